This design comes from an exercise in tuning for small area and a short achievable clock period on the open sky130 flow, not from production work.
At most, simulation tests tie the RTL to the original design; equivalence was not proved.
The runs stand in the order in which they began. Some may have run side by side, so a run need not build on the results above it, and the first need not be the original design.
Some runs may be left out. An edit can pass the tests and still lose a function that they never use.
Only the layout flow was run in runs 2 to 8, 10 to 15, 23 to 25, 31, 32 and 38; the RTL was not checked for function there.
Power figures rest on the tool's default switching activity, not on a simulated workload.

[flow/config.mk]
export PLATFORM = sky130hd
export DESIGN_NAME = fir_retimed
export DESIGN_NICKNAME = fir_retimed
export VERILOG_FILES = /design/flow/design.v
export SDC_FILE = /design/flow/constraint.sdc
export NUM_CORES = 4
export LEC_CHECK = 0
export CAP_MARGIN = 20
export CORE_MARGIN = 2
export CORE_UTILIZATION = 40
export SLEW_MARGIN = 20
[flow/design.v]
module fir_retimed #(
    parameter N_TAPS = 4, 
    parameter DATA_WIDTH = 18,
    parameter COEFF_WIDTH = 18
) (
    input clk,
    input reset_n,
    input ena,
    input signed [DATA_WIDTH-1:0] data_in,
    output signed [(DATA_WIDTH + COEFF_WIDTH + 2)-1:0] data_out  
);
    localparam OUTPUT_WIDTH = DATA_WIDTH + COEFF_WIDTH + 2;  
    localparam PRODUCT_WIDTH = DATA_WIDTH + COEFF_WIDTH;
    localparam INTERMEDIATE_SUM_WIDTH = OUTPUT_WIDTH; 
    localparam signed [COEFF_WIDTH-1:0] b0 = 18'd10;
    localparam signed [COEFF_WIDTH-1:0] b1 = 18'd20;
    localparam signed [COEFF_WIDTH-1:0] b2 = 18'd30;
    localparam signed [COEFF_WIDTH-1:0] b3 = 18'd40;
    reg signed [DATA_WIDTH-1:0] delay_line_s1 [0:3]; 
    wire signed [PRODUCT_WIDTH-1:0] product_s1_comb [0:3]; 
    reg signed [PRODUCT_WIDTH-1:0] product_reg_s2 [0:3];
    wire signed [INTERMEDIATE_SUM_WIDTH-1:0] sum1_s2_comb;
    wire signed [INTERMEDIATE_SUM_WIDTH-1:0] sum2_s2_comb;
    reg signed [INTERMEDIATE_SUM_WIDTH-1:0] sum1_reg_s3;
    reg signed [INTERMEDIATE_SUM_WIDTH-1:0] sum2_reg_s3;
    wire signed [OUTPUT_WIDTH-1:0] final_sum_s3_comb;
    reg signed [OUTPUT_WIDTH-1:0] data_out_reg_s4;
    assign data_out = data_out_reg_s4; 
    always @(posedge clk or negedge reset_n) begin
        if (!reset_n) begin
            delay_line_s1[0] <= {DATA_WIDTH{1'b0}};
            delay_line_s1[1] <= {DATA_WIDTH{1'b0}};
            delay_line_s1[2] <= {DATA_WIDTH{1'b0}};
            delay_line_s1[3] <= {DATA_WIDTH{1'b0}};
        end else if (ena) begin
            delay_line_s1[0] <= data_in;
            delay_line_s1[1] <= delay_line_s1[0];
            delay_line_s1[2] <= delay_line_s1[1];
            delay_line_s1[3] <= delay_line_s1[2];
        end
    end
    assign product_s1_comb[0] = delay_line_s1[0] * b0;
    assign product_s1_comb[1] = delay_line_s1[1] * b1;
    assign product_s1_comb[2] = delay_line_s1[2] * b2;
    assign product_s1_comb[3] = delay_line_s1[3] * b3;
    always @(posedge clk or negedge reset_n) begin
        if (!reset_n) begin
            product_reg_s2[0] <= {PRODUCT_WIDTH{1'b0}};
            product_reg_s2[1] <= {PRODUCT_WIDTH{1'b0}};
            product_reg_s2[2] <= {PRODUCT_WIDTH{1'b0}};
            product_reg_s2[3] <= {PRODUCT_WIDTH{1'b0}};
        end else if (ena) begin
            product_reg_s2[0] <= product_s1_comb[0];
            product_reg_s2[1] <= product_s1_comb[1];
            product_reg_s2[2] <= product_s1_comb[2];
            product_reg_s2[3] <= product_s1_comb[3];
        end
    end
    assign sum1_s2_comb = product_reg_s2[0] + product_reg_s2[1];
    assign sum2_s2_comb = product_reg_s2[2] + product_reg_s2[3];
    always @(posedge clk or negedge reset_n) begin
        if (!reset_n) begin
            sum1_reg_s3 <= {INTERMEDIATE_SUM_WIDTH{1'b0}};
            sum2_reg_s3 <= {INTERMEDIATE_SUM_WIDTH{1'b0}};
        end else if (ena) begin
            sum1_reg_s3 <= sum1_s2_comb;
            sum2_reg_s3 <= sum2_s2_comb;
        end
    end
    assign final_sum_s3_comb = sum1_reg_s3 + sum2_reg_s3;
    always @(posedge clk or negedge reset_n) begin
        if (!reset_n) begin
            data_out_reg_s4 <= {OUTPUT_WIDTH{1'b0}};
        end else if (ena) begin
            data_out_reg_s4 <= final_sum_s3_comb;
        end
    end
endmodule 
[flow/run.sh]
#!/bin/bash
# synth_recipe.tcl (not shown) runs the flow's synth.tcl, then flattens the netlist and writes it again
# the make line also repeats each setting of config.mk as NAME=value (left out here)
make -C /OpenROAD-flow-scripts/flow DESIGN_CONFIG=/design/flow/config.mk WORK_HOME=/design/flow/orfs CLKGATE_MAP_FILE= SYNTH_SCRIPT=/design/flow/synth_recipe.tcl finish
[flow/constraint.sdc]
create_clock -name core_clock -period 4.5 [get_ports {clk}]
set_input_delay 0.9000 -clock core_clock [delete_from_list [all_inputs] [get_ports {clk}]]
set_output_delay 0.9000 -clock core_clock [all_outputs]
set_load 0.01 [all_outputs]
==> flow_metrics.env, run 1 <==
export IMPL_synth_seq_area_share=0.360
export IMPL_post_detailed_routing_wire_length_mm=39.2
export IMPL_cts_reportedPaths_clkPinSlew_ns=0.06
export IMPL_rr_startpoint="delay_line_s1[2][3]$_DFFE_PN0P_"
export IMPL_status="timing/DRC/antenna clean"
export IMPL_gr_total_overflow=0
export IMPL_buffer_cell_driving_the_clock_tree_root="sky130_fd_sc_hd__clkbuf_16"
export IMPL_cts_tree="built"
export IMPL_synth_distinct_cells=67
export IMPL_route_detailed_vias_per_inst=5.28
export IMPL_ys_warn_count=3
export IMPL_synth_cell_area_sq_um=18300
export IMPL_nets_finish=2109
export IMPL_cts_setup_buffers=0
export IMPL_cpMaxStageDelayCell="sky130_fd_sc_hd__fa_1"
export IMPL_critical_path_max_stage_delay_ns=0.50
export IMPL_routabilityCongestion=0.848
export IMPL_hold_buffers=0
export IMPL_clk_latency_ns=0.54
export IMPL_hp_class="primary input to async pin"
export IMPL_routed_wire_length_per_instance_um=15.9
export IMPL_floorplan_die_area_sq_um=47500
export IMPL_dp_hpwl_mm=29.3
export IMPL_io_pin_count=59
export IMPL_slew_viol_final=0
export IMPL_ctsResizeCount=0
export IMPL_synth_edf_count=0
export IMPL_timing_worst_setup_path_type="flip-flop to flip-flop"
export IMPL_grt_first_pass_wirelength_mm=66.2
export IMPL_required_ns=4.92
export IMPL_setup_viol=0
export IMPL_postSynth_asyncResetShare=1.00
export IMPL_grt_setup_unrepaired="false"
export IMPL_critPathCaptureType="flip-flop"
export IMPL_tritoncts_num_buffers=34
export IMPL_timing_critical_path_cells="ha_1 > fa_1 > inv_1 > fa_1 > inv_1 > ha_1 > a21o_1 > nor3_2 > a211oi_1 > a2111oi_1 > buf_4 > a21oi_2 > o41ai_2 > o21a_2 > xnor2_1 > mux2_4"
export IMPL_synthDominantAreaCellType="sky130_fd_sc_hd__dfrtp_1"
export IMPL_port_buffers=57
export IMPL_tightest_slew_ns=0.921
export IMPL_crit_arrival_ns=4.60
export IMPL_synthesized_flop_and_latch_total=263
export IMPL_post_route_cells_drive_above_1_share=0.142
export IMPL_cts_path_max_buffers=3
export IMPL_cp_start_kind="flip-flop"
export IMPL_period_minus_slack_ns=4.18
export IMPL_die_width_um=218
export IMPL_worst_clock_skew_ns=0.0161
export IMPL_synth_top_cells_by_area="sky130_fd_sc_hd__dfrtp_1 (36%), sky130_fd_sc_hd__ha_1 (15%), sky130_fd_sc_hd__mux2_2 (11%)"
export IMPL_max_freq_ghz=0.239
export IMPL_grt_antenna_before_repair=0
export IMPL_grt_max_degree=125
export IMPL_most_repeated_cell_in_the_gate_level_netlist_after_synthesis="sky130_fd_sc_hd__dfrtp_1"
export IMPL_synth_top_area_frac=0.360
export IMPL_hold_violations=0
export IMPL_mappedNetlistNets=2059
export IMPL_clock_sinks=263
export IMPL_max_slew_margin_rel=0.386
export IMPL_worst_path_dominant_cell_family="adder cells"
export IMPL_synth_top_cells_by_count="sky130_fd_sc_hd__dfrtp_1 (263), sky130_fd_sc_hd__ha_1 (220), sky130_fd_sc_hd__mux2_2 (174), sky130_fd_sc_hd__a21oi_1 (129), sky130_fd_sc_hd__inv_1 (113)"
export IMPL_die_y_um=218
export IMPL_firstDrtPassIters=5
export IMPL_drc=0
export IMPL_dr_first_iter_drc_count=688
export IMPL_synth_avg_cell_area_sq_um=10.3
export IMPL_ant_nets=0
export IMPL_grt_usage=0.171
export IMPL_synth_main_ff_cell="sky130_fd_sc_hd__dfrtp_1"
export IMPL_cts_htree_levels=2
export IMPL_antennaDiodeCount=0
export IMPL_period_share=0.929
export IMPL_via_count_of_the_first_global_routing_pass=13200
export IMPL_max_cap_viol_count=0
export IMPL_vias=13000
export IMPL_path_buf_inv=3
export IMPL_synthesis_instances=1783
export IMPL_floorplan_core_area_sq_um=45300
export IMPL_path_max_fanout=6
export IMPL_initial_utilization=0.404
export IMPL_synthToLayoutAreaGrowth_pct=13.2
export IMPL_num_rows=78
export IMPL_finalSetupTns_ns=0
export IMPL_timing_critical_path_from="delay_line_s1[2][3]$_DFFE_PN0P_"
-- layout make-up --
| class | count | area [sq um] |
|---|---|---|
| fill | 4302 | 24600 |
| multi-input combinational | 1354 | 11100 |
| inverter | 113 | 424 |
| clock inverter | 10 | 143 |
| sequential | 263 | 6580 |
| tap | 600 | 751 |
| timing repair buffer | 67 | 693 |
| clock buffer | 50 | 1020 |
-- final timing paths --
kind | slack (ns) | cells after the start | to
hold reg to reg | 0.48 | 1 | sum2_reg_s3[27]$_DFFE_PN0P_
hold / removal | 0.32 | 1 | delay_line_s1[0][7]$_DFFE_PN0P_
setup reg to reg | 0.32 | 16 | product_reg_s2[2][21]$_DFFE_PN0P_
min in group core_clock | 0.48 | 1 | sum2_reg_s3[27]$_DFFE_PN0P_
max in group asynchronous | 3.13 | 2 | sum2_reg_s3[27]$_DFFE_PN0P_
setup / recovery | 0.32 | 16 | product_reg_s2[2][21]$_DFFE_PN0P_
-- placed cells by master (no fill, tap or decap), types with 27 or more instances in the layout --
cell type	n
sky130_fd_sc_hd__a21o_1	59
sky130_fd_sc_hd__a21oi_1	128
sky130_fd_sc_hd__clkbuf_16	37
sky130_fd_sc_hd__clkdlybuf4s50_1	55
sky130_fd_sc_hd__dfrtp_1	263
sky130_fd_sc_hd__fa_1	35
sky130_fd_sc_hd__ha_1	220
sky130_fd_sc_hd__inv_1	112
sky130_fd_sc_hd__mux2_2	174
sky130_fd_sc_hd__nand2_1	99
sky130_fd_sc_hd__nand3_1	27
sky130_fd_sc_hd__nor2_1	101
sky130_fd_sc_hd__o21a_1	33
sky130_fd_sc_hd__o21ai_0	100
sky130_fd_sc_hd__xnor2_1	97
sky130_fd_sc_hd__xor2_1	36
-- per-layer routing --
metal	global-route usage	wire, um	up-vias	share of wire
met3	0.0226	1260	64	0.032
met2	0.272	17400	193	0.44
met4	0.0549	939	0	0.024
li1	-	-	6493	-
met5	0	0	-	0
met1	0.240	19600	6233	0.50
-- cells by family after synthesis --
logic type,count (synthesis),share of synthesized area
fa+ha+maj,255,0.189
simple gates,341,0.0876
xor+xnor,133,0.0637
compound gates,446,0.156
buf+inv,166,0.0343
other cells,1,0.000205
flops,263,0.360
mux,178,0.110
-- sequential cells by signal (all words and copies together) (netlist names) --
register	count
data_out_reg_s4	37
sum1_reg_s3	35
delay_line_s1	72
sum2_reg_s3	35
product_reg_s2	84
-- metrics by stage --
stage | utilization | cell area [sq um] | std cells | hold WS [ns] | setup WS [ns]
after detailed placement | 0.431 | 19500 | 2397 | 0.473 | 0.282
after floorplan | - | 18300 | 1783 | 0.449 | 0.571
after global placement | 0.431 | 19500 | 2397 | 0.465 | 0.311
after CTS | 0.457 | 20700 | 2457 | 0.328 | 0.264
final | 0.457 | 20700 | 2457 | 0.321 | 0.320
after global routing | 0.457 | 20700 | 2457 | 0.354 | 0.0142
-- worst register-to-register path, stage by stage (launching register included) --
cell	delay [ns]
sky130_fd_sc_hd__dfrtp_1	0.46
sky130_fd_sc_hd__ha_1	0.34
sky130_fd_sc_hd__fa_1	0.50
sky130_fd_sc_hd__inv_1	0.05
sky130_fd_sc_hd__fa_1	0.49
sky130_fd_sc_hd__inv_1	0.04
sky130_fd_sc_hd__ha_1	0.30
sky130_fd_sc_hd__a21o_1	0.22
sky130_fd_sc_hd__nor3_2	0.14
sky130_fd_sc_hd__a211oi_1	0.10
sky130_fd_sc_hd__a2111oi_1	0.35
sky130_fd_sc_hd__buf_4	0.19
sky130_fd_sc_hd__a21oi_2	0.06
sky130_fd_sc_hd__o41ai_2	0.29
sky130_fd_sc_hd__o21a_2	0.23
sky130_fd_sc_hd__xnor2_1	0.06
sky130_fd_sc_hd__mux2_4	0.25
Power of run 1 is not shown: the default activity estimate is doubtful for this run.
==> run 2: changes to the inputs <==
==> flow/design.v (replaced) <==
module fir_retimed #(
    parameter N_TAPS = 4,
    parameter DATA_WIDTH = 18,
    parameter COEFF_WIDTH = 18
) (
    input clk,
    input reset_n,
    input ena,
    input signed [DATA_WIDTH-1:0] data_in,
    output signed [(DATA_WIDTH + COEFF_WIDTH + 2)-1:0] data_out
);
    reg signed [17:0] x0, x1, x2, x3, x4, x5;
    reg signed [23:0] z;
    wire signed [23:0] a = x2;
    wire signed [23:0] b = x3;
    wire signed [23:0] c = x4;
    wire signed [23:0] d = x5;
    wire signed [23:0] z_next = (a <<< 2) + a + (b <<< 3) + (b <<< 1)
                              + (c <<< 4) - c + (d <<< 4) + (d <<< 2);
    always @(posedge clk or negedge reset_n) begin
        if (!reset_n) begin
            x0 <= 18'd0;
            x1 <= 18'd0;
            x2 <= 18'd0;
            x3 <= 18'd0;
            x4 <= 18'd0;
            x5 <= 18'd0;
            z  <= 24'd0;
        end else if (ena) begin
            x0 <= data_in;
            x1 <= x0;
            x2 <= x1;
            x3 <= x2;
            x4 <= x3;
            x5 <= x4;
            z  <= z_next;
        end
    end
    assign data_out = {{13{z[23]}}, z, 1'b0};
endmodule
==> flow_metrics.env, run 2 <==
export IMPL_layout_cells_most_common_list="sky130_fd_sc_hd__inv_1 (132), sky130_fd_sc_hd__dfrtp_1 (130), sky130_fd_sc_hd__fa_1 (108)"
export IMPL_synthDominantAreaCellType="sky130_fd_sc_hd__dfrtp_1"
export IMPL_cp_start_kind="flip-flop"
export IMPL_synth_seq_area_share=0.379
export IMPL_mappedNetlistNets=912
export IMPL_drc=0
export IMPL_cell_count_final_fillers_out=1098
export IMPL_route_detailed_vias_per_inst=4.85
export IMPL_status="timing/DRC/antenna clean"
export IMPL_num_rows=54
export IMPL_timing_worst_setup_path_type="flip-flop to flip-flop"
export IMPL_crit_arrival_ns=4.67
export IMPL_tightest_slew_ns=0.721
export IMPL_globalRouteMet2Util=0.285
export IMPL_globalRoute_busiestLayer="met2"
export IMPL_clock_sinks=132
export IMPL_die_y_um=152
export IMPL_port_buffers=57
export IMPL_cts_htree_levels=4
export IMPL_worst_clock_skew_ns=0.00743
export IMPL_synth_edf_count=0
export IMPL_initial_utilization=0.404
export IMPL_flip_flop_count_of_the_largest_register_all_copies_and_words_added=24
export IMPL_grt_use_met3=0.0353
export IMPL_io_pin_count=59
export IMPL_buffer_cell_driving_the_clock_tree_root="sky130_fd_sc_hd__clkbuf_16"
export IMPL_hold_ws_ns=0.420
export IMPL_tritoncts_num_buffers=17
export IMPL_grt_max_degree=69
export IMPL_placed_cells_incl_taps=1064
export IMPL_critPathCaptureType="flip-flop"
export IMPL_routabilityCongestion=0.793
export IMPL_postSynth_asyncResetShare=1.00
export IMPL_cpMaxStageDelayCell="sky130_fd_sc_hd__fa_1"
export IMPL_nets_finish=966
export IMPL_layout_cells_most_common="sky130_fd_sc_hd__inv_1"
export IMPL_ant_nets=0
export IMPL_period_minus_slack_ns=4.36
export IMPL_max_slew_margin_rel=0.519
export IMPL_die_width_um=152
export IMPL_clk_latency_ns=0.42
export IMPL_slew_viol_final=0
export IMPL_max_cap_viol_count=0
export IMPL_cts_path_max_buffers=2
export IMPL_synth_top_cells_by_area="sky130_fd_sc_hd__dfrtp_1 (38%), sky130_fd_sc_hd__fa_1 (25%), sky130_fd_sc_hd__mux2_2 (10%)"
export IMPL_post_detailed_routing_wire_length_mm=16.6
export IMPL_required_ns=4.81
export IMPL_via_count_of_the_first_global_routing_pass=5770
export IMPL_period_share=0.969
export IMPL_grt_antenna_before_repair=0
export IMPL_grt_first_pass_wirelength_mm=28.1
export IMPL_dp_hpwl_mm=12.5
export IMPL_vias=5322
export IMPL_critical_path_max_stage_delay_ns=0.55
export IMPL_timing_critical_path_cells="inv_2 > fa_1 > inv_1 > fa_1 > fa_1 > inv_1 > fa_1 > inv_1 > ha_4 > o21ai_2 > o21a_1 > or2_4 > o2111ai_1 > xor2_1 > mux2_2"
export IMPL_synthesis_instances=751
export IMPL_synth_top_cells_by_count="sky130_fd_sc_hd__inv_1 (138), sky130_fd_sc_hd__dfrtp_1 (132), sky130_fd_sc_hd__fa_1 (109), sky130_fd_sc_hd__mux2_2 (79), sky130_fd_sc_hd__nand2_1 (63)"
export IMPL_synthToLayoutAreaGrowth_pct=18.4
export IMPL_synthesized_flop_and_latch_total=132
export IMPL_hp_class="primary input to async pin"
export IMPL_path_max_fanout=3
export IMPL_cts_reportedPaths_clkPinSlew_ns=0.06
export IMPL_floorplan_core_area_sq_um=21600
export IMPL_synth_top_area_frac=0.379
export IMPL_floorplan_die_area_sq_um=23000
export IMPL_layout_core_utilization=0.478
export IMPL_synth_main_ff_cell="sky130_fd_sc_hd__dfrtp_1"
export IMPL_met1_usage=0.192
export IMPL_synth_distinct_cells=46
export IMPL_cts_tree="built"
export IMPL_firstDrtPassIters=6
export IMPL_hold_violations=0
export IMPL_synth_avg_cell_area_sq_um=11.6
export IMPL_post_route_cells_drive_above_1_share=0.198
export IMPL_grt_usage=0.160
export IMPL_synth_cell_area_sq_um=8720
export IMPL_gr_total_overflow=0
export IMPL_dr_first_iter_drc_count=207
export IMPL_most_repeated_cell_in_the_gate_level_netlist_after_synthesis="sky130_fd_sc_hd__inv_1"
export IMPL_antennaDiodeCount=0
export IMPL_ys_warn_count=1
export IMPL_registers_top_by_ff_count="z"
export IMPL_max_freq_ghz=0.229
export IMPL_library_cell_appearing_most_often_on_the_critical_path="sky130_fd_sc_hd__fa_1"
export IMPL_setup_viol=0
export IMPL_routed_wire_length_per_instance_um=15.1
-- run 2: changes by cell type in the layout (fill, tap and decap cells not counted), moves of 31 or more --
cell / change
sky130_fd_sc_hd__ha_1: -194
sky130_fd_sc_hd__dfrtp_1: -133
sky130_fd_sc_hd__a21oi_1: -113
sky130_fd_sc_hd__mux2_2: -95
sky130_fd_sc_hd__nor2_1: -92
sky130_fd_sc_hd__xnor2_1: -86
sky130_fd_sc_hd__fa_1: +73
sky130_fd_sc_hd__a21o_1: -53
sky130_fd_sc_hd__o21ai_0: -47
sky130_fd_sc_hd__nand2_1: -36
sky130_fd_sc_hd__xor2_1: -32
sky130_fd_sc_hd__o21a_1: -31
-- run 2: area by class of cell --
| type | instances | area, sq um |
|---|---|---|
| fill | 1982 | 11300 |
| multi-input combinational | 442 | 4850 |
| sequential | 132 | 3310 |
| timing repair buffer | 74 | 701 |
| inverter | 138 | 518 |
| clock buffer | 18 | 429 |
| tap | 280 | 350 |
| clock inverter | 14 | 174 |
-- run 2: what timing repair did --
| action | CTS | global route |
|---|---|---|
| pin swaps | 0 | 8 |
| gates resized for setup | 2 | 31 |
| endpoints found under the setup margin | 1 | 12 |
| buffers inserted | 0 | 2 |
| hold buffers | 0 | 0 |
| cloned | 0 | 0 |
-- run 2: per-stage QoR --
step | worst slack (ns) | cell area (sq um) | setup TNS (ns)
after floorplan | 0.273 | 8720 | 0
after global placement | 0.0690 | 9560 | 0
after detailed placement | 0.0128 | 9560 | 0
after CTS | 0.0391 | 10200 | 0
after global routing | -0.0141 | 10300 | -0.0228
final | 0.141 | 10300 | 0
-- run 2: worst paths after layout --
check,slack [ns],endpoint,cells past startpoint,startpoint
setup / recovery,0.14,z[17]$_DFFE_PN0P_,15,x3[3]$_DFFE_PN0P_
hold / removal,0.42,x1[5]$_DFFE_PN0P_,1,reset_n
setup reg to reg,0.14,z[17]$_DFFE_PN0P_,15,x3[3]$_DFFE_PN0P_
hold reg to reg,0.48,x4[5]$_DFFE_PN0P_,2,x3[5]$_DFFE_PN0P_
max in group asynchronous,3.12,z[14]$_DFFE_PN0P_,2,reset_n
min in group core_clock,0.48,x4[5]$_DFFE_PN0P_,2,x3[5]$_DFFE_PN0P_
-- run 2: critical path, delay by kind of cell, from the launching register on --
| kind | cells | cell delay, ns |
|---|---|---|
| AND/OR/NAND/NOR | 1 | 0.29 |
| multiplexers | 1 | 0.27 |
| flip-flops | 1 | 0.35 |
| XOR/XNOR | 1 | 0.13 |
| adder cells (fa/ha/maj) | 5 | 2.42 |
| AO/OA/AOI/OAI | 3 | 0.53 |
| buffers and inverters | 4 | 0.26 |
-- run 2: logic make-up after synthesis --
logic type,count (synthesis),share of synthesized area
AO/OA/AOI/OAI,107,0.0751
XOR/XNOR,15,0.0151
adder cells (fa/ha/maj),140,0.295
buffers and inverters,177,0.0826
flip-flops,132,0.379
multiplexers,81,0.104
other,1,0.000430
AND/OR/NAND/NOR,98,0.0492
-- run 2: layer usage --
| layer | routed length (um) | vias to the layer above |
|---|---|---|
| met2 | 8870 | 56 |
| met3 | 364 | 17 |
| li1 | - | 2492 |
| met4 | 205 | 0 |
| met1 | 7120 | 2757 |
| met5 | 0 | - |
Power of run 2 is not shown: default switching activity piles up to over one toggle a cycle in this logic, so the estimate is an artifact.
==> run 3: changes to the inputs <==
==> flow/design.v (replaced) <==
module fir_retimed #(
    parameter N_TAPS = 4,
    parameter DATA_WIDTH = 18,
    parameter COEFF_WIDTH = 18
) (
    input clk,
    input reset_n,
    input ena,
    input signed [DATA_WIDTH-1:0] data_in,
    output signed [(DATA_WIDTH + COEFF_WIDTH + 2)-1:0] data_out
);
    reg signed [17:0] x0, x1, x2, x3;
    reg signed [23:0] q;
    reg signed [23:0] p;
    reg signed [23:0] z;
    wire signed [23:0] b = x2;
    wire signed [23:0] d = x3;
    wire signed [23:0] q_next = (b <<< 4) - b + (d <<< 4) + (d <<< 2);
    wire signed [23:0] p_next = q + (b <<< 3) + (b <<< 1);
    wire signed [23:0] z_next = p + (b <<< 2) + b;
    always @(posedge clk or negedge reset_n) begin
        if (!reset_n) begin
            x0 <= 18'd0;
            x1 <= 18'd0;
            x2 <= 18'd0;
            x3 <= 18'd0;
            q  <= 24'd0;
            p  <= 24'd0;
            z  <= 24'd0;
        end else if (ena) begin
            x0 <= data_in;
            x1 <= x0;
            x2 <= x1;
            x3 <= x2;
            q  <= q_next;
            p  <= p_next;
            z  <= z_next;
        end
    end
    assign data_out = {{13{z[23]}}, z, 1'b0};
endmodule
--- a/flow/config.mk
+++ b/flow/config.mk
@@ -6,6 +6,8 @@
 export NUM_CORES = 4
 export LEC_CHECK = 0
+export ABC_CLOCK_PERIOD_IN_PS = 2000
 export CAP_MARGIN = 20
 export CORE_MARGIN = 2
 export CORE_UTILIZATION = 40
+export SETUP_SLACK_MARGIN = 2.5
 export SLEW_MARGIN = 20
==> flow_metrics.env, run 3 <==
export IMPL_cts_tree="built"
export IMPL_ys_warn_count=1
export IMPL_postSynth_asyncResetShare=1.00
export IMPL_layout_cells_most_common_list="sky130_fd_sc_hd__dfrtp_1 (124), sky130_fd_sc_hd__inv_1 (96), sky130_fd_sc_hd__buf_4 (77)"
export IMPL_grt_usage=0.175
export IMPL_finalSetupTns_ns=0
export IMPL_via_count_of_the_first_global_routing_pass=7665
export IMPL_tightest_slew_ns=0.855
export IMPL_ant_nets=0
export IMPL_crit_arrival_ns=3.62
export IMPL_layout_top_registers="p (24), q (24), z (24)"
export IMPL_synthToLayoutAreaGrowth_pct=32.9
export IMPL_hold_buffers=0
export IMPL_synthesis_instances=1000
export IMPL_layout_core_utilization=0.542
export IMPL_port_buffers=57
export IMPL_hp_class="flip-flop to flip-flop"
export IMPL_clk_latency_ns=0.42
export IMPL_antennaDiodeCount=0
export IMPL_tritoncts_num_buffers=17
export IMPL_buffer_cell_driving_the_clock_tree_root="sky130_fd_sc_hd__clkbuf_16"
export IMPL_cp_start_kind="flip-flop"
export IMPL_post_detailed_routing_wire_length_mm=23.1
export IMPL_period_minus_slack_ns=3.32
export IMPL_layout_cells_most_common="sky130_fd_sc_hd__dfrtp_1"
export IMPL_firstDrtPassIters=5
export IMPL_critPathCaptureType="flip-flop"
export IMPL_mappedNetlistNets=1166
export IMPL_r2r_setup_slack_ns=1.18
export IMPL_vias=7569
export IMPL_nets_finish=1304
export IMPL_post_route_cells_drive_above_1_share=0.372
export IMPL_num_rows=58
export IMPL_synth_distinct_cells=68
export IMPL_timing_critical_path_cells="inv_2 > fa_1 > inv_2 > fa_1 > inv_2 > ha_4 > a21oi_4 > buf_6 > o22ai_4 > o2111ai_4 > o211ai_1 > buf_4 > xor2_1 > mux2_4"
export IMPL_cts_reportedPaths_clkPinSlew_ns=0.06
export IMPL_routed_wire_length_per_instance_um=15.6
export IMPL_setup_viol=0
export IMPL_io_pin_count=59
export IMPL_die_y_um=164
export IMPL_grt_max_degree=135
export IMPL_max_freq_ghz=0.301
export IMPL_synthesized_flop_and_latch_total=143
export IMPL_floorplan_die_area_sq_um=27000
export IMPL_grt_first_pass_wirelength_mm=37.7
export IMPL_grt_antenna_before_repair=0
export IMPL_grt_setup_unrepaired="true"
export IMPL_route_detailed_vias_per_inst=5.11
export IMPL_synth_main_ff_cell="sky130_fd_sc_hd__dfrtp_1"
export IMPL_slew_viol_final=0
export IMPL_clock_sinks=143
export IMPL_initial_utilization=0.408
export IMPL_max_slew_margin_rel=0.430
export IMPL_drc=0
export IMPL_synth_cell_area_sq_um=10300
export IMPL_max_cap_viol_count=0
export IMPL_critical_path_max_stage_delay_ns=0.55
export IMPL_gr_total_overflow=0
export IMPL_synth_top_area_frac=0.348
export IMPL_floorplan_core_area_sq_um=25300
export IMPL_hold_violations=0
export IMPL_synth_top_cells_by_count="sky130_fd_sc_hd__dfrtp_1 (143), sky130_fd_sc_hd__inv_1 (116), sky130_fd_sc_hd__mux2_2 (83), sky130_fd_sc_hd__ha_1 (75), sky130_fd_sc_hd__nand2_1 (74)"
export IMPL_path_max_fanout=4
export IMPL_die_width_um=164
export IMPL_synthDominantAreaCellType="sky130_fd_sc_hd__dfrtp_1"
export IMPL_required_ns=4.80
export IMPL_period_share=0.738
export IMPL_worst_clock_skew_ns=0.00984
export IMPL_library_cell_appearing_most_often_on_the_critical_path="sky130_fd_sc_hd__inv_2"
export IMPL_synth_top_cells_by_area="sky130_fd_sc_hd__dfrtp_1 (35%), sky130_fd_sc_hd__fa_1 (14%), sky130_fd_sc_hd__ha_1 (9.1%)"
export IMPL_dr_first_iter_drc_count=342
export IMPL_routabilityCongestion=0.822
export IMPL_dp_hpwl_mm=14.8
export IMPL_synth_avg_cell_area_sq_um=10.3
export IMPL_most_repeated_cell_in_the_gate_level_netlist_after_synthesis="sky130_fd_sc_hd__dfrtp_1"
export IMPL_timing_worst_setup_path_type="flip-flop to flip-flop"
export IMPL_cpMaxStageDelayCell="sky130_fd_sc_hd__fa_1"
export IMPL_synth_seq_area_share=0.348
export IMPL_cts_path_max_buffers=2
export IMPL_status="timing/DRC/antenna clean"
export IMPL_cts_htree_levels=4
export IMPL_synth_edf_count=0
export IMPL_hold_ws_ns=0.479
==> run 3: cell count changes after synthesis, sizes merged, moves of 7 or more <==
cell    before  now
a21oi       16   67
ha          31   75
fa         109   70
nor2        10   38
xnor2       11   35
inv        138  116
a21o         7   23
nand3        3   16
dfrtp      132  143
nand2       63   74
o21ai       57   68
xor2         4   12
clkbuf      19   26
==> run 3: path summary, 6_finish.rpt <==
path                                    from                 to  depth (start not counted)
max                        x2[6]$_DFFE_PN0P_  q[20]$_DFFE_PN0P_                         14
min                        x1[1]$_DFFE_PN0P_  x2[1]$_DFFE_PN0P_                          2
max reg2reg                x2[6]$_DFFE_PN0P_  q[20]$_DFFE_PN0P_                         14
min reg2reg                x1[1]$_DFFE_PN0P_  x2[1]$_DFFE_PN0P_                          2
max in group asynchronous            reset_n  z[18]$_DFFE_PN0P_                          2
min in group asynchronous            reset_n  x0[3]$_DFFE_PN0P_                          1
==> run 3: timing repair <==
action | 4_1_cts | 5_1_grt
buffers inserted | 77 | 30
setup endpoints to repair | 96 | 109
gates resized for setup | 182 | 79
pin swaps | 87 | 51
cloned | 0 | 1
==> run 3: worst max-delay path, delay by kind of cell, from the launching register on <==
family,cells,cell delay (ns)
compound gates,4,0.76
xor+xnor,1,0.06
fa+ha+maj,3,1.35
buf+inv,5,0.41
flops,1,0.37
mux,1,0.25
==> run 3: layout make-up <==
type / count / area, sq um
Clock inverter: 10 / 88.8
Timing Repair Buffer: 169 / 1620
Tap cell: 330 / 413
Sequential cell: 143 / 3600
Multi-Input combinational cell: 691 / 7050
Fill cell: 2185 / 11600
Clock buffer: 22 / 464
Inverter: 116 / 439
==> run 3: stage by stage <==
stage | setup WS (ns) | cell area [sq um] | std cells
2_1_floorplan | 1.21 | 10900 | 1000
3_3_place_gp | 0.942 | 11600 | 1341
3_5_place_dp | 0.903 | 11600 | 1341
4_1_cts | 1.16 | 13100 | 1450
5_1_grt | 1.05 | 13700 | 1481
6_report | 1.18 | 13700 | 1481
==> run 3: cell families after synthesis <==
group | Yosys count | synth area share
mux | 84 | 0.0918
compound gates | 238 | 0.148
xor+xnor | 47 | 0.0400
fa+ha+maj | 145 | 0.227
flops | 143 | 0.348
simple gates | 176 | 0.0791
buf+inv | 166 | 0.0660
other cells | 1 | 0.000364
==> run 3: per-layer routing <==
layer	track usage	part of all wire	up-vias
li1	-	-	3717
met5	0	0	-
met2	0.288	0.47	101
met3	0.0221	0.020	22
met1	0.241	0.49	3729
met4	0.0557	0.017	0
Power of run 3 is not shown: the default activity estimate is doubtful for this run.
==> run 4: changes to the inputs <==
--- a/flow/config.mk
+++ b/flow/config.mk
@@ -6,8 +6,6 @@
 export NUM_CORES = 4
 export LEC_CHECK = 0
-export ABC_CLOCK_PERIOD_IN_PS = 2000
 export CAP_MARGIN = 20
 export CORE_MARGIN = 2
 export CORE_UTILIZATION = 40
-export SETUP_SLACK_MARGIN = 2.5
 export SLEW_MARGIN = 20
==> flow_metrics.env, run 4 <==
export IMPL_required_ns=4.80
export IMPL_path_max_fanout=7
export IMPL_critPathCaptureType="flip-flop"
export IMPL_floorplan_core_area_sq_um=25300
export IMPL_hold_buffers=0
export IMPL_ant_nets=0
export IMPL_grt_max_degree=81
export IMPL_layout_top_registers="p (24), q (24), z (24)"
export IMPL_hp_class="flip-flop to flip-flop"
export IMPL_synth_main_ff_cell="sky130_fd_sc_hd__dfrtp_1"
export IMPL_floorplan_die_area_sq_um=27000
export IMPL_worst_clock_skew_ns=0.0130
export IMPL_cts_path_max_buffers=2
export IMPL_cell_count_final_fillers_out=1375
export IMPL_grt_antenna_before_repair=0
export IMPL_setup_viol=0
export IMPL_finish_instance_area_sq_um=11700
export IMPL_drc=0
export IMPL_finalWorstSetupSlack_ns=0.626
export IMPL_status="timing/DRC/antenna clean"
export IMPL_port_buffers=57
export IMPL_via_count_of_the_first_global_routing_pass=6996
export IMPL_sequential_cell_area_sq_um=3580
export IMPL_gr_total_overflow=0
export IMPL_r2r_setup_slack_ns=0.63
export IMPL_layout_cells_most_common_list="sky130_fd_sc_hd__dfrtp_1 (143), sky130_fd_sc_hd__inv_1 (116), sky130_fd_sc_hd__mux2_2 (83)"
export IMPL_vias=7054
export IMPL_slew_viol_final=0
export IMPL_synthDominantAreaCellType="sky130_fd_sc_hd__dfrtp_1"
export IMPL_synth_top_cells_by_area="sky130_fd_sc_hd__dfrtp_1 (35%), sky130_fd_sc_hd__fa_1 (14%), sky130_fd_sc_hd__ha_1 (9.1%)"
export IMPL_grt_usage=0.162
export IMPL_most_repeated_cell_in_the_gate_level_netlist_after_synthesis="sky130_fd_sc_hd__dfrtp_1"
export IMPL_io_pin_count=59
export IMPL_nets_finish=1198
export IMPL_synth_edf_count=0
export IMPL_clk_latency_ns=0.42
export IMPL_die_y_um=164
export IMPL_synthesis_instances=1000
export IMPL_cell_area_after_placement_sq_um=11100
export IMPL_clock_sinks=143
export IMPL_synth_seq_area_share=0.348
export IMPL_buffer_cell_driving_the_clock_tree_root="sky130_fd_sc_hd__clkbuf_16"
export IMPL_synth_distinct_cells=68
export IMPL_ff2ff_path_depth=13
export IMPL_synthesized_flop_and_latch_total=143
export IMPL_ys_warn_count=1
export IMPL_grt_setup_unrepaired="false"
export IMPL_period_minus_slack_ns=3.87
export IMPL_tritoncts_num_buffers=17
export IMPL_cts_reportedPaths_clkPinSlew_ns=0.07
export IMPL_post_route_cells_drive_above_1_share=0.131
export IMPL_max_freq_ghz=0.258
export IMPL_timing_worst_setup_path_type="flip-flop to flip-flop"
export IMPL_max_cap_viol_count=0
export IMPL_die_width_um=164
export IMPL_dr_first_iter_drc_count=330
export IMPL_initial_utilization=0.408
export IMPL_placed_cells_incl_taps=1343
export IMPL_max_slew_margin_rel=0.446
export IMPL_cp_start_kind="flip-flop"
export IMPL_area_of_combinational_cells_with_multiple_inputs_sq_um=6040
export IMPL_synth_top_cells_by_count="sky130_fd_sc_hd__dfrtp_1 (143), sky130_fd_sc_hd__inv_1 (116), sky130_fd_sc_hd__mux2_2 (83), sky130_fd_sc_hd__ha_1 (75), sky130_fd_sc_hd__nand2_1 (74)"
export IMPL_postSynth_asyncResetShare=1.00
export IMPL_route_detailed_vias_per_inst=5.13
export IMPL_cts_tree="built"
export IMPL_grt_first_pass_wirelength_mm=34.9
export IMPL_post_detailed_routing_wire_length_mm=20.4
export IMPL_finalSetupTns_ns=0
export IMPL_ctsResizeCount=0
export IMPL_synth_top_area_frac=0.348
export IMPL_cts_setup_buffers=0
export IMPL_crit_arrival_ns=4.18
export IMPL_tightest_slew_ns=0.832
export IMPL_mappedNetlistNets=1166
export IMPL_period_share=0.861
export IMPL_routabilityCongestion=0.875
export IMPL_synth_cell_area_sq_um=10300
export IMPL_synthToLayoutAreaGrowth_pct=13.9
export IMPL_filler_cell_count=2399
export IMPL_min_path_cells=2
export IMPL_routed_wire_length_per_instance_um=14.8
export IMPL_firstDrtPassIters=4
export IMPL_num_rows=58
export IMPL_layout_cells_most_common="sky130_fd_sc_hd__dfrtp_1"
export IMPL_cts_htree_levels=4
export IMPL_hold_violations=0
export IMPL_pre_cts_slack_ns=0.588
export IMPL_dp_hpwl_mm=14.9
export IMPL_antennaDiodeCount=0
export IMPL_synth_avg_cell_area_sq_um=10.3
[run 4: layout make-up]
| class | count | area share |
|---|---|---|
| multi-input combinational | 691 | 0.515 |
| sequential | 143 | 0.305 |
| timing repair buffer | 63 | 0.0538 |
| clock buffer | 19 | 0.0386 |
| inverter | 116 | 0.0371 |
| tap | 330 | 0.0352 |
| clock inverter | 13 | 0.0149 |
[run 4: kinds of logic (layout without fill, tap and decap cells)]
group | after synthesis | count (layout) | synth area share
other | 1 | 1 | 0.000364
adders and majority gates | 145 | 145 | 0.227
AOI/OAI and AO/OA | 238 | 238 | 0.148
DFF | 143 | 143 | 0.348
muxes | 84 | 84 | 0.0918
and+or+nand+nor | 176 | 176 | 0.0791
buffers and inverters | 166 | 211 | 0.0660
xor gates and xnor gates | 47 | 47 | 0.0400
[run 4: final timing paths]
path | start | end
worst min register to register | x1[12]$_DFFE_PN0P_ | x2[12]$_DFFE_PN0P_
min in group asynchronous | reset_n | x0[2]$_DFFE_PN0P_
worst max register to register | x2[6]$_DFFE_PN0P_ | q[21]$_DFFE_PN0P_
max in group asynchronous | reset_n | p[14]$_DFFE_PN0P_
worst min-delay path | x1[12]$_DFFE_PN0P_ | x2[12]$_DFFE_PN0P_
worst max-delay path | x2[6]$_DFFE_PN0P_ | q[21]$_DFFE_PN0P_
[run 4: critical path, cell delays in order, from the launching register on]
cell and delay [ns]:
sky130_fd_sc_hd__dfrtp_1 0.64, sky130_fd_sc_hd__inv_1 0.15, sky130_fd_sc_hd__fa_1 0.52, sky130_fd_sc_hd__inv_1 0.05, sky130_fd_sc_hd__fa_1 0.49, sky130_fd_sc_hd__inv_1 0.04
sky130_fd_sc_hd__ha_1 0.35, sky130_fd_sc_hd__a21oi_2 0.20, sky130_fd_sc_hd__o21ai_2 0.10, sky130_fd_sc_hd__a41o_1 0.29, sky130_fd_sc_hd__a21o_1 0.21, sky130_fd_sc_hd__a41oi_2 0.24
sky130_fd_sc_hd__mux2i_1 0.10, sky130_fd_sc_hd__a2111o_1 0.37
[run 4: through the flow]
stage / hold WS, ns / utilization
2_1_floorplan: 0.449 / -
3_3_place_gp: 0.465 / 0.439
3_5_place_dp: 0.470 / 0.439
4_1_cts: 0.486 / 0.464
5_1_grt: 0.504 / 0.464
6_report: 0.480 / 0.464
[run 4: routing by layer]
metal,vias to the layer above,wire (um),GRT usage
met1,3415,10600,0.240
met5,-,0,0
met3,17,662,0.0251
met4,0,212,0.0403
met2,115,8920,0.248
li1,3507,-,-
Power of run 4 is not shown: the default activity estimate is doubtful for this run.
==> run 5: changes to the inputs <==
==> flow/design.v (replaced) <==
module fir_retimed #(
    parameter N_TAPS = 4,
    parameter DATA_WIDTH = 18,
    parameter COEFF_WIDTH = 18
) (
    input clk,
    input reset_n,
    input ena,
    input signed [DATA_WIDTH-1:0] data_in,
    output signed [(DATA_WIDTH + COEFF_WIDTH + 2)-1:0] data_out
);
    reg signed [17:0] x0, x1, x2;
    reg signed [19:0] t;
    reg signed [20:0] s2;
    reg signed [21:0] s1;
    reg signed [21:0] s;
    reg signed [23:0] z;
    wire signed [19:0] t_next  = {{2{x0[17]}}, x0} + {x0[17], x0, 1'b0};
    wire signed [20:0] s2_next = {t[19], t} + {{1{x2[17]}}, x2, 2'b00};
    wire signed [21:0] s1_next = {s2[20], s2} + {{3{x1[17]}}, x1, 1'b0};
    wire signed [21:0] s_next  = s1 + {{4{x1[17]}}, x1};
    wire signed [23:0] z_next  = {{2{s[21]}}, s} + {s, 2'b00};
    always @(posedge clk or negedge reset_n) begin
        if (!reset_n) begin
            x0 <= 18'd0;
            x1 <= 18'd0;
            x2 <= 18'd0;
            t  <= 20'd0;
            s2 <= 21'd0;
            s1 <= 22'd0;
            s  <= 22'd0;
            z  <= 24'd0;
        end else if (ena) begin
            x0 <= data_in;
            x1 <= x0;
            x2 <= x1;
            t  <= t_next;
            s2 <= s2_next;
            s1 <= s1_next;
            s  <= s_next;
            z  <= z_next;
        end
    end
    assign data_out = {{13{z[23]}}, z, 1'b0};
endmodule
==> flow_metrics.env, run 5 <==
export IMPL_max_cap_viol_count=0
export IMPL_filler_cell_count=2584
export IMPL_synthesized_flop_and_latch_total=160
export IMPL_hold_ws_ns=0.480
export IMPL_hold_buffers=0
export IMPL_timing_worst_setup_path_type="flip-flop to flip-flop"
export IMPL_cts_htree_levels=4
export IMPL_clk_latency_ns=0.43
export IMPL_most_repeated_cell_in_the_gate_level_netlist_after_synthesis="sky130_fd_sc_hd__dfrtp_1"
export IMPL_tritoncts_num_buffers=17
export IMPL_vdd_ir_drop_worst_mv=0.283
export IMPL_cts_reportedPaths_clkPinSlew_ns=0.08
export IMPL_buffer_cell_driving_the_clock_tree_root="sky130_fd_sc_hd__clkbuf_16"
export IMPL_ff2ff_path_depth=9
export IMPL_p_seq_frac=0.259
export IMPL_synth_avg_cell_area_sq_um=9.90
export IMPL_synthDominantAreaCellType="sky130_fd_sc_hd__dfrtp_1"
export IMPL_worst_hold_path_endpoint="z[15]$_DFFE_PN0P_"
export IMPL_synth_cell_area_sq_um=10900
export IMPL_hold_violations=0
export IMPL_routed_wire_length_per_instance_um=15.6
export IMPL_period_minus_slack_ns=2.85
export IMPL_cts_setup_buffers=0
export IMPL_synth_distinct_cells=83
export IMPL_synth_main_ff_cell="sky130_fd_sc_hd__dfrtp_1"
export IMPL_power_total_mw=9.19
export IMPL_synth_seq_area_share=0.367
export IMPL_synth_edf_count=0
export IMPL_nets_finish=1256
export IMPL_p_comb_frac=0.579
export IMPL_floorplan_die_area_sq_um=28600
export IMPL_die_y_um=169
export IMPL_cts_path_max_buffers=2
export IMPL_flip_flop_count_of_the_largest_register_all_copies_and_words_added=24
export IMPL_critical_path_max_stage_delay_ns=0.71
export IMPL_power_density_nw_per_um2=747
export IMPL_rr_startpoint="x2[0]$_DFFE_PN0P_"
export IMPL_grt_usage=0.167
export IMPL_status="timing/DRC/antenna clean"
export IMPL_antennaDiodeCount=0
export IMPL_path_max_fanout=3
export IMPL_placed_cells_incl_taps=1455
export IMPL_synthToLayoutAreaGrowth_pct=12.7
export IMPL_drc=0
export IMPL_gr_total_overflow=0
export IMPL_clock_sinks=160
export IMPL_r2r_setup_slack_ns=1.65
export IMPL_hp_class="flip-flop to flip-flop"
export IMPL_grt_first_pass_wirelength_mm=39.4
export IMPL_synth_top_area_frac=0.367
export IMPL_timing_critical_path_cells="ha_1 > inv_1 > fa_1 > nor2b_1 > o31a_1 > o21ai_0 > a2111oi_0 > mux2i_1 > o311ai_0"
export IMPL_worstHoldStart="z[15]$_DFFE_PN0P_"
export IMPL_grt_setup_unrepaired="false"
export IMPL_crit_arrival_ns=3.13
export IMPL_layout_cells_most_common_list="sky130_fd_sc_hd__dfrtp_1 (160), sky130_fd_sc_hd__mux2_2 (97), sky130_fd_sc_hd__ha_1 (97)"
export IMPL_period_share=0.633
export IMPL_io_pin_count=59
export IMPL_cell_count_final_fillers_out=1487
export IMPL_static_leakage_power_nw=5.25
export IMPL_cp_start_kind="flip-flop"
export IMPL_layout_cells_most_common="sky130_fd_sc_hd__dfrtp_1"
export IMPL_min_path_cells=2
export IMPL_registers_top_by_ff_count="z"
export IMPL_critPathCaptureType="flip-flop"
export IMPL_max_freq_ghz=0.351
export IMPL_critical_path_reg2reg_endpoint="s2[16]$_DFFE_PN0P_"
export IMPL_ctsResizeCount=0
export IMPL_ant_nets=0
export IMPL_mappedNetlistNets=1226
export IMPL_ys_warn_count=1
export IMPL_slew_viol_final=0
export IMPL_initial_utilization=0.406
export IMPL_post_detailed_routing_wire_length_mm=23.1
export IMPL_tightest_slew_ns=0.985
export IMPL_max_slew_margin_rel=0.344
export IMPL_dr_first_iter_drc_count=452
export IMPL_grt_antenna_before_repair=0
export IMPL_route_detailed_vias_per_inst=5.54
export IMPL_layout_core_utilization=0.458
export IMPL_synth_top_cells_by_area="sky130_fd_sc_hd__dfrtp_1 (37%), sky130_fd_sc_hd__ha_1 (11%), sky130_fd_sc_hd__mux2_2 (10%)"
export IMPL_floorplan_core_area_sq_um=26900
export IMPL_via_count_of_the_first_global_routing_pass=8184
export IMPL_cts_tree="built"
export IMPL_cpMaxStageDelayCell="sky130_fd_sc_hd__a2111oi_0"
export IMPL_num_rows=60
export IMPL_clock_group_share_of_total_power=0.162
export IMPL_grt_max_degree=103
export IMPL_sw_frac_of_total=0.419
export IMPL_power_net_switching_mw=3.85
export IMPL_synth_top_cells_by_count="sky130_fd_sc_hd__dfrtp_1 (160), sky130_fd_sc_hd__ha_1 (97), sky130_fd_sc_hd__mux2_2 (97), sky130_fd_sc_hd__nand2_1 (76), sky130_fd_sc_hd__nor2_1 (73)"
export IMPL_layout_top_registers="z (24), s1 (22), s (22)"
export IMPL_setup_viol=0
export IMPL_synthesis_instances=1103
export IMPL_post_route_cells_drive_above_1_share=0.140
export IMPL_die_width_um=169
export IMPL_worst_clock_skew_ns=0.0153
export IMPL_vias=8239
export IMPL_port_buffers=57
export IMPL_finalSetupTns_ns=0
export IMPL_dp_hpwl_mm=16.5
export IMPL_postSynth_asyncResetShare=1.00
export IMPL_routabilityCongestion=0.864
export IMPL_cell_internal_pwr_mw=5.34
export IMPL_firstDrtPassIters=5
export IMPL_required_ns=4.78
-- run 5: changes by cell type after synthesis, moves of 14 or more --
cell                       delta
sky130_fd_sc_hd__nor2_1      +35
sky130_fd_sc_hd__inv_1       -83
sky130_fd_sc_hd__nor3_1      +15
sky130_fd_sc_hd__a211oi_1    +21
sky130_fd_sc_hd__fa_1        -65
sky130_fd_sc_hd__dfrtp_1     +17
sky130_fd_sc_hd__ha_1        +22
sky130_fd_sc_hd__o21a_1      +15
sky130_fd_sc_hd__mux2_2      +14
-- run 5: per-layer routing --
layer  routed length [um]  GRT usage
met3                  658     0.0247
met1                11300      0.225
met4                  289     0.0476
met2                10900      0.280
met5                    0          0
-- run 5: final cells by class --
type	instances	area [sq um]	share of cell area
Multi-Input combinational cell	859	6540	0.531
Tap cell	341	427	0.0347
Inverter	34	128	0.0104
Clock inverter	14	166	0.0135
Timing Repair Buffer	61	616	0.0500
Sequential cell	160	4000	0.325
Clock buffer	18	429	0.0349
-- run 5: worst max-delay path, delay by kind of cell (launching register included) --
family | cells | cell delay, ns
adder cells (fa/ha/maj) | 2 | 0.61
multiplexers | 1 | 0.24
AO/OA/AOI/OAI | 4 | 1.21
buffers and inverters | 1 | 0.06
flip-flops | 1 | 0.38
AND/OR/NAND/NOR | 1 | 0.19
-- run 5: cell families after synthesis --
logic type | synth area share
xor gates and xnor gates | 0.0393
muxes | 0.108
and+or+nand+nor | 0.126
buffers and inverters | 0.0346
adders and majority gates | 0.120
AOI/OAI and AO/OA | 0.205
DFF | 0.367
other | 0.000343
-- run 5: worst max-delay path by stage --
| stage | startpoint | endpoint | slack [ns] |
|---|---|---|---|
| after detailed placement | ena | s1[14]$_DFFE_PN0P_ | 1.51 |
| after CTS | t[0]$_DFFE_PN0P_ | s1[17]$_DFFE_PN0P_ | 1.66 |
| after floorplan | t[0]$_DFFE_PN0P_ | s1[17]$_DFFE_PN0P_ | 2.07 |
| final | x2[0]$_DFFE_PN0P_ | s2[16]$_DFFE_PN0P_ | 1.65 |
| after global routing | t[0]$_DFFE_PN0P_ | s1[17]$_DFFE_PN0P_ | 1.48 |
| after global placement | ena | s2[16]$_DFFE_PN0P_ | 1.54 |
-- run 5: metrics by stage --
step                      area [sq um]  setup slack, ns
after floorplan                  10900             2.07
after global placement           11700             1.54
after detailed placement         11700             1.51
after CTS                        12300             1.66
after global routing             12300             1.48
final                            12300             1.65
-- run 5: power groups by stage --
stage	Clock, mW	Sequential, mW	Combinational (mW)
2_1_floorplan	0	2.34	4.14
3_3_place_gp	0	2.40	5.19
3_5_place_dp	0	2.42	5.28
4_1_cts	1.54	2.39	5.31
5_1_grt	1.60	2.47	5.97
6_report	1.49	2.38	5.32
==> run 6: changes to the inputs <==
--- a/flow/config.mk
+++ b/flow/config.mk
@@ -6,6 +6,8 @@
 export NUM_CORES = 4
 export LEC_CHECK = 0
+export ABC_CLOCK_PERIOD_IN_PS = 1500
 export CAP_MARGIN = 20
 export CORE_MARGIN = 2
 export CORE_UTILIZATION = 40
+export SETUP_SLACK_MARGIN = 2.5
 export SLEW_MARGIN = 20
==> flow_metrics.env, run 6 <==
export IMPL_io_pin_count=59
export IMPL_worst_path_dominant_cell_family="compound AO/OA/AOI/OAI gates"
export IMPL_grt_first_pass_wirelength_mm=42.9
export IMPL_synth_top_cells_by_count="sky130_fd_sc_hd__dfrtp_1 (160), sky130_fd_sc_hd__ha_1 (97), sky130_fd_sc_hd__mux2_2 (97), sky130_fd_sc_hd__nand2_1 (76), sky130_fd_sc_hd__nor2_1 (73)"
export IMPL_port_buffers=57
export IMPL_rr_startpoint="t[0]$_DFFE_PN0P_"
export IMPL_nets_finish=1381
export IMPL_grt_usage=0.182
export IMPL_area_of_combinational_cells_with_multiple_inputs_sq_um=7950
export IMPL_clock_sinks=160
export IMPL_routabilityCongestion=0.834
export IMPL_most_repeated_cell_in_the_gate_level_netlist_after_synthesis="sky130_fd_sc_hd__dfrtp_1"
export IMPL_synth_top_area_frac=0.367
export IMPL_postSynth_asyncResetShare=1.00
export IMPL_r2r_setup_slack_ns=2.10
export IMPL_path_buf_inv=0
export IMPL_drc=0
export IMPL_worst_clock_skew_ns=0.0150
export IMPL_die_width_um=169
export IMPL_route_detailed_vias_per_inst=5.61
export IMPL_hp_class="flip-flop to flip-flop"
export IMPL_placed_cells_incl_taps=1457
export IMPL_grt_antenna_before_repair=0
export IMPL_synth_main_ff_cell="sky130_fd_sc_hd__dfrtp_1"
export IMPL_max_slew_margin_rel=0.383
export IMPL_cell_count_final_fillers_out=1612
export IMPL_synth_top_cells_by_area="sky130_fd_sc_hd__dfrtp_1 (37%), sky130_fd_sc_hd__ha_1 (11%), sky130_fd_sc_hd__mux2_2 (10%)"
export IMPL_max_cap_viol_count=0
export IMPL_tightest_slew_ns=0.925
export IMPL_main_combinational_cell_family_by_area_after_synthesis="compound AO/OA/AOI/OAI gates"
export IMPL_ff2ff_path_depth=8
export IMPL_dp_hpwl_mm=16.5
export IMPL_antennaDiodeCount=0
export IMPL_synth_edf_count=0
export IMPL_cp_start_kind="flip-flop"
export IMPL_layout_core_utilization=0.554
export IMPL_floorplan_die_area_sq_um=28600
export IMPL_synthesis_instances=1103
export IMPL_vias=9040
export IMPL_grt_setup_unrepaired="true"
export IMPL_grt_max_degree=101
export IMPL_post_detailed_routing_wire_length_mm=26.8
export IMPL_synth_avg_cell_area_sq_um=9.90
export IMPL_gr_total_overflow=0
export IMPL_synth_cell_area_sq_um=10900
export IMPL_dr_first_iter_drc_count=481
export IMPL_synthSimpleGateAreaFrac=0.126
export IMPL_status="timing/DRC/antenna clean"
export IMPL_critical_path_max_stage_delay_ns=0.45
export IMPL_critPathCaptureType="flip-flop"
export IMPL_required_ns=4.80
export IMPL_post_synthesis_compound_gate_area_fraction=0.205
export IMPL_floorplan_core_area_sq_um=26900
export IMPL_synth_xor_area_frac=0.0393
export IMPL_synth_seq_area_share=0.367
export IMPL_period_share=0.534
export IMPL_setup_viol=0
export IMPL_cpMaxStageDelayCell="sky130_fd_sc_hd__dfrtp_2"
export IMPL_buffer_cell_driving_the_clock_tree_root="sky130_fd_sc_hd__clkbuf_16"
export IMPL_mappedNetlistNets=1226
export IMPL_critical_path_depth=8
export IMPL_endpoint="s1[17]$_DFFE_PN0P_"
export IMPL_critical_path_reg2reg_endpoint="s1[17]$_DFFE_PN0P_"
export IMPL_flip_flop_count_of_the_largest_register_all_copies_and_words_added=24
export IMPL_sequential_cell_area_sq_um=4040
export IMPL_initial_utilization=0.406
export IMPL_period_minus_slack_ns=2.40
export IMPL_routed_wire_length_per_instance_um=16.6
export IMPL_firstDrtPassIters=5
export IMPL_synth_distinct_cells=83
export IMPL_layout_cells_most_common="sky130_fd_sc_hd__dfrtp_1"
export IMPL_die_y_um=169
export IMPL_cts_tree="built"
export IMPL_hold_buffers=0
export IMPL_max_freq_ghz=0.416
export IMPL_filler_cell_count=2280
export IMPL_ant_nets=0
export IMPL_crit_arrival_ns=2.71
export IMPL_tritoncts_num_buffers=17
export IMPL_via_count_of_the_first_global_routing_pass=8959
export IMPL_hold_violations=0
export IMPL_timing_worst_setup_path_type="flip-flop to flip-flop"
export IMPL_clk_latency_ns=0.43
export IMPL_synthToLayoutAreaGrowth_pct=36.3
export IMPL_finalSetupTns_ns=0
export IMPL_num_rows=60
export IMPL_post_synth_fa_ha_maj_area_fraction=0.120
export IMPL_synthDominantAreaCellType="sky130_fd_sc_hd__dfrtp_1"
export IMPL_path_max_fanout=3
export IMPL_cts_htree_levels=4
export IMPL_ys_warn_count=1
export IMPL_timing_critical_path_from="t[0]$_DFFE_PN0P_"
export IMPL_slew_viol_final=0
export IMPL_layout_cells_most_common_list="sky130_fd_sc_hd__dfrtp_1 (135), sky130_fd_sc_hd__buf_4 (92), sky130_fd_sc_hd__mux2_2 (89)"
export IMPL_cts_reportedPaths_clkPinSlew_ns=0.07
export IMPL_synthesized_flop_and_latch_total=160
export IMPL_registers_top_by_ff_count="z"
export IMPL_post_route_cells_drive_above_1_share=0.391
export IMPL_cts_path_max_buffers=2
export IMPL_synth_area_mux_share=0.108
export IMPL_layout_top_registers="z (24), s1 (22), s (22)"
export IMPL_timing_critical_path_cells="ha_4 > fa_2 > a211oi_4 > o211ai_2 > a32oi_2 > o21a_2 > nor4b_1 > or3_1"
==> run 6: cell counts after synthesis <==
Identical to the previous run, type by type.
==> run 6: worst min-delay path by stage <==
stage / cells past startpoint / end / slack (ns) / startpoint
finish: 2 / z[15]$_DFFE_PN0P_ / 0.48 / z[15]$_DFFE_PN0P_
global placement: 1 / s1[4]$_DFFE_PN0P_ / 0.47 / s1[4]$_DFFE_PN0P_
detailed placement: 2 / z[16]$_DFFE_PN0P_ / 0.47 / z[16]$_DFFE_PN0P_
global route: 2 / z[15]$_DFFE_PN0P_ / 0.51 / z[15]$_DFFE_PN0P_
floorplan: 2 / s2[3]$_DFFE_PN0P_ / 0.46 / s2[3]$_DFFE_PN0P_
CTS: 2 / z[15]$_DFFE_PN0P_ / 0.48 / z[15]$_DFFE_PN0P_
==> run 6: routing by layer <==
layer	GRT usage	vias to the layer above	wire [um]
met5	0	-	0
met1	0.234	4427	12700
met2	0.319	162	13200
met4	0.0569	0	364
li1	-	4420	-
met3	0.0252	31	563
==> run 6: cell families after synthesis <==
kind of cell / after synthesis
AOI/OAI and AO/OA: 323
and+or+nand+nor: 279
DFF: 160
muxes: 105
adders and majority gates: 102
buffers and inverters: 84
xor gates and xnor gates: 49
other: 1
==> run 6: tightest hold or removal path, stage by stage, from the launching register on <==
cell                      delay (ns)
sky130_fd_sc_hd__dfrtp_1        0.34
sky130_fd_sc_hd__nand2_1        0.05
sky130_fd_sc_hd__o31ai_1        0.05
==> run 6: timing repair <==
action                                  in CTS  in global routing
endpoints found under the hold margin        0                  0
gates resized for setup                    306                118
setup buffers                               90                 33
endpoints found under the setup margin     172                152
pin swaps                                   98                 89
==> run 6: final cells by class <==
| cell class | instances | share of cell area |
|---|---|---|
| multi-input combinational | 859 | 0.534 |
| timing repair buffer | 186 | 0.117 |
| clock buffer | 18 | 0.0295 |
| inverter | 34 | 0.00875 |
| clock inverter | 14 | 0.0103 |
| tap | 341 | 0.0287 |
| sequential | 160 | 0.271 |
==> run 6: metrics by stage <==
step                      area, sq um  hold WS [ns]  worst slack [ns]
after floorplan                 11100         0.457              2.21
after global placement          11900         0.472              1.54
after detailed placement        11900         0.473              1.48
after CTS                       14100         0.485              2.14
after global routing            14900         0.506              2.05
final                           14900         0.485              2.10
Power of run 6 is not shown: the default activity estimate is doubtful for this run.
==> run 7: changes to the inputs <==
--- a/flow/design.v
+++ b/flow/design.v
@@ -10,12 +10,12 @@
     output signed [(DATA_WIDTH + COEFF_WIDTH + 2)-1:0] data_out
 );
-    reg signed [17:0] x0, x1, x2;
-    reg signed [19:0] t;
+    reg signed [17:0] x0, x1;
+    reg signed [18:0] u;
     reg signed [20:0] s2;
     reg signed [21:0] s1;
     reg signed [21:0] s;
     reg signed [23:0] z;
-    wire signed [19:0] t_next  = {{2{x0[17]}}, x0} + {x0[17], x0, 1'b0};
-    wire signed [20:0] s2_next = {t[19], t} + {{1{x2[17]}}, x2, 2'b00};
+    wire signed [18:0] u_next  = {x0[17], x0} + {x1[17], x1};
+    wire signed [20:0] s2_next = {u, 2'b00} - {{3{x1[17]}}, x1};
     wire signed [21:0] s1_next = {s2[20], s2} + {{3{x1[17]}}, x1, 1'b0};
     wire signed [21:0] s_next  = s1 + {{4{x1[17]}}, x1};
@@ -25,6 +25,5 @@
             x0 <= 18'd0;
             x1 <= 18'd0;
-            x2 <= 18'd0;
-            t  <= 20'd0;
+            u  <= 19'd0;
             s2 <= 21'd0;
             s1 <= 22'd0;
@@ -34,6 +33,5 @@
             x0 <= data_in;
             x1 <= x0;
-            x2 <= x1;
-            t  <= t_next;
+            u  <= u_next;
             s2 <= s2_next;
             s1 <= s1_next;
--- a/flow/config.mk
+++ b/flow/config.mk
@@ -6,8 +6,7 @@
 export NUM_CORES = 4
 export LEC_CHECK = 0
-export ABC_CLOCK_PERIOD_IN_PS = 1500
 export CAP_MARGIN = 20
 export CORE_MARGIN = 2
 export CORE_UTILIZATION = 40
-export SETUP_SLACK_MARGIN = 2.5
+export SETUP_SLACK_MARGIN = 1.8
 export SLEW_MARGIN = 20
==> flow_metrics.env, run 7 <==
export IMPL_cts_htree_levels=4
export IMPL_post_route_cells_drive_above_1_share=0.150
export IMPL_timing_critical_path_cells="ha_1 > o21ai_0 > a211oi_1 > nand3_1 > a21boi_1 > a221oi_1 > xnor2_1 > mux2_2"
export IMPL_dr_first_iter_drc_count=378
export IMPL_synth_distinct_cells=77
export IMPL_power_density_nw_per_um2=737
export IMPL_layout_top_registers="z (24), s1 (22), s (22)"
export IMPL_pre_cts_slack_ns=1.70
export IMPL_critPathCaptureType="flip-flop"
export IMPL_synth_seq_area_share=0.348
export IMPL_floorplan_die_area_sq_um=27200
export IMPL_synthToLayoutAreaGrowth_pct=15.8
export IMPL_worst_path_dominant_cell_family="compound AO/OA/AOI/OAI gates"
export IMPL_die_y_um=165
export IMPL_layout_cells_most_common="sky130_fd_sc_hd__dfrtp_1"
export IMPL_static_leakage_power_nw=5.25
export IMPL_nets_finish=1269
export IMPL_timing_worst_setup_path_type="flip-flop to flip-flop"
export IMPL_setup_viol=0
export IMPL_critical_path_max_stage_delay_ns=0.48
export IMPL_num_rows=58
export IMPL_io_pin_count=59
export IMPL_clk_latency_ns=0.43
export IMPL_routed_wire_length_per_instance_um=15.4
export IMPL_status="timing/DRC/antenna clean"
export IMPL_finalSetupTns_ns=0
export IMPL_max_slew_margin_rel=0.398
export IMPL_clock_sinks=144
export IMPL_worst_clock_skew_ns=0.0156
export IMPL_hold_buffers=0
export IMPL_synthesis_instances=1102
export IMPL_grt_setup_unrepaired="true"
export IMPL_buffer_cell_driving_the_clock_tree_root="sky130_fd_sc_hd__clkbuf_16"
export IMPL_max_cap_viol_count=0
export IMPL_routabilityCongestion=0.834
export IMPL_required_ns=4.82
export IMPL_port_buffers=57
export IMPL_path_buf_inv=0
export IMPL_post_detailed_routing_wire_length_mm=22.9
export IMPL_max_freq_ghz=0.381
export IMPL_synth_top_area_frac=0.348
export IMPL_ys_warn_count=1
export IMPL_grt_max_degree=96
export IMPL_drc=0
export IMPL_slew_viol_final=0
export IMPL_synth_avg_cell_area_sq_um=9.38
export IMPL_route_detailed_vias_per_inst=5.47
export IMPL_cts_path_max_buffers=2
export IMPL_period_share=0.584
export IMPL_synth_main_ff_cell="sky130_fd_sc_hd__dfrtp_1"
export IMPL_synthesized_flop_and_latch_total=144
export IMPL_die_width_um=165
export IMPL_vias=8132
export IMPL_area_of_combinational_cells_with_multiple_inputs_sq_um=6430
export IMPL_hold_violations=0
export IMPL_registers_top_by_ff_count="z"
export IMPL_initial_utilization=0.409
export IMPL_hp_class="flip-flop to flip-flop"
export IMPL_crit_arrival_ns=2.94
export IMPL_grt_first_pass_wirelength_mm=38.6
export IMPL_firstDrtPassIters=5
export IMPL_filler_cell_count=2424
export IMPL_synth_top_cells_by_area="sky130_fd_sc_hd__dfrtp_1 (35%), sky130_fd_sc_hd__ha_1 (12%), sky130_fd_sc_hd__mux2_2 (7.6%)"
export IMPL_mappedNetlistNets=1226
export IMPL_power_total_mw=8.82
export IMPL_path_max_fanout=4
export IMPL_flip_flop_count_of_the_largest_register_all_copies_and_words_added=24
export IMPL_synth_cell_area_sq_um=10300
export IMPL_hold_ws_ns=0.479
export IMPL_sequential_cell_area_sq_um=3610
export IMPL_cpMaxStageDelayCell="sky130_fd_sc_hd__a211oi_1"
export IMPL_cp_start_kind="flip-flop"
export IMPL_grt_antenna_before_repair=0
export IMPL_cts_reportedPaths_clkPinSlew_ns=0.07
export IMPL_postSynth_asyncResetShare=1.00
export IMPL_via_count_of_the_first_global_routing_pass=7952
export IMPL_gr_total_overflow=0
export IMPL_antennaDiodeCount=0
export IMPL_synthDominantAreaCellType="sky130_fd_sc_hd__dfrtp_1"
export IMPL_period_minus_slack_ns=2.63
export IMPL_finalWorstSetupSlack_ns=1.87
export IMPL_floorplan_core_area_sq_um=25300
export IMPL_vdd_ir_drop_worst_mv=0.306
export IMPL_dp_hpwl_mm=16.3
export IMPL_synth_edf_count=0
export IMPL_most_repeated_cell_in_the_gate_level_netlist_after_synthesis="sky130_fd_sc_hd__dfrtp_1"
export IMPL_grt_usage=0.175
export IMPL_synth_top_cells_by_count="sky130_fd_sc_hd__dfrtp_1 (144), sky130_fd_sc_hd__ha_1 (99), sky130_fd_sc_hd__a21oi_1 (86), sky130_fd_sc_hd__nand2_1 (83), sky130_fd_sc_hd__mux2_2 (70)"
export IMPL_tightest_slew_ns=0.903
export IMPL_ant_nets=0
export IMPL_tritoncts_num_buffers=17
export IMPL_cts_tree="built"
export IMPL_layout_cells_most_common_list="sky130_fd_sc_hd__dfrtp_1 (135), sky130_fd_sc_hd__ha_1 (88), sky130_fd_sc_hd__nand2_1 (83)"
## run 7: cell count changes in the layout (fill, tap and decap cells not counted), moves of 23 or more
cell,previous run,this run
sky130_fd_sc_hd__buf_4,92,15
sky130_fd_sc_hd__buf_6,48,2
sky130_fd_sc_hd__ha_1,43,88
sky130_fd_sc_hd__ha_4,45,2
sky130_fd_sc_hd__clkdlybuf4s50_1,18,55
sky130_fd_sc_hd__a21oi_1,46,82
sky130_fd_sc_hd__inv_1,29,61
sky130_fd_sc_hd__o21ai_0,37,63
sky130_fd_sc_hd__clkdlybuf4s15_1,23,0
## run 7: where the power goes
part,internal (mW),leakage [nW],switching (mW)
logic,2.53,3.27,2.65
registers,1.82,1.69,0.379
clock network,0.844,0.287,0.603
## run 7: worst paths after layout
kind	start	end	slack, ns	cells after the start
max in group asynchronous	reset_n	x1[8]$_DFFE_PN0P_	2.98	2
worst max register to register	x1[5]$_DFFE_PN0P_	u[17]$_DFFE_PN0P_	1.87	8
min in group asynchronous	reset_n	x0[16]$_DFFE_PN0P_	0.54	1
worst min-delay path	z[6]$_DFFE_PN0P_	z[6]$_DFFE_PN0P_	0.48	1
worst max-delay path	x1[5]$_DFFE_PN0P_	u[17]$_DFFE_PN0P_	1.87	8
worst min register to register	z[6]$_DFFE_PN0P_	z[6]$_DFFE_PN0P_	0.48	1
## run 7: routing by layer
layer	track usage	part of all wire	vias up
li1	-	-	4153
met1	0.238	0.50	3859
met2	0.293	0.47	109
met3	0.0326	0.024	11
met4	0.0356	0.0077	0
met5	0	0	-
## run 7: through the flow
stage	utilization	cell area, sq um	std cells
final	0.474	12000	1488
after global routing	0.474	12000	1488
after CTS	0.465	11800	1479
after detailed placement	0.441	11100	1447
after global placement	0.441	11100	1447
after floorplan	-	10300	1102
## run 7: repair_timing
action,4_1_cts,5_1_grt
setup buffers,0,9
pin swaps,0,8
endpoints found under the setup margin,10,25
gates resized for setup,4,39
## run 7: area by class of cell
cell class                      instances  area share
Timing Repair Buffer                   72      0.0573
Clock inverter                         13      0.0127
Multi-Input combinational cell        848       0.537
Sequential cell                       144       0.302
Inverter                               62      0.0194
Tap cell                              330      0.0345
Clock buffer                           19      0.0370
## run 7: worst register-to-register path: stages, from the launching register on
cell and delay (ns):
sky130_fd_sc_hd__dfrtp_2 0.46, sky130_fd_sc_hd__ha_1 0.37, sky130_fd_sc_hd__o21ai_0 0.13, sky130_fd_sc_hd__a211oi_1 0.48, sky130_fd_sc_hd__nand3_1 0.21, sky130_fd_sc_hd__a21boi_1 0.29, sky130_fd_sc_hd__a221oi_1 0.16, sky130_fd_sc_hd__xnor2_1 0.15
sky130_fd_sc_hd__mux2_2 0.27
## run 7: cells by family after synthesis
logic type	Yosys count	synth area share
other	1	0.000363
muxes	74	0.0801
buffers and inverters	110	0.0450
xor gates and xnor gates	55	0.0466
and+or+nand+nor	278	0.137
adders and majority gates	103	0.128
DFF	144	0.348
AOI/OAI and AO/OA	337	0.215
==> run 8: changes to the inputs <==
--- a/flow/config.mk
+++ b/flow/config.mk
@@ -9,4 +9,3 @@
 export CORE_MARGIN = 2
 export CORE_UTILIZATION = 40
-export SETUP_SLACK_MARGIN = 1.8
 export SLEW_MARGIN = 20
==> flow_metrics.env, run 8 <==
export IMPL_status="timing/DRC/antenna clean"
export IMPL_flip_flop_count_of_the_largest_register_all_copies_and_words_added=24
export IMPL_port_buffers=57
export IMPL_layout_top_registers="z (24), s1 (22), s (22)"
export IMPL_power_net_switching_mw=3.53
export IMPL_floorplan_core_area_sq_um=25300
export IMPL_hp_class="flip-flop to flip-flop"
export IMPL_routed_wire_length_per_instance_um=15.1
export IMPL_worst_path_dominant_cell_family="compound AO/OA/AOI/OAI gates"
export IMPL_synthesized_flop_and_latch_total=144
export IMPL_sw_frac_of_total=0.410
export IMPL_tritoncts_num_buffers=17
export IMPL_synth_distinct_cells=77
export IMPL_cts_path_max_buffers=2
export IMPL_grt_usage=0.175
export IMPL_crit_arrival_ns=3.19
export IMPL_cell_area_after_placement_sq_um=11100
export IMPL_layout_cells_most_common="sky130_fd_sc_hd__dfrtp_1"
export IMPL_worst_clock_skew_ns=0.0152
export IMPL_ctsResizeCount=0
export IMPL_power_total_mw=8.63
export IMPL_grt_antenna_before_repair=0
export IMPL_synthesis_instances=1102
export IMPL_firstDrtPassIters=5
export IMPL_max_cap_viol_count=0
export IMPL_vdd_ir_drop_worst_mv=0.297
export IMPL_clock_group_share_of_total_power=0.167
export IMPL_synth_cell_area_sq_um=10300
export IMPL_cpMaxStageDelayCell="sky130_fd_sc_hd__dfrtp_1"
export IMPL_period_share=0.627
export IMPL_vias=8140
export IMPL_antennaDiodeCount=0
export IMPL_synth_edf_count=0
export IMPL_gr_total_overflow=0
export IMPL_most_repeated_cell_in_the_gate_level_netlist_after_synthesis="sky130_fd_sc_hd__dfrtp_1"
export IMPL_grt_first_pass_wirelength_mm=38.5
export IMPL_die_y_um=165
export IMPL_post_route_cells_drive_above_1_share=0.111
export IMPL_registers_top_by_ff_count="z"
export IMPL_synth_main_ff_cell="sky130_fd_sc_hd__dfrtp_1"
export IMPL_drc=0
export IMPL_p_comb_frac=0.578
export IMPL_cell_internal_pwr_mw=5.10
export IMPL_hold_violations=0
export IMPL_synthDominantAreaCellType="sky130_fd_sc_hd__dfrtp_1"
export IMPL_cell_count_final_fillers_out=1479
export IMPL_synth_avg_cell_area_sq_um=9.38
export IMPL_dr_first_iter_drc_count=412
export IMPL_ys_warn_count=1
export IMPL_finish_instance_area_sq_um=11700
export IMPL_synthToLayoutAreaGrowth_pct=13.5
export IMPL_m1WireLength_mm=11.2
export IMPL_nets_finish=1260
export IMPL_cts_htree_levels=4
export IMPL_routabilityCongestion=0.834
export IMPL_critPathCaptureType="flip-flop"
export IMPL_met2_wirelength_mm=10.5
export IMPL_period_minus_slack_ns=2.82
export IMPL_setup_viol=0
export IMPL_routed_top_layer="met4"
export IMPL_num_rows=58
export IMPL_hold_buffers=0
export IMPL_via_count_of_the_first_global_routing_pass=7945
export IMPL_initial_utilization=0.409
export IMPL_clk_latency_ns=0.43
export IMPL_finalSetupTns_ns=0
export IMPL_static_leakage_power_nw=5.21
export IMPL_cts_reportedPaths_clkPinSlew_ns=0.07
export IMPL_cp_start_kind="flip-flop"
export IMPL_path_max_fanout=6
export IMPL_cts_setup_buffers=0
export IMPL_power_density_nw_per_um2=735
export IMPL_synth_top_cells_by_area="sky130_fd_sc_hd__dfrtp_1 (35%), sky130_fd_sc_hd__ha_1 (12%), sky130_fd_sc_hd__mux2_2 (7.6%)"
export IMPL_critical_path_max_stage_delay_ns=0.50
export IMPL_ant_nets=0
export IMPL_tightest_slew_ns=0.906
export IMPL_postSynth_asyncResetShare=1.00
export IMPL_timing_critical_path_cells="inv_1 > ha_1 > a211oi_2 > o21bai_1 > o221ai_2 > a21boi_2 > or4_4 > a2111o_1 > nand3_1"
export IMPL_buffer_cell_driving_the_clock_tree_root="sky130_fd_sc_hd__clkbuf_16"
export IMPL_placed_cells_incl_taps=1447
export IMPL_path_buf_inv=1
export IMPL_slew_viol_final=0
export IMPL_die_width_um=165
export IMPL_cts_tree="built"
export IMPL_met3WireLength_um=601
export IMPL_synth_top_area_frac=0.348
export IMPL_synth_top_cells_by_count="sky130_fd_sc_hd__dfrtp_1 (144), sky130_fd_sc_hd__ha_1 (99), sky130_fd_sc_hd__a21oi_1 (86), sky130_fd_sc_hd__nand2_1 (83), sky130_fd_sc_hd__mux2_2 (70)"
export IMPL_p_seq_frac=0.254
export IMPL_max_freq_ghz=0.354
export IMPL_io_pin_count=59
export IMPL_route_detailed_vias_per_inst=5.50
export IMPL_required_ns=4.86
export IMPL_grt_setup_unrepaired="false"
export IMPL_max_slew_margin_rel=0.396
export IMPL_layout_cells_most_common_list="sky130_fd_sc_hd__dfrtp_1 (144), sky130_fd_sc_hd__ha_1 (99), sky130_fd_sc_hd__a21oi_1 (86)"
export IMPL_synth_seq_area_share=0.348
export IMPL_floorplan_die_area_sq_um=27200
export IMPL_timing_worst_setup_path_type="flip-flop to flip-flop"
export IMPL_mappedNetlistNets=1226
export IMPL_grt_max_degree=96
export IMPL_dp_hpwl_mm=16.3
export IMPL_post_detailed_routing_wire_length_mm=22.4
export IMPL_clock_sinks=144
==> run 8: changes by cell type in the layout (fill, tap and decap cells not counted), moves of 9 or more <==
cell and delta:
sky130_fd_sc_hd__buf_4 -9, sky130_fd_sc_hd__dfrtp_1 +9, sky130_fd_sc_hd__dfrtp_2 -9, sky130_fd_sc_hd__ha_1 +11, sky130_fd_sc_hd__ha_2 -9
==> run 8: worst reg2reg max path: stages, from the launching register on <==
cell                       delay [ns]
sky130_fd_sc_hd__dfrtp_1         0.50
sky130_fd_sc_hd__inv_1           0.19
sky130_fd_sc_hd__ha_1            0.29
sky130_fd_sc_hd__a211oi_2        0.22
sky130_fd_sc_hd__o21bai_1        0.19
sky130_fd_sc_hd__o221ai_2        0.32
sky130_fd_sc_hd__a21boi_2        0.10
sky130_fd_sc_hd__or4_4           0.43
sky130_fd_sc_hd__a2111o_1        0.42
sky130_fd_sc_hd__nand3_1         0.08
==> run 8: cell families after synthesis <==
kind of cell	Yosys count	synth area share
flops	144	0.348
compound gates	337	0.215
simple gates	278	0.137
fa+ha+maj	103	0.128
xor+xnor	55	0.0466
other cells	1	0.000363
mux	74	0.0801
buf+inv	110	0.0450
==> run 8: path summary, 6_finish.rpt <==
check                                  startpoint                 end  slack [ns]  depth (start not counted)
worst max-delay path            x1[1]$_DFFE_PN0P_  s2[18]$_DFFE_PN0P_        1.68                          9
worst min-delay path             z[6]$_DFFE_PN0P_    z[6]$_DFFE_PN0P_        0.48                          1
worst max register to register  x1[1]$_DFFE_PN0P_  s2[18]$_DFFE_PN0P_        1.68                          9
worst min register to register   z[6]$_DFFE_PN0P_    z[6]$_DFFE_PN0P_        0.48                          1
max in group asynchronous                 reset_n   x1[2]$_DFFE_PN0P_        2.99                          2
min in group asynchronous                 reset_n  x0[16]$_DFFE_PN0P_        0.54                          1
==> run 8: power groups by stage <==
| stage | combinational, mW | sequential (mW) | clock [mW] |
|---|---|---|---|
| 2_1_floorplan | 3.89 | 2.15 | 0 |
| 3_3_place_gp | 4.92 | 2.20 | 0 |
| 3_5_place_dp | 4.97 | 2.23 | 0 |
| 4_1_cts | 5.01 | 2.20 | 1.49 |
| 5_1_grt | 5.64 | 2.28 | 1.54 |
| 6_report | 4.99 | 2.19 | 1.45 |
==> run 8: layer usage <==
| layer | global-route usage | vias up |
|---|---|---|
| met5 | 0 | - |
| met4 | 0.0356 | 0 |
| met3 | 0.0326 | 14 |
| met2 | 0.292 | 125 |
| met1 | 0.238 | 3860 |
| li1 | - | 4141 |
==> run 8: final cells by class <==
| class | count | area, sq um |
|---|---|---|
| Multi-Input combinational cell | 848 | 6270 |
| Inverter | 62 | 233 |
| Timing Repair Buffer | 63 | 618 |
| Clock buffer | 19 | 443 |
| Fill cell | 2448 | 13500 |
| Sequential cell | 144 | 3600 |
| Tap cell | 330 | 413 |
| Clock inverter | 13 | 153 |
==> run 8: through the flow <==
step / util / setup slack, ns / hold WS [ns]
detailed placement: 0.441 / 1.70 / 0.469
finish: 0.465 / 1.68 / 0.480
CTS: 0.465 / 1.68 / 0.485
floorplan: - / 2.05 / 0.450
global placement: 0.441 / 1.74 / 0.467
global route: 0.465 / 1.47 / 0.515
==> run 9: changes to the inputs <==
--- a/flow/design.v
+++ b/flow/design.v
@@ -10,4 +10,5 @@
     output signed [(DATA_WIDTH + COEFF_WIDTH + 2)-1:0] data_out
 );
+    localparam KIND = 0;
     reg signed [17:0] x0, x1;
     reg signed [18:0] u;
@@ -16,9 +17,21 @@
     reg signed [21:0] s;
     reg signed [23:0] z;
-    wire signed [18:0] u_next  = {x0[17], x0} + {x1[17], x1};
-    wire signed [20:0] s2_next = {u, 2'b00} - {{3{x1[17]}}, x1};
-    wire signed [21:0] s1_next = {s2[20], s2} + {{3{x1[17]}}, x1, 1'b0};
-    wire signed [21:0] s_next  = s1 + {{4{x1[17]}}, x1};
-    wire signed [23:0] z_next  = {{2{s[21]}}, s} + {s, 2'b00};
+    wire [18:0] u_next;
+    wire [20:0] s2_next;
+    wire [21:0] s1_next;
+    wire [21:0] s_next;
+    wire [23:0] z_next;
+    pfx_add #(.W(19), .KIND(KIND)) add_u (
+        .a({x0[17], x0}), .b({x1[17], x1}), .ci(1'b0), .s(u_next));
+    pfx_add #(.W(21), .KIND(KIND)) add_s2 (
+        .a({u, 2'b00}), .b(~{{3{x1[17]}}, x1}), .ci(1'b1), .s(s2_next));
+    pfx_add #(.W(21), .KIND(KIND)) add_s1 (
+        .a({s2[20], s2[20:1]}), .b({{3{x1[17]}}, x1}), .ci(1'b0), .s(s1_next[21:1]));
+    assign s1_next[0] = s2[0];
+    pfx_add #(.W(22), .KIND(KIND)) add_s (
+        .a(s1), .b({{4{x1[17]}}, x1}), .ci(1'b0), .s(s_next));
+    pfx_add #(.W(22), .KIND(KIND)) add_z (
+        .a({s[21], s[21], s[21:2]}), .b(s), .ci(1'b0), .s(z_next[23:2]));
+    assign z_next[1:0] = s[1:0];
     always @(posedge clk or negedge reset_n) begin
         if (!reset_n) begin
@@ -42,2 +55,47 @@
     assign data_out = {{13{z[23]}}, z, 1'b0};
 endmodule
+module pfx_add #(parameter W = 22, parameter KIND = 0) (
+    input  [W-1:0] a,
+    input  [W-1:0] b,
+    input          ci,
+    output [W-1:0] s
+);
+    reg [W-1:0] g, p, p0;
+    integer i, l, j;
+    always @* begin
+        p0 = a ^ b;
+        g  = a & b;
+        p  = p0;
+        g[0] = g[0] | (p[0] & ci);
+        if (KIND == 0) begin
+            for (l = 1; (1 << l) <= 2*W; l = l + 1)
+                for (j = (1 << l) - 1; j < W; j = j + (1 << l)) begin
+                    g[j] = g[j] | (p[j] & g[j - (1 << (l-1))]);
+                    p[j] = p[j] & p[j - (1 << (l-1))];
+                end
+            for (l = 12; l > 0; l = l - 1)
+                for (j = (1 << l) + (1 << (l-1)) - 1; j < W; j = j + (1 << l)) begin
+                    g[j] = g[j] | (p[j] & g[j - (1 << (l-1))]);
+                    p[j] = p[j] & p[j - (1 << (l-1))];
+                end
+        end else if (KIND == 1) begin
+            for (l = 0; (1 << l) < W; l = l + 1)
+                for (i = W - 1; i >= 0; i = i - 1)
+                    if ((i >> l) & 1) begin
+                        j = ((i >> l) << l) - 1;
+                        g[i] = g[i] | (p[i] & g[j]);
+                        p[i] = p[i] & p[j];
+                    end
+        end else if (KIND == 2) begin
+            for (l = 0; (1 << l) < W; l = l + 1)
+                for (i = W - 1; i >= (1 << l); i = i - 1) begin
+                    g[i] = g[i] | (p[i] & g[i - (1 << l)]);
+                    p[i] = p[i] & p[i - (1 << l)];
+                end
+        end else begin
+            for (i = 1; i < W; i = i + 1)
+                g[i] = g[i] | (p[i] & g[i-1]);
+        end
+    end
+    assign s = p0 ^ {g[W-2:0], ci};
+endmodule
--- a/flow/config.mk
+++ b/flow/config.mk
@@ -9,3 +9,4 @@
 export CORE_MARGIN = 2
 export CORE_UTILIZATION = 40
+export SETUP_SLACK_MARGIN = 1.8
 export SLEW_MARGIN = 20
==> flow_metrics.env, run 9 <==
export IMPL_crit_arrival_ns=3.16
export IMPL_synth_seq_area_share=0.388
export IMPL_routed_wire_length_per_instance_um=14.2
export IMPL_nets_finish=1088
export IMPL_grt_max_degree=103
export IMPL_dp_hpwl_mm=12.2
export IMPL_cell_internal_pwr_mw=5.07
export IMPL_ant_nets=0
export IMPL_cts_htree_levels=4
export IMPL_period_minus_slack_ns=2.85
export IMPL_die_y_um=156
export IMPL_grt_use_met3=0.0244
export IMPL_layout_top_registers="z (24), s1 (22), s (22)"
export IMPL_timing_worst_setup_path_type="flip-flop to flip-flop"
export IMPL_flip_flop_count_of_the_largest_register_all_copies_and_words_added=24
export IMPL_postSynth_asyncResetShare=1.00
export IMPL_port_buffers=57
export IMPL_cts_tree="built"
export IMPL_p_comb_frac=0.561
export IMPL_finalWorstSetupSlack_ns=1.65
export IMPL_cell_count_final_fillers_out=1222
export IMPL_vdd_ir_drop_worst_mv=0.327
export IMPL_filler_cell_count=2053
export IMPL_post_detailed_routing_wire_length_mm=17.4
export IMPL_via_count_of_the_first_global_routing_pass=6172
export IMPL_tritoncts_num_buffers=17
export IMPL_synth_top_cells_by_area="sky130_fd_sc_hd__dfrtp_1 (39%), sky130_fd_sc_hd__ha_1 (13%), sky130_fd_sc_hd__fa_1 (11%)"
export IMPL_sw_frac_of_total=0.380
export IMPL_met1_usage=0.219
export IMPL_layout_cells_most_common="sky130_fd_sc_hd__dfrtp_1"
export IMPL_floorplan_core_area_sq_um=22700
export IMPL_hp_class="flip-flop to flip-flop"
export IMPL_path_max_fanout=5
export IMPL_slew_viol_final=0
export IMPL_placed_cells_incl_taps=1143
export IMPL_synth_distinct_cells=53
export IMPL_p_seq_frac=0.279
export IMPL_ys_warn_count=4
export IMPL_globalRoute_busiestLayer="met2"
export IMPL_tightest_slew_ns=0.938
export IMPL_worst_clock_skew_ns=0.0114
export IMPL_most_repeated_cell_in_the_gate_level_netlist_after_synthesis="sky130_fd_sc_hd__dfrtp_1"
export IMPL_synth_edf_count=0
export IMPL_grt_antenna_before_repair=0
export IMPL_routabilityCongestion=0.787
export IMPL_floorplan_die_area_sq_um=24500
export IMPL_antennaDiodeCount=0
export IMPL_max_freq_ghz=0.351
export IMPL_grt_setup_unrepaired="true"
export IMPL_grt_usage=0.153
export IMPL_synth_cell_area_sq_um=9290
export IMPL_clock_sinks=144
export IMPL_max_slew_margin_rel=0.374
export IMPL_synth_avg_cell_area_sq_um=11.2
export IMPL_hold_ws_ns=0.505
export IMPL_cts_path_max_buffers=2
export IMPL_power_density_nw_per_um2=714
export IMPL_num_rows=55
export IMPL_post_route_cells_drive_above_1_share=0.270
export IMPL_setup_viol=0
export IMPL_clock_group_share_of_total_power=0.160
export IMPL_required_ns=4.81
export IMPL_mappedNetlistNets=996
export IMPL_cts_reportedPaths_clkPinSlew_ns=0.06
export IMPL_hold_violations=0
export IMPL_period_share=0.632
export IMPL_critPathCaptureType="flip-flop"
export IMPL_synthToLayoutAreaGrowth_pct=23.2
export IMPL_io_pin_count=59
export IMPL_gr_total_overflow=0
export IMPL_route_detailed_vias_per_inst=4.99
export IMPL_synth_top_cells_by_count="sky130_fd_sc_hd__dfrtp_1 (144), sky130_fd_sc_hd__ha_1 (93), sky130_fd_sc_hd__inv_1 (81), sky130_fd_sc_hd__mux2_2 (61), sky130_fd_sc_hd__nand2_1 (53)"
export IMPL_synthDominantAreaCellType="sky130_fd_sc_hd__dfrtp_1"
export IMPL_grt_first_pass_wirelength_mm=30.0
export IMPL_buffer_cell_driving_the_clock_tree_root="sky130_fd_sc_hd__clkbuf_16"
export IMPL_static_leakage_power_nw=5.24
export IMPL_area_of_combinational_cells_with_multiple_inputs_sq_um=5620
export IMPL_finish_instance_area_sq_um=11500
export IMPL_synth_top_area_frac=0.388
export IMPL_max_cap_viol_count=0
export IMPL_globalRouteMet2Util=0.237
export IMPL_layout_cells_most_common_list="sky130_fd_sc_hd__dfrtp_1 (128), sky130_fd_sc_hd__ha_1 (78), sky130_fd_sc_hd__inv_1 (72)"
export IMPL_finalSetupTns_ns=0
export IMPL_power_net_switching_mw=3.11
export IMPL_sequential_cell_area_sq_um=3620
export IMPL_drc=0
export IMPL_synthesis_instances=832
export IMPL_die_width_um=156
export IMPL_dr_first_iter_drc_count=259
export IMPL_synthesized_flop_and_latch_total=144
export IMPL_pre_cts_slack_ns=1.44
export IMPL_initial_utilization=0.409
export IMPL_cp_start_kind="flip-flop"
export IMPL_status="timing/DRC/antenna clean"
export IMPL_vias=6101
export IMPL_firstDrtPassIters=4
export IMPL_synth_main_ff_cell="sky130_fd_sc_hd__dfrtp_1"
export IMPL_registers_top_by_ff_count="z"
export IMPL_cell_area_after_placement_sq_um=10100
export IMPL_clk_latency_ns=0.43
-- run 9: cell types whose count changed in the layout (fill, tap and decap cells not counted), sizes merged, moves of 14 or more --
cell	delta
buf	+46
fa	+46
a21oi	-41
nand2	-30
o21ai	-29
mux2i	+23
a211oi	-17
nor2	-17
nand3	-16
o21a	-14
xor2	-14
-- run 9: layout make-up --
type,count,share of cell area
clock inverters,14,0.0103
repair buffers,109,0.0859
inverters,81,0.0282
clock buffers,18,0.0375
multi-input cells,571,0.491
flip-flops and latches,144,0.316
well taps,285,0.0311
-- run 9: final timing paths --
path | from | to | slack (ns) | cells after the start
worst min register to register | z[20]$_DFFE_PN0P_ | z[20]$_DFFE_PN0P_ | 0.50 | 1
worst max register to register | x1[0]$_DFFE_PN0P_ | s1[17]$_DFFE_PN0P_ | 1.65 | 11
max in group asynchronous | reset_n | z[5]$_DFFE_PN0P_ | 3.02 | 2
worst max-delay path | x1[0]$_DFFE_PN0P_ | s1[17]$_DFFE_PN0P_ | 1.65 | 11
worst min-delay path | z[20]$_DFFE_PN0P_ | z[20]$_DFFE_PN0P_ | 0.50 | 1
min in group asynchronous | reset_n | x0[3]$_DFFE_PN0P_ | 0.61 | 1
-- run 9: power by group through the flow --
stage          clock (mW)  combinational, mW  sequential (mW)
6_report             1.31               4.59             2.28
5_1_grt              1.42               5.21             2.37
4_1_cts              1.36               4.23             2.28
3_5_place_dp            0               3.95             2.28
3_3_place_gp            0               3.86             2.27
2_1_floorplan           0               3.03             2.21
-- run 9: metrics by stage --
step / power, mW / util
after floorplan: 5.25 / -
after global placement: 6.13 / 0.445
after detailed placement: 6.23 / 0.445
after CTS: 7.87 / 0.482
after global routing: 9.00 / 0.504
final: 8.18 / 0.504
-- run 9: critical path, cell delays in order, from the launching register on --
cell	delay, ns
sky130_fd_sc_hd__dfrtp_2	0.43
sky130_fd_sc_hd__ha_2	0.19
sky130_fd_sc_hd__fa_2	0.37
sky130_fd_sc_hd__a21o_1	0.19
sky130_fd_sc_hd__nand4_1	0.11
sky130_fd_sc_hd__a21boi_2	0.10
sky130_fd_sc_hd__o2111ai_2	0.18
sky130_fd_sc_hd__nand2_2	0.09
sky130_fd_sc_hd__buf_4	0.14
sky130_fd_sc_hd__or2_4	0.23
sky130_fd_sc_hd__fa_2	0.44
sky130_fd_sc_hd__mux2_2	0.26
-- run 9: logic make-up (layout without fill, tap and decap cells) --
logic type	count (synthesis)	in the layout	synth area share
AOI/OAI and AO/OA	166	166	0.118
xor gates and xnor gates	47	47	0.0443
adders and majority gates	143	143	0.233
buffers and inverters	117	222	0.0532
DFF	144	144	0.388
muxes	88	88	0.103
other	1	1	0.000403
and+or+nand+nor	126	126	0.0603
-- run 9: what timing repair did --
item                       in CTS  in global routing
hold buffers                    0                  0
setup buffers                  16                 31
setup endpoints to repair      45                 49
pin swaps                      28                 53
gates resized for setup        43                 69
-- run 9: layer usage --
layer | part of all wire | wire (um)
met3 | 0.023 | 408
met1 | 0.51 | 8860
met2 | 0.45 | 7850
met5 | 0 | 0
met4 | 0.016 | 285
==> run 10: changes to the inputs <==
--- a/flow/design.v
+++ b/flow/design.v
@@ -10,5 +10,5 @@
     output signed [(DATA_WIDTH + COEFF_WIDTH + 2)-1:0] data_out
 );
-    localparam KIND = 0;
+    localparam KIND = 2;
     reg signed [17:0] x0, x1;
     reg signed [18:0] u;
==> flow_metrics.env, run 10 <==
export IMPL_power_net_switching_mw=3.58
export IMPL_vdd_ir_drop_worst_mv=0.298
export IMPL_via_count_of_the_first_global_routing_pass=7489
export IMPL_grt_antenna_before_repair=0
export IMPL_synthToLayoutAreaGrowth_pct=17.2
export IMPL_static_leakage_power_nw=5.20
export IMPL_p_seq_frac=0.243
export IMPL_port_buffers=57
export IMPL_path_max_fanout=4
export IMPL_dr_first_iter_drc_count=371
export IMPL_cell_count_final_fillers_out=1424
export IMPL_synth_distinct_cells=75
export IMPL_slew_viol_final=0
export IMPL_critPathCaptureType="flip-flop"
export IMPL_worst_path_dominant_cell_family="compound AO/OA/AOI/OAI gates"
export IMPL_synthDominantAreaCellType="sky130_fd_sc_hd__dfrtp_1"
export IMPL_required_ns=4.82
export IMPL_period_share=0.594
export IMPL_floorplan_die_area_sq_um=26500
export IMPL_synth_edf_count=0
export IMPL_nets_finish=1205
export IMPL_synth_cell_area_sq_um=10100
export IMPL_pre_cts_slack_ns=1.52
export IMPL_cts_tree="built"
export IMPL_antennaDiodeCount=0
export IMPL_die_y_um=163
export IMPL_mappedNetlistNets=1152
export IMPL_initial_utilization=0.404
export IMPL_clock_sinks=144
export IMPL_synth_avg_cell_area_sq_um=9.82
export IMPL_synthesized_flop_and_latch_total=144
export IMPL_dp_hpwl_mm=15.4
export IMPL_buffer_cell_driving_the_clock_tree_root="sky130_fd_sc_hd__clkbuf_16"
export IMPL_tightest_slew_ns=0.984
export IMPL_critical_path_max_stage_delay_ns=0.40
export IMPL_grt_setup_unrepaired="true"
export IMPL_post_detailed_routing_wire_length_mm=21.5
export IMPL_p_comb_frac=0.584
export IMPL_filler_cell_count=2398
export IMPL_sw_frac_of_total=0.398
export IMPL_cts_path_max_buffers=2
export IMPL_clock_group_share_of_total_power=0.173
export IMPL_worstHoldStart="s1[14]$_DFFE_PN0P_"
export IMPL_num_rows=58
export IMPL_max_slew_margin_rel=0.344
export IMPL_cpMaxStageDelayCell="sky130_fd_sc_hd__dfrtp_1"
export IMPL_routed_wire_length_per_instance_um=15.1
export IMPL_cts_htree_levels=4
export IMPL_synth_top_cells_by_area="sky130_fd_sc_hd__dfrtp_1 (36%), sky130_fd_sc_hd__ha_1 (12%), sky130_fd_sc_hd__mux2_2 (8.4%)"
export IMPL_ys_warn_count=4
export IMPL_timing_worst_setup_path_type="flip-flop to flip-flop"
export IMPL_gr_total_overflow=0
export IMPL_io_pin_count=59
export IMPL_max_cap_viol_count=0
export IMPL_route_detailed_vias_per_inst=5.40
export IMPL_vias=7689
export IMPL_timing_critical_path_from="s[2]$_DFFE_PN0P_"
export IMPL_period_minus_slack_ns=2.67
export IMPL_setup_viol=0
export IMPL_grt_max_degree=102
export IMPL_flip_flop_count_of_the_largest_register_all_copies_and_words_added=24
export IMPL_finalWorstSetupSlack_ns=1.83
export IMPL_registers_top_by_ff_count="z"
export IMPL_synthesis_instances=1028
export IMPL_crit_arrival_ns=2.99
export IMPL_most_repeated_cell_in_the_gate_level_netlist_after_synthesis="sky130_fd_sc_hd__dfrtp_1"
export IMPL_layout_cells_most_common="sky130_fd_sc_hd__dfrtp_1"
export IMPL_ant_nets=0
export IMPL_power_density_nw_per_um2=760
export IMPL_cts_reportedPaths_clkPinSlew_ns=0.06
export IMPL_synth_seq_area_share=0.357
export IMPL_routabilityCongestion=0.831
export IMPL_firstDrtPassIters=4
export IMPL_hold_violations=0
export IMPL_layout_cells_most_common_list="sky130_fd_sc_hd__dfrtp_1 (140), sky130_fd_sc_hd__ha_1 (95), sky130_fd_sc_hd__a21oi_1 (82)"
export IMPL_placed_cells_incl_taps=1380
export IMPL_worst_clock_skew_ns=0.0122
export IMPL_clk_latency_ns=0.43
export IMPL_rr_startpoint="s[2]$_DFFE_PN0P_"
export IMPL_die_width_um=163
export IMPL_power_total_mw=8.99
export IMPL_synth_top_cells_by_count="sky130_fd_sc_hd__dfrtp_1 (144), sky130_fd_sc_hd__ha_1 (99), sky130_fd_sc_hd__a21oi_1 (86), sky130_fd_sc_hd__mux2_2 (75), sky130_fd_sc_hd__nand2_1 (63)"
export IMPL_synth_top_area_frac=0.357
export IMPL_tritoncts_num_buffers=17
export IMPL_post_route_cells_drive_above_1_share=0.158
export IMPL_hp_class="flip-flop to flip-flop"
export IMPL_max_freq_ghz=0.374
export IMPL_floorplan_core_area_sq_um=25000
export IMPL_path_buf_inv=0
export IMPL_grt_first_pass_wirelength_mm=35.7
export IMPL_synth_main_ff_cell="sky130_fd_sc_hd__dfrtp_1"
export IMPL_postSynth_asyncResetShare=1.00
export IMPL_hold_buffers=0
export IMPL_grt_usage=0.166
export IMPL_finalSetupTns_ns=0
export IMPL_timing_critical_path_cells="ha_2 > fa_2 > a211oi_4 > o211ai_1 > a31oi_4 > nor2b_1 > o41a_1 > or3_1 > a31o_1"
export IMPL_drc=0
export IMPL_status="timing/DRC/antenna clean"
export IMPL_cp_start_kind="flip-flop"
export IMPL_cell_internal_pwr_mw=5.41
export IMPL_layout_top_registers="z (24), s1 (22), s (22)"
[run 10: kinds of logic after synthesis]
kind of cell               synth area share
AOI/OAI and AO/OA                     0.227
xor gates and xnor gates             0.0573
adders and majority gates             0.131
buffers and inverters                0.0361
DFF                                   0.357
muxes                                0.0862
other                              0.000372
and+or+nand+nor                       0.105
[run 10: power by group through the flow]
stage	Combinational [mW]	Sequential [mW]	Clock (mW)
floorplan	3.94	2.15	0
global placement	4.95	2.20	0
detailed placement	4.99	2.21	0
CTS	5.10	2.19	1.60
global route	5.85	2.26	1.65
finish	5.25	2.19	1.56
[run 10: area by class of cell]
cell class	count	area, sq um	area share
clock inverters	12	179	0.0151
flip-flops and latches	144	3610	0.305
clock buffers	20	467	0.0394
well taps	330	413	0.0349
inverters	42	158	0.0133
multi-input cells	801	6300	0.532
repair buffers	75	708	0.0598
[run 10: routing by layer]
layer	GRT usage	wire, um
met5	0	0
met1	0.221	10900
met2	0.277	9930
met3	0.0285	518
met4	0.0438	227
[run 10: worst paths after layout]
| path | slack [ns] | cells after the start | endpoint |
|---|---|---|---|
| hold / removal | 0.49 | 2 | s1[14]$_DFFE_PN0P_ |
| max in group asynchronous | 3.01 | 2 | x1[5]$_DFFE_PN0P_ |
| min in group asynchronous | 0.57 | 1 | z[4]$_DFFE_PN0P_ |
| setup / recovery | 1.83 | 9 | z[16]$_DFFE_PN0P_ |
| hold reg to reg | 0.49 | 2 | s1[14]$_DFFE_PN0P_ |
| setup reg to reg | 1.83 | 9 | z[16]$_DFFE_PN0P_ |
[run 10: metrics by stage]
stage / util / hold slack (ns) / instance area [sq um]
4_1_cts: 0.467 / 0.492 / 11700
3_3_place_gp: 0.438 / 0.475 / 10900
2_1_floorplan: - / 0.450 / 10100
6_report: 0.474 / 0.489 / 11800
5_1_grt: 0.474 / 0.510 / 11800
3_5_place_dp: 0.438 / 0.475 / 10900
[run 10: worst reg2reg max path, stage by stage (launching register included)]
cell	delay [ns]
sky130_fd_sc_hd__dfrtp_1	0.40
sky130_fd_sc_hd__ha_2	0.20
sky130_fd_sc_hd__fa_2	0.37
sky130_fd_sc_hd__a211oi_4	0.24
sky130_fd_sc_hd__o211ai_1	0.15
sky130_fd_sc_hd__a31oi_4	0.26
sky130_fd_sc_hd__nor2b_1	0.09
sky130_fd_sc_hd__o41a_1	0.32
sky130_fd_sc_hd__or3_1	0.30
sky130_fd_sc_hd__a31o_1	0.22
[run 10: repair_timing]
| action | in CTS | in global routing |
|---|---|---|
| buffers inserted | 7 | 5 |
| endpoints found under the setup margin | 15 | 27 |
| resized for setup | 13 | 24 |
| pin swaps | 10 | 15 |
==> run 11: changes to the inputs <==
==> flow/design.v (replaced) <==
module fir_retimed #(
    parameter N_TAPS = 4,
    parameter DATA_WIDTH = 18,
    parameter COEFF_WIDTH = 18
) (
    input clk,
    input reset_n,
    input ena,
    input signed [DATA_WIDTH-1:0] data_in,
    output signed [(DATA_WIDTH + COEFF_WIDTH + 2)-1:0] data_out
);
    reg signed [17:0] x0, x1;
    reg signed [18:0] u;
    reg signed [20:0] s2;
    reg signed [21:0] s1;
    reg signed [21:0] s;
    reg signed [23:0] z;
    wire signed [18:0] u_next  = {x0[17], x0} + {x1[17], x1};
    wire signed [20:0] s2_next = {u, 2'b00} - {{3{x1[17]}}, x1};
    wire signed [21:0] s1_next = {s2[20], s2} + {{3{x1[17]}}, x1, 1'b0};
    wire signed [21:0] s_next  = s1 + {{4{x1[17]}}, x1};
    wire signed [23:0] z_next  = {{2{s[21]}}, s} + {s, 2'b00};
    always @(posedge clk or negedge reset_n) begin
        if (!reset_n) begin
            x0 <= 18'd0;
            x1 <= 18'd0;
            u  <= 19'd0;
            s2 <= 21'd0;
            s1 <= 22'd0;
            s  <= 22'd0;
            z  <= 24'd0;
        end else if (ena) begin
            x0 <= data_in;
            x1 <= x0;
            u  <= u_next;
            s2 <= s2_next;
            s1 <= s1_next;
            s  <= s_next;
            z  <= z_next;
        end
    end
    assign data_out = {{13{z[23]}}, z, 1'b0};
endmodule
==> flow/flow/run.sh (new file) <==
#!/bin/bash
# The standard layout, with plain buffers (not delay cells) on the ports.
set -euo pipefail
bash standard.sh BUFFER_PORTS_ARGS="-buffer_cell sky130_fd_sc_hd__buf_2" finish > make_finish.log 2>&1
==> flow/standard.sh (new file) <==
#!/bin/bash
# synth_recipe.tcl (not shown) runs the flow's synth.tcl, then flattens the netlist and writes it again
# the make line also repeats each setting of config.mk as NAME=value (left out here)
make -C /OpenROAD-flow-scripts/flow DESIGN_CONFIG=/design/flow/config.mk WORK_HOME=/design/flow/orfs CLKGATE_MAP_FILE= SYNTH_SCRIPT=/design/flow/synth_recipe.tcl "${@:-finish}"
removed: flow/run.sh
==> flow_metrics.env, run 11 <==
export IMPL_cts_htree_levels=4
export IMPL_critical_path_reg2reg_endpoint="s[16]$_DFFE_PN0P_"
export IMPL_synth_edf_count=0
export IMPL_floorplan_core_area_sq_um=25300
export IMPL_endpoint="s[16]$_DFFE_PN0P_"
export IMPL_synth_cell_area_sq_um=10300
export IMPL_power_density_nw_per_um2=732
export IMPL_area_of_combinational_cells_with_multiple_inputs_sq_um=6380
export IMPL_period_share=0.591
export IMPL_synthesized_flop_and_latch_total=144
export IMPL_period_minus_slack_ns=2.66
export IMPL_critPathCaptureType="flip-flop"
export IMPL_initial_utilization=0.409
export IMPL_synthesis_instances=1102
export IMPL_pre_cts_slack_ns=1.65
export IMPL_antennaDiodeCount=0
export IMPL_routabilityCongestion=0.844
export IMPL_status="timing/DRC/antenna clean"
export IMPL_port_buffers=57
export IMPL_critical_path_max_stage_delay_ns=0.40
export IMPL_layout_top_registers="z (24), s1 (22), s (22)"
export IMPL_post_route_cells_drive_above_1_share=0.188
export IMPL_tritoncts_num_buffers=17
export IMPL_required_ns=4.81
export IMPL_nets_finish=1268
export IMPL_grt_usage=0.168
export IMPL_synth_distinct_cells=77
export IMPL_gr_total_overflow=0
export IMPL_worst_clock_skew_ns=0.0107
export IMPL_cpMaxStageDelayCell="sky130_fd_sc_hd__dfrtp_1"
export IMPL_synth_avg_cell_area_sq_um=9.38
export IMPL_timing_critical_path_from="x1[2]$_DFFE_PN0P_"
export IMPL_synthToLayoutAreaGrowth_pct=12.7
export IMPL_synthDominantAreaCellType="sky130_fd_sc_hd__dfrtp_1"
export IMPL_crit_arrival_ns=2.97
export IMPL_postSynth_asyncResetShare=1.00
export IMPL_filler_cell_count=2405
export IMPL_clock_sinks=144
export IMPL_cts_path_max_buffers=2
export IMPL_path_max_fanout=5
export IMPL_die_width_um=165
export IMPL_critical_path_depth=9
export IMPL_cp_start_kind="flip-flop"
export IMPL_slew_viol_final=0
export IMPL_layout_cells_most_common="sky130_fd_sc_hd__dfrtp_1"
export IMPL_r2r_setup_slack_ns=1.84
export IMPL_drc=0
export IMPL_rr_startpoint="x1[2]$_DFFE_PN0P_"
export IMPL_grt_first_pass_wirelength_mm=37.1
export IMPL_finalWorstSetupSlack_ns=1.84
export IMPL_path_buf_inv=1
export IMPL_vdd_ir_drop_worst_mv=0.296
export IMPL_grt_max_degree=98
export IMPL_dp_hpwl_mm=16.2
export IMPL_finalSetupTns_ns=0
export IMPL_max_freq_ghz=0.376
export IMPL_io_pin_count=59
export IMPL_routed_wire_length_per_instance_um=14.9
export IMPL_most_repeated_cell_in_the_gate_level_netlist_after_synthesis="sky130_fd_sc_hd__dfrtp_1"
export IMPL_flip_flop_count_of_the_largest_register_all_copies_and_words_added=24
export IMPL_buffer_cell_driving_the_clock_tree_root="sky130_fd_sc_hd__clkbuf_16"
export IMPL_floorplan_die_area_sq_um=27200
export IMPL_timing_worst_setup_path_type="flip-flop to flip-flop"
export IMPL_worst_path_dominant_cell_family="compound AO/OA/AOI/OAI gates"
export IMPL_hp_class="flip-flop to flip-flop"
export IMPL_dr_first_iter_drc_count=438
export IMPL_route_detailed_vias_per_inst=5.47
export IMPL_synth_top_area_frac=0.348
export IMPL_layout_core_utilization=0.462
export IMPL_ant_nets=0
export IMPL_cts_tree="built"
export IMPL_worstHoldStart="z[10]$_DFFE_PN0P_"
export IMPL_placed_cells_incl_taps=1447
export IMPL_tightest_slew_ns=0.926
export IMPL_cell_count_final_fillers_out=1487
export IMPL_post_detailed_routing_wire_length_mm=22.2
export IMPL_cts_reportedPaths_clkPinSlew_ns=0.07
export IMPL_timing_critical_path_cells="buf_4 > ha_1 > nor2b_1 > o31a_1 > o211ai_1 > a21oi_1 > a41o_1 > xnor2_1 > mux2_2"
export IMPL_synth_seq_area_share=0.348
export IMPL_static_leakage_power_nw=5.27
export IMPL_via_count_of_the_first_global_routing_pass=7681
export IMPL_registers_top_by_ff_count="z"
export IMPL_max_slew_margin_rel=0.383
export IMPL_grt_setup_unrepaired="true"
export IMPL_grt_antenna_before_repair=0
export IMPL_die_y_um=165
export IMPL_setup_viol=0
export IMPL_max_cap_viol_count=0
export IMPL_synth_main_ff_cell="sky130_fd_sc_hd__dfrtp_1"
export IMPL_ff2ff_path_depth=9
export IMPL_power_total_mw=8.53
export IMPL_vias=8130
export IMPL_mappedNetlistNets=1226
export IMPL_num_rows=58
export IMPL_layout_cells_most_common_list="sky130_fd_sc_hd__dfrtp_1 (136), sky130_fd_sc_hd__ha_1 (95), sky130_fd_sc_hd__a21oi_1 (83), sky130_fd_sc_hd__nand2_1 (83), sky130_fd_sc_hd__mux2_2 (70)"
export IMPL_synth_top_cells_by_count="sky130_fd_sc_hd__dfrtp_1 (144), sky130_fd_sc_hd__ha_1 (99), sky130_fd_sc_hd__a21oi_1 (86), sky130_fd_sc_hd__nand2_1 (83), sky130_fd_sc_hd__mux2_2 (70)"
export IMPL_sequential_cell_area_sq_um=3610
export IMPL_ys_warn_count=1
export IMPL_hold_violations=0
export IMPL_clk_latency_ns=0.42
export IMPL_firstDrtPassIters=5
export IMPL_synth_top_cells_by_area="sky130_fd_sc_hd__dfrtp_1 (35%), sky130_fd_sc_hd__ha_1 (12%), sky130_fd_sc_hd__mux2_2 (7.6%)"
-- run 11: cell count changes in the layout (fill, tap and decap cells not counted), sizes merged, moves of 7 or more --
| cell | previous run | this run |
|---|---|---|
| clkdlybuf4s50 | 55 | 0 |
| buf | 20 | 71 |
| nand2 | 63 | 83 |
| inv | 45 | 63 |
| nand3 | 12 | 22 |
| xor2 | 22 | 14 |
| o21ai | 68 | 75 |
-- run 11: cells by family after synthesis --
kind of cell	Yosys count	synth area share
adders and majority gates	103	0.128
DFF	144	0.348
muxes	74	0.0801
xor gates and xnor gates	55	0.0466
other	1	0.000363
buffers and inverters	110	0.0450
and+or+nand+nor	278	0.137
AOI/OAI and AO/OA	337	0.215
-- run 11: stage by stage --
step | hold slack (ns) | area, sq um
after floorplan | 0.450 | 10300
after global placement | 0.462 | 10900
after detailed placement | 0.465 | 10900
after CTS | 0.480 | 11500
after global routing | 0.498 | 11700
final | 0.477 | 11700
-- run 11: tightest hold or removal path, cell delays in order, from the launching register on --
cell,delay (ns)
sky130_fd_sc_hd__dfrtp_1,0.34
sky130_fd_sc_hd__nand2_1,0.05
sky130_fd_sc_hd__o31ai_1,0.05
-- run 11: worst min path at each step --
stage	to	slack (ns)	cells after the start
2_1_floorplan	s2[11]$_DFFE_PN0P_	0.45	2
3_3_place_gp	z[6]$_DFFE_PN0P_	0.46	1
3_5_place_dp	z[10]$_DFFE_PN0P_	0.47	2
4_1_cts	z[10]$_DFFE_PN0P_	0.48	2
5_1_grt	s2[10]$_DFFE_PN0P_	0.50	1
6_report	z[10]$_DFFE_PN0P_	0.48	2
-- run 11: layout make-up --
cell class / instances / share of cell area
clock inverters: 12 / 0.0116
multi-input cells: 848 / 0.547
flip-flops and latches: 144 / 0.310
clock buffers: 20 / 0.0392
repair buffers: 71 / 0.0367
inverters: 62 / 0.0200
well taps: 330 / 0.0354
-- run 11: metal layers --
layer	vias up	global-route usage	wire (um)
met2	118	0.273	10000
met1	3841	0.233	11400
met3	16	0.0276	581
li1	4155	-	-
met5	-	0	0
met4	0	0.0387	217
-- run 11: repair_timing --
| item | CTS | global route |
|---|---|---|
| endpoints found under the setup margin | 10 | 25 |
| hold buffers | 0 | 0 |
| setup buffers | 0 | 8 |
| pin swaps | 0 | 6 |
| gates resized for setup | 5 | 25 |
-- run 11: power by group --
group          leakage (nW)  internal (mW)  total (mW)  switching [mW]
registers              1.69           1.82        2.19           0.365
logic                  3.30           2.32        4.92            2.61
clock network         0.279          0.847        1.42           0.571
==> run 12: changes to the inputs <==
--- a/flow/config.mk
+++ b/flow/config.mk
@@ -9,4 +9,4 @@
 export CORE_MARGIN = 2
 export CORE_UTILIZATION = 40
-export SETUP_SLACK_MARGIN = 1.8
+export SETUP_SLACK_MARGIN = 2.4
 export SLEW_MARGIN = 20
==> flow_metrics.env, run 12 <==
export IMPL_status="timing/DRC/antenna clean"
export IMPL_dp_hpwl_mm=16.5
export IMPL_layout_cells_most_common="sky130_fd_sc_hd__dfrtp_1"
export IMPL_cts_reportedPaths_clkPinSlew_ns=0.07
export IMPL_synth_top_cells_by_count="sky130_fd_sc_hd__dfrtp_1 (144), sky130_fd_sc_hd__ha_1 (99), sky130_fd_sc_hd__a21oi_1 (86), sky130_fd_sc_hd__nand2_1 (83), sky130_fd_sc_hd__mux2_2 (70)"
export IMPL_hold_violations=0
export IMPL_cts_htree_levels=4
export IMPL_grt_usage=0.191
export IMPL_worst_clock_skew_ns=0.0120
export IMPL_timing_worst_setup_path_type="flip-flop to flip-flop"
export IMPL_required_ns=4.81
export IMPL_synth_main_ff_cell="sky130_fd_sc_hd__dfrtp_1"
export IMPL_layout_core_utilization=0.547
export IMPL_drc=0
export IMPL_slew_viol_final=0
export IMPL_synth_seq_area_share=0.348
export IMPL_grt_max_degree=75
export IMPL_grt_setup_unrepaired="true"
export IMPL_max_cap_viol_count=0
export IMPL_clk_latency_ns=0.43
export IMPL_vdd_ir_drop_worst_mv=0.330
export IMPL_dr_first_iter_drc_count=393
export IMPL_hold_buffers=0
export IMPL_p_comb_frac=0.644
export IMPL_grt_first_pass_wirelength_mm=41.8
export IMPL_flip_flop_count_of_the_largest_register_all_copies_and_words_added=24
export IMPL_ff2ff_path_depth=11
export IMPL_die_y_um=165
export IMPL_synthesized_flop_and_latch_total=144
export IMPL_period_minus_slack_ns=2.51
export IMPL_routabilityCongestion=0.797
export IMPL_firstDrtPassIters=4
export IMPL_cell_internal_pwr_mw=6.11
export IMPL_hp_class="primary input to async pin"
export IMPL_layout_top_registers="z (24), s1 (22), s (22)"
export IMPL_registers_top_by_ff_count="z"
export IMPL_grt_antenna_before_repair=0
export IMPL_clock_sinks=144
export IMPL_antennaDiodeCount=0
export IMPL_floorplan_core_area_sq_um=25300
export IMPL_sw_frac_of_total=0.418
export IMPL_synth_cell_area_sq_um=10300
export IMPL_path_max_fanout=5
export IMPL_floorplan_die_area_sq_um=27200
export IMPL_layout_cells_most_common_list="sky130_fd_sc_hd__dfrtp_1 (123), sky130_fd_sc_hd__buf_4 (83), sky130_fd_sc_hd__nand2_1 (76)"
export IMPL_ant_nets=0
export IMPL_most_repeated_cell_in_the_gate_level_netlist_after_synthesis="sky130_fd_sc_hd__dfrtp_1"
export IMPL_hold_ws_ns=0.466
export IMPL_gr_total_overflow=0
export IMPL_cts_path_max_buffers=2
export IMPL_routed_wire_length_per_instance_um=16.4
export IMPL_tritoncts_num_buffers=17
export IMPL_cp_start_kind="flip-flop"
export IMPL_critical_path_reg2reg_endpoint="u[10]$_DFFE_PN0P_"
export IMPL_ys_warn_count=1
export IMPL_max_freq_ghz=0.399
export IMPL_synth_edf_count=0
export IMPL_synth_top_area_frac=0.348
export IMPL_die_width_um=165
export IMPL_cts_tree="built"
export IMPL_mappedNetlistNets=1226
export IMPL_synth_top_cells_by_area="sky130_fd_sc_hd__dfrtp_1 (35%), sky130_fd_sc_hd__ha_1 (12%), sky130_fd_sc_hd__mux2_2 (7.6%)"
export IMPL_synthToLayoutAreaGrowth_pct=33.6
export IMPL_via_count_of_the_first_global_routing_pass=8569
export IMPL_rr_startpoint="x1[0]$_DFFE_PN0P_"
export IMPL_synthDominantAreaCellType="sky130_fd_sc_hd__dfrtp_1"
export IMPL_static_leakage_power_nw=5.94
export IMPL_io_pin_count=59
export IMPL_tightest_slew_ns=0.720
export IMPL_power_net_switching_mw=4.38
export IMPL_period_share=0.557
export IMPL_initial_utilization=0.409
export IMPL_crit_arrival_ns=2.82
export IMPL_p_seq_frac=0.216
export IMPL_clock_group_share_of_total_power=0.139
export IMPL_synthesis_instances=1102
export IMPL_finalSetupTns_ns=0
export IMPL_postSynth_asyncResetShare=1.00
export IMPL_post_route_cells_drive_above_1_share=0.396
export IMPL_port_buffers=57
export IMPL_route_detailed_vias_per_inst=5.54
export IMPL_vias=8772
export IMPL_max_slew_margin_rel=0.520
export IMPL_synth_avg_cell_area_sq_um=9.38
export IMPL_r2r_setup_slack_ns=1.99
export IMPL_setup_viol=0
export IMPL_power_density_nw_per_um2=759
export IMPL_post_detailed_routing_wire_length_mm=26.0
export IMPL_num_rows=58
export IMPL_buffer_cell_driving_the_clock_tree_root="sky130_fd_sc_hd__clkbuf_16"
export IMPL_nets_finish=1365
export IMPL_synth_distinct_cells=77
export IMPL_critPathCaptureType="flip-flop"
-- run 12: cell count changes in the layout (fill, tap and decap cells not counted), sizes merged --
cell,change
buf,+97
inv,+6
clkbuf,-3
clkinvlp,-3
-- run 12: cells by family after synthesis --
| family | share of synthesized area |
|---|---|
| other cells | 0.000363 |
| simple gates | 0.137 |
| compound gates | 0.215 |
| flops | 0.348 |
| mux | 0.0801 |
| buf+inv | 0.0450 |
| fa+ha+maj | 0.128 |
| xor+xnor | 0.0466 |
-- run 12: layout make-up --
class / instances / area, sq um
well taps: 330 / 413
clock buffers: 17 / 425
flip-flops and latches: 144 / 3630
multi-input cells: 848 / 7670
fillers: 2207 / 11400
clock inverters: 15 / 174
repair buffers: 168 / 1260
inverters: 62 / 238
-- run 12: routing by layer --
layer | GRT usage | share of wire | vias up | wire length, um
li1 | - | - | 4346 | -
met1 | 0.251 | 0.47 | 4258 | 12300
met2 | 0.330 | 0.48 | 139 | 12600
met3 | 0.0314 | 0.026 | 29 | 667
met4 | 0.0443 | 0.015 | 0 | 379
met5 | 0 | 0 | - | 0
-- run 12: worst max-delay path, stage by stage, from the launching register on --
cell and delay [ns]:
sky130_fd_sc_hd__dfrtp_2 0.48, sky130_fd_sc_hd__buf_4 0.17, sky130_fd_sc_hd__ha_4 0.17, sky130_fd_sc_hd__inv_2 0.07, sky130_fd_sc_hd__fa_2 0.23, sky130_fd_sc_hd__nand2b_4 0.15
sky130_fd_sc_hd__a21oi_4 0.06, sky130_fd_sc_hd__or3_4 0.36, sky130_fd_sc_hd__a31o_1 0.21, sky130_fd_sc_hd__a21oi_2 0.16, sky130_fd_sc_hd__xnor2_1 0.08, sky130_fd_sc_hd__mux2_2 0.26
-- run 12: stage by stage --
| step | cells | total power [mW] | instance area, sq um | setup slack [ns] |
|---|---|---|---|---|
| 5_1_grt | 1584 | 11.3 | 13800 | 1.91 |
| 4_1_cts | 1549 | 9.78 | 13000 | 2.02 |
| 6_report | 1584 | 10.5 | 13800 | 1.99 |
| 2_1_floorplan | 1102 | 6.26 | 10600 | 2.17 |
| 3_5_place_dp | 1447 | 7.25 | 11100 | 1.83 |
| 3_3_place_gp | 1447 | 7.19 | 11100 | 1.85 |
-- run 12: worst max path at each step --
stage | start | end | slack, ns | depth (start not counted)
floorplan | x1[8]$_DFFE_PN0P_ | s2[18]$_DFFE_PN0P_ | 2.17 | 9
global placement | ena | s[17]$_DFFE_PN0P_ | 1.85 | 5
detailed placement | ena | s[17]$_DFFE_PN0P_ | 1.83 | 5
CTS | x1[0]$_DFFE_PN0P_ | s1[13]$_DFFE_PN0P_ | 2.02 | 9
global route | x1[0]$_DFFE_PN0P_ | s[20]$_DFFE_PN0P_ | 1.91 | 11
finish | x1[0]$_DFFE_PN0P_ | u[10]$_DFFE_PN0P_ | 1.99 | 11
-- run 12: power groups by stage --
stage	combinational (mW)	sequential, mW	clock (mW)
final	6.76	2.27	1.46
after global routing	7.42	2.34	1.56
after CTS	6.03	2.26	1.50
after detailed placement	5.01	2.24	0
after global placement	4.96	2.23	0
after floorplan	4.09	2.18	0
-- run 12: repair_timing --
item                       4_1_cts  5_1_grt
pin swaps                       72      106
buffers inserted                70       35
resized for setup              169      103
setup endpoints to repair       79       88
==> run 13: changes to the inputs <==
--- a/flow/config.mk
+++ b/flow/config.mk
@@ -8,5 +8,5 @@
 export CAP_MARGIN = 20
 export CORE_MARGIN = 2
-export CORE_UTILIZATION = 40
-export SETUP_SLACK_MARGIN = 2.4
+export CORE_UTILIZATION = 65
+export SETUP_SLACK_MARGIN = 1.8
 export SLEW_MARGIN = 20
==> flow_metrics.env, run 13 <==
export IMPL_tritoncts_num_buffers=17
export IMPL_path_max_fanout=5
export IMPL_via_count_of_the_first_global_routing_pass=7787
export IMPL_tightest_slew_ns=0.803
export IMPL_vias=8202
export IMPL_synth_edf_count=0
export IMPL_dp_hpwl_mm=15.3
export IMPL_flip_flop_count_of_the_largest_register_all_copies_and_words_added=24
export IMPL_nets_finish=1267
export IMPL_cts_htree_levels=4
export IMPL_initial_utilization=0.658
export IMPL_max_freq_ghz=0.377
export IMPL_antennaDiodeCount=0
export IMPL_registers_top_by_ff_count="z"
export IMPL_cts_tree="built"
export IMPL_cell_area_after_placement_sq_um=10700
export IMPL_timing_worst_setup_path_type="flip-flop to flip-flop"
export IMPL_finalSetupTns_ns=0
export IMPL_routabilityCongestion=0.887
export IMPL_cell_count_final_fillers_out=1371
export IMPL_filler_cell_count=1195
export IMPL_routed_wire_length_per_instance_um=15.8
export IMPL_postSynth_asyncResetShare=1.00
export IMPL_floorplan_core_area_sq_um=15700
export IMPL_die_width_um=130
export IMPL_critPathCaptureType="flip-flop"
export IMPL_grt_antenna_before_repair=0
export IMPL_firstDrtPassIters=5
export IMPL_layout_top_registers="z (24), s1 (22), s (22)"
export IMPL_hp_class="flip-flop to flip-flop"
export IMPL_period_share=0.589
export IMPL_max_cap_viol_count=0
export IMPL_cp_start_kind="flip-flop"
export IMPL_crit_arrival_ns=3.01
export IMPL_num_rows=46
export IMPL_synthDominantAreaCellType="sky130_fd_sc_hd__dfrtp_1"
export IMPL_synth_cell_area_sq_um=10300
export IMPL_synth_distinct_cells=77
export IMPL_grt_usage=0.264
export IMPL_die_y_um=130
export IMPL_ant_nets=0
export IMPL_layout_core_utilization=0.736
export IMPL_mappedNetlistNets=1226
export IMPL_max_slew_margin_rel=0.465
export IMPL_grt_max_degree=99
export IMPL_synthesized_flop_and_latch_total=144
export IMPL_static_leakage_power_nw=5.27
export IMPL_gr_total_overflow=0
export IMPL_layout_cells_most_common_list="sky130_fd_sc_hd__dfrtp_1 (135), sky130_fd_sc_hd__ha_1 (94), sky130_fd_sc_hd__nand2_1 (83)"
export IMPL_power_net_switching_mw=3.56
export IMPL_synth_top_area_frac=0.348
export IMPL_buffer_cell_driving_the_clock_tree_root="sky130_fd_sc_hd__clkbuf_16"
export IMPL_route_detailed_vias_per_inst=5.98
export IMPL_post_route_cells_drive_above_1_share=0.190
export IMPL_synthesis_instances=1102
export IMPL_synth_seq_area_share=0.348
export IMPL_synth_main_ff_cell="sky130_fd_sc_hd__dfrtp_1"
export IMPL_hold_buffers=0
export IMPL_synth_top_cells_by_count="sky130_fd_sc_hd__dfrtp_1 (144), sky130_fd_sc_hd__ha_1 (99), sky130_fd_sc_hd__a21oi_1 (86), sky130_fd_sc_hd__nand2_1 (83), sky130_fd_sc_hd__mux2_2 (70)"
export IMPL_floorplan_die_area_sq_um=16900
export IMPL_sequential_cell_area_sq_um=3610
export IMPL_grt_first_pass_wirelength_mm=36.0
export IMPL_placed_cells_incl_taps=1333
export IMPL_period_minus_slack_ns=2.65
export IMPL_clock_group_share_of_total_power=0.174
export IMPL_dr_first_iter_drc_count=441
export IMPL_synth_top_cells_by_area="sky130_fd_sc_hd__dfrtp_1 (35%), sky130_fd_sc_hd__ha_1 (12%), sky130_fd_sc_hd__mux2_2 (7.6%)"
export IMPL_synth_avg_cell_area_sq_um=9.38
export IMPL_grt_setup_unrepaired="true"
export IMPL_ys_warn_count=1
export IMPL_power_density_nw_per_um2=751
export IMPL_clk_latency_ns=0.42
export IMPL_worst_clock_skew_ns=0.00664
export IMPL_finish_instance_area_sq_um=11600
export IMPL_setup_viol=0
export IMPL_slew_viol_final=0
export IMPL_drc=0
export IMPL_area_of_combinational_cells_with_multiple_inputs_sq_um=6420
export IMPL_most_repeated_cell_in_the_gate_level_netlist_after_synthesis="sky130_fd_sc_hd__dfrtp_1"
export IMPL_cell_internal_pwr_mw=5.14
export IMPL_hold_violations=0
export IMPL_clock_sinks=144
export IMPL_cts_path_max_buffers=2
export IMPL_p_seq_frac=0.251
export IMPL_vdd_ir_drop_worst_mv=0.329
export IMPL_required_ns=4.86
export IMPL_cts_reportedPaths_clkPinSlew_ns=0.06
export IMPL_layout_cells_most_common="sky130_fd_sc_hd__dfrtp_1"
export IMPL_synthToLayoutAreaGrowth_pct=11.9
export IMPL_post_detailed_routing_wire_length_mm=21.6
export IMPL_status="timing/DRC/antenna clean"
export IMPL_io_pin_count=59
export IMPL_sw_frac_of_total=0.409
export IMPL_p_comb_frac=0.575
export IMPL_port_buffers=57
## run 13: cell counts after synthesis
No cell type changed its count.
## run 13: layout make-up
cell class | instances | share of cell area
inverters | 62 | 0.0203
multi-input cells | 848 | 0.555
clock buffers | 22 | 0.0410
repair buffers | 70 | 0.0342
clock inverters | 9 | 0.0135
flip-flops and latches | 144 | 0.312
well taps | 216 | 0.0234
## run 13: cells by family after synthesis
logic type,count (synthesis),synth area share
XOR/XNOR,55,0.0466
buffers and inverters,110,0.0450
multiplexers,74,0.0801
other,1,0.000363
AO/OA/AOI/OAI,337,0.215
AND/OR/NAND/NOR,278,0.137
flip-flops,144,0.348
adder cells (fa/ha/maj),103,0.128
## run 13: metrics by stage
step / total power [mW] / setup WS [ns] / hold slack (ns)
4_1_cts: 8.55 / 1.77 / 0.478
2_1_floorplan: 6.04 / 2.05 / 0.450
3_3_place_gp: 6.85 / 1.47 / 0.459
5_1_grt: 9.45 / 1.73 / 0.497
6_report: 8.69 / 1.85 / 0.475
3_5_place_dp: 6.97 / 1.44 / 0.463
## run 13: path summary, 6_finish.rpt
| kind | startpoint | end | slack, ns | cells past startpoint |
|---|---|---|---|---|
| min in group asynchronous | reset_n | z[1]$_DFFE_PN0P_ | 0.50 | 1 |
| max in group asynchronous | reset_n | x1[10]$_DFFE_PN0P_ | 3.13 | 2 |
| hold reg to reg | z[16]$_DFFE_PN0P_ | z[16]$_DFFE_PN0P_ | 0.48 | 2 |
| setup / recovery | x1[7]$_DFFE_PN0P_ | s2[18]$_DFFE_PN0P_ | 1.85 | 9 |
| setup reg to reg | x1[7]$_DFFE_PN0P_ | s2[18]$_DFFE_PN0P_ | 1.85 | 9 |
| hold / removal | z[16]$_DFFE_PN0P_ | z[16]$_DFFE_PN0P_ | 0.48 | 2 |
## run 13: power groups by stage
stage	clock network, mW	logic, mW	registers [mW]
floorplan	0	3.89	2.15
global placement	0	4.67	2.18
detailed placement	0	4.77	2.20
CTS	1.54	4.83	2.18
global route	1.59	5.60	2.26
finish	1.51	4.99	2.18
## run 13: worst max-delay path, cell delays in order (launching register included)
cell                       delay, ns
sky130_fd_sc_hd__dfrtp_2        0.41
sky130_fd_sc_hd__inv_1          0.08
sky130_fd_sc_hd__ha_1           0.25
sky130_fd_sc_hd__or2_4          0.27
sky130_fd_sc_hd__a211o_1        0.27
sky130_fd_sc_hd__o221ai_4       0.25
sky130_fd_sc_hd__a21boi_2       0.12
sky130_fd_sc_hd__or4_4          0.43
sky130_fd_sc_hd__a2111o_1       0.42
sky130_fd_sc_hd__nand3_1        0.08
## run 13: repair_timing
| action | 4_1_cts | 5_1_grt |
|---|---|---|
| pin swaps | 1 | 11 |
| gates resized for setup | 8 | 33 |
| buffers inserted | 0 | 7 |
| setup endpoints to repair | 12 | 25 |
| endpoints found under the hold margin | 0 | 0 |
## run 13: metal layers
metal  vias to the layer above  GRT usage  part of all wire
met4                         0     0.0835             0.015
met3                        19     0.0369             0.034
met5                         -          0                 0
met1                      3880      0.344              0.47
met2                       159      0.456              0.49
li1                       4144          -                 -
==> run 14: changes to the inputs <==
--- a/flow/config.mk
+++ b/flow/config.mk
@@ -6,7 +6,8 @@
 export NUM_CORES = 4
 export LEC_CHECK = 0
+export ABC_AREA = 1
 export CAP_MARGIN = 20
 export CORE_MARGIN = 2
-export CORE_UTILIZATION = 65
+export CORE_UTILIZATION = 40
 export SETUP_SLACK_MARGIN = 1.8
 export SLEW_MARGIN = 20
==> flow_metrics.env, run 14 <==
export IMPL_globalRouteMet2Util=0.394
export IMPL_dp_hpwl_mm=23.8
export IMPL_synth_main_ff_cell="sky130_fd_sc_hd__dfrtp_1"
export IMPL_min_path_cells=2
export IMPL_worst_hold_path_endpoint="z[16]$_DFFE_PN0P_"
export IMPL_synth_top_cells_by_count="sky130_fd_sc_hd__nand2_1 (722), sky130_fd_sc_hd__inv_1 (193), sky130_fd_sc_hd__dfrtp_1 (144), sky130_fd_sc_hd__nand3_1 (120), sky130_fd_sc_hd__nor2_1 (110)"
export IMPL_floorplan_core_area_sq_um=28800
export IMPL_grt_usage=0.207
export IMPL_synth_seq_area_share=0.308
export IMPL_power_total_mw=8.41
export IMPL_grt_setup_unrepaired="false"
export IMPL_max_slew_margin_rel=0.363
export IMPL_io_pin_count=59
export IMPL_worst_path_dominant_cell_family="simple AND/OR/NAND/NOR gates"
export IMPL_ant_nets=0
export IMPL_antennaDiodeCount=0
export IMPL_synthesis_instances=1763
export IMPL_synth_distinct_cells=39
export IMPL_grt_antenna_before_repair=0
export IMPL_ctsResizeCount=0
export IMPL_worst_clock_skew_ns=0.0210
export IMPL_clk_latency_ns=0.45
export IMPL_critical_path_depth=12
export IMPL_grt_first_pass_wirelength_mm=51.1
export IMPL_postSynth_asyncResetShare=1.00
export IMPL_synth_top_area_frac=0.308
export IMPL_routabilityCongestion=0.915
export IMPL_ys_warn_count=1
export IMPL_synth_top_cells_by_area="sky130_fd_sc_hd__dfrtp_1 (31%), sky130_fd_sc_hd__nand2_1 (23%), sky130_fd_sc_hd__ha_1 (11%)"
export IMPL_synth_cell_area_sq_um=11700
export IMPL_post_detailed_routing_wire_length_mm=30.7
export IMPL_max_cap_viol_count=0
export IMPL_static_leakage_power_nw=6.97
export IMPL_cpMaxStageDelayCell="sky130_fd_sc_hd__dfrtp_1"
export IMPL_cts_reportedPaths_clkPinSlew_ns=0.07
export IMPL_ff2ff_path_depth=12
export IMPL_route_detailed_vias_per_inst=4.90
export IMPL_cts_tree="built"
export IMPL_timing_worst_setup_path_type="flip-flop to flip-flop"
export IMPL_clock_sinks=144
export IMPL_mappedNetlistNets=1887
export IMPL_critical_path_max_stage_delay_ns=0.54
export IMPL_critical_path_reg2reg_endpoint="s[16]$_DFFE_PN0P_"
export IMPL_synthDominantAreaCellType="sky130_fd_sc_hd__dfrtp_1"
export IMPL_library_cell_appearing_most_often_on_the_critical_path="sky130_fd_sc_hd__nand2_1"
export IMPL_hold_buffers=0
export IMPL_nets_finish=1924
export IMPL_max_freq_ghz=0.428
export IMPL_via_count_of_the_first_global_routing_pass=10700
export IMPL_critPathCaptureType="flip-flop"
export IMPL_floorplan_die_area_sq_um=30700
export IMPL_layout_cells_most_common_list="sky130_fd_sc_hd__nand2_1 (722), sky130_fd_sc_hd__inv_1 (193), sky130_fd_sc_hd__dfrtp_1 (144)"
export IMPL_grt_use_met3=0.0257
export IMPL_worstHoldStart="z[16]$_DFFE_PN0P_"
export IMPL_buffer_cell_driving_the_clock_tree_root="sky130_fd_sc_hd__clkbuf_16"
export IMPL_synthToLayoutAreaGrowth_pct=10.3
export IMPL_required_ns=4.83
export IMPL_globalRoute_busiestLayer="met2"
export IMPL_die_y_um=175
export IMPL_layout_cells_most_common="sky130_fd_sc_hd__nand2_1"
export IMPL_routed_wire_length_per_instance_um=14.0
export IMPL_setup_viol=0
export IMPL_gr_total_overflow=0
export IMPL_cts_setup_buffers=0
export IMPL_path_max_fanout=5
export IMPL_synth_edf_count=0
export IMPL_crit_arrival_ns=2.66
export IMPL_period_share=0.519
export IMPL_flip_flop_count_of_the_largest_register_all_copies_and_words_added=24
export IMPL_r2r_setup_slack_ns=2.16
export IMPL_port_buffers=57
export IMPL_hp_class="flip-flop to flip-flop"
export IMPL_num_rows=62
export IMPL_firstDrtPassIters=5
export IMPL_cts_path_max_buffers=2
export IMPL_status="timing/DRC/antenna clean"
export IMPL_path_buf_inv=2
export IMPL_dr_first_iter_drc_count=470
export IMPL_layout_top_registers="z (24), s1 (22), s (22)"
export IMPL_cp_start_kind="flip-flop"
export IMPL_synth_avg_cell_area_sq_um=6.65
export IMPL_most_repeated_cell_in_the_gate_level_netlist_after_synthesis="sky130_fd_sc_hd__nand2_1"
export IMPL_initial_utilization=0.407
export IMPL_grt_max_degree=101
export IMPL_vdd_ir_drop_worst_mv=0.265
export IMPL_cts_htree_levels=4
export IMPL_period_minus_slack_ns=2.34
export IMPL_vias=10800
export IMPL_die_width_um=175
export IMPL_drc=0
export IMPL_slew_viol_final=0
export IMPL_post_route_cells_drive_above_1_share=0.0877
export IMPL_registers_top_by_ff_count="z"
export IMPL_tightest_slew_ns=0.956
export IMPL_finalSetupTns_ns=0
export IMPL_hold_violations=0
export IMPL_synthesized_flop_and_latch_total=144
export IMPL_met1_usage=0.233
export IMPL_timing_critical_path_cells="inv_1 > fa_1 > inv_1 > nand3_1 > nand3_1 > nand2_1 > nand2_1 > nand3b_1 > nand2_1 > nand2_1 > nand3_1 > nand2_1"
export IMPL_rr_startpoint="x1[1]$_DFFE_PN0P_"
export IMPL_tritoncts_num_buffers=17
export IMPL_power_density_nw_per_um2=651
[run 14: cell types whose count changed after synthesis, sizes merged, moves of 14 or more]
cell	change
nor2b	-14
nor2	+77
mux2	-70
and3	-14
nand3b	+37
o21a	-14
inv	+135
xnor2	-19
nand2	+655
a21oi	-21
clkbuf	-14
a211oi	-18
nand3	+106
a21o	-38
[run 14: routing by layer]
metal  vias up  part of all wire
met3        58             0.022
met4         0             0.030
li1       5672                 -
met5         -                 0
met1      4875              0.43
met2       154              0.52
[run 14: worst max-delay path by stage]
stage	endpoint	startpoint	slack, ns
final	s[16]$_DFFE_PN0P_	x1[1]$_DFFE_PN0P_	2.16
after global routing	s[12]$_DFFE_PN0P_	x1[1]$_DFFE_PN0P_	1.96
after CTS	s[16]$_DFFE_PN0P_	x1[1]$_DFFE_PN0P_	2.18
after detailed placement	z[23]$_DFFE_PN0P_	ena	1.91
after global placement	z[23]$_DFFE_PN0P_	ena	1.91
after floorplan	s1[13]$_DFFE_PN0P_	x1[0]$_DFFE_PN0P_	2.65
[run 14: layout make-up]
cell class                 count  area (sq um)
inverter                     197           742
sequential                   144          3600
multi-input combinational   1377          7140
tap                          384           480
clock inverter                14           169
fill                        3075         15900
clock buffer                  18           429
timing repair buffer          63           352
[run 14: report_power, final]
group          leakage [nW]  switching, mW  internal [mW]
Sequential             1.75          0.334           1.75
Combinational          4.92           3.02           1.83
Clock                 0.296          0.645          0.838
[run 14: logic make-up (layout without fill, tap and decap cells)]
kind of cell             Yosys count  in the layout  synth area share
AND/OR/NAND/NOR                 1086           1086             0.399
buffers and inverters            242            292            0.0829
AO/OA/AOI/OAI                    155            155            0.0740
flip-flops                       144            144             0.308
adder cells (fa/ha/maj)          103            103             0.113
XOR/XNOR                          32             32            0.0239
other                              1              1          0.000320
[run 14: worst register-to-register path: cells and delay by family (launching register included)]
| family | cells | cell delay [ns] |
|---|---|---|
| buf+inv | 2 | 0.39 |
| flops | 1 | 0.54 |
| simple gates | 9 | 0.83 |
| fa+ha+maj | 1 | 0.46 |
[run 14: through the flow]
stage,std cells,area [sq um],setup slack [ns],hold WS [ns],utilization
4_1_cts,2197,12900,2.18,0.479,0.449
2_1_floorplan,1763,11700,2.65,0.446,-
3_3_place_gp,2165,12300,1.91,0.461,0.428
3_5_place_dp,2165,12300,1.91,0.460,0.428
6_report,2197,12900,2.16,0.473,0.449
5_1_grt,2197,12900,1.96,0.497,0.449
==> run 15: changes to the inputs <==
--- a/flow/design.v
+++ b/flow/design.v
@@ -10,4 +10,5 @@
     output signed [(DATA_WIDTH + COEFF_WIDTH + 2)-1:0] data_out
 );
+    localparam KIND = 1;
     reg signed [17:0] x0, x1;
     reg signed [18:0] u;
@@ -16,9 +17,21 @@
     reg signed [21:0] s;
     reg signed [23:0] z;
-    wire signed [18:0] u_next  = {x0[17], x0} + {x1[17], x1};
-    wire signed [20:0] s2_next = {u, 2'b00} - {{3{x1[17]}}, x1};
-    wire signed [21:0] s1_next = {s2[20], s2} + {{3{x1[17]}}, x1, 1'b0};
-    wire signed [21:0] s_next  = s1 + {{4{x1[17]}}, x1};
-    wire signed [23:0] z_next  = {{2{s[21]}}, s} + {s, 2'b00};
+    wire [18:0] u_next;
+    wire [20:0] s2_next;
+    wire [21:0] s1_next;
+    wire [21:0] s_next;
+    wire [23:0] z_next;
+    pfx_add #(.W(19), .KIND(KIND)) add_u (
+        .a({x0[17], x0}), .b({x1[17], x1}), .ci(1'b0), .s(u_next));
+    pfx_add #(.W(21), .KIND(KIND)) add_s2 (
+        .a({u, 2'b00}), .b(~{{3{x1[17]}}, x1}), .ci(1'b1), .s(s2_next));
+    pfx_add #(.W(21), .KIND(KIND)) add_s1 (
+        .a({s2[20], s2[20:1]}), .b({{3{x1[17]}}, x1}), .ci(1'b0), .s(s1_next[21:1]));
+    assign s1_next[0] = s2[0];
+    pfx_add #(.W(22), .KIND(KIND)) add_s (
+        .a(s1), .b({{4{x1[17]}}, x1}), .ci(1'b0), .s(s_next));
+    pfx_add #(.W(22), .KIND(KIND)) add_z (
+        .a({s[21], s[21], s[21:2]}), .b(s), .ci(1'b0), .s(z_next[23:2]));
+    assign z_next[1:0] = s[1:0];
     always @(posedge clk or negedge reset_n) begin
         if (!reset_n) begin
@@ -42,2 +55,47 @@
     assign data_out = {{13{z[23]}}, z, 1'b0};
 endmodule
+module pfx_add #(parameter W = 22, parameter KIND = 0) (
+    input  [W-1:0] a,
+    input  [W-1:0] b,
+    input          ci,
+    output [W-1:0] s
+);
+    reg [W-1:0] g, p, p0;
+    integer i, l, j;
+    always @* begin
+        p0 = a ^ b;
+        g  = a & b;
+        p  = p0;
+        g[0] = g[0] | (p[0] & ci);
+        if (KIND == 0) begin
+            for (l = 1; (1 << l) <= 2*W; l = l + 1)
+                for (j = (1 << l) - 1; j < W; j = j + (1 << l)) begin
+                    g[j] = g[j] | (p[j] & g[j - (1 << (l-1))]);
+                    p[j] = p[j] & p[j - (1 << (l-1))];
+                end
+            for (l = 12; l > 0; l = l - 1)
+                for (j = (1 << l) + (1 << (l-1)) - 1; j < W; j = j + (1 << l)) begin
+                    g[j] = g[j] | (p[j] & g[j - (1 << (l-1))]);
+                    p[j] = p[j] & p[j - (1 << (l-1))];
+                end
+        end else if (KIND == 1) begin
+            for (l = 0; (1 << l) < W; l = l + 1)
+                for (i = W - 1; i >= 0; i = i - 1)
+                    if ((i >> l) & 1) begin
+                        j = ((i >> l) << l) - 1;
+                        g[i] = g[i] | (p[i] & g[j]);
+                        p[i] = p[i] & p[j];
+                    end
+        end else if (KIND == 2) begin
+            for (l = 0; (1 << l) < W; l = l + 1)
+                for (i = W - 1; i >= (1 << l); i = i - 1) begin
+                    g[i] = g[i] | (p[i] & g[i - (1 << l)]);
+                    p[i] = p[i] & p[i - (1 << l)];
+                end
+        end else begin
+            for (i = 1; i < W; i = i + 1)
+                g[i] = g[i] | (p[i] & g[i-1]);
+        end
+    end
+    assign s = p0 ^ {g[W-2:0], ci};
+endmodule
==> flow_metrics.env, run 15 <==
export IMPL_synth_main_ff_cell="sky130_fd_sc_hd__dfrtp_1"
export IMPL_dr_first_iter_drc_count=321
export IMPL_grt_antenna_before_repair=0
export IMPL_synth_edf_count=0
export IMPL_power_total_mw=6.92
export IMPL_mappedNetlistNets=1391
export IMPL_layout_core_utilization=0.451
export IMPL_grt_max_degree=101
export IMPL_max_slew_margin_rel=0.385
export IMPL_cts_setup_buffers=0
export IMPL_port_buffers=57
export IMPL_worst_clock_skew_ns=0.0133
export IMPL_postSynth_asyncResetShare=1.00
export IMPL_synth_seq_area_share=0.369
export IMPL_path_buf_inv=2
export IMPL_vias=7480
export IMPL_ctsResizeCount=0
export IMPL_synth_top_cells_by_count="sky130_fd_sc_hd__nand2_1 (459), sky130_fd_sc_hd__dfrtp_1 (144), sky130_fd_sc_hd__inv_1 (126), sky130_fd_sc_hd__ha_1 (95), sky130_fd_sc_hd__nand3_1 (65)"
export IMPL_tritoncts_num_buffers=17
export IMPL_finish_instance_area_sq_um=10900
export IMPL_hp_class="flip-flop to flip-flop"
export IMPL_antennaDiodeCount=0
export IMPL_area_of_combinational_cells_with_multiple_inputs_sq_um=5440
export IMPL_dp_hpwl_mm=13.0
export IMPL_synthesis_instances=1251
export IMPL_post_detailed_routing_wire_length_mm=18.3
export IMPL_nets_finish=1426
export IMPL_cts_htree_levels=4
export IMPL_layout_cells_most_common_list="sky130_fd_sc_hd__nand2_1 (459), sky130_fd_sc_hd__dfrtp_1 (144), sky130_fd_sc_hd__inv_1 (126)"
export IMPL_finalSetupTns_ns=0
export IMPL_initial_utilization=0.404
export IMPL_crit_arrival_ns=2.73
export IMPL_synthDominantAreaCellType="sky130_fd_sc_hd__dfrtp_1"
export IMPL_grt_setup_unrepaired="false"
export IMPL_floorplan_core_area_sq_um=24200
export IMPL_timing_critical_path_cells="inv_1 > ha_1 > nand3_1 > nand3_1 > nand2_1 > nand2_2 > nand2_1 > nand2_2 > inv_1 > fa_1 > xor2_1 > o21ai_0"
export IMPL_max_cap_viol_count=0
export IMPL_routabilityCongestion=0.783
export IMPL_synth_top_cells_by_area="sky130_fd_sc_hd__dfrtp_1 (37%), sky130_fd_sc_hd__nand2_1 (18%), sky130_fd_sc_hd__ha_1 (12%)"
export IMPL_max_freq_ghz=0.406
export IMPL_hold_ws_ns=0.465
export IMPL_flip_flop_count_of_the_largest_register_all_copies_and_words_added=24
export IMPL_synth_top_area_frac=0.369
export IMPL_io_pin_count=59
export IMPL_sequential_cell_area_sq_um=3600
export IMPL_synthToLayoutAreaGrowth_pct=11.5
export IMPL_cts_reportedPaths_clkPinSlew_ns=0.06
export IMPL_timing_worst_setup_path_type="flip-flop to flip-flop"
export IMPL_vdd_ir_drop_worst_mv=0.278
export IMPL_status="timing/DRC/antenna clean"
export IMPL_static_leakage_power_nw=5.85
export IMPL_period_minus_slack_ns=2.46
export IMPL_tightest_slew_ns=0.923
export IMPL_layout_cells_most_common="sky130_fd_sc_hd__nand2_1"
export IMPL_hold_buffers=0
export IMPL_grt_usage=0.153
export IMPL_critPathCaptureType="flip-flop"
export IMPL_cts_tree="built"
export IMPL_cpMaxStageDelayCell="sky130_fd_sc_hd__dfrtp_1"
export IMPL_grt_first_pass_wirelength_mm=32.9
export IMPL_cts_path_max_buffers=2
export IMPL_drc=0
export IMPL_synth_avg_cell_area_sq_um=7.81
export IMPL_registers_top_by_ff_count="z"
export IMPL_num_rows=57
export IMPL_slew_viol_final=0
export IMPL_clk_latency_ns=0.43
export IMPL_buffer_cell_driving_the_clock_tree_root="sky130_fd_sc_hd__clkbuf_16"
export IMPL_firstDrtPassIters=4
export IMPL_routed_wire_length_per_instance_um=11.3
export IMPL_ys_warn_count=4
export IMPL_worst_path_dominant_cell_family="adder cells"
export IMPL_route_detailed_vias_per_inst=4.61
export IMPL_die_y_um=160
export IMPL_floorplan_die_area_sq_um=25700
export IMPL_filler_cell_count=2416
export IMPL_synthesized_flop_and_latch_total=144
export IMPL_die_width_um=160
export IMPL_via_count_of_the_first_global_routing_pass=7263
export IMPL_required_ns=4.76
export IMPL_hold_violations=0
export IMPL_most_repeated_cell_in_the_gate_level_netlist_after_synthesis="sky130_fd_sc_hd__nand2_1"
export IMPL_gr_total_overflow=0
export IMPL_synth_distinct_cells=38
export IMPL_ant_nets=0
export IMPL_path_max_fanout=7
export IMPL_period_share=0.547
export IMPL_critical_path_max_stage_delay_ns=0.46
export IMPL_layout_top_registers="z (24), s1 (22), s (22)"
export IMPL_setup_viol=0
export IMPL_post_route_cells_drive_above_1_share=0.119
export IMPL_cp_start_kind="flip-flop"
export IMPL_clock_sinks=144
export IMPL_cell_area_after_placement_sq_um=10300
export IMPL_synth_cell_area_sq_um=9780
export IMPL_power_density_nw_per_um2=635
[run 15: worst min-delay path: cells and delay by family (launching register included)]
kind	cells	cell delay (ns)
simple gates	2	0.09
flops	1	0.34
[run 15: worst paths after layout]
| kind | from | end | slack, ns | depth (start not counted) |
|---|---|---|---|---|
| max in group asynchronous | reset_n | z[15]$_DFFE_PN0P_ | 3.03 | 2 |
| worst min-delay path | z[2]$_DFFE_PN0P_ | z[2]$_DFFE_PN0P_ | 0.47 | 2 |
| worst max-delay path | x1[2]$_DFFE_PN0P_ | s2[17]$_DFFE_PN0P_ | 2.04 | 12 |
| worst min register to register | z[2]$_DFFE_PN0P_ | z[2]$_DFFE_PN0P_ | 0.47 | 2 |
| worst max register to register | x1[2]$_DFFE_PN0P_ | s2[17]$_DFFE_PN0P_ | 2.04 | 12 |
| min in group asynchronous | reset_n | x0[2]$_DFFE_PN0P_ | 0.59 | 1 |
[run 15: final cells by class]
cell class | instances | share of cell area
repair buffers | 61 | 0.0309
clock inverters | 8 | 0.0118
flip-flops and latches | 144 | 0.331
inverters | 133 | 0.0460
multi-input cells | 929 | 0.499
clock buffers | 23 | 0.0448
well taps | 324 | 0.0372
[run 15: per-stage QoR]
step	instances	setup WS (ns)
6_report	1622	2.04
5_1_grt	1622	1.80
4_1_cts	1622	2.00
3_5_place_dp	1591	1.86
3_3_place_gp	1591	1.88
2_1_floorplan	1251	2.26
[run 15: cell families (layout without fill, tap and decap cells)]
kind of cell               after synthesis  count (layout)  synth area share
xor gates and xnor gates                30              30            0.0269
adders and majority gates              119             119             0.171
buffers and inverters                  178             225            0.0754
other                                    1               1          0.000384
DFF                                    144             144             0.369
AOI/OAI and AO/OA                      139             139            0.0797
and+or+nand+nor                        640             640             0.278
[run 15: per-layer routing]
layer / wire length (um) / share of wire / vias to the layer above / global-route usage
met2: 8010 / 0.44 / 95 / 0.249
met3: 468 / 0.026 / 14 / 0.0276
li1: - / - / 4044 / -
met4: 194 / 0.011 / 0 / 0.0414
met5: 0 / 0 / - / 0
met1: 9630 / 0.53 / 3327 / 0.211
[run 15: power by group]
part	switching (mW)	leakage [nW]	internal [mW]	total (mW)
Combinational	1.94	3.80	1.39	3.34
Clock	0.544	0.288	0.929	1.47
Sequential	0.356	1.76	1.76	2.11
Total	2.84	5.85	4.08	6.92
==> run 16: changes to the inputs <==
--- a/flow/design.v
+++ b/flow/design.v
@@ -10,5 +10,5 @@
     output signed [(DATA_WIDTH + COEFF_WIDTH + 2)-1:0] data_out
 );
-    localparam KIND = 1;
+    localparam KIND = 0;
     reg signed [17:0] x0, x1;
     reg signed [18:0] u;
--- a/flow/config.mk
+++ b/flow/config.mk
@@ -10,4 +10,4 @@
 export CORE_MARGIN = 2
 export CORE_UTILIZATION = 40
-export SETUP_SLACK_MARGIN = 1.8
+export SETUP_SLACK_MARGIN = 2.2
 export SLEW_MARGIN = 20
==> flow_metrics.env, run 16 <==
export IMPL_status="timing/DRC/antenna clean"
export IMPL_power_net_switching_mw=2.92
export IMPL_critical_path_max_stage_delay_ns=0.45
export IMPL_path_max_fanout=4
export IMPL_max_slew_margin_rel=0.348
export IMPL_grt_setup_unrepaired="true"
export IMPL_num_rows=55
export IMPL_cts_path_max_buffers=2
export IMPL_grt_max_degree=116
export IMPL_library_cell_appearing_most_often_on_the_critical_path="sky130_fd_sc_hd__buf_6"
export IMPL_path_buf_inv=4
export IMPL_p_seq_frac=0.302
export IMPL_port_buffers=57
export IMPL_synthesis_instances=1018
export IMPL_max_cap_viol_count=0
export IMPL_post_route_cells_drive_above_1_share=0.271
export IMPL_drc=0
export IMPL_nets_finish=1270
export IMPL_cpMaxStageDelayCell="sky130_fd_sc_hd__dfrtp_2"
export IMPL_floorplan_core_area_sq_um=22600
export IMPL_synth_top_area_frac=0.392
export IMPL_worst_clock_skew_ns=0.0134
export IMPL_slew_viol_final=0
export IMPL_layout_cells_most_common="sky130_fd_sc_hd__nand2_1"
export IMPL_max_freq_ghz=0.399
export IMPL_initial_utilization=0.406
export IMPL_timing_worst_setup_path_type="flip-flop to flip-flop"
export IMPL_critPathCaptureType="flip-flop"
export IMPL_synthesized_flop_and_latch_total=144
export IMPL_placed_cells_incl_taps=1319
export IMPL_finish_instance_area_sq_um=11400
export IMPL_p_comb_frac=0.510
export IMPL_firstDrtPassIters=4
export IMPL_hold_ws_ns=0.465
export IMPL_dp_hpwl_mm=11.7
export IMPL_buffer_cell_driving_the_clock_tree_root="sky130_fd_sc_hd__clkbuf_16"
export IMPL_layout_cells_most_common_list="sky130_fd_sc_hd__nand2_1 (294), sky130_fd_sc_hd__dfrtp_1 (128), sky130_fd_sc_hd__inv_1 (78)"
export IMPL_tightest_slew_ns=0.977
export IMPL_clock_sinks=144
export IMPL_grt_usage=0.160
export IMPL_grt_first_pass_wirelength_mm=31.6
export IMPL_cts_tree="built"
export IMPL_layout_core_utilization=0.505
export IMPL_flip_flop_count_of_the_largest_register_all_copies_and_words_added=24
export IMPL_gr_total_overflow=0
export IMPL_cp_start_kind="flip-flop"
export IMPL_synth_cell_area_sq_um=9200
export IMPL_grt_antenna_before_repair=0
export IMPL_route_detailed_vias_per_inst=4.70
export IMPL_clock_group_share_of_total_power=0.188
export IMPL_hold_violations=0
export IMPL_sw_frac_of_total=0.403
export IMPL_period_share=0.557
export IMPL_cell_internal_pwr_mw=4.33
export IMPL_filler_cell_count=2073
export IMPL_registers_top_by_ff_count="z"
export IMPL_clk_latency_ns=0.43
export IMPL_die_width_um=156
export IMPL_synthToLayoutAreaGrowth_pct=24.2
export IMPL_routed_wire_length_per_instance_um=13.0
export IMPL_via_count_of_the_first_global_routing_pass=6516
export IMPL_die_y_um=156
export IMPL_vias=6596
export IMPL_mappedNetlistNets=1182
export IMPL_synth_top_cells_by_count="sky130_fd_sc_hd__nand2_1 (313), sky130_fd_sc_hd__dfrtp_1 (144), sky130_fd_sc_hd__o21ai_0 (106), sky130_fd_sc_hd__inv_1 (95), sky130_fd_sc_hd__ha_1 (93)"
export IMPL_setup_viol=0
export IMPL_period_minus_slack_ns=2.50
export IMPL_hp_class="flip-flop to flip-flop"
export IMPL_dr_first_iter_drc_count=245
export IMPL_static_leakage_power_nw=5.53
export IMPL_most_repeated_cell_in_the_gate_level_netlist_after_synthesis="sky130_fd_sc_hd__nand2_1"
export IMPL_routabilityCongestion=0.727
export IMPL_synth_seq_area_share=0.392
export IMPL_tritoncts_num_buffers=17
export IMPL_sequential_cell_area_sq_um=3630
export IMPL_synth_main_ff_cell="sky130_fd_sc_hd__dfrtp_1"
export IMPL_synth_edf_count=0
export IMPL_cell_count_final_fillers_out=1404
export IMPL_synth_avg_cell_area_sq_um=9.04
export IMPL_crit_arrival_ns=2.77
export IMPL_finalSetupTns_ns=0
export IMPL_synth_top_cells_by_area="sky130_fd_sc_hd__dfrtp_1 (39%), sky130_fd_sc_hd__nand2_1 (13%), sky130_fd_sc_hd__ha_1 (13%)"
export IMPL_vdd_ir_drop_worst_mv=0.300
export IMPL_cts_reportedPaths_clkPinSlew_ns=0.06
export IMPL_floorplan_die_area_sq_um=24200
export IMPL_cts_htree_levels=4
export IMPL_synth_distinct_cells=34
export IMPL_ys_warn_count=4
export IMPL_ant_nets=0
export IMPL_post_detailed_routing_wire_length_mm=18.2
export IMPL_cell_area_after_placement_sq_um=9730
export IMPL_layout_top_registers="z (24), s1 (22), s (22)"
export IMPL_synthDominantAreaCellType="sky130_fd_sc_hd__dfrtp_1"
export IMPL_antennaDiodeCount=0
export IMPL_timing_critical_path_cells="buf_6 > buf_6 > buf_6 > inv_4 > ha_4 > nand2_1 > nand2_1 > a21oi_4 > nand2_4 > a21oi_4 > o21bai_1 > fa_2 > xnor2_2 > o21ai_0"
export IMPL_power_density_nw_per_um2=634
export IMPL_worst_path_dominant_cell_family="adder cells"
export IMPL_hold_buffers=0
export IMPL_area_of_combinational_cells_with_multiple_inputs_sq_um=5710
export IMPL_postSynth_asyncResetShare=1.00
export IMPL_required_ns=4.77
export IMPL_io_pin_count=59
## run 16: logic make-up after synthesis
group / after synthesis / synth area share
AOI/OAI and AO/OA: 170 / 0.102
xor gates and xnor gates: 47 / 0.0448
adders and majority gates: 143 / 0.235
buffers and inverters: 141 / 0.0669
DFF: 144 / 0.392
other: 1 / 0.000408
and+or+nand+nor: 372 / 0.158
## run 16: final timing paths
check	depth (start not counted)	startpoint	slack (ns)	to
setup / recovery	14	x1[7]$_DFFE_PN0P_	2.00	s2[15]$_DFFE_PN0P_
hold / removal	2	z[3]$_DFFE_PN0P_	0.46	z[3]$_DFFE_PN0P_
setup reg to reg	14	x1[7]$_DFFE_PN0P_	2.00	s2[15]$_DFFE_PN0P_
hold reg to reg	2	z[3]$_DFFE_PN0P_	0.46	z[3]$_DFFE_PN0P_
max in group asynchronous	2	reset_n	2.98	z[17]$_DFFE_PN0P_
min in group asynchronous	1	reset_n	0.51	x0[3]$_DFFE_PN0P_
## run 16: final cells by class
cell class / instances / share of cell area
Inverter: 96 / 0.0338
Sequential cell: 144 / 0.317
Timing Repair Buffer: 114 / 0.0685
Clock inverter: 12 / 0.00964
Clock buffer: 20 / 0.0400
Tap cell: 285 / 0.0312
Multi-Input combinational cell: 733 / 0.499
## run 16: per-stage QoR
| step | setup slack [ns] | total power [mW] |
|---|---|---|
| after global routing | 1.89 | 8.01 |
| after CTS | 2.02 | 6.78 |
| after global placement | 1.81 | 5.03 |
| after floorplan | 2.07 | 4.47 |
| final | 2.00 | 7.24 |
| after detailed placement | 1.80 | 5.08 |
## run 16: what timing repair did
action                                  CTS  global route
endpoints found under the hold margin     0             0
setup buffers                            27            26
pin swaps                                44            61
endpoints found under the setup margin   50            61
resized for setup                        76           121
## run 16: worst reg2reg max path, cell delays in order (launching register included)
cell and delay (ns):
sky130_fd_sc_hd__dfrtp_2 0.45, sky130_fd_sc_hd__buf_6 0.13, sky130_fd_sc_hd__buf_6 0.10, sky130_fd_sc_hd__buf_6 0.10
sky130_fd_sc_hd__inv_4 0.05, sky130_fd_sc_hd__ha_4 0.21, sky130_fd_sc_hd__nand2_1 0.07, sky130_fd_sc_hd__nand2_1 0.09
sky130_fd_sc_hd__a21oi_4 0.15, sky130_fd_sc_hd__nand2_4 0.10, sky130_fd_sc_hd__a21oi_4 0.15, sky130_fd_sc_hd__o21bai_1 0.10
sky130_fd_sc_hd__fa_2 0.37, sky130_fd_sc_hd__xnor2_2 0.17, sky130_fd_sc_hd__o21ai_0 0.11
## run 16: metal layers
metal  track usage  part of all wire  vias to the layer above
met5             0                 0                        -
met4        0.0529             0.014                        0
met3        0.0250             0.019                       19
met2         0.245              0.45                       57
met1         0.233              0.52                     3078
li1              -                 -                     3442
## run 16: power by group through the flow
stage	sequential (mW)	combinational (mW)	clock [mW]
floorplan	2.14	2.33	0
global placement	2.18	2.85	0
detailed placement	2.18	2.90	0
CTS	2.18	3.21	1.39
global route	2.27	4.29	1.45
finish	2.19	3.69	1.36
==> run 17: changes to the inputs <==
--- a/flow/config.mk
+++ b/flow/config.mk
@@ -10,4 +10,4 @@
 export CORE_MARGIN = 2
 export CORE_UTILIZATION = 40
-export SETUP_SLACK_MARGIN = 2.2
+export SETUP_SLACK_MARGIN = 1.4
 export SLEW_MARGIN = 20
==> flow_metrics.env, run 17 <==
export IMPL_finalWorstSetupSlack_ns=1.67
export IMPL_vias=6343
export IMPL_path_max_fanout=5
export IMPL_flip_flop_count_of_the_largest_register_all_copies_and_words_added=24
export IMPL_max_slew_margin_rel=0.378
export IMPL_vdd_ir_drop_worst_mv=0.280
export IMPL_pre_cts_slack_ns=1.61
export IMPL_static_leakage_power_nw=5.26
export IMPL_r2r_setup_slack_ns=1.67
export IMPL_num_rows=55
export IMPL_postSynth_asyncResetShare=1.00
export IMPL_hold_ws_ns=0.463
export IMPL_layout_cells_most_common="sky130_fd_sc_hd__nand2_1"
export IMPL_synth_distinct_cells=34
export IMPL_timing_worst_setup_path_type="flip-flop to flip-flop"
export IMPL_routabilityCongestion=0.799
export IMPL_gr_total_overflow=0
export IMPL_tightest_slew_ns=0.933
export IMPL_synth_area_mux_share=0
export IMPL_synth_xor_area_frac=0.0447
export IMPL_period_share=0.628
export IMPL_critical_path_reg2reg_endpoint="u[15]$_DFFE_PN0P_"
export IMPL_synth_main_ff_cell="sky130_fd_sc_hd__dfrtp_1"
export IMPL_power_total_mw=6.62
export IMPL_slew_viol_final=0
export IMPL_routed_wire_length_per_instance_um=12.5
export IMPL_dp_hpwl_mm=12.0
export IMPL_synth_seq_area_share=0.392
export IMPL_clock_sinks=144
export IMPL_worstHoldStart="z[14]$_DFFE_PN0P_"
export IMPL_hold_buffers=0
export IMPL_worst_clock_skew_ns=0.00959
export IMPL_grt_setup_unrepaired="false"
export IMPL_nets_finish=1219
export IMPL_max_freq_ghz=0.354
export IMPL_tritoncts_num_buffers=17
export IMPL_drc=0
export IMPL_post_route_cells_drive_above_1_share=0.103
export IMPL_critPathCaptureType="flip-flop"
export IMPL_cp_start_kind="flip-flop"
export IMPL_ys_warn_count=4
export IMPL_route_detailed_vias_per_inst=4.69
export IMPL_worst_hold_path_endpoint="z[14]$_DFFE_PN0P_"
export IMPL_layout_core_utilization=0.456
export IMPL_crit_arrival_ns=3.11
export IMPL_initial_utilization=0.406
export IMPL_synth_cell_area_sq_um=9200
export IMPL_finalSetupTns_ns=0
export IMPL_timing_critical_path_from="x1[0]$_DFFE_PN0P_"
export IMPL_synthSimpleGateAreaFrac=0.158
export IMPL_filler_cell_count=2224
export IMPL_power_density_nw_per_um2=641
export IMPL_floorplan_die_area_sq_um=24200
export IMPL_port_buffers=57
export IMPL_max_cap_viol_count=0
export IMPL_layout_top_registers="z (24), s1 (22), s (22)"
export IMPL_synth_top_cells_by_count="sky130_fd_sc_hd__nand2_1 (313), sky130_fd_sc_hd__dfrtp_1 (144), sky130_fd_sc_hd__o21ai_0 (106), sky130_fd_sc_hd__inv_1 (95), sky130_fd_sc_hd__ha_1 (93)"
export IMPL_buffer_cell_driving_the_clock_tree_root="sky130_fd_sc_hd__clkbuf_16"
export IMPL_antennaDiodeCount=0
export IMPL_synth_top_cells_by_area="sky130_fd_sc_hd__dfrtp_1 (39%), sky130_fd_sc_hd__nand2_1 (13%), sky130_fd_sc_hd__ha_1 (13%)"
export IMPL_main_combinational_cell_family_by_area_after_synthesis="adder cells"
export IMPL_cts_reportedPaths_clkPinSlew_ns=0.06
export IMPL_rr_startpoint="x1[0]$_DFFE_PN0P_"
export IMPL_period_minus_slack_ns=2.83
export IMPL_required_ns=4.78
export IMPL_via_count_of_the_first_global_routing_pass=6249
export IMPL_post_detailed_routing_wire_length_mm=16.9
export IMPL_registers_top_by_ff_count="z"
export IMPL_grt_max_degree=102
export IMPL_die_y_um=156
export IMPL_hp_class="flip-flop to flip-flop"
export IMPL_firstDrtPassIters=5
export IMPL_clk_latency_ns=0.43
export IMPL_cts_htree_levels=4
export IMPL_setup_viol=0
export IMPL_layout_cells_most_common_list="sky130_fd_sc_hd__nand2_1 (313), sky130_fd_sc_hd__dfrtp_1 (143), sky130_fd_sc_hd__o21ai_0 (106)"
export IMPL_synthToLayoutAreaGrowth_pct=12.3
export IMPL_die_width_um=156
export IMPL_min_path_cells=2
export IMPL_synth_avg_cell_area_sq_um=9.04
export IMPL_synthDominantAreaCellType="sky130_fd_sc_hd__dfrtp_1"
export IMPL_ant_nets=0
export IMPL_synthesis_instances=1018
export IMPL_status="timing/DRC/antenna clean"
export IMPL_post_synthesis_compound_gate_area_fraction=0.102
export IMPL_grt_usage=0.152
export IMPL_io_pin_count=59
export IMPL_synth_edf_count=0
export IMPL_grt_first_pass_wirelength_mm=30.0
export IMPL_synth_top_area_frac=0.392
export IMPL_hold_violations=0
export IMPL_most_repeated_cell_in_the_gate_level_netlist_after_synthesis="sky130_fd_sc_hd__nand2_1"
export IMPL_floorplan_core_area_sq_um=22600
export IMPL_ff2ff_path_depth=11
export IMPL_cts_tree="built"
export IMPL_grt_antenna_before_repair=0
export IMPL_dr_first_iter_drc_count=293
export IMPL_post_synth_fa_ha_maj_area_fraction=0.235
export IMPL_mappedNetlistNets=1182
export IMPL_synthesized_flop_and_latch_total=144
export IMPL_cts_path_max_buffers=2
[run 17: changes by cell type in the layout (fill, tap and decap cells not counted), moves of 21 or more]
cell	delta
sky130_fd_sc_hd__o21ai_0	+41
sky130_fd_sc_hd__o21ai_1	-39
sky130_fd_sc_hd__buf_4	-38
sky130_fd_sc_hd__fa_1	+29
sky130_fd_sc_hd__fa_2	-29
sky130_fd_sc_hd__ha_1	+21
[run 17: worst max-delay path by stage]
stage | depth (start not counted) | slack [ns] | end
finish | 11 | 1.67 | u[15]$_DFFE_PN0P_
global route | 13 | 1.41 | s[21]$_DFFE_PN0P_
CTS | 13 | 1.59 | s[19]$_DFFE_PN0P_
detailed placement | 13 | 1.61 | s[20]$_DFFE_PN0P_
global placement | 13 | 1.65 | s[21]$_DFFE_PN0P_
floorplan | 13 | 1.88 | s[21]$_DFFE_PN0P_
[run 17: area by class of cell]
| class | count | area [sq um] | area share |
|---|---|---|---|
| Clock buffer | 19 | 443 | 0.0429 |
| Tap cell | 285 | 357 | 0.0345 |
| Timing Repair Buffer | 63 | 352 | 0.0340 |
| Clock inverter | 13 | 233 | 0.0225 |
| Sequential cell | 144 | 3600 | 0.349 |
| Multi-Input combinational cell | 733 | 4980 | 0.482 |
| Inverter | 96 | 363 | 0.0351 |
[run 17: repair_timing]
action / CTS / global route
setup buffers: 0 / 1
resized for setup: 0 / 1
endpoints found under the hold margin: 0 / 0
endpoints found under the setup margin: 0 / 1
[run 17: cell families (layout without fill, tap and decap cells)]
group,after synthesis,in the layout
buffers and inverters,141,191
and+or+nand+nor,372,372
adders and majority gates,143,143
other,1,1
AOI/OAI and AO/OA,170,170
xor gates and xnor gates,47,47
DFF,144,144
[run 17: layer usage]
metal	vias to the layer above	share of wire	track usage
met4	0	0.0099	0.0367
li1	3341	-	-
met3	18	0.031	0.0344
met2	75	0.43	0.233
met5	-	0	0
met1	2909	0.53	0.220
[run 17: worst max-delay path: stages, from the launching register on]
cell and delay, ns:
sky130_fd_sc_hd__dfrtp_2 0.44, sky130_fd_sc_hd__ha_1 0.22, sky130_fd_sc_hd__fa_1 0.45, sky130_fd_sc_hd__nand3_1 0.08, sky130_fd_sc_hd__nand3_1 0.12, sky130_fd_sc_hd__nand4_1 0.10
sky130_fd_sc_hd__nand2_1 0.14, sky130_fd_sc_hd__a21oi_1 0.29, sky130_fd_sc_hd__o21bai_1 0.13, sky130_fd_sc_hd__fa_1 0.45, sky130_fd_sc_hd__xnor2_1 0.16, sky130_fd_sc_hd__o21ai_0 0.09
[run 17: stage by stage]
step	instance area, sq um	std cells
floorplan	9200	1018
global placement	9650	1320
detailed placement	9650	1320
CTS	10300	1352
global route	10300	1353
finish	10300	1353
[run 17: report_power, final]
part           internal (mW)  leakage (nW)  switching (mW)
sequential              1.76          1.76           0.385
clock                   1.06         0.328           0.578
combinational           1.26          3.16            1.58
==> run 18: changes to the inputs <==
--- a/flow/config.mk
+++ b/flow/config.mk
@@ -10,4 +10,3 @@
 export CORE_MARGIN = 2
 export CORE_UTILIZATION = 40
-export SETUP_SLACK_MARGIN = 1.4
 export SLEW_MARGIN = 20
==> flow_metrics.env, run 18 <==
export IMPL_ant_nets=0
export IMPL_flip_flop_count_of_the_largest_register_all_copies_and_words_added=24
export IMPL_synth_top_cells_by_area="sky130_fd_sc_hd__dfrtp_1 (39%), sky130_fd_sc_hd__nand2_1 (13%), sky130_fd_sc_hd__ha_1 (13%)"
export IMPL_dr_first_iter_drc_count=299
export IMPL_firstDrtPassIters=4
export IMPL_ff2ff_path_depth=13
export IMPL_routabilityCongestion=0.799
export IMPL_buffer_cell_driving_the_clock_tree_root="sky130_fd_sc_hd__clkbuf_16"
export IMPL_dp_hpwl_mm=12.0
export IMPL_finalSetupTns_ns=0
export IMPL_die_width_um=156
export IMPL_antennaDiodeCount=0
export IMPL_grt_antenna_before_repair=0
export IMPL_timing_worst_setup_path_type="flip-flop to flip-flop"
export IMPL_hold_ws_ns=0.464
export IMPL_hold_violations=0
export IMPL_port_buffers=57
export IMPL_worstHoldStart="z[14]$_DFFE_PN0P_"
export IMPL_max_cap_viol_count=0
export IMPL_synth_seq_area_share=0.392
export IMPL_gr_total_overflow=0
export IMPL_pre_cts_slack_ns=1.61
export IMPL_hold_buffers=0
export IMPL_grt_setup_unrepaired="false"
export IMPL_grt_max_degree=102
export IMPL_grt_first_pass_wirelength_mm=30.0
export IMPL_power_net_switching_mw=2.54
export IMPL_required_ns=4.85
export IMPL_path_max_fanout=5
export IMPL_nets_finish=1218
export IMPL_clock_sinks=144
export IMPL_synth_edf_count=0
export IMPL_area_of_combinational_cells_with_multiple_inputs_sq_um=4980
export IMPL_layout_top_registers="z (24), s1 (22), s (22)"
export IMPL_static_leakage_power_nw=5.25
export IMPL_via_count_of_the_first_global_routing_pass=6249
export IMPL_power_density_nw_per_um2=640
export IMPL_setup_viol=0
export IMPL_max_freq_ghz=0.351
export IMPL_worst_hold_path_endpoint="z[14]$_DFFE_PN0P_"
export IMPL_period_minus_slack_ns=2.85
export IMPL_tritoncts_num_buffers=17
export IMPL_grt_usage=0.152
export IMPL_filler_cell_count=2226
export IMPL_synth_top_area_frac=0.392
export IMPL_min_path_cells=2
export IMPL_cell_count_final_fillers_out=1352
export IMPL_routed_wire_length_per_instance_um=12.5
export IMPL_layout_cells_most_common_list="sky130_fd_sc_hd__nand2_1 (313), sky130_fd_sc_hd__dfrtp_1 (144), sky130_fd_sc_hd__o21ai_0 (106)"
export IMPL_cts_htree_levels=4
export IMPL_max_slew_margin_rel=0.377
export IMPL_cts_path_max_buffers=2
export IMPL_sequential_cell_area_sq_um=3600
export IMPL_synthDominantAreaCellType="sky130_fd_sc_hd__dfrtp_1"
export IMPL_route_detailed_vias_per_inst=4.67
export IMPL_cell_internal_pwr_mw=4.07
export IMPL_hp_class="flip-flop to flip-flop"
export IMPL_p_comb_frac=0.428
export IMPL_cts_reportedPaths_clkPinSlew_ns=0.06
export IMPL_synth_distinct_cells=34
export IMPL_die_y_um=156
export IMPL_post_detailed_routing_wire_length_mm=16.9
export IMPL_p_seq_frac=0.325
export IMPL_initial_utilization=0.406
export IMPL_ctsResizeCount=0
export IMPL_cts_tree="built"
export IMPL_floorplan_die_area_sq_um=24200
export IMPL_layout_cells_most_common="sky130_fd_sc_hd__nand2_1"
export IMPL_floorplan_core_area_sq_um=22600
export IMPL_ys_warn_count=4
export IMPL_power_total_mw=6.61
export IMPL_status="timing/DRC/antenna clean"
export IMPL_most_repeated_cell_in_the_gate_level_netlist_after_synthesis="sky130_fd_sc_hd__nand2_1"
export IMPL_cp_start_kind="flip-flop"
export IMPL_registers_top_by_ff_count="z"
export IMPL_drc=0
export IMPL_tightest_slew_ns=0.935
export IMPL_slew_viol_final=0
export IMPL_critPathCaptureType="flip-flop"
export IMPL_synthesized_flop_and_latch_total=144
export IMPL_vias=6309
export IMPL_synthesis_instances=1018
export IMPL_synthToLayoutAreaGrowth_pct=12.2
export IMPL_num_rows=55
export IMPL_clk_latency_ns=0.43
export IMPL_mappedNetlistNets=1182
export IMPL_rr_startpoint="x1[0]$_DFFE_PN0P_"
export IMPL_sw_frac_of_total=0.384
export IMPL_worst_clock_skew_ns=0.00943
export IMPL_io_pin_count=59
export IMPL_finalWorstSetupSlack_ns=1.65
export IMPL_synth_main_ff_cell="sky130_fd_sc_hd__dfrtp_1"
export IMPL_synth_cell_area_sq_um=9200
export IMPL_vdd_ir_drop_worst_mv=0.278
export IMPL_synth_top_cells_by_count="sky130_fd_sc_hd__nand2_1 (313), sky130_fd_sc_hd__dfrtp_1 (144), sky130_fd_sc_hd__o21ai_0 (106), sky130_fd_sc_hd__inv_1 (95), sky130_fd_sc_hd__ha_1 (93)"
export IMPL_synth_avg_cell_area_sq_um=9.04
export IMPL_cts_setup_buffers=0
export IMPL_placed_cells_incl_taps=1320
export IMPL_critical_path_reg2reg_endpoint="s[21]$_DFFE_PN0P_"
export IMPL_post_route_cells_drive_above_1_share=0.101
export IMPL_clock_group_share_of_total_power=0.247
export IMPL_period_share=0.633
export IMPL_postSynth_asyncResetShare=1.00
export IMPL_crit_arrival_ns=3.20
export IMPL_r2r_setup_slack_ns=1.65
## run 18: cell counts after synthesis
Identical to the previous run, type by type.
## run 18: worst max-delay path by stage
stage	to	cells past startpoint	slack, ns	start
2_1_floorplan	s[21]$_DFFE_PN0P_	13	1.88	x1[0]$_DFFE_PN0P_
3_3_place_gp	s[21]$_DFFE_PN0P_	13	1.65	x1[0]$_DFFE_PN0P_
3_5_place_dp	s[20]$_DFFE_PN0P_	13	1.61	x1[0]$_DFFE_PN0P_
4_1_cts	s[19]$_DFFE_PN0P_	13	1.59	x1[0]$_DFFE_PN0P_
5_1_grt	s[21]$_DFFE_PN0P_	13	1.36	x1[0]$_DFFE_PN0P_
6_report	s[21]$_DFFE_PN0P_	13	1.65	x1[0]$_DFFE_PN0P_
## run 18: metrics by stage
stage | instance area [sq um] | util
3_5_place_dp | 9650 | 0.426
6_report | 10300 | 0.456
5_1_grt | 10300 | 0.456
3_3_place_gp | 9650 | 0.426
2_1_floorplan | 9200 | -
4_1_cts | 10300 | 0.456
## run 18: cell type report
type	count	share of cell area
Multi-Input combinational cell	733	0.482
Tap cell	285	0.0345
Inverter	96	0.0352
Clock buffer	19	0.0429
Timing Repair Buffer	62	0.0333
Sequential cell	144	0.349
Clock inverter	13	0.0225
## run 18: cell families after synthesis
kind of cell	count (synthesis)	share of synthesized area
AOI/OAI and AO/OA	170	0.102
xor gates and xnor gates	47	0.0448
adders and majority gates	143	0.235
buffers and inverters	141	0.0669
DFF	144	0.392
other	1	0.000408
and+or+nand+nor	372	0.158
## run 18: power by group through the flow
stage | clock, mW | sequential, mW | combinational, mW
after global placement | 0 | 2.16 | 2.78
after floorplan | 0 | 2.13 | 2.27
final | 1.63 | 2.15 | 2.83
after detailed placement | 0 | 2.17 | 2.87
after CTS | 1.67 | 2.15 | 2.90
after global routing | 1.74 | 2.22 | 3.38
## run 18: per-layer routing
| layer | share of wire | GRT usage |
|---|---|---|
| met1 | 0.53 | 0.220 |
| met2 | 0.43 | 0.233 |
| met3 | 0.029 | 0.0344 |
| met4 | 0.0087 | 0.0367 |
| met5 | 0 | 0 |
## run 18: critical path, cell delays in order, from the launching register on
cell and delay, ns:
sky130_fd_sc_hd__dfrtp_1 0.44, sky130_fd_sc_hd__ha_1 0.25, sky130_fd_sc_hd__fa_1 0.42, sky130_fd_sc_hd__inv_1 0.11, sky130_fd_sc_hd__nor2_1 0.07, sky130_fd_sc_hd__a211oi_2 0.29, sky130_fd_sc_hd__o21ai_2 0.14, sky130_fd_sc_hd__nand2_1 0.08
sky130_fd_sc_hd__nand2_1 0.10, sky130_fd_sc_hd__nand2_1 0.08, sky130_fd_sc_hd__nand2_1 0.07, sky130_fd_sc_hd__fa_1 0.43, sky130_fd_sc_hd__xor2_1 0.16, sky130_fd_sc_hd__o21ai_0 0.13
==> run 19: changes to the inputs <==
--- a/flow/config.mk
+++ b/flow/config.mk
@@ -10,3 +10,4 @@
 export CORE_MARGIN = 2
 export CORE_UTILIZATION = 40
+export SETUP_SLACK_MARGIN = 2.0
 export SLEW_MARGIN = 20
==> flow_metrics.env, run 19 <==
export IMPL_timing_critical_path_cells="buf_4 > ha_4 > fa_2 > nand3_2 > nand3_2 > nand4_1 > nand2_2 > a21oi_2 > o21bai_2 > fa_2 > nand2_1 > o21ai_1"
export IMPL_io_pin_count=59
export IMPL_firstDrtPassIters=5
export IMPL_grt_max_degree=98
export IMPL_grt_first_pass_wirelength_mm=30.1
export IMPL_cell_area_after_placement_sq_um=9680
export IMPL_via_count_of_the_first_global_routing_pass=6469
export IMPL_antennaDiodeCount=0
export IMPL_period_minus_slack_ns=2.56
export IMPL_worst_path_dominant_cell_family="adder cells"
export IMPL_synth_main_ff_cell="sky130_fd_sc_hd__dfrtp_1"
export IMPL_clk_latency_ns=0.43
export IMPL_cts_tree="built"
export IMPL_grt_usage=0.153
export IMPL_ant_nets=0
export IMPL_synthesis_instances=1018
export IMPL_layout_cells_most_common_list="sky130_fd_sc_hd__nand2_1 (299), sky130_fd_sc_hd__dfrtp_1 (127), sky130_fd_sc_hd__o21ai_0 (89)"
export IMPL_max_slew_margin_rel=0.383
export IMPL_ys_warn_count=4
export IMPL_num_rows=55
export IMPL_floorplan_core_area_sq_um=22600
export IMPL_die_width_um=156
export IMPL_cts_htree_levels=4
export IMPL_layout_cells_most_common="sky130_fd_sc_hd__nand2_1"
export IMPL_hold_violations=0
export IMPL_flip_flop_count_of_the_largest_register_all_copies_and_words_added=24
export IMPL_nets_finish=1248
export IMPL_mappedNetlistNets=1182
export IMPL_synth_seq_area_share=0.392
export IMPL_slew_viol_final=0
export IMPL_synth_edf_count=0
export IMPL_synth_top_cells_by_area="sky130_fd_sc_hd__dfrtp_1 (39%), sky130_fd_sc_hd__nand2_1 (13%), sky130_fd_sc_hd__ha_1 (13%)"
export IMPL_crit_arrival_ns=2.92
export IMPL_synthDominantAreaCellType="sky130_fd_sc_hd__dfrtp_1"
export IMPL_critPathCaptureType="flip-flop"
export IMPL_hold_buffers=0
export IMPL_buffer_cell_driving_the_clock_tree_root="sky130_fd_sc_hd__clkbuf_16"
export IMPL_routabilityCongestion=0.802
export IMPL_most_repeated_cell_in_the_gate_level_netlist_after_synthesis="sky130_fd_sc_hd__nand2_1"
export IMPL_hp_class="flip-flop to flip-flop"
export IMPL_drc=0
export IMPL_tritoncts_num_buffers=17
export IMPL_synth_top_cells_by_count="sky130_fd_sc_hd__nand2_1 (313), sky130_fd_sc_hd__dfrtp_1 (144), sky130_fd_sc_hd__o21ai_0 (106), sky130_fd_sc_hd__inv_1 (95), sky130_fd_sc_hd__ha_1 (93)"
export IMPL_synthToLayoutAreaGrowth_pct=16.7
export IMPL_setup_viol=0
export IMPL_max_cap_viol_count=0
export IMPL_filler_cell_count=2158
export IMPL_status="timing/DRC/antenna clean"
export IMPL_path_max_fanout=5
export IMPL_postSynth_asyncResetShare=1.00
export IMPL_dr_first_iter_drc_count=306
export IMPL_floorplan_die_area_sq_um=24200
export IMPL_grt_setup_unrepaired="true"
export IMPL_route_detailed_vias_per_inst=4.67
export IMPL_post_route_cells_drive_above_1_share=0.203
export IMPL_layout_top_registers="z (24), s1 (22), s (22)"
export IMPL_timing_worst_setup_path_type="flip-flop to flip-flop"
export IMPL_worst_clock_skew_ns=0.0117
export IMPL_cp_start_kind="flip-flop"
export IMPL_vdd_ir_drop_worst_mv=0.289
export IMPL_vias=6453
export IMPL_synthesized_flop_and_latch_total=144
export IMPL_clock_sinks=144
export IMPL_finish_instance_area_sq_um=10700
export IMPL_post_detailed_routing_wire_length_mm=17.1
export IMPL_dp_hpwl_mm=11.9
export IMPL_synth_cell_area_sq_um=9200
export IMPL_finalSetupTns_ns=0
export IMPL_period_share=0.570
export IMPL_synth_top_area_frac=0.392
export IMPL_cts_path_max_buffers=2
export IMPL_path_buf_inv=1
export IMPL_synth_avg_cell_area_sq_um=9.04
export IMPL_synth_distinct_cells=34
export IMPL_registers_top_by_ff_count="z"
export IMPL_power_density_nw_per_um2=622
export IMPL_routed_wire_length_per_instance_um=12.4
export IMPL_port_buffers=57
export IMPL_tightest_slew_ns=0.925
export IMPL_cts_reportedPaths_clkPinSlew_ns=0.07
export IMPL_grt_antenna_before_repair=0
export IMPL_die_y_um=156
export IMPL_gr_total_overflow=0
export IMPL_initial_utilization=0.406
export IMPL_required_ns=4.85
export IMPL_critical_path_max_stage_delay_ns=0.52
export IMPL_cpMaxStageDelayCell="sky130_fd_sc_hd__fa_2"
export IMPL_static_leakage_power_nw=5.33
export IMPL_max_freq_ghz=0.390
==> run 19: cell types whose count changed in the layout (fill, tap and decap cells not counted), moves of 7 or more <==
cell	previous run	this run
sky130_fd_sc_hd__buf_4	5	36
sky130_fd_sc_hd__dfrtp_1	144	127
sky130_fd_sc_hd__dfrtp_2	0	17
sky130_fd_sc_hd__o21ai_0	106	89
sky130_fd_sc_hd__fa_1	50	34
sky130_fd_sc_hd__fa_2	0	16
sky130_fd_sc_hd__o21ai_1	0	16
sky130_fd_sc_hd__nand2_1	313	299
sky130_fd_sc_hd__nand2_2	6	20
sky130_fd_sc_hd__inv_1	95	86
sky130_fd_sc_hd__a21oi_1	31	24
==> run 19: final cells by class <==
class	count	area, sq um	share of cell area
inverter	96	379	0.0353
tap	285	357	0.0332
clock buffer	19	443	0.0412
multi-input combinational	733	5230	0.487
sequential	144	3620	0.338
timing repair buffer	92	557	0.0519
clock inverter	13	151	0.0141
==> run 19: layer usage <==
layer | wire length, um | vias up | GRT usage | share of wire
met5 | 0 | - | 0 | 0
met4 | 169 | 0 | 0.0428 | 0.0099
met3 | 518 | 15 | 0.0325 | 0.030
met2 | 7470 | 76 | 0.239 | 0.44
met1 | 8990 | 2961 | 0.215 | 0.52
li1 | - | 3401 | - | -
==> run 19: worst paths after layout <==
| check | slack (ns) | start | endpoint | depth (start not counted) |
|---|---|---|---|---|
| worst max-delay path | 1.94 | x1[0]$_DFFE_PN0P_ | u[14]$_DFFE_PN0P_ | 12 |
| worst min-delay path | 0.47 | z[1]$_DFFE_PN0P_ | z[1]$_DFFE_PN0P_ | 2 |
| worst max register to register | 1.94 | x1[0]$_DFFE_PN0P_ | u[14]$_DFFE_PN0P_ | 12 |
| worst min register to register | 0.47 | z[1]$_DFFE_PN0P_ | z[1]$_DFFE_PN0P_ | 2 |
| max in group asynchronous | 2.98 | reset_n | x1[14]$_DFFE_PN0P_ | 2 |
| min in group asynchronous | 0.56 | reset_n | x0[2]$_DFFE_PN0P_ | 1 |
==> run 19: cell families (layout without fill, tap and decap cells) <==
group                      after synthesis  count (layout)  share of synthesized area
xor gates and xnor gates                47              47                     0.0448
adders and majority gates              143             143                      0.235
and+or+nand+nor                        372             372                      0.158
buffers and inverters                  141             220                     0.0669
AOI/OAI and AO/OA                      170             170                      0.102
DFF                                    144             144                      0.392
other                                    1               1                   0.000408
==> run 19: what timing repair did <==
item	4_1_cts	5_1_grt
pin swaps	13	35
gates resized for setup	33	67
endpoints found under the setup margin	36	42
hold endpoints to repair	0	0
setup buffers	10	18
==> run 19: through the flow <==
stage / util / hold WS (ns) / std cells / power (mW) / setup WS [ns]
floorplan: - / 0.446 / 1018 / 4.42 / 2.01
global placement: 0.427 / 0.451 / 1322 / 4.96 / 1.77
detailed placement: 0.427 / 0.457 / 1322 / 5.04 / 1.73
CTS: 0.460 / 0.473 / 1364 / 6.60 / 1.96
global route: 0.474 / 0.488 / 1382 / 7.42 / 1.85
finish: 0.474 / 0.465 / 1382 / 6.68 / 1.94
==> run 19: power by group <==
part / switching (mW) / internal (mW) / total [mW]
logic: 1.68 / 1.41 / 3.08
clock network: 0.594 / 0.842 / 1.44
registers: 0.394 / 1.77 / 2.16
==> run 19: worst min-delay path, stage by stage, from the launching register on <==
cell and delay, ns:
sky130_fd_sc_hd__dfrtp_1 0.34, sky130_fd_sc_hd__nand2_1 0.05, sky130_fd_sc_hd__nand2_1 0.05
==> run 20: changes to the inputs <==
--- a/flow/config.mk
+++ b/flow/config.mk
@@ -10,4 +10,6 @@
 export CORE_MARGIN = 2
 export CORE_UTILIZATION = 40
-export SETUP_SLACK_MARGIN = 2.0
+export CTS_CLUSTER_DIAMETER = 200
+export CTS_CLUSTER_SIZE = 40
+export SETUP_SLACK_MARGIN = 1.8
 export SLEW_MARGIN = 20
==> flow_metrics.env, run 20 <==
export IMPL_synth_distinct_cells=34
export IMPL_die_width_um=156
export IMPL_synth_main_ff_cell="sky130_fd_sc_hd__dfrtp_1"
export IMPL_ff2ff_path_depth=13
export IMPL_critical_path_max_stage_delay_ns=0.56
export IMPL_grt_usage=0.153
export IMPL_finish_instance_area_sq_um=10600
export IMPL_cpMaxStageDelayCell="sky130_fd_sc_hd__fa_2"
export IMPL_clock_sinks=144
export IMPL_post_synth_fa_ha_maj_area_fraction=0.235
export IMPL_main_combinational_cell_family_by_area_after_synthesis="adder cells"
export IMPL_pre_cts_slack_ns=1.61
export IMPL_firstDrtPassIters=4
export IMPL_drc=0
export IMPL_cp_start_kind="flip-flop"
export IMPL_status="timing/DRC/antenna clean"
export IMPL_layout_cells_most_common="sky130_fd_sc_hd__nand2_1"
export IMPL_tritoncts_num_buffers=17
export IMPL_synth_top_cells_by_area="sky130_fd_sc_hd__dfrtp_1 (39%), sky130_fd_sc_hd__nand2_1 (13%), sky130_fd_sc_hd__ha_1 (13%)"
export IMPL_library_cell_appearing_most_often_on_the_critical_path="sky130_fd_sc_hd__nand2_1"
export IMPL_synth_top_area_frac=0.392
export IMPL_period_minus_slack_ns=2.56
export IMPL_max_cap_viol_count=0
export IMPL_max_freq_ghz=0.391
export IMPL_flip_flop_count_of_the_largest_register_all_copies_and_words_added=24
export IMPL_cts_path_max_buffers=2
export IMPL_rr_startpoint="x1[0]$_DFFE_PN0P_"
export IMPL_port_buffers=57
export IMPL_clock_group_share_of_total_power=0.241
export IMPL_nets_finish=1240
export IMPL_path_buf_inv=1
export IMPL_worstHoldStart="z[14]$_DFFE_PN0P_"
export IMPL_dr_first_iter_drc_count=287
export IMPL_hold_violations=0
export IMPL_path_max_fanout=4
export IMPL_synthDominantAreaCellType="sky130_fd_sc_hd__dfrtp_1"
export IMPL_critical_path_reg2reg_endpoint="s[20]$_DFFE_PN0P_"
export IMPL_routed_wire_length_per_instance_um=12.5
export IMPL_post_route_cells_drive_above_1_share=0.150
export IMPL_routabilityCongestion=0.799
export IMPL_p_comb_frac=0.442
export IMPL_synth_cell_area_sq_um=9200
export IMPL_synth_area_mux_share=0
export IMPL_cell_count_final_fillers_out=1374
export IMPL_worst_clock_skew_ns=0.00752
export IMPL_grt_setup_unrepaired="true"
export IMPL_gr_total_overflow=0
export IMPL_grt_first_pass_wirelength_mm=30.1
export IMPL_synthToLayoutAreaGrowth_pct=14.9
export IMPL_most_repeated_cell_in_the_gate_level_netlist_after_synthesis="sky130_fd_sc_hd__nand2_1"
export IMPL_p_seq_frac=0.317
export IMPL_power_density_nw_per_um2=641
export IMPL_synth_top_cells_by_count="sky130_fd_sc_hd__nand2_1 (313), sky130_fd_sc_hd__dfrtp_1 (144), sky130_fd_sc_hd__o21ai_0 (106), sky130_fd_sc_hd__inv_1 (95), sky130_fd_sc_hd__ha_1 (93)"
export IMPL_cts_reportedPaths_clkPinSlew_ns=0.06
export IMPL_critPathCaptureType="flip-flop"
export IMPL_synthSimpleGateAreaFrac=0.158
export IMPL_setup_viol=0
export IMPL_sequential_cell_area_sq_um=3610
export IMPL_min_path_cells=2
export IMPL_layout_top_registers="z (24), s1 (22), s (22)"
export IMPL_cell_internal_pwr_mw=4.19
export IMPL_antennaDiodeCount=0
export IMPL_placed_cells_incl_taps=1320
export IMPL_r2r_setup_slack_ns=1.94
export IMPL_post_detailed_routing_wire_length_mm=17.1
export IMPL_sw_frac_of_total=0.383
export IMPL_synth_seq_area_share=0.392
export IMPL_hp_class="flip-flop to flip-flop"
export IMPL_via_count_of_the_first_global_routing_pass=6292
export IMPL_route_detailed_vias_per_inst=4.66
export IMPL_slew_viol_final=0
export IMPL_initial_utilization=0.406
export IMPL_synth_edf_count=0
export IMPL_timing_critical_path_cells="ha_2 > fa_2 > inv_2 > nor2_1 > a211oi_2 > o21ai_2 > nand2_1 > nand2_2 > nand2_1 > nand2_1 > fa_2 > nand2_1 > o21ai_1"
export IMPL_layout_cells_most_common_list="sky130_fd_sc_hd__nand2_1 (309), sky130_fd_sc_hd__dfrtp_1 (138), sky130_fd_sc_hd__o21ai_0 (101)"
export IMPL_ant_nets=0
export IMPL_max_slew_margin_rel=0.377
export IMPL_registers_top_by_ff_count="z"
export IMPL_floorplan_core_area_sq_um=22600
export IMPL_cts_tree="built"
export IMPL_hold_buffers=0
export IMPL_cell_area_after_placement_sq_um=9650
export IMPL_synth_avg_cell_area_sq_um=9.04
export IMPL_synthesized_flop_and_latch_total=144
export IMPL_worst_hold_path_endpoint="z[14]$_DFFE_PN0P_"
export IMPL_io_pin_count=59
export IMPL_mappedNetlistNets=1182
export IMPL_ys_warn_count=4
export IMPL_power_net_switching_mw=2.59
export IMPL_vias=6397
export IMPL_num_rows=55
export IMPL_synth_xor_area_frac=0.0447
export IMPL_grt_max_degree=102
export IMPL_finalSetupTns_ns=0
export IMPL_required_ns=4.85
export IMPL_cts_htree_levels=4
export IMPL_static_leakage_power_nw=5.34
export IMPL_area_of_combinational_cells_with_multiple_inputs_sq_um=5050
export IMPL_finalWorstSetupSlack_ns=1.94
export IMPL_dp_hpwl_mm=12.0
export IMPL_synthesis_instances=1018
export IMPL_vdd_ir_drop_worst_mv=0.279
export IMPL_floorplan_die_area_sq_um=24200
export IMPL_filler_cell_count=2212
export IMPL_postSynth_asyncResetShare=1.00
export IMPL_crit_arrival_ns=2.90
export IMPL_grt_antenna_before_repair=0
export IMPL_buffer_cell_driving_the_clock_tree_root="sky130_fd_sc_hd__clkbuf_16"
export IMPL_period_share=0.569
export IMPL_tightest_slew_ns=0.935
export IMPL_worst_path_dominant_cell_family="adder cells"
export IMPL_die_y_um=156
export IMPL_timing_worst_setup_path_type="flip-flop to flip-flop"
export IMPL_clk_latency_ns=0.43
export IMPL_post_synthesis_compound_gate_area_fraction=0.102
==> run 20: worst max path at each step <==
| stage | from | endpoint | slack [ns] | cells past startpoint |
|---|---|---|---|---|
| after floorplan | x1[0]$_DFFE_PN0P_ | s[21]$_DFFE_PN0P_ | 1.88 | 13 |
| after global placement | x1[0]$_DFFE_PN0P_ | s[21]$_DFFE_PN0P_ | 1.65 | 13 |
| after detailed placement | x1[0]$_DFFE_PN0P_ | s[20]$_DFFE_PN0P_ | 1.61 | 13 |
| after CTS | x1[0]$_DFFE_PN0P_ | s[21]$_DFFE_PN0P_ | 1.79 | 13 |
| after global routing | x1[0]$_DFFE_PN0P_ | s[20]$_DFFE_PN0P_ | 1.78 | 13 |
| final | x1[0]$_DFFE_PN0P_ | s[20]$_DFFE_PN0P_ | 1.94 | 13 |
==> run 20: cell type report <==
cell class | instances | area share
Sequential cell | 144 | 0.342
Multi-Input combinational cell | 733 | 0.478
Tap cell | 285 | 0.0337
Clock buffer | 19 | 0.0419
Inverter | 96 | 0.0350
Timing Repair Buffer | 84 | 0.0482
Clock inverter | 13 | 0.0220
==> run 20: metal layers <==
metal / track usage / routed length, um / vias to the layer above
met5: 0 / 0 / -
met1: 0.220 / 9000 / 2941
met2: 0.236 / 7530 / 60
met4: 0.0367 / 150 / 0
li1: - / - / 3384
met3: 0.0344 / 461 / 12
==> run 20: what timing repair did <==
action,CTS,global route
setup endpoints to repair,16,27
buffers inserted,9,13
pin swaps,8,15
gates resized for setup,15,23
cloned,0,0
==> run 20: power by group through the flow <==
stage	clock network [mW]	registers, mW	logic, mW
2_1_floorplan	0	2.13	2.27
3_3_place_gp	0	2.16	2.78
3_5_place_dp	0	2.17	2.87
4_1_cts	1.67	2.15	2.98
5_1_grt	1.74	2.22	3.55
6_report	1.63	2.15	3.00
==> run 20: per-stage QoR <==
stage / hold slack (ns) / power, mW / utilization
final: 0.463 / 6.78 / 0.467
after global routing: 0.489 / 7.50 / 0.467
after CTS: 0.471 / 6.80 / 0.460
after detailed placement: 0.455 / 5.05 / 0.426
after global placement: 0.453 / 4.94 / 0.426
after floorplan: 0.446 / 4.40 / -
==> run 20: cell families after synthesis <==
| group | count (synthesis) |
|---|---|
| buf+inv | 141 |
| flops | 144 |
| other cells | 1 |
| simple gates | 372 |
| compound gates | 170 |
| fa+ha+maj | 143 |
| xor+xnor | 47 |
==> run 20: worst min-delay path: stages, from the launching register on <==
cell	delay (ns)
sky130_fd_sc_hd__dfrtp_1	0.34
sky130_fd_sc_hd__nand2_1	0.05
sky130_fd_sc_hd__nand2_1	0.04
==> run 21: changes to the inputs <==
--- a/flow/config.mk
+++ b/flow/config.mk
@@ -10,6 +10,4 @@
 export CORE_MARGIN = 2
 export CORE_UTILIZATION = 40
-export CTS_CLUSTER_DIAMETER = 200
-export CTS_CLUSTER_SIZE = 40
 export SETUP_SLACK_MARGIN = 1.8
 export SLEW_MARGIN = 20
==> flow_metrics.env, run 21 <==
export IMPL_hp_class="flip-flop to flip-flop"
export IMPL_critPathCaptureType="flip-flop"
export IMPL_crit_arrival_ns=2.90
export IMPL_io_pin_count=59
export IMPL_vias=6397
export IMPL_cts_htree_levels=4
export IMPL_finish_instance_area_sq_um=10600
export IMPL_clock_sinks=144
export IMPL_finalWorstSetupSlack_ns=1.94
export IMPL_sequential_cell_area_sq_um=3610
export IMPL_flip_flop_count_of_the_largest_register_all_copies_and_words_added=24
export IMPL_cts_reportedPaths_clkPinSlew_ns=0.06
export IMPL_drc=0
export IMPL_clk_latency_ns=0.43
export IMPL_post_route_cells_drive_above_1_share=0.150
export IMPL_route_detailed_vias_per_inst=4.66
export IMPL_cell_area_after_placement_sq_um=9650
export IMPL_layout_cells_most_common_list="sky130_fd_sc_hd__nand2_1 (309), sky130_fd_sc_hd__dfrtp_1 (138), sky130_fd_sc_hd__o21ai_0 (101)"
export IMPL_ys_warn_count=4
export IMPL_max_freq_ghz=0.391
export IMPL_static_leakage_power_nw=5.34
export IMPL_cts_tree="built"
export IMPL_max_slew_margin_rel=0.377
export IMPL_period_minus_slack_ns=2.56
export IMPL_finalSetupTns_ns=0
export IMPL_post_detailed_routing_wire_length_mm=17.1
export IMPL_postSynth_asyncResetShare=1.00
export IMPL_mappedNetlistNets=1182
export IMPL_die_width_um=156
export IMPL_area_of_combinational_cells_with_multiple_inputs_sq_um=5050
export IMPL_grt_first_pass_wirelength_mm=30.1
export IMPL_required_ns=4.85
export IMPL_filler_cell_count=2212
export IMPL_layout_core_utilization=0.467
export IMPL_grt_max_degree=102
export IMPL_vdd_ir_drop_worst_mv=0.279
export IMPL_synth_seq_area_share=0.392
export IMPL_buffer_cell_driving_the_clock_tree_root="sky130_fd_sc_hd__clkbuf_16"
export IMPL_timing_worst_setup_path_type="flip-flop to flip-flop"
export IMPL_pre_cts_slack_ns=1.61
export IMPL_max_cap_viol_count=0
export IMPL_setup_viol=0
export IMPL_synthesis_instances=1018
export IMPL_floorplan_die_area_sq_um=24200
export IMPL_grt_usage=0.153
export IMPL_synth_distinct_cells=34
export IMPL_synth_edf_count=0
export IMPL_synth_top_cells_by_count="sky130_fd_sc_hd__nand2_1 (313), sky130_fd_sc_hd__dfrtp_1 (144), sky130_fd_sc_hd__o21ai_0 (106), sky130_fd_sc_hd__inv_1 (95), sky130_fd_sc_hd__ha_1 (93)"
export IMPL_dp_hpwl_mm=12.0
export IMPL_nets_finish=1240
export IMPL_routed_wire_length_per_instance_um=12.5
export IMPL_period_share=0.569
export IMPL_floorplan_core_area_sq_um=22600
export IMPL_gr_total_overflow=0
export IMPL_hold_violations=0
export IMPL_grt_antenna_before_repair=0
export IMPL_synth_top_area_frac=0.392
export IMPL_hold_buffers=0
export IMPL_cts_path_max_buffers=2
export IMPL_synthDominantAreaCellType="sky130_fd_sc_hd__dfrtp_1"
export IMPL_r2r_setup_slack_ns=1.94
export IMPL_cp_start_kind="flip-flop"
export IMPL_synth_cell_area_sq_um=9200
export IMPL_synth_avg_cell_area_sq_um=9.04
export IMPL_synth_main_ff_cell="sky130_fd_sc_hd__dfrtp_1"
export IMPL_routabilityCongestion=0.799
export IMPL_most_repeated_cell_in_the_gate_level_netlist_after_synthesis="sky130_fd_sc_hd__nand2_1"
export IMPL_tritoncts_num_buffers=17
export IMPL_dr_first_iter_drc_count=287
export IMPL_synthToLayoutAreaGrowth_pct=14.9
export IMPL_path_max_fanout=4
export IMPL_num_rows=55
export IMPL_worst_clock_skew_ns=0.00752
export IMPL_initial_utilization=0.406
export IMPL_registers_top_by_ff_count="z"
export IMPL_tightest_slew_ns=0.935
export IMPL_slew_viol_final=0
export IMPL_via_count_of_the_first_global_routing_pass=6292
export IMPL_grt_setup_unrepaired="true"
export IMPL_firstDrtPassIters=4
export IMPL_status="timing/DRC/antenna clean"
export IMPL_synth_top_cells_by_area="sky130_fd_sc_hd__dfrtp_1 (39%), sky130_fd_sc_hd__nand2_1 (13%), sky130_fd_sc_hd__ha_1 (13%)"
export IMPL_power_density_nw_per_um2=641
export IMPL_layout_top_registers="z (24), s1 (22), s (22)"
export IMPL_layout_cells_most_common="sky130_fd_sc_hd__nand2_1"
export IMPL_die_y_um=156
export IMPL_synthesized_flop_and_latch_total=144
export IMPL_antennaDiodeCount=0
export IMPL_power_total_mw=6.78
export IMPL_port_buffers=57
export IMPL_ant_nets=0
run 21: power breakdown:
part	total (mW)	internal, mW	switching (mW)
clock network	1.63	1.06	0.573
logic	3.00	1.37	1.63
registers	2.15	1.76	0.386
total	6.78	4.19	2.59
run 21: final timing paths:
| path | from | endpoint | depth (start not counted) |
|---|---|---|---|
| worst max-delay path | x1[0]$_DFFE_PN0P_ | s[20]$_DFFE_PN0P_ | 13 |
| worst min-delay path | z[14]$_DFFE_PN0P_ | z[14]$_DFFE_PN0P_ | 2 |
| worst max register to register | x1[0]$_DFFE_PN0P_ | s[20]$_DFFE_PN0P_ | 13 |
| worst min register to register | z[14]$_DFFE_PN0P_ | z[14]$_DFFE_PN0P_ | 2 |
| max in group asynchronous | reset_n | s[2]$_DFFE_PN0P_ | 2 |
| min in group asynchronous | reset_n | x0[1]$_DFFE_PN0P_ | 1 |
run 21: repair_timing:
item	4_1_cts	5_1_grt
resized for setup	15	23
setup buffers	9	13
endpoints found under the setup margin	16	27
pin swaps	8	15
run 21: cell type report:
class / instances / share of cell area
multi-input cells: 733 / 0.478
repair buffers: 84 / 0.0482
well taps: 285 / 0.0337
clock buffers: 19 / 0.0419
clock inverters: 13 / 0.0220
inverters: 96 / 0.0350
flip-flops and latches: 144 / 0.342
run 21: worst max-delay path, stage by stage (launching register included):
cell                       delay, ns
sky130_fd_sc_hd__dfrtp_2        0.44
sky130_fd_sc_hd__ha_2           0.19
sky130_fd_sc_hd__fa_2           0.38
sky130_fd_sc_hd__inv_2          0.06
sky130_fd_sc_hd__nor2_1         0.05
sky130_fd_sc_hd__a211oi_2       0.21
sky130_fd_sc_hd__o21ai_2        0.11
sky130_fd_sc_hd__nand2_1        0.10
sky130_fd_sc_hd__nand2_2        0.07
sky130_fd_sc_hd__nand2_1        0.06
sky130_fd_sc_hd__nand2_1        0.07
sky130_fd_sc_hd__fa_2           0.56
sky130_fd_sc_hd__nand2_1        0.05
sky130_fd_sc_hd__o21ai_1        0.12
run 21: stage by stage:
step / std cells / hold WS (ns)
2_1_floorplan: 1018 / 0.446
3_3_place_gp: 1320 / 0.453
3_5_place_dp: 1320 / 0.455
4_1_cts: 1361 / 0.471
5_1_grt: 1374 / 0.489
6_report: 1374 / 0.463
run 21: logic make-up after synthesis:
logic type	count (synthesis)	synth area share
other	1	0.000408
xor gates and xnor gates	47	0.0448
adders and majority gates	143	0.235
and+or+nand+nor	372	0.158
DFF	144	0.392
buffers and inverters	141	0.0669
AOI/OAI and AO/OA	170	0.102
run 21: metal layers:
layer	wire (um)	share of wire	up-vias	GRT usage
met4	150	0.0087	0	0.0367
met1	9000	0.53	2941	0.220
met2	7530	0.44	60	0.236
met3	461	0.027	12	0.0344
met5	0	0	-	0
li1	-	-	3384	-
==> run 22: changes to the inputs <==
==> flow/flow/run.sh (replaced) <==
#!/bin/bash
# The standard layout, with plain buffers (not delay cells) on the ports.
set -euo pipefail
bash standard.sh BUFFER_PORTS_ARGS="-buffer_cell sky130_fd_sc_hd__buf_1" finish > make_finish.log 2>&1
--- a/flow/config.mk
+++ b/flow/config.mk
@@ -7,7 +7,8 @@
 export LEC_CHECK = 0
 export ABC_AREA = 1
-export CAP_MARGIN = 20
+export CAP_MARGIN = 0
 export CORE_MARGIN = 2
 export CORE_UTILIZATION = 40
+export CTS_BUF_LIST = sky130_fd_sc_hd__clkbuf_8
 export SETUP_SLACK_MARGIN = 1.8
-export SLEW_MARGIN = 20
+export SLEW_MARGIN = 0
==> flow_metrics.env, run 22 <==
export IMPL_status="timing/DRC/antenna clean"
export IMPL_io_pin_count=59
export IMPL_mappedNetlistNets=1182
export IMPL_setup_viol=0
export IMPL_required_ns=4.90
export IMPL_synth_xor_area_frac=0.0447
export IMPL_grt_antenna_before_repair=0
export IMPL_synth_top_cells_by_area="sky130_fd_sc_hd__dfrtp_1 (39%), sky130_fd_sc_hd__nand2_1 (13%), sky130_fd_sc_hd__ha_1 (13%)"
export IMPL_buffer_cell_driving_the_clock_tree_root="sky130_fd_sc_hd__clkbuf_8"
export IMPL_max_freq_ghz=0.387
export IMPL_tightest_slew_ns=0.950
export IMPL_vdd_ir_drop_worst_mv=0.216
export IMPL_synth_distinct_cells=34
export IMPL_die_width_um=156
export IMPL_cts_tree="built"
export IMPL_initial_utilization=0.406
export IMPL_routed_wire_length_per_instance_um=12.2
export IMPL_synth_seq_area_share=0.392
export IMPL_synth_avg_cell_area_sq_um=9.04
export IMPL_clk_latency_ns=0.47
export IMPL_floorplan_core_area_sq_um=22600
export IMPL_nets_finish=1242
export IMPL_post_synthesis_compound_gate_area_fraction=0.102
export IMPL_power_density_nw_per_um2=591
export IMPL_post_synth_fa_ha_maj_area_fraction=0.235
export IMPL_layout_core_utilization=0.452
export IMPL_route_detailed_vias_per_inst=4.69
export IMPL_crit_arrival_ns=2.99
export IMPL_layout_cells_most_common="sky130_fd_sc_hd__nand2_1"
export IMPL_synth_top_cells_by_count="sky130_fd_sc_hd__nand2_1 (313), sky130_fd_sc_hd__dfrtp_1 (144), sky130_fd_sc_hd__o21ai_0 (106), sky130_fd_sc_hd__inv_1 (95), sky130_fd_sc_hd__ha_1 (93)"
export IMPL_antennaDiodeCount=0
export IMPL_period_minus_slack_ns=2.59
export IMPL_ant_nets=0
export IMPL_flip_flop_count_of_the_largest_register_all_copies_and_words_added=24
export IMPL_synth_cell_area_sq_um=9200
export IMPL_synth_main_ff_cell="sky130_fd_sc_hd__dfrtp_1"
export IMPL_synth_edf_count=0
export IMPL_library_cell_appearing_most_often_on_the_critical_path="sky130_fd_sc_hd__nand2_1"
export IMPL_period_share=0.575
export IMPL_clock_sinks=144
export IMPL_synthesized_flop_and_latch_total=144
export IMPL_drc=0
export IMPL_synthSimpleGateAreaFrac=0.158
export IMPL_cts_path_max_buffers=2
export IMPL_layout_cells_most_common_list="sky130_fd_sc_hd__nand2_1 (308), sky130_fd_sc_hd__dfrtp_1 (135), sky130_fd_sc_hd__o21ai_0 (104)"
export IMPL_vias=6445
export IMPL_path_buf_inv=1
export IMPL_max_cap_viol_count=0
export IMPL_hp_class="primary input to async pin"
export IMPL_max_slew_margin_rel=0.367
export IMPL_main_combinational_cell_family_by_area_after_synthesis="adder cells"
export IMPL_r2r_setup_slack_ns=1.91
export IMPL_firstDrtPassIters=4
export IMPL_num_rows=55
export IMPL_cts_reportedPaths_clkPinSlew_ns=0.08
export IMPL_die_y_um=156
export IMPL_grt_setup_unrepaired="true"
export IMPL_timing_critical_path_cells="buf_4 > ha_2 > fa_2 > nand2_1 > nand2_1 > nand3_2 > nand2_2 > nand2_2 > nand2_2 > a31o_4 > fa_2 > nand2_1 > nand2_1"
export IMPL_cp_start_kind="flip-flop"
export IMPL_postSynth_asyncResetShare=1.00
export IMPL_finalSetupTns_ns=0
export IMPL_hold_buffers=0
export IMPL_post_detailed_routing_wire_length_mm=16.8
export IMPL_grt_max_degree=108
export IMPL_most_repeated_cell_in_the_gate_level_netlist_after_synthesis="sky130_fd_sc_hd__nand2_1"
export IMPL_layout_top_registers="z (24), s1 (22), s (22)"
export IMPL_timing_worst_setup_path_type="flip-flop to flip-flop"
export IMPL_floorplan_die_area_sq_um=24200
export IMPL_synthToLayoutAreaGrowth_pct=11.1
export IMPL_cts_htree_levels=4
export IMPL_synth_top_area_frac=0.392
export IMPL_synthesis_instances=1018
export IMPL_synthDominantAreaCellType="sky130_fd_sc_hd__dfrtp_1"
export IMPL_tritoncts_num_buffers=17
export IMPL_dr_first_iter_drc_count=321
export IMPL_gr_total_overflow=0
export IMPL_path_max_fanout=4
export IMPL_hold_violations=0
export IMPL_filler_cell_count=2228
export IMPL_dp_hpwl_mm=11.7
export IMPL_worst_clock_skew_ns=0.0176
export IMPL_cpMaxStageDelayCell="sky130_fd_sc_hd__fa_2"
export IMPL_grt_usage=0.150
export IMPL_worst_path_dominant_cell_family="adder cells"
export IMPL_port_buffers=57
export IMPL_static_leakage_power_nw=5.04
export IMPL_routabilityCongestion=0.811
export IMPL_via_count_of_the_first_global_routing_pass=6367
export IMPL_grt_first_pass_wirelength_mm=29.6
export IMPL_synth_area_mux_share=0
export IMPL_critical_path_max_stage_delay_ns=0.55
export IMPL_ys_warn_count=4
export IMPL_registers_top_by_ff_count="z"
export IMPL_slew_viol_final=0
export IMPL_critPathCaptureType="flip-flop"
export IMPL_post_route_cells_drive_above_1_share=0.0973
run 22: cell count changes in the layout (fill, tap and decap cells not counted), sizes merged:
cell,before,now
bufinv,6,2
clkinv,4,6
clkinvlp,3,5
run 22: layer usage:
layer	routed length [um]	part of all wire	global-route usage	up-vias
li1	-	-	-	3384
met1	8790	0.52	0.208	2974
met2	7350	0.44	0.238	74
met3	515	0.031	0.0328	13
met4	156	0.0093	0.0393	0
met5	0	0	0	-
run 22: area by class of cell:
| type | instances | area [sq um] | area share |
|---|---|---|---|
| multi-input cells | 733 | 5050 | 0.494 |
| flip-flops and latches | 144 | 3610 | 0.354 |
| repair buffers | 86 | 464 | 0.0454 |
| inverters | 96 | 374 | 0.0366 |
| well taps | 285 | 357 | 0.0349 |
| clock buffers | 17 | 234 | 0.0229 |
| clock inverters | 13 | 128 | 0.0125 |
run 22: worst paths after layout:
kind                                      end               from  cells after the start
max                        s1[19]$_DFFE_PN0P_  x1[0]$_DFFE_PN0P_                     13
min in group core_clock      z[0]$_DFFE_PN0P_   z[0]$_DFFE_PN0P_                      2
max reg2reg                s1[19]$_DFFE_PN0P_  x1[0]$_DFFE_PN0P_                     13
min                         x0[1]$_DFFE_PN0P_            reset_n                      1
min reg2reg                  z[0]$_DFFE_PN0P_   z[0]$_DFFE_PN0P_                      2
max in group asynchronous    z[8]$_DFFE_PN0P_            reset_n                      2
run 22: power by group:
part	total, mW	internal (mW)	leakage [nW]	switching (mW)
clock	0.984	0.478	0.191	0.506
combinational	2.92	1.30	3.09	1.61
sequential	2.14	1.76	1.75	0.383
run 22: kinds of logic (layout without fill, tap and decap cells):
logic type / Yosys count / after routing
flops: 144 / 144
fa+ha+maj: 143 / 143
buf+inv: 141 / 212
other cells: 1 / 1
simple gates: 372 / 372
compound gates: 170 / 170
xor+xnor: 47 / 47
run 22: repair_timing:
action,4_1_cts,5_1_grt
gates resized for setup,8,29
endpoints found under the setup margin,14,33
pin swaps,5,11
buffers inserted,8,17
run 22: worst reg2reg max path, cell delays in order, from the launching register on:
cell,delay (ns)
sky130_fd_sc_hd__dfrtp_2,0.46
sky130_fd_sc_hd__buf_4,0.15
sky130_fd_sc_hd__ha_2,0.17
sky130_fd_sc_hd__fa_2,0.38
sky130_fd_sc_hd__nand2_1,0.07
sky130_fd_sc_hd__nand2_1,0.08
sky130_fd_sc_hd__nand3_2,0.08
sky130_fd_sc_hd__nand2_2,0.07
sky130_fd_sc_hd__nand2_2,0.07
sky130_fd_sc_hd__nand2_2,0.07
sky130_fd_sc_hd__a31o_4,0.23
sky130_fd_sc_hd__fa_2,0.55
sky130_fd_sc_hd__nand2_1,0.05
sky130_fd_sc_hd__nand2_1,0.09
run 22: stage by stage:
step	power [mW]	cells	hold WS [ns]	worst slack [ns]	area, sq um
after global routing	6.76	1374	0.448	1.75	10200
final	6.04	1374	0.430	1.91	10200
after floorplan	4.40	1018	0.446	1.88	9200
after global placement	4.90	1319	0.457	1.64	9580
after CTS	6.06	1357	0.425	1.78	10000
after detailed placement	4.99	1319	0.460	1.58	9580
==> run 23: changes to the inputs <==
--- a/flow/design.v
+++ b/flow/design.v
@@ -10,5 +10,5 @@
     output signed [(DATA_WIDTH + COEFF_WIDTH + 2)-1:0] data_out
 );
-    localparam KIND = 0;
+    localparam KIND = 4;
     reg signed [17:0] x0, x1;
     reg signed [18:0] u;
@@ -61,5 +61,5 @@
     output [W-1:0] s
 );
-    reg [W-1:0] g, p, p0;
+    reg [W-1:0] g, p, p0, gp2, pp2;
     integer i, l, j;
     always @* begin
@@ -87,4 +87,22 @@
                         p[i] = p[i] & p[j];
                     end
+        end else if (KIND == 4) begin
+            gp2 = g; pp2 = p;
+            for (i = 2; i < W; i = i + 2) begin
+                gp2[i] = g[i] | (p[i] & g[i-1]);
+                pp2[i] = p[i] & p[i-1];
+            end
+            for (l = 0; (1 << l) < W; l = l + 1)
+                for (i = W - 1; i >= 0; i = i - 1)
+                    if ((i >> l) & 1) begin
+                        j = ((i >> l) << l) - 1;
+                        if (j == i - 1 && j > 0 && ((i >> (l+1)) == 0)) begin
+                            g[i] = gp2[i] | (pp2[i] & g[i-2]);
+                            p[i] = pp2[i] & p[i-2];
+                        end else begin
+                            g[i] = g[i] | (p[i] & g[j]);
+                            p[i] = p[i] & p[j];
+                        end
+                    end
         end else if (KIND == 2) begin
             for (l = 0; (1 << l) < W; l = l + 1)
==> flow/flow/run.sh (replaced) <==
#!/bin/bash
# The standard layout, with plain buffers (not delay cells) on the ports.
set -euo pipefail
bash standard.sh BUFFER_PORTS_ARGS="-buffer_cell sky130_fd_sc_hd__buf_2" finish > make_finish.log 2>&1
--- a/flow/config.mk
+++ b/flow/config.mk
@@ -7,8 +7,7 @@
 export LEC_CHECK = 0
 export ABC_AREA = 1
-export CAP_MARGIN = 0
+export CAP_MARGIN = 20
 export CORE_MARGIN = 2
 export CORE_UTILIZATION = 40
-export CTS_BUF_LIST = sky130_fd_sc_hd__clkbuf_8
 export SETUP_SLACK_MARGIN = 1.8
-export SLEW_MARGIN = 0
+export SLEW_MARGIN = 20
==> flow_metrics.env, run 23 <==
export IMPL_status="timing/DRC/antenna clean"
export IMPL_initial_utilization=0.405
export IMPL_critPathCaptureType="flip-flop"
export IMPL_setup_viol=0
export IMPL_max_freq_ghz=0.462
export IMPL_registers_top_by_ff_count="z"
export IMPL_floorplan_die_area_sq_um=25800
export IMPL_worst_clock_skew_ns=0.0125
export IMPL_required_ns=4.81
export IMPL_max_cap_viol_count=0
export IMPL_cts_setup_buffers=0
export IMPL_sequential_cell_area_sq_um=3600
export IMPL_floorplan_core_area_sq_um=24200
export IMPL_grt_setup_unrepaired="false"
export IMPL_flip_flop_count_of_the_largest_register_all_copies_and_words_added=24
export IMPL_dr_first_iter_drc_count=305
export IMPL_post_route_cells_drive_above_1_share=0.0928
export IMPL_synth_avg_cell_area_sq_um=7.38
export IMPL_hp_class="flip-flop to flip-flop"
export IMPL_clock_sinks=144
export IMPL_synth_main_ff_cell="sky130_fd_sc_hd__dfrtp_1"
export IMPL_grt_antenna_before_repair=0
export IMPL_grt_max_degree=99
export IMPL_die_y_um=161
export IMPL_mappedNetlistNets=1456
export IMPL_cp_start_kind="flip-flop"
export IMPL_synthesis_instances=1332
export IMPL_layout_core_utilization=0.452
export IMPL_power_density_nw_per_um2=652
export IMPL_synth_top_cells_by_count="sky130_fd_sc_hd__nand2_1 (513), sky130_fd_sc_hd__dfrtp_1 (144), sky130_fd_sc_hd__inv_1 (121), sky130_fd_sc_hd__ha_1 (99), sky130_fd_sc_hd__nand3_1 (92)"
export IMPL_post_detailed_routing_wire_length_mm=19.6
export IMPL_num_rows=57
export IMPL_area_of_combinational_cells_with_multiple_inputs_sq_um=5530
export IMPL_grt_usage=0.161
export IMPL_postSynth_asyncResetShare=1.00
export IMPL_layout_cells_most_common="sky130_fd_sc_hd__nand2_1"
export IMPL_cts_path_max_buffers=2
export IMPL_crit_arrival_ns=2.48
export IMPL_filler_cell_count=2485
export IMPL_die_width_um=161
export IMPL_cts_tree="built"
export IMPL_routed_wire_length_per_instance_um=11.5
export IMPL_ctsResizeCount=0
export IMPL_most_repeated_cell_in_the_gate_level_netlist_after_synthesis="sky130_fd_sc_hd__nand2_1"
export IMPL_dp_hpwl_mm=13.8
export IMPL_cts_htree_levels=4
export IMPL_synth_top_area_frac=0.367
export IMPL_firstDrtPassIters=5
export IMPL_via_count_of_the_first_global_routing_pass=7700
export IMPL_buffer_cell_driving_the_clock_tree_root="sky130_fd_sc_hd__clkbuf_16"
export IMPL_period_minus_slack_ns=2.17
export IMPL_port_buffers=57
export IMPL_synth_edf_count=0
export IMPL_timing_worst_setup_path_type="flip-flop to flip-flop"
export IMPL_io_pin_count=59
export IMPL_synth_seq_area_share=0.367
export IMPL_synthDominantAreaCellType="sky130_fd_sc_hd__dfrtp_1"
export IMPL_hold_violations=0
export IMPL_synth_distinct_cells=35
export IMPL_drc=0
export IMPL_vias=7970
export IMPL_synth_cell_area_sq_um=9830
export IMPL_layout_top_registers="z (24), s1 (22), s (22)"
export IMPL_ant_nets=0
export IMPL_synthToLayoutAreaGrowth_pct=11.4
export IMPL_period_share=0.481
export IMPL_max_slew_margin_rel=0.316
export IMPL_cts_reportedPaths_clkPinSlew_ns=0.06
export IMPL_grt_first_pass_wirelength_mm=34.9
export IMPL_tritoncts_num_buffers=17
export IMPL_nets_finish=1491
export IMPL_finalSetupTns_ns=0
export IMPL_slew_viol_final=0
export IMPL_antennaDiodeCount=0
export IMPL_route_detailed_vias_per_inst=4.68
export IMPL_routabilityCongestion=0.842
export IMPL_synth_top_cells_by_area="sky130_fd_sc_hd__dfrtp_1 (37%), sky130_fd_sc_hd__nand2_1 (20%), sky130_fd_sc_hd__ha_1 (13%)"
export IMPL_static_leakage_power_nw=5.96
export IMPL_clk_latency_ns=0.43
export IMPL_gr_total_overflow=0
export IMPL_vdd_ir_drop_worst_mv=0.265
export IMPL_ys_warn_count=10
export IMPL_path_max_fanout=6
export IMPL_tightest_slew_ns=1.03
export IMPL_hold_buffers=0
export IMPL_layout_cells_most_common_list="sky130_fd_sc_hd__nand2_1 (513), sky130_fd_sc_hd__dfrtp_1 (144), sky130_fd_sc_hd__inv_1 (120)"
export IMPL_synthesized_flop_and_latch_total=144
run 23: critical path, cell delays in order, from the launching register on:
cell	delay (ns)
sky130_fd_sc_hd__dfrtp_1	0.44
sky130_fd_sc_hd__ha_1	0.26
sky130_fd_sc_hd__fa_1	0.39
sky130_fd_sc_hd__nand2_1	0.10
sky130_fd_sc_hd__nand2_1	0.09
sky130_fd_sc_hd__nand3_1	0.12
sky130_fd_sc_hd__nand2_2	0.13
sky130_fd_sc_hd__nand2_1	0.08
sky130_fd_sc_hd__nand3_1	0.10
sky130_fd_sc_hd__or2_0	0.22
sky130_fd_sc_hd__nand3_1	0.07
sky130_fd_sc_hd__nand2_1	0.06
run 23: cell families (layout without fill, tap and decap cells):
group,after synthesis,count (layout),share of synthesized area
flops,144,144,0.367
fa+ha+maj,103,103,0.134
simple gates,712,712,0.301
buf+inv,167,215,0.0704
xor+xnor,41,41,0.0365
compound gates,164,164,0.0907
other cells,1,1,0.000382
run 23: layout make-up:
type / instances / share of cell area
inverter: 122 / 0.0421
sequential: 144 / 0.329
clock buffer: 21 / 0.0421
timing repair buffer: 61 / 0.0307
multi-input combinational: 1021 / 0.505
tap: 324 / 0.0370
clock inverter: 11 / 0.0139
run 23: per-layer routing:
| layer | share of wire | global-route usage |
|---|---|---|
| met5 | 0 | 0 |
| met4 | 0.0086 | 0.0402 |
| met3 | 0.023 | 0.0266 |
| met2 | 0.46 | 0.271 |
| met1 | 0.51 | 0.218 |
run 23: final timing paths:
check                                  start                 to  slack, ns  depth (start not counted)
setup / recovery           x1[0]$_DFFE_PN0P_  u[12]$_DFFE_PN0P_       2.33                         11
hold / removal              z[3]$_DFFE_PN0P_   z[3]$_DFFE_PN0P_       0.47                          2
setup reg to reg           x1[0]$_DFFE_PN0P_  u[12]$_DFFE_PN0P_       2.33                         11
hold reg to reg             z[3]$_DFFE_PN0P_   z[3]$_DFFE_PN0P_       0.47                          2
max in group asynchronous            reset_n  z[16]$_DFFE_PN0P_       3.03                          2
min in group asynchronous            reset_n  x0[3]$_DFFE_PN0P_       0.58                          1
run 23: power breakdown:
group / leakage, nW / internal, mW / switching, mW
Clock: 0.291 / 0.908 / 0.566
Sequential: 1.75 / 1.75 / 0.325
Combinational: 3.92 / 1.49 / 2.10
run 23: stage by stage:
step	instances	power (mW)	hold slack (ns)	instance area (sq um)	setup WS, ns
final	1704	7.13	0.465	10900	2.33
after global routing	1704	7.94	0.493	10900	2.14
after CTS	1704	7.22	0.471	10900	2.34
after detailed placement	1672	5.69	0.455	10300	1.94
after global placement	1672	5.64	0.451	10300	1.95
after floorplan	1332	5.01	0.446	9830	2.58
==> run 24: changes to the inputs <==
==> flow/flow/run.sh (replaced) <==
#!/bin/bash
# The standard layout, with plain buffers (not delay cells) on the ports.
set -euo pipefail
bash standard.sh BUFFER_PORTS_ARGS="-buffer_cell sky130_fd_sc_hd__buf_1" finish > make_finish.log 2>&1
--- a/flow/config.mk
+++ b/flow/config.mk
@@ -7,7 +7,8 @@
 export LEC_CHECK = 0
 export ABC_AREA = 1
-export CAP_MARGIN = 20
+export CAP_MARGIN = 0
 export CORE_MARGIN = 2
 export CORE_UTILIZATION = 40
-export SETUP_SLACK_MARGIN = 1.8
-export SLEW_MARGIN = 20
+export CTS_BUF_LIST = sky130_fd_sc_hd__clkbuf_8
+export SETUP_SLACK_MARGIN = 2.4
+export SLEW_MARGIN = 0
==> flow_metrics.env, run 24 <==
export IMPL_drc=0
export IMPL_route_detailed_vias_per_inst=4.65
export IMPL_io_pin_count=59
export IMPL_post_route_cells_drive_above_1_share=0.0914
export IMPL_mappedNetlistNets=1456
export IMPL_min_path_cells=2
export IMPL_grt_antenna_before_repair=0
export IMPL_gr_total_overflow=0
export IMPL_clk_latency_ns=0.45
export IMPL_flip_flop_count_of_the_largest_register_all_copies_and_words_added=24
export IMPL_floorplan_die_area_sq_um=25800
export IMPL_cts_htree_levels=4
export IMPL_synth_edf_count=0
export IMPL_clock_group_share_of_total_power=0.165
export IMPL_static_leakage_power_nw=5.80
export IMPL_post_detailed_routing_wire_length_mm=19.5
export IMPL_critical_path_reg2reg_endpoint="u[16]$_DFFE_PN0P_"
export IMPL_cp_start_kind="flip-flop"
export IMPL_worst_clock_skew_ns=0.0121
export IMPL_via_count_of_the_first_global_routing_pass=7560
export IMPL_num_rows=57
export IMPL_tightest_slew_ns=0.913
export IMPL_synth_cell_area_sq_um=9830
export IMPL_tritoncts_num_buffers=17
export IMPL_cts_reportedPaths_clkPinSlew_ns=0.08
export IMPL_timing_worst_setup_path_type="flip-flop to primary output"
export IMPL_ff2ff_path_depth=11
export IMPL_grt_setup_unrepaired="true"
export IMPL_placed_cells_incl_taps=1673
export IMPL_synthToLayoutAreaGrowth_pct=12.1
export IMPL_max_slew_margin_rel=0.391
export IMPL_finalSetupTns_ns=0
export IMPL_grt_max_degree=81
export IMPL_path_max_fanout=8
export IMPL_worstHoldStart="z[3]$_DFFE_PN0P_"
export IMPL_period_share=0.455
export IMPL_required_ns=3.60
export IMPL_synthesis_instances=1332
export IMPL_vias=7972
export IMPL_r2r_setup_slack_ns=2.47
export IMPL_max_cap_viol_count=0
export IMPL_synth_seq_area_share=0.367
export IMPL_vdd_ir_drop_worst_mv=0.231
export IMPL_setup_viol=0
export IMPL_antennaDiodeCount=0
export IMPL_timing_critical_path_cells="buf_4 > buf_1"
export IMPL_period_minus_slack_ns=2.05
export IMPL_path_buf_inv=2
export IMPL_routed_wire_length_per_instance_um=11.4
export IMPL_grt_first_pass_wirelength_mm=34.3
export IMPL_cts_path_max_buffers=2
export IMPL_die_y_um=161
export IMPL_cell_internal_pwr_mw=3.93
export IMPL_cpMaxStageDelayCell="sky130_fd_sc_hd__dfrtp_2"
export IMPL_power_density_nw_per_um2=629
export IMPL_layout_top_registers="z (24), s1 (22), s (22)"
export IMPL_initial_utilization=0.405
export IMPL_p_seq_frac=0.301
export IMPL_filler_cell_count=2467
export IMPL_routabilityCongestion=0.787
export IMPL_layout_cells_most_common="sky130_fd_sc_hd__nand2_1"
export IMPL_registers_top_by_ff_count="z"
export IMPL_nets_finish=1500
export IMPL_synth_main_ff_cell="sky130_fd_sc_hd__dfrtp_1"
export IMPL_postSynth_asyncResetShare=1.00
export IMPL_hp_class="flip-flop to flip-flop"
export IMPL_synthDominantAreaCellType="sky130_fd_sc_hd__dfrtp_1"
export IMPL_buffer_cell_driving_the_clock_tree_root="sky130_fd_sc_hd__clkbuf_8"
export IMPL_max_freq_ghz=0.488
export IMPL_ant_nets=0
export IMPL_clock_sinks=144
export IMPL_grt_usage=0.158
export IMPL_worst_hold_path_endpoint="z[3]$_DFFE_PN0P_"
export IMPL_dr_first_iter_drc_count=340
export IMPL_crit_arrival_ns=1.15
export IMPL_most_repeated_cell_in_the_gate_level_netlist_after_synthesis="sky130_fd_sc_hd__nand2_1"
export IMPL_synthesized_flop_and_latch_total=144
export IMPL_rr_startpoint="x1[0]$_DFFE_PN0P_"
export IMPL_die_width_um=161
export IMPL_synth_top_area_frac=0.367
export IMPL_synth_distinct_cells=35
export IMPL_cell_count_final_fillers_out=1713
export IMPL_sw_frac_of_total=0.433
export IMPL_synth_top_cells_by_count="sky130_fd_sc_hd__nand2_1 (513), sky130_fd_sc_hd__dfrtp_1 (144), sky130_fd_sc_hd__inv_1 (121), sky130_fd_sc_hd__ha_1 (99), sky130_fd_sc_hd__nand3_1 (92)"
export IMPL_floorplan_core_area_sq_um=24200
export IMPL_hold_buffers=0
export IMPL_cts_tree="built"
export IMPL_port_buffers=57
export IMPL_layout_cells_most_common_list="sky130_fd_sc_hd__nand2_1 (499), sky130_fd_sc_hd__dfrtp_1 (132), sky130_fd_sc_hd__inv_1 (123)"
export IMPL_worst_path_dominant_cell_family="flip-flops"
export IMPL_p_comb_frac=0.534
export IMPL_power_net_switching_mw=3.00
export IMPL_slew_viol_final=0
export IMPL_synth_avg_cell_area_sq_um=7.38
export IMPL_dp_hpwl_mm=13.6
export IMPL_critPathCaptureType="primary output"
export IMPL_hold_violations=0
export IMPL_ys_warn_count=10
export IMPL_critical_path_max_stage_delay_ns=0.40
export IMPL_synth_top_cells_by_area="sky130_fd_sc_hd__dfrtp_1 (37%), sky130_fd_sc_hd__nand2_1 (20%), sky130_fd_sc_hd__ha_1 (13%)"
export IMPL_status="timing/DRC/antenna clean"
export IMPL_firstDrtPassIters=4
==> run 24: cell count changes in the layout (fill, tap and decap cells not counted), sizes merged <==
cell      previous run  this run
bufinv               3         4
inv                126       124
clkinvlp             3         1
clkbuf              21        22
buf                 61        68
clkinv               1         5
==> run 24: how the worst max path moves through the flow <==
stage | end | slack (ns) | from | cells after the start
CTS | s1[13]$_DFFE_PN0P_ | 2.40 | x1[0]$_DFFE_PN0P_ | 11
floorplan | z[14]$_DFFE_PN0P_ | 2.58 | s[0]$_DFFE_PN0P_ | 11
global placement | z[10]$_DFFE_PN0P_ | 1.88 | ena | 4
finish | data_out[24] | 2.45 | z[23]$_DFFE_PN0P_ | 2
detailed placement | s[4]$_DFFE_PN0P_ | 1.85 | ena | 4
global route | u[12]$_DFFE_PN0P_ | 2.35 | x1[0]$_DFFE_PN0P_ | 11
==> run 24: worst register-to-register path: cells and delay by family (launching register included) <==
| family | cells | cell delay [ns] |
|---|---|---|
| adders and majority gates | 2 | 0.60 |
| and+or+nand+nor | 9 | 0.83 |
| DFF | 1 | 0.50 |
==> run 24: logic make-up after synthesis <==
| logic type | share of synthesized area |
|---|---|
| simple gates | 0.301 |
| other cells | 0.000382 |
| xor+xnor | 0.0365 |
| compound gates | 0.0907 |
| flops | 0.367 |
| fa+ha+maj | 0.134 |
| buf+inv | 0.0704 |
==> run 24: area by class of cell <==
type,count,area (sq um),area share
clock buffers,20,275,0.0250
clock inverters,12,166,0.0151
inverters,122,470,0.0427
multi-input cells,1021,5720,0.520
flip-flops and latches,144,3620,0.329
well taps,324,405,0.0368
repair buffers,70,353,0.0320
==> run 24: repair_timing <==
action	in CTS	in global routing
setup endpoints to repair	42	81
setup buffers	3	5
resized for setup	9	57
pin swaps	3	13
==> run 24: power by group through the flow <==
stage	clock network (mW)	registers, mW	logic [mW]
2_1_floorplan	0	2.07	2.94
3_3_place_gp	0	2.11	3.50
3_5_place_dp	0	2.11	3.54
4_1_cts	1.18	2.09	3.60
5_1_grt	1.24	2.15	4.32
6_report	1.14	2.08	3.70
==> run 24: metal layers <==
metal	part of all wire	GRT usage	up-vias	routed length, um
met1	0.52	0.219	3507	10200
met2	0.44	0.259	85	8630
met5	0	0	-	0
li1	-	-	4370	-
met3	0.027	0.0297	10	535
met4	0.0063	0.0349	0	123
==> run 24: stage by stage <==
step	setup slack [ns]	total power, mW	instance area, sq um	utilization	hold WS (ns)
floorplan	2.58	5.01	9830	-	0.446
global placement	1.88	5.61	10300	0.424	0.457
detailed placement	1.85	5.66	10300	0.424	0.462
CTS	2.40	6.87	10800	0.445	0.484
global route	2.35	7.72	11000	0.454	0.511
finish	2.45	6.92	11000	0.454	0.475
==> run 25: changes to the inputs <==
--- a/flow/config.mk
+++ b/flow/config.mk
@@ -11,4 +11,4 @@
 export CORE_UTILIZATION = 40
 export CTS_BUF_LIST = sky130_fd_sc_hd__clkbuf_8
-export SETUP_SLACK_MARGIN = 2.4
+export SETUP_SLACK_MARGIN = 1.8
 export SLEW_MARGIN = 0
==> flow_metrics.env, run 25 <==
export IMPL_post_detailed_routing_wire_length_mm=19.1
export IMPL_vdd_ir_drop_worst_mv=0.231
export IMPL_cpMaxStageDelayCell="sky130_fd_sc_hd__inv_4"
export IMPL_period_share=0.480
export IMPL_max_freq_ghz=0.463
export IMPL_required_ns=4.82
export IMPL_mappedNetlistNets=1456
export IMPL_power_density_nw_per_um2=630
export IMPL_power_total_mw=6.76
export IMPL_dp_hpwl_mm=13.6
export IMPL_synth_top_cells_by_area="sky130_fd_sc_hd__dfrtp_1 (37%), sky130_fd_sc_hd__nand2_1 (20%), sky130_fd_sc_hd__ha_1 (13%)"
export IMPL_cp_start_kind="primary input"
export IMPL_grt_first_pass_wirelength_mm=34.2
export IMPL_num_rows=57
export IMPL_initial_utilization=0.405
export IMPL_synth_cell_area_sq_um=9830
export IMPL_route_detailed_vias_per_inst=4.63
export IMPL_worst_path_dominant_cell_family="buffers and inverters"
export IMPL_cts_path_max_buffers=2
export IMPL_placed_cells_incl_taps=1673
export IMPL_clock_sinks=144
export IMPL_slew_viol_final=0
export IMPL_m1WireLength_mm=10.0
export IMPL_most_repeated_cell_in_the_gate_level_netlist_after_synthesis="sky130_fd_sc_hd__nand2_1"
export IMPL_grt_antenna_before_repair=0
export IMPL_path_max_fanout=53
export IMPL_synth_seq_area_share=0.367
export IMPL_synthDominantAreaCellType="sky130_fd_sc_hd__dfrtp_1"
export IMPL_tritoncts_num_buffers=17
export IMPL_postSynth_asyncResetShare=1.00
export IMPL_die_y_um=161
export IMPL_synth_distinct_cells=35
export IMPL_ant_nets=0
export IMPL_ff2ff_path_depth=11
export IMPL_ys_warn_count=10
export IMPL_via_count_of_the_first_global_routing_pass=7541
export IMPL_synth_top_cells_by_count="sky130_fd_sc_hd__nand2_1 (513), sky130_fd_sc_hd__dfrtp_1 (144), sky130_fd_sc_hd__inv_1 (121), sky130_fd_sc_hd__ha_1 (99), sky130_fd_sc_hd__nand3_1 (92)"
export IMPL_layout_cells_most_common_list="sky130_fd_sc_hd__nand2_1 (513), sky130_fd_sc_hd__dfrtp_1 (144), sky130_fd_sc_hd__inv_1 (123)"
export IMPL_nets_finish=1492
export IMPL_max_cap_viol_count=0
export IMPL_cts_htree_levels=4
export IMPL_routed_wire_length_per_instance_um=11.2
export IMPL_tightest_slew_ns=0.910
export IMPL_worst_clock_skew_ns=0.0117
export IMPL_min_path_cells=2
export IMPL_setup_viol=0
export IMPL_met3WireLength_um=518
export IMPL_routed_top_layer="met4"
export IMPL_cts_reportedPaths_clkPinSlew_ns=0.08
export IMPL_layout_top_registers="z (24), s1 (22), s (22)"
export IMPL_static_leakage_power_nw=5.74
export IMPL_antennaDiodeCount=0
export IMPL_io_pin_count=59
export IMPL_drc=0
export IMPL_finalWorstSetupSlack_ns=2.34
export IMPL_grt_setup_unrepaired="false"
export IMPL_layout_cells_most_common="sky130_fd_sc_hd__nand2_1"
export IMPL_pre_cts_slack_ns=1.85
export IMPL_ctsResizeCount=0
export IMPL_finalSetupTns_ns=0
export IMPL_cts_tree="built"
export IMPL_firstDrtPassIters=4
export IMPL_hp_class="flip-flop to flip-flop"
export IMPL_synthesized_flop_and_latch_total=144
export IMPL_filler_cell_count=2486
export IMPL_synthToLayoutAreaGrowth_pct=9.16
export IMPL_dr_first_iter_drc_count=316
export IMPL_critical_path_max_stage_delay_ns=0.55
export IMPL_synth_main_ff_cell="sky130_fd_sc_hd__dfrtp_1"
export IMPL_floorplan_die_area_sq_um=25800
export IMPL_timing_worst_setup_path_type="primary input to flip-flop"
export IMPL_die_width_um=161
export IMPL_vias=7891
export IMPL_routabilityCongestion=0.787
export IMPL_gr_total_overflow=0
export IMPL_grt_max_degree=81
export IMPL_status="timing/DRC/antenna clean"
export IMPL_post_route_cells_drive_above_1_share=0.0529
export IMPL_floorplan_core_area_sq_um=24200
export IMPL_buffer_cell_driving_the_clock_tree_root="sky130_fd_sc_hd__clkbuf_8"
export IMPL_period_minus_slack_ns=2.16
export IMPL_synth_edf_count=0
export IMPL_critical_path_depth=4
export IMPL_hold_violations=0
export IMPL_path_buf_inv=3
export IMPL_critPathCaptureType="flip-flop"
export IMPL_cts_setup_buffers=0
export IMPL_grt_usage=0.158
export IMPL_cell_count_final_fillers_out=1705
export IMPL_registers_top_by_ff_count="z"
export IMPL_timing_critical_path_cells="clkbuf_4 > inv_4 > buf_4 > o21ai_0"
export IMPL_synthesis_instances=1332
export IMPL_clk_latency_ns=0.45
export IMPL_synth_avg_cell_area_sq_um=7.38
export IMPL_crit_arrival_ns=2.48
export IMPL_met2_wirelength_mm=8.41
export IMPL_port_buffers=57
export IMPL_synth_top_area_frac=0.367
export IMPL_max_slew_margin_rel=0.394
export IMPL_hold_buffers=0
export IMPL_flip_flop_count_of_the_largest_register_all_copies_and_words_added=24
run 25: cell counts after synthesis:
Identical to the previous run, type by type.
run 25: cell families (layout without fill, tap and decap cells):
family | after synthesis | after routing | share of synthesized area
simple gates | 712 | 712 | 0.301
other cells | 1 | 1 | 0.000382
compound gates | 164 | 164 | 0.0907
buf+inv | 167 | 216 | 0.0704
fa+ha+maj | 103 | 103 | 0.134
xor+xnor | 41 | 41 | 0.0365
flops | 144 | 144 | 0.367
run 25: cell type report:
cell class | count | area [sq um] | area share
clock buffers | 20 | 275 | 0.0257
clock inverters | 12 | 166 | 0.0155
inverters | 122 | 460 | 0.0429
multi-input cells | 1021 | 5530 | 0.516
flip-flops and latches | 144 | 3600 | 0.336
well taps | 324 | 405 | 0.0378
repair buffers | 62 | 284 | 0.0265
run 25: per-stage QoR:
step / utilization / area, sq um / hold slack, ns
floorplan: - / 9830 / 0.446
global placement: 0.424 / 10300 / 0.457
detailed placement: 0.424 / 10300 / 0.462
CTS: 0.442 / 10700 / 0.484
global route: 0.442 / 10700 / 0.511
finish: 0.442 / 10700 / 0.475
run 25: where the power goes:
group	internal [mW]	total (mW)	switching, mW
clock	0.642	1.14	0.499
sequential	1.75	2.09	0.336
combinational	1.45	3.53	2.09
total	3.84	6.76	2.92
run 25: worst reg2reg max path, cell delays in order, from the launching register on:
cell                      delay [ns]
sky130_fd_sc_hd__dfrtp_1        0.46
sky130_fd_sc_hd__ha_1           0.26
sky130_fd_sc_hd__fa_1           0.40
sky130_fd_sc_hd__nand2_1        0.10
sky130_fd_sc_hd__nand2_1        0.08
sky130_fd_sc_hd__nand3_1        0.11
sky130_fd_sc_hd__nand2_2        0.11
sky130_fd_sc_hd__nand2_1        0.08
sky130_fd_sc_hd__nand3_1        0.10
sky130_fd_sc_hd__or2_0          0.22
sky130_fd_sc_hd__nand3_1        0.07
sky130_fd_sc_hd__nand2_1        0.06
run 25: final timing paths:
kind                              startpoint           endpoint  slack [ns]
min reg2reg                 z[3]$_DFFE_PN0P_   z[3]$_DFFE_PN0P_        0.47
max                                      ena   z[6]$_DFFE_PN0P_        2.34
max reg2reg                x1[0]$_DFFE_PN0P_  u[12]$_DFFE_PN0P_        2.35
min                         z[3]$_DFFE_PN0P_   z[3]$_DFFE_PN0P_        0.47
min in group asynchronous            reset_n  x0[2]$_DFFE_PN0P_        0.55
max in group asynchronous            reset_n  s2[8]$_DFFE_PN0P_        3.04
run 25: layer usage:
layer	vias up	GRT usage
met3	10	0.0297
li1	4354	-
met5	-	0
met4	0	0.0349
met2	81	0.259
met1	3446	0.218
==> run 26: changes to the inputs <==
--- a/flow/design.v
+++ b/flow/design.v
@@ -10,5 +10,5 @@
     output signed [(DATA_WIDTH + COEFF_WIDTH + 2)-1:0] data_out
 );
-    localparam KIND = 4;
+    localparam KIND = 5;
     reg signed [17:0] x0, x1;
     reg signed [18:0] u;
@@ -87,5 +87,5 @@
                         p[i] = p[i] & p[j];
                     end
-        end else if (KIND == 4) begin
+        end else if (KIND == 4 || KIND == 5) begin
             gp2 = g; pp2 = p;
             for (i = 2; i < W; i = i + 2) begin
@@ -97,5 +97,8 @@
                     if ((i >> l) & 1) begin
                         j = ((i >> l) << l) - 1;
-                        if (j == i - 1 && j > 0 && ((i >> (l+1)) == 0)) begin
+                        if (KIND == 5 && i == 1) begin
+                            g[1] = g[1] | ((p[1] & a[0]) & b[0]) | ((p[1] & p0[0]) & ci);
+                            p[1] = p[1] & p[0];
+                        end else if (j == i - 1 && j > 0 && ((i >> (l+1)) == 0)) begin
                             g[i] = gp2[i] | (pp2[i] & g[i-2]);
                             p[i] = pp2[i] & p[i-2];
--- a/flow/config.mk
+++ b/flow/config.mk
@@ -11,4 +11,4 @@
 export CORE_UTILIZATION = 40
 export CTS_BUF_LIST = sky130_fd_sc_hd__clkbuf_8
-export SETUP_SLACK_MARGIN = 1.8
+export SETUP_SLACK_MARGIN = 2.2
 export SLEW_MARGIN = 0
==> flow_metrics.env, run 26 <==
export IMPL_hold_buffers=0
export IMPL_routed_wire_length_per_instance_um=11.0
export IMPL_setup_viol=0
export IMPL_required_ns=3.60
export IMPL_critPathCaptureType="primary output"
export IMPL_post_synth_fa_ha_maj_area_fraction=0.129
export IMPL_grt_first_pass_wirelength_mm=32.7
export IMPL_max_cap_viol_count=0
export IMPL_power_total_mw=6.59
export IMPL_timing_critical_path_cells="buf_1"
export IMPL_synth_main_ff_cell="sky130_fd_sc_hd__dfrtp_1"
export IMPL_buffer_cell_driving_the_clock_tree_root="sky130_fd_sc_hd__clkbuf_8"
export IMPL_cpMaxStageDelayCell="sky130_fd_sc_hd__dfrtp_1"
export IMPL_drc=0
export IMPL_synthToLayoutAreaGrowth_pct=9.43
export IMPL_critical_path_max_stage_delay_ns=0.57
export IMPL_die_y_um=159
export IMPL_period_share=0.470
export IMPL_die_width_um=159
export IMPL_initial_utilization=0.408
export IMPL_timing_worst_setup_path_type="flip-flop to primary output"
export IMPL_nets_finish=1444
export IMPL_pre_cts_slack_ns=1.63
export IMPL_crit_arrival_ns=1.21
export IMPL_grt_max_degree=95
export IMPL_floorplan_core_area_sq_um=23500
export IMPL_antennaDiodeCount=0
export IMPL_slew_viol_final=0
export IMPL_dr_first_iter_drc_count=294
export IMPL_worst_path_dominant_cell_family="flip-flops"
export IMPL_synth_seq_area_share=0.375
export IMPL_main_combinational_cell_family_by_area_after_synthesis="simple AND/OR/NAND/NOR gates"
export IMPL_io_pin_count=59
export IMPL_synth_avg_cell_area_sq_um=7.47
export IMPL_ys_warn_count=4
export IMPL_postSynth_asyncResetShare=1.00
export IMPL_mappedNetlistNets=1408
export IMPL_cts_htree_levels=4
export IMPL_synth_top_cells_by_count="sky130_fd_sc_hd__nand2_1 (463), sky130_fd_sc_hd__dfrtp_1 (144), sky130_fd_sc_hd__inv_1 (133), sky130_fd_sc_hd__ha_1 (99), sky130_fd_sc_hd__o21ai_0 (78)"
export IMPL_dp_hpwl_mm=13.1
export IMPL_synthDominantAreaCellType="sky130_fd_sc_hd__dfrtp_1"
export IMPL_synth_edf_count=0
export IMPL_via_count_of_the_first_global_routing_pass=7285
export IMPL_max_slew_margin_rel=0.582
export IMPL_post_synthesis_compound_gate_area_fraction=0.108
export IMPL_finalWorstSetupSlack_ns=2.39
export IMPL_synth_area_mux_share=0
export IMPL_most_repeated_cell_in_the_gate_level_netlist_after_synthesis="sky130_fd_sc_hd__nand2_1"
export IMPL_synth_xor_area_frac=0.0492
export IMPL_path_buf_inv=1
export IMPL_ant_nets=0
export IMPL_layout_cells_most_common_list="sky130_fd_sc_hd__nand2_1 (463), sky130_fd_sc_hd__dfrtp_1 (144), sky130_fd_sc_hd__inv_1 (135)"
export IMPL_post_route_cells_drive_above_1_share=0.0524
export IMPL_num_rows=56
export IMPL_synthesized_flop_and_latch_total=144
export IMPL_clock_sinks=144
export IMPL_finalSetupTns_ns=0
export IMPL_static_leakage_power_nw=5.64
export IMPL_grt_antenna_before_repair=0
export IMPL_cp_start_kind="flip-flop"
export IMPL_tritoncts_num_buffers=17
export IMPL_cts_reportedPaths_clkPinSlew_ns=0.08
export IMPL_synth_distinct_cells=28
export IMPL_synth_top_cells_by_area="sky130_fd_sc_hd__dfrtp_1 (37%), sky130_fd_sc_hd__nand2_1 (18%), sky130_fd_sc_hd__ha_1 (13%)"
export IMPL_cts_tree="built"
export IMPL_layout_cells_most_common="sky130_fd_sc_hd__nand2_1"
export IMPL_firstDrtPassIters=4
export IMPL_synth_cell_area_sq_um=9620
export IMPL_floorplan_die_area_sq_um=25300
export IMPL_synthesis_instances=1288
export IMPL_gr_total_overflow=0
export IMPL_cts_path_max_buffers=2
export IMPL_worst_clock_skew_ns=0.0152
export IMPL_path_max_fanout=15
export IMPL_status="timing/DRC/antenna clean"
export IMPL_routabilityCongestion=0.763
export IMPL_post_detailed_routing_wire_length_mm=18.2
export IMPL_synthSimpleGateAreaFrac=0.263
export IMPL_grt_setup_unrepaired="true"
export IMPL_synth_top_area_frac=0.375
export IMPL_route_detailed_vias_per_inst=4.58
export IMPL_flip_flop_count_of_the_largest_register_all_copies_and_words_added=24
export IMPL_max_freq_ghz=0.473
export IMPL_tightest_slew_ns=0.626
export IMPL_power_density_nw_per_um2=627
export IMPL_filler_cell_count=2458
export IMPL_hp_class="primary input to async pin"
export IMPL_registers_top_by_ff_count="z"
export IMPL_vias=7581
export IMPL_vdd_ir_drop_worst_mv=0.271
export IMPL_grt_usage=0.151
export IMPL_layout_top_registers="z (24), s1 (22), s (22)"
export IMPL_clk_latency_ns=0.45
export IMPL_period_minus_slack_ns=2.11
export IMPL_hold_violations=0
export IMPL_port_buffers=57
-- run 26: changes by cell type after synthesis, moves of 5 or more --
cell and change:
sky130_fd_sc_hd__a21oi_1 +5, sky130_fd_sc_hd__a31oi_1 -9, sky130_fd_sc_hd__buf_2 -9, sky130_fd_sc_hd__clkbuf_1 +13, sky130_fd_sc_hd__inv_1 +12, sky130_fd_sc_hd__nand2_1 -50, sky130_fd_sc_hd__nand2_2 +6, sky130_fd_sc_hd__nand3_1 -19
sky130_fd_sc_hd__nor2_1 -13, sky130_fd_sc_hd__o21ai_0 +31, sky130_fd_sc_hd__o21bai_1 +9, sky130_fd_sc_hd__or2_1 -9, sky130_fd_sc_hd__xnor2_1 +12
-- run 26: path summary, 6_finish.rpt --
check                                    from                  to  slack, ns  cells after the start
setup / recovery            z[23]$_DFFE_PN0P_        data_out[31]       2.39                      1
hold / removal                        reset_n   x1[4]$_DFFE_PN0P_       0.46                      1
setup reg to reg           x1[17]$_DFFE_PN0P_  s2[20]$_DFFE_PN0P_       2.40                      8
hold reg to reg              z[0]$_DFFE_PN0P_    z[0]$_DFFE_PN0P_       0.47                      2
max in group asynchronous             reset_n  s1[14]$_DFFE_PN0P_       3.21                      2
min in group core_clock      z[0]$_DFFE_PN0P_    z[0]$_DFFE_PN0P_       0.47                      2
-- run 26: kinds of logic (layout without fill, tap and decap cells) --
kind of cell               after synthesis  count (layout)
DFF                                    144             144
and+or+nand+nor                        617             617
xor gates and xnor gates                54              54
AOI/OAI and AO/OA                      194             194
buffers and inverters                  179             227
other                                    1               1
adders and majority gates               99              99
-- run 26: metrics by stage --
step | std cells | util | instance area, sq um | hold WS (ns)
4_1_cts | 1655 | 0.447 | 10500 | 0.457
3_5_place_dp | 1624 | 0.428 | 10100 | 0.458
6_report | 1655 | 0.447 | 10500 | 0.457
5_1_grt | 1655 | 0.447 | 10500 | 0.478
2_1_floorplan | 1288 | - | 9620 | 0.446
3_3_place_gp | 1624 | 0.428 | 10100 | 0.458
-- run 26: repair_timing --
item / CTS / global route
buffers inserted: 0 / 0
resized for setup: 1 / 2
endpoints found under the setup margin: 25 / 25
-- run 26: cell type report --
| class | count | area [sq um] | share of cell area |
|---|---|---|---|
| repair buffers | 62 | 284 | 0.0270 |
| flip-flops and latches | 144 | 3600 | 0.342 |
| multi-input cells | 965 | 5290 | 0.502 |
| inverters | 134 | 510 | 0.0485 |
| clock buffers | 20 | 275 | 0.0262 |
| well taps | 319 | 399 | 0.0379 |
| clock inverters | 11 | 164 | 0.0156 |
-- run 26: report_power, final --
part | switching [mW] | internal, mW
clock network | 0.495 | 0.643
registers | 0.331 | 1.75
logic | 1.96 | 1.41
-- run 26: layer usage --
layer	global-route usage	wire length, um
met1	0.210	9760
met2	0.244	7830
met3	0.0266	405
met4	0.0426	206
met5	0	0
==> run 27: changes to the inputs <==
--- a/flow/config.mk
+++ b/flow/config.mk
@@ -11,4 +11,4 @@
 export CORE_UTILIZATION = 40
 export CTS_BUF_LIST = sky130_fd_sc_hd__clkbuf_8
-export SETUP_SLACK_MARGIN = 2.2
+export SETUP_SLACK_MARGIN = 2.4
 export SLEW_MARGIN = 0
==> flow_metrics.env, run 27 <==
export IMPL_synth_distinct_cells=28
export IMPL_postSynth_asyncResetShare=1.00
export IMPL_max_slew_margin_rel=0.582
export IMPL_main_combinational_cell_family_by_area_after_synthesis="simple AND/OR/NAND/NOR gates"
export IMPL_timing_critical_path_cells="buf_4 > buf_1"
export IMPL_synthToLayoutAreaGrowth_pct=10.5
export IMPL_post_synth_fa_ha_maj_area_fraction=0.129
export IMPL_critical_path_max_stage_delay_ns=0.40
export IMPL_post_synthesis_compound_gate_area_fraction=0.108
export IMPL_flip_flop_count_of_the_largest_register_all_copies_and_words_added=24
export IMPL_dr_first_iter_drc_count=294
export IMPL_post_route_cells_drive_above_1_share=0.0700
export IMPL_path_max_fanout=8
export IMPL_port_buffers=57
export IMPL_gr_total_overflow=0
export IMPL_worst_clock_skew_ns=0.0144
export IMPL_layout_cells_most_common_list="sky130_fd_sc_hd__nand2_1 (463), sky130_fd_sc_hd__inv_1 (135), sky130_fd_sc_hd__dfrtp_1 (133)"
export IMPL_grt_usage=0.151
export IMPL_synth_xor_area_frac=0.0492
export IMPL_layout_top_registers="z (24), s1 (22), s (22)"
export IMPL_vdd_ir_drop_worst_mv=0.271
export IMPL_ant_nets=0
export IMPL_clk_latency_ns=0.45
export IMPL_required_ns=3.60
export IMPL_floorplan_core_area_sq_um=23500
export IMPL_max_freq_ghz=0.491
export IMPL_cts_path_max_buffers=2
export IMPL_finalSetupTns_ns=0
export IMPL_cts_htree_levels=4
export IMPL_grt_max_degree=95
export IMPL_firstDrtPassIters=4
export IMPL_buffer_cell_driving_the_clock_tree_root="sky130_fd_sc_hd__clkbuf_8"
export IMPL_synth_area_mux_share=0
export IMPL_ys_warn_count=4
export IMPL_synth_seq_area_share=0.375
export IMPL_clock_sinks=144
export IMPL_nets_finish=1450
export IMPL_vias=7627
export IMPL_grt_first_pass_wirelength_mm=32.7
export IMPL_cts_reportedPaths_clkPinSlew_ns=0.08
export IMPL_status="timing/DRC/antenna clean"
export IMPL_synth_top_cells_by_count="sky130_fd_sc_hd__nand2_1 (463), sky130_fd_sc_hd__dfrtp_1 (144), sky130_fd_sc_hd__inv_1 (133), sky130_fd_sc_hd__ha_1 (99), sky130_fd_sc_hd__o21ai_0 (78)"
export IMPL_critPathCaptureType="primary output"
export IMPL_cpMaxStageDelayCell="sky130_fd_sc_hd__dfrtp_2"
export IMPL_setup_viol=0
export IMPL_most_repeated_cell_in_the_gate_level_netlist_after_synthesis="sky130_fd_sc_hd__nand2_1"
export IMPL_static_leakage_power_nw=5.68
export IMPL_mappedNetlistNets=1408
export IMPL_synth_avg_cell_area_sq_um=7.47
export IMPL_layout_core_utilization=0.451
export IMPL_grt_setup_unrepaired="true"
export IMPL_synth_top_cells_by_area="sky130_fd_sc_hd__dfrtp_1 (37%), sky130_fd_sc_hd__nand2_1 (18%), sky130_fd_sc_hd__ha_1 (13%)"
export IMPL_route_detailed_vias_per_inst=4.59
export IMPL_synth_cell_area_sq_um=9620
export IMPL_post_detailed_routing_wire_length_mm=18.4
export IMPL_slew_viol_final=0
export IMPL_routabilityCongestion=0.763
export IMPL_registers_top_by_ff_count="z"
export IMPL_antennaDiodeCount=0
export IMPL_path_buf_inv=2
export IMPL_hp_class="primary input to async pin"
export IMPL_worst_path_dominant_cell_family="flip-flops"
export IMPL_synth_main_ff_cell="sky130_fd_sc_hd__dfrtp_1"
export IMPL_tritoncts_num_buffers=17
export IMPL_cts_tree="built"
export IMPL_drc=0
export IMPL_period_minus_slack_ns=2.04
export IMPL_grt_antenna_before_repair=0
export IMPL_power_density_nw_per_um2=626
export IMPL_max_cap_viol_count=0
export IMPL_initial_utilization=0.408
export IMPL_synthSimpleGateAreaFrac=0.263
export IMPL_routed_wire_length_per_instance_um=11.1
export IMPL_die_y_um=159
export IMPL_hold_violations=0
export IMPL_dp_hpwl_mm=13.1
export IMPL_io_pin_count=59
export IMPL_cp_start_kind="flip-flop"
export IMPL_period_share=0.453
export IMPL_synth_top_area_frac=0.375
export IMPL_synth_edf_count=0
export IMPL_tightest_slew_ns=0.627
export IMPL_floorplan_die_area_sq_um=25300
export IMPL_crit_arrival_ns=1.14
export IMPL_timing_worst_setup_path_type="flip-flop to primary output"
export IMPL_die_width_um=159
export IMPL_synthesis_instances=1288
export IMPL_via_count_of_the_first_global_routing_pass=7285
export IMPL_synthesized_flop_and_latch_total=144
export IMPL_synthDominantAreaCellType="sky130_fd_sc_hd__dfrtp_1"
export IMPL_num_rows=56
export IMPL_layout_cells_most_common="sky130_fd_sc_hd__nand2_1"
[run 27: cell families (layout without fill, tap and decap cells)]
family / Yosys count / count (layout)
AND/OR/NAND/NOR: 617 / 617
AO/OA/AOI/OAI: 194 / 194
buffers and inverters: 179 / 233
flip-flops: 144 / 144
adder cells (fa/ha/maj): 99 / 99
XOR/XNOR: 54 / 54
other: 1 / 1
[run 27: metrics by stage]
stage	power, mW	area (sq um)	setup slack, ns	std cells	hold WS (ns)
finish	6.65	10600	2.46	1661	0.453
global route	7.39	10600	2.36	1661	0.474
CTS	6.68	10500	2.41	1655	0.457
detailed placement	5.50	10100	1.63	1624	0.458
global placement	5.44	10100	1.66	1624	0.458
floorplan	4.89	9620	2.72	1288	0.446
[run 27: metal layers]
| layer | routed length, um | up-vias | GRT usage |
|---|---|---|---|
| li1 | - | 4211 | - |
| met1 | 9820 | 3333 | 0.210 |
| met2 | 7960 | 68 | 0.244 |
| met3 | 396 | 15 | 0.0266 |
| met4 | 206 | 0 | 0.0426 |
| met5 | 0 | - | 0 |
[run 27: final cells by class]
cell class / count / area (sq um)
well taps: 319 / 399
multi-input cells: 965 / 5320
repair buffers: 68 / 334
flip-flops and latches: 144 / 3620
fillers: 2449 / 12900
clock inverters: 11 / 164
clock buffers: 20 / 275
inverters: 134 / 519
[run 27: what timing repair did]
action	in CTS	in global routing
endpoints found under the setup margin	79	63
setup buffers	0	6
hold buffers	0	0
pin swaps	0	0
gates resized for setup	5	26
[run 27: where the power goes]
part / total, mW / switching, mW / internal (mW) / leakage [nW]
logic: 3.43 / 2.00 / 1.44 / 3.70
clock network: 1.14 / 0.501 / 0.643 / 0.231
registers: 2.07 / 0.319 / 1.75 / 1.75
[run 27: worst paths after layout]
| check | startpoint | end | slack, ns | cells after the start |
|---|---|---|---|---|
| max | z[23]$_DFFE_PN0P_ | data_out[31] | 2.46 | 2 |
| min | reset_n | x0[3]$_DFFE_PN0P_ | 0.45 | 1 |
| max reg2reg | x1[7]$_DFFE_PN0P_ | u[16]$_DFFE_PN0P_ | 2.56 | 11 |
| min reg2reg | z[0]$_DFFE_PN0P_ | z[0]$_DFFE_PN0P_ | 0.47 | 2 |
| max in group asynchronous | reset_n | z[23]$_DFFE_PN0P_ | 3.20 | 2 |
| min in group core_clock | z[0]$_DFFE_PN0P_ | z[0]$_DFFE_PN0P_ | 0.47 | 2 |
==> run 28: changes to the inputs <==
--- a/flow/config.mk
+++ b/flow/config.mk
@@ -9,5 +9,5 @@
 export CAP_MARGIN = 0
 export CORE_MARGIN = 2
-export CORE_UTILIZATION = 40
+export CORE_UTILIZATION = 60
 export CTS_BUF_LIST = sky130_fd_sc_hd__clkbuf_8
 export SETUP_SLACK_MARGIN = 2.4
==> flow_metrics.env, run 28 <==
export IMPL_cpMaxStageDelayCell="sky130_fd_sc_hd__dfrtp_2"
export IMPL_rr_startpoint="x1[7]$_DFFE_PN0P_"
export IMPL_ys_warn_count=4
export IMPL_layout_cells_most_common="sky130_fd_sc_hd__nand2_1"
export IMPL_mappedNetlistNets=1408
export IMPL_critical_path_reg2reg_endpoint="u[16]$_DFFE_PN0P_"
export IMPL_ant_nets=0
export IMPL_synth_distinct_cells=28
export IMPL_cts_reportedPaths_clkPinSlew_ns=0.08
export IMPL_clk_latency_ns=0.44
export IMPL_grt_max_degree=102
export IMPL_synth_avg_cell_area_sq_um=7.47
export IMPL_registers_top_by_ff_count="z"
export IMPL_met3WireLength_um=382
export IMPL_slew_viol_final=0
export IMPL_hold_violations=0
export IMPL_cell_area_after_placement_sq_um=9940
export IMPL_status="timing/DRC/antenna clean"
export IMPL_tritoncts_num_buffers=17
export IMPL_most_repeated_cell_in_the_gate_level_netlist_after_synthesis="sky130_fd_sc_hd__nand2_1"
export IMPL_finish_instance_area_sq_um=10500
export IMPL_io_pin_count=59
export IMPL_p_seq_frac=0.308
export IMPL_period_share=0.445
export IMPL_grt_usage=0.219
export IMPL_buffer_cell_driving_the_clock_tree_root="sky130_fd_sc_hd__clkbuf_8"
export IMPL_routabilityCongestion=0.829
export IMPL_critPathCaptureType="primary output"
export IMPL_layout_top_registers="z (24), s1 (22), s (22)"
export IMPL_route_detailed_vias_per_inst=4.93
export IMPL_cts_path_max_buffers=2
export IMPL_antennaDiodeCount=0
export IMPL_cp_start_kind="flip-flop"
export IMPL_power_net_switching_mw=2.81
export IMPL_grt_first_pass_wirelength_mm=30.5
export IMPL_power_density_nw_per_um2=638
export IMPL_timing_worst_setup_path_type="flip-flop to primary output"
export IMPL_die_y_um=131
export IMPL_worstHoldStart="z[0]$_DFFE_PN0P_"
export IMPL_post_detailed_routing_wire_length_mm=17.6
export IMPL_floorplan_core_area_sq_um=15800
export IMPL_cts_htree_levels=4
export IMPL_synth_cell_area_sq_um=9620
export IMPL_vdd_ir_drop_worst_mv=0.247
export IMPL_met2_wirelength_mm=8.12
export IMPL_synth_top_area_frac=0.375
export IMPL_path_buf_inv=1
export IMPL_sw_frac_of_total=0.418
export IMPL_num_rows=46
export IMPL_postSynth_asyncResetShare=1.00
export IMPL_critical_path_max_stage_delay_ns=0.48
export IMPL_period_minus_slack_ns=2.00
export IMPL_nets_finish=1448
export IMPL_r2r_setup_slack_ns=2.51
export IMPL_flip_flop_count_of_the_largest_register_all_copies_and_words_added=24
export IMPL_port_buffers=57
export IMPL_min_path_cells=2
export IMPL_firstDrtPassIters=5
export IMPL_grt_antenna_before_repair=0
export IMPL_p_comb_frac=0.514
export IMPL_static_leakage_power_nw=5.66
export IMPL_ff2ff_path_depth=11
export IMPL_synth_main_ff_cell="sky130_fd_sc_hd__dfrtp_1"
export IMPL_synth_top_cells_by_count="sky130_fd_sc_hd__nand2_1 (463), sky130_fd_sc_hd__dfrtp_1 (144), sky130_fd_sc_hd__inv_1 (133), sky130_fd_sc_hd__ha_1 (99), sky130_fd_sc_hd__o21ai_0 (78)"
export IMPL_crit_arrival_ns=1.10
export IMPL_vias=7671
export IMPL_worst_hold_path_endpoint="z[0]$_DFFE_PN0P_"
export IMPL_drc=0
export IMPL_required_ns=3.60
export IMPL_max_cap_viol_count=0
export IMPL_synthDominantAreaCellType="sky130_fd_sc_hd__dfrtp_1"
export IMPL_synthToLayoutAreaGrowth_pct=9.54
export IMPL_routed_top_layer="met4"
export IMPL_max_slew_margin_rel=0.385
export IMPL_worst_clock_skew_ns=0.00851
export IMPL_timing_critical_path_cells="buf_1"
export IMPL_worst_path_dominant_cell_family="flip-flops"
export IMPL_dp_hpwl_mm=12.2
export IMPL_cell_internal_pwr_mw=3.91
export IMPL_synth_edf_count=0
export IMPL_tightest_slew_ns=0.923
export IMPL_gr_total_overflow=0
export IMPL_synth_top_cells_by_area="sky130_fd_sc_hd__dfrtp_1 (37%), sky130_fd_sc_hd__nand2_1 (18%), sky130_fd_sc_hd__ha_1 (13%)"
export IMPL_m1WireLength_mm=8.95
export IMPL_die_width_um=131
export IMPL_via_count_of_the_first_global_routing_pass=7010
export IMPL_clock_sinks=144
export IMPL_clock_group_share_of_total_power=0.178
export IMPL_setup_viol=0
export IMPL_layout_cells_most_common_list="sky130_fd_sc_hd__nand2_1 (463), sky130_fd_sc_hd__inv_1 (134), sky130_fd_sc_hd__dfrtp_1 (132)"
export IMPL_synthesized_flop_and_latch_total=144
export IMPL_hp_class="flip-flop to flip-flop"
export IMPL_path_max_fanout=15
export IMPL_finalSetupTns_ns=0
export IMPL_grt_setup_unrepaired="true"
export IMPL_max_freq_ghz=0.500
export IMPL_post_route_cells_drive_above_1_share=0.0723
export IMPL_routed_wire_length_per_instance_um=11.3
export IMPL_floorplan_die_area_sq_um=17100
export IMPL_synth_seq_area_share=0.375
export IMPL_initial_utilization=0.610
export IMPL_synthesis_instances=1288
export IMPL_dr_first_iter_drc_count=299
export IMPL_cts_tree="built"
-- run 28: cell count changes in the layout (fill, tap and decap cells not counted), moves of 2 or more --
cell                         before  now
sky130_fd_sc_hd__ha_4             0    2
sky130_fd_sc_hd__ha_1            99   97
sky130_fd_sc_hd__clkinv_4         3    0
sky130_fd_sc_hd__clkinvlp_4       0    2
sky130_fd_sc_hd__buf_4            9    6
-- run 28: per-layer routing --
layer  vias to the layer above  global-route usage
met5                         -                   0
met4                         0              0.0632
met3                        15              0.0350
met2                        92               0.374
met1                      3361               0.290
li1                       4203                   -
-- run 28: power groups by stage --
stage	registers (mW)	logic, mW	clock network [mW]
5_1_grt	2.15	4.04	1.28
2_1_floorplan	2.07	2.82	0
3_3_place_gp	2.08	3.32	0
4_1_cts	2.07	3.42	1.23
6_report	2.07	3.45	1.20
3_5_place_dp	2.09	3.40	0
-- run 28: what timing repair did --
action | in CTS | in global routing
gates resized for setup | 2 | 26
cloned | 0 | 0
hold buffers | 0 | 0
pin swaps | 0 | 0
endpoints found under the setup margin | 15 | 24
setup buffers | 0 | 5
-- run 28: worst max path at each step --
stage          cells after the start               start                  to
3_3_place_gp                       6                 ena  s2[18]$_DFFE_PN0P_
3_5_place_dp                       6                 ena  s2[18]$_DFFE_PN0P_
2_1_floorplan                      8  x1[17]$_DFFE_PN0P_  s2[20]$_DFFE_PN0P_
5_1_grt                           11   x1[7]$_DFFE_PN0P_   u[16]$_DFFE_PN0P_
6_report                           1   z[23]$_DFFE_PN0P_        data_out[26]
4_1_cts                           11   x1[9]$_DFFE_PN0P_  s2[20]$_DFFE_PN0P_
-- run 28: layout make-up --
| class | instances | area [sq um] |
|---|---|---|
| sequential | 144 | 3620 |
| clock buffer | 21 | 289 |
| multi-input combinational | 965 | 5350 |
| timing repair buffer | 66 | 318 |
| tap | 216 | 270 |
| fill | 1432 | 5240 |
| clock inverter | 11 | 184 |
| inverter | 134 | 505 |
-- run 28: through the flow --
stage / power (mW) / setup slack (ns) / utilization / cells / hold WS (ns)
after floorplan: 4.89 / 2.72 / - / 1288 / 0.446
after global placement: 5.40 / 2.07 / 0.631 / 1520 / 0.454
after detailed placement: 5.49 / 2.05 / 0.631 / 1520 / 0.457
after CTS: 6.73 / 2.39 / 0.661 / 1552 / 0.477
after global routing: 7.47 / 2.36 / 0.668 / 1557 / 0.509
final: 6.72 / 2.50 / 0.668 / 1557 / 0.473
-- run 28: worst register-to-register path, stage by stage (launching register included) --
cell	delay (ns)
sky130_fd_sc_hd__dfrtp_2	0.44
sky130_fd_sc_hd__buf_4	0.15
sky130_fd_sc_hd__ha_1	0.30
sky130_fd_sc_hd__inv_1	0.10
sky130_fd_sc_hd__o21bai_1	0.07
sky130_fd_sc_hd__a21oi_1	0.23
sky130_fd_sc_hd__nand2_4	0.11
sky130_fd_sc_hd__nand3_1	0.08
sky130_fd_sc_hd__nand2_1	0.07
sky130_fd_sc_hd__or2_1	0.21
sky130_fd_sc_hd__nand3_1	0.07
sky130_fd_sc_hd__nand2_1	0.06
-- run 28: kinds of logic after synthesis --
kind of cell | share of synthesized area
AND/OR/NAND/NOR | 0.263
XOR/XNOR | 0.0492
other | 0.000390
flip-flops | 0.375
AO/OA/AOI/OAI | 0.108
buffers and inverters | 0.0755
adder cells (fa/ha/maj) | 0.129
==> run 29: changes to the inputs <==
--- a/flow/config.mk
+++ b/flow/config.mk
@@ -9,6 +9,6 @@
 export CAP_MARGIN = 0
 export CORE_MARGIN = 2
-export CORE_UTILIZATION = 60
+export CORE_UTILIZATION = 40
 export CTS_BUF_LIST = sky130_fd_sc_hd__clkbuf_8
-export SETUP_SLACK_MARGIN = 2.4
+export SETUP_SLACK_MARGIN = 2.6
 export SLEW_MARGIN = 0
==> flow_metrics.env, run 29 <==
export IMPL_ys_warn_count=4
export IMPL_synth_distinct_cells=28
export IMPL_post_detailed_routing_wire_length_mm=21.3
export IMPL_grt_setup_unrepaired="true"
export IMPL_gr_total_overflow=0
export IMPL_grt_antenna_before_repair=0
export IMPL_cts_reportedPaths_clkPinSlew_ns=0.08
export IMPL_required_ns=3.60
export IMPL_port_buffers=57
export IMPL_clk_latency_ns=0.45
export IMPL_cts_path_max_buffers=2
export IMPL_floorplan_die_area_sq_um=25300
export IMPL_tightest_slew_ns=0.548
export IMPL_synth_top_cells_by_count="sky130_fd_sc_hd__nand2_1 (463), sky130_fd_sc_hd__dfrtp_1 (144), sky130_fd_sc_hd__inv_1 (133), sky130_fd_sc_hd__ha_1 (99), sky130_fd_sc_hd__o21ai_0 (78)"
export IMPL_synthDominantAreaCellType="sky130_fd_sc_hd__dfrtp_1"
export IMPL_clock_sinks=144
export IMPL_period_share=0.451
export IMPL_layout_top_registers="z (24), s1 (22), s (22)"
export IMPL_antennaDiodeCount=0
export IMPL_timing_worst_setup_path_type="flip-flop to primary output"
export IMPL_cell_internal_pwr_mw=4.57
export IMPL_static_leakage_power_nw=6.26
export IMPL_grt_first_pass_wirelength_mm=33.5
export IMPL_floorplan_core_area_sq_um=23500
export IMPL_critPathCaptureType="primary output"
export IMPL_synth_cell_area_sq_um=9620
export IMPL_buffer_cell_driving_the_clock_tree_root="sky130_fd_sc_hd__clkbuf_8"
export IMPL_synthToLayoutAreaGrowth_pct=29.2
export IMPL_period_minus_slack_ns=2.03
export IMPL_post_route_cells_drive_above_1_share=0.259
export IMPL_finalWorstSetupSlack_ns=2.47
export IMPL_mappedNetlistNets=1408
export IMPL_synth_seq_area_share=0.375
export IMPL_pre_cts_slack_ns=1.63
export IMPL_hp_class="primary input to async pin"
export IMPL_setup_viol=0
export IMPL_initial_utilization=0.408
export IMPL_tritoncts_num_buffers=17
export IMPL_grt_max_degree=82
export IMPL_dp_hpwl_mm=13.1
export IMPL_nets_finish=1512
export IMPL_routabilityCongestion=0.763
export IMPL_vdd_ir_drop_worst_mv=0.266
export IMPL_synth_main_ff_cell="sky130_fd_sc_hd__dfrtp_1"
export IMPL_clock_group_share_of_total_power=0.144
export IMPL_routed_wire_length_per_instance_um=12.4
export IMPL_slew_viol_final=0
export IMPL_cpMaxStageDelayCell="sky130_fd_sc_hd__dfrtp_2"
export IMPL_cp_start_kind="flip-flop"
export IMPL_synth_top_cells_by_area="sky130_fd_sc_hd__dfrtp_1 (37%), sky130_fd_sc_hd__nand2_1 (18%), sky130_fd_sc_hd__ha_1 (13%)"
export IMPL_most_repeated_cell_in_the_gate_level_netlist_after_synthesis="sky130_fd_sc_hd__nand2_1"
export IMPL_postSynth_asyncResetShare=1.00
export IMPL_cts_htree_levels=4
export IMPL_io_pin_count=59
export IMPL_dr_first_iter_drc_count=220
export IMPL_cts_tree="built"
export IMPL_max_cap_viol_count=0
export IMPL_synthesized_flop_and_latch_total=144
export IMPL_flip_flop_count_of_the_largest_register_all_copies_and_words_added=24
export IMPL_vias=8179
export IMPL_p_comb_frac=0.581
export IMPL_layout_cells_most_common="sky130_fd_sc_hd__nand2_1"
export IMPL_firstDrtPassIters=7
export IMPL_status="timing/DRC/antenna clean"
export IMPL_ant_nets=0
export IMPL_critical_path_max_stage_delay_ns=0.42
export IMPL_power_total_mw=7.94
export IMPL_finalSetupTns_ns=0
export IMPL_die_width_um=159
export IMPL_synth_edf_count=0
export IMPL_route_detailed_vias_per_inst=4.75
export IMPL_synthesis_instances=1288
export IMPL_p_seq_frac=0.275
export IMPL_max_freq_ghz=0.493
export IMPL_crit_arrival_ns=1.13
export IMPL_worst_clock_skew_ns=0.0171
export IMPL_power_net_switching_mw=3.37
export IMPL_timing_critical_path_cells="buf_6 > clkbuf_2"
export IMPL_hold_buffers=0
export IMPL_synth_top_area_frac=0.375
export IMPL_hold_violations=0
export IMPL_max_slew_margin_rel=0.635
export IMPL_die_y_um=159
export IMPL_layout_cells_most_common_list="sky130_fd_sc_hd__nand2_1 (409), sky130_fd_sc_hd__dfrtp_1 (125), sky130_fd_sc_hd__inv_1 (120)"
export IMPL_synth_avg_cell_area_sq_um=7.47
export IMPL_grt_usage=0.156
export IMPL_registers_top_by_ff_count="z"
export IMPL_num_rows=56
export IMPL_via_count_of_the_first_global_routing_pass=7452
export IMPL_path_max_fanout=8
export IMPL_power_density_nw_per_um2=639
export IMPL_drc=0
export IMPL_sw_frac_of_total=0.425
run 29: cell families after synthesis:
family / count (synthesis) / synth area share
buffers and inverters: 179 / 0.0755
adder cells (fa/ha/maj): 99 / 0.129
other: 1 / 0.000390
XOR/XNOR: 54 / 0.0492
AO/OA/AOI/OAI: 194 / 0.108
AND/OR/NAND/NOR: 617 / 0.263
flip-flops: 144 / 0.375
run 29: what timing repair did:
item,CTS,global route
pin swaps,3,66
gates cloned,1,0
setup endpoints to repair,132,98
setup buffers,11,56
gates resized for setup,42,247
run 29: power by group through the flow:
| stage | clock network [mW] | logic (mW) | registers (mW) |
|---|---|---|---|
| 5_1_grt | 1.22 | 5.22 | 2.25 |
| 3_5_place_dp | 0 | 3.40 | 2.10 |
| 2_1_floorplan | 0 | 2.82 | 2.07 |
| 4_1_cts | 1.18 | 3.54 | 2.08 |
| 3_3_place_gp | 0 | 3.34 | 2.11 |
| 6_report | 1.14 | 4.62 | 2.18 |
run 29: metrics by stage:
step | instance area [sq um] | instances | util | hold WS, ns
after floorplan | 9620 | 1288 | - | 0.446
final | 12400 | 1723 | 0.528 | 0.458
after detailed placement | 10100 | 1624 | 0.428 | 0.458
after CTS | 10700 | 1667 | 0.456 | 0.457
after global placement | 10100 | 1624 | 0.428 | 0.458
after global routing | 12400 | 1723 | 0.528 | 0.476
run 29: final timing paths:
path | startpoint | to | slack [ns] | depth (start not counted)
worst min-delay path | reset_n | x0[3]$_DFFE_PN0P_ | 0.46 | 1
worst min register to register | z[0]$_DFFE_PN0P_ | z[0]$_DFFE_PN0P_ | 0.48 | 2
worst max register to register | x1[1]$_DFFE_PN0P_ | s[21]$_DFFE_PN0P_ | 2.61 | 15
max in group asynchronous | reset_n | z[23]$_DFFE_PN0P_ | 3.20 | 2
min in group core_clock | z[0]$_DFFE_PN0P_ | z[0]$_DFFE_PN0P_ | 0.48 | 2
worst max-delay path | z[23]$_DFFE_PN0P_ | data_out[37] | 2.47 | 2
run 29: layer usage:
metal / share of wire / GRT usage / wire length [um] / up-vias
met3: 0.030 / 0.0266 / 640 / 22
met4: 0.012 / 0.0421 / 254 / 0
met2: 0.47 / 0.256 / 9970 / 109
li1: - / - / - / 4345
met1: 0.49 / 0.214 / 10500 / 3703
met5: 0 / 0 / 0 / -
run 29: critical path: cells and delay by family, from the launching register on:
| kind | cells | cell delay, ns |
|---|---|---|
| flip-flops | 1 | 0.42 |
| buffers and inverters | 2 | 0.25 |
run 29: layout make-up:
cell class	instances	area, sq um
clock buffers	20	275
clock inverters	11	164
fillers	2213	11100
inverters	134	527
multi-input cells	965	6490
flip-flops and latches	144	3630
well taps	319	399
repair buffers	129	930
repair inverters	1	8.76
==> run 30: changes to the inputs <==
--- a/flow/config.mk
+++ b/flow/config.mk
@@ -11,4 +11,5 @@
 export CORE_UTILIZATION = 40
 export CTS_BUF_LIST = sky130_fd_sc_hd__clkbuf_8
-export SETUP_SLACK_MARGIN = 2.6
+export PLACE_DENSITY = 0.8
+export SETUP_SLACK_MARGIN = 2.4
 export SLEW_MARGIN = 0
==> flow_metrics.env, run 30 <==
export IMPL_floorplan_core_area_sq_um=23500
export IMPL_synthToLayoutAreaGrowth_pct=10.0
export IMPL_layout_cells_most_common="sky130_fd_sc_hd__nand2_1"
export IMPL_cts_tree="built"
export IMPL_layout_core_utilization=0.450
export IMPL_grt_use_met3=0.0310
export IMPL_synthesized_flop_and_latch_total=144
export IMPL_grt_first_pass_wirelength_mm=33.3
export IMPL_post_synthesis_compound_gate_area_fraction=0.108
export IMPL_cts_reportedPaths_clkPinSlew_ns=0.08
export IMPL_critPathCaptureType="primary output"
export IMPL_period_share=0.448
export IMPL_synth_top_cells_by_area="sky130_fd_sc_hd__dfrtp_1 (37%), sky130_fd_sc_hd__nand2_1 (18%), sky130_fd_sc_hd__ha_1 (13%)"
export IMPL_path_buf_inv=1
export IMPL_vdd_ir_drop_worst_mv=0.261
export IMPL_flip_flop_count_of_the_largest_register_all_copies_and_words_added=24
export IMPL_vias=7909
export IMPL_setup_viol=0
export IMPL_nets_finish=1445
export IMPL_synth_cell_area_sq_um=9620
export IMPL_tightest_slew_ns=1.03
export IMPL_cts_path_max_buffers=2
export IMPL_most_repeated_cell_in_the_gate_level_netlist_after_synthesis="sky130_fd_sc_hd__nand2_1"
export IMPL_globalRoute_busiestLayer="met2"
export IMPL_placed_cells_incl_taps=1622
export IMPL_dr_first_iter_drc_count=377
export IMPL_layout_cells_most_common_list="sky130_fd_sc_hd__nand2_1 (463), sky130_fd_sc_hd__inv_1 (133), sky130_fd_sc_hd__dfrtp_1 (132)"
export IMPL_met1_usage=0.194
export IMPL_clock_sinks=144
export IMPL_timing_critical_path_cells="buf_1"
export IMPL_postSynth_asyncResetShare=1.00
export IMPL_synthDominantAreaCellType="sky130_fd_sc_hd__dfrtp_1"
export IMPL_ys_warn_count=4
export IMPL_cell_count_final_fillers_out=1656
export IMPL_synth_xor_area_frac=0.0492
export IMPL_mappedNetlistNets=1408
export IMPL_required_ns=3.60
export IMPL_post_route_cells_drive_above_1_share=0.0696
export IMPL_num_rows=56
export IMPL_finalSetupTns_ns=0
export IMPL_io_pin_count=59
export IMPL_synth_area_mux_share=0
export IMPL_hp_class="flip-flop to flip-flop"
export IMPL_port_buffers=57
export IMPL_post_synth_fa_ha_maj_area_fraction=0.129
export IMPL_main_combinational_cell_family_by_area_after_synthesis="simple AND/OR/NAND/NOR gates"
export IMPL_tritoncts_num_buffers=17
export IMPL_synth_main_ff_cell="sky130_fd_sc_hd__dfrtp_1"
export IMPL_cp_start_kind="flip-flop"
export IMPL_antennaDiodeCount=0
export IMPL_die_y_um=159
export IMPL_max_cap_viol_count=0
export IMPL_die_width_um=159
export IMPL_route_detailed_vias_per_inst=4.78
export IMPL_buffer_cell_driving_the_clock_tree_root="sky130_fd_sc_hd__clkbuf_8"
export IMPL_drc=0
export IMPL_max_freq_ghz=0.496
export IMPL_hold_ws_ns=0.476
export IMPL_power_total_mw=6.66
export IMPL_clk_latency_ns=0.45
export IMPL_dp_hpwl_mm=13.2
export IMPL_status="timing/DRC/antenna clean"
export IMPL_static_leakage_power_nw=5.62
export IMPL_filler_cell_count=2305
export IMPL_registers_top_by_ff_count="z"
export IMPL_grt_max_degree=110
export IMPL_power_density_nw_per_um2=629
export IMPL_synthesis_instances=1288
export IMPL_routabilityCongestion=0.817
export IMPL_synthSimpleGateAreaFrac=0.263
export IMPL_gr_total_overflow=0
export IMPL_via_count_of_the_first_global_routing_pass=7727
export IMPL_initial_utilization=0.408
export IMPL_grt_usage=0.153
export IMPL_crit_arrival_ns=1.12
export IMPL_synth_top_area_frac=0.375
export IMPL_firstDrtPassIters=5
export IMPL_cts_htree_levels=4
export IMPL_path_max_fanout=15
export IMPL_cpMaxStageDelayCell="sky130_fd_sc_hd__dfrtp_2"
export IMPL_slew_viol_final=0
export IMPL_floorplan_die_area_sq_um=25300
export IMPL_post_detailed_routing_wire_length_mm=18.9
export IMPL_synth_top_cells_by_count="sky130_fd_sc_hd__nand2_1 (463), sky130_fd_sc_hd__dfrtp_1 (144), sky130_fd_sc_hd__inv_1 (133), sky130_fd_sc_hd__ha_1 (99), sky130_fd_sc_hd__o21ai_0 (78)"
export IMPL_critical_path_max_stage_delay_ns=0.48
export IMPL_layout_top_registers="z (24), s1 (22), s (22)"
export IMPL_synth_edf_count=0
export IMPL_worst_clock_skew_ns=0.0118
export IMPL_timing_worst_setup_path_type="flip-flop to primary output"
export IMPL_synth_seq_area_share=0.375
export IMPL_synth_avg_cell_area_sq_um=7.47
export IMPL_hold_violations=0
export IMPL_worst_path_dominant_cell_family="flip-flops"
export IMPL_routed_wire_length_per_instance_um=11.4
export IMPL_globalRouteMet2Util=0.263
export IMPL_synth_distinct_cells=28
export IMPL_grt_antenna_before_repair=0
export IMPL_max_slew_margin_rel=0.315
export IMPL_period_minus_slack_ns=2.02
export IMPL_ant_nets=0
export IMPL_grt_setup_unrepaired="true"
run 30: cell counts after synthesis:
No cell type changed its count.
run 30: report_power, final:
part	internal (mW)	switching (mW)	leakage (nW)
clock network	0.584	0.483	0.206
logic	1.44	2.06	3.67
registers	1.75	0.335	1.74
total	3.78	2.88	5.62
run 30: cell type report:
cell class / instances / area (sq um) / share of cell area
multi-input combinational: 965 / 5350 / 0.506
clock buffer: 20 / 275 / 0.0260
timing repair buffer: 63 / 295 / 0.0279
sequential: 144 / 3620 / 0.342
tap: 319 / 399 / 0.0377
clock inverter: 11 / 138 / 0.0130
inverter: 134 / 505 / 0.0478
run 30: logic make-up after synthesis:
kind of cell / after synthesis
AOI/OAI and AO/OA: 194
buffers and inverters: 179
adders and majority gates: 99
other: 1
xor gates and xnor gates: 54
DFF: 144
and+or+nand+nor: 617
run 30: final timing paths:
path	start	endpoint	slack, ns	cells after the start
worst min-delay path	z[0]$_DFFE_PN0P_	z[0]$_DFFE_PN0P_	0.48	2
worst max-delay path	z[23]$_DFFE_PN0P_	data_out[37]	2.48	1
worst max register to register	x1[13]$_DFFE_PN0P_	s2[20]$_DFFE_PN0P_	2.49	10
min in group asynchronous	reset_n	x0[0]$_DFFE_PN0P_	0.64	1
worst min register to register	z[0]$_DFFE_PN0P_	z[0]$_DFFE_PN0P_	0.48	2
max in group asynchronous	reset_n	z[23]$_DFFE_PN0P_	2.95	2
run 30: layer usage:
layer  up-vias  wire [um]  part of all wire
met1      3561       9280              0.49
met4         0        221             0.012
met2       134       8730              0.46
met5         -          0                 0
li1       4193          -                 -
met3        21        711             0.038
run 30: through the flow:
step | setup WS [ns] | instance area [sq um]
detailed placement | 2.01 | 10100
global route | 2.30 | 10600
finish | 2.48 | 10600
CTS | 2.41 | 10500
global placement | 2.11 | 10100
floorplan | 2.72 | 9620
run 30: what timing repair did:
item                       4_1_cts  5_1_grt
hold buffers                     0        0
buffers inserted                 0        3
pin swaps                        0        1
hold endpoints to repair         0        0
cloned                           0        0
resized for setup                2       23
setup endpoints to repair       16       27
==> run 31: changes to the inputs <==
--- a/flow/design.v
+++ b/flow/design.v
@@ -17,4 +17,5 @@
     reg signed [21:0] s;
     reg signed [23:0] z;
+    reg zs;
     wire [18:0] u_next;
     wire [20:0] s2_next;
@@ -43,4 +44,5 @@
             s  <= 22'd0;
             z  <= 24'd0;
+            zs <= 1'b0;
         end else if (ena) begin
             x0 <= data_in;
@@ -51,7 +53,8 @@
             s  <= s_next;
             z  <= z_next;
+            zs <= s[21];
         end
     end
-    assign data_out = {{13{z[23]}}, z, 1'b0};
+    assign data_out = {{7{zs}}, {6{z[23]}}, z, 1'b0};
 endmodule
 module pfx_add #(parameter W = 22, parameter KIND = 0) (
--- a/flow/config.mk
+++ b/flow/config.mk
@@ -11,5 +11,4 @@
 export CORE_UTILIZATION = 40
 export CTS_BUF_LIST = sky130_fd_sc_hd__clkbuf_8
-export PLACE_DENSITY = 0.8
 export SETUP_SLACK_MARGIN = 2.4
 export SLEW_MARGIN = 0
==> flow_metrics.env, run 31 <==
export IMPL_worstHoldStart="z[0]$_DFFE_PN0P_"
export IMPL_cpMaxStageDelayCell="sky130_fd_sc_hd__bufinv_8"
export IMPL_cts_reportedPaths_clkPinSlew_ns=0.08
export IMPL_grt_usage=0.156
export IMPL_gr_total_overflow=0
export IMPL_synth_top_cells_by_area="sky130_fd_sc_hd__dfrtp_1 (38%), sky130_fd_sc_hd__nand2_1 (18%), sky130_fd_sc_hd__ha_1 (13%)"
export IMPL_power_total_mw=6.67
export IMPL_floorplan_core_area_sq_um=23600
export IMPL_drc=0
export IMPL_clock_group_share_of_total_power=0.163
export IMPL_grt_setup_unrepaired="true"
export IMPL_cell_count_final_fillers_out=1664
export IMPL_nets_finish=1452
export IMPL_grt_use_met3=0.0229
export IMPL_finish_instance_area_sq_um=10700
export IMPL_postSynth_asyncResetShare=1.00
export IMPL_worst_path_dominant_cell_family="buffers and inverters"
export IMPL_path_buf_inv=3
export IMPL_max_freq_ghz=0.500
export IMPL_timing_critical_path_cells="clkbuf_4 > bufinv_8 > buf_4 > a21oi_1 > nand3_1 > nand2_1"
export IMPL_rr_startpoint="x1[7]$_DFFE_PN0P_"
export IMPL_timing_worst_setup_path_type="primary input to flip-flop"
export IMPL_cp_start_kind="primary input"
export IMPL_status="timing/DRC/antenna clean"
export IMPL_setup_viol=0
export IMPL_period_minus_slack_ns=2.00
export IMPL_cts_htree_levels=4
export IMPL_ant_nets=0
export IMPL_worst_clock_skew_ns=0.0105
export IMPL_p_seq_frac=0.315
export IMPL_post_route_cells_drive_above_1_share=0.0766
export IMPL_cts_tree="built"
export IMPL_hold_buffers=0
export IMPL_synth_avg_cell_area_sq_um=7.50
export IMPL_vias=7655
export IMPL_layout_cells_most_common_list="sky130_fd_sc_hd__nand2_1 (464), sky130_fd_sc_hd__dfrtp_1 (135), sky130_fd_sc_hd__inv_1 (131)"
export IMPL_layout_top_registers="z (24), s1 (22), s (22)"
export IMPL_synthDominantAreaCellType="sky130_fd_sc_hd__dfrtp_1"
export IMPL_ys_warn_count=4
export IMPL_buffer_cell_driving_the_clock_tree_root="sky130_fd_sc_hd__clkbuf_8"
export IMPL_synth_top_cells_by_count="sky130_fd_sc_hd__nand2_1 (464), sky130_fd_sc_hd__dfrtp_1 (145), sky130_fd_sc_hd__inv_1 (131), sky130_fd_sc_hd__ha_1 (99), sky130_fd_sc_hd__o21ai_0 (76)"
export IMPL_num_rows=56
export IMPL_static_leakage_power_nw=5.68
export IMPL_firstDrtPassIters=4
export IMPL_routed_wire_length_per_instance_um=11.2
export IMPL_tightest_slew_ns=1.09
export IMPL_power_density_nw_per_um2=626
export IMPL_synth_cell_area_sq_um=9670
export IMPL_period_share=0.445
export IMPL_initial_utilization=0.409
export IMPL_critPathCaptureType="flip-flop"
export IMPL_max_slew_margin_rel=0.275
export IMPL_met1_usage=0.222
export IMPL_mappedNetlistNets=1408
export IMPL_synthToLayoutAreaGrowth_pct=10.3
export IMPL_grt_antenna_before_repair=0
export IMPL_post_detailed_routing_wire_length_mm=18.6
export IMPL_clock_sinks=145
export IMPL_critical_path_max_stage_delay_ns=0.67
export IMPL_registers_top_by_ff_count="z"
export IMPL_grt_first_pass_wirelength_mm=33.6
export IMPL_synth_edf_count=0
export IMPL_timing_critical_path_from="ena"
export IMPL_finalSetupTns_ns=0
export IMPL_dp_hpwl_mm=13.0
export IMPL_via_count_of_the_first_global_routing_pass=7476
export IMPL_synth_distinct_cells=29
export IMPL_route_detailed_vias_per_inst=4.60
export IMPL_layout_cells_most_common="sky130_fd_sc_hd__nand2_1"
export IMPL_pre_cts_slack_ns=2.00
export IMPL_finalWorstSetupSlack_ns=2.50
export IMPL_layout_core_utilization=0.451
export IMPL_globalRouteMet2Util=0.244
export IMPL_clk_latency_ns=0.44
export IMPL_dr_first_iter_drc_count=346
export IMPL_crit_arrival_ns=2.34
export IMPL_power_net_switching_mw=2.86
export IMPL_synth_main_ff_cell="sky130_fd_sc_hd__dfrtp_1"
export IMPL_globalRoute_busiestLayer="met2"
export IMPL_synthesized_flop_and_latch_total=145
export IMPL_tritoncts_num_buffers=17
export IMPL_synthesis_instances=1288
export IMPL_hold_ws_ns=0.480
export IMPL_synth_top_area_frac=0.375
export IMPL_floorplan_die_area_sq_um=25400
export IMPL_cts_path_max_buffers=2
export IMPL_required_ns=4.84
export IMPL_hold_violations=0
export IMPL_io_pin_count=59
export IMPL_port_buffers=57
export IMPL_slew_viol_final=0
export IMPL_cell_area_after_placement_sq_um=10100
export IMPL_routabilityCongestion=0.780
export IMPL_die_y_um=159
export IMPL_antennaDiodeCount=0
export IMPL_most_repeated_cell_in_the_gate_level_netlist_after_synthesis="sky130_fd_sc_hd__nand2_1"
export IMPL_path_max_fanout=139
export IMPL_vdd_ir_drop_worst_mv=0.192
export IMPL_cell_internal_pwr_mw=3.81
export IMPL_synth_seq_area_share=0.375
export IMPL_grt_max_degree=140
export IMPL_max_cap_viol_count=0
export IMPL_sw_frac_of_total=0.429
export IMPL_flip_flop_count_of_the_largest_register_all_copies_and_words_added=24
export IMPL_p_comb_frac=0.521
export IMPL_hp_class="flip-flop to flip-flop"
export IMPL_die_width_um=159
export IMPL_placed_cells_incl_taps=1625
run 31: changes by cell type after synthesis, sizes merged, moves of 2 or more:
cell    previous run  this run
nand2            491       494
buf               15        26
nand3             74        76
clkbuf            30        19
inv              134       131
o21ai             95        93
run 31: per-layer routing:
layer  routed length [um]  share of wire
met4                  268          0.014
met1                 9970           0.54
met3                  412          0.022
met2                 7910           0.43
met5                    0              0
run 31: tightest hold or removal path, stage by stage (launching register included):
cell and delay (ns):
sky130_fd_sc_hd__dfrtp_1 0.35, sky130_fd_sc_hd__nand2_1 0.05, sky130_fd_sc_hd__nand2_1 0.05
run 31: path summary, 6_finish.rpt:
check	slack (ns)	end	depth (start not counted)
setup / recovery	2.50	z[15]$_DFFE_PN0P_	6
hold / removal	0.48	z[0]$_DFFE_PN0P_	2
setup reg to reg	2.55	s2[20]$_DFFE_PN0P_	13
hold reg to reg	0.48	z[0]$_DFFE_PN0P_	2
max in group asynchronous	2.84	x1[17]$_DFFE_PN0P_	2
min in group asynchronous	0.62	x1[4]$_DFFE_PN0P_	1
run 31: repair_timing:
item / CTS / global route
resized for setup: 3 / 21
setup endpoints to repair: 1 / 32
hold endpoints to repair: 0 / 0
buffers inserted: 0 / 7
run 31: cell families after synthesis:
logic type                 after synthesis  share of synthesized area
adders and majority gates               99                      0.128
other                                    1                   0.000388
buffers and inverters                  177                     0.0752
AOI/OAI and AO/OA                      191                      0.106
and+or+nand+nor                        620                      0.265
DFF                                    145                      0.375
xor gates and xnor gates                55                     0.0498
run 31: layout make-up:
cell class / instances / area (sq um)
Multi-Input combinational cell: 966 / 5370
Tap cell: 319 / 399
Clock inverter: 13 / 159
Sequential cell: 145 / 3640
Clock buffer: 19 / 262
Timing Repair Buffer: 70 / 319
Fill cell: 2434 / 13000
Inverter: 132 / 509
run 31: power by group through the flow:
| stage | Combinational [mW] | Sequential [mW] | Clock [mW] |
|---|---|---|---|
| floorplan | 2.84 | 2.08 | 0 |
| global placement | 3.36 | 2.12 | 0 |
| detailed placement | 3.43 | 2.12 | 0 |
| CTS | 3.45 | 2.10 | 1.13 |
| global route | 4.10 | 2.18 | 1.18 |
| finish | 3.48 | 2.10 | 1.09 |
==> run 32: changes to the inputs <==
--- a/flow/config.mk
+++ b/flow/config.mk
@@ -11,4 +11,4 @@
 export CORE_UTILIZATION = 40
 export CTS_BUF_LIST = sky130_fd_sc_hd__clkbuf_8
-export SETUP_SLACK_MARGIN = 2.4
+export SETUP_SLACK_MARGIN = 2.5
 export SLEW_MARGIN = 0
==> flow_metrics.env, run 32 <==
export IMPL_power_net_switching_mw=2.99
export IMPL_cts_path_max_buffers=2
export IMPL_p_seq_frac=0.308
export IMPL_pre_cts_slack_ns=2.00
export IMPL_period_share=0.444
export IMPL_ys_warn_count=4
export IMPL_crit_arrival_ns=2.34
export IMPL_synth_avg_cell_area_sq_um=7.50
export IMPL_synth_cell_area_sq_um=9670
export IMPL_timing_worst_setup_path_type="primary input to flip-flop"
export IMPL_die_y_um=159
export IMPL_gr_total_overflow=0
export IMPL_p_comb_frac=0.536
export IMPL_required_ns=4.84
export IMPL_cts_tree="built"
export IMPL_post_detailed_routing_wire_length_mm=19.4
export IMPL_dp_hpwl_mm=13.0
export IMPL_power_total_mw=6.99
export IMPL_registers_top_by_ff_count="z"
export IMPL_dr_first_iter_drc_count=376
export IMPL_synth_seq_area_share=0.375
export IMPL_flip_flop_count_of_the_largest_register_all_copies_and_words_added=24
export IMPL_port_buffers=57
export IMPL_grt_first_pass_wirelength_mm=33.6
export IMPL_hold_violations=0
export IMPL_synthDominantAreaCellType="sky130_fd_sc_hd__dfrtp_1"
export IMPL_power_density_nw_per_um2=633
export IMPL_nets_finish=1459
export IMPL_critPathCaptureType="flip-flop"
export IMPL_post_route_cells_drive_above_1_share=0.117
export IMPL_mappedNetlistNets=1408
export IMPL_cts_reportedPaths_clkPinSlew_ns=0.08
export IMPL_finalSetupTns_ns=0
export IMPL_synth_distinct_cells=29
export IMPL_filler_cell_count=2369
export IMPL_cts_htree_levels=4
export IMPL_grt_max_degree=140
export IMPL_clk_latency_ns=0.44
export IMPL_grt_setup_unrepaired="true"
export IMPL_synth_top_cells_by_count="sky130_fd_sc_hd__nand2_1 (464), sky130_fd_sc_hd__dfrtp_1 (145), sky130_fd_sc_hd__inv_1 (131), sky130_fd_sc_hd__ha_1 (99), sky130_fd_sc_hd__o21ai_0 (76)"
export IMPL_most_repeated_cell_in_the_gate_level_netlist_after_synthesis="sky130_fd_sc_hd__nand2_1"
export IMPL_slew_viol_final=0
export IMPL_period_minus_slack_ns=2.00
export IMPL_cell_internal_pwr_mw=4.00
export IMPL_worst_clock_skew_ns=0.00853
export IMPL_max_freq_ghz=0.500
export IMPL_tightest_slew_ns=1.10
export IMPL_floorplan_core_area_sq_um=23600
export IMPL_drc=0
export IMPL_clock_sinks=145
export IMPL_grt_usage=0.156
export IMPL_synthesis_instances=1288
export IMPL_tritoncts_num_buffers=17
export IMPL_synthToLayoutAreaGrowth_pct=14.4
export IMPL_static_leakage_power_nw=5.73
export IMPL_max_slew_margin_rel=0.269
export IMPL_route_detailed_vias_per_inst=4.63
export IMPL_vias=7739
export IMPL_floorplan_die_area_sq_um=25400
export IMPL_num_rows=56
export IMPL_finalWorstSetupSlack_ns=2.50
export IMPL_grt_antenna_before_repair=0
export IMPL_synth_top_cells_by_area="sky130_fd_sc_hd__dfrtp_1 (38%), sky130_fd_sc_hd__nand2_1 (18%), sky130_fd_sc_hd__ha_1 (13%)"
export IMPL_path_max_fanout=139
export IMPL_layout_cells_most_common="sky130_fd_sc_hd__nand2_1"
export IMPL_clock_group_share_of_total_power=0.156
export IMPL_hold_buffers=0
export IMPL_vdd_ir_drop_worst_mv=0.201
export IMPL_sw_frac_of_total=0.427
export IMPL_firstDrtPassIters=4
export IMPL_hp_class="flip-flop to flip-flop"
export IMPL_max_cap_viol_count=0
export IMPL_initial_utilization=0.409
export IMPL_io_pin_count=59
export IMPL_postSynth_asyncResetShare=1.00
export IMPL_antennaDiodeCount=0
export IMPL_routabilityCongestion=0.780
export IMPL_ant_nets=0
export IMPL_synth_main_ff_cell="sky130_fd_sc_hd__dfrtp_1"
export IMPL_buffer_cell_driving_the_clock_tree_root="sky130_fd_sc_hd__clkbuf_8"
export IMPL_synthesized_flop_and_latch_total=145
export IMPL_layout_cells_most_common_list="sky130_fd_sc_hd__nand2_1 (461), sky130_fd_sc_hd__inv_1 (129), sky130_fd_sc_hd__dfrtp_1 (127)"
export IMPL_synth_top_area_frac=0.375
export IMPL_status="timing/DRC/antenna clean"
export IMPL_layout_top_registers="z (24), s1 (22), s (22)"
export IMPL_setup_viol=0
export IMPL_via_count_of_the_first_global_routing_pass=7495
export IMPL_synth_edf_count=0
export IMPL_die_width_um=159
export IMPL_cp_start_kind="primary input"
export IMPL_routed_wire_length_per_instance_um=11.6
[run 32: cell counts after synthesis]
Identical to the previous run, type by type.
[run 32: cell families (layout without fill, tap and decap cells)]
kind of cell	Yosys count	count (layout)	share of synthesized area
and+or+nand+nor	620	620	0.265
adders and majority gates	99	99	0.128
xor gates and xnor gates	55	55	0.0498
DFF	145	145	0.375
other	1	1	0.000388
AOI/OAI and AO/OA	191	191	0.106
buffers and inverters	177	241	0.0752
[run 32: power by group through the flow]
stage	Combinational, mW	Sequential (mW)	Clock, mW
final	3.75	2.15	1.09
after floorplan	2.84	2.08	0
after global placement	3.36	2.12	0
after detailed placement	3.43	2.12	0
after CTS	3.46	2.10	1.13
after global routing	4.36	2.23	1.18
[run 32: per-stage QoR]
step	cell area [sq um]	std cells	utilization	hold WS, ns
final	11100	1671	0.468	0.478
after global routing	11100	1671	0.468	0.509
after CTS	10600	1658	0.447	0.483
after detailed placement	10100	1625	0.428	0.461
after global placement	10100	1625	0.428	0.456
after floorplan	9670	1288	-	0.446
[run 32: final timing paths]
check	end	depth (start not counted)	slack (ns)	startpoint
hold reg to reg	z[0]$_DFFE_PN0P_	2	0.48	z[0]$_DFFE_PN0P_
min in group asynchronous	x0[2]$_DFFE_PN0P_	1	0.61	reset_n
setup reg to reg	s2[16]$_DFFE_PN0P_	8	2.55	x1[13]$_DFFE_PN0P_
hold / removal	z[0]$_DFFE_PN0P_	2	0.48	z[0]$_DFFE_PN0P_
setup / recovery	z[15]$_DFFE_PN0P_	6	2.50	ena
max in group asynchronous	x1[17]$_DFFE_PN0P_	2	2.84	reset_n
[run 32: timing repair]
action                     in CTS  in global routing
cloned                          0                  0
gates resized for setup        16                 69
pin swaps                       0                  1
buffers inserted                1                 13
setup endpoints to repair      24                 64
[run 32: layout make-up]
cell class	count	area [sq um]	area share
Multi-Input combinational cell	966	5660	0.512
Sequential cell	145	3650	0.330
Inverter	132	509	0.0461
Timing Repair Buffer	77	418	0.0378
Tap cell	319	399	0.0361
Clock buffer	19	262	0.0237
Clock inverter	13	159	0.0144
[run 32: critical path, cell delays in order]
cell and delay, ns:
sky130_fd_sc_hd__clkbuf_4 0.11, sky130_fd_sc_hd__bufinv_8 0.67, sky130_fd_sc_hd__buf_4 0.41, sky130_fd_sc_hd__a21oi_1 0.07, sky130_fd_sc_hd__nand3_1 0.09, sky130_fd_sc_hd__nand2_1 0.05
[run 32: per-layer routing]
layer  part of all wire  up-vias  global-route usage
met5                  0        -                   0
met4              0.015        0              0.0479
met3              0.023       20              0.0229
met2               0.44       77               0.246
met1               0.53     3411               0.222
li1                   -     4231                   -
==> run 33: changes to the inputs <==
--- a/flow/design.v
+++ b/flow/design.v
@@ -17,5 +17,4 @@
     reg signed [21:0] s;
     reg signed [23:0] z;
-    reg zs;
     wire [18:0] u_next;
     wire [20:0] s2_next;
@@ -44,5 +43,4 @@
             s  <= 22'd0;
             z  <= 24'd0;
-            zs <= 1'b0;
         end else if (ena) begin
             x0 <= data_in;
@@ -53,8 +51,7 @@
             s  <= s_next;
             z  <= z_next;
-            zs <= s[21];
         end
     end
-    assign data_out = {{7{zs}}, {6{z[23]}}, z, 1'b0};
+    assign data_out = {{13{z[23]}}, z, 1'b0};
 endmodule
 module pfx_add #(parameter W = 22, parameter KIND = 0) (
==> flow/flow/run.sh (replaced) <==
#!/bin/bash
# The standard layout, with plain buffers (not delay cells) on the ports and
# a clock tree with fewer, more loaded sink buffers and no dummy loads.
set -euo pipefail
bash standard.sh \
  BUFFER_PORTS_ARGS="-buffer_cell sky130_fd_sc_hd__buf_1" \
  CTS_ARGS="-sink_clustering_enable -repair_clock_nets -buf_list sky130_fd_sc_hd__clkbuf_8 -sink_buffer_max_cap_derate 0.5 -dont_use_dummy_load" \
  finish > make_finish.log 2>&1
--- a/flow/config.mk
+++ b/flow/config.mk
@@ -11,4 +11,4 @@
 export CORE_UTILIZATION = 40
 export CTS_BUF_LIST = sky130_fd_sc_hd__clkbuf_8
-export SETUP_SLACK_MARGIN = 2.5
+export SETUP_SLACK_MARGIN = 2.4
 export SLEW_MARGIN = 0
==> flow_metrics.env, run 33 <==
export IMPL_ys_warn_count=4
export IMPL_crit_arrival_ns=1.14
export IMPL_grt_max_degree=95
export IMPL_synthDominantAreaCellType="sky130_fd_sc_hd__dfrtp_1"
export IMPL_endpoint="data_out[27]"
export IMPL_hold_buffers=0
export IMPL_cts_path_max_buffers=2
export IMPL_grt_first_pass_wirelength_mm=32.5
export IMPL_clk_latency_ns=0.45
export IMPL_buffer_cell_driving_the_clock_tree_root="sky130_fd_sc_hd__clkbuf_8"
export IMPL_hold_violations=0
export IMPL_port_buffers=57
export IMPL_synth_top_cells_by_count="sky130_fd_sc_hd__nand2_1 (463), sky130_fd_sc_hd__dfrtp_1 (144), sky130_fd_sc_hd__inv_1 (133), sky130_fd_sc_hd__ha_1 (99), sky130_fd_sc_hd__o21ai_0 (78)"
export IMPL_floorplan_core_area_sq_um=23500
export IMPL_layout_top_registers="z (24), s1 (22), s (22)"
export IMPL_timing_critical_path_from="z[23]$_DFFE_PN0P_"
export IMPL_via_count_of_the_first_global_routing_pass=7217
export IMPL_routed_wire_length_per_instance_um=11.1
export IMPL_synth_distinct_cells=28
export IMPL_slew_viol_final=0
export IMPL_filler_cell_count=2467
export IMPL_grt_antenna_before_repair=0
export IMPL_tritoncts_num_buffers=17
export IMPL_synth_top_area_frac=0.375
export IMPL_num_rows=56
export IMPL_finalWorstSetupSlack_ns=2.46
export IMPL_most_repeated_cell_in_the_gate_level_netlist_after_synthesis="sky130_fd_sc_hd__nand2_1"
export IMPL_dp_hpwl_mm=13.1
export IMPL_synth_cell_area_sq_um=9620
export IMPL_floorplan_die_area_sq_um=25300
export IMPL_period_share=0.452
export IMPL_layout_cells_most_common="sky130_fd_sc_hd__nand2_1"
export IMPL_timing_critical_path_cells="buf_4 > clkbuf_2"
export IMPL_cts_tree="built"
export IMPL_max_slew_margin_rel=0.583
export IMPL_route_detailed_vias_per_inst=4.60
export IMPL_rr_startpoint="x1[17]$_DFFE_PN0P_"
export IMPL_pre_cts_slack_ns=1.63
export IMPL_nets_finish=1449
export IMPL_flip_flop_count_of_the_largest_register_all_copies_and_words_added=24
export IMPL_vias=7576
export IMPL_grt_setup_unrepaired="true"
export IMPL_tightest_slew_ns=0.626
export IMPL_postSynth_asyncResetShare=1.00
export IMPL_placed_cells_incl_taps=1624
export IMPL_synth_seq_area_share=0.375
export IMPL_static_leakage_power_nw=5.58
export IMPL_power_total_mw=6.28
export IMPL_antennaDiodeCount=0
export IMPL_required_ns=3.60
export IMPL_firstDrtPassIters=5
export IMPL_ff2ff_path_depth=8
export IMPL_path_max_fanout=7
export IMPL_setup_viol=0
export IMPL_ant_nets=0
export IMPL_clock_sinks=144
export IMPL_die_width_um=159
export IMPL_synth_avg_cell_area_sq_um=7.47
export IMPL_critical_path_max_stage_delay_ns=0.40
export IMPL_gr_total_overflow=0
export IMPL_critical_path_depth=2
export IMPL_synth_top_cells_by_area="sky130_fd_sc_hd__dfrtp_1 (37%), sky130_fd_sc_hd__nand2_1 (18%), sky130_fd_sc_hd__ha_1 (13%)"
export IMPL_synthesis_instances=1288
export IMPL_post_route_cells_drive_above_1_share=0.0671
export IMPL_initial_utilization=0.408
export IMPL_period_minus_slack_ns=2.04
export IMPL_io_pin_count=59
export IMPL_cell_count_final_fillers_out=1646
export IMPL_grt_usage=0.151
export IMPL_critical_path_reg2reg_endpoint="s2[20]$_DFFE_PN0P_"
export IMPL_layout_cells_most_common_list="sky130_fd_sc_hd__nand2_1 (463), sky130_fd_sc_hd__inv_1 (133), sky130_fd_sc_hd__dfrtp_1 (132)"
export IMPL_critPathCaptureType="primary output"
export IMPL_synth_main_ff_cell="sky130_fd_sc_hd__dfrtp_1"
export IMPL_max_freq_ghz=0.491
export IMPL_routabilityCongestion=0.763
export IMPL_timing_worst_setup_path_type="flip-flop to primary output"
export IMPL_cp_start_kind="flip-flop"
export IMPL_vdd_ir_drop_worst_mv=0.245
export IMPL_synthesized_flop_and_latch_total=144
export IMPL_r2r_setup_slack_ns=2.56
export IMPL_path_buf_inv=2
export IMPL_cts_htree_levels=4
export IMPL_post_detailed_routing_wire_length_mm=18.2
export IMPL_max_cap_viol_count=0
export IMPL_cpMaxStageDelayCell="sky130_fd_sc_hd__dfrtp_2"
export IMPL_dr_first_iter_drc_count=280
export IMPL_status="timing/DRC/antenna clean"
export IMPL_worst_clock_skew_ns=0.0291
export IMPL_registers_top_by_ff_count="z"
export IMPL_synthToLayoutAreaGrowth_pct=8.63
export IMPL_layout_core_utilization=0.444
export IMPL_drc=0
export IMPL_cts_reportedPaths_clkPinSlew_ns=0.08
export IMPL_synth_edf_count=0
export IMPL_die_y_um=159
export IMPL_worst_path_dominant_cell_family="flip-flops"
export IMPL_finalSetupTns_ns=0
export IMPL_power_density_nw_per_um2=601
export IMPL_mappedNetlistNets=1408
export IMPL_hp_class="primary input to async pin"
run 33: changes by cell type after synthesis, sizes merged, moves of 2 or more:
cell / delta
buf: -11
clkbuf: +11
inv: +3
nand2: -3
nand3: -2
o21ai: +2
run 33: area by class of cell:
class | instances | area [sq um] | area share
well taps | 319 | 399 | 0.0382
repair buffers | 67 | 333 | 0.0319
clock buffers | 17 | 234 | 0.0224
inverters | 134 | 519 | 0.0497
flip-flops and latches | 144 | 3620 | 0.346
multi-input cells | 965 | 5340 | 0.511
run 33: how the worst min path moves through the flow:
stage,depth (start not counted),end,slack (ns)
floorplan,2,s1[1]$_DFFE_PN0P_,0.45
global placement,2,z[2]$_DFFE_PN0P_,0.46
detailed placement,2,z[0]$_DFFE_PN0P_,0.46
CTS,1,x0[16]$_DFFE_PN0P_,0.46
global route,1,x0[16]$_DFFE_PN0P_,0.47
finish,1,x0[16]$_DFFE_PN0P_,0.47
run 33: cells by family (layout without fill, tap and decap cells):
group,after synthesis,count (layout),synth area share
buffers and inverters,179,218,0.0755
adders and majority gates,99,99,0.129
DFF,144,144,0.375
other,1,1,0.000390
xor gates and xnor gates,54,54,0.0492
and+or+nand+nor,617,617,0.263
AOI/OAI and AO/OA,194,194,0.108
run 33: repair_timing:
| item | CTS | global route |
|---|---|---|
| resized for setup | 5 | 34 |
| setup endpoints to repair | 80 | 60 |
| hold endpoints to repair | 0 | 0 |
| setup buffers | 0 | 5 |
run 33: through the flow:
| stage | cell area, sq um | hold slack (ns) |
|---|---|---|
| after global routing | 10400 | 0.469 |
| after floorplan | 9620 | 0.446 |
| after detailed placement | 10100 | 0.458 |
| after CTS | 10300 | 0.459 |
| after global placement | 10100 | 0.458 |
| final | 10400 | 0.465 |
run 33: metal layers:
layer,vias to the layer above,share of wire,wire [um],track usage
met5,-,0,0,0
met4,0,0.0092,168,0.0388
met3,12,0.023,424,0.0313
met2,67,0.43,7870,0.242
met1,3296,0.54,9760,0.209
li1,4201,-,-,-
run 33: power by group:
group          switching, mW  leakage, nW  internal (mW)  total, mW
Sequential             0.322         1.74           1.76       2.08
Combinational           1.99         3.71           1.45       3.44
Clock                  0.426        0.122          0.333      0.759
Total                   2.74         5.58           3.54       6.28
==> run 34: changes to the inputs <==
==> flow/flow/run.sh (replaced) <==
#!/bin/bash
# The standard layout, with plain buffers (not delay cells) on the ports and
# a clock tree with fewer, more loaded sink buffers and no dummy loads.
set -euo pipefail
bash standard.sh \
  BUFFER_PORTS_ARGS="-buffer_cell sky130_fd_sc_hd__buf_1" \
  CTS_ARGS="-sink_clustering_enable -repair_clock_nets -buf_list sky130_fd_sc_hd__clkbuf_8 -sink_clustering_size 40 -sink_clustering_max_diameter 300 -sink_buffer_max_cap_derate 0.5 -dont_use_dummy_load" \
  finish > make_finish.log 2>&1
==> flow_metrics.env, run 34 <==
export IMPL_ant_nets=0
export IMPL_layout_top_registers="z (24), s1 (22), s (22)"
export IMPL_initial_utilization=0.408
export IMPL_post_detailed_routing_wire_length_mm=18.2
export IMPL_dr_first_iter_drc_count=280
export IMPL_sw_frac_of_total=0.437
export IMPL_cts_path_max_buffers=2
export IMPL_tritoncts_num_buffers=17
export IMPL_via_count_of_the_first_global_routing_pass=7217
export IMPL_worst_clock_skew_ns=0.0291
export IMPL_finalSetupTns_ns=0
export IMPL_mappedNetlistNets=1408
export IMPL_route_detailed_vias_per_inst=4.60
export IMPL_layout_cells_most_common_list="sky130_fd_sc_hd__nand2_1 (463), sky130_fd_sc_hd__inv_1 (133), sky130_fd_sc_hd__dfrtp_1 (132)"
export IMPL_max_cap_viol_count=0
export IMPL_grt_setup_unrepaired="true"
export IMPL_static_leakage_power_nw=5.58
export IMPL_hold_violations=0
export IMPL_synth_top_cells_by_area="sky130_fd_sc_hd__dfrtp_1 (37%), sky130_fd_sc_hd__nand2_1 (18%), sky130_fd_sc_hd__ha_1 (13%)"
export IMPL_clk_latency_ns=0.45
export IMPL_period_minus_slack_ns=2.04
export IMPL_clock_sinks=144
export IMPL_pre_cts_slack_ns=1.63
export IMPL_cp_start_kind="flip-flop"
export IMPL_cpMaxStageDelayCell="sky130_fd_sc_hd__dfrtp_2"
export IMPL_cts_reportedPaths_clkPinSlew_ns=0.08
export IMPL_die_y_um=159
export IMPL_timing_critical_path_cells="buf_4 > clkbuf_2"
export IMPL_flip_flop_count_of_the_largest_register_all_copies_and_words_added=24
export IMPL_layout_core_utilization=0.444
export IMPL_dp_hpwl_mm=13.1
export IMPL_power_density_nw_per_um2=601
export IMPL_ys_warn_count=4
export IMPL_post_route_cells_drive_above_1_share=0.0671
export IMPL_worst_path_dominant_cell_family="flip-flops"
export IMPL_path_max_fanout=7
export IMPL_synthesis_instances=1288
export IMPL_floorplan_die_area_sq_um=25300
export IMPL_routabilityCongestion=0.763
export IMPL_most_repeated_cell_in_the_gate_level_netlist_after_synthesis="sky130_fd_sc_hd__nand2_1"
export IMPL_firstDrtPassIters=5
export IMPL_max_freq_ghz=0.491
export IMPL_cell_count_final_fillers_out=1646
export IMPL_max_slew_margin_rel=0.583
export IMPL_slew_viol_final=0
export IMPL_timing_worst_setup_path_type="flip-flop to primary output"
export IMPL_grt_first_pass_wirelength_mm=32.5
export IMPL_drc=0
export IMPL_vias=7576
export IMPL_synthToLayoutAreaGrowth_pct=8.63
export IMPL_synthesized_flop_and_latch_total=144
export IMPL_hold_ws_ns=0.465
export IMPL_crit_arrival_ns=1.14
export IMPL_synth_avg_cell_area_sq_um=7.47
export IMPL_buffer_cell_driving_the_clock_tree_root="sky130_fd_sc_hd__clkbuf_8"
export IMPL_num_rows=56
export IMPL_postSynth_asyncResetShare=1.00
export IMPL_floorplan_core_area_sq_um=23500
export IMPL_placed_cells_incl_taps=1624
export IMPL_nets_finish=1449
export IMPL_power_net_switching_mw=2.74
export IMPL_hold_buffers=0
export IMPL_synth_edf_count=0
export IMPL_layout_cells_most_common="sky130_fd_sc_hd__nand2_1"
export IMPL_tightest_slew_ns=0.626
export IMPL_power_total_mw=6.28
export IMPL_cell_area_after_placement_sq_um=10100
export IMPL_r2r_setup_slack_ns=2.56
export IMPL_routed_wire_length_per_instance_um=11.1
export IMPL_synth_main_ff_cell="sky130_fd_sc_hd__dfrtp_1"
export IMPL_ff2ff_path_depth=8
export IMPL_path_buf_inv=2
export IMPL_registers_top_by_ff_count="z"
export IMPL_rr_startpoint="x1[17]$_DFFE_PN0P_"
export IMPL_finalWorstSetupSlack_ns=2.46
export IMPL_vdd_ir_drop_worst_mv=0.245
export IMPL_synth_cell_area_sq_um=9620
export IMPL_critPathCaptureType="primary output"
export IMPL_synth_seq_area_share=0.375
export IMPL_port_buffers=57
export IMPL_required_ns=3.60
export IMPL_cell_internal_pwr_mw=3.54
export IMPL_die_width_um=159
export IMPL_period_share=0.452
export IMPL_setup_viol=0
export IMPL_critical_path_reg2reg_endpoint="s2[20]$_DFFE_PN0P_"
export IMPL_synthDominantAreaCellType="sky130_fd_sc_hd__dfrtp_1"
export IMPL_io_pin_count=59
export IMPL_hp_class="primary input to async pin"
export IMPL_finish_instance_area_sq_um=10400
export IMPL_grt_max_degree=95
export IMPL_cts_tree="built"
export IMPL_synth_top_cells_by_count="sky130_fd_sc_hd__nand2_1 (463), sky130_fd_sc_hd__dfrtp_1 (144), sky130_fd_sc_hd__inv_1 (133), sky130_fd_sc_hd__ha_1 (99), sky130_fd_sc_hd__o21ai_0 (78)"
export IMPL_grt_usage=0.151
export IMPL_critical_path_max_stage_delay_ns=0.40
export IMPL_synth_top_area_frac=0.375
export IMPL_p_seq_frac=0.331
export IMPL_status="timing/DRC/antenna clean"
export IMPL_antennaDiodeCount=0
export IMPL_grt_antenna_before_repair=0
export IMPL_gr_total_overflow=0
export IMPL_clock_group_share_of_total_power=0.121
export IMPL_p_comb_frac=0.548
export IMPL_synth_distinct_cells=28
export IMPL_cts_htree_levels=4
==> run 34: cell counts in the layout (fill, tap and decap cells not counted) <==
Identical to the previous run, type by type.
==> run 34: final cells by class <==
cell class / count / area (sq um)
fillers: 2467 / 13100
clock buffers: 17 / 234
multi-input cells: 965 / 5340
flip-flops and latches: 144 / 3620
repair buffers: 67 / 333
well taps: 319 / 399
inverters: 134 / 519
==> run 34: timing repair <==
| action | in CTS | in global routing |
|---|---|---|
| resized for setup | 5 | 34 |
| cloned | 0 | 0 |
| endpoints found under the setup margin | 80 | 60 |
| setup buffers | 0 | 5 |
==> run 34: worst max path at each step <==
| stage | startpoint | endpoint | slack, ns | depth (start not counted) |
|---|---|---|---|---|
| floorplan | x1[17]$_DFFE_PN0P_ | s2[20]$_DFFE_PN0P_ | 2.72 | 8 |
| finish | z[23]$_DFFE_PN0P_ | data_out[27] | 2.46 | 2 |
| global placement | ena | z[7]$_DFFE_PN0P_ | 1.66 | 4 |
| CTS | ena | s1[9]$_DFFE_PN0P_ | 2.41 | 4 |
| global route | x1[17]$_DFFE_PN0P_ | s2[20]$_DFFE_PN0P_ | 2.38 | 8 |
| detailed placement | ena | s[4]$_DFFE_PN0P_ | 1.63 | 4 |
==> run 34: cells by family after synthesis <==
logic type | share of synthesized area
AOI/OAI and AO/OA | 0.108
xor gates and xnor gates | 0.0492
adders and majority gates | 0.129
buffers and inverters | 0.0755
DFF | 0.375
other | 0.000390
and+or+nand+nor | 0.263
==> run 34: per-layer routing <==
| layer | wire length, um | share of wire | vias up | track usage |
|---|---|---|---|---|
| met5 | 0 | 0 | - | 0 |
| met4 | 168 | 0.0092 | 0 | 0.0388 |
| met3 | 424 | 0.023 | 12 | 0.0313 |
| met2 | 7870 | 0.43 | 67 | 0.242 |
| met1 | 9760 | 0.54 | 3296 | 0.209 |
| li1 | - | - | 4201 | - |
==> run 34: power groups by stage <==
stage          clock, mW  combinational, mW  sequential, mW
2_1_floorplan          0               2.82            2.07
3_3_place_gp           0               3.34            2.11
3_5_place_dp           0               3.40            2.10
4_1_cts            0.794               3.42            2.09
5_1_grt            0.846               4.03            2.15
6_report           0.759               3.44            2.08
==> run 35: changes to the inputs <==
==> flow/flow/run.sh (replaced) <==
#!/bin/bash
# The standard layout, with plain buffers (not delay cells) on the ports and
# a clock tree with fewer, more loaded sink buffers and no dummy loads.
set -euo pipefail
bash standard.sh \
  BUFFER_PORTS_ARGS="-buffer_cell sky130_fd_sc_hd__buf_1" \
  CTS_ARGS="-sink_clustering_enable -repair_clock_nets -buf_list sky130_fd_sc_hd__clkbuf_8 -sink_buffer_max_cap_derate 0.5 -dont_use_dummy_load" \
  RECOVER_POWER=100 \
  finish > make_finish.log 2>&1
==> flow_metrics.env, run 35 <==
export IMPL_layout_top_registers="z (24), s1 (22), s (22)"
export IMPL_via_count_of_the_first_global_routing_pass=7217
export IMPL_max_freq_ghz=0.383
export IMPL_registers_top_by_ff_count="z"
export IMPL_placed_cells_incl_taps=1624
export IMPL_nets_finish=1449
export IMPL_vdd_ir_drop_worst_mv=0.230
export IMPL_p_comb_frac=0.543
export IMPL_firstDrtPassIters=4
export IMPL_static_leakage_power_nw=5.54
export IMPL_die_y_um=159
export IMPL_io_pin_count=59
export IMPL_critPathCaptureType="flip-flop"
export IMPL_path_max_fanout=94
export IMPL_synthToLayoutAreaGrowth_pct=7.51
export IMPL_crit_arrival_ns=2.87
export IMPL_synth_top_cells_by_count="sky130_fd_sc_hd__nand2_1 (463), sky130_fd_sc_hd__dfrtp_1 (144), sky130_fd_sc_hd__inv_1 (133), sky130_fd_sc_hd__ha_1 (99), sky130_fd_sc_hd__o21ai_0 (78)"
export IMPL_period_share=0.580
export IMPL_hp_class="flip-flop to flip-flop"
export IMPL_dp_hpwl_mm=13.1
export IMPL_port_buffers=57
export IMPL_period_minus_slack_ns=2.61
export IMPL_route_detailed_vias_per_inst=4.59
export IMPL_cell_internal_pwr_mw=3.50
export IMPL_mappedNetlistNets=1408
export IMPL_routabilityCongestion=0.763
export IMPL_floorplan_core_area_sq_um=23500
export IMPL_grt_antenna_before_repair=0
export IMPL_most_repeated_cell_in_the_gate_level_netlist_after_synthesis="sky130_fd_sc_hd__nand2_1"
export IMPL_timing_worst_setup_path_type="primary input to flip-flop"
export IMPL_p_seq_frac=0.335
export IMPL_synthesis_instances=1288
export IMPL_buffer_cell_driving_the_clock_tree_root="sky130_fd_sc_hd__clkbuf_8"
export IMPL_cell_count_final_fillers_out=1646
export IMPL_synth_seq_area_share=0.375
export IMPL_initial_utilization=0.408
export IMPL_ant_nets=0
export IMPL_num_rows=56
export IMPL_post_detailed_routing_wire_length_mm=18.3
export IMPL_synth_distinct_cells=28
export IMPL_clock_group_share_of_total_power=0.122
export IMPL_synth_top_cells_by_area="sky130_fd_sc_hd__dfrtp_1 (37%), sky130_fd_sc_hd__nand2_1 (18%), sky130_fd_sc_hd__ha_1 (13%)"
export IMPL_status="finished with violations"
export IMPL_synth_main_ff_cell="sky130_fd_sc_hd__dfrtp_1"
export IMPL_ys_warn_count=4
export IMPL_finalSetupTns_ns=0
export IMPL_so_violations="max-capacitance violations, max-slew violations"
export IMPL_cp_start_kind="primary input"
export IMPL_synth_top_area_frac=0.375
export IMPL_sw_frac_of_total=0.436
export IMPL_cts_path_max_buffers=2
export IMPL_flip_flop_count_of_the_largest_register_all_copies_and_words_added=24
export IMPL_tritoncts_num_buffers=17
export IMPL_grt_setup_unrepaired="true"
export IMPL_post_route_cells_drive_above_1_share=0.0414
export IMPL_layout_cells_most_common="sky130_fd_sc_hd__nand2_1"
export IMPL_required_ns=4.76
export IMPL_worst_clock_skew_ns=0.0318
export IMPL_filler_cell_count=2487
export IMPL_gr_total_overflow=0
export IMPL_postSynth_asyncResetShare=1.00
export IMPL_synthesized_flop_and_latch_total=144
export IMPL_layout_cells_most_common_list="sky130_fd_sc_hd__nand2_1 (484), sky130_fd_sc_hd__dfrtp_1 (134), sky130_fd_sc_hd__inv_1 (133)"
export IMPL_cts_reportedPaths_clkPinSlew_ns=0.07
export IMPL_hold_buffers=0
export IMPL_floorplan_die_area_sq_um=25300
export IMPL_grt_usage=0.151
export IMPL_clk_latency_ns=0.45
export IMPL_power_total_mw=6.21
export IMPL_grt_first_pass_wirelength_mm=32.5
export IMPL_synthDominantAreaCellType="sky130_fd_sc_hd__dfrtp_1"
export IMPL_cell_area_after_placement_sq_um=10100
export IMPL_synth_edf_count=0
export IMPL_power_net_switching_mw=2.71
export IMPL_max_cap_viol_count=1
export IMPL_setup_viol=0
export IMPL_clock_sinks=144
export IMPL_dr_first_iter_drc_count=288
export IMPL_grt_max_degree=95
export IMPL_max_slew_margin_rel=-0.399
export IMPL_antennaDiodeCount=0
export IMPL_routed_wire_length_per_instance_um=11.1
export IMPL_drc=0
export IMPL_cts_htree_levels=4
export IMPL_finish_instance_area_sq_um=10300
export IMPL_slew_viol_final=37
export IMPL_power_density_nw_per_um2=600
export IMPL_layout_core_utilization=0.439
export IMPL_tightest_slew_ns=2.10
export IMPL_synth_avg_cell_area_sq_um=7.47
export IMPL_synth_cell_area_sq_um=9620
export IMPL_die_width_um=159
export IMPL_cts_tree="built"
export IMPL_vias=7560
export IMPL_hold_violations=0
## run 35: cell counts after synthesis
No cell type changed its count.
## run 35: timing repair
action,in CTS,in global routing
buffers inserted,0,5
cloned,0,0
setup endpoints to repair,80,60
gates resized for setup,5,34
## run 35: power by group through the flow
stage	Combinational, mW	Clock, mW	Sequential, mW
4_1_cts	3.42	0.794	2.09
6_report	3.37	0.759	2.08
5_1_grt	3.96	0.846	2.15
2_1_floorplan	2.82	0	2.07
3_5_place_dp	3.40	0	2.10
3_3_place_gp	3.34	0	2.11
## run 35: cell families (layout without fill, tap and decap cells)
family / Yosys count / in the layout / share of synthesized area
AND/OR/NAND/NOR: 617 / 617 / 0.263
AO/OA/AOI/OAI: 194 / 194 / 0.108
buffers and inverters: 179 / 218 / 0.0755
flip-flops: 144 / 144 / 0.375
adder cells (fa/ha/maj): 99 / 99 / 0.129
XOR/XNOR: 54 / 54 / 0.0492
other: 1 / 1 / 0.000390
## run 35: area by class of cell
class / instances / area (sq um) / share of cell area
Multi-Input combinational cell: 965 / 5260 / 0.509
Sequential cell: 144 / 3620 / 0.350
Clock buffer: 17 / 234 / 0.0226
Inverter: 134 / 519 / 0.0502
Tap cell: 319 / 399 / 0.0386
Timing Repair Buffer: 67 / 312 / 0.0301
## run 35: routing by layer
metal,up-vias,share of wire,global-route usage
met3,8,0.024,0.0313
met2,63,0.43,0.242
met1,3292,0.54,0.209
li1,4197,-,-
met5,-,0,0
met4,0,0.0054,0.0388
## run 35: worst max-delay path: stages
cell	delay, ns
sky130_fd_sc_hd__buf_4	0.30
sky130_fd_sc_hd__inv_16	0.33
sky130_fd_sc_hd__clkbuf_1	1.04
sky130_fd_sc_hd__o21ai_0	0.25
## run 35: per-stage QoR
stage | setup WS, ns | hold slack [ns]
floorplan | 2.72 | 0.446
global placement | 1.66 | 0.458
CTS | 2.41 | 0.459
global route | 1.63 | 0.499
finish | 1.89 | 0.471
detailed placement | 1.63 | 0.458
## run 35: worst paths after layout
| kind | startpoint | end | slack, ns | depth (start not counted) |
|---|---|---|---|---|
| worst min register to register | z[0]$_DFFE_PN0P_ | z[0]$_DFFE_PN0P_ | 0.47 | 2 |
| min in group asynchronous | reset_n | x0[16]$_DFFE_PN0P_ | 1.06 | 1 |
| worst max-delay path | ena | s[10]$_DFFE_PN0P_ | 1.89 | 4 |
| max in group asynchronous | reset_n | x1[6]$_DFFE_PN0P_ | 2.07 | 1 |
| worst max register to register | x1[2]$_DFFE_PN0P_ | s2[20]$_DFFE_PN0P_ | 2.40 | 12 |
| worst min-delay path | z[0]$_DFFE_PN0P_ | z[0]$_DFFE_PN0P_ | 0.47 | 2 |
==> run 36: changes to the inputs <==
==> flow/flow/run.sh (replaced) <==
#!/bin/bash
# The standard layout, with plain buffers (not delay cells) on the ports and
# a clock tree with fewer, more loaded sink buffers and no dummy loads.
set -euo pipefail
bash standard.sh \
  BUFFER_PORTS_ARGS="-buffer_cell sky130_fd_sc_hd__buf_1" \
  CTS_ARGS="-sink_clustering_enable -repair_clock_nets -buf_list sky130_fd_sc_hd__clkbuf_8 -dont_use_dummy_load" \
  finish > make_finish.log 2>&1
--- a/flow/config.mk
+++ b/flow/config.mk
@@ -11,4 +11,4 @@
 export CORE_UTILIZATION = 40
 export CTS_BUF_LIST = sky130_fd_sc_hd__clkbuf_8
-export SETUP_SLACK_MARGIN = 2.4
+export SETUP_SLACK_MARGIN = 2.3
 export SLEW_MARGIN = 0
==> flow_metrics.env, run 36 <==
export IMPL_status="timing/DRC/antenna clean"
export IMPL_floorplan_die_area_sq_um=25300
export IMPL_library_cell_appearing_most_often_on_the_critical_path="sky130_fd_sc_hd__nand3_1"
export IMPL_layout_cells_most_common_list="sky130_fd_sc_hd__nand2_1 (463), sky130_fd_sc_hd__dfrtp_1 (138), sky130_fd_sc_hd__inv_1 (133)"
export IMPL_tritoncts_num_buffers=17
export IMPL_floorplan_core_area_sq_um=23500
export IMPL_post_detailed_routing_wire_length_mm=18.0
export IMPL_synth_top_cells_by_area="sky130_fd_sc_hd__dfrtp_1 (37%), sky130_fd_sc_hd__nand2_1 (18%), sky130_fd_sc_hd__ha_1 (13%)"
export IMPL_crit_arrival_ns=2.35
export IMPL_slew_viol_final=0
export IMPL_die_y_um=159
export IMPL_cts_reportedPaths_clkPinSlew_ns=0.08
export IMPL_dr_first_iter_drc_count=271
export IMPL_vdd_ir_drop_worst_mv=0.245
export IMPL_drc=0
export IMPL_cpMaxStageDelayCell="sky130_fd_sc_hd__dfrtp_1"
export IMPL_static_leakage_power_nw=5.53
export IMPL_setup_viol=0
export IMPL_routed_wire_length_per_instance_um=11.0
export IMPL_clock_sinks=144
export IMPL_post_route_cells_drive_above_1_share=0.0484
export IMPL_synthToLayoutAreaGrowth_pct=7.51
export IMPL_cts_tree="built"
export IMPL_io_pin_count=59
export IMPL_synthDominantAreaCellType="sky130_fd_sc_hd__dfrtp_1"
export IMPL_max_cap_viol_count=0
export IMPL_grt_usage=0.151
export IMPL_synth_seq_area_share=0.375
export IMPL_power_density_nw_per_um2=601
export IMPL_max_slew_margin_rel=0.546
export IMPL_routabilityCongestion=0.763
export IMPL_cp_start_kind="flip-flop"
export IMPL_dp_hpwl_mm=13.1
export IMPL_nets_finish=1444
export IMPL_registers_top_by_ff_count="z"
export IMPL_max_freq_ghz=0.494
export IMPL_most_repeated_cell_in_the_gate_level_netlist_after_synthesis="sky130_fd_sc_hd__nand2_1"
export IMPL_power_total_mw=6.22
export IMPL_critPathCaptureType="flip-flop"
export IMPL_r2r_setup_slack_ns=2.48
export IMPL_rr_startpoint="x1[0]$_DFFE_PN0P_"
export IMPL_initial_utilization=0.408
export IMPL_synth_cell_area_sq_um=9620
export IMPL_timing_worst_setup_path_type="flip-flop to flip-flop"
export IMPL_period_share=0.450
export IMPL_met1_usage=0.209
export IMPL_critical_path_max_stage_delay_ns=0.52
export IMPL_grt_use_met3=0.0313
export IMPL_grt_first_pass_wirelength_mm=32.5
export IMPL_grt_max_degree=95
export IMPL_layout_cells_most_common="sky130_fd_sc_hd__nand2_1"
export IMPL_timing_critical_path_from="x1[0]$_DFFE_PN0P_"
export IMPL_route_detailed_vias_per_inst=4.59
export IMPL_finalSetupTns_ns=0
export IMPL_num_rows=56
export IMPL_synth_edf_count=0
export IMPL_port_buffers=57
export IMPL_worst_clock_skew_ns=0.0298
export IMPL_timing_critical_path_cells="inv_1 > ha_1 > nand2_1 > nand3_1 > nand3_1 > nand3_2 > nand3_1 > nand2_2 > nand2_1 > nand3_1 > nand3_1 > nand2_1"
export IMPL_globalRouteMet2Util=0.242
export IMPL_flip_flop_count_of_the_largest_register_all_copies_and_words_added=24
export IMPL_antennaDiodeCount=0
export IMPL_ant_nets=0
export IMPL_path_buf_inv=1
export IMPL_firstDrtPassIters=4
export IMPL_synthesized_flop_and_latch_total=144
export IMPL_grt_antenna_before_repair=0
export IMPL_path_max_fanout=8
export IMPL_synth_top_area_frac=0.375
export IMPL_hold_violations=0
export IMPL_period_minus_slack_ns=2.02
export IMPL_vias=7534
export IMPL_cts_path_max_buffers=2
export IMPL_cts_setup_buffers=0
export IMPL_synthesis_instances=1288
export IMPL_via_count_of_the_first_global_routing_pass=7217
export IMPL_gr_total_overflow=0
export IMPL_required_ns=4.83
export IMPL_layout_top_registers="z (24), s1 (22), s (22)"
export IMPL_cts_htree_levels=4
export IMPL_tightest_slew_ns=0.681
export IMPL_worst_path_dominant_cell_family="simple AND/OR/NAND/NOR gates"
export IMPL_globalRoute_busiestLayer="met2"
export IMPL_mappedNetlistNets=1408
export IMPL_postSynth_asyncResetShare=1.00
export IMPL_ys_warn_count=4
export IMPL_die_width_um=159
export IMPL_synth_main_ff_cell="sky130_fd_sc_hd__dfrtp_1"
export IMPL_clk_latency_ns=0.45
export IMPL_synth_top_cells_by_count="sky130_fd_sc_hd__nand2_1 (463), sky130_fd_sc_hd__dfrtp_1 (144), sky130_fd_sc_hd__inv_1 (133), sky130_fd_sc_hd__ha_1 (99), sky130_fd_sc_hd__o21ai_0 (78)"
export IMPL_synth_avg_cell_area_sq_um=7.47
export IMPL_grt_setup_unrepaired="true"
export IMPL_synth_distinct_cells=28
export IMPL_hp_class="primary input to async pin"
export IMPL_buffer_cell_driving_the_clock_tree_root="sky130_fd_sc_hd__clkbuf_8"
run 36: cell count changes in the layout (fill, tap and decap cells not counted), sizes merged:
cell,delta
buf,+5
clkbuf,-10
run 36: through the flow:
stage	cell area (sq um)	worst slack, ns	std cells	util	hold WS, ns
global placement	10100	1.66	1624	0.428	0.458
finish	10300	2.48	1641	0.439	0.465
floorplan	9620	2.72	1288	-	0.446
detailed placement	10100	1.63	1624	0.428	0.458
CTS	10300	2.33	1641	0.438	0.459
global route	10300	2.26	1641	0.439	0.469
run 36: worst reg2reg max path: stages, from the launching register on:
cell                      delay, ns
sky130_fd_sc_hd__dfrtp_1       0.52
sky130_fd_sc_hd__inv_1         0.13
sky130_fd_sc_hd__ha_1          0.23
sky130_fd_sc_hd__nand2_1       0.08
sky130_fd_sc_hd__nand3_1       0.09
sky130_fd_sc_hd__nand3_1       0.11
sky130_fd_sc_hd__nand3_2       0.15
sky130_fd_sc_hd__nand3_1       0.16
sky130_fd_sc_hd__nand2_2       0.10
sky130_fd_sc_hd__nand2_1       0.12
sky130_fd_sc_hd__nand3_1       0.07
sky130_fd_sc_hd__nand3_1       0.08
sky130_fd_sc_hd__nand2_1       0.05
run 36: power breakdown:
part	switching (mW)	leakage [nW]	internal (mW)
Clock	0.426	0.122	0.333
Sequential	0.329	1.75	1.75
Combinational	1.96	3.66	1.41
run 36: final cells by class:
cell class	instances	area, sq um
clock buffers	17	234
well taps	319	399
inverters	134	519
flip-flops and latches	144	3610
fillers	2475	13200
repair buffers	62	288
multi-input cells	965	5290
run 36: cells by family (layout without fill, tap and decap cells):
family,Yosys count,count (layout),synth area share
xor+xnor,54,54,0.0492
flops,144,144,0.375
fa+ha+maj,99,99,0.129
compound gates,194,194,0.108
simple gates,617,617,0.263
other cells,1,1,0.000390
buf+inv,179,213,0.0755
run 36: worst paths after layout:
| check | to | cells after the start |
|---|---|---|
| max in group asynchronous | s1[15]$_DFFE_PN0P_ | 2 |
| min in group core_clock | z[0]$_DFFE_PN0P_ | 2 |
| hold reg to reg | z[0]$_DFFE_PN0P_ | 2 |
| setup / recovery | s2[20]$_DFFE_PN0P_ | 12 |
| setup reg to reg | s2[20]$_DFFE_PN0P_ | 12 |
| hold / removal | x0[16]$_DFFE_PN0P_ | 1 |
run 36: repair_timing:
action,in CTS,in global routing
hold buffers,0,0
endpoints found under the setup margin,64,37
cloned,0,0
gates resized for setup,2,10
run 36: metal layers:
metal / routed length (um) / part of all wire
met1: 9700 / 0.54
met4: 168 / 0.0093
met3: 414 / 0.023
met2: 7760 / 0.43
met5: 0 / 0
==> run 37: changes to the inputs <==
--- a/flow/config.mk
+++ b/flow/config.mk
@@ -11,4 +11,4 @@
 export CORE_UTILIZATION = 40
 export CTS_BUF_LIST = sky130_fd_sc_hd__clkbuf_8
-export SETUP_SLACK_MARGIN = 2.3
+export SETUP_SLACK_MARGIN = 2.45
 export SLEW_MARGIN = 0
==> flow_metrics.env, run 37 <==
export IMPL_status="timing/DRC/antenna clean"
export IMPL_route_detailed_vias_per_inst=4.62
export IMPL_finalSetupTns_ns=0
export IMPL_nets_finish=1457
export IMPL_synth_avg_cell_area_sq_um=7.47
export IMPL_synth_edf_count=0
export IMPL_clock_sinks=144
export IMPL_synth_top_cells_by_area="sky130_fd_sc_hd__dfrtp_1 (37%), sky130_fd_sc_hd__nand2_1 (18%), sky130_fd_sc_hd__ha_1 (13%)"
export IMPL_floorplan_core_area_sq_um=23500
export IMPL_die_width_um=159
export IMPL_num_rows=56
export IMPL_via_count_of_the_first_global_routing_pass=7260
export IMPL_sw_frac_of_total=0.435
export IMPL_crit_arrival_ns=1.13
export IMPL_filler_cell_count=2451
export IMPL_max_cap_viol_count=0
export IMPL_post_route_cells_drive_above_1_share=0.0914
export IMPL_dr_first_iter_drc_count=247
export IMPL_cts_htree_levels=4
export IMPL_routabilityCongestion=0.763
export IMPL_clk_latency_ns=0.45
export IMPL_post_detailed_routing_wire_length_mm=18.7
export IMPL_power_net_switching_mw=2.80
export IMPL_cp_start_kind="flip-flop"
export IMPL_synth_top_cells_by_count="sky130_fd_sc_hd__nand2_1 (463), sky130_fd_sc_hd__dfrtp_1 (144), sky130_fd_sc_hd__inv_1 (133), sky130_fd_sc_hd__ha_1 (99), sky130_fd_sc_hd__o21ai_0 (78)"
export IMPL_period_share=0.452
export IMPL_grt_setup_unrepaired="true"
export IMPL_port_buffers=57
export IMPL_drc=0
export IMPL_hold_violations=0
export IMPL_slew_viol_final=0
export IMPL_routed_wire_length_per_instance_um=11.3
export IMPL_layout_top_registers="z (24), s1 (22), s (22)"
export IMPL_initial_utilization=0.408
export IMPL_synthesized_flop_and_latch_total=144
export IMPL_vias=7649
export IMPL_firstDrtPassIters=5
export IMPL_synth_distinct_cells=28
export IMPL_antennaDiodeCount=0
export IMPL_grt_usage=0.152
export IMPL_mappedNetlistNets=1408
export IMPL_p_comb_frac=0.557
export IMPL_tightest_slew_ns=0.632
export IMPL_synthesis_instances=1288
export IMPL_synthToLayoutAreaGrowth_pct=11.1
export IMPL_hold_buffers=0
export IMPL_postSynth_asyncResetShare=1.00
export IMPL_floorplan_die_area_sq_um=25300
export IMPL_registers_top_by_ff_count="z"
export IMPL_cts_reportedPaths_clkPinSlew_ns=0.08
export IMPL_ant_nets=0
export IMPL_worst_clock_skew_ns=0.0291
export IMPL_tritoncts_num_buffers=17
export IMPL_grt_max_degree=95
export IMPL_period_minus_slack_ns=2.03
export IMPL_path_max_fanout=7
export IMPL_hold_ws_ns=0.461
export IMPL_cts_path_max_buffers=2
export IMPL_synth_cell_area_sq_um=9620
export IMPL_ys_warn_count=4
export IMPL_io_pin_count=59
export IMPL_vdd_ir_drop_worst_mv=0.245
export IMPL_layout_cells_most_common_list="sky130_fd_sc_hd__nand2_1 (463), sky130_fd_sc_hd__inv_1 (132), sky130_fd_sc_hd__dfrtp_1 (129)"
export IMPL_synthDominantAreaCellType="sky130_fd_sc_hd__dfrtp_1"
export IMPL_flip_flop_count_of_the_largest_register_all_copies_and_words_added=24
export IMPL_most_repeated_cell_in_the_gate_level_netlist_after_synthesis="sky130_fd_sc_hd__nand2_1"
export IMPL_power_density_nw_per_um2=601
export IMPL_layout_cells_most_common="sky130_fd_sc_hd__nand2_1"
export IMPL_synth_top_area_frac=0.375
export IMPL_p_seq_frac=0.325
export IMPL_required_ns=3.60
export IMPL_die_y_um=159
export IMPL_dp_hpwl_mm=13.1
export IMPL_grt_antenna_before_repair=0
export IMPL_max_slew_margin_rel=0.578
export IMPL_buffer_cell_driving_the_clock_tree_root="sky130_fd_sc_hd__clkbuf_8"
export IMPL_cts_tree="built"
export IMPL_setup_viol=0
export IMPL_grt_first_pass_wirelength_mm=32.8
export IMPL_clock_group_share_of_total_power=0.118
export IMPL_synth_main_ff_cell="sky130_fd_sc_hd__dfrtp_1"
export IMPL_timing_worst_setup_path_type="flip-flop to primary output"
export IMPL_max_freq_ghz=0.492
export IMPL_hp_class="primary input to async pin"
export IMPL_cell_internal_pwr_mw=3.63
export IMPL_gr_total_overflow=0
export IMPL_synth_seq_area_share=0.375
export IMPL_critPathCaptureType="primary output"
export IMPL_static_leakage_power_nw=5.66
## run 37: cell counts after synthesis
Identical to the previous run, type by type.
## run 37: final timing paths
check                             startpoint  cells past startpoint  slack [ns]            endpoint
max in group asynchronous            reset_n                      2        3.19  s1[15]$_DFFE_PN0P_
max reg2reg                x1[7]$_DFFE_PN0P_                     12        2.56   u[14]$_DFFE_PN0P_
max                        z[23]$_DFFE_PN0P_                      2        2.47        data_out[30]
min                                  reset_n                      1        0.46  x0[16]$_DFFE_PN0P_
min in group core_clock     z[0]$_DFFE_PN0P_                      2        0.47    z[0]$_DFFE_PN0P_
min reg2reg                 z[0]$_DFFE_PN0P_                      2        0.47    z[0]$_DFFE_PN0P_
## run 37: logic make-up after synthesis
family          count (synthesis)  share of synthesized area
compound gates                194                      0.108
fa+ha+maj                      99                      0.129
simple gates                  617                      0.263
other cells                     1                   0.000390
xor+xnor                       54                     0.0492
flops                         144                      0.375
buf+inv                       179                     0.0755
## run 37: power by group through the flow
| stage | logic, mW | registers [mW] | clock network [mW] |
|---|---|---|---|
| finish | 3.58 | 2.09 | 0.758 |
| global route | 4.17 | 2.16 | 0.846 |
| CTS | 3.48 | 2.08 | 0.794 |
| detailed placement | 3.40 | 2.10 | 0 |
| global placement | 3.34 | 2.11 | 0 |
| floorplan | 2.82 | 2.07 | 0 |
## run 37: stage by stage
stage | setup slack [ns] | total power [mW] | instances | instance area, sq um | utilization
global route | 2.40 | 7.17 | 1654 | 10700 | 0.454
global placement | 1.66 | 5.44 | 1624 | 10100 | 0.428
CTS | 2.41 | 6.35 | 1643 | 10400 | 0.441
detailed placement | 1.63 | 5.50 | 1624 | 10100 | 0.428
floorplan | 2.72 | 4.89 | 1288 | 9620 | -
finish | 2.47 | 6.43 | 1654 | 10700 | 0.454
## run 37: layout make-up
class	instances	area, sq um	share of cell area
Multi-Input combinational cell	965	5450	0.510
Sequential cell	144	3620	0.339
Inverter	134	519	0.0486
Timing Repair Buffer	75	460	0.0431
Tap cell	319	399	0.0373
Clock buffer	17	234	0.0219
## run 37: critical path, stage by stage, from the launching register on
cell and delay, ns:
sky130_fd_sc_hd__dfrtp_2 0.42, sky130_fd_sc_hd__buf_6 0.14, sky130_fd_sc_hd__buf_6 0.12
## run 37: routing by layer
layer	GRT usage	routed length [um]	vias to the layer above
met5	0	0	-
li1	-	-	4217
met3	0.0313	430	13
met1	0.211	9880	3354
met2	0.244	8210	65
met4	0.0388	172	0
## run 37: repair_timing
action	CTS	global route
setup buffers	2	11
pin swaps	0	2
resized for setup	22	55
hold endpoints to repair	0	0
setup endpoints to repair	80	88
==> run 38: changes to the inputs <==
--- a/flow/design.v
+++ b/flow/design.v
@@ -17,4 +17,5 @@
     reg signed [21:0] s;
     reg signed [23:0] z;
+    reg zs;
     wire [18:0] u_next;
     wire [20:0] s2_next;
@@ -43,4 +44,5 @@
             s  <= 22'd0;
             z  <= 24'd0;
+            zs <= 1'b0;
         end else if (ena) begin
             x0 <= data_in;
@@ -51,7 +53,8 @@
             s  <= s_next;
             z  <= z_next;
+            zs <= s[21];
         end
     end
-    assign data_out = {{13{z[23]}}, z, 1'b0};
+    assign data_out = {{7{zs}}, {6{z[23]}}, z, 1'b0};
 endmodule
 module pfx_add #(parameter W = 22, parameter KIND = 0) (
--- a/flow/config.mk
+++ b/flow/config.mk
@@ -11,4 +11,4 @@
 export CORE_UTILIZATION = 40
 export CTS_BUF_LIST = sky130_fd_sc_hd__clkbuf_8
-export SETUP_SLACK_MARGIN = 2.45
+export SETUP_SLACK_MARGIN = 2.4
 export SLEW_MARGIN = 0
==> flow_metrics.env, run 38 <==
export IMPL_vdd_ir_drop_worst_mv=0.180
export IMPL_static_leakage_power_nw=5.59
export IMPL_rr_startpoint="x1[13]$_DFFE_PN0P_"
export IMPL_cts_path_max_buffers=2
export IMPL_flip_flop_count_of_the_largest_register_all_copies_and_words_added=24
export IMPL_critical_path_reg2reg_endpoint="s2[16]$_DFFE_PN0P_"
export IMPL_p_seq_frac=0.332
export IMPL_filler_cell_count=2454
export IMPL_clock_group_share_of_total_power=0.119
export IMPL_sequential_cell_area_sq_um=3640
export IMPL_layout_cells_most_common="sky130_fd_sc_hd__nand2_1"
export IMPL_route_detailed_vias_per_inst=4.62
export IMPL_hold_violations=0
export IMPL_synthDominantAreaCellType="sky130_fd_sc_hd__dfrtp_1"
export IMPL_floorplan_core_area_sq_um=23600
export IMPL_synth_main_ff_cell="sky130_fd_sc_hd__dfrtp_1"
export IMPL_cell_internal_pwr_mw=3.57
export IMPL_placed_cells_incl_taps=1625
export IMPL_routabilityCongestion=0.780
export IMPL_grt_antenna_before_repair=0
export IMPL_mappedNetlistNets=1408
export IMPL_synthesized_flop_and_latch_total=145
export IMPL_worst_clock_skew_ns=0.0263
export IMPL_synth_area_mux_share=0
export IMPL_crit_arrival_ns=2.34
export IMPL_synthesis_instances=1288
export IMPL_required_ns=4.83
export IMPL_timing_worst_setup_path_type="primary input to flip-flop"
export IMPL_synth_top_cells_by_count="sky130_fd_sc_hd__nand2_1 (464), sky130_fd_sc_hd__dfrtp_1 (145), sky130_fd_sc_hd__inv_1 (131), sky130_fd_sc_hd__ha_1 (99), sky130_fd_sc_hd__o21ai_0 (76)"
export IMPL_power_net_switching_mw=2.77
export IMPL_sw_frac_of_total=0.437
export IMPL_path_max_fanout=139
export IMPL_ff2ff_path_depth=8
export IMPL_dr_first_iter_drc_count=309
export IMPL_max_freq_ghz=0.499
export IMPL_area_of_combinational_cells_with_multiple_inputs_sq_um=5390
export IMPL_port_buffers=57
export IMPL_routed_wire_length_per_instance_um=11.2
export IMPL_grt_setup_unrepaired="true"
export IMPL_antennaDiodeCount=0
export IMPL_tritoncts_num_buffers=17
export IMPL_synth_avg_cell_area_sq_um=7.50
export IMPL_post_route_cells_drive_above_1_share=0.0662
export IMPL_setup_viol=0
export IMPL_cell_count_final_fillers_out=1649
export IMPL_gr_total_overflow=0
export IMPL_cts_reportedPaths_clkPinSlew_ns=0.07
export IMPL_synthToLayoutAreaGrowth_pct=8.54
export IMPL_r2r_setup_slack_ns=2.55
export IMPL_most_repeated_cell_in_the_gate_level_netlist_after_synthesis="sky130_fd_sc_hd__nand2_1"
export IMPL_period_share=0.446
export IMPL_initial_utilization=0.409
export IMPL_synth_cell_area_sq_um=9670
export IMPL_synth_xor_area_frac=0.0498
export IMPL_power_density_nw_per_um2=605
export IMPL_period_minus_slack_ns=2.01
export IMPL_via_count_of_the_first_global_routing_pass=7381
export IMPL_ys_warn_count=4
export IMPL_main_combinational_cell_family_by_area_after_synthesis="simple AND/OR/NAND/NOR gates"
export IMPL_cp_start_kind="primary input"
export IMPL_cts_tree="built"
export IMPL_hp_class="flip-flop to flip-flop"
export IMPL_status="timing/DRC/antenna clean"
export IMPL_die_y_um=159
export IMPL_firstDrtPassIters=4
export IMPL_floorplan_die_area_sq_um=25400
export IMPL_clk_latency_ns=0.45
export IMPL_synth_top_area_frac=0.375
export IMPL_slew_viol_final=0
export IMPL_clock_sinks=145
export IMPL_p_comb_frac=0.549
export IMPL_tightest_slew_ns=1.08
export IMPL_timing_critical_path_from="ena"
export IMPL_grt_max_degree=140
export IMPL_layout_cells_most_common_list="sky130_fd_sc_hd__nand2_1 (464), sky130_fd_sc_hd__dfrtp_1 (136), sky130_fd_sc_hd__inv_1 (131)"
export IMPL_registers_top_by_ff_count="z"
export IMPL_nets_finish=1452
export IMPL_num_rows=56
export IMPL_synth_edf_count=0
export IMPL_vias=7612
export IMPL_die_width_um=159
export IMPL_synth_seq_area_share=0.375
export IMPL_min_path_cells=2
export IMPL_io_pin_count=59
export IMPL_post_detailed_routing_wire_length_mm=18.4
export IMPL_worst_hold_path_endpoint="z[0]$_DFFE_PN0P_"
export IMPL_dp_hpwl_mm=13.0
export IMPL_layout_top_registers="z (24), s1 (22), s (22)"
export IMPL_drc=0
export IMPL_grt_first_pass_wirelength_mm=33.3
export IMPL_synthSimpleGateAreaFrac=0.265
export IMPL_max_slew_margin_rel=0.279
export IMPL_worstHoldStart="z[0]$_DFFE_PN0P_"
export IMPL_postSynth_asyncResetShare=1.00
export IMPL_post_synthesis_compound_gate_area_fraction=0.106
export IMPL_buffer_cell_driving_the_clock_tree_root="sky130_fd_sc_hd__clkbuf_8"
export IMPL_ant_nets=0
export IMPL_finalSetupTns_ns=0
export IMPL_synth_top_cells_by_area="sky130_fd_sc_hd__dfrtp_1 (38%), sky130_fd_sc_hd__nand2_1 (18%), sky130_fd_sc_hd__ha_1 (13%)"
export IMPL_max_cap_viol_count=0
export IMPL_post_synth_fa_ha_maj_area_fraction=0.128
export IMPL_grt_usage=0.155
export IMPL_synth_distinct_cells=29
export IMPL_cts_htree_levels=4
export IMPL_critPathCaptureType="flip-flop"
## run 38: power by group through the flow
stage / logic, mW / clock network (mW) / registers (mW)
after floorplan: 2.84 / 0 / 2.08
after global placement: 3.36 / 0 / 2.12
after detailed placement: 3.43 / 0 / 2.12
after CTS: 3.45 / 0.795 / 2.10
after global routing: 4.11 / 0.832 / 2.18
final: 3.49 / 0.755 / 2.11
## run 38: per-stage QoR
stage | power, mW | instance area, sq um | hold slack [ns] | setup WS (ns) | util
global route | 7.12 | 10500 | 0.507 | 2.36 | 0.444
detailed placement | 5.55 | 10100 | 0.461 | 2.00 | 0.428
CTS | 6.35 | 10300 | 0.482 | 2.42 | 0.438
floorplan | 4.92 | 9670 | 0.446 | 2.72 | -
global placement | 5.48 | 10100 | 0.456 | 2.02 | 0.428
finish | 6.35 | 10500 | 0.478 | 2.49 | 0.444
## run 38: critical path: stages
cell                       delay (ns)
sky130_fd_sc_hd__clkbuf_4        0.11
sky130_fd_sc_hd__bufinv_8        0.67
sky130_fd_sc_hd__buf_4           0.41
sky130_fd_sc_hd__a21oi_1         0.07
sky130_fd_sc_hd__nand3_1         0.09
sky130_fd_sc_hd__nand2_1         0.05
## run 38: repair_timing
action	CTS	global route
endpoints found under the setup margin	1	32
resized for setup	3	21
endpoints found under the hold margin	0	0
hold buffers	0	0
buffers inserted	0	7
## run 38: worst max path at each step
stage / end / slack (ns) / cells past startpoint
5_1_grt: s1[20]$_DFFE_PN0P_ / 2.36 / 10
4_1_cts: s2[20]$_DFFE_PN0P_ / 2.42 / 13
6_report: z[15]$_DFFE_PN0P_ / 2.49 / 6
3_3_place_gp: z[15]$_DFFE_PN0P_ / 2.02 / 6
3_5_place_dp: z[15]$_DFFE_PN0P_ / 2.00 / 6
2_1_floorplan: s2[20]$_DFFE_PN0P_ / 2.72 / 8
## run 38: final cells by class
cell class | count | area share
sequential | 145 | 0.347
multi-input combinational | 966 | 0.514
tap | 319 | 0.0380
inverter | 132 | 0.0485
timing repair buffer | 70 | 0.0304
clock buffer | 17 | 0.0223
## run 38: metal layers
| layer | share of wire | vias to the layer above | GRT usage |
|---|---|---|---|
| met5 | 0 | - | 0 |
| met4 | 0.015 | 0 | 0.0459 |
| met1 | 0.54 | 3310 | 0.221 |
| li1 | - | 4204 | - |
| met3 | 0.031 | 17 | 0.0253 |
| met2 | 0.42 | 81 | 0.242 |
## run 38: cells by family after synthesis
logic type | count (synthesis)
AND/OR/NAND/NOR | 620
AO/OA/AOI/OAI | 191
XOR/XNOR | 55
adder cells (fa/ha/maj) | 99
other | 1
flip-flops | 145
buffers and inverters | 177
==> run 39: changes to the inputs <==
--- a/flow/design.v
+++ b/flow/design.v
@@ -17,5 +17,4 @@
     reg signed [21:0] s;
     reg signed [23:0] z;
-    reg zs;
     wire [18:0] u_next;
     wire [20:0] s2_next;
@@ -44,5 +43,4 @@
             s  <= 22'd0;
             z  <= 24'd0;
-            zs <= 1'b0;
         end else if (ena) begin
             x0 <= data_in;
@@ -53,8 +51,7 @@
             s  <= s_next;
             z  <= z_next;
-            zs <= s[21];
         end
     end
-    assign data_out = {{7{zs}}, {6{z[23]}}, z, 1'b0};
+    assign data_out = {{13{z[23]}}, z, 1'b0};
 endmodule
 module pfx_add #(parameter W = 22, parameter KIND = 0) (
==> flow_metrics.env, run 39 <==
export IMPL_synth_top_cells_by_area="sky130_fd_sc_hd__dfrtp_1 (37%), sky130_fd_sc_hd__nand2_1 (18%), sky130_fd_sc_hd__ha_1 (13%)"
export IMPL_setup_viol=0
export IMPL_static_leakage_power_nw=5.58
export IMPL_synth_main_ff_cell="sky130_fd_sc_hd__dfrtp_1"
export IMPL_r2r_setup_slack_ns=2.56
export IMPL_hold_buffers=0
export IMPL_ff2ff_path_depth=8
export IMPL_endpoint="data_out[27]"
export IMPL_cts_path_max_buffers=2
export IMPL_status="timing/DRC/antenna clean"
export IMPL_firstDrtPassIters=5
export IMPL_gr_total_overflow=0
export IMPL_cp_start_kind="flip-flop"
export IMPL_dr_first_iter_drc_count=280
export IMPL_post_synth_fa_ha_maj_area_fraction=0.129
export IMPL_synth_edf_count=0
export IMPL_synthSimpleGateAreaFrac=0.263
export IMPL_clk_latency_ns=0.45
export IMPL_layout_top_registers="z (24), s1 (22), s (22)"
export IMPL_period_minus_slack_ns=2.04
export IMPL_tightest_slew_ns=0.626
export IMPL_flip_flop_count_of_the_largest_register_all_copies_and_words_added=24
export IMPL_max_slew_margin_rel=0.583
export IMPL_synth_top_area_frac=0.375
export IMPL_vias=7576
export IMPL_hold_ws_ns=0.465
export IMPL_power_density_nw_per_um2=601
export IMPL_layout_cells_most_common_list="sky130_fd_sc_hd__nand2_1 (463), sky130_fd_sc_hd__inv_1 (133), sky130_fd_sc_hd__dfrtp_1 (132)"
export IMPL_grt_max_degree=95
export IMPL_clock_sinks=144
export IMPL_post_route_cells_drive_above_1_share=0.0671
export IMPL_cpMaxStageDelayCell="sky130_fd_sc_hd__dfrtp_2"
export IMPL_critPathCaptureType="primary output"
export IMPL_hold_violations=0
export IMPL_io_pin_count=59
export IMPL_finalSetupTns_ns=0
export IMPL_pre_cts_slack_ns=1.63
export IMPL_routabilityCongestion=0.763
export IMPL_synthesis_instances=1288
export IMPL_timing_critical_path_cells="buf_4 > clkbuf_2"
export IMPL_critical_path_max_stage_delay_ns=0.40
export IMPL_mappedNetlistNets=1408
export IMPL_ys_warn_count=4
export IMPL_cts_htree_levels=4
export IMPL_initial_utilization=0.408
export IMPL_vdd_ir_drop_worst_mv=0.245
export IMPL_area_of_combinational_cells_with_multiple_inputs_sq_um=5340
export IMPL_power_total_mw=6.28
export IMPL_floorplan_core_area_sq_um=23500
export IMPL_num_rows=56
export IMPL_grt_first_pass_wirelength_mm=32.5
export IMPL_max_cap_viol_count=0
export IMPL_most_repeated_cell_in_the_gate_level_netlist_after_synthesis="sky130_fd_sc_hd__nand2_1"
export IMPL_main_combinational_cell_family_by_area_after_synthesis="simple AND/OR/NAND/NOR gates"
export IMPL_die_y_um=159
export IMPL_tritoncts_num_buffers=17
export IMPL_synth_area_mux_share=0
export IMPL_synth_distinct_cells=28
export IMPL_drc=0
export IMPL_finalWorstSetupSlack_ns=2.46
export IMPL_sequential_cell_area_sq_um=3620
export IMPL_post_detailed_routing_wire_length_mm=18.2
export IMPL_floorplan_die_area_sq_um=25300
export IMPL_timing_critical_path_from="z[23]$_DFFE_PN0P_"
export IMPL_max_freq_ghz=0.491
export IMPL_ant_nets=0
export IMPL_dp_hpwl_mm=13.1
export IMPL_route_detailed_vias_per_inst=4.60
export IMPL_filler_cell_count=2467
export IMPL_critical_path_reg2reg_endpoint="s2[20]$_DFFE_PN0P_"
export IMPL_postSynth_asyncResetShare=1.00
export IMPL_timing_worst_setup_path_type="flip-flop to primary output"
export IMPL_routed_wire_length_per_instance_um=11.1
export IMPL_synth_xor_area_frac=0.0492
export IMPL_layout_core_utilization=0.444
export IMPL_worst_clock_skew_ns=0.0291
export IMPL_crit_arrival_ns=1.14
export IMPL_antennaDiodeCount=0
export IMPL_buffer_cell_driving_the_clock_tree_root="sky130_fd_sc_hd__clkbuf_8"
export IMPL_synth_seq_area_share=0.375
export IMPL_slew_viol_final=0
export IMPL_layout_cells_most_common="sky130_fd_sc_hd__nand2_1"
export IMPL_grt_antenna_before_repair=0
export IMPL_synth_top_cells_by_count="sky130_fd_sc_hd__nand2_1 (463), sky130_fd_sc_hd__dfrtp_1 (144), sky130_fd_sc_hd__inv_1 (133), sky130_fd_sc_hd__ha_1 (99), sky130_fd_sc_hd__o21ai_0 (78)"
export IMPL_port_buffers=57
export IMPL_synth_cell_area_sq_um=9620
export IMPL_nets_finish=1449
export IMPL_hp_class="primary input to async pin"
export IMPL_synthDominantAreaCellType="sky130_fd_sc_hd__dfrtp_1"
export IMPL_post_synthesis_compound_gate_area_fraction=0.108
export IMPL_grt_usage=0.151
export IMPL_cts_tree="built"
export IMPL_grt_setup_unrepaired="true"
export IMPL_via_count_of_the_first_global_routing_pass=7217
export IMPL_die_width_um=159
export IMPL_required_ns=3.60
export IMPL_path_max_fanout=7
export IMPL_rr_startpoint="x1[17]$_DFFE_PN0P_"
export IMPL_synthToLayoutAreaGrowth_pct=8.63
export IMPL_registers_top_by_ff_count="z"
export IMPL_period_share=0.452
export IMPL_synthesized_flop_and_latch_total=144
export IMPL_cts_reportedPaths_clkPinSlew_ns=0.08
export IMPL_synth_avg_cell_area_sq_um=7.47
==> run 39: cell count changes after synthesis, sizes merged, moves of 2 or more <==
cell	delta
nand2	-3
inv	+3
buf	-11
o21ai	+2
clkbuf	+11
nand3	-2
==> run 39: timing repair <==
action,4_1_cts,5_1_grt
gates resized for setup,5,34
setup buffers,0,5
setup endpoints to repair,80,60
pin swaps,0,0
==> run 39: cells by family (layout without fill, tap and decap cells) <==
kind of cell,Yosys count,after routing
DFF,144,144
xor gates and xnor gates,54,54
adders and majority gates,99,99
AOI/OAI and AO/OA,194,194
other,1,1
buffers and inverters,179,218
and+or+nand+nor,617,617
==> run 39: worst min-delay path by stage <==
stage	start	end	slack, ns	depth (start not counted)
finish	reset_n	x0[16]$_DFFE_PN0P_	0.47	1
global route	reset_n	x0[16]$_DFFE_PN0P_	0.47	1
CTS	reset_n	x0[16]$_DFFE_PN0P_	0.46	1
detailed placement	z[0]$_DFFE_PN0P_	z[0]$_DFFE_PN0P_	0.46	2
global placement	z[2]$_DFFE_PN0P_	z[2]$_DFFE_PN0P_	0.46	2
floorplan	s1[1]$_DFFE_PN0P_	s1[1]$_DFFE_PN0P_	0.45	2
==> run 39: metal layers <==
metal | up-vias | wire length [um] | GRT usage
met5 | - | 0 | 0
met4 | 0 | 168 | 0.0388
met3 | 12 | 424 | 0.0313
met2 | 67 | 7870 | 0.242
met1 | 3296 | 9760 | 0.209
li1 | 4201 | - | -
==> run 39: area by class of cell <==
| class | instances | share of cell area |
|---|---|---|
| clock buffers | 17 | 0.0224 |
| inverters | 134 | 0.0497 |
| multi-input cells | 965 | 0.511 |
| flip-flops and latches | 144 | 0.346 |
| well taps | 319 | 0.0382 |
| repair buffers | 67 | 0.0319 |
==> run 39: per-stage QoR <==
stage	cell area [sq um]	instances
after floorplan	9620	1288
after global placement	10100	1624
after detailed placement	10100	1624
after CTS	10300	1641
after global routing	10400	1646
final	10400	1646
==> run 39: critical path, delay by kind of cell, from the launching register on <==
kind	cells	cell delay, ns
flip-flops	1	0.40
buffers and inverters	2	0.28
==> run 39: power breakdown <==
group | switching (mW) | internal, mW | total [mW]
Clock | 0.426 | 0.333 | 0.759
Sequential | 0.322 | 1.76 | 2.08
Combinational | 1.99 | 1.45 | 3.44
Total | 2.74 | 3.54 | 6.28
==> run 40: changes to the inputs <==
--- a/flow/config.mk
+++ b/flow/config.mk
@@ -9,5 +9,5 @@
 export CAP_MARGIN = 0
 export CORE_MARGIN = 2
-export CORE_UTILIZATION = 40
+export CORE_UTILIZATION = 50
 export CTS_BUF_LIST = sky130_fd_sc_hd__clkbuf_8
 export SETUP_SLACK_MARGIN = 2.4
==> flow_metrics.env, run 40 <==
export IMPL_post_detailed_routing_wire_length_mm=17.9
export IMPL_layout_cells_most_common="sky130_fd_sc_hd__nand2_1"
export IMPL_grt_max_degree=103
export IMPL_cp_start_kind="flip-flop"
export IMPL_period_minus_slack_ns=2.05
export IMPL_hp_class="flip-flop to flip-flop"
export IMPL_synth_distinct_cells=28
export IMPL_finish_instance_area_sq_um=10400
export IMPL_antennaDiodeCount=0
export IMPL_cell_area_after_placement_sq_um=9980
export IMPL_synthSimpleGateAreaFrac=0.263
export IMPL_cts_htree_levels=4
export IMPL_vias=7553
export IMPL_max_cap_viol_count=0
export IMPL_power_density_nw_per_um2=605
export IMPL_status="timing/DRC/antenna clean"
export IMPL_synthToLayoutAreaGrowth_pct=7.92
export IMPL_synth_xor_area_frac=0.0492
export IMPL_synth_top_area_frac=0.375
export IMPL_most_repeated_cell_in_the_gate_level_netlist_after_synthesis="sky130_fd_sc_hd__nand2_1"
export IMPL_worst_clock_skew_ns=0.0269
export IMPL_routed_wire_length_per_instance_um=11.4
export IMPL_synthesized_flop_and_latch_total=144
export IMPL_path_buf_inv=1
export IMPL_firstDrtPassIters=5
export IMPL_synth_cell_area_sq_um=9620
export IMPL_crit_arrival_ns=2.37
export IMPL_ff2ff_path_depth=10
export IMPL_critical_path_depth=10
export IMPL_critical_path_max_stage_delay_ns=0.44
export IMPL_registers_top_by_ff_count="z"
export IMPL_hold_buffers=0
export IMPL_dp_hpwl_mm=12.6
export IMPL_synth_seq_area_share=0.375
export IMPL_tritoncts_num_buffers=17
export IMPL_hold_violations=0
export IMPL_postSynth_asyncResetShare=1.00
export IMPL_static_leakage_power_nw=5.55
export IMPL_ys_warn_count=4
export IMPL_main_combinational_cell_family_by_area_after_synthesis="simple AND/OR/NAND/NOR gates"
export IMPL_endpoint="s2[20]$_DFFE_PN0P_"
export IMPL_required_ns=4.82
export IMPL_layout_top_registers="z (24), s1 (22), s (22)"
export IMPL_route_detailed_vias_per_inst=4.83
export IMPL_grt_antenna_before_repair=0
export IMPL_path_max_fanout=5
export IMPL_cts_reportedPaths_clkPinSlew_ns=0.08
export IMPL_max_freq_ghz=0.488
export IMPL_gr_total_overflow=0
export IMPL_met2_wirelength_mm=7.96
export IMPL_cts_tree="built"
export IMPL_buffer_cell_driving_the_clock_tree_root="sky130_fd_sc_hd__clkbuf_8"
export IMPL_synth_top_cells_by_count="sky130_fd_sc_hd__nand2_1 (463), sky130_fd_sc_hd__dfrtp_1 (144), sky130_fd_sc_hd__inv_1 (133), sky130_fd_sc_hd__ha_1 (99), sky130_fd_sc_hd__o21ai_0 (78)"
export IMPL_post_synthesis_compound_gate_area_fraction=0.108
export IMPL_synthesis_instances=1288
export IMPL_grt_first_pass_wirelength_mm=31.6
export IMPL_die_width_um=143
export IMPL_finalSetupTns_ns=0
export IMPL_period_share=0.455
export IMPL_grt_setup_unrepaired="true"
export IMPL_critPathCaptureType="flip-flop"
export IMPL_timing_critical_path_cells="inv_1 > ha_1 > a21oi_2 > o21ai_0 > a21oi_2 > nand2_2 > nand2_1 > nand3_1 > nand3_1 > nand2_1"
export IMPL_hold_ws_ns=0.474
export IMPL_met3WireLength_um=449
export IMPL_rr_startpoint="x1[13]$_DFFE_PN0P_"
export IMPL_drc=0
export IMPL_floorplan_die_area_sq_um=20400
export IMPL_num_rows=50
export IMPL_timing_worst_setup_path_type="flip-flop to flip-flop"
export IMPL_routabilityCongestion=0.807
export IMPL_timing_critical_path_from="x1[13]$_DFFE_PN0P_"
export IMPL_critical_path_reg2reg_endpoint="s2[20]$_DFFE_PN0P_"
export IMPL_synth_area_mux_share=0
export IMPL_m1WireLength_mm=9.34
export IMPL_floorplan_core_area_sq_um=18800
export IMPL_synthDominantAreaCellType="sky130_fd_sc_hd__dfrtp_1"
export IMPL_dr_first_iter_drc_count=328
export IMPL_die_y_um=143
export IMPL_tightest_slew_ns=0.922
export IMPL_max_slew_margin_rel=0.385
export IMPL_cts_path_max_buffers=2
export IMPL_worst_path_dominant_cell_family="compound AO/OA/AOI/OAI gates"
export IMPL_synth_top_cells_by_area="sky130_fd_sc_hd__dfrtp_1 (37%), sky130_fd_sc_hd__nand2_1 (18%), sky130_fd_sc_hd__ha_1 (13%)"
export IMPL_mappedNetlistNets=1408
export IMPL_flip_flop_count_of_the_largest_register_all_copies_and_words_added=24
export IMPL_routed_top_layer="met4"
export IMPL_nets_finish=1451
export IMPL_io_pin_count=59
export IMPL_initial_utilization=0.512
export IMPL_setup_viol=0
export IMPL_vdd_ir_drop_worst_mv=0.241
export IMPL_cpMaxStageDelayCell="sky130_fd_sc_hd__dfrtp_2"
export IMPL_ant_nets=0
export IMPL_r2r_setup_slack_ns=2.45
export IMPL_grt_usage=0.189
export IMPL_clock_sinks=144
export IMPL_clk_latency_ns=0.45
export IMPL_synth_avg_cell_area_sq_um=7.47
export IMPL_via_count_of_the_first_global_routing_pass=7096
export IMPL_layout_cells_most_common_list="sky130_fd_sc_hd__nand2_1 (463), sky130_fd_sc_hd__inv_1 (132), sky130_fd_sc_hd__dfrtp_1 (132)"
export IMPL_post_route_cells_drive_above_1_share=0.0700
export IMPL_synth_edf_count=0
export IMPL_port_buffers=57
export IMPL_slew_viol_final=0
export IMPL_post_synth_fa_ha_maj_area_fraction=0.129
export IMPL_synth_main_ff_cell="sky130_fd_sc_hd__dfrtp_1"
-- run 40: cell type report --
type,instances,area (sq um)
multi-input combinational,965,5400
fill,1825,8390
inverter,134,508
timing repair buffer,69,328
sequential,144,3620
tap,234,293
clock buffer,17,234
-- run 40: worst min-delay path: cells and delay by family, from the launching register on --
family	cells	cell delay, ns
flip-flops	1	0.35
AND/OR/NAND/NOR	2	0.09
-- run 40: worst min-delay path by stage --
stage | start | endpoint | slack [ns] | cells after the start
3_3_place_gp | z[0]$_DFFE_PN0P_ | z[0]$_DFFE_PN0P_ | 0.46 | 2
2_1_floorplan | s1[1]$_DFFE_PN0P_ | s1[1]$_DFFE_PN0P_ | 0.45 | 2
6_report | z[0]$_DFFE_PN0P_ | z[0]$_DFFE_PN0P_ | 0.47 | 2
4_1_cts | z[0]$_DFFE_PN0P_ | z[0]$_DFFE_PN0P_ | 0.48 | 2
3_5_place_dp | z[0]$_DFFE_PN0P_ | z[0]$_DFFE_PN0P_ | 0.46 | 2
5_1_grt | z[13]$_DFFE_PN0P_ | z[13]$_DFFE_PN0P_ | 0.50 | 2
-- run 40: where the power goes --
part	total [mW]	switching, mW	internal, mW	leakage [nW]
sequential	2.08	0.327	1.76	1.74
combinational	3.45	1.99	1.46	3.69
clock	0.747	0.414	0.333	0.122
-- run 40: cell families after synthesis --
kind of cell	after synthesis
adders and majority gates	99
AOI/OAI and AO/OA	194
DFF	144
xor gates and xnor gates	54
other	1
and+or+nand+nor	617
buffers and inverters	179
-- run 40: routing by layer --
layer / up-vias / track usage
met4: 0 / 0.0417
met3: 9 / 0.0406
met5: - / 0
met2: 76 / 0.316
li1: 4212 / -
met1: 3256 / 0.254
-- run 40: timing repair --
action | CTS | global route
resized for setup | 2 | 32
setup buffers | 0 | 5
pin swaps | 0 | 1
setup endpoints to repair | 15 | 45
-- run 40: through the flow --
step           utilization  power (mW)  instances  setup WS, ns
2_1_floorplan            -        4.89       1288          2.72
3_3_place_gp         0.532        5.43       1541          1.97
3_5_place_dp         0.532        5.48       1541          1.94
4_1_cts              0.544        6.27       1558          2.37
5_1_grt              0.553        7.05       1563          2.26
6_report             0.553        6.27       1563          2.45
==> run 41: changes to the inputs <==
--- a/flow/config.mk
+++ b/flow/config.mk
@@ -9,6 +9,7 @@
 export CAP_MARGIN = 0
 export CORE_MARGIN = 2
-export CORE_UTILIZATION = 50
+export CORE_UTILIZATION = 40
 export CTS_BUF_LIST = sky130_fd_sc_hd__clkbuf_8
+export GPL_TIMING_DRIVEN = 0
 export SETUP_SLACK_MARGIN = 2.4
 export SLEW_MARGIN = 0
==> flow_metrics.env, run 41 <==
export IMPL_synth_main_ff_cell="sky130_fd_sc_hd__dfrtp_1"
export IMPL_ant_nets=0
export IMPL_period_share=0.472
export IMPL_grt_usage=0.178
export IMPL_status="timing/DRC/antenna clean"
export IMPL_mappedNetlistNets=1408
export IMPL_routed_top_layer="met4"
export IMPL_static_leakage_power_nw=5.83
export IMPL_synth_distinct_cells=28
export IMPL_grt_first_pass_wirelength_mm=36.7
export IMPL_synthesized_flop_and_latch_total=144
export IMPL_post_route_cells_drive_above_1_share=0.0970
export IMPL_cp_start_kind="flip-flop"
export IMPL_synth_top_area_frac=0.375
export IMPL_ys_warn_count=4
export IMPL_grt_antenna_before_repair=0
export IMPL_post_detailed_routing_wire_length_mm=21.7
export IMPL_met3WireLength_um=728
export IMPL_flip_flop_count_of_the_largest_register_all_copies_and_words_added=24
export IMPL_library_cell_appearing_most_often_on_the_critical_path="sky130_fd_sc_hd__buf_6"
export IMPL_most_repeated_cell_in_the_gate_level_netlist_after_synthesis="sky130_fd_sc_hd__nand2_1"
export IMPL_via_count_of_the_first_global_routing_pass=7677
export IMPL_vdd_ir_drop_worst_mv=0.240
export IMPL_slew_viol_final=0
export IMPL_max_freq_ghz=0.471
export IMPL_synth_cell_area_sq_um=9620
export IMPL_clk_latency_ns=0.46
export IMPL_power_density_nw_per_um2=599
export IMPL_synth_seq_area_share=0.375
export IMPL_firstDrtPassIters=4
export IMPL_path_buf_inv=3
export IMPL_cts_tree="built"
export IMPL_path_max_fanout=8
export IMPL_die_width_um=159
export IMPL_registers_top_by_ff_count="z"
export IMPL_initial_utilization=0.408
export IMPL_synth_top_cells_by_area="sky130_fd_sc_hd__dfrtp_1 (37%), sky130_fd_sc_hd__nand2_1 (18%), sky130_fd_sc_hd__ha_1 (13%)"
export IMPL_max_cap_viol_count=0
export IMPL_routabilityCongestion=0.833
export IMPL_power_total_mw=6.52
export IMPL_synthToLayoutAreaGrowth_pct=13.2
export IMPL_dr_first_iter_drc_count=322
export IMPL_antennaDiodeCount=0
export IMPL_vias=7925
export IMPL_hold_violations=0
export IMPL_io_pin_count=59
export IMPL_die_y_um=159
export IMPL_timing_worst_setup_path_type="flip-flop to primary output"
export IMPL_crit_arrival_ns=1.22
export IMPL_num_rows=56
export IMPL_finalSetupTns_ns=0
export IMPL_met2_wirelength_mm=10.1
export IMPL_synthDominantAreaCellType="sky130_fd_sc_hd__dfrtp_1"
export IMPL_cts_htree_levels=4
export IMPL_hp_class="primary input to async pin"
export IMPL_r2r_setup_slack_ns=2.53
export IMPL_hold_ws_ns=0.451
export IMPL_layout_cells_most_common="sky130_fd_sc_hd__nand2_1"
export IMPL_max_slew_margin_rel=0.600
export IMPL_cts_reportedPaths_clkPinSlew_ns=0.07
export IMPL_floorplan_die_area_sq_um=25300
export IMPL_hold_buffers=0
export IMPL_synth_top_cells_by_count="sky130_fd_sc_hd__nand2_1 (463), sky130_fd_sc_hd__dfrtp_1 (144), sky130_fd_sc_hd__inv_1 (133), sky130_fd_sc_hd__ha_1 (99), sky130_fd_sc_hd__o21ai_0 (78)"
export IMPL_grt_max_degree=43
export IMPL_buffer_cell_driving_the_clock_tree_root="sky130_fd_sc_hd__clkbuf_8"
export IMPL_synth_edf_count=0
export IMPL_critPathCaptureType="primary output"
export IMPL_worst_path_dominant_cell_family="flip-flops"
export IMPL_cpMaxStageDelayCell="sky130_fd_sc_hd__dfrtp_2"
export IMPL_drc=0
export IMPL_gr_total_overflow=0
export IMPL_setup_viol=0
export IMPL_timing_critical_path_cells="buf_6 > buf_4 > buf_6"
export IMPL_required_ns=3.60
export IMPL_dp_hpwl_mm=16.7
export IMPL_tightest_slew_ns=0.600
export IMPL_period_minus_slack_ns=2.12
export IMPL_layout_cells_most_common_list="sky130_fd_sc_hd__nand2_1 (463), sky130_fd_sc_hd__inv_1 (133), sky130_fd_sc_hd__dfrtp_1 (132)"
export IMPL_tritoncts_num_buffers=17
export IMPL_critical_path_max_stage_delay_ns=0.41
export IMPL_grt_setup_unrepaired="true"
export IMPL_port_buffers=57
export IMPL_m1WireLength_mm=10.6
export IMPL_routed_wire_length_per_instance_um=12.8
export IMPL_synthesis_instances=1288
export IMPL_clock_sinks=144
export IMPL_synth_avg_cell_area_sq_um=7.47
export IMPL_worst_clock_skew_ns=0.0245
export IMPL_cts_path_max_buffers=2
export IMPL_route_detailed_vias_per_inst=4.66
export IMPL_postSynth_asyncResetShare=1.00
export IMPL_layout_top_registers="z (24), s1 (22), s (22)"
export IMPL_floorplan_core_area_sq_um=23500
export IMPL_nets_finish=1504
run 41: cell types whose count changed in the layout (fill, tap and decap cells not counted), moves of 2 or more:
cell	before	now
sky130_fd_sc_hd__buf_4	10	18
sky130_fd_sc_hd__ha_1	94	98
sky130_fd_sc_hd__ha_4	5	1
sky130_fd_sc_hd__clkbuf_2	0	14
sky130_fd_sc_hd__a21oi_2	10	7
sky130_fd_sc_hd__clkbuf_4	2	0
sky130_fd_sc_hd__buf_6	1	25
sky130_fd_sc_hd__buf_2	0	2
sky130_fd_sc_hd__buf_12	1	4
sky130_fd_sc_hd__a21oi_1	67	70
sky130_fd_sc_hd__clkbuf_1	0	16
sky130_fd_sc_hd__buf_1	55	43
run 41: worst paths after layout:
path	startpoint	depth (start not counted)	to
min in group core_clock	z[0]$_DFFE_PN0P_	2	z[0]$_DFFE_PN0P_
hold reg to reg	z[0]$_DFFE_PN0P_	2	z[0]$_DFFE_PN0P_
max in group asynchronous	reset_n	4	s[15]$_DFFE_PN0P_
hold / removal	reset_n	1	x0[2]$_DFFE_PN0P_
setup reg to reg	x1[12]$_DFFE_PN0P_	11	s2[20]$_DFFE_PN0P_
setup / recovery	z[23]$_DFFE_PN0P_	3	data_out[33]
run 41: final cells by class:
type                       instances  area [sq um]
buffer                            45           278
clock buffer                      17           234
inverter                         134           503
tap                              319           399
timing repair buffer              77           520
multi-input combinational        965          5340
sequential                       144          3620
fill                            2440         12700
run 41: repair_timing:
item	in CTS	in global routing
gates resized for setup	28	63
endpoints found under the setup margin	63	52
setup buffers	3	13
run 41: stage by stage:
step                      area (sq um)  instances  setup slack [ns]  utilization
after global placement           10200       1664             -4.10        0.435
after CTS                        10600       1688              2.33        0.452
after detailed placement         10300       1668              1.76        0.438
after floorplan                   9620       1288              2.72            -
after global routing             10900       1701              2.32        0.463
final                            10900       1701              2.38        0.463
run 41: layer usage:
metal  vias up  track usage
met2        92        0.300
met1      3510        0.240
met5         -            0
li1       4307            -
met4         0       0.0492
met3        16       0.0247
run 41: report_power, final:
part / switching, mW / internal (mW) / leakage, nW
Combinational: 2.08 / 1.60 / 3.97
Sequential: 0.318 / 1.76 / 1.74
Clock: 0.435 / 0.333 / 0.122
Total: 2.83 / 3.69 / 5.83
run 41: cells by family after synthesis:
| logic type | Yosys count | synth area share |
|---|---|---|
| and+or+nand+nor | 617 | 0.263 |
| AOI/OAI and AO/OA | 194 | 0.108 |
| buffers and inverters | 179 | 0.0755 |
| DFF | 144 | 0.375 |
| adders and majority gates | 99 | 0.129 |
| xor gates and xnor gates | 54 | 0.0492 |
| other | 1 | 0.000390 |
==> run 42: changes to the inputs <==
--- a/flow/config.mk
+++ b/flow/config.mk
@@ -11,5 +11,5 @@
 export CORE_UTILIZATION = 40
 export CTS_BUF_LIST = sky130_fd_sc_hd__clkbuf_8
-export GPL_TIMING_DRIVEN = 0
+export PLACE_DENSITY_LB_ADDON = 0.2
 export SETUP_SLACK_MARGIN = 2.4
 export SLEW_MARGIN = 0
==> flow_metrics.env, run 42 <==
export IMPL_hp_class="flip-flop to flip-flop"
export IMPL_synth_main_ff_cell="sky130_fd_sc_hd__dfrtp_1"
export IMPL_grt_first_pass_wirelength_mm=32.2
export IMPL_grt_usage=0.150
export IMPL_synth_top_cells_by_count="sky130_fd_sc_hd__nand2_1 (463), sky130_fd_sc_hd__dfrtp_1 (144), sky130_fd_sc_hd__inv_1 (133), sky130_fd_sc_hd__ha_1 (99), sky130_fd_sc_hd__o21ai_0 (78)"
export IMPL_antennaDiodeCount=0
export IMPL_postSynth_asyncResetShare=1.00
export IMPL_critical_path_max_stage_delay_ns=0.47
export IMPL_vdd_ir_drop_worst_mv=0.192
export IMPL_grt_setup_unrepaired="true"
export IMPL_flip_flop_count_of_the_largest_register_all_copies_and_words_added=24
export IMPL_port_buffers=57
export IMPL_placed_cells_incl_taps=1623
export IMPL_via_count_of_the_first_global_routing_pass=7259
export IMPL_synthDominantAreaCellType="sky130_fd_sc_hd__dfrtp_1"
export IMPL_power_total_mw=6.29
export IMPL_cts_tree="built"
export IMPL_synth_avg_cell_area_sq_um=7.47
export IMPL_required_ns=3.60
export IMPL_synth_top_area_frac=0.375
export IMPL_tritoncts_num_buffers=17
export IMPL_synth_distinct_cells=28
export IMPL_synth_seq_area_share=0.375
export IMPL_route_detailed_vias_per_inst=4.59
export IMPL_finalSetupTns_ns=0
export IMPL_static_leakage_power_nw=5.58
export IMPL_max_freq_ghz=0.507
export IMPL_r2r_setup_slack_ns=2.54
export IMPL_ant_nets=0
export IMPL_num_rows=56
export IMPL_synth_top_cells_by_area="sky130_fd_sc_hd__dfrtp_1 (37%), sky130_fd_sc_hd__nand2_1 (18%), sky130_fd_sc_hd__ha_1 (13%)"
export IMPL_status="timing/DRC/antenna clean"
export IMPL_dr_first_iter_drc_count=287
export IMPL_ys_warn_count=4
export IMPL_dp_hpwl_mm=13.1
export IMPL_synth_cell_area_sq_um=9620
export IMPL_die_y_um=159
export IMPL_synthSimpleGateAreaFrac=0.263
export IMPL_synth_xor_area_frac=0.0492
export IMPL_post_route_cells_drive_above_1_share=0.0631
export IMPL_max_cap_viol_count=0
export IMPL_buffer_cell_driving_the_clock_tree_root="sky130_fd_sc_hd__clkbuf_8"
export IMPL_synth_edf_count=0
export IMPL_most_repeated_cell_in_the_gate_level_netlist_after_synthesis="sky130_fd_sc_hd__nand2_1"
export IMPL_layout_core_utilization=0.444
export IMPL_synth_area_mux_share=0
export IMPL_layout_cells_most_common_list="sky130_fd_sc_hd__nand2_1 (462), sky130_fd_sc_hd__dfrtp_1 (136), sky130_fd_sc_hd__inv_1 (133)"
export IMPL_floorplan_die_area_sq_um=25300
export IMPL_cts_reportedPaths_clkPinSlew_ns=0.08
export IMPL_initial_utilization=0.408
export IMPL_vias=7578
export IMPL_registers_top_by_ff_count="z"
export IMPL_gr_total_overflow=0
export IMPL_crit_arrival_ns=1.07
export IMPL_nets_finish=1453
export IMPL_firstDrtPassIters=5
export IMPL_hold_ws_ns=0.474
export IMPL_worst_path_dominant_cell_family="flip-flops"
export IMPL_main_combinational_cell_family_by_area_after_synthesis="simple AND/OR/NAND/NOR gates"
export IMPL_slew_viol_final=0
export IMPL_post_synth_fa_ha_maj_area_fraction=0.129
export IMPL_cp_start_kind="flip-flop"
export IMPL_setup_viol=0
export IMPL_grt_max_degree=121
export IMPL_clk_latency_ns=0.45
export IMPL_critPathCaptureType="primary output"
export IMPL_floorplan_core_area_sq_um=23500
export IMPL_routabilityCongestion=0.767
export IMPL_path_buf_inv=1
export IMPL_cpMaxStageDelayCell="sky130_fd_sc_hd__dfrtp_2"
export IMPL_timing_worst_setup_path_type="flip-flop to primary output"
export IMPL_post_synthesis_compound_gate_area_fraction=0.108
export IMPL_routed_wire_length_per_instance_um=11.1
export IMPL_io_pin_count=59
export IMPL_hold_violations=0
export IMPL_synthesized_flop_and_latch_total=144
export IMPL_worst_clock_skew_ns=0.0276
export IMPL_period_minus_slack_ns=1.97
export IMPL_path_max_fanout=15
export IMPL_period_share=0.438
export IMPL_timing_critical_path_cells="buf_1"
export IMPL_power_density_nw_per_um2=602
export IMPL_clock_sinks=144
export IMPL_layout_top_registers="z (24), s1 (22), s (22)"
export IMPL_die_width_um=159
export IMPL_cts_path_max_buffers=2
export IMPL_cell_count_final_fillers_out=1650
export IMPL_post_detailed_routing_wire_length_mm=18.4
export IMPL_synthToLayoutAreaGrowth_pct=8.73
export IMPL_drc=0
export IMPL_mappedNetlistNets=1408
export IMPL_layout_cells_most_common="sky130_fd_sc_hd__nand2_1"
export IMPL_grt_antenna_before_repair=0
export IMPL_synthesis_instances=1288
export IMPL_tightest_slew_ns=0.837
export IMPL_max_slew_margin_rel=0.442
export IMPL_cts_htree_levels=4
-- run 42: layout make-up --
class | count | area, sq um
sequential | 144 | 3610
tap | 319 | 399
multi-input combinational | 965 | 5340
clock buffer | 17 | 234
fill | 2464 | 13100
inverter | 134 | 515
timing repair buffer | 71 | 353
-- run 42: repair_timing --
item	in CTS	in global routing
resized for setup	5	23
setup buffers	0	10
endpoints found under the setup margin	91	79
gates cloned	0	0
hold buffers	0	0
-- run 42: path summary, 6_finish.rpt --
path / startpoint / endpoint / cells after the start
max in group asynchronous: reset_n / s[14]$_DFFE_PN0P_ / 2
worst min register to register: z[2]$_DFFE_PN0P_ / z[2]$_DFFE_PN0P_ / 2
worst max-delay path: z[23]$_DFFE_PN0P_ / data_out[37] / 1
worst max register to register: x1[7]$_DFFE_PN0P_ / s1[15]$_DFFE_PN0P_ / 12
worst min-delay path: z[2]$_DFFE_PN0P_ / z[2]$_DFFE_PN0P_ / 2
min in group asynchronous: reset_n / u[2]$_DFFE_PN0P_ / 1
-- run 42: logic make-up after synthesis --
| logic type | count (synthesis) |
|---|---|
| other | 1 |
| XOR/XNOR | 54 |
| adder cells (fa/ha/maj) | 99 |
| buffers and inverters | 179 |
| flip-flops | 144 |
| AO/OA/AOI/OAI | 194 |
| AND/OR/NAND/NOR | 617 |
-- run 42: power by group --
part | total [mW] | internal, mW | switching [mW]
combinational | 3.46 | 1.45 | 2.00
sequential | 2.07 | 1.75 | 0.320
clock | 0.761 | 0.333 | 0.428
total | 6.29 | 3.54 | 2.75
-- run 42: through the flow --
| stage | setup slack (ns) | area (sq um) |
|---|---|---|
| floorplan | 2.72 | 9620 |
| global placement | 1.69 | 10100 |
| detailed placement | 1.66 | 10100 |
| CTS | 2.35 | 10300 |
| global route | 2.35 | 10500 |
| finish | 2.53 | 10500 |
-- run 42: per-layer routing --
layer	share of wire	wire length [um]	GRT usage	vias to the layer above
met5	0	0	0	-
met4	0.0076	140	0.0372	0
met3	0.027	503	0.0287	8
met2	0.43	7830	0.239	85
met1	0.54	9900	0.212	3289
li1	-	-	-	4196
==> run 43: changes to the inputs <==
--- a/flow/config.mk
+++ b/flow/config.mk
@@ -11,5 +11,5 @@
 export CORE_UTILIZATION = 40
 export CTS_BUF_LIST = sky130_fd_sc_hd__clkbuf_8
-export PLACE_DENSITY_LB_ADDON = 0.2
+export PLACE_DENSITY_LB_ADDON = 0.1
 export SETUP_SLACK_MARGIN = 2.4
 export SLEW_MARGIN = 0
==> flow_metrics.env, run 43 <==
export IMPL_cts_path_max_buffers=2
export IMPL_die_y_um=159
export IMPL_buffer_cell_driving_the_clock_tree_root="sky130_fd_sc_hd__clkbuf_8"
export IMPL_cts_reportedPaths_clkPinSlew_ns=0.08
export IMPL_clk_latency_ns=0.46
export IMPL_synth_cell_area_sq_um=9620
export IMPL_power_density_nw_per_um2=598
export IMPL_cts_htree_levels=4
export IMPL_max_slew_margin_rel=0.484
export IMPL_vias=7460
export IMPL_worst_clock_skew_ns=0.0305
export IMPL_layout_cells_most_common="sky130_fd_sc_hd__nand2_1"
export IMPL_placed_cells_incl_taps=1622
export IMPL_synth_top_area_frac=0.375
export IMPL_tightest_slew_ns=0.773
export IMPL_port_buffers=57
export IMPL_synthToLayoutAreaGrowth_pct=9.16
export IMPL_cpMaxStageDelayCell="sky130_fd_sc_hd__dfrtp_2"
export IMPL_hold_violations=0
export IMPL_most_repeated_cell_in_the_gate_level_netlist_after_synthesis="sky130_fd_sc_hd__nand2_1"
export IMPL_status="timing/DRC/antenna clean"
export IMPL_synth_top_cells_by_area="sky130_fd_sc_hd__dfrtp_1 (37%), sky130_fd_sc_hd__nand2_1 (18%), sky130_fd_sc_hd__ha_1 (13%)"
export IMPL_floorplan_core_area_sq_um=23500
export IMPL_cts_tree="built"
export IMPL_route_detailed_vias_per_inst=4.51
export IMPL_routed_wire_length_per_instance_um=11.1
export IMPL_period_minus_slack_ns=2.04
export IMPL_synth_seq_area_share=0.375
export IMPL_synth_avg_cell_area_sq_um=7.47
export IMPL_max_cap_viol_count=0
export IMPL_dr_first_iter_drc_count=241
export IMPL_finalSetupTns_ns=0
export IMPL_synthDominantAreaCellType="sky130_fd_sc_hd__dfrtp_1"
export IMPL_ant_nets=0
export IMPL_hold_buffers=0
export IMPL_layout_core_utilization=0.446
export IMPL_crit_arrival_ns=1.14
export IMPL_num_rows=56
export IMPL_pre_cts_slack_ns=1.80
export IMPL_postSynth_asyncResetShare=1.00
export IMPL_antennaDiodeCount=0
export IMPL_static_leakage_power_nw=5.61
export IMPL_io_pin_count=59
export IMPL_ys_warn_count=4
export IMPL_grt_setup_unrepaired="true"
export IMPL_required_ns=3.60
export IMPL_flip_flop_count_of_the_largest_register_all_copies_and_words_added=24
export IMPL_finalWorstSetupSlack_ns=2.46
export IMPL_grt_usage=0.154
export IMPL_path_max_fanout=8
export IMPL_timing_critical_path_cells="buf_4 > buf_1"
export IMPL_grt_antenna_before_repair=0
export IMPL_clock_sinks=144
export IMPL_tritoncts_num_buffers=17
export IMPL_post_route_cells_drive_above_1_share=0.0645
export IMPL_cell_area_after_placement_sq_um=10100
export IMPL_timing_worst_setup_path_type="flip-flop to primary output"
export IMPL_max_freq_ghz=0.489
export IMPL_floorplan_die_area_sq_um=25300
export IMPL_finish_instance_area_sq_um=10500
export IMPL_layout_top_registers="z (24), s1 (22), s (22)"
export IMPL_firstDrtPassIters=4
export IMPL_initial_utilization=0.408
export IMPL_synthesized_flop_and_latch_total=144
export IMPL_routabilityCongestion=0.755
export IMPL_cp_start_kind="flip-flop"
export IMPL_cell_count_final_fillers_out=1653
export IMPL_synth_distinct_cells=28
export IMPL_synthesis_instances=1288
export IMPL_drc=0
export IMPL_synth_edf_count=0
export IMPL_gr_total_overflow=0
export IMPL_layout_cells_most_common_list="sky130_fd_sc_hd__nand2_1 (462), sky130_fd_sc_hd__dfrtp_1 (135), sky130_fd_sc_hd__inv_1 (133)"
export IMPL_mappedNetlistNets=1408
export IMPL_nets_finish=1456
export IMPL_dp_hpwl_mm=12.9
export IMPL_grt_first_pass_wirelength_mm=32.9
export IMPL_vdd_ir_drop_worst_mv=0.190
export IMPL_period_share=0.454
export IMPL_post_detailed_routing_wire_length_mm=18.4
export IMPL_synth_main_ff_cell="sky130_fd_sc_hd__dfrtp_1"
export IMPL_setup_viol=0
export IMPL_grt_max_degree=109
export IMPL_via_count_of_the_first_global_routing_pass=7224
export IMPL_slew_viol_final=0
export IMPL_hp_class="flip-flop to flip-flop"
export IMPL_die_width_um=159
export IMPL_critical_path_max_stage_delay_ns=0.40
export IMPL_registers_top_by_ff_count="z"
export IMPL_synth_top_cells_by_count="sky130_fd_sc_hd__nand2_1 (463), sky130_fd_sc_hd__dfrtp_1 (144), sky130_fd_sc_hd__inv_1 (133), sky130_fd_sc_hd__ha_1 (99), sky130_fd_sc_hd__o21ai_0 (78)"
export IMPL_critPathCaptureType="primary output"
## run 43: cell counts after synthesis
Identical to the previous run, type by type.
## run 43: critical path: cells and delay by family (launching register included)
| family | cells | cell delay, ns |
|---|---|---|
| buffers and inverters | 2 | 0.29 |
| flip-flops | 1 | 0.40 |
## run 43: repair_timing
item	4_1_cts	5_1_grt
gates resized for setup	5	26
endpoints found under the setup margin	78	90
pin swaps	0	1
setup buffers	0	14
## run 43: kinds of logic after synthesis
| family | after synthesis | share of synthesized area |
|---|---|---|
| compound gates | 194 | 0.108 |
| xor+xnor | 54 | 0.0492 |
| fa+ha+maj | 99 | 0.129 |
| buf+inv | 179 | 0.0755 |
| flops | 144 | 0.375 |
| other cells | 1 | 0.000390 |
| simple gates | 617 | 0.263 |
## run 43: final cells by class
type	count	area, sq um
well taps	319	399
fillers	2541	13000
inverters	134	529
multi-input cells	965	5320
repair buffers	74	403
clock buffers	17	234
flip-flops and latches	144	3610
## run 43: power by group
| part | leakage (nW) | switching [mW] | internal, mW | total, mW |
|---|---|---|---|---|
| Sequential | 1.75 | 0.307 | 1.75 | 2.06 |
| Clock | 0.122 | 0.433 | 0.333 | 0.766 |
| Combinational | 3.74 | 2.00 | 1.45 | 3.45 |
## run 43: layer usage
| metal | global-route usage | routed length (um) |
|---|---|---|
| met3 | 0.0247 | 408 |
| met5 | 0 | 0 |
| met1 | 0.214 | 10000 |
| met4 | 0.0471 | 237 |
| met2 | 0.247 | 7750 |
## run 43: metrics by stage
stage / hold slack, ns / power, mW
2_1_floorplan: 0.446 / 4.89
3_3_place_gp: 0.456 / 5.47
3_5_place_dp: 0.459 / 5.51
4_1_cts: 0.481 / 6.32
5_1_grt: 0.501 / 7.06
6_report: 0.476 / 6.28
## run 43: worst paths after layout
| check | end | start | slack [ns] | cells past startpoint |
|---|---|---|---|---|
| worst max-delay path | data_out[28] | z[23]$_DFFE_PN0P_ | 2.46 | 2 |
| worst min-delay path | z[1]$_DFFE_PN0P_ | z[1]$_DFFE_PN0P_ | 0.48 | 2 |
| worst max register to register | s2[20]$_DFFE_PN0P_ | x1[13]$_DFFE_PN0P_ | 2.48 | 10 |
| worst min register to register | z[1]$_DFFE_PN0P_ | z[1]$_DFFE_PN0P_ | 0.48 | 2 |
| max in group asynchronous | s[15]$_DFFE_PN0P_ | reset_n | 3.01 | 2 |
| min in group asynchronous | x1[5]$_DFFE_PN0P_ | reset_n | 0.54 | 1 |
==> run 44: changes to the inputs <==
--- a/flow/config.mk
+++ b/flow/config.mk
@@ -11,5 +11,5 @@
 export CORE_UTILIZATION = 40
 export CTS_BUF_LIST = sky130_fd_sc_hd__clkbuf_8
-export PLACE_DENSITY_LB_ADDON = 0.1
+export PLACE_DENSITY_LB_ADDON = 0.35
 export SETUP_SLACK_MARGIN = 2.4
 export SLEW_MARGIN = 0
==> flow_metrics.env, run 44 <==
export IMPL_synth_area_mux_share=0
export IMPL_synth_seq_area_share=0.375
export IMPL_hold_buffers=0
export IMPL_route_detailed_vias_per_inst=4.66
export IMPL_timing_worst_setup_path_type="flip-flop to primary output"
export IMPL_setup_viol=0
export IMPL_flip_flop_count_of_the_largest_register_all_copies_and_words_added=24
export IMPL_drc=0
export IMPL_synthDominantAreaCellType="sky130_fd_sc_hd__dfrtp_1"
export IMPL_most_repeated_cell_in_the_gate_level_netlist_after_synthesis="sky130_fd_sc_hd__nand2_1"
export IMPL_clk_latency_ns=0.45
export IMPL_mappedNetlistNets=1408
export IMPL_layout_cells_most_common="sky130_fd_sc_hd__nand2_1"
export IMPL_synth_edf_count=0
export IMPL_cts_reportedPaths_clkPinSlew_ns=0.08
export IMPL_hold_ws_ns=0.469
export IMPL_synthesized_flop_and_latch_total=144
export IMPL_synth_top_cells_by_count="sky130_fd_sc_hd__nand2_1 (463), sky130_fd_sc_hd__dfrtp_1 (144), sky130_fd_sc_hd__inv_1 (133), sky130_fd_sc_hd__ha_1 (99), sky130_fd_sc_hd__o21ai_0 (78)"
export IMPL_area_of_combinational_cells_with_multiple_inputs_sq_um=5330
export IMPL_die_y_um=159
export IMPL_antennaDiodeCount=0
export IMPL_critPathCaptureType="primary output"
export IMPL_static_leakage_power_nw=5.56
export IMPL_post_synthesis_compound_gate_area_fraction=0.108
export IMPL_synth_distinct_cells=28
export IMPL_crit_arrival_ns=1.14
export IMPL_period_share=0.453
export IMPL_min_path_cells=2
export IMPL_ff2ff_path_depth=10
export IMPL_vdd_ir_drop_worst_mv=0.222
export IMPL_synth_top_cells_by_area="sky130_fd_sc_hd__dfrtp_1 (37%), sky130_fd_sc_hd__nand2_1 (18%), sky130_fd_sc_hd__ha_1 (13%)"
export IMPL_buffer_cell_driving_the_clock_tree_root="sky130_fd_sc_hd__clkbuf_8"
export IMPL_gr_total_overflow=0
export IMPL_registers_top_by_ff_count="z"
export IMPL_grt_max_degree=136
export IMPL_die_width_um=159
export IMPL_ant_nets=0
export IMPL_cts_path_max_buffers=2
export IMPL_main_combinational_cell_family_by_area_after_synthesis="simple AND/OR/NAND/NOR gates"
export IMPL_tritoncts_num_buffers=17
export IMPL_finish_instance_area_sq_um=10400
export IMPL_synth_top_area_frac=0.375
export IMPL_cts_htree_levels=4
export IMPL_port_buffers=57
export IMPL_cp_start_kind="flip-flop"
export IMPL_worst_clock_skew_ns=0.0277
export IMPL_synthToLayoutAreaGrowth_pct=8.50
export IMPL_max_cap_viol_count=0
export IMPL_nets_finish=1449
export IMPL_sequential_cell_area_sq_um=3620
export IMPL_grt_setup_unrepaired="true"
export IMPL_routabilityCongestion=0.817
export IMPL_dp_hpwl_mm=12.6
export IMPL_io_pin_count=59
export IMPL_required_ns=3.60
export IMPL_period_minus_slack_ns=2.04
export IMPL_post_detailed_routing_wire_length_mm=18.3
export IMPL_floorplan_die_area_sq_um=25300
export IMPL_ys_warn_count=4
export IMPL_cell_area_after_placement_sq_um=10100
export IMPL_synthesis_instances=1288
export IMPL_num_rows=56
export IMPL_hp_class="flip-flop to flip-flop"
export IMPL_cts_tree="built"
export IMPL_post_route_cells_drive_above_1_share=0.0603
export IMPL_max_freq_ghz=0.491
export IMPL_via_count_of_the_first_global_routing_pass=7255
export IMPL_synthSimpleGateAreaFrac=0.263
export IMPL_vias=7673
export IMPL_synth_avg_cell_area_sq_um=7.47
export IMPL_synth_cell_area_sq_um=9620
export IMPL_layout_cells_most_common_list="sky130_fd_sc_hd__nand2_1 (463), sky130_fd_sc_hd__dfrtp_1 (134), sky130_fd_sc_hd__inv_1 (133)"
export IMPL_slew_viol_final=0
export IMPL_synth_xor_area_frac=0.0492
export IMPL_post_synth_fa_ha_maj_area_fraction=0.129
export IMPL_grt_first_pass_wirelength_mm=31.8
export IMPL_grt_usage=0.148
export IMPL_max_slew_margin_rel=0.301
export IMPL_clock_sinks=144
export IMPL_tightest_slew_ns=1.05
export IMPL_dr_first_iter_drc_count=293
export IMPL_hold_violations=0
export IMPL_layout_top_registers="z (24), s1 (22), s (22)"
export IMPL_filler_cell_count=2392
export IMPL_routed_wire_length_per_instance_um=11.1
export IMPL_path_max_fanout=8
export IMPL_postSynth_asyncResetShare=1.00
export IMPL_finalWorstSetupSlack_ns=2.46
export IMPL_floorplan_core_area_sq_um=23500
export IMPL_power_density_nw_per_um2=600
export IMPL_grt_antenna_before_repair=0
export IMPL_synth_main_ff_cell="sky130_fd_sc_hd__dfrtp_1"
export IMPL_status="timing/DRC/antenna clean"
export IMPL_pre_cts_slack_ns=1.79
export IMPL_finalSetupTns_ns=0
export IMPL_firstDrtPassIters=5
export IMPL_initial_utilization=0.408
run 44: cell counts after synthesis:
No cell type changed its count.
run 44: kinds of logic (layout without fill, tap and decap cells):
group	count (synthesis)	after routing
buf+inv	179	218
fa+ha+maj	99	99
flops	144	144
xor+xnor	54	54
compound gates	194	194
simple gates	617	617
other cells	1	1
run 44: repair_timing:
action                     4_1_cts  5_1_grt
setup buffers                    0        6
setup endpoints to repair       97       90
gates resized for setup          5       22
gates cloned                     0        1
run 44: stage by stage:
step                utilization  power (mW)  cells
floorplan                     -        4.89   1288
global placement          0.428        5.42   1622
detailed placement        0.428        5.49   1622
CTS                       0.438        6.28   1639
global route              0.443        7.01   1646
finish                    0.443        6.26   1646
run 44: layout make-up:
type	instances	share of cell area
Multi-Input combinational cell	965	0.510
Sequential cell	144	0.347
Inverter	134	0.0487
Tap cell	319	0.0383
Timing Repair Buffer	67	0.0337
Clock buffer	17	0.0224
run 44: critical path, stage by stage, from the launching register on:
cell and delay [ns]:
sky130_fd_sc_hd__dfrtp_2 0.40, sky130_fd_sc_hd__buf_4 0.16, sky130_fd_sc_hd__buf_1 0.13
run 44: report_power, final:
part | leakage [nW] | switching, mW | internal, mW | total [mW]
registers | 1.75 | 0.309 | 1.75 | 2.06
logic | 3.69 | 2.00 | 1.44 | 3.44
clock network | 0.122 | 0.423 | 0.333 | 0.756
total | 5.56 | 2.73 | 3.53 | 6.26
run 44: metal layers:
layer	share of wire	wire length, um	vias up	track usage
met3	0.035	647	8	0.0305
met1	0.51	9370	3376	0.199
met4	0.0058	105	0	0.0430
met2	0.45	8120	104	0.242
li1	-	-	4185	-
met5	0	0	-	0
run 44: final timing paths:
| path | start | to | slack [ns] |
|---|---|---|---|
| worst min register to register | z[0]$_DFFE_PN0P_ | z[0]$_DFFE_PN0P_ | 0.47 |
| min in group asynchronous | reset_n | x0[1]$_DFFE_PN0P_ | 0.66 |
| max in group asynchronous | reset_n | z[23]$_DFFE_PN0P_ | 2.92 |
| worst max register to register | x1[13]$_DFFE_PN0P_ | s2[20]$_DFFE_PN0P_ | 2.54 |
| worst min-delay path | z[0]$_DFFE_PN0P_ | z[0]$_DFFE_PN0P_ | 0.47 |
| worst max-delay path | z[23]$_DFFE_PN0P_ | data_out[37] | 2.46 |
==> run 45: changes to the inputs <==
--- a/flow/flow/run.sh
+++ b/flow/flow/run.sh
@@ -1,5 +1,5 @@
 #!/bin/bash
 # The standard layout, with plain buffers (not delay cells) on the ports and
-# a clock tree with fewer, more loaded sink buffers and no dummy loads.
+# no dummy loads in the clock tree.
 set -euo pipefail
 bash standard.sh \
--- a/flow/config.mk
+++ b/flow/config.mk
@@ -11,5 +11,5 @@
 export CORE_UTILIZATION = 40
 export CTS_BUF_LIST = sky130_fd_sc_hd__clkbuf_8
-export PLACE_DENSITY_LB_ADDON = 0.35
+export PLACE_DENSITY_LB_ADDON = 0.2
 export SETUP_SLACK_MARGIN = 2.4
 export SLEW_MARGIN = 0
==> flow_metrics.env, run 45 <==
export IMPL_path_buf_inv=1
export IMPL_cell_count_final_fillers_out=1650
export IMPL_static_leakage_power_nw=5.58
export IMPL_critical_path_max_stage_delay_ns=0.47
export IMPL_synthesis_instances=1288
export IMPL_max_cap_viol_count=0
export IMPL_slew_viol_final=0
export IMPL_synth_top_area_frac=0.375
export IMPL_power_density_nw_per_um2=602
export IMPL_mappedNetlistNets=1408
export IMPL_grt_setup_unrepaired="true"
export IMPL_io_pin_count=59
export IMPL_die_width_um=159
export IMPL_placed_cells_incl_taps=1623
export IMPL_critPathCaptureType="primary output"
export IMPL_vias=7578
export IMPL_grt_usage=0.150
export IMPL_period_share=0.438
export IMPL_synth_edf_count=0
export IMPL_cpMaxStageDelayCell="sky130_fd_sc_hd__dfrtp_2"
export IMPL_route_detailed_vias_per_inst=4.59
export IMPL_cell_area_after_placement_sq_um=10100
export IMPL_synth_seq_area_share=0.375
export IMPL_period_minus_slack_ns=1.97
export IMPL_layout_cells_most_common_list="sky130_fd_sc_hd__nand2_1 (462), sky130_fd_sc_hd__dfrtp_1 (136), sky130_fd_sc_hd__inv_1 (133)"
export IMPL_synth_top_cells_by_area="sky130_fd_sc_hd__dfrtp_1 (37%), sky130_fd_sc_hd__nand2_1 (18%), sky130_fd_sc_hd__ha_1 (13%)"
export IMPL_cts_reportedPaths_clkPinSlew_ns=0.08
export IMPL_gr_total_overflow=0
export IMPL_ant_nets=0
export IMPL_grt_antenna_before_repair=0
export IMPL_synthesized_flop_and_latch_total=144
export IMPL_synth_cell_area_sq_um=9620
export IMPL_dp_hpwl_mm=13.1
export IMPL_timing_worst_setup_path_type="flip-flop to primary output"
export IMPL_grt_max_degree=121
export IMPL_worst_clock_skew_ns=0.0276
export IMPL_drc=0
export IMPL_dr_first_iter_drc_count=287
export IMPL_postSynth_asyncResetShare=1.00
export IMPL_max_freq_ghz=0.507
export IMPL_hp_class="flip-flop to flip-flop"
export IMPL_port_buffers=57
export IMPL_floorplan_core_area_sq_um=23500
export IMPL_buffer_cell_driving_the_clock_tree_root="sky130_fd_sc_hd__clkbuf_8"
export IMPL_num_rows=56
export IMPL_firstDrtPassIters=5
export IMPL_hold_buffers=0
export IMPL_tritoncts_num_buffers=17
export IMPL_initial_utilization=0.408
export IMPL_die_y_um=159
export IMPL_synth_avg_cell_area_sq_um=7.47
export IMPL_status="timing/DRC/antenna clean"
export IMPL_routabilityCongestion=0.767
export IMPL_cp_start_kind="flip-flop"
export IMPL_synth_top_cells_by_count="sky130_fd_sc_hd__nand2_1 (463), sky130_fd_sc_hd__dfrtp_1 (144), sky130_fd_sc_hd__inv_1 (133), sky130_fd_sc_hd__ha_1 (99), sky130_fd_sc_hd__o21ai_0 (78)"
export IMPL_registers_top_by_ff_count="z"
export IMPL_timing_critical_path_cells="buf_1"
export IMPL_setup_viol=0
export IMPL_antennaDiodeCount=0
export IMPL_layout_cells_most_common="sky130_fd_sc_hd__nand2_1"
export IMPL_flip_flop_count_of_the_largest_register_all_copies_and_words_added=24
export IMPL_post_detailed_routing_wire_length_mm=18.4
export IMPL_post_route_cells_drive_above_1_share=0.0631
export IMPL_via_count_of_the_first_global_routing_pass=7259
export IMPL_finish_instance_area_sq_um=10500
export IMPL_cts_tree="built"
export IMPL_tightest_slew_ns=0.837
export IMPL_most_repeated_cell_in_the_gate_level_netlist_after_synthesis="sky130_fd_sc_hd__nand2_1"
export IMPL_required_ns=3.60
export IMPL_worst_path_dominant_cell_family="flip-flops"
export IMPL_floorplan_die_area_sq_um=25300
export IMPL_power_total_mw=6.29
export IMPL_finalSetupTns_ns=0
export IMPL_max_slew_margin_rel=0.442
export IMPL_layout_top_registers="z (24), s1 (22), s (22)"
export IMPL_grt_first_pass_wirelength_mm=32.2
export IMPL_hold_violations=0
export IMPL_crit_arrival_ns=1.07
export IMPL_routed_wire_length_per_instance_um=11.1
export IMPL_path_max_fanout=15
export IMPL_clock_sinks=144
export IMPL_nets_finish=1453
export IMPL_cts_path_max_buffers=2
export IMPL_clk_latency_ns=0.45
export IMPL_synthToLayoutAreaGrowth_pct=8.73
export IMPL_synthDominantAreaCellType="sky130_fd_sc_hd__dfrtp_1"
export IMPL_cts_htree_levels=4
export IMPL_synth_distinct_cells=28
export IMPL_vdd_ir_drop_worst_mv=0.192
export IMPL_synth_main_ff_cell="sky130_fd_sc_hd__dfrtp_1"
export IMPL_ys_warn_count=4
[run 45: cell counts after synthesis]
No cell type changed its count.
[run 45: repair_timing]
action | 4_1_cts | 5_1_grt
buffers inserted | 0 | 10
resized for setup | 5 | 23
endpoints found under the hold margin | 0 | 0
endpoints found under the setup margin | 91 | 79
[run 45: through the flow]
step	worst slack [ns]	hold WS, ns	utilization
global route	2.35	0.509	0.444
detailed placement	1.66	0.461	0.428
global placement	1.69	0.458	0.428
finish	2.53	0.474	0.444
floorplan	2.72	0.446	-
CTS	2.35	0.482	0.438
[run 45: cell type report]
cell class | count | area (sq um)
Clock buffer | 17 | 234
Fill cell | 2464 | 13100
Inverter | 134 | 515
Multi-Input combinational cell | 965 | 5340
Sequential cell | 144 | 3610
Tap cell | 319 | 399
Timing Repair Buffer | 71 | 353
[run 45: path summary, 6_finish.rpt]
path / start / endpoint / slack [ns] / cells after the start
worst max-delay path: z[23]$_DFFE_PN0P_ / data_out[37] / 2.53 / 1
worst min-delay path: z[2]$_DFFE_PN0P_ / z[2]$_DFFE_PN0P_ / 0.47 / 2
min in group asynchronous: reset_n / u[2]$_DFFE_PN0P_ / 0.57 / 1
max in group asynchronous: reset_n / s[14]$_DFFE_PN0P_ / 3.10 / 2
worst min register to register: z[2]$_DFFE_PN0P_ / z[2]$_DFFE_PN0P_ / 0.47 / 2
worst max register to register: x1[7]$_DFFE_PN0P_ / s1[15]$_DFFE_PN0P_ / 2.54 / 12
[run 45: kinds of logic after synthesis]
kind of cell / share of synthesized area
simple gates: 0.263
xor+xnor: 0.0492
fa+ha+maj: 0.129
compound gates: 0.108
buf+inv: 0.0755
flops: 0.375
other cells: 0.000390
[run 45: power breakdown]
group          internal [mW]  leakage [nW]  switching (mW)
Clock                  0.333         0.122           0.428
Sequential              1.75          1.75           0.320
Combinational           1.45          3.71            2.00
Total                   3.54          5.58            2.75
[run 45: per-layer routing]
metal / GRT usage / share of wire / vias up
met5: 0 / 0 / -
met4: 0.0372 / 0.0076 / 0
met3: 0.0287 / 0.027 / 8
met2: 0.239 / 0.43 / 85
met1: 0.212 / 0.54 / 3289
li1: - / - / 4196
[run 45: worst min-delay path, stage by stage, from the launching register on]
cell                      delay (ns)
sky130_fd_sc_hd__dfrtp_1        0.35
sky130_fd_sc_hd__nand2_1        0.05
sky130_fd_sc_hd__nand2_1        0.05
==> run 46: changes to the inputs <==
--- a/flow/config.mk
+++ b/flow/config.mk
@@ -12,4 +12,5 @@
 export CTS_BUF_LIST = sky130_fd_sc_hd__clkbuf_8
 export PLACE_DENSITY_LB_ADDON = 0.2
-export SETUP_SLACK_MARGIN = 2.4
+export SETUP_SLACK_MARGIN = 2.5
 export SLEW_MARGIN = 0
+export TNS_END_PERCENT = 20
==> flow_metrics.env, run 46 <==
export IMPL_status="timing/DRC/antenna clean"
export IMPL_dp_hpwl_mm=13.1
export IMPL_port_buffers=57
export IMPL_max_slew_margin_rel=0.441
export IMPL_io_pin_count=59
export IMPL_critPathCaptureType="primary output"
export IMPL_layout_top_registers="z (24), s1 (22), s (22)"
export IMPL_clk_latency_ns=0.45
export IMPL_die_y_um=159
export IMPL_tightest_slew_ns=0.838
export IMPL_setup_viol=0
export IMPL_period_share=0.442
export IMPL_tritoncts_num_buffers=17
export IMPL_grt_setup_unrepaired="true"
export IMPL_slew_viol_final=0
export IMPL_synth_avg_cell_area_sq_um=7.47
export IMPL_synth_main_ff_cell="sky130_fd_sc_hd__dfrtp_1"
export IMPL_synth_seq_area_share=0.375
export IMPL_flip_flop_count_of_the_largest_register_all_copies_and_words_added=24
export IMPL_pre_cts_slack_ns=1.66
export IMPL_grt_first_pass_wirelength_mm=32.3
export IMPL_cts_path_max_buffers=2
export IMPL_finalSetupTns_ns=0
export IMPL_synthDominantAreaCellType="sky130_fd_sc_hd__dfrtp_1"
export IMPL_floorplan_die_area_sq_um=25300
export IMPL_timing_critical_path_cells="buf_6 > clkbuf_2"
export IMPL_crit_arrival_ns=1.09
export IMPL_ys_warn_count=4
export IMPL_critical_path_reg2reg_endpoint="s1[15]$_DFFE_PN0P_"
export IMPL_timing_worst_setup_path_type="flip-flop to primary output"
export IMPL_synth_top_cells_by_area="sky130_fd_sc_hd__dfrtp_1 (37%), sky130_fd_sc_hd__nand2_1 (18%), sky130_fd_sc_hd__ha_1 (13%)"
export IMPL_layout_cells_most_common_list="sky130_fd_sc_hd__nand2_1 (460), sky130_fd_sc_hd__inv_1 (132), sky130_fd_sc_hd__dfrtp_1 (126)"
export IMPL_vias=7671
export IMPL_routed_top_layer="met4"
export IMPL_route_detailed_vias_per_inst=4.63
export IMPL_die_width_um=159
export IMPL_path_buf_inv=2
export IMPL_synth_top_cells_by_count="sky130_fd_sc_hd__nand2_1 (463), sky130_fd_sc_hd__dfrtp_1 (144), sky130_fd_sc_hd__inv_1 (133), sky130_fd_sc_hd__ha_1 (99), sky130_fd_sc_hd__o21ai_0 (78)"
export IMPL_max_freq_ghz=0.502
export IMPL_met3WireLength_um=441
export IMPL_critical_path_depth=2
export IMPL_via_count_of_the_first_global_routing_pass=7265
export IMPL_synthesized_flop_and_latch_total=144
export IMPL_rr_startpoint="x1[7]$_DFFE_PN0P_"
export IMPL_cts_htree_levels=4
export IMPL_r2r_setup_slack_ns=2.54
export IMPL_power_total_mw=6.52
export IMPL_worst_path_dominant_cell_family="flip-flops"
export IMPL_met2_wirelength_mm=8.05
export IMPL_synth_edf_count=0
export IMPL_finish_instance_area_sq_um=10800
export IMPL_postSynth_asyncResetShare=1.00
export IMPL_registers_top_by_ff_count="z"
export IMPL_post_detailed_routing_wire_length_mm=18.7
export IMPL_period_minus_slack_ns=1.99
export IMPL_power_density_nw_per_um2=605
export IMPL_floorplan_core_area_sq_um=23500
export IMPL_buffer_cell_driving_the_clock_tree_root="sky130_fd_sc_hd__clkbuf_8"
export IMPL_firstDrtPassIters=4
export IMPL_num_rows=56
export IMPL_cts_reportedPaths_clkPinSlew_ns=0.08
export IMPL_m1WireLength_mm=10.0
export IMPL_drc=0
export IMPL_grt_antenna_before_repair=0
export IMPL_ff2ff_path_depth=12
export IMPL_synthToLayoutAreaGrowth_pct=12.1
export IMPL_cp_start_kind="flip-flop"
export IMPL_endpoint="data_out[34]"
export IMPL_synthesis_instances=1288
export IMPL_nets_finish=1460
export IMPL_vdd_ir_drop_worst_mv=0.194
export IMPL_cts_tree="built"
export IMPL_post_route_cells_drive_above_1_share=0.103
export IMPL_finalWorstSetupSlack_ns=2.51
export IMPL_gr_total_overflow=0
export IMPL_static_leakage_power_nw=5.65
export IMPL_routed_wire_length_per_instance_um=11.3
export IMPL_synth_distinct_cells=28
export IMPL_hp_class="flip-flop to flip-flop"
export IMPL_dr_first_iter_drc_count=298
export IMPL_synth_top_area_frac=0.375
export IMPL_path_max_fanout=8
export IMPL_antennaDiodeCount=0
export IMPL_ant_nets=0
export IMPL_required_ns=3.60
export IMPL_worst_clock_skew_ns=0.0275
export IMPL_grt_max_degree=121
export IMPL_cell_area_after_placement_sq_um=10100
export IMPL_timing_critical_path_from="z[23]$_DFFE_PN0P_"
export IMPL_mappedNetlistNets=1408
export IMPL_layout_cells_most_common="sky130_fd_sc_hd__nand2_1"
export IMPL_grt_usage=0.150
export IMPL_synth_cell_area_sq_um=9620
export IMPL_hold_violations=0
export IMPL_routabilityCongestion=0.767
export IMPL_max_cap_viol_count=0
export IMPL_initial_utilization=0.408
export IMPL_critical_path_max_stage_delay_ns=0.41
export IMPL_clock_sinks=144
export IMPL_most_repeated_cell_in_the_gate_level_netlist_after_synthesis="sky130_fd_sc_hd__nand2_1"
export IMPL_cpMaxStageDelayCell="sky130_fd_sc_hd__dfrtp_2"
## run 46: changes by cell type in the layout (fill, tap and decap cells not counted), sizes merged
cell    previous run  this run
clkbuf            18        28
buf               70        67
## run 46: through the flow
step / instances / hold slack (ns) / utilization
floorplan: 1288 / 0.446 / -
global placement: 1623 / 0.458 / 0.428
detailed placement: 1623 / 0.461 / 0.428
CTS: 1640 / 0.482 / 0.439
global route: 1657 / 0.509 / 0.458
finish: 1657 / 0.474 / 0.458
## run 46: cell type report
cell class | count | area [sq um]
timing repair buffer | 78 | 445
tap | 319 | 399
inverter | 134 | 529
fill | 2422 | 12800
clock buffer | 17 | 234
multi-input combinational | 965 | 5540
sequential | 144 | 3630
## run 46: kinds of logic after synthesis
kind of cell | after synthesis | share of synthesized area
AND/OR/NAND/NOR | 617 | 0.263
AO/OA/AOI/OAI | 194 | 0.108
buffers and inverters | 179 | 0.0755
flip-flops | 144 | 0.375
adder cells (fa/ha/maj) | 99 | 0.129
XOR/XNOR | 54 | 0.0492
other | 1 | 0.000390
## run 46: routing by layer
metal | GRT usage | vias up
li1 | - | 4208
met1 | 0.212 | 3379
met2 | 0.239 | 74
met3 | 0.0287 | 10
met4 | 0.0372 | 0
met5 | 0 | -
## run 46: how the worst min path moves through the flow
stage,from,cells past startpoint,end,slack (ns)
after floorplan,s1[1]$_DFFE_PN0P_,2,s1[1]$_DFFE_PN0P_,0.45
after global placement,z[0]$_DFFE_PN0P_,2,z[0]$_DFFE_PN0P_,0.46
after detailed placement,z[1]$_DFFE_PN0P_,2,z[1]$_DFFE_PN0P_,0.46
after CTS,z[0]$_DFFE_PN0P_,2,z[0]$_DFFE_PN0P_,0.48
after global routing,z[13]$_DFFE_PN0P_,2,z[13]$_DFFE_PN0P_,0.51
final,z[2]$_DFFE_PN0P_,2,z[2]$_DFFE_PN0P_,0.47
## run 46: worst reg2reg max path: stages (launching register included)
cell and delay [ns]:
sky130_fd_sc_hd__dfrtp_2 0.42, sky130_fd_sc_hd__buf_4 0.16, sky130_fd_sc_hd__ha_1 0.31, sky130_fd_sc_hd__inv_1 0.10, sky130_fd_sc_hd__o21bai_1 0.08, sky130_fd_sc_hd__a21oi_1 0.21, sky130_fd_sc_hd__nand2_4 0.11, sky130_fd_sc_hd__nand2_1 0.08
sky130_fd_sc_hd__nand2_2 0.07, sky130_fd_sc_hd__nand2_2 0.08, sky130_fd_sc_hd__nand3_1 0.07, sky130_fd_sc_hd__nand3_1 0.09, sky130_fd_sc_hd__nand2_1 0.05
## run 46: power by group
group	switching [mW]	total, mW	internal, mW
clock	0.431	0.764	0.333
sequential	0.339	2.10	1.76
combinational	2.07	3.66	1.59
## run 46: repair_timing
| action | 4_1_cts | 5_1_grt |
|---|---|---|
| gates resized for setup | 13 | 73 |
| setup endpoints to repair | 94 | 99 |
| hold buffers | 0 | 0 |
| setup buffers | 0 | 17 |
| pin swaps | 0 | 5 |
==> run 47: changes to the inputs <==
--- a/flow/config.mk
+++ b/flow/config.mk
@@ -12,5 +12,5 @@
 export CTS_BUF_LIST = sky130_fd_sc_hd__clkbuf_8
 export PLACE_DENSITY_LB_ADDON = 0.2
-export SETUP_SLACK_MARGIN = 2.5
+export SETUP_SLACK_MARGIN = 2.4
 export SLEW_MARGIN = 0
 export TNS_END_PERCENT = 20
==> flow_metrics.env, run 47 <==
export IMPL_status="timing/DRC/antenna clean"
export IMPL_synthToLayoutAreaGrowth_pct=8.63
export IMPL_finalSetupTns_ns=0
export IMPL_cts_path_max_buffers=2
export IMPL_worst_path_dominant_cell_family="flip-flops"
export IMPL_clock_sinks=144
export IMPL_most_repeated_cell_in_the_gate_level_netlist_after_synthesis="sky130_fd_sc_hd__nand2_1"
export IMPL_antennaDiodeCount=0
export IMPL_die_width_um=159
export IMPL_registers_top_by_ff_count="z"
export IMPL_timing_worst_setup_path_type="flip-flop to primary output"
export IMPL_post_route_cells_drive_above_1_share=0.0600
export IMPL_synth_distinct_cells=28
export IMPL_synth_top_area_frac=0.375
export IMPL_cell_area_after_placement_sq_um=10100
export IMPL_routed_wire_length_per_instance_um=11.1
export IMPL_grt_usage=0.150
export IMPL_clk_latency_ns=0.45
export IMPL_gr_total_overflow=0
export IMPL_grt_first_pass_wirelength_mm=32.2
export IMPL_cell_count_final_fillers_out=1652
export IMPL_synth_top_cells_by_area="sky130_fd_sc_hd__dfrtp_1 (37%), sky130_fd_sc_hd__nand2_1 (18%), sky130_fd_sc_hd__ha_1 (13%)"
export IMPL_layout_core_utilization=0.444
export IMPL_max_freq_ghz=0.485
export IMPL_setup_viol=0
export IMPL_nets_finish=1455
export IMPL_placed_cells_incl_taps=1623
export IMPL_drc=0
export IMPL_critPathCaptureType="primary output"
export IMPL_finish_instance_area_sq_um=10400
export IMPL_synthDominantAreaCellType="sky130_fd_sc_hd__dfrtp_1"
export IMPL_finalWorstSetupSlack_ns=2.44
export IMPL_vdd_ir_drop_worst_mv=0.192
export IMPL_cp_start_kind="flip-flop"
export IMPL_num_rows=56
export IMPL_synth_edf_count=0
export IMPL_pre_cts_slack_ns=1.66
export IMPL_port_buffers=57
export IMPL_hold_violations=0
export IMPL_period_minus_slack_ns=2.06
export IMPL_hold_buffers=0
export IMPL_mappedNetlistNets=1408
export IMPL_cts_tree="built"
export IMPL_required_ns=3.60
export IMPL_max_cap_viol_count=0
export IMPL_initial_utilization=0.408
export IMPL_firstDrtPassIters=5
export IMPL_floorplan_core_area_sq_um=23500
export IMPL_slew_viol_final=0
export IMPL_max_slew_margin_rel=0.445
export IMPL_power_total_mw=6.27
export IMPL_ys_warn_count=4
export IMPL_grt_antenna_before_repair=0
export IMPL_synthesis_instances=1288
export IMPL_tightest_slew_ns=0.832
export IMPL_critical_path_max_stage_delay_ns=0.54
export IMPL_route_detailed_vias_per_inst=4.60
export IMPL_period_share=0.458
export IMPL_synth_top_cells_by_count="sky130_fd_sc_hd__nand2_1 (463), sky130_fd_sc_hd__dfrtp_1 (144), sky130_fd_sc_hd__inv_1 (133), sky130_fd_sc_hd__ha_1 (99), sky130_fd_sc_hd__o21ai_0 (78)"
export IMPL_static_leakage_power_nw=5.59
export IMPL_vias=7605
export IMPL_hp_class="flip-flop to flip-flop"
export IMPL_dp_hpwl_mm=13.1
export IMPL_cts_htree_levels=4
export IMPL_layout_cells_most_common_list="sky130_fd_sc_hd__nand2_1 (463), sky130_fd_sc_hd__dfrtp_1 (138), sky130_fd_sc_hd__inv_1 (133)"
export IMPL_synth_avg_cell_area_sq_um=7.47
export IMPL_synth_seq_area_share=0.375
export IMPL_grt_max_degree=121
export IMPL_io_pin_count=59
export IMPL_buffer_cell_driving_the_clock_tree_root="sky130_fd_sc_hd__clkbuf_8"
export IMPL_worst_clock_skew_ns=0.0269
export IMPL_post_detailed_routing_wire_length_mm=18.4
export IMPL_hold_ws_ns=0.474
export IMPL_grt_setup_unrepaired="true"
export IMPL_layout_top_registers="z (24), s1 (22), s (22)"
export IMPL_floorplan_die_area_sq_um=25300
export IMPL_postSynth_asyncResetShare=1.00
export IMPL_synth_cell_area_sq_um=9620
export IMPL_path_buf_inv=1
export IMPL_die_y_um=159
export IMPL_tritoncts_num_buffers=17
export IMPL_routabilityCongestion=0.767
export IMPL_timing_critical_path_cells="buf_1"
export IMPL_synth_main_ff_cell="sky130_fd_sc_hd__dfrtp_1"
export IMPL_crit_arrival_ns=1.16
export IMPL_cts_reportedPaths_clkPinSlew_ns=0.08
export IMPL_ant_nets=0
export IMPL_dr_first_iter_drc_count=297
export IMPL_path_max_fanout=15
export IMPL_cpMaxStageDelayCell="sky130_fd_sc_hd__dfrtp_1"
export IMPL_layout_cells_most_common="sky130_fd_sc_hd__nand2_1"
export IMPL_flip_flop_count_of_the_largest_register_all_copies_and_words_added=24
export IMPL_via_count_of_the_first_global_routing_pass=7259
export IMPL_power_density_nw_per_um2=600
export IMPL_synthesized_flop_and_latch_total=144
==> run 47: worst paths after layout <==
path,startpoint,to,slack (ns),cells past startpoint
max reg2reg,x1[3]$_DFFE_PN0P_,s2[20]$_DFFE_PN0P_,2.51,12
min,z[2]$_DFFE_PN0P_,z[2]$_DFFE_PN0P_,0.47,2
max,z[23]$_DFFE_PN0P_,data_out[37],2.44,1
min reg2reg,z[2]$_DFFE_PN0P_,z[2]$_DFFE_PN0P_,0.47,2
max in group asynchronous,reset_n,s[14]$_DFFE_PN0P_,3.10,2
min in group asynchronous,reset_n,u[2]$_DFFE_PN0P_,0.57,1
==> run 47: repair_timing <==
action / CTS / global route
gates resized for setup: 2 / 16
endpoints found under the hold margin: 0 / 0
pin swaps: 0 / 0
endpoints found under the setup margin: 91 / 94
buffers inserted: 0 / 12
gates cloned: 0 / 0
==> run 47: logic make-up (layout without fill, tap and decap cells) <==
logic type | Yosys count | after routing | synth area share
AOI/OAI and AO/OA | 194 | 194 | 0.108
xor gates and xnor gates | 54 | 54 | 0.0492
adders and majority gates | 99 | 99 | 0.129
buffers and inverters | 179 | 224 | 0.0755
DFF | 144 | 144 | 0.375
other | 1 | 1 | 0.000390
and+or+nand+nor | 617 | 617 | 0.263
==> run 47: layer usage <==
metal  vias up  share of wire  track usage
met5         -              0            0
met4         0         0.0068       0.0372
li1       4204              -            -
met2        83           0.42        0.239
met3         5          0.026       0.0287
met1      3313           0.54        0.212
==> run 47: layout make-up <==
type,instances,area [sq um]
inverters,134,515
fillers,2467,13100
clock buffers,17,234
well taps,319,399
repair buffers,73,380
multi-input cells,965,5310
flip-flops and latches,144,3610
==> run 47: where the power goes <==
part / switching, mW / total (mW) / internal, mW
sequential: 0.317 / 2.07 / 1.75
combinational: 2.00 / 3.43 / 1.44
clock: 0.431 / 0.764 / 0.333

## static timing again, ports no longer ideal
The results above use ideal ports. As a check the final layouts listed here were re-extracted and re-timed, cells and wires unchanged. Step 1 sets driving cells, clkbuf_16 on the clock port and buf_2 on the other inputs (assumed; they add their load-dependent delay and slew). Step 2 moves the port delays by t, midway between the first and last clock arrival at a register: inputs arrive t later, outputs are due t later. That takes back most of the time a late clock gives input paths. Three values: ideal, step 1, step 2; two values: the first two.
| run | shift t [ns] | setup slack, ns | worst setup path after step 2 | worst slew at a driven data input, ns | pins driven straight from the clock port |
|---|---|---|---|---|---|
| run 1 | 0.585 | 0.320 / 0.320 / 0.320 | register to register | 0.06 | 1 |
| run 2 | 0.460 | 0.141 / 0.141 / 0.141 | register to register | 0.05 | 1 |
| run 3 | 0.463 | 1.179 / 1.179 / 1.179 | register to register | 0.04 | 1 |
| run 4 | 0.460 | 0.626 / 0.626 / 0.626 | register to register | 0.04 | 1 |
| run 5 | 0.471 | 1.651 / 1.651 / 1.485 | input to register | 0.04 | 1 |
| run 6 | 0.471 | 2.096 / 2.096 / 1.794 | input to register | 0.09 | 1 |
| run 7 | 0.468 | 1.873 / 1.873 / 1.799 | input to register | 0.04 | 1 |
| run 8 | 0.470 | 1.676 / 1.676 / 1.676 | register to register | 0.04 | 1 |
| run 9 | 0.460 | 1.654 / 1.654 / 1.654 | register to register | 0.04 | 1 |
| run 10 | 0.471 | 1.829 / 1.829 / 1.829 | register to register | 0.04 | 1 |
| run 11 | 0.461 | 1.842 / 1.842 / 1.625 | input to register | 0.04 | 1 |
| run 12 | 0.473 | 1.995 / 1.995 / 1.986 | input to register | 0.04 | 1 |
| run 13 | 0.466 | 1.850 / 1.850 / 1.531 | input to register | 0.05 | 1 |
| run 14 | 0.491 | 2.164 / 2.164 / 1.905 | input to register | 0.04 | 1 |
| run 15 | 0.460 | 2.038 / 2.038 / 1.873 | input to register | 0.04 | 1 |
| run 16 | 0.466 | 1.995 / 1.995 / 1.995 | register to register | 0.04 | 1 |
| run 17 | 0.467 | 1.673 / 1.673 / 1.673 | register to register | 0.04 | 1 |
| run 18 | 0.465 | 1.652 / 1.652 / 1.652 | register to register | 0.04 | 1 |
| run 19 | 0.470 | 1.936 / 1.936 / 1.936 | register to register | 0.04 | 1 |
| run 20 | 0.463 | 1.941 / 1.941 / 1.941 | register to register | 0.04 | 1 |
| run 21 | 0.463 | 1.941 / 1.941 / 1.941 | register to register | 0.04 | 1 |
| run 22 | 0.493 | 1.913 / 1.913 / 1.913 | register to register | 0.03 | 1 |
| run 23 | 0.462 | 2.335 / 2.335 / 1.952 | input to register | 0.04 | 1 |
| run 24 | 0.485 | 2.451 / 2.414 / 2.204 | input to register | 0.04 | 1 |
| run 25 | 0.485 | 2.341 / 2.320 / 1.872 | input to register | 0.03 | 1 |
| run 26 | 0.479 | 2.386 / 2.349 / 1.938 | input to register | 0.03 | 1 |
| run 27 | 0.480 | 2.464 / 2.427 / 2.145 | input to register | 0.03 | 1 |
| run 28 | 0.476 | 2.499 / 2.460 / 2.202 | input to register | 0.03 | 1 |
| run 29 | 0.479 | 2.472 / 2.434 / 2.335 | input to register | 0.03 | 1 |
| run 30 | 0.481 | 2.485 / 2.448 / 2.089 | input to register | 0.03 | 1 |
| run 31 | 0.478 | 2.499 / 2.488 / 2.039 | input to register | 0.03 | 1 |
| run 32 | 0.479 | 2.501 / 2.467 / 2.041 | input to register | 0.03 | 1 |
| run 33 | 0.472 | 2.464 / 2.428 / 2.148 | input to register | 0.03 | 1 |
| run 34 | 0.472 | 2.464 / 2.428 / 2.148 | input to register | 0.03 | 1 |
| run 35 | 0.474 | 1.891 / 1.908 / 1.434 | input to register | 0.03 | 1 |
| run 36 | 0.470 | 2.476 / 2.448 / 2.064 | input to register | 0.03 | 1 |
| run 37 | 0.474 | 2.467 / 2.430 / 2.136 | input to register | 0.03 | 1 |
| run 38 | 0.473 | 2.494 / 2.490 / 2.040 | input to register | 0.03 | 1 |
| run 39 | 0.472 | 2.464 / 2.428 / 2.148 | input to register | 0.03 | 1 |
| run 40 | 0.475 | 2.451 / 2.451 / 2.175 | input to register | 0.03 | 1 |
| run 41 | 0.482 | 2.375 / 2.338 / 2.063 | input to register | 0.03 | 1 |
| run 42 | 0.470 | 2.528 / 2.490 / 2.066 | input to register | 0.04 | 1 |
| run 43 | 0.485 | 2.457 / 2.417 / 2.139 | input to register | 0.04 | 1 |
| run 44 | 0.476 | 2.463 / 2.424 / 2.140 | input to register | 0.03 | 1 |
| run 45 | 0.470 | 2.528 / 2.490 / 2.066 | input to register | 0.04 | 1 |
| run 46 | 0.472 | 2.509 / 2.471 / 2.172 | input to register | 0.03 | 1 |
| run 47 | 0.471 | 2.437 / 2.399 / 2.060 | input to register | 0.04 | 1 |
The setup slack of run 25, which loses most, moves by -0.021 ns with the drivers and by -0.469 ns with both steps.
